What follows belongs to an exercise in optimizing a design on an open flow for small area; a production flow would make more cautious choices.
RTL that was checked went through simulation tests only; none was proved equivalent to the original.
The runs stand in the order in which they began. Some may have run side by side, so a run need not build on the results above it, and the first need not be the original design.
Some runs may be left out. An edit can pass the tests and still lose a function that they never use.
No functional check of the RTL was part of runs 1 to 7, 10, 11, 14, 15, 17 and 18.
Power figures rest on the tool's default switching activity, not on a simulated workload.

==> design.v <==
module tap(reset, clk, data_in, data_out, coef, sum_in, sum_out);
    input reset, clk;
    input signed [7:0] data_in;
    input signed [15:0] coef;
    input signed [23:0] sum_in;
    output reg signed [7:0] data_out;
    output reg signed [23:0] sum_out;
    always@(posedge clk) begin
        if(reset) begin
			  sum_out <= 0;
			  data_out <= 0;
        end else begin
			  data_out <= data_in;
			  sum_out <= sum_in + coef * data_in;
        end
    end
endmodule
module SRRC_filter (clk, reset, symb_in, symb_out);
	input clk, reset;
	input signed[7:0] symb_in;
	output reg signed[7:0] symb_out;
	wire signed [15:0] coeff [0:20];
	wire signed [23:0] sum [0:20];
	wire signed [7:0] buffer [0:20];
	wire signed [23:0] acc;
    integer i;
    tap tap0 (reset, clk, symb_in, buffer[0], coeff[0], 0, sum[0]);
    tap tap1 (reset, clk, symb_in, buffer[1], coeff[1], sum[0], sum[1]);
    tap tap2 (reset, clk, symb_in, buffer[2], coeff[2], sum[1], sum[2]);
    tap tap3 (reset, clk, symb_in, buffer[3], coeff[3], sum[2], sum[3]);
    tap tap4 (reset, clk, symb_in, buffer[4], coeff[4], sum[3], sum[4]);
    tap tap5 (reset, clk, symb_in, buffer[5], coeff[5], sum[4], sum[5]);
    tap tap6 (reset, clk, symb_in, buffer[6], coeff[6], sum[5], sum[6]);
    tap tap7 (reset, clk, symb_in, buffer[7], coeff[7], sum[6], sum[7]);
    tap tap8 (reset, clk, symb_in, buffer[8], coeff[8], sum[7], sum[8]);
    tap tap9 (reset, clk, symb_in, buffer[9], coeff[9], sum[8], sum[9]);
    tap tap10 (reset, clk, symb_in, buffer[10], coeff[10], sum[9], sum[10]);
    tap tap11 (reset, clk, symb_in, buffer[11], coeff[11], sum[10], sum[11]);
    tap tap12 (reset, clk, symb_in, buffer[12], coeff[12], sum[11], sum[12]);
    tap tap13 (reset, clk, symb_in, buffer[13], coeff[13], sum[12], sum[13]);
    tap tap14 (reset, clk, symb_in, buffer[14], coeff[14], sum[13], sum[14]);
    tap tap15 (reset, clk, symb_in, buffer[15], coeff[15], sum[14], sum[15]);
    tap tap16 (reset, clk, symb_in, buffer[16], coeff[16], sum[15], sum[16]);
    tap tap17 (reset, clk, symb_in, buffer[17], coeff[17], sum[16], sum[17]);
    tap tap18 (reset, clk, symb_in, buffer[18], coeff[18], sum[17], sum[18]);
    tap tap19 (reset, clk, symb_in, buffer[19], coeff[19], sum[18], sum[19]);
    tap tap20 (reset, clk, symb_in, buffer[20], coeff[20], sum[19], acc);
    always @(posedge clk) begin
        if (reset) begin
            symb_out <= 8'b0;
        end else begin
				symb_out <= acc[23:16];
        end
    end
	assign coeff[0] = -16'sd 171;
	assign coeff[1] = 16'sd 265;
	assign coeff[2] = 16'sd 453;
	assign coeff[3] = -16'sd 85;
	assign coeff[4] = -16'sd 1145;
	assign coeff[5] = -16'sd 1604;
	assign coeff[6] = -16'sd 2;
	assign coeff[7] = 16'sd 4318;
	assign coeff[8] = 16'sd 10364;
	assign coeff[9] = 16'sd 15720;
	assign coeff[10] = 16'sd 17862;
	assign coeff[11] = 16'sd 15720;
	assign coeff[12] = 16'sd 10364;
	assign coeff[13] = 16'sd 4318;
	assign coeff[14] = -16'sd 2;
	assign coeff[15] = -16'sd 1604;
	assign coeff[16] = -16'sd 1145;
	assign coeff[17] = -16'sd 85;
	assign coeff[18] = 16'sd 453;
	assign coeff[19] = 16'sd 265;
	assign coeff[20] = -16'sd 171;
endmodule
==> run.sh <==
#!/bin/bash
# synth_recipe.tcl (not shown) runs the flow's synth.tcl, then flattens the netlist and writes it again
# the make line also repeats each setting of config.mk as NAME=value (left out here)
make -C /OpenROAD-flow-scripts/flow DESIGN_CONFIG=/design/flow/config.mk WORK_HOME=/design/flow/orfs CLKGATE_MAP_FILE= SYNTH_SCRIPT=/design/flow/synth_recipe.tcl finish
==> config.mk <==
export PLATFORM = sky130hd
export DESIGN_NAME = SRRC_filter
export DESIGN_NICKNAME = SRRC_filter
export VERILOG_FILES = /design/flow/design.v
export SDC_FILE = /design/flow/constraint.sdc
export NUM_CORES = 4
export LEC_CHECK = 0
export CAP_MARGIN = 20
export CORE_MARGIN = 2
export CORE_UTILIZATION = 40
export SLEW_MARGIN = 20
==> constraint.sdc <==
create_clock -name core_clock -period 10.0 [get_ports {clk}]
set_input_delay 2.0000 -clock core_clock [delete_from_list [all_inputs] [get_ports {clk}]]
set_output_delay 2.0000 -clock core_clock [all_outputs]
set_load 0.01 [all_outputs]
==> results of run 1 <==
==> how the worst min path moves through the flow <==
stage / endpoint / cells after the start / from / slack, ns
floorplan: symb_out[0] / 1 / tap20.sum_out[16] / 0.41
global placement: tap11.sum_out[0] / 1 / tap10.sum_out[0] / 0.42
detailed placement: tap11.sum_out[0] / 1 / tap10.sum_out[0] / 0.42
CTS: tap11.sum_out[0] / 1 / tap10.sum_out[0] / 0.44
global route: tap12.sum_out[1] / 1 / tap11.sum_out[1] / 0.45
finish: tap11.sum_out[0] / 1 / tap10.sum_out[0] / 0.43
==> area by class of cell <==
cell class              count  area (um^2)  area share, %
clock buffers              71         1530           3.21
flip-flops and latches    489         9790           20.5
well taps                1414         1770           3.71
multi-input cells        3968        31800           66.7
clock inverters            30          483           1.01
repair buffers             68          561           1.18
inverters                 468         1760           3.69
==> logic make-up after synthesis <==
kind of cell / after synthesis
simple gates: 1390
compound gates: 1152
fa+ha+maj: 946
buf+inv: 538
flops: 489
xor+xnor: 459
mux: 21
==> worst max-delay path, stage by stage <==
cell             delay [ns]
clkdlybuf4s50_1        0.84
inv_1                  0.22
ha_1                   0.67
ha_1                   0.33
inv_1                  0.08
fa_1                   0.45
fa_1                   0.50
inv_1                  0.04
ha_1                   0.32
o21ai_0                0.20
o21bai_1               0.12
a21oi_1                0.34
o21bai_1               0.15
a21oi_1                0.36
xnor2_1                0.20
ha_1                   0.43
and3_1                 0.23
a2111oi_2              0.07
nor4b_1                0.27
nor3b_1                0.30
nor2_2                 0.12
o31ai_2                0.31
o31a_1                 0.20
mux2_1                 0.31
or3_1                  0.37
==> synth_stat cells (14+ instances only) <==
| cell type | n |
|---|---|
| ha_1 | 764 |
| nor2_1 | 598 |
| dfxtp_1 | 489 |
| inv_1 | 468 |
| a21oi_1 | 332 |
| xnor2_1 | 264 |
| o21ai_0 | 202 |
| xor2_1 | 190 |
| fa_1 | 182 |
| a21o_1 | 159 |
| nand2_1 | 159 |
| nor2b_1 | 147 |
| nor3_1 | 125 |
| nand2b_1 | 68 |
| o21a_1 | 66 |
| nand3_1 | 65 |
| clkbuf_1 | 60 |
| a211oi_1 | 56 |
| o21bai_1 | 54 |
| a31oi_1 | 49 |
| o211ai_1 | 40 |
| and3_1 | 38 |
| or3_1 | 35 |
| and2_1 | 24 |
| nand4_1 | 24 |
| nor3b_1 | 24 |
| o31ai_1 | 23 |
| or2_2 | 23 |
| a211o_1 | 17 |
| a21boi_0 | 17 |
| nor4_1 | 14 |
==> per-layer routing <==
layer	vias to the layer above	global-route usage, %
li1	17600	-
met1	16400	29.6
met2	744	36.7
met3	181	2.91
met4	0	7.88
met5	-	0
==> metrics by stage <==
stage	setup slack, ns	hold slack [ns]
after global placement	0.683	0.416
after global routing	0.717	0.447
final	1.05	0.435
after floorplan	0.925	0.414
after detailed placement	0.444	0.424
after CTS	1.14	0.438
==> flow_metrics.tcl, run 1 <==
set metrics [dict create \
    status "finished clean" \
    startpoint_type "input port" \
    htreeDepth 2 \
    dieWidth_um 334 \
    yosysTopAreaCell "dfxtp_1" \
    fin_crit_ns 8.95 \
    clk_latency_ns 0.65 \
    ys_seq_area_share_pct 22.5 \
    antenna_found_initial 3 \
    final_area_um2 47600 \
    start_util_pct 40.2 \
    yosysWarnings 2 \
    highest_layer "met4" \
    grt_max_degree 173 \
    numCtsBuffers 56 \
    synth_cell_types 83 \
    cts-root-buf "clkbuf_16" \
    slew_headroom_pct 28.9 \
    hold_buffers 0 \
    syn_to_final_growth_pct 9.37 \
    dieArea_um2 112000 \
    cts_resized 0 \
    wl_met2_um 57400 \
    detail_route.iter0.violations 2355 \
    wl_met3_um 5800 \
    rrSetupSlack_ns 6.53 \
    ant_nets 0 \
    layout_common_cells "ha_1 (763), nor2_1 (598), dfxtp_1 (489)" \
    viasPerCell 5.36 \
    grt_first_pass_wirelength_um 192000 \
    critPathKind "input port to flip-flop" \
    maxCapViolations 0 \
    synth-simple-area-share_pct 15.4 \
    grt.total_usage_pct 22.2 \
    synth_seq_cells 489 \
    synthXorXnorAreaFrac_pct 9.39 \
    hold_viol 0 \
    cts.sinks 489 \
    arrival_ns 9.48 \
    critPathLaunch "symb_in[3]" \
    drt-total-wl_um 126000 \
    drc_errors 0 \
    port_buffers 17 \
    netlist_instances 4995 \
    synthMuxAreaShare_pct 0.514 \
    num_rows 121 \
    r2r_cells 11 \
    post_drt_wl_per_cell_um 19.4 \
    timing.rr.end "tap6.sum_out[23]" \
    skew_ns 0.0223 \
    required_ns 10.53 \
    setup_viol 0 \
    numPlacedInstances 6407 \
    drv_slew 0 \
    layoutNonFillerInstCount 6508 \
    netlist.area_leader.share_pct 22.5 \
    synth_top_family_by_area "adder cells" \
    async_flop_share_pct 0 \
    fill_cells 10800 \
    antenna_cells 0 \
    dpl_cell_area_um2 45600 \
    max_clock_freq_mhz 112 \
    core_region_area_um2 108000 \
    ys_top_cells_by_area "dfxtp_1 (22%), ha_1 (22%), fa_1 (8.4%)" \
    synthAdderAreaFrac_pct 30.3 \
    tightestPinTransition_ns 1.06 \
    routabilityCongestion 0.947 \
    max-clock-path-buffers 3 \
    crit_path_max_fanout 9 \
    drive_gt1_share_pct 4.08 \
    cts_tree "built" \
    final_common_cell "ha_1" \
    nNetsFinal 6007 \
    grt_pass1_vias 33500 \
    finalCritPeriodShare_pct 89.5 \
    avgSynthCellArea_um2 8.72 \
    hold_class "flip-flop to flip-flop" \
    post_cts_buffers 0 \
    r2r-start "tap5.sum_out[1]" \
    cp-endpoint "tap13.sum_out[22]" \
    die_h_um 334 \
    finalSetupTns_ns 0 \
    place_hpwl_um 103000 \
    gr-total-overflow 0 \
    synth_ff_type "dfxtp_1" \
    fin_util_pct 43.9 \
    wl_met1_um 58100 \
    clk_pin_slew_ns 0.06 \
    synth_compound_area_share_pct 17.3 \
    endpoint_kind "flip-flop" \
    synth_edf_count 0 \
    rsz0062_at_grt "no" \
    ios 18 \
    vias 34900 \
    syn_area_um2 43600 \
    firstDrtPassIters 6 \
]
Power of run 1 is left out: the tool's default activity adds up to more than one toggle a clock period on the data nets, which glitch-free logic cannot reach.
==> run 2, diff against run 1 <==
==> design.v (replaced) <==
module srrc_fa (a, b, c, s, co);
	input a, b, c;
	output s, co;
	assign s = a ^ b ^ c;
	assign co = (a & b) | (c & (a ^ b));
endmodule
module SRRC_filter (clk, reset, symb_in, symb_out);
	input clk, reset;
	input signed [7:0] symb_in;
	output reg signed [7:0] symb_out;
	reg [7:0] r1;
	reg [7:0] r2;
	reg [7:0] r3;
	reg [7:0] r4;
	reg [7:0] r5;
	reg [7:0] r6;
	reg [7:0] r7;
	reg [7:0] r8;
	reg [7:0] r9;
	reg [7:0] r10;
	reg [7:0] r11;
	reg [7:0] r12;
	reg [7:0] r13;
	reg [7:0] r14;
	reg [7:0] r15;
	reg [7:0] r16;
	reg [7:0] r17;
	reg [7:0] r18;
	reg [7:0] r19;
	reg [7:0] r20;
	reg [7:0] r21;
	wire [23:0] rowa, rowb, acc;
	wire s1;
	wire c2;
	wire s3;
	wire c4;
	wire s5;
	wire c6;
	wire s7;
	wire c8;
	wire s9;
	wire c10;
	wire s11;
	wire c12;
	wire s13;
	wire c14;
	wire s15;
	wire c16;
	wire s17;
	wire c18;
	wire s19;
	wire c20;
	wire s21;
	wire c22;
	wire s23;
	wire c24;
	wire s25;
	wire c26;
	wire s27;
	wire c28;
	wire s29;
	wire c30;
	wire s31;
	wire c32;
	wire s33;
	wire c34;
	wire s35;
	wire c36;
	wire s37;
	wire c38;
	wire s39;
	wire c40;
	wire s41;
	wire c42;
	wire s43;
	wire c44;
	wire s45;
	wire c46;
	wire s47;
	wire c48;
	wire s49;
	wire c50;
	wire s51;
	wire c52;
	wire s53;
	wire c54;
	wire s55;
	wire c56;
	wire s57;
	wire c58;
	wire s59;
	wire c60;
	wire s61;
	wire c62;
	wire s63;
	wire c64;
	wire s65;
	wire c66;
	wire s67;
	wire c68;
	wire s69;
	wire c70;
	wire s71;
	wire c72;
	wire s73;
	wire c74;
	wire s75;
	wire c76;
	wire s77;
	wire c78;
	wire s79;
	wire c80;
	wire s81;
	wire c82;
	wire s83;
	wire c84;
	wire s85;
	wire c86;
	wire s87;
	wire c88;
	wire s89;
	wire c90;
	wire s91;
	wire c92;
	wire s93;
	wire c94;
	wire s95;
	wire c96;
	wire s97;
	wire c98;
	wire s99;
	wire c100;
	wire s101;
	wire c102;
	wire s103;
	wire c104;
	wire s105;
	wire c106;
	wire s107;
	wire c108;
	wire s109;
	wire c110;
	wire s111;
	wire c112;
	wire s113;
	wire c114;
	wire s115;
	wire c116;
	wire s117;
	wire c118;
	wire s119;
	wire c120;
	wire s121;
	wire c122;
	wire s123;
	wire c124;
	wire s125;
	wire c126;
	wire s127;
	wire c128;
	wire s129;
	wire c130;
	wire s131;
	wire c132;
	wire s133;
	wire c134;
	wire s135;
	wire c136;
	wire s137;
	wire c138;
	wire s139;
	wire c140;
	wire s141;
	wire c142;
	wire s143;
	wire c144;
	wire s145;
	wire c146;
	wire n147;
	wire s148;
	wire c149;
	wire s150;
	wire c151;
	wire s152;
	wire c153;
	wire s154;
	wire c155;
	wire s156;
	wire c157;
	wire n158;
	wire s159;
	wire c160;
	wire s161;
	wire c162;
	wire s163;
	wire c164;
	wire s165;
	wire c166;
	wire s167;
	wire c168;
	wire s169;
	wire c170;
	wire s171;
	wire c172;
	wire s173;
	wire c174;
	wire s175;
	wire c176;
	wire n177;
	wire s178;
	wire c179;
	wire n180;
	wire s181;
	wire c182;
	wire s183;
	wire c184;
	wire s185;
	wire c186;
	wire s187;
	wire c188;
	wire s189;
	wire c190;
	wire s191;
	wire c192;
	wire s193;
	wire c194;
	wire s195;
	wire c196;
	wire s197;
	wire c198;
	wire s199;
	wire c200;
	wire s201;
	wire c202;
	wire s203;
	wire c204;
	wire n205;
	wire s206;
	wire c207;
	wire s208;
	wire c209;
	wire s210;
	wire c211;
	wire s212;
	wire c213;
	wire s214;
	wire c215;
	wire s216;
	wire c217;
	wire s218;
	wire c219;
	wire s220;
	wire c221;
	wire s222;
	wire c223;
	wire s224;
	wire c225;
	wire s226;
	wire c227;
	wire s228;
	wire c229;
	wire s230;
	wire c231;
	wire s232;
	wire c233;
	wire s234;
	wire c235;
	wire s236;
	wire c237;
	wire n238;
	wire s239;
	wire c240;
	wire s241;
	wire c242;
	wire s243;
	wire c244;
	wire s245;
	wire c246;
	wire s247;
	wire c248;
	wire s249;
	wire c250;
	wire s251;
	wire c252;
	wire s253;
	wire c254;
	wire s255;
	wire c256;
	wire s257;
	wire c258;
	wire s259;
	wire c260;
	wire s261;
	wire c262;
	wire s263;
	wire c264;
	wire s265;
	wire c266;
	wire s267;
	wire c268;
	wire s269;
	wire c270;
	wire s271;
	wire c272;
	wire s273;
	wire c274;
	wire s275;
	wire c276;
	wire n277;
	wire s278;
	wire c279;
	wire s280;
	wire c281;
	wire s282;
	wire c283;
	wire s284;
	wire c285;
	wire s286;
	wire c287;
	wire s288;
	wire c289;
	wire s290;
	wire c291;
	wire s292;
	wire c293;
	wire s294;
	wire c295;
	wire s296;
	wire c297;
	wire s298;
	wire c299;
	wire s300;
	wire c301;
	wire s302;
	wire c303;
	wire s304;
	wire c305;
	wire s306;
	wire c307;
	wire s308;
	wire c309;
	wire s310;
	wire c311;
	wire s312;
	wire c313;
	wire s314;
	wire c315;
	wire s316;
	wire c317;
	wire s318;
	wire c319;
	wire n320;
	wire s321;
	wire c322;
	wire n323;
	wire s324;
	wire c325;
	wire s326;
	wire c327;
	wire s328;
	wire c329;
	wire s330;
	wire c331;
	wire s332;
	wire c333;
	wire s334;
	wire c335;
	wire s336;
	wire c337;
	wire s338;
	wire c339;
	wire s340;
	wire c341;
	wire s342;
	wire c343;
	wire s344;
	wire c345;
	wire s346;
	wire c347;
	wire s348;
	wire c349;
	wire s350;
	wire c351;
	wire s352;
	wire c353;
	wire s354;
	wire c355;
	wire s356;
	wire c357;
	wire s358;
	wire c359;
	wire s360;
	wire c361;
	wire s362;
	wire c363;
	wire s364;
	wire c365;
	wire s366;
	wire c367;
	wire s368;
	wire c369;
	wire s370;
	wire c371;
	wire s372;
	wire c373;
	wire n374;
	wire s375;
	wire c376;
	wire s377;
	wire c378;
	wire s379;
	wire c380;
	wire s381;
	wire c382;
	wire s383;
	wire c384;
	wire s385;
	wire c386;
	wire s387;
	wire c388;
	wire s389;
	wire c390;
	wire s391;
	wire c392;
	wire s393;
	wire c394;
	wire s395;
	wire c396;
	wire s397;
	wire c398;
	wire s399;
	wire c400;
	wire s401;
	wire c402;
	wire s403;
	wire c404;
	wire s405;
	wire c406;
	wire s407;
	wire c408;
	wire s409;
	wire c410;
	wire s411;
	wire c412;
	wire s413;
	wire c414;
	wire s415;
	wire c416;
	wire s417;
	wire c418;
	wire s419;
	wire c420;
	wire s421;
	wire c422;
	wire s423;
	wire c424;
	wire s425;
	wire c426;
	wire s427;
	wire c428;
	wire s429;
	wire c430;
	wire n431;
	wire s432;
	wire c433;
	wire s434;
	wire c435;
	wire s436;
	wire c437;
	wire s438;
	wire c439;
	wire s440;
	wire c441;
	wire s442;
	wire c443;
	wire s444;
	wire c445;
	wire s446;
	wire c447;
	wire s448;
	wire c449;
	wire s450;
	wire c451;
	wire s452;
	wire c453;
	wire s454;
	wire c455;
	wire s456;
	wire c457;
	wire s458;
	wire c459;
	wire s460;
	wire c461;
	wire s462;
	wire c463;
	wire s464;
	wire c465;
	wire s466;
	wire c467;
	wire s468;
	wire c469;
	wire s470;
	wire c471;
	wire s472;
	wire c473;
	wire s474;
	wire c475;
	wire s476;
	wire c477;
	wire s478;
	wire c479;
	wire s480;
	wire c481;
	wire s482;
	wire c483;
	wire s484;
	wire c485;
	wire n486;
	wire s487;
	wire c488;
	wire s489;
	wire c490;
	wire s491;
	wire c492;
	wire s493;
	wire c494;
	wire s495;
	wire c496;
	wire s497;
	wire c498;
	wire s499;
	wire c500;
	wire s501;
	wire c502;
	wire s503;
	wire c504;
	wire s505;
	wire c506;
	wire s507;
	wire c508;
	wire s509;
	wire c510;
	wire s511;
	wire c512;
	wire s513;
	wire c514;
	wire s515;
	wire c516;
	wire s517;
	wire c518;
	wire s519;
	wire c520;
	wire s521;
	wire c522;
	wire s523;
	wire c524;
	wire s525;
	wire c526;
	wire s527;
	wire c528;
	wire s529;
	wire c530;
	wire s531;
	wire c532;
	wire s533;
	wire c534;
	wire s535;
	wire c536;
	wire s537;
	wire c538;
	wire s539;
	wire c540;
	wire s541;
	wire c542;
	wire n543;
	wire s544;
	wire c545;
	wire n546;
	wire s547;
	wire c548;
	wire s549;
	wire c550;
	wire s551;
	wire c552;
	wire s553;
	wire c554;
	wire s555;
	wire c556;
	wire s557;
	wire c558;
	wire s559;
	wire c560;
	wire s561;
	wire c562;
	wire s563;
	wire c564;
	wire s565;
	wire c566;
	wire s567;
	wire c568;
	wire s569;
	wire c570;
	wire s571;
	wire c572;
	wire s573;
	wire c574;
	wire s575;
	wire c576;
	wire s577;
	wire c578;
	wire s579;
	wire c580;
	wire s581;
	wire c582;
	wire s583;
	wire c584;
	wire s585;
	wire c586;
	wire s587;
	wire c588;
	wire s589;
	wire c590;
	wire s591;
	wire c592;
	wire s593;
	wire c594;
	wire s595;
	wire c596;
	wire n597;
	wire s598;
	wire c599;
	wire n600;
	wire s601;
	wire c602;
	wire s603;
	wire c604;
	wire s605;
	wire c606;
	wire s607;
	wire c608;
	wire s609;
	wire c610;
	wire s611;
	wire c612;
	wire s613;
	wire c614;
	wire s615;
	wire c616;
	wire s617;
	wire c618;
	wire s619;
	wire c620;
	wire s621;
	wire c622;
	wire s623;
	wire c624;
	wire s625;
	wire c626;
	wire s627;
	wire c628;
	wire s629;
	wire c630;
	wire s631;
	wire c632;
	wire s633;
	wire c634;
	wire s635;
	wire c636;
	wire s637;
	wire c638;
	wire s639;
	wire c640;
	wire s641;
	wire c642;
	wire s643;
	wire c644;
	wire s645;
	wire c646;
	wire s647;
	wire c648;
	wire n649;
	wire s650;
	wire c651;
	wire s652;
	wire c653;
	wire s654;
	wire c655;
	wire s656;
	wire c657;
	wire s658;
	wire c659;
	wire s660;
	wire c661;
	wire s662;
	wire c663;
	wire s664;
	wire c665;
	wire s666;
	wire c667;
	wire s668;
	wire c669;
	wire s670;
	wire c671;
	wire s672;
	wire c673;
	wire s674;
	wire c675;
	wire s676;
	wire c677;
	wire s678;
	wire c679;
	wire s680;
	wire c681;
	wire s682;
	wire c683;
	wire s684;
	wire c685;
	wire s686;
	wire c687;
	wire s688;
	wire c689;
	wire s690;
	wire c691;
	wire s692;
	wire c693;
	wire n694;
	wire s695;
	wire c696;
	wire s697;
	wire c698;
	wire s699;
	wire c700;
	wire s701;
	wire c702;
	wire s703;
	wire c704;
	wire s705;
	wire c706;
	wire s707;
	wire c708;
	wire s709;
	wire c710;
	wire s711;
	wire c712;
	wire s713;
	wire c714;
	wire s715;
	wire c716;
	wire s717;
	wire c718;
	wire s719;
	wire c720;
	wire s721;
	wire c722;
	wire s723;
	wire c724;
	wire s725;
	wire c726;
	wire s727;
	wire c728;
	wire s729;
	wire c730;
	wire s731;
	wire c732;
	wire s733;
	wire c734;
	wire s735;
	wire c736;
	wire s737;
	wire c738;
	wire n739;
	wire s740;
	wire c741;
	wire s742;
	wire c743;
	wire s744;
	wire c745;
	wire s746;
	wire c747;
	wire s748;
	wire c749;
	wire s750;
	wire c751;
	wire s752;
	wire c753;
	wire s754;
	wire c755;
	wire s756;
	wire c757;
	wire s758;
	wire c759;
	wire s760;
	wire c761;
	wire s762;
	wire c763;
	wire s764;
	wire c765;
	wire s766;
	wire c767;
	wire s768;
	wire c769;
	wire s770;
	wire c771;
	wire s772;
	wire c773;
	wire s774;
	wire c775;
	wire s776;
	wire c777;
	wire s778;
	wire c779;
	wire n780;
	wire s781;
	wire c782;
	wire s783;
	wire c784;
	wire s785;
	wire c786;
	wire s787;
	wire c788;
	wire s789;
	wire c790;
	wire s791;
	wire c792;
	wire s793;
	wire c794;
	wire s795;
	wire c796;
	wire s797;
	wire c798;
	wire s799;
	wire c800;
	wire s801;
	wire c802;
	wire s803;
	wire c804;
	wire s805;
	wire c806;
	wire s807;
	wire c808;
	wire s809;
	wire c810;
	wire s811;
	wire c812;
	wire n813;
	wire s814;
	wire c815;
	wire s816;
	wire c817;
	wire s818;
	wire c819;
	wire s820;
	wire c821;
	wire s822;
	wire c823;
	wire s824;
	wire c825;
	wire s826;
	wire c827;
	wire s828;
	wire c829;
	wire s830;
	wire c831;
	wire s832;
	wire c833;
	wire s834;
	wire c835;
	wire s836;
	wire c837;
	wire n838;
	wire s839;
	wire c840;
	wire s841;
	wire c842;
	wire s843;
	wire c844;
	wire s845;
	wire c846;
	wire s847;
	wire c848;
	wire s849;
	wire c850;
	wire s851;
	wire c852;
	wire s853;
	wire c854;
	wire s855;
	wire c856;
	wire s857;
	wire c858;
	wire n859;
	wire s860;
	wire c861;
	wire n862;
	wire s863;
	wire c864;
	wire s865;
	wire c866;
	wire s867;
	wire c868;
	wire s869;
	wire c870;
	wire s871;
	wire c872;
	wire s873;
	wire c874;
	wire n875;
	wire s876;
	wire c877;
	wire n878;
	wire s879;
	wire c880;
	wire s881;
	wire c882;
	wire s883;
	wire c884;
	wire s885;
	wire c886;
	wire n887;
	wire s888;
	wire c889;
	wire n890;
	wire s891;
	wire c892;
	wire s893;
	wire c894;
	wire s895;
	wire c896;
	wire n897;
	wire n898;
	wire s899;
	wire c900;
	wire n901;
	always @(posedge clk) begin
		if (reset) begin
			r1 <= 8'h7f;
			r2 <= 8'h80;
			r3 <= 8'h7f;
			r4 <= 8'h80;
			r5 <= 8'h7f;
			r6 <= 8'h80;
			r7 <= 8'h7f;
			r8 <= 8'h80;
			r9 <= 8'h7f;
			r10 <= 8'h80;
			r11 <= 8'h7f;
			r12 <= 8'h80;
			r13 <= 8'h7f;
			r14 <= 8'h80;
			r15 <= 8'h7f;
			r16 <= 8'h80;
			r17 <= 8'h7f;
			r18 <= 8'h80;
			r19 <= 8'h7f;
			r20 <= 8'h80;
			r21 <= 8'h7f;
			symb_out <= 8'd0;
		end else begin
			r1 <= {symb_in[7], ~symb_in[6:0]};
			r2 <= ~r1;
			r3 <= ~r2;
			r4 <= ~r3;
			r5 <= ~r4;
			r6 <= ~r5;
			r7 <= ~r6;
			r8 <= ~r7;
			r9 <= ~r8;
			r10 <= ~r9;
			r11 <= ~r10;
			r12 <= ~r11;
			r13 <= ~r12;
			r14 <= ~r13;
			r15 <= ~r14;
			r16 <= ~r15;
			r17 <= ~r16;
			r18 <= ~r17;
			r19 <= ~r18;
			r20 <= ~r19;
			r21 <= ~r20;
			symb_out <= acc[23:16];
		end
	end
	assign s1 = r1[0] ^ r21[0];
	assign c2 = r1[0] & r21[0];
	srrc_fa us3 (r1[1], r21[1], c2, s3, c4);
	srrc_fa us5 (r1[2], r21[2], c4, s5, c6);
	srrc_fa us7 (r1[3], r21[3], c6, s7, c8);
	srrc_fa us9 (r1[4], r21[4], c8, s9, c10);
	srrc_fa us11 (r1[5], r21[5], c10, s11, c12);
	srrc_fa us13 (r1[6], r21[6], c12, s13, c14);
	srrc_fa us15 (r1[7], r21[7], c14, s15, c16);
	assign s17 = r2[0] ^ r20[0];
	assign c18 = r2[0] & r20[0];
	srrc_fa us19 (r2[1], r20[1], c18, s19, c20);
	srrc_fa us21 (r2[2], r20[2], c20, s21, c22);
	srrc_fa us23 (r2[3], r20[3], c22, s23, c24);
	srrc_fa us25 (r2[4], r20[4], c24, s25, c26);
	srrc_fa us27 (r2[5], r20[5], c26, s27, c28);
	srrc_fa us29 (r2[6], r20[6], c28, s29, c30);
	srrc_fa us31 (r2[7], r20[7], c30, s31, c32);
	assign s33 = r3[0] ^ r19[0];
	assign c34 = r3[0] & r19[0];
	srrc_fa us35 (r3[1], r19[1], c34, s35, c36);
	srrc_fa us37 (r3[2], r19[2], c36, s37, c38);
	srrc_fa us39 (r3[3], r19[3], c38, s39, c40);
	srrc_fa us41 (r3[4], r19[4], c40, s41, c42);
	srrc_fa us43 (r3[5], r19[5], c42, s43, c44);
	srrc_fa us45 (r3[6], r19[6], c44, s45, c46);
	srrc_fa us47 (r3[7], r19[7], c46, s47, c48);
	assign s49 = r4[0] ^ r18[0];
	assign c50 = r4[0] & r18[0];
	srrc_fa us51 (r4[1], r18[1], c50, s51, c52);
	srrc_fa us53 (r4[2], r18[2], c52, s53, c54);
	srrc_fa us55 (r4[3], r18[3], c54, s55, c56);
	srrc_fa us57 (r4[4], r18[4], c56, s57, c58);
	srrc_fa us59 (r4[5], r18[5], c58, s59, c60);
	srrc_fa us61 (r4[6], r18[6], c60, s61, c62);
	srrc_fa us63 (r4[7], r18[7], c62, s63, c64);
	assign s65 = r5[0] ^ r17[0];
	assign c66 = r5[0] & r17[0];
	srrc_fa us67 (r5[1], r17[1], c66, s67, c68);
	srrc_fa us69 (r5[2], r17[2], c68, s69, c70);
	srrc_fa us71 (r5[3], r17[3], c70, s71, c72);
	srrc_fa us73 (r5[4], r17[4], c72, s73, c74);
	srrc_fa us75 (r5[5], r17[5], c74, s75, c76);
	srrc_fa us77 (r5[6], r17[6], c76, s77, c78);
	srrc_fa us79 (r5[7], r17[7], c78, s79, c80);
	assign s81 = r6[0] ^ r16[0];
	assign c82 = r6[0] & r16[0];
	srrc_fa us83 (r6[1], r16[1], c82, s83, c84);
	srrc_fa us85 (r6[2], r16[2], c84, s85, c86);
	srrc_fa us87 (r6[3], r16[3], c86, s87, c88);
	srrc_fa us89 (r6[4], r16[4], c88, s89, c90);
	srrc_fa us91 (r6[5], r16[5], c90, s91, c92);
	srrc_fa us93 (r6[6], r16[6], c92, s93, c94);
	srrc_fa us95 (r6[7], r16[7], c94, s95, c96);
	assign s97 = r8[0] ^ r14[0];
	assign c98 = r8[0] & r14[0];
	srrc_fa us99 (r8[1], r14[1], c98, s99, c100);
	srrc_fa us101 (r8[2], r14[2], c100, s101, c102);
	srrc_fa us103 (r8[3], r14[3], c102, s103, c104);
	srrc_fa us105 (r8[4], r14[4], c104, s105, c106);
	srrc_fa us107 (r8[5], r14[5], c106, s107, c108);
	srrc_fa us109 (r8[6], r14[6], c108, s109, c110);
	srrc_fa us111 (r8[7], r14[7], c110, s111, c112);
	assign s113 = r9[0] ^ r13[0];
	assign c114 = r9[0] & r13[0];
	srrc_fa us115 (r9[1], r13[1], c114, s115, c116);
	srrc_fa us117 (r9[2], r13[2], c116, s117, c118);
	srrc_fa us119 (r9[3], r13[3], c118, s119, c120);
	srrc_fa us121 (r9[4], r13[4], c120, s121, c122);
	srrc_fa us123 (r9[5], r13[5], c122, s123, c124);
	srrc_fa us125 (r9[6], r13[6], c124, s125, c126);
	srrc_fa us127 (r9[7], r13[7], c126, s127, c128);
	assign s129 = r10[0] ^ r12[0];
	assign c130 = r10[0] & r12[0];
	srrc_fa us131 (r10[1], r12[1], c130, s131, c132);
	srrc_fa us133 (r10[2], r12[2], c132, s133, c134);
	srrc_fa us135 (r10[3], r12[3], c134, s135, c136);
	srrc_fa us137 (r10[4], r12[4], c136, s137, c138);
	srrc_fa us139 (r10[5], r12[5], c138, s139, c140);
	srrc_fa us141 (r10[6], r12[6], c140, s141, c142);
	srrc_fa us143 (r10[7], r12[7], c142, s143, c144);
	srrc_fa us145 (s1, s33, s49, s145, c146);
	assign n147 = ~s145;
	srrc_fa us148 (s17, s65, n147, s148, c149);
	srrc_fa us150 (r7[0], r15[0], r11[0], s150, c151);
	srrc_fa us152 (s150, s19, s67, s152, c153);
	srrc_fa us154 (s97, c146, s3, s154, c155);
	srrc_fa us156 (s35, s51, s154, s156, c157);
	assign n158 = ~s156;
	srrc_fa us159 (s152, c149, n158, s159, c160);
	srrc_fa us161 (r7[1], r15[1], r11[1], s161, c162);
	srrc_fa us163 (s1, s33, s49, s163, c164);
	srrc_fa us165 (s113, c151, s161, s165, c166);
	srrc_fa us167 (s81, s99, s163, s167, c168);
	srrc_fa us169 (s165, c153, s21, s169, c170);
	srrc_fa us171 (c155, s5, s37, s171, c172);
	srrc_fa us173 (s53, s167, c157, s173, c174);
	srrc_fa us175 (s69, s169, c160, s175, c176);
	assign n177 = ~s175;
	srrc_fa us178 (s171, s173, n177, s178, c179);
	assign n180 = ~s178;
	srrc_fa us181 (r7[2], r15[2], r11[2], s181, c182);
	srrc_fa us183 (s17, s129, c162, s183, c184);
	srrc_fa us185 (r11[0], s65, c164, s185, c186);
	srrc_fa us187 (s3, s35, s51, s187, c188);
	srrc_fa us189 (s181, s115, c166, s189, c190);
	srrc_fa us191 (s83, c168, s185, s191, c192);
	srrc_fa us193 (s183, s189, c170, s193, c194);
	srrc_fa us195 (s101, s187, c172, s195, c196);
	srrc_fa us197 (s191, s7, s39, s197, c198);
	srrc_fa us199 (s23, s71, s193, s199, c200);
	srrc_fa us201 (s55, c174, s195, s201, c202);
	srrc_fa us203 (s197, s201, c179, s203, c204);
	assign n205 = ~s203;
	srrc_fa us206 (s199, c176, n205, s206, c207);
	srrc_fa us208 (r7[3], r15[3], r11[3], s208, c209);
	srrc_fa us210 (r11[1], s1, s49, s210, c211);
	srrc_fa us212 (c182, s208, s19, s212, c213);
	srrc_fa us214 (s67, s210, c186, s214, c215);
	srrc_fa us216 (s131, c184, s117, s216, c217);
	srrc_fa us218 (c188, s5, s37, s218, c219);
	srrc_fa us220 (s53, s85, c192, s220, c221);
	srrc_fa us222 (s212, c190, s216, s222, c223);
	srrc_fa us224 (s214, s103, s218, s224, c225);
	srrc_fa us226 (c196, s220, c198, s226, c227);
	srrc_fa us228 (c194, s25, s73, s228, c229);
	srrc_fa us230 (s9, s41, s57, s230, c231);
	srrc_fa us232 (s224, c202, s226, s232, c233);
	srrc_fa us234 (s222, c200, s228, s234, c235);
	srrc_fa us236 (s230, s232, c204, s236, c237);
	assign n238 = ~s236;
	srrc_fa us239 (s234, c207, n238, s239, c240);
	srrc_fa us241 (r7[4], r15[4], r11[4], s241, c242);
	srrc_fa us243 (r11[2], s97, s129, s243, c244);
	srrc_fa us245 (c211, s3, s51, s245, c246);
	srrc_fa us247 (c209, s241, c213, s247, c248);
	srrc_fa us249 (s243, s69, s245, s249, c250);
	srrc_fa us251 (s21, s133, c217, s251, c252);
	srrc_fa us253 (c215, c219, s7, s253, c254);
	srrc_fa us255 (s39, s55, s87, s255, c256);
	srrc_fa us257 (s247, s119, s251, s257, c258);
	srrc_fa us259 (s249, c221, c225, s259, c260);
	srrc_fa us261 (s105, s253, s255, s261, c262);
	srrc_fa us263 (c223, s257, c229, s263, c264);
	srrc_fa us265 (c227, c231, s259, s265, c266);
	srrc_fa us267 (s11, s43, s59, s267, c268);
	srrc_fa us269 (s27, s75, c235, s269, c270);
	srrc_fa us271 (s261, c233, s265, s271, c272);
	srrc_fa us273 (s267, s271, c237, s273, c274);
	srrc_fa us275 (s263, s269, c240, s275, c276);
	assign n277 = ~s273;
	srrc_fa us278 (r7[5], r15[5], r11[5], s278, c279);
	srrc_fa us280 (r11[3], s1, s49, s280, c281);
	srrc_fa us282 (r11[0], s33, c242, s282, c283);
	srrc_fa us284 (s81, c244, s99, s284, c285);
	srrc_fa us286 (s131, s280, c246, s286, c287);
	srrc_fa us288 (s5, s53, s284, s288, c289);
	srrc_fa us290 (s278, s282, c248, s290, c291);
	srrc_fa us292 (c250, s286, s71, s292, c293);
	srrc_fa us294 (s23, s135, c252, s294, c295);
	srrc_fa us296 (s288, c254, c256, s296, c297);
	srrc_fa us298 (s9, s41, s57, s298, c299);
	srrc_fa us300 (s290, s121, s294, s300, c301);
	srrc_fa us302 (s89, s292, c260, s302, c303);
	srrc_fa us304 (c262, s296, s107, s304, c305);
	srrc_fa us306 (c258, s300, c264, s306, c307);
	srrc_fa us308 (s298, c266, s302, s308, c309);
	srrc_fa us310 (c268, s13, s45, s310, c311);
	srrc_fa us312 (s29, s77, c270, s312, c313);
	srrc_fa us314 (s61, s304, c272, s314, c315);
	srrc_fa us316 (s308, s310, s314, s316, c317);
	srrc_fa us318 (s306, s312, c276, s318, c319);
	assign n320 = ~s318;
	srrc_fa us321 (s316, c274, n320, s321, c322);
	assign n323 = ~s321;
	srrc_fa us324 (r7[6], r15[6], r11[6], s324, c325);
	srrc_fa us326 (r11[4], s113, s129, s326, c327);
	srrc_fa us328 (r11[1], s65, c279, s328, c329);
	srrc_fa us330 (c281, s3, s51, s330, c331);
	srrc_fa us332 (s324, s35, c283, s332, c333);
	srrc_fa us334 (s83, s326, c285, s334, c335);
	srrc_fa us336 (s101, s133, s330, s336, c337);
	srrc_fa us338 (c287, c289, s334, s338, c339);
	srrc_fa us340 (s7, s55, s336, s340, c341);
	srrc_fa us342 (s328, s332, c291, s342, c343);
	srrc_fa us344 (s338, c293, s73, s344, c345);
	srrc_fa us346 (s25, s137, c295, s346, c347);
	srrc_fa us348 (s340, c297, c299, s348, c349);
	srrc_fa us350 (s11, s43, s59, s350, c351);
	srrc_fa us352 (s342, s123, c301, s352, c353);
	srrc_fa us354 (s91, s344, c303, s354, c355);
	srrc_fa us356 (c305, s348, s109, s356, c357);
	srrc_fa us358 (s346, s352, c307, s358, c359);
	srrc_fa us360 (s350, c309, s354, s360, c361);
	srrc_fa us362 (c311, s15, s47, s362, c363);
	srrc_fa us364 (s31, s79, c313, s364, c365);
	srrc_fa us366 (s63, s356, c315, s366, c367);
	srrc_fa us368 (s360, s362, c317, s368, c369);
	srrc_fa us370 (s358, s364, c319, s370, c371);
	srrc_fa us372 (s366, s368, c322, s372, c373);
	assign n374 = ~s372;
	srrc_fa us375 (r7[7], r15[7], r11[7], s375, c376);
	srrc_fa us377 (r11[2], s1, s17, s377, c378);
	srrc_fa us379 (s97, c325, s375, s379, c380);
	srrc_fa us381 (r11[5], c327, s115, s381, c382);
	srrc_fa us383 (s67, s377, c329, s383, c384);
	srrc_fa us385 (s379, s37, c333, s385, c386);
	srrc_fa us387 (s131, c331, s5, s387, c388);
	srrc_fa us389 (s53, s85, s381, s389, c390);
	srrc_fa us391 (c335, c337, s103, s391, c392);
	srrc_fa us393 (s135, s387, s389, s393, c394);
	srrc_fa us395 (c339, c341, s9, s395, c396);
	srrc_fa us397 (s57, s391, s393, s397, c398);
	srrc_fa us399 (s383, s385, c343, s399, c400);
	srrc_fa us401 (c345, s75, s395, s401, c402);
	srrc_fa us403 (s27, s139, c347, s403, c404);
	srrc_fa us405 (s397, c349, c351, s405, c406);
	srrc_fa us407 (s13, s45, s61, s407, c408);
	srrc_fa us409 (s399, s125, c353, s409, c410);
	srrc_fa us411 (s93, s401, c355, s411, c412);
	srrc_fa us413 (s403, c32, c80, s413, c414);
	srrc_fa us415 (c357, s405, c16, s415, c416);
	srrc_fa us417 (c48, c64, s111, s417, c418);
	srrc_fa us419 (s407, c361, s411, s419, c420);
	srrc_fa us421 (s409, c359, s413, s421, c422);
	srrc_fa us423 (c363, s415, s417, s423, c424);
	srrc_fa us425 (c367, s419, s423, s425, c426);
	srrc_fa us427 (c365, s421, c371, s427, c428);
	srrc_fa us429 (c369, s425, c373, s429, c430);
	assign n431 = ~s429;
	srrc_fa us432 (r11[3], r11[0], s81, s432, c433);
	srrc_fa us434 (r11[6], s33, s129, s434, c435);
	srrc_fa us436 (c376, c378, s3, s436, c437);
	srrc_fa us438 (s19, s99, s432, s438, c439);
	srrc_fa us440 (c380, s69, c384, s440, c441);
	srrc_fa us442 (s434, c382, s117, s442, c443);
	srrc_fa us444 (s436, s438, c386, s444, c445);
	srrc_fa us446 (s133, c388, c390, s446, c447);
	srrc_fa us448 (s7, s55, s87, s448, c449);
	srrc_fa us450 (s39, s440, s444, s450, c451);
	srrc_fa us452 (s442, s446, c392, s452, c453);
	srrc_fa us454 (c394, s105, s137, s454, c455);
	srrc_fa us456 (s448, c396, c398, s456, c457);
	srrc_fa us458 (s452, s11, s59, s458, c459);
	srrc_fa us460 (s454, c402, s456, s460, c461);
	srrc_fa us462 (s450, c400, s29, s462, c463);
	srrc_fa us464 (s77, s458, c406, s464, c465);
	srrc_fa us466 (s141, c404, s127, s466, c467);
	srrc_fa us468 (c408, s460, s15, s468, c469);
	srrc_fa us470 (s47, s63, s95, s470, c471);
	srrc_fa us472 (c112, c412, s464, s472, c473);
	srrc_fa us474 (s462, c410, c414, s474, c475);
	srrc_fa us476 (c416, c418, s468, s476, c477);
	srrc_fa us478 (s470, c420, s472, s478, c479);
	srrc_fa us480 (s466, c422, s474, s480, c481);
	srrc_fa us482 (c424, s476, s478, s482, c483);
	srrc_fa us484 (c426, s482, c430, s484, c485);
	assign n486 = ~s484;
	srrc_fa us487 (s480, c428, n486, s487, c488);
	srrc_fa us489 (r11[4], r11[1], s65, s489, c490);
	srrc_fa us491 (c433, s83, s489, s491, c492);
	srrc_fa us493 (r11[7], c435, s35, s493, c494);
	srrc_fa us495 (c437, c439, s5, s495, c496);
	srrc_fa us497 (s21, s101, s491, s497, c498);
	srrc_fa us499 (s131, s493, c443, s499, c500);
	srrc_fa us501 (c441, s71, s495, s501, c502);
	srrc_fa us503 (s119, s135, c447, s503, c504);
	srrc_fa us505 (s497, c445, s41, s505, c506);
	srrc_fa us507 (s499, c449, s9, s507, c508);
	srrc_fa us509 (s57, s89, s503, s509, c510);
	srrc_fa us511 (s501, c451, s505, s511, c512);
	srrc_fa us513 (c453, c455, s107, s513, c514);
	srrc_fa us515 (s139, s507, s509, s515, c516);
	srrc_fa us517 (c457, c459, s13, s517, c518);
	srrc_fa us519 (s61, s513, s515, s519, c520);
	srrc_fa us521 (s511, c463, s31, s521, c522);
	srrc_fa us523 (c461, c16, c48, s523, c524);
	srrc_fa us525 (c64, s79, c96, s525, c526);
	srrc_fa us527 (s517, c465, s519, s527, c528);
	srrc_fa us529 (c128, s143, c467, s529, c530);
	srrc_fa us531 (c469, c471, s523, s531, c532);
	srrc_fa us533 (s525, c473, s527, s533, c534);
	srrc_fa us535 (s521, c475, s529, s535, c536);
	srrc_fa us537 (c477, s531, c479, s537, c538);
	srrc_fa us539 (s533, c483, s537, s539, c540);
	srrc_fa us541 (c481, s535, c488, s541, c542);
	assign n543 = ~s541;
	srrc_fa us544 (s539, c485, n543, s544, c545);
	assign n546 = ~s544;
	srrc_fa us547 (r11[0], s81, s113, s547, c548);
	srrc_fa us549 (r11[5], r11[2], c490, s549, c550);
	srrc_fa us551 (s67, c492, s549, s551, c552);
	srrc_fa us553 (s547, c494, s37, s553, c554);
	srrc_fa us555 (s85, c496, c498, s555, c556);
	srrc_fa us557 (s551, s7, s23, s557, c558);
	srrc_fa us559 (s133, s553, c500, s559, c560);
	srrc_fa us561 (s103, s555, c502, s561, c562);
	srrc_fa us563 (s121, s137, c504, s563, c564);
	srrc_fa us565 (s73, s557, c506, s565, c566);
	srrc_fa us567 (s559, c508, s11, s567, c568);
	srrc_fa us569 (s59, s91, c510, s569, c570);
	srrc_fa us571 (s561, s43, c512, s571, c572);
	srrc_fa us573 (s563, c514, s109, s573, c574);
	srrc_fa us575 (s141, s567, c516, s575, c576);
	srrc_fa us577 (s565, s571, c32, s577, c578);
	srrc_fa us579 (s569, c518, s15, s579, c580);
	srrc_fa us581 (s63, c80, s573, s581, c582);
	srrc_fa us583 (c520, s575, c524, s583, c584);
	srrc_fa us585 (c144, c522, s577, s585, c586);
	srrc_fa us587 (c526, s579, s581, s587, c588);
	srrc_fa us589 (c528, c532, s583, s589, c590);
	srrc_fa us591 (c530, s585, c536, s591, c592);
	srrc_fa us593 (s587, c534, s589, s593, c594);
	srrc_fa us595 (c538, s593, c540, s595, c596);
	assign n597 = ~s595;
	srrc_fa us598 (s591, n597, c542, s598, c599);
	assign n600 = ~c545;
	srrc_fa us601 (r11[6], r11[3], s97, s601, c602);
	srrc_fa us603 (r11[1], c548, s83, s603, c604);
	srrc_fa us605 (s601, c550, s69, s605, c606);
	srrc_fa us607 (s115, s603, c554, s607, c608);
	srrc_fa us609 (c552, s87, s605, s609, c610);
	srrc_fa us611 (s39, s135, s607, s611, c612);
	srrc_fa us613 (c556, c558, s9, s613, c614);
	srrc_fa us615 (s25, s105, s609, s615, c616);
	srrc_fa us617 (c562, s75, s613, s617, c618);
	srrc_fa us619 (c560, s611, s123, s619, c620);
	srrc_fa us621 (s139, c564, c568, s621, c622);
	srrc_fa us623 (s615, c566, s45, s623, c624);
	srrc_fa us625 (s13, s61, s93, s625, c626);
	srrc_fa us627 (s619, c570, c574, s627, c628);
	srrc_fa us629 (s617, c572, s623, s629, c630);
	srrc_fa us631 (s621, c16, c64, s631, c632);
	srrc_fa us633 (s111, s143, s625, s633, c634);
	srrc_fa us635 (c576, c580, c582, s635, c636);
	srrc_fa us637 (s627, s631, s633, s637, c638);
	srrc_fa us639 (c578, s629, c586, s639, c640);
	srrc_fa us641 (c584, c588, s635, s641, c642);
	srrc_fa us643 (s637, c590, s641, s643, c644);
	srrc_fa us645 (c594, s643, c596, s645, c646);
	srrc_fa us647 (s639, c592, c599, s647, c648);
	assign n649 = ~s645;
	srrc_fa us650 (r11[7], r11[4], c602, s650, c651);
	srrc_fa us652 (r11[2], s113, c604, s652, c653);
	srrc_fa us654 (s99, s650, c606, s654, c655);
	srrc_fa us656 (s85, s117, s652, s656, c657);
	srrc_fa us658 (s71, s654, c610, s658, c659);
	srrc_fa us660 (c608, s656, s41, s660, c661);
	srrc_fa us662 (s89, c614, c616, s662, c663);
	srrc_fa us664 (s658, s11, s27, s664, c665);
	srrc_fa us666 (s137, c612, s660, s666, c667);
	srrc_fa us668 (s107, c618, s662, s668, c669);
	srrc_fa us670 (c620, s125, s141, s670, c671);
	srrc_fa us672 (s77, s664, c624, s672, c673);
	srrc_fa us674 (s666, c622, c626, s674, c675);
	srrc_fa us676 (s15, s63, s95, s676, c677);
	srrc_fa us678 (c112, c144, s670, s678, c679);
	srrc_fa us680 (s668, s47, c630, s680, c681);
	srrc_fa us682 (c628, c632, c634, s682, c683);
	srrc_fa us684 (s674, s676, s678, s684, c685);
	srrc_fa us686 (c636, c638, s682, s686, c687);
	srrc_fa us688 (s672, s680, c640, s688, c689);
	srrc_fa us690 (s684, c642, s686, s690, c691);
	srrc_fa us692 (c644, s690, c646, s692, c693);
	assign n694 = ~s692;
	srrc_fa us695 (s688, n694, c648, s695, c696);
	srrc_fa us697 (r11[3], r11[0], s115, s697, c698);
	srrc_fa us699 (r11[5], s129, c651, s699, c700);
	srrc_fa us701 (s697, c653, s87, s701, c702);
	srrc_fa us703 (s101, s699, c655, s703, c704);
	srrc_fa us705 (s119, c657, s701, s705, c706);
	srrc_fa us707 (s73, s703, c659, s707, c708);
	srrc_fa us709 (c661, s43, s139, s709, c710);
	srrc_fa us711 (s91, c663, s707, s711, c712);
	srrc_fa us713 (c665, s13, s29, s713, c714);
	srrc_fa us715 (s705, c667, s709, s715, c716);
	srrc_fa us717 (s109, c669, s711, s717, c718);
	srrc_fa us719 (c48, s79, s713, s719, c720);
	srrc_fa us721 (c671, c16, c64, s721, c722);
	srrc_fa us723 (c96, s127, s143, s723, c724);
	srrc_fa us725 (s715, c675, c677, s725, c726);
	srrc_fa us727 (c673, s717, s719, s727, c728);
	srrc_fa us729 (c679, s721, s723, s729, c730);
	srrc_fa us731 (c683, c685, s725, s731, c732);
	srrc_fa us733 (s729, c687, s731, s733, c734);
	srrc_fa us735 (c681, s727, c689, s735, c736);
	srrc_fa us737 (c691, s733, c693, s737, c738);
	assign n739 = ~s737;
	srrc_fa us740 (s735, n739, c696, s740, c741);
	srrc_fa us742 (r11[4], r11[1], c698, s742, c743);
	srrc_fa us744 (r11[6], s131, c700, s744, c745);
	srrc_fa us746 (s117, s742, c702, s746, c747);
	srrc_fa us748 (s103, s744, c704, s748, c749);
	srrc_fa us750 (s89, s121, c706, s750, c751);
	srrc_fa us752 (s75, s748, c708, s752, c753);
	srrc_fa us754 (s746, c710, s750, s754, c755);
	srrc_fa us756 (s93, c712, s752, s756, c757);
	srrc_fa us758 (s45, s141, c716, s758, c759);
	srrc_fa us760 (c714, s15, s31, s760, c761);
	srrc_fa us762 (s754, c128, c144, s762, c763);
	srrc_fa us764 (c80, s111, c718, s764, c765);
	srrc_fa us766 (c722, c724, s758, s766, c767);
	srrc_fa us768 (s756, c720, s760, s768, c769);
	srrc_fa us770 (s762, c726, c730, s770, c771);
	srrc_fa us772 (s764, c728, s768, s772, c773);
	srrc_fa us774 (s766, c732, s770, s774, c775);
	srrc_fa us776 (c734, s774, c738, s776, c777);
	srrc_fa us778 (s772, c736, c741, s778, c779);
	assign n780 = ~s776;
	srrc_fa us781 (r11[5], r11[2], c743, s781, c782);
	srrc_fa us783 (r11[7], s133, c745, s783, c784);
	srrc_fa us785 (s119, s781, c747, s785, c786);
	srrc_fa us787 (s105, s783, c749, s787, c788);
	srrc_fa us789 (s91, s123, c751, s789, c790);
	srrc_fa us791 (s77, s787, c753, s791, c792);
	srrc_fa us793 (s785, c755, s789, s793, c794);
	srrc_fa us795 (c16, c32, s95, s795, c796);
	srrc_fa us797 (c112, c757, s791, s797, c798);
	srrc_fa us799 (s47, s143, c759, s799, c800);
	srrc_fa us801 (c761, s795, c765, s801, c802);
	srrc_fa us803 (s793, c763, c767, s803, c804);
	srrc_fa us805 (s797, c769, s801, s805, c806);
	srrc_fa us807 (s799, c771, s803, s807, c808);
	srrc_fa us809 (c775, s807, c777, s809, c810);
	srrc_fa us811 (c773, s805, c779, s811, c812);
	assign n813 = ~s809;
	srrc_fa us814 (r11[6], r11[3], c782, s814, c815);
	srrc_fa us816 (s135, c784, s107, s816, c817);
	srrc_fa us818 (s121, s814, c786, s818, c819);
	srrc_fa us820 (s93, s125, c790, s820, c821);
	srrc_fa us822 (s816, c788, s79, s822, c823);
	srrc_fa us824 (s818, c48, c144, s824, c825);
	srrc_fa us826 (c96, c792, c796, s826, c827);
	srrc_fa us828 (c794, s820, s824, s828, c829);
	srrc_fa us830 (s822, c798, s826, s830, c831);
	srrc_fa us832 (c800, s828, c804, s832, c833);
	srrc_fa us834 (c802, s830, c806, s834, c835);
	srrc_fa us836 (c808, s832, c810, s836, c837);
	assign n838 = ~s836;
	srrc_fa us839 (s834, n838, c812, s839, c840);
	srrc_fa us841 (r11[7], r11[4], c815, s841, c842);
	srrc_fa us843 (s137, c817, s109, s843, c844);
	srrc_fa us845 (s123, s841, c819, s845, c846);
	srrc_fa us847 (s95, s127, c821, s847, c848);
	srrc_fa us849 (c80, s843, c823, s849, c850);
	srrc_fa us851 (s845, c825, s847, s851, c852);
	srrc_fa us853 (c827, s849, c831, s853, c854);
	srrc_fa us855 (c829, s851, c833, s855, c856);
	srrc_fa us857 (s853, c835, c840, s857, c858);
	assign n859 = ~s857;
	srrc_fa us860 (s855, c837, n859, s860, c861);
	assign n862 = ~s860;
	srrc_fa us863 (r11[5], c842, s125, s863, c864);
	srrc_fa us865 (s139, c844, s111, s865, c866);
	srrc_fa us867 (c96, c128, s863, s867, c868);
	srrc_fa us869 (c846, s867, c848, s869, c870);
	srrc_fa us871 (s865, c850, c854, s871, c872);
	srrc_fa us873 (c852, s869, c856, s873, c874);
	assign n875 = ~s873;
	srrc_fa us876 (s871, n875, c858, s876, c877);
	assign n878 = ~c861;
	srrc_fa us879 (r11[6], c864, s127, s879, c880);
	srrc_fa us881 (s141, c112, c866, s881, c882);
	srrc_fa us883 (c868, s879, c870, s883, c884);
	srrc_fa us885 (s881, c872, c877, s885, c886);
	assign n887 = ~s885;
	srrc_fa us888 (s883, c874, n887, s888, c889);
	assign n890 = ~s888;
	srrc_fa us891 (r11[7], c128, c880, s891, c892);
	srrc_fa us893 (s143, c882, c886, s893, c894);
	srrc_fa us895 (s891, c884, c889, s895, c896);
	assign n897 = ~s895;
	assign n898 = ~c892;
	srrc_fa us899 (c144, n898, c894, s899, c900);
	assign n901 = ~c896;
	assign rowa = {c900, s899, s893, n890, s876, n862, s839, s811, s778, s740, s695, s647, s598, n546, s487, s427, s370, n323, s275, s239, s206, n180, s159, s148};
	assign rowb = {1'b0, n901, n897, 1'b0, n878, 1'b0, 1'b0, n813, n780, 1'b0, 1'b0, n649, n600, 1'b0, 1'b0, n431, n374, 1'b0, n277, 1'b0, 1'b0, 1'b0, 1'b0, 1'b0};
	assign acc = rowa + rowb + 24'h4ab449;
endmodule
--- a/config.mk
+++ b/config.mk
@@ -9,3 +9,5 @@
 export CORE_MARGIN = 2
 export CORE_UTILIZATION = 40
 export SLEW_MARGIN = 20
+export SYNTH_HIERARCHICAL = 1
+export SYNTH_MINIMUM_KEEP_SIZE = 0
==> flow_metrics.tcl, run 2 <==
set metrics [dict create \
    crit_path_top_delay_cell "fa_2" \
    synth_cell_types 47 \
    fin_crit_ns 13.28 \
    max_stage_delay_ns 0.55 \
    syn_to_final_growth_pct 20.5 \
    grt_max_degree 112 \
    antenna_found_initial 0 \
    cp_common_cell "fa_2" \
    synthAdderAreaFrac_pct 63.4 \
    synth_ff_type "dfxtp_1" \
    final_critical_path_setup_slack_ns -3.28 \
    viasPerCell 4.75 \
    netlist_instances 945 \
    yosysTopAreaCell "fa_1" \
    ant_nets 0 \
    grt.total_usage_pct 21.3 \
    arrival_ns 13.59 \
    synth_top_family_by_area "adder cells" \
    synth_edf_count 0 \
    rsz0062_at_grt "yes" \
    critPathLaunch "r1[0]" \
    r2r-start "r1[0]" \
    ys_top_cells_by_area "fa_1 (60%), dfxtp_1 (25%), nand2b_1 (3.9%)" \
    cp-endpoint "symb_out[7]" \
    synth-simple-area-share_pct 7.59 \
    async_flop_share_pct 0 \
    max_clock_freq_mhz 75.3 \
    antenna_cells 0 \
    drc_errors 0 \
    detail_route.iter0.violations 522 \
    setup_viol 8 \
    die_h_um 192 \
    clk_pin_slew_ns 0.07 \
    status "failed layout checks" \
    nNetsFinal 1609 \
    cts.sinks 176 \
    yosysWarnings 7 \
    maxCapViolations 0 \
    fill_cells 2981 \
    violations "negative setup slack" \
    dieWidth_um 192 \
    grt_pass1_vias 8912 \
    timing.rr.end "symb_out[7]" \
    hold_buffers 0 \
    startpoint_type "flip-flop" \
    clk_latency_ns 0.44 \
    drive_gt1_share_pct 24.8 \
    final_common_cell "fa_1" \
    synthXorXnorAreaFrac_pct 0.310 \
    syn_area_um2 14100 \
    layoutNonFillerInstCount 1605 \
    max-clock-path-buffers 2 \
    hold_class "flip-flop to flip-flop" \
    numCtsBuffers 17 \
    routabilityCongestion 0.951 \
    crit_path_max_fanout 3 \
    dieArea_um2 36900 \
    yosysMostFrequentCell "fa_1" \
    tightestPinTransition_ns 0.927 \
    synthMuxAreaShare_pct 0.186 \
    finalCritPeriodShare_pct 133 \
    place_hpwl_um 32100 \
    firstDrtPassIters 5 \
    drv_slew 0 \
    critPathKind "flip-flop to flip-flop" \
    synth_seq_cells 176 \
    fin_util_pct 49.1 \
    port_buffers 17 \
    synth_common_cells "fa_1 (426), dfxtp_1 (176), nor2_1 (89)" \
    numPlacedInstances 1573 \
    drt-total-wl_um 35600 \
    r2r_cells 44 \
    cts_tree "built" \
    synth_compound_area_share_pct 1.96 \
    vias 7631 \
    layout_common_cells "fa_1 (399), dfxtp_1 (174), buf_4 (172)" \
    htreeDepth 4 \
    rrSetupSlack_ns -3.28 \
    skew_ns 0.0180 \
    netlist.area_leader.share_pct 60.3 \
    num_rows 68 \
    cts-root-buf "clkbuf_16" \
    start_util_pct 40.7 \
    ys_seq_area_share_pct 24.9 \
    required_ns 10.31 \
    endpoint_kind "flip-flop" \
    core_region_area_um2 34700 \
    slew_headroom_pct 38.2 \
    gr-total-overflow 0 \
    post_drt_wl_per_cell_um 22.2 \
    avgSynthCellArea_um2 15.0 \
    grt_first_pass_wirelength_um 54600 \
    whs_ns 0.399 \
    ios 18 \
    hold_viol 0 \
]
==> run 2: cell count changes after synthesis, moves of 152 or more <==
cell	delta
fa_1	+244
nand2_1	-152
xor2_1	-188
nor2_1	-509
a21oi_1	-327
xnor2_1	-261
ha_1	-729
a21o_1	-155
o21ai_0	-200
dfxtp_1	-313
inv_1	-429
==> run 2: modules after synthesis, one instance, submodules excluded <==
module / cells / times used / flops+latches / cell area [um^2]
SRRC_filter: 519 / 1 / 176 / 5610
srrc_fa: 1 / 426 / 0 / 20.0
==> run 2: timing repair <==
action                                 4_1_cts  5_1_grt
resized for setup                           28        7
pin swaps                                    9        6
endpoints found under the hold margin        0        0
setup buffers                                1        1
setup endpoints to repair                    8        8
==> run 2: layout make-up <==
type | instances | area [um^2] | area share, %
multi-input cells | 709 | 10700 | 62.6
inverters | 39 | 146 | 0.859
repair buffers | 195 | 1530 | 8.98
well taps | 455 | 569 | 3.34
clock buffers | 18 | 439 | 2.58
flip-flops and latches | 176 | 3530 | 20.7
clock inverters | 13 | 154 | 0.903
==> run 2: critical path: cells and delay by family, from the launching register on <==
kind	cells	cell delay, ns
AOI/OAI and AO/OA	2	0.27
DFF	1	0.34
and+or+nand+nor	2	0.17
buffers and inverters	7	0.32
xor gates and xnor gates	1	0.13
adders and majority gates	32	11.89
==> run 2: metrics by stage <==
| step | setup WS, ns | setup TNS [ns] | area [um^2] |
|---|---|---|---|
| 5_1_grt | -3.67 | -21.11 | 17000 |
| 3_5_place_dp | -3.46 | -19.68 | 16300 |
| 3_3_place_gp | -3.30 | -18.75 | 16300 |
| 2_1_floorplan | -3.12 | -16.72 | 14300 |
| 4_1_cts | -3.39 | -18.91 | 17000 |
| 6_report | -3.28 | -18.34 | 17000 |
==> run 2: worst min path at each step <==
stage | start | to | slack (ns) | depth (start not counted)
after floorplan | r12[0] | r13[0] | 0.37 | 1
after CTS | r12[0] | r13[0] | 0.40 | 1
after global routing | r16[0] | r17[0] | 0.42 | 1
final | r12[0] | r13[0] | 0.40 | 1
after global placement | r18[0] | r19[0] | 0.38 | 1
after detailed placement | r12[0] | r13[0] | 0.39 | 1
==> run 2: layer usage <==
| metal | up-vias | track usage [%] | share of wire, % |
|---|---|---|---|
| li1 | 3303 | - | - |
| met1 | 4132 | 29.5 | 43 |
| met2 | 176 | 33.7 | 49 |
| met3 | 20 | 5.72 | 7.0 |
| met4 | 0 | 4.87 | 1.4 |
| met5 | - | 0 | 0 |
==> run 2: cell families after synthesis <==
| logic type | after synthesis |
|---|---|
| adders and majority gates | 461 |
| and+or+nand+nor | 206 |
| DFF | 176 |
| buffers and inverters | 60 |
| AOI/OAI and AO/OA | 35 |
| xor gates and xnor gates | 5 |
| muxes | 2 |
Power of run 2 is left out for the same reason.
--- run 3: outline of the changes from run 2 ---
design.v: 1461 -> 1861 lines; modules unchanged: 0
  SRRC_filter: edited, 1455 -> 1833 lines, shown in part
  srrc_fa: edited, 6 -> 6 lines
  srrc_cpa: new, 6 lines
  srrc_ha: new, 6 lines
  srrc_nand2: new, 5 lines
  srrc_nor2: new, 5 lines
==> module SRRC_filter, changes in run 3, first 126 of 2578 lines <==
@@ -23,7 +23,29 @@
 	reg [7:0] r19;
 	reg [7:0] r20;
 	reg [7:0] r21;
-	wire [23:0] rowa, rowb, acc;
+	wire [7:0] acc;
+	wire nrst;
+	wire [7:0] d1;
+	wire [7:0] d2;
+	wire [7:0] d3;
+	wire [7:0] d4;
+	wire [7:0] d5;
+	wire [7:0] d6;
+	wire [7:0] d7;
+	wire [7:0] d8;
+	wire [7:0] d9;
+	wire [7:0] d10;
+	wire [7:0] d11;
+	wire [7:0] d12;
+	wire [7:0] d13;
+	wire [7:0] d14;
+	wire [7:0] d15;
+	wire [7:0] d16;
+	wire [7:0] d17;
+	wire [7:0] d18;
+	wire [7:0] d19;
+	wire [7:0] d20;
+	wire [7:0] d21;
 	wire s1;
 	wire c2;
 	wire s3;
@@ -179,13 +201,13 @@
 	wire c153;
 	wire s154;
 	wire c155;
-	wire s156;
-	wire c157;
-	wire n158;
-	wire s159;
-	wire c160;
-	wire s161;
-	wire c162;
+	wire n156;
+	wire s157;
+	wire c158;
+	wire n159;
+	wire s160;
+	wire c161;
+	wire n162;
 	wire s163;
 	wire c164;
 	wire s165;
@@ -200,76 +222,76 @@
 	wire c174;
 	wire s175;
 	wire c176;
-	wire n177;
-	wire s178;
-	wire c179;
-	wire n180;
-	wire s181;
-	wire c182;
-	wire s183;
-	wire c184;
-	wire s185;
-	wire c186;
-	wire s187;
-	wire c188;
-	wire s189;
-	wire c190;
-	wire s191;
-	wire c192;
-	wire s193;
-	wire c194;
-	wire s195;
-	wire c196;
-	wire s197;
-	wire c198;
-	wire s199;
-	wire c200;
-	wire s201;
-	wire c202;
-	wire s203;
-	wire c204;
-	wire n205;
-	wire s206;
-	wire c207;
+	wire s177;
+	wire c178;
+	wire s179;
+	wire c180;
+	wire n181;
+	wire s182;
+	wire c183;
+	wire s184;
+	wire c185;
+	wire s186;
+	wire c187;
+	wire s188;
+	wire c189;
+	wire s190;
+	wire c191;
+	wire s192;
+	wire c193;
+	wire s194;
+	wire c195;
+	wire s196;
+	wire c197;
+	wire s198;
+	wire c199;
+	wire s200;
+	wire c201;
+	wire s202;
+	wire c203;
+	wire n204;
+	wire s205;
+	wire c206;
+	wire n207;
 	wire s208;
 	wire c209;
-	wire s210;
-	wire c211;
-	wire s212;
-	wire c213;
-	wire s214;
-	wire c215;
==> module srrc_fa as of run 3 <==
module srrc_fa (a, b, ci, s, co);
	input a, b, ci;
	output s, co;
	assign s = a ^ b ^ ci;
	assign co = (a & b) | (ci & (a ^ b));
endmodule
==> module srrc_cpa as of run 3 <==
module srrc_cpa (a, b, ci, s);
	input [15:0] a, b;
	input ci;
	output [15:0] s;
	assign s = a + b + ci;
endmodule
==> module srrc_ha as of run 3 <==
module srrc_ha (a, b, s, co);
	input a, b;
	output s, co;
	assign s = a ^ b;
	assign co = a & b;
endmodule
==> module srrc_nand2 as of run 3 <==
module srrc_nand2 (a, b, y);
	input a, b;
	output y;
	assign y = ~(a & b);
endmodule
==> module srrc_nor2 as of run 3 <==
module srrc_nor2 (a, b, y);
	input a, b;
	output y;
	assign y = ~(a | b);
endmodule
==> flow_metrics.tcl, run 3 <==
set metrics [dict create \
    status "finished clean" \
    tightestPinTransition_ns 1.05 \
    antenna_cells 0 \
    endpoint_kind "flip-flop" \
    dieWidth_um 192 \
    viasPerCell 4.96 \
    port_buffers 17 \
    drv_slew 0 \
    startpoint_type "flip-flop" \
    final_common_cell "fa_1" \
    gr-total-overflow 0 \
    drc_errors 0 \
    maxCapViolations 0 \
    rsz0062_at_grt "no" \
    num_rows 68 \
    drt-total-wl_um 33500 \
    nNetsFinal 1517 \
    numCtsBuffers 17 \
    critPathKind "flip-flop to flip-flop" \
    cts_tree "built" \
    syn_area_um2 14100 \
    routabilityCongestion 0.923 \
    firstDrtPassIters 5 \
    grt_pass1_vias 8609 \
    skew_ns 0.00829 \
    cts_resized 0 \
    post_drt_wl_per_cell_um 22.4 \
    grt_max_degree 91 \
    clk_latency_ns 0.44 \
    arrival_ns 9.60 \
    detail_route.iter0.violations 514 \
    setup_viol 0 \
    grt.total_usage_pct 20.1 \
    yosysWarnings 7 \
    crit_path_max_fanout 5 \
    cts.sinks 176 \
    max_clock_freq_mhz 107 \
    die_h_um 192 \
    htreeDepth 4 \
    dieArea_um2 36800 \
    place_hpwl_um 29000 \
    vias 7418 \
    syn_to_final_growth_pct 10.2 \
    cts-root-buf "clkbuf_16" \
    antenna_found_initial 0 \
    post_cts_buffers 0 \
    hold_viol 0 \
    finalSetupTns_ns 0 \
    seq_area_um2 3520 \
    hold_buffers 0 \
    slew_headroom_pct 30.3 \
    start_util_pct 40.7 \
    hold_class "flip-flop to flip-flop" \
    ant_nets 0 \
    fill_cells 3072 \
    max-clock-path-buffers 2 \
    avgSynthCellArea_um2 14.4 \
    drive_gt1_share_pct 4.99 \
    core_region_area_um2 34600 \
    netlist_instances 980 \
    grt_first_pass_wirelength_um 52000 \
    ios 18 \
    required_ns 10.29 \
    fin_crit_ns 9.30 \
    clk_pin_slew_ns 0.08 \
    multi_input_area_um2 10300 \
    layout_common_cells "fa_1 (421), dfxtp_1 (176), nand2_1 (95)" \
    finalCritPeriodShare_pct 93.0 \
]
## run 3: path summary, 6_finish.rpt
| kind | startpoint | endpoint | slack (ns) | cells past startpoint |
|---|---|---|---|---|
| worst max-delay path | r3[0] | symb_out[6] | 0.70 | 25 |
| worst min-delay path | r16[0] | r17[0] | 0.39 | 1 |
| worst max register to register | r3[0] | symb_out[6] | 0.70 | 25 |
| worst min register to register | r16[0] | r17[0] | 0.39 | 1 |
## run 3: metal layers
layer / up-vias / track usage [%] / routed length (um)
li1: 3097 / - / -
met1: 4097 / 28.2 / 14400
met4: 0 / 4.14 / 409
met5: - / 0 / 0
met3: 28 / 3.25 / 1820
met2: 196 / 33.1 / 16900
## run 3: layout make-up
type	count	share of cell area, %
clock inverters	15	1.18
clock buffers	17	2.74
flip-flops and latches	176	22.7
inverters	88	2.13
repair buffers	28	1.59
well taps	455	3.66
multi-input cells	718	66.0
## run 3: metrics by stage
stage	area [um^2]	utilization [%]	worst slack (ns)	cells	hold WS (ns)
after floorplan	14100	-	1.37	982	0.362
after global placement	14900	43.1	0.773	1465	0.366
after detailed placement	14900	43.1	0.657	1465	0.376
after CTS	15500	44.9	0.638	1497	0.397
after global routing	15500	44.9	0.369	1497	0.412
final	15500	44.9	0.697	1497	0.391
## run 3: worst max-delay path, stage by stage, from the launching register on
cell	delay, ns
dfxtp_1	0.33
ha_1	0.21
fa_1	0.38
fa_1	0.40
fa_1	0.78
fa_1	0.51
fa_1	0.41
fa_1	0.44
fa_1	0.46
fa_1	0.44
fa_1	0.52
inv_1	0.05
fa_1	0.51
fa_1	0.44
fa_1	0.40
fa_1	0.42
fa_1	0.40
fa_1	0.44
ha_1	0.28
inv_1	0.04
ha_1	0.35
and3_1	0.22
a31oi_2	0.26
o221ai_1	0.18
xor2_1	0.16
nor2b_1	0.13
Power of run 3 is not shown: the default activity estimate is doubtful for this run.
## Run 4: large edit since run 3, in outline
design.v: 1861 -> 1761 lines; modules unchanged: 4
  SRRC_filter: edited, 1833 -> 1733 lines, shown in part
  srrc_cpa: edited, 6 -> 6 lines
==> module SRRC_filter, changes in run 4, first 136 of 2289 lines <==
@@ -190,43 +190,43 @@
 	wire c142;
 	wire s143;
 	wire c144;
-	wire s145;
-	wire c146;
+	wire n145;
+	wire n146;
 	wire n147;
-	wire s148;
-	wire c149;
-	wire s150;
-	wire c151;
-	wire s152;
-	wire c153;
+	wire n148;
+	wire n149;
+	wire n150;
+	wire n151;
+	wire n152;
+	wire n153;
 	wire s154;
 	wire c155;
-	wire n156;
-	wire s157;
-	wire c158;
-	wire n159;
+	wire s156;
+	wire c157;
+	wire s158;
+	wire c159;
 	wire s160;
 	wire c161;
-	wire n162;
-	wire s163;
-	wire c164;
-	wire s165;
-	wire c166;
-	wire s167;
-	wire c168;
-	wire s169;
-	wire c170;
-	wire s171;
-	wire c172;
-	wire s173;
-	wire c174;
-	wire s175;
-	wire c176;
-	wire s177;
-	wire c178;
-	wire s179;
-	wire c180;
-	wire n181;
+	wire s162;
+	wire c163;
+	wire s164;
+	wire c165;
+	wire s166;
+	wire c167;
+	wire s168;
+	wire c169;
+	wire s170;
+	wire c171;
+	wire s172;
+	wire c173;
+	wire s174;
+	wire c175;
+	wire s176;
+	wire c177;
+	wire s178;
+	wire c179;
+	wire s180;
+	wire c181;
 	wire s182;
 	wire c183;
 	wire s184;
@@ -235,27 +235,27 @@
 	wire c187;
 	wire s188;
 	wire c189;
-	wire s190;
-	wire c191;
-	wire s192;
-	wire c193;
-	wire s194;
-	wire c195;
-	wire s196;
-	wire c197;
-	wire s198;
-	wire c199;
-	wire s200;
-	wire c201;
-	wire s202;
-	wire c203;
-	wire n204;
+	wire n190;
+	wire n191;
+	wire n192;
+	wire n193;
+	wire n194;
+	wire n195;
+	wire n196;
+	wire n197;
+	wire n198;
+	wire s199;
+	wire c200;
+	wire s201;
+	wire c202;
+	wire s203;
+	wire c204;
 	wire s205;
 	wire c206;
-	wire n207;
-	wire s208;
-	wire c209;
-	wire n210;
+	wire s207;
+	wire c208;
+	wire s209;
+	wire c210;
 	wire s211;
 	wire c212;
 	wire s213;
@@ -278,20 +278,20 @@
 	wire c230;
 	wire s231;
 	wire c232;
-	wire n233;
-	wire s234;
-	wire c235;
-	wire s236;
-	wire c237;
-	wire s238;
-	wire c239;
-	wire s240;
-	wire c241;
==> module srrc_cpa as of run 4 <==
module srrc_cpa (a, b, ci, s);
	input [11:0] a, b;
	input ci;
	output [11:0] s;
	assign s = a + b + ci;
endmodule
==> flow_metrics.tcl, run 4 <==
set metrics [dict create \
    ant_nets 0 \
    peakVddDrop_mv 0.265 \
    dieArea_um2 34200 \
    nNetsFinal 1429 \
    tightestPinTransition_ns 0.710 \
    status "finished clean" \
    grt.total_usage_pct 19.2 \
    hold_viol 0 \
    maxCapViolations 0 \
    cellInternalPower_mw 2.26 \
    layout_common_cells "fa_1 (358), dfxtp_1 (176), inv_1 (125)" \
    dieWidth_um 185 \
    port_buffers 17 \
    viasPerCell 4.74 \
    skew_ns 0.0104 \
    max_clock_freq_mhz 106 \
    swShare_pct 39.1 \
    endpoint_kind "flip-flop" \
    core_region_area_um2 32400 \
    numCtsBuffers 17 \
    finalSetupTns_ns 0 \
    max-clock-path-buffers 2 \
    yosysWarnings 7 \
    grt_max_degree 67 \
    switchingPower_mw 1.45 \
    avgSynthCellArea_um2 13.7 \
    finalCritPeriodShare_pct 94.5 \
    arrival_ns 9.76 \
    setup_viol 0 \
    ios 18 \
    routabilityCongestion 0.938 \
    drive_gt1_share_pct 4.65 \
    power_frac_comb_pct 60.8 \
    clk_latency_ns 0.44 \
    netlist_instances 956 \
    powerDensity_nw_per_um2 257 \
    hold_buffers 0 \
    cts.sinks 176 \
    leakagePower_nw 5.76 \
    r2r_cells 26 \
    place_hpwl_um 26100 \
    start_util_pct 40.4 \
    rsz0062_at_grt "no" \
    slew_headroom_pct 52.7 \
    post_cts_buffers 0 \
    cts_resized 0 \
    pwr-share-seq_pct 19.8 \
    antenna_found_initial 0 \
    clk_pin_slew_ns 0.07 \
    power_frac_clock_pct 19.4 \
    syn_area_um2 13100 \
    drt-total-wl_um 29700 \
    startpoint_type "flip-flop" \
    grt_pass1_vias 8060 \
    vias 6885 \
    num_rows 66 \
    hp-start "r10[0]" \
    cts_tree "built" \
    hold_depth 1 \
    drv_slew 0 \
    antenna_cells 0 \
    crit_path_max_fanout 4 \
    grt_first_pass_wirelength_um 46800 \
    final_common_cell "fa_1" \
    htreeDepth 4 \
    r2r-start "r4[0]" \
    rrSetupSlack_ns 0.55 \
    die_h_um 185 \
    syn_to_final_growth_pct 10.7 \
    required_ns 10.31 \
    firstDrtPassIters 5 \
    cts-root-buf "clkbuf_16" \
    critPathKind "flip-flop to flip-flop" \
    fin_util_pct 44.7 \
    final_area_um2 14500 \
    detail_route.iter0.violations 375 \
    post_drt_wl_per_cell_um 20.5 \
    dpl_cell_area_um2 13800 \
    hold_class "flip-flop to flip-flop" \
    gr-total-overflow 0 \
    min_to "r11[0]" \
    drc_errors 0 \
    fin_crit_ns 9.45 \
    timing.rr.end "symb_out[4]" \
]
run 4: power groups by stage:
stage	clock network (mW)	registers, mW	logic (mW)
CTS	0.736	0.735	2.34
detailed placement	0	0.751	2.33
finish	0.721	0.735	2.26
global route	0.765	0.736	2.65
floorplan	0	0.757	1.82
global placement	0	0.751	2.27
run 4: how the worst max path moves through the flow:
stage | start | endpoint | slack [ns] | cells past startpoint
after floorplan | r1[0] | symb_out[4] | 1.08 | 25
after global placement | r4[0] | symb_out[4] | 0.53 | 27
after detailed placement | r4[0] | symb_out[4] | 0.51 | 26
after CTS | r4[0] | symb_out[4] | 0.48 | 26
after global routing | r4[0] | symb_out[6] | 0.19 | 26
final | r4[0] | symb_out[4] | 0.55 | 26
run 4: cell type report:
type	count	area, um^2
fillers	2949	17900
multi-input cells	655	9080
flip-flops and latches	176	3520
well taps	442	553
inverters	126	473
clock buffers	20	457
repair buffers	23	210
clock inverters	11	179
run 4: metrics by stage:
| step | worst slack, ns | hold slack [ns] | power (mW) | cells |
|---|---|---|---|---|
| floorplan | 1.08 | 0.358 | 2.58 | 957 |
| global placement | 0.528 | 0.371 | 3.02 | 1422 |
| detailed placement | 0.507 | 0.370 | 3.08 | 1422 |
| CTS | 0.479 | 0.384 | 3.81 | 1453 |
| global route | 0.187 | 0.395 | 4.16 | 1453 |
| finish | 0.550 | 0.387 | 3.71 | 1453 |
run 4: per-layer routing:
metal	GRT usage (%)	routed length, um	vias to the layer above
met5	0	0	-
met3	4.09	1440	39
li1	-	-	2965
met4	6.16	677	0
met2	30.6	14700	171
met1	26.6	12900	3710
run 4: worst max-delay path: stages, from the launching register on:
cell and delay, ns:
dfxtp_1 0.32, ha_1 0.21, fa_1 0.39, fa_1 0.41
fa_1 0.41, fa_1 0.39, fa_1 0.43, fa_1 0.41
fa_1 0.49, fa_1 0.79, fa_1 0.53, fa_1 0.45
fa_1 0.49, fa_1 0.49, inv_1 0.05, fa_1 0.39
fa_1 0.42, fa_1 0.46, fa_1 0.42, inv_1 0.08
fa_1 0.16, nor2b_1 0.05, o31a_1 0.29, o21a_1 0.20
o41a_1 0.32, xor2_1 0.14, nor2b_1 0.12
==> run 5, diff against run 4 <==
--- a/config.mk
+++ b/config.mk
@@ -8,6 +8,8 @@
 export CAP_MARGIN = 20
 export CORE_MARGIN = 2
 export CORE_UTILIZATION = 40
+export CTS_BUF_LIST = sky130_fd_sc_hd__clkbuf_8
+export CTS_CLUSTER_SIZE = 20
 export SLEW_MARGIN = 20
 export SYNTH_HIERARCHICAL = 1
 export SYNTH_MINIMUM_KEEP_SIZE = 0
==> flow_metrics.tcl, run 5 <==
set metrics [dict create \
    routabilityCongestion 0.938 \
    htreeDepth 4 \
    detail_route.iter0.violations 403 \
    dieWidth_um 185 \
    whs_ns 0.391 \
    post_cts_buffers 0 \
    hold_viol 0 \
    core_region_area_um2 32400 \
    grt_first_pass_wirelength_um 46500 \
    grt.total_usage_pct 19.1 \
    vias 6807 \
    netlist_instances 956 \
    max_stage_delay_ns 0.79 \
    ant_nets 0 \
    syn_to_final_growth_pct 9.26 \
    finalCritPeriodShare_pct 94.3 \
    arrival_ns 9.78 \
    finalSetupTns_ns 0 \
    peakVddDrop_mv 0.265 \
    rsz0062_at_grt "no" \
    swShare_pct 40.4 \
    die_h_um 185 \
    cts-root-buf "clkbuf_8" \
    power_frac_clock_pct 15.6 \
    hold_class "flip-flop to flip-flop" \
    layoutNonFillerInstCount 1453 \
    tightestPinTransition_ns 0.690 \
    grt_pass1_vias 8073 \
    powerDensity_nw_per_um2 248 \
    viasPerCell 4.68 \
    antenna_found_initial 0 \
    cp_top_family "adder cells" \
    num_rows 66 \
    ios 18 \
    final_common_cell "fa_1" \
    startpoint_type "flip-flop" \
    antenna_cells 0 \
    yosysWarnings 7 \
    leakagePower_nw 5.68 \
    power_frac_comb_pct 63.7 \
    avgSynthCellArea_um2 13.7 \
    place_hpwl_um 26100 \
    timing.rr.end "symb_out[4]" \
    drt-total-wl_um 29500 \
    path_buf_inv 2 \
    clk_latency_ns 0.47 \
    max_clock_freq_mhz 106 \
    skew_ns 0.0179 \
    fin_crit_ns 9.43 \
    hp-start "r10[0]" \
    nNetsFinal 1429 \
    dieArea_um2 34200 \
    cp_common_cell "fa_1" \
    gr-total-overflow 0 \
    maxCapViolations 0 \
    cts.sinks 176 \
    status "finished clean" \
    switchingPower_mw 1.43 \
    cts_resized 0 \
    drv_slew 0 \
    rrSetupSlack_ns 0.57 \
    max-clock-path-buffers 2 \
    endpoint_kind "flip-flop" \
    firstDrtPassIters 4 \
    hold_depth 1 \
    r2r_cells 26 \
    clk_pin_slew_ns 0.10 \
    drc_errors 0 \
    layout_common_cells "fa_1 (358), dfxtp_1 (176), inv_1 (126)" \
    grt_max_degree 67 \
    drive_gt1_share_pct 4.65 \
    r2r-start "r4[0]" \
    numCtsBuffers 17 \
    numPlacedInstances 1422 \
    hold_buffers 0 \
    min_to "r11[0]" \
    post_drt_wl_per_cell_um 20.3 \
    cts_tree "built" \
    required_ns 10.35 \
    slew_headroom_pct 54.0 \
    crit_path_top_delay_cell "fa_1" \
    fin_util_pct 44.1 \
    port_buffers 17 \
    setup_viol 0 \
    syn_area_um2 13100 \
    start_util_pct 40.4 \
    pwr-share-seq_pct 20.7 \
    cellInternalPower_mw 2.11 \
    critPathKind "flip-flop to flip-flop" \
    crit_path_max_fanout 4 \
]
## run 5: cell type report
type / count / area (um^2)
fill: 2978 / 18100
multi-input combinational: 655 / 9080
sequential: 176 / 3520
tap: 442 / 553
inverter: 126 / 473
clock buffer: 19 / 262
timing repair buffer: 23 / 210
clock inverter: 12 / 183
## run 5: how the worst max path moves through the flow
stage / startpoint / to / cells past startpoint
global placement: r4[0] / symb_out[4] / 27
floorplan: r1[0] / symb_out[4] / 25
finish: r4[0] / symb_out[4] / 26
global route: r4[0] / symb_out[6] / 26
CTS: r4[0] / symb_out[4] / 26
detailed placement: r4[0] / symb_out[4] / 26
## run 5: per-stage QoR
| stage | total power, mW | setup slack [ns] | instance area, um^2 |
|---|---|---|---|
| after CTS | 3.64 | 0.501 | 14300 |
| after global routing | 3.99 | 0.194 | 14300 |
| after floorplan | 2.58 | 1.08 | 13100 |
| final | 3.55 | 0.567 | 14300 |
| after detailed placement | 3.08 | 0.507 | 13800 |
| after global placement | 3.02 | 0.528 | 13800 |
## run 5: power by group through the flow
stage	Clock, mW	Combinational, mW	Sequential, mW
2_1_floorplan	0	1.82	0.757
3_3_place_gp	0	2.27	0.751
3_5_place_dp	0	2.33	0.751
4_1_cts	0.567	2.34	0.734
5_1_grt	0.595	2.65	0.736
6_report	0.552	2.26	0.734
## run 5: metal layers
metal	wire [um]	share of wire, %	track usage [%]	up-vias
met4	638	2.2	5.90	0
met2	14600	50	30.4	152
li1	-	-	-	2960
met1	12700	43	26.5	3662
met5	0	0	0	-
met3	1570	5.3	4.01	33
==> run 6, diff against run 5 <==
==> flow/run.sh (new file) <==
#!/bin/bash
# The standard layout (standard.sh) with two changes:
#  * clock tree synthesis adds no dummy balancing loads on the leaves;
#  * the port buffers that buffer_ports inserts are buf_1 cells.
set -e
export CTS_ARGS="-sink_clustering_enable -repair_clock_nets -dont_use_dummy_load"
export BUFFER_PORTS_ARGS="-buffer_cell sky130_fd_sc_hd__buf_1"
bash standard.sh > standard.log 2>&1
==> standard.sh (new file) <==
#!/bin/bash
# synth_recipe.tcl (not shown) runs the flow's synth.tcl, then flattens the netlist and writes it again
# the make line also repeats each setting of config.mk as NAME=value (left out here)
make -C /OpenROAD-flow-scripts/flow DESIGN_CONFIG=/design/flow/config.mk WORK_HOME=/design/flow/orfs CLKGATE_MAP_FILE= SYNTH_SCRIPT=/design/flow/synth_recipe.tcl "${@:-finish}"
--- a/config.mk
+++ b/config.mk
@@ -9,7 +9,6 @@
 export CORE_MARGIN = 2
 export CORE_UTILIZATION = 40
 export CTS_BUF_LIST = sky130_fd_sc_hd__clkbuf_8
-export CTS_CLUSTER_SIZE = 20
 export SLEW_MARGIN = 20
 export SYNTH_HIERARCHICAL = 1
 export SYNTH_MINIMUM_KEEP_SIZE = 0
removed: run.sh
==> flow_metrics.tcl, run 6 <==
set metrics [dict create \
    status "finished clean" \
    dieArea_um2 34200 \
    peakVddDrop_mv 0.230 \
    detail_route.iter0.violations 441 \
    clk_latency_ns 0.45 \
    drt-total-wl_um 29200 \
    antenna_cells 0 \
    max_stage_delay_ns 0.51 \
    critPathKind "flip-flop to flip-flop" \
    finalSetupTns_ns 0 \
    endpoint_kind "flip-flop" \
    hold_viol 0 \
    crit_path_top_delay_cell "fa_1" \
    drc_errors 0 \
    ios 18 \
    vias 6770 \
    start_util_pct 40.4 \
    rsz0062_at_grt "no" \
    cts.sinks 176 \
    startpoint_type "flip-flop" \
    syn_to_final_growth_pct 8.35 \
    ant_nets 0 \
    post_drt_wl_per_cell_um 20.3 \
    cts_resized 0 \
    r2r_cells 27 \
    slew_headroom_pct 45.4 \
    path_depth 27 \
    fill_cells 2964 \
    fin_crit_ns 9.47 \
    nNetsFinal 1429 \
    port_buffers 17 \
    place_hpwl_um 25900 \
    dieWidth_um 185 \
    hold_buffers 0 \
    drive_gt1_share_pct 3.41 \
    post_cts_buffers 0 \
    tightestPinTransition_ns 0.819 \
    routabilityCongestion 0.946 \
    finalPower_mw 3.49 \
    layout_common_cells "fa_1 (358), dfxtp_1 (176), inv_1 (125)" \
    grt.total_usage_pct 18.8 \
    skew_ns 0.0351 \
    viasPerCell 4.70 \
    gr-total-overflow 0 \
    hold_depth 1 \
    max-clock-path-buffers 2 \
    drv_slew 0 \
    finalCritPeriodShare_pct 94.7 \
    cp_top_family "adder cells" \
    required_ns 10.27 \
    arrival_ns 9.74 \
    hold_class "flip-flop to flip-flop" \
    die_h_um 185 \
    clk_pin_slew_ns 0.07 \
    max_clock_freq_mhz 106 \
    cp_common_cell "fa_1" \
    avgSynthCellArea_um2 13.7 \
    num_rows 66 \
    grt_pass1_vias 7940 \
    grt_max_degree 76 \
    core_region_area_um2 32400 \
    final_common_cell "fa_1" \
    powerDensity_nw_per_um2 246 \
    rrSetupSlack_ns 0.53 \
    firstDrtPassIters 4 \
    netlist_instances 956 \
    whs_ns 0.388 \
    htreeDepth 4 \
    cts_tree "built" \
    cts-root-buf "clkbuf_16" \
    yosysWarnings 7 \
    syn_area_um2 13100 \
    path_buf_inv 2 \
    crit_path_max_fanout 4 \
    numCtsBuffers 17 \
    maxCapViolations 0 \
    antenna_found_initial 0 \
    grt_first_pass_wirelength_um 45800 \
    leakagePower_nw 5.63 \
    setup_viol 0 \
]
run 6: per-layer routing:
| layer | up-vias | global-route usage [%] | wire [um] |
|---|---|---|---|
| met2 | 158 | 31.0 | 14800 |
| met4 | 0 | 4.73 | 458 |
| met3 | 27 | 4.07 | 1480 |
| met5 | - | 0 | 0 |
| li1 | 2949 | - | - |
| met1 | 3636 | 25.3 | 12500 |
run 6: final cells by class:
| cell class | count | area [um^2] | share of cell area (%) |
|---|---|---|---|
| timing repair buffer | 23 | 110 | 0.777 |
| multi-input combinational | 655 | 9080 | 64.1 |
| sequential | 176 | 3520 | 24.9 |
| tap | 442 | 553 | 3.90 |
| clock buffer | 17 | 425 | 3.00 |
| inverter | 126 | 473 | 3.34 |
run 6: worst register-to-register path, cell delays in order, from the launching register on:
cell	delay (ns)
dfxtp_1	0.32
ha_1	0.21
fa_1	0.38
fa_1	0.40
fa_1	0.42
fa_1	0.41
fa_1	0.44
fa_1	0.50
fa_1	0.47
fa_1	0.39
fa_1	0.39
ha_1	0.47
fa_1	0.49
fa_1	0.40
fa_1	0.51
inv_1	0.05
fa_1	0.39
fa_1	0.41
fa_1	0.46
fa_1	0.42
inv_1	0.08
fa_1	0.15
nor2b_1	0.05
o31a_1	0.29
o21a_1	0.21
o41a_1	0.32
xor2_1	0.14
nor2b_1	0.12
run 6: worst paths after layout:
kind / from / end
worst max-delay path: r4[0] / symb_out[4]
worst max register to register: r4[0] / symb_out[4]
worst min-delay path: r8[0] / r9[0]
worst min register to register: r8[0] / r9[0]
run 6: power breakdown:
part	internal (mW)	switching [mW]
sequential	0.727	0.00774
combinational	1.07	1.15
clock	0.295	0.239
run 6: per-stage QoR:
stage | utilization (%) | instance area, um^2 | setup slack, ns | instances
floorplan | - | 13100 | 1.08 | 957
global placement | 42.5 | 13700 | 0.534 | 1422
detailed placement | 42.5 | 13700 | 0.500 | 1422
CTS | 43.8 | 14200 | 0.468 | 1439
global route | 43.8 | 14200 | 0.227 | 1439
finish | 43.8 | 14200 | 0.534 | 1439
==> run 7, diff against run 6 <==
--- a/config.mk
+++ b/config.mk
@@ -8,7 +8,9 @@
 export CAP_MARGIN = 20
 export CORE_MARGIN = 2
 export CORE_UTILIZATION = 40
-export CTS_BUF_LIST = sky130_fd_sc_hd__clkbuf_8
+export CTS_BUF_LIST = sky130_fd_sc_hd__clkbuf_4 sky130_fd_sc_hd__clkbuf_8
+export CTS_CLUSTER_DIAMETER = 100
+export CTS_CLUSTER_SIZE = 30
 export SLEW_MARGIN = 20
 export SYNTH_HIERARCHICAL = 1
 export SYNTH_MINIMUM_KEEP_SIZE = 0
==> flow_metrics.tcl, run 7 <==
set metrics [dict create \
    status "finished clean" \
    nNetsFinal 1429 \
    cts-root-buf "clkbuf_16" \
    routabilityCongestion 0.946 \
    rsz0062_at_grt "no" \
    use_met3_pct 4.07 \
    yosysWarnings 7 \
    layout_common_cells "fa_1 (358), dfxtp_1 (176), inv_1 (125)" \
    tightestPinTransition_ns 0.819 \
    avgSynthCellArea_um2 13.7 \
    ios 18 \
    netlist_instances 956 \
    dieWidth_um 185 \
    start_util_pct 40.4 \
    required_ns 10.27 \
    place_hpwl_um 25900 \
    final_area_um2 14200 \
    post_drt_wl_per_cell_um 20.3 \
    cts.sinks 176 \
    grt_use_met1_pct 25.3 \
    port_buffers 17 \
    grt_util_met2_pct 31.0 \
    drv_slew 0 \
    hold_class "flip-flop to flip-flop" \
    max_clock_freq_mhz 106 \
    finalCritPeriodShare_pct 94.7 \
    fin_crit_ns 9.47 \
    viasPerCell 4.70 \
    num_rows 66 \
    cts_resized 0 \
    numCtsBuffers 17 \
    drt-total-wl_um 29200 \
    syn_to_final_growth_pct 8.35 \
    numPlacedInstances 1422 \
    cts_tree "built" \
    slew_headroom_pct 45.4 \
    drive_gt1_share_pct 3.41 \
    gr-total-overflow 0 \
    final_common_cell "fa_1" \
    dieArea_um2 34200 \
    peakVddDrop_mv 0.230 \
    rrSetupSlack_ns 0.53 \
    htreeDepth 4 \
    dpl_cell_area_um2 13700 \
    grt.total_usage_pct 18.8 \
    firstDrtPassIters 4 \
    antenna_cells 0 \
    max-clock-path-buffers 2 \
    detail_route.iter0.violations 441 \
    drc_errors 0 \
    hold_buffers 0 \
    clk_latency_ns 0.45 \
    post_cts_buffers 0 \
    vias 6770 \
    grt_first_pass_wirelength_um 45800 \
    maxCapViolations 0 \
    critPathKind "flip-flop to flip-flop" \
    setup_viol 0 \
    skew_ns 0.0351 \
    leakagePower_nw 5.63 \
    endpoint_kind "flip-flop" \
    grt_pass1_vias 7940 \
    layoutNonFillerInstCount 1439 \
    finalSetupTns_ns 0 \
    arrival_ns 9.74 \
    antenna_found_initial 0 \
    crit_path_max_fanout 4 \
    r2r_cells 27 \
    clk_pin_slew_ns 0.07 \
    hold_viol 0 \
    hold_depth 1 \
    powerDensity_nw_per_um2 246 \
    ant_nets 0 \
    syn_area_um2 13100 \
    grt_max_degree 76 \
    startpoint_type "flip-flop" \
    core_region_area_um2 32400 \
    die_h_um 185 \
    gr-max-usage-layer "met2" \
]
==> run 7: per-stage QoR <==
stage / power [mW] / worst slack [ns] / hold slack [ns] / utilization (%)
3_3_place_gp: 3.00 / 0.534 / 0.375 / 42.5
2_1_floorplan: 2.58 / 1.08 / 0.358 / -
3_5_place_dp: 3.02 / 0.500 / 0.376 / 42.5
4_1_cts: 3.56 / 0.468 / 0.389 / 43.8
5_1_grt: 3.90 / 0.227 / 0.399 / 43.8
6_report: 3.49 / 0.534 / 0.388 / 43.8
==> run 7: layout make-up <==
type	count	area, um^2
repair buffers	23	110
well taps	442	553
multi-input cells	655	9080
clock buffers	17	425
inverters	126	473
fillers	2964	18200
flip-flops and latches	176	3520
==> run 7: path summary, 6_finish.rpt <==
| path | from | endpoint |
|---|---|---|
| setup reg to reg | r4[0] | symb_out[4] |
| hold reg to reg | r8[0] | r9[0] |
| setup / recovery | r4[0] | symb_out[4] |
| hold / removal | r8[0] | r9[0] |
==> run 7: routing by layer <==
| layer | wire length [um] | up-vias |
|---|---|---|
| met2 | 14800 | 158 |
| met5 | 0 | - |
| met4 | 458 | 0 |
| li1 | - | 2949 |
| met1 | 12500 | 3636 |
| met3 | 1480 | 27 |
==> run 7: report_power, final <==
group / switching (mW) / internal, mW
Clock: 0.239 / 0.295
Sequential: 0.00774 / 0.727
Combinational: 1.15 / 1.07
Total: 1.39 / 2.09
==> run 7: critical path, stage by stage, from the launching register on <==
cell and delay (ns):
dfxtp_1 0.32, ha_1 0.21, fa_1 0.38, fa_1 0.39
fa_1 0.42, fa_1 0.41, fa_1 0.44, fa_1 0.50
fa_1 0.47, fa_1 0.39, fa_1 0.39, ha_1 0.47
fa_1 0.48, fa_1 0.40, fa_1 0.51, inv_1 0.05
fa_1 0.39, fa_1 0.41, fa_1 0.46, fa_1 0.42
inv_1 0.08, fa_1 0.15, nor2b_1 0.05, o31a_1 0.29
o21a_1 0.21, o41a_1 0.32, xor2_1 0.14, nor2b_1 0.12
## Run 8: large edit since run 7, in outline
design.v: 1761 -> 1719 lines; modules unchanged: 4
  SRRC_filter: edited, 1733 -> 1697 lines, shown in part
  removed: srrc_cpa
==> module SRRC_filter, changes in run 8, first 128 of 2091 lines <==
@@ -1,7 +1,7 @@
 module SRRC_filter (clk, reset, symb_in, symb_out);
 	input clk, reset;
 	input signed [7:0] symb_in;
-	output reg signed [7:0] symb_out;
+	output signed [7:0] symb_out;
 	reg [7:0] r1;
 	reg [7:0] r2;
 	reg [7:0] r3;
@@ -24,6 +24,37 @@
 	reg [7:0] r20;
 	reg [7:0] r21;
 	wire [7:0] acc;
+	reg rc;
+	reg ra16;
+	reg rb16;
+	reg ra17;
+	reg rb17;
+	reg ra18;
+	reg rb18;
+	reg ra19;
+	reg rb19;
+	reg ra20;
+	reg rb20;
+	reg ra21;
+	reg rb21;
+	reg ra22;
+	reg rb22;
+	reg ra23;
+	reg rb23;
+	wire q16;
+	wire qc16;
+	wire q17;
+	wire qc17;
+	wire q18;
+	wire qc18;
+	wire q19;
+	wire qc19;
+	wire q20;
+	wire qc20;
+	wire q21;
+	wire qc21;
+	wire q22;
+	wire qc22;
 	wire nrst;
 	wire [7:0] d1;
 	wire [7:0] d2;
@@ -235,87 +266,87 @@
 	wire c187;
 	wire s188;
 	wire c189;
-	wire n190;
-	wire n191;
-	wire n192;
-	wire n193;
-	wire n194;
-	wire n195;
-	wire n196;
-	wire n197;
-	wire n198;
-	wire s199;
-	wire c200;
-	wire s201;
-	wire c202;
-	wire s203;
-	wire c204;
-	wire s205;
-	wire c206;
-	wire s207;
-	wire c208;
-	wire s209;
-	wire c210;
-	wire s211;
-	wire c212;
-	wire s213;
-	wire c214;
-	wire s215;
-	wire c216;
-	wire s217;
-	wire c218;
-	wire s219;
-	wire c220;
-	wire s221;
-	wire c222;
-	wire s223;
-	wire c224;
-	wire s225;
-	wire c226;
-	wire s227;
-	wire c228;
-	wire s229;
-	wire c230;
-	wire s231;
-	wire c232;
-	wire s233;
-	wire c234;
-	wire s235;
-	wire c236;
-	wire s237;
-	wire c238;
-	wire s239;
-	wire c240;
-	wire s241;
-	wire c242;
-	wire s243;
-	wire c244;
-	wire s245;
-	wire c246;
-	wire s247;
-	wire c248;
-	wire s249;
-	wire c250;
-	wire s251;
-	wire c252;
+	wire s190;
+	wire c191;
+	wire s192;
+	wire c193;
+	wire s194;
+	wire c195;
+	wire s196;
+	wire c197;
+	wire s198;
+	wire c199;
+	wire s200;
+	wire c201;
+	wire s202;
+	wire c203;
==> flow/run.sh (replaced) <==
#!/bin/bash
# The standard layout (standard.sh) with two changes:
#  * clock tree synthesis uses clkbuf_4/8, clusters of up to 24 sinks and adds no dummy balancing loads;
#  * the port buffers that buffer_ports inserts are buf_1 cells.
set -e
export CTS_ARGS="-sink_clustering_enable -repair_clock_nets -dont_use_dummy_load -buf_list {sky130_fd_sc_hd__clkbuf_4 sky130_fd_sc_hd__clkbuf_8} -sink_clustering_size 24 -sink_clustering_max_diameter 80"
export BUFFER_PORTS_ARGS="-buffer_cell sky130_fd_sc_hd__buf_1"
bash standard.sh > standard.log 2>&1
--- a/config.mk
+++ b/config.mk
@@ -8,9 +8,6 @@
 export CAP_MARGIN = 20
 export CORE_MARGIN = 2
 export CORE_UTILIZATION = 40
-export CTS_BUF_LIST = sky130_fd_sc_hd__clkbuf_4 sky130_fd_sc_hd__clkbuf_8
-export CTS_CLUSTER_DIAMETER = 100
-export CTS_CLUSTER_SIZE = 30
 export SLEW_MARGIN = 20
 export SYNTH_HIERARCHICAL = 1
 export SYNTH_MINIMUM_KEEP_SIZE = 0
==> flow_metrics.tcl, run 8 <==
set metrics [dict create \
    status "finished clean" \
    grt.total_usage_pct 18.5 \
    syn_area_um2 12600 \
    grt_max_degree 90 \
    drt-total-wl_um 27900 \
    drive_gt1_share_pct 2.39 \
    finalCritPeriodShare_pct 91.7 \
    path_buf_inv 0 \
    timing.rr.end "rb16" \
    numCtsBuffers 17 \
    hold_class "flip-flop to flip-flop" \
    grt_util_met2_pct 29.9 \
    critPathLaunch "r8[0]" \
    synth_seq_cells 185 \
    dieWidth_um 182 \
    synth_cell_types 25 \
    post_cts_buffers 0 \
    grt_use_met1_pct 25.3 \
    layoutNonFillerInstCount 1323 \
    cellInternalPower_mw 1.63 \
    tightestPinTransition_ns 0.738 \
    hp-start "r18[4]" \
    synth_edf_count 0 \
    netlist.area_leader.share_pct 55.7 \
    antenna_found_initial 0 \
    max_stage_delay_ns 0.54 \
    dieArea_um2 33000 \
    viasPerCell 4.71 \
    place_hpwl_um 25100 \
    num_rows 65 \
    leakagePower_nw 5.28 \
    synth_common_cells "fa_1 (352), dfxtp_1 (185), inv_1 (96)" \
    fill_cells 2842 \
    cp_top_family "adder cells" \
    use_met3_pct 3.63 \
    detail_route.iter0.violations 398 \
    r2r-start "r8[0]" \
    r2r_cells 21 \
    ios 18 \
    yosysTopAreaCell "fa_1" \
    antenna_cells 0 \
    arrival_ns 9.47 \
    nNetsFinal 1333 \
    ant_nets 0 \
    netlist_instances 894 \
    avgSynthCellArea_um2 14.1 \
    core_region_area_um2 31300 \
    yosysWarnings 7 \
    firstDrtPassIters 4 \
    syn_to_final_growth_pct 5.97 \
    grt_pass1_vias 7349 \
    maxCapViolations 0 \
    rrSetupSlack_ns 0.83 \
    die_h_um 182 \
    skew_ns 0.0367 \
    hold_viol 0 \
    ys_top_cells_by_area "fa_1 (56%), dfxtp_1 (29%), ha_1 (4.8%)" \
    power_frac_clock_pct 14.3 \
    pwr-share-seq_pct 29.4 \
    finalSetupTns_ns 0 \
    hold_buffers 0 \
    switchingPower_mw 1.02 \
    drc_errors 0 \
    grt_first_pass_wirelength_um 43100 \
    required_ns 10.30 \
    crit_path_max_fanout 2 \
    vias 6234 \
    crit_path_top_delay_cell "fa_1" \
    gr-total-overflow 0 \
    final_common_cell "fa_1" \
    cts-root-buf "clkbuf_8" \
    critPathKind "flip-flop to flip-flop" \
    ys_seq_area_share_pct 29.3 \
    startpoint_type "flip-flop" \
    htreeDepth 4 \
    powerDensity_nw_per_um2 198 \
    swShare_pct 38.5 \
    yosysMostFrequentCell "fa_1" \
    synth_ff_type "dfxtp_1" \
    cts_resized 0 \
    port_buffers 17 \
    setup_viol 0 \
    power_frac_comb_pct 56.3 \
    min_to "r19[4]" \
    max-clock-path-buffers 2 \
    async_flop_share_pct 0 \
    path_cells "ha_1 > fa_1 > fa_1 > fa_1 > fa_1 > fa_1 > fa_1 > fa_1 > fa_1 > fa_1 > fa_1 > fa_1 > fa_1 > fa_1 > fa_1 > fa_1 > fa_1 > fa_1 > fa_1 > fa_1 > nor2_1" \
    max_clock_freq_mhz 109 \
    clk_pin_slew_ns 0.10 \
    endpoint_kind "flip-flop" \
    hold_depth 1 \
    fin_crit_ns 9.17 \
    routabilityCongestion 0.920 \
    peakVddDrop_mv 0.180 \
    cp_common_cell "fa_1" \
    start_util_pct 40.4 \
    post_drt_wl_per_cell_um 21.1 \
    slew_headroom_pct 50.8 \
    numPlacedInstances 1306 \
    cts_tree "built" \
    clk_latency_ns 0.47 \
    layout_common_cells "fa_1 (352), dfxtp_1 (185), inv_1 (96)" \
    cts.sinks 185 \
    rsz0062_at_grt "no" \
    seq_area_um2 3700 \
    drv_slew 0 \
    gr-max-usage-layer "met2" \
    multi_input_area_um2 8500 \
]
==> run 8: power by group through the flow <==
| stage | Clock (mW) | Combinational [mW] | Sequential [mW] |
|---|---|---|---|
| 2_1_floorplan | 0 | 1.22 | 0.796 |
| 3_3_place_gp | 0 | 1.50 | 0.799 |
| 3_5_place_dp | 0 | 1.54 | 0.799 |
| 4_1_cts | 0.401 | 1.54 | 0.782 |
| 5_1_grt | 0.423 | 1.74 | 0.785 |
| 6_report | 0.380 | 1.50 | 0.781 |
==> run 8: metal layers <==
layer  vias to the layer above  share of wire, %
li1                       2715                 -
met5                         -                 0
met1                      3369                42
met3                        29               6.0
met2                       121                49
met4                         0               2.1
==> run 8: cells by family after synthesis <==
family                     count (synthesis)  synth area share (%)
AOI/OAI and AO/OA                          9                 0.574
adders and majority gates                401                  60.6
and+or+nand+nor                          191                  5.90
buffers and inverters                    105                  3.44
DFF                                      185                  29.3
xor gates and xnor gates                   3                 0.208
==> run 8: final cells by class <==
cell class	instances	share of cell area [%]
clock buffers	17	1.75
well taps	402	3.75
flip-flops and latches	185	27.6
repair buffers	18	0.560
multi-input cells	604	63.5
inverters	97	2.82
==> run 8: Yosys stat by module (local to each module, per instance) <==
module       copies in the design  flops+latches  area (um^2)  cells inside
srrc_fa                       352              0         20.0             1
srrc_nand2                     87              0         3.75             1
srrc_nor2                      80              0         3.75             1
SRRC_filter                     1            185         4620           347
srrc_ha                        28              0         12.5             1
==> run 8: how the worst max path moves through the flow <==
stage,endpoint,slack [ns],cells past startpoint
floorplan,rb16,1.32,21
global placement,rb16,0.88,21
detailed placement,rb16,0.79,21
global route,rb16,0.55,21
CTS,rb16,0.75,21
finish,rb16,0.83,21
==> run 8: worst register-to-register path: stages (launching register included) <==
cell and delay (ns):
dfxtp_1 0.33, ha_1 0.21, fa_1 0.44, fa_1 0.40
fa_1 0.41, fa_1 0.40, fa_1 0.39, fa_1 0.54
fa_1 0.48, fa_1 0.39, fa_1 0.52, fa_1 0.48
fa_1 0.42, fa_1 0.54, fa_1 0.44, fa_1 0.39
fa_1 0.40, fa_1 0.48, fa_1 0.43, fa_1 0.41
fa_1 0.50, nor2_1 0.04
==> run 8: metrics by stage <==
stage | setup WS (ns) | cell area [um^2] | utilization (%) | hold WS, ns | total power, mW
floorplan | 1.32 | 12600 | - | 0.358 | 2.02
global placement | 0.877 | 13200 | 42.0 | 0.368 | 2.30
detailed placement | 0.790 | 13200 | 42.0 | 0.375 | 2.34
CTS | 0.746 | 13400 | 42.8 | 0.378 | 2.73
global route | 0.554 | 13400 | 42.8 | 0.387 | 2.94
finish | 0.826 | 13400 | 42.8 | 0.380 | 2.66
==> run 9, diff against run 8 <==
==> flow/run.sh (replaced) <==
#!/bin/bash
# The standard layout (standard.sh) with two changes:
#  * clock tree synthesis uses clkbuf_8 and adds no dummy balancing loads;
#  * the port buffers that buffer_ports inserts are buf_1 cells.
set -e
export CTS_ARGS="-sink_clustering_enable -repair_clock_nets -dont_use_dummy_load -buf_list sky130_fd_sc_hd__clkbuf_8"
export BUFFER_PORTS_ARGS="-buffer_cell sky130_fd_sc_hd__buf_1"
bash standard.sh > standard.log 2>&1
==> flow_metrics.tcl, run 9 <==
set metrics [dict create \
    num_rows 65 \
    place_hpwl_um 25100 \
    htreeDepth 4 \
    cts_tree "built" \
    power_frac_clock_pct 14.3 \
    grt_util_met2_pct 29.9 \
    hold_buffers 0 \
    pre_cts_ws_ns 0.790 \
    min_to "r19[4]" \
    power_frac_comb_pct 56.3 \
    cp_common_cell "fa_1" \
    peakVddDrop_mv 0.180 \
    switchingPower_mw 1.02 \
    tightestPinTransition_ns 0.738 \
    crit_path_max_fanout 2 \
    timing.rr.end "rb16" \
    routabilityCongestion 0.920 \
    async_flop_share_pct 0 \
    hold_class "flip-flop to flip-flop" \
    grt.total_usage_pct 18.5 \
    drc_errors 0 \
    use_met3_pct 3.63 \
    viasPerCell 4.71 \
    startpoint_type "flip-flop" \
    ant_nets 0 \
    arrival_ns 9.47 \
    post_drt_wl_per_cell_um 21.1 \
    max_stage_delay_ns 0.54 \
    dieWidth_um 182 \
    drv_slew 0 \
    dpl_cell_area_um2 13200 \
    finalCritPeriodShare_pct 91.7 \
    cts.sinks 185 \
    maxCapViolations 0 \
    finalSetupTns_ns 0 \
    clk_latency_ns 0.47 \
    endpoint_kind "flip-flop" \
    vias 6234 \
    swShare_pct 38.5 \
    fin_crit_ns 9.17 \
    synth_ff_type "dfxtp_1" \
    hold_depth 1 \
    required_ns 10.30 \
    netlist_instances 894 \
    setup_viol 0 \
    drive_gt1_share_pct 2.39 \
    numCtsBuffers 17 \
    antenna_found_initial 0 \
    critPathLaunch "r8[0]" \
    fill_cells 2842 \
    ys_seq_area_share_pct 29.3 \
    final_area_um2 13400 \
    max_clock_freq_mhz 109 \
    syn_to_final_growth_pct 5.97 \
    port_buffers 17 \
    skew_ns 0.0367 \
    pwr-share-seq_pct 29.4 \
    yosysTopAreaCell "fa_1" \
    crit_path_top_delay_cell "fa_1" \
    hold_viol 0 \
    critPathKind "flip-flop to flip-flop" \
    leakagePower_nw 5.28 \
    post_cts_buffers 0 \
    detail_route.iter0.violations 398 \
    grt_use_met1_pct 25.3 \
    antenna_cells 0 \
    gr-total-overflow 0 \
    rsz0062_at_grt "no" \
    grt_max_degree 90 \
    cellInternalPower_mw 1.63 \
    ys_top_cells_by_area "fa_1 (56%), dfxtp_1 (29%), ha_1 (4.8%)" \
    grt_first_pass_wirelength_um 43100 \
    synth_cell_types 25 \
    yosysWarnings 7 \
    powerDensity_nw_per_um2 198 \
    r2r-start "r8[0]" \
    status "finished clean" \
    nNetsFinal 1333 \
    yosysMostFrequentCell "fa_1" \
    grt_pass1_vias 7349 \
    whs_ns 0.380 \
    die_h_um 182 \
    final_common_cell "fa_1" \
    cts_resized 0 \
    syn_area_um2 12600 \
    synth_seq_cells 185 \
    netlist.area_leader.share_pct 55.7 \
    synth_edf_count 0 \
    path_cells "ha_1 > fa_1 > fa_1 > fa_1 > fa_1 > fa_1 > fa_1 > fa_1 > fa_1 > fa_1 > fa_1 > fa_1 > fa_1 > fa_1 > fa_1 > fa_1 > fa_1 > fa_1 > fa_1 > fa_1 > nor2_1" \
    avgSynthCellArea_um2 14.1 \
    clk_pin_slew_ns 0.10 \
    synth_common_cells "fa_1 (352), dfxtp_1 (185), inv_1 (96)" \
    cts-root-buf "clkbuf_8" \
    rrSetupSlack_ns 0.83 \
    final_critical_path_setup_slack_ns 0.826 \
    layout_common_cells "fa_1 (352), dfxtp_1 (185), inv_1 (96)" \
    core_region_area_um2 31300 \
    firstDrtPassIters 4 \
    hp-start "r18[4]" \
    dieArea_um2 33000 \
    ios 18 \
    max-clock-path-buffers 2 \
    finalPower_mw 2.66 \
    drt-total-wl_um 27900 \
    gr-max-usage-layer "met2" \
    start_util_pct 40.4 \
    r2r_cells 21 \
    slew_headroom_pct 50.8 \
]
-- run 9: cell counts in the layout (fill, tap and decap cells not counted) --
No cell type changed its count.
-- run 9: metal layers --
layer	part of all wire (%)	up-vias
met4	2.1	0
met2	49	121
met1	42	3369
met5	0	-
met3	6.0	29
li1	-	2715
-- run 9: cell type report --
| type | count | area [um^2] | share of cell area [%] |
|---|---|---|---|
| sequential | 185 | 3700 | 27.6 |
| multi-input combinational | 604 | 8500 | 63.5 |
| timing repair buffer | 18 | 75.1 | 0.560 |
| clock buffer | 17 | 234 | 1.75 |
| tap | 402 | 503 | 3.75 |
| inverter | 97 | 378 | 2.82 |
-- run 9: worst max-delay path by stage --
stage	slack [ns]	cells after the start	end
finish	0.83	21	rb16
global placement	0.88	21	rb16
detailed placement	0.79	21	rb16
floorplan	1.32	21	rb16
CTS	0.75	21	rb16
global route	0.55	21	rb16
-- run 9: worst max-delay path: cells and delay by family (launching register included) --
kind	cells	cell delay, ns
adders and majority gates	20	8.65
and+or+nand+nor	1	0.04
DFF	1	0.33
-- run 9: per-stage QoR --
stage,util [%],cells
after floorplan,-,894
after global placement,42.0,1306
after detailed placement,42.0,1306
after CTS,42.8,1323
after global routing,42.8,1323
final,42.8,1323
-- run 9: kinds of logic (layout without fill, tap and decap cells) --
group	count (synthesis)	after routing	share of synthesized area [%]
compound gates	9	9	0.574
xor+xnor	3	3	0.208
fa+ha+maj	401	401	60.6
buf+inv	105	132	3.44
flops	185	185	29.3
simple gates	191	191	5.90
-- run 9: per-module statistics from Yosys, one instance, submodules excluded --
module | flops+latches | area (um^2) | copies in the design
srrc_nand2 | 0 | 3.75 | 87
srrc_ha | 0 | 12.5 | 28
srrc_nor2 | 0 | 3.75 | 80
SRRC_filter | 185 | 4620 | 1
srrc_fa | 0 | 20.0 | 352
-- run 9: power by group through the flow --
stage | clock network [mW] | registers (mW) | logic, mW
CTS | 0.401 | 0.782 | 1.54
global placement | 0 | 0.799 | 1.50
detailed placement | 0 | 0.799 | 1.54
finish | 0.380 | 0.781 | 1.50
floorplan | 0 | 0.796 | 1.22
global route | 0.423 | 0.785 | 1.74
==> run 10: too many edits to list; what changed since run 9 <==
design.v: 1719 -> 1647 lines; modules unchanged: 4
  SRRC_filter: edited, 1697 -> 1625 lines, shown in part
==> module SRRC_filter, changes in run 10, first 135 of 1559 lines <==
@@ -26,13 +26,11 @@
 	wire [7:0] acc;
 	reg rc;
 	reg ra16;
-	reg rb16;
 	reg ra17;
 	reg rb17;
 	reg ra18;
 	reg rb18;
 	reg ra19;
-	reg rb19;
 	reg ra20;
 	reg rb20;
 	reg ra21;
@@ -318,8 +316,8 @@
 	wire c239;
 	wire s240;
 	wire c241;
-	wire s242;
-	wire c243;
+	wire n242;
+	wire n243;
 	wire n244;
 	wire n245;
 	wire n246;
@@ -327,8 +325,8 @@
 	wire n248;
 	wire n249;
 	wire n250;
-	wire n251;
-	wire n252;
+	wire s251;
+	wire c252;
 	wire s253;
 	wire c254;
 	wire s255;
@@ -361,8 +359,8 @@
 	wire c282;
 	wire s283;
 	wire c284;
-	wire s285;
-	wire c286;
+	wire n285;
+	wire n286;
 	wire n287;
 	wire n288;
 	wire n289;
@@ -370,8 +368,8 @@
 	wire n291;
 	wire n292;
 	wire n293;
-	wire n294;
-	wire n295;
+	wire s294;
+	wire c295;
 	wire s296;
 	wire c297;
 	wire s298;
@@ -390,35 +388,35 @@
 	wire c311;
 	wire s312;
 	wire c313;
-	wire s314;
-	wire c315;
-	wire n316;
-	wire s317;
-	wire c318;
-	wire s319;
-	wire c320;
-	wire s321;
-	wire c322;
-	wire s323;
-	wire c324;
-	wire s325;
-	wire c326;
-	wire n327;
-	wire s328;
-	wire c329;
-	wire n330;
-	wire s331;
-	wire c332;
-	wire s333;
-	wire c334;
-	wire s335;
-	wire c336;
-	wire s337;
-	wire c338;
-	wire s339;
-	wire c340;
-	wire s341;
-	wire c342;
+	wire n314;
+	wire s315;
+	wire c316;
+	wire n317;
+	wire s318;
+	wire c319;
+	wire s320;
+	wire c321;
+	wire s322;
+	wire c323;
+	wire s324;
+	wire c325;
+	wire n326;
+	wire s327;
+	wire c328;
+	wire n329;
+	wire s330;
+	wire c331;
+	wire s332;
+	wire c333;
+	wire s334;
+	wire c335;
+	wire s336;
+	wire c337;
+	wire s338;
+	wire c339;
+	wire s340;
+	wire c341;
+	wire n342;
 	wire s343;
 	wire c344;
 	wire n345;
@@ -438,9 +436,9 @@
 	wire c359;
 	wire s360;
 	wire c361;
-	wire n362;
-	wire s363;
-	wire c364;
+	wire s362;
+	wire c363;
+	wire n364;
 	wire s365;
 	wire c366;
==> flow_metrics.tcl, run 10 <==
set metrics [dict create \
    num_rows 64 \
    rsz0062_at_grt "no" \
    hold_buffers 0 \
    pre_cts_ws_ns 0.937 \
    peakVddDrop_mv 0.210 \
    finalCritPeriodShare_pct 90.2 \
    seq_area_um2 3660 \
    leakagePower_nw 5.20 \
    core_region_area_um2 30500 \
    hold_class "flip-flop to flip-flop" \
    skew_ns 0.0340 \
    die_h_um 180 \
    setup_viol 0 \
    clk_pin_slew_ns 0.08 \
    status "finished clean" \
    dieWidth_um 180 \
    finalPower_mw 2.52 \
    yosysMostFrequentCell "fa_1" \
    cp_common_cell "fa_1" \
    max_stage_delay_ns 0.59 \
    post_drt_wl_per_cell_um 21.9 \
    grt_pass1_vias 7330 \
    syn_area_um2 12400 \
    avgSynthCellArea_um2 14.2 \
    cts_tree "built" \
    antenna_found_initial 0 \
    startpoint_type "flip-flop" \
    rrSetupSlack_ns 0.98 \
    firstDrtPassIters 4 \
    drt-total-wl_um 28400 \
    ios 18 \
    yosysWarnings 7 \
    r2r_cells 21 \
    nNetsFinal 1295 \
    synth_edf_count 0 \
    port_buffers 17 \
    crit_path_max_fanout 2 \
    viasPerCell 4.75 \
    netlist_instances 871 \
    vias 6157 \
    crit_path_top_delay_cell "fa_1" \
    ys_top_cells_by_area "fa_1 (56%), dfxtp_1 (30%), ha_1 (3.6%)" \
    powerDensity_nw_per_um2 192 \
    required_ns 10.32 \
    synth_common_cells "fa_1 (348), dfxtp_1 (183), inv_1 (94)" \
    max_clock_freq_mhz 111 \
    synth_seq_cells 183 \
    final_critical_path_setup_slack_ns 0.980 \
    htreeDepth 4 \
    synth_cell_types 23 \
    fill_cells 2795 \
    drc_errors 0 \
    cts-root-buf "clkbuf_8" \
    synth_ff_type "dfxtp_1" \
    critPathKind "flip-flop to flip-flop" \
    clk_latency_ns 0.47 \
    ys_seq_area_share_pct 29.7 \
    multi_input_area_um2 8280 \
    dieArea_um2 32300 \
    yosysTopAreaCell "fa_1" \
    start_util_pct 40.5 \
    grt_first_pass_wirelength_um 43800 \
    tightestPinTransition_ns 0.901 \
    max-clock-path-buffers 2 \
    routabilityCongestion 0.933 \
    layout_common_cells "fa_1 (348), dfxtp_1 (183), inv_1 (93)" \
    grt.total_usage_pct 18.8 \
    fin_crit_ns 9.02 \
    finalSetupTns_ns 0 \
    final_common_cell "fa_1" \
    grt_max_degree 87 \
    gr-total-overflow 0 \
    place_hpwl_um 25500 \
    hold_viol 0 \
    numCtsBuffers 17 \
    syn_to_final_growth_pct 6.12 \
    async_flop_share_pct 0 \
    drv_slew 0 \
    arrival_ns 9.34 \
    antenna_cells 0 \
    drive_gt1_share_pct 2.67 \
    endpoint_kind "flip-flop" \
    detail_route.iter0.violations 325 \
    ant_nets 0 \
    path_cells "ha_1 > fa_1 > fa_1 > fa_1 > fa_1 > fa_1 > fa_1 > fa_1 > fa_1 > fa_1 > fa_1 > fa_1 > fa_1 > fa_1 > fa_1 > fa_1 > fa_1 > fa_1 > fa_1 > fa_1 > nor2_1" \
    cts_resized 0 \
    cts.sinks 183 \
    slew_headroom_pct 39.9 \
    netlist.area_leader.share_pct 56.4 \
    post_cts_buffers 0 \
    maxCapViolations 0 \
    hold_depth 1 \
]
[run 10: area by class of cell]
class	count	share of cell area (%)
clock buffers	17	1.78
inverters	94	2.69
multi-input cells	586	63.2
flip-flops and latches	183	27.9
well taps	396	3.78
repair buffers	19	0.630
[run 10: through the flow]
step | utilization [%] | area (um^2) | std cells | hold WS (ns)
after floorplan | - | 12400 | 871 | 0.362
after global placement | 42.2 | 12900 | 1278 | 0.373
after detailed placement | 42.2 | 12900 | 1278 | 0.371
after CTS | 43.0 | 13100 | 1295 | 0.395
after global routing | 43.0 | 13100 | 1295 | 0.404
final | 43.0 | 13100 | 1295 | 0.388
[run 10: final timing paths]
kind                            startpoint      to
worst min-delay path                r20[0]  r21[0]
worst min register to register      r20[0]  r21[0]
worst max-delay path                 r8[0]    ra16
worst max register to register       r8[0]    ra16
[run 10: Yosys stat by module (local to each module, per instance)]
| module | cells | flip-flops and latches | copies in the design | area, um^2 |
|---|---|---|---|---|
| SRRC_filter | 330 | 183 | 1 | 4440 |
| srrc_fa | 1 | 0 | 348 | 20.0 |
| srrc_ha | 1 | 0 | 26 | 12.5 |
| srrc_nand2 | 1 | 0 | 87 | 3.75 |
| srrc_nor2 | 1 | 0 | 80 | 3.75 |
[run 10: worst max-delay path, delay by kind of cell, from the launching register on]
| kind | cells | cell delay [ns] |
|---|---|---|
| fa+ha+maj | 20 | 8.54 |
| flops | 1 | 0.31 |
| simple gates | 1 | 0.04 |
[run 10: cell families after synthesis]
group / share of synthesized area, %
AOI/OAI and AO/OA: 0.719
DFF: 29.7
and+or+nand+nor: 5.95
xor gates and xnor gates: 0.142
buffers and inverters: 3.31
adders and majority gates: 60.2
[run 10: power breakdown]
part           switching [mW]  total (mW)  internal (mW)  leakage (nW)
registers              0.0117       0.764          0.752          1.49
logic                   0.731        1.38          0.650          3.59
clock network           0.222       0.372          0.150         0.122
total                   0.964        2.52           1.55          5.20
[run 10: layer usage]
| layer | GRT usage (%) | routed length (um) | vias up |
|---|---|---|---|
| met4 | 5.89 | 694 | 0 |
| li1 | - | - | 2639 |
| met2 | 30.1 | 13800 | 127 |
| met1 | 25.1 | 12200 | 3357 |
| met3 | 5.27 | 1680 | 34 |
| met5 | 0 | 0 | - |
## Run 11: large edit since run 10, in outline
design.v: 1647 -> 1606 lines; modules unchanged: 4
  SRRC_filter: edited, 1625 -> 1584 lines, shown in part
==> module SRRC_filter, changes in run 11, first 137 of 1682 lines <==
@@ -26,8 +26,8 @@
 	wire [7:0] acc;
 	reg rc;
 	reg ra16;
+	reg rb16;
 	reg ra17;
-	reg rb17;
 	reg ra18;
 	reg rb18;
 	reg ra19;
@@ -316,100 +316,100 @@
 	wire c239;
 	wire s240;
 	wire c241;
-	wire n242;
-	wire n243;
-	wire n244;
-	wire n245;
-	wire n246;
-	wire n247;
-	wire n248;
-	wire n249;
-	wire n250;
-	wire s251;
-	wire c252;
-	wire s253;
-	wire c254;
-	wire s255;
-	wire c256;
-	wire s257;
-	wire c258;
-	wire s259;
-	wire c260;
-	wire s261;
-	wire c262;
-	wire s263;
-	wire c264;
-	wire s265;
-	wire c266;
-	wire s267;
-	wire c268;
-	wire s269;
-	wire c270;
-	wire s271;
-	wire c272;
-	wire s273;
-	wire c274;
-	wire s275;
-	wire c276;
-	wire s277;
-	wire c278;
-	wire s279;
-	wire c280;
-	wire s281;
-	wire c282;
-	wire s283;
-	wire c284;
-	wire n285;
-	wire n286;
-	wire n287;
+	wire s242;
+	wire c243;
+	wire s244;
+	wire c245;
+	wire s246;
+	wire c247;
+	wire s248;
+	wire c249;
+	wire s250;
+	wire c251;
+	wire s252;
+	wire c253;
+	wire s254;
+	wire c255;
+	wire s256;
+	wire c257;
+	wire s258;
+	wire c259;
+	wire s260;
+	wire c261;
+	wire s262;
+	wire c263;
+	wire s264;
+	wire c265;
+	wire s266;
+	wire c267;
+	wire s268;
+	wire c269;
+	wire s270;
+	wire c271;
+	wire s272;
+	wire c273;
+	wire s274;
+	wire c275;
+	wire s276;
+	wire c277;
+	wire s278;
+	wire c279;
+	wire s280;
+	wire c281;
+	wire s282;
+	wire c283;
+	wire s284;
+	wire c285;
+	wire s286;
+	wire c287;
 	wire n288;
 	wire n289;
 	wire n290;
 	wire n291;
 	wire n292;
 	wire n293;
-	wire s294;
-	wire c295;
-	wire s296;
-	wire c297;
-	wire s298;
-	wire c299;
-	wire s300;
-	wire c301;
-	wire s302;
-	wire c303;
-	wire s304;
-	wire c305;
-	wire s306;
-	wire c307;
-	wire s308;
-	wire c309;
-	wire s310;
-	wire c311;
-	wire s312;
-	wire c313;
-	wire n314;
+	wire n294;
+	wire n295;
+	wire n296;
+	wire s297;
==> flow_metrics.tcl, run 11 <==
set metrics [dict create \
    drc_errors 0 \
    max-clock-path-buffers 2 \
    maxCapViolations 0 \
    power_frac_comb_pct 57.5 \
    synth_edf_count 0 \
    core_region_area_um2 29600 \
    synth_common_cells "fa_1 (333), dfxtp_1 (183), nor2_1 (92)" \
    grt.total_usage_pct 18.8 \
    tightestPinTransition_ns 0.970 \
    cts-root-buf "clkbuf_8" \
    synth_seq_cells 183 \
    leakagePower_nw 4.92 \
    drt-total-wl_um 27000 \
    setup_viol 0 \
    place_hpwl_um 24200 \
    cts_tree "built" \
    fin_util_pct 43.2 \
    skew_ns 0.0242 \
    hold_class "flip-flop to flip-flop" \
    yosysTopAreaCell "fa_1" \
    critPathKind "flip-flop to flip-flop" \
    synth_cell_types 23 \
    fill_cells 2784 \
    finalCritPeriodShare_pct 96.2 \
    crit_path_top_delay_cell "fa_1" \
    grt_pass1_vias 6884 \
    async_flop_share_pct 0 \
    rsz0062_at_grt "no" \
    layout_common_cells "fa_1 (325), dfxtp_1 (183), nor2_1 (92)" \
    max_clock_freq_mhz 104 \
    cts.sinks 183 \
    start_util_pct 40.6 \
    grt_max_degree 89 \
    antenna_cells 0 \
    power_frac_clock_pct 14.0 \
    detail_route.iter0.violations 341 \
    num_rows 63 \
    yosysMostFrequentCell "fa_1" \
    nNetsFinal 1258 \
    max_stage_delay_ns 0.59 \
    antenna_found_initial 0 \
    ios 18 \
    peakVddDrop_mv 0.227 \
    avgSynthCellArea_um2 14.3 \
    switchingPower_mw 1.06 \
    path_cells "ha_1 > fa_1 > fa_2 > fa_1 > fa_1 > fa_1 > fa_1 > fa_1 > fa_1 > fa_1 > fa_2 > fa_1 > fa_1 > fa_2 > fa_1 > fa_1 > fa_1 > inv_1 > fa_1 > fa_1 > fa_1 > nand3b_4 > or4_1 > o21bai_1" \
    yosysWarnings 7 \
    fin_crit_ns 9.62 \
    synth_ff_type "dfxtp_1" \
    routabilityCongestion 0.934 \
    ys_seq_area_share_pct 30.4 \
    drv_slew 0 \
    hold_viol 0 \
    gr-total-overflow 0 \
    netlist.area_leader.share_pct 55.4 \
    required_ns 10.40 \
    grt_first_pass_wirelength_um 41300 \
    numPlacedInstances 1245 \
    numCtsBuffers 17 \
    layoutNonFillerInstCount 1262 \
    viasPerCell 4.76 \
    arrival_ns 10.02 \
    syn_to_final_growth_pct 6.51 \
    firstDrtPassIters 4 \
    post_drt_wl_per_cell_um 21.4 \
    ant_nets 0 \
    powerDensity_nw_per_um2 210 \
    cp_common_cell "fa_1" \
    endpoint_kind "flip-flop" \
    post_cts_buffers 0 \
    hold_buffers 0 \
    drive_gt1_share_pct 3.78 \
    netlist_instances 842 \
    die_h_um 177 \
    final_common_cell "fa_1" \
    crit_path_max_fanout 3 \
    status "finished clean" \
    clk_latency_ns 0.47 \
    swShare_pct 39.4 \
    syn_area_um2 12000 \
    dieArea_um2 31500 \
    startpoint_type "flip-flop" \
    clk_pin_slew_ns 0.08 \
    finalSetupTns_ns 0 \
    ys_top_cells_by_area "fa_1 (55%), dfxtp_1 (30%), ha_1 (4.3%)" \
    htreeDepth 4 \
    dieWidth_um 177 \
    path_buf_inv 1 \
    slew_headroom_pct 35.3 \
    port_buffers 17 \
    cellInternalPower_mw 1.63 \
    rrSetupSlack_ns 0.38 \
    cp_top_family "adder cells" \
    pwr-share-seq_pct 28.5 \
    vias 6001 \
]
-- run 11: layer usage --
layer  vias to the layer above  GRT usage [%]  share of wire [%]
li1                       2588              -                  -
met1                      3280           25.7                 43
met2                       119           30.1                 49
met3                        14           4.97                6.7
met4                         0           4.30               0.99
met5                         -              0                  0
-- run 11: layout make-up --
| cell class | instances | area, um^2 | share of cell area (%) |
|---|---|---|---|
| Sequential cell | 183 | 3660 | 28.6 |
| Tap cell | 390 | 488 | 3.81 |
| Inverter | 72 | 270 | 2.11 |
| Multi-Input combinational cell | 579 | 8070 | 62.9 |
| Clock buffer | 17 | 234 | 1.83 |
| Timing Repair Buffer | 21 | 97.6 | 0.761 |
-- run 11: path summary, 6_finish.rpt --
| path | from | end | cells past startpoint |
|---|---|---|---|
| worst min register to register | r8[0] | r9[0] | 1 |
| worst min-delay path | r8[0] | r9[0] | 1 |
| worst max-delay path | r8[0] | rc | 24 |
| worst max register to register | r8[0] | rc | 24 |
-- run 11: repair_timing --
item / CTS / global route
endpoints found under the setup margin: 0 / 1
hold endpoints to repair: 0 / 0
gates resized for setup: 0 / 8
-- run 11: per-module statistics from Yosys (local to each module, per instance) --
module,cells inside,flops+latches
srrc_ha,1,0
srrc_nor2,1,0
SRRC_filter,308,183
srrc_nand2,1,0
srrc_fa,1,0
-- run 11: power by group through the flow --
stage | clock network, mW | logic [mW] | registers (mW)
final | 0.376 | 1.55 | 0.767
after global routing | 0.417 | 1.82 | 0.770
after CTS | 0.388 | 1.60 | 0.767
after detailed placement | 0 | 1.60 | 0.784
after global placement | 0 | 1.56 | 0.783
after floorplan | 0 | 1.23 | 0.782
-- run 11: logic make-up after synthesis --
kind of cell | after synthesis | share of synthesized area, %
adders and majority gates | 374 | 59.7
and+or+nand+nor | 193 | 6.44
DFF | 183 | 30.4
buffers and inverters | 80 | 2.71
AOI/OAI and AO/OA | 9 | 0.541
xor gates and xnor gates | 3 | 0.218
-- run 11: per-stage QoR --
stage                     hold WS, ns  setup slack, ns  cell area [um^2]  power, mW
after floorplan                 0.362            0.509             12000       2.01
after global placement          0.370            0.258             12600       2.34
after detailed placement        0.373            0.155             12600       2.38
after CTS                       0.390            0.168             12800       2.75
after global routing            0.400           0.0482             12800       3.00
final                           0.391            0.385             12800       2.69
-- run 11: worst register-to-register path, delay by kind of cell, from the launching register on --
kind | cells | cell delay (ns)
and+or+nand+nor | 2 | 0.58
AOI/OAI and AO/OA | 1 | 0.12
buffers and inverters | 1 | 0.05
adders and majority gates | 20 | 8.49
DFF | 1 | 0.31
==> run 12, diff against run 11 <==
--- a/design.v
+++ b/design.v
@@ -26,7 +26,6 @@
 	wire [7:0] acc;
 	reg rc;
 	reg ra16;
-	reg rb16;
 	reg ra17;
 	reg ra18;
 	reg rb18;
@@ -34,11 +33,9 @@
 	reg ra20;
 	reg rb20;
 	reg ra21;
-	reg rb21;
 	reg ra22;
 	reg rb22;
 	reg ra23;
-	reg rb23;
 	wire q16;
 	wire qc16;
 	wire q17;
@@ -656,13 +653,13 @@
 	wire c579;
 	wire s580;
 	wire c581;
-	wire s582;
-	wire c583;
-	wire n584;
-	wire s585;
-	wire c586;
-	wire s587;
-	wire c588;
+	wire n582;
+	wire s583;
+	wire c584;
+	wire n585;
+	wire s586;
+	wire c587;
+	wire n588;
 	wire s589;
 	wire c590;
 	wire s591;
@@ -683,61 +680,61 @@
 	wire c606;
 	wire s607;
 	wire c608;
-	wire n609;
-	wire s610;
-	wire c611;
-	wire n612;
-	wire s613;
-	wire c614;
-	wire s615;
-	wire c616;
-	wire s617;
-	wire c618;
-	wire s619;
-	wire c620;
-	wire s621;
-	wire c622;
-	wire s623;
-	wire c624;
-	wire s625;
-	wire c626;
-	wire s627;
-	wire c628;
-	wire s629;
-	wire c630;
-	wire s631;
-	wire c632;
-	wire n633;
+	wire s609;
+	wire c610;
+	wire n611;
+	wire s612;
+	wire c613;
+	wire n614;
+	wire n615;
+	wire s616;
+	wire c617;
+	wire s618;
+	wire c619;
+	wire s620;
+	wire c621;
+	wire s622;
+	wire c623;
+	wire s624;
+	wire c625;
+	wire s626;
+	wire c627;
+	wire s628;
+	wire c629;
+	wire s630;
+	wire c631;
+	wire s632;
+	wire c633;
 	wire s634;
 	wire c635;
 	wire n636;
 	wire s637;
 	wire c638;
-	wire s639;
-	wire c640;
-	wire s641;
-	wire c642;
-	wire s643;
-	wire c644;
-	wire s645;
-	wire c646;
-	wire s647;
-	wire c648;
-	wire s649;
-	wire c650;
-	wire s651;
-	wire c652;
-	wire s653;
-	wire c654;
-	wire s655;
-	wire c656;
-	wire s657;
-	wire c658;
-	wire n659;
-	wire s660;
-	wire c661;
-	wire s662;
-	wire c663;
+	wire n639;
+	wire s640;
+	wire c641;
+	wire s642;
+	wire c643;
+	wire s644;
+	wire c645;
+	wire s646;
+	wire c647;
+	wire s648;
+	wire c649;
+	wire s650;
+	wire c651;
+	wire s652;
+	wire c653;
+	wire s654;
+	wire c655;
+	wire s656;
+	wire c657;
+	wire s658;
+	wire c659;
+	wire n660;
+	wire s661;
+	wire c662;
+	wire n663;
 	wire s664;
 	wire c665;
 	wire s666;
@@ -758,9 +755,9 @@
 	wire c681;
 	wire s682;
 	wire c683;
-	wire n684;
-	wire s685;
-	wire c686;
+	wire s684;
+	wire c685;
+	wire n686;
 	wire s687;
 	wire c688;
 	wire s689;
@@ -799,9 +796,9 @@
 	wire n722;
 	wire s723;
 	wire c724;
-	wire s725;
-	wire c726;
-	wire n727;
+	wire n725;
+	wire s726;
+	wire c727;
 	wire s728;
 	wire c729;
 	wire n730;
@@ -820,21 +817,21 @@
 	wire n743;
 	wire s744;
 	wire c745;
-	wire s746;
-	wire c747;
-	wire n748;
+	wire n746;
+	wire s747;
+	wire c748;
 	wire n749;
-	wire s750;
-	wire c751;
-	wire s752;
-	wire c753;
-	wire s754;
-	wire c755;
-	wire s756;
-	wire c757;
-	wire s758;
-	wire c759;
-	wire n760;
+	wire n750;
+	wire s751;
+	wire c752;
+	wire s753;
+	wire c754;
+	wire s755;
+	wire c756;
+	wire s757;
+	wire c758;
+	wire s759;
+	wire c760;
 	wire s761;
 	wire c762;
 	wire n763;
@@ -859,22 +856,22 @@
 	wire c782;
 	wire s783;
 	wire c784;
-	wire s785;
-	wire c786;
-	wire n787;
-	wire n788;
-	wire s789;
-	wire c790;
+	wire n785;
+	wire s786;
+	wire c787;
+	wire s788;
+	wire c789;
+	wire n790;
 	wire s791;
 	wire c792;
 	wire n793;
-	wire n794;
-	wire s795;
-	wire c796;
-	wire n797;
-	wire n798;
-	wire s799;
-	wire c800;
+	wire s794;
+	wire c795;
+	wire s796;
+	wire c797;
+	wire s798;
+	wire c799;
+	wire k800;
 	wire k801;
 	wire k802;
 	wire k803;
@@ -890,7 +887,6 @@
 	wire k813;
 	wire k814;
 	wire k815;
-	wire k816;
 	assign nrst = ~reset;
 	srrc_nand2 g1_0 (.a(nrst), .b(symb_in[0]), .y(d1[0]));
 	srrc_nand2 g1_1 (.a(nrst), .b(symb_in[1]), .y(d1[1]));
@@ -1085,7 +1081,6 @@
 		if (reset) begin
 			rc <= 1'b0;
 			ra16 <= 1'b0;
-			rb16 <= 1'b0;
 			ra17 <= 1'b0;
 			ra18 <= 1'b0;
 			rb18 <= 1'b0;
@@ -1093,27 +1088,22 @@
 			ra20 <= 1'b0;
 			rb20 <= 1'b0;
 			ra21 <= 1'b0;
-			rb21 <= 1'b0;
 			ra22 <= 1'b0;
 			rb22 <= 1'b0;
 			ra23 <= 1'b0;
-			rb23 <= 1'b0;
 		end else begin
-			rc <= k816;
-			ra16 <= c686;
-			rb16 <= n709;
+			rc <= k815;
+			ra16 <= n709;
 			ra17 <= n730;
-			ra18 <= n748;
-			rb18 <= n749;
+			ra18 <= n749;
+			rb18 <= n750;
 			ra19 <= n766;
-			ra20 <= 1'b1;
+			ra20 <= s778;
 			rb20 <= n780;
-			ra21 <= n787;
-			rb21 <= n788;
-			ra22 <= n793;
-			rb22 <= n794;
-			ra23 <= s795;
-			rb23 <= n798;
+			ra21 <= s794;
+			ra22 <= s796;
+			rb22 <= c795;
+			ra23 <= s798;
 		end
 	end
 	srrc_ha us1 (.a(r1[0]), .b(r21[0]), .s(s1), .co(c2));
@@ -1413,7 +1403,7 @@
 	srrc_fa us552 (.a(c526), .b(s550), .ci(s242), .s(s552), .co(c553));
 	srrc_fa us554 (.a(s546), .b(c522), .ci(c530), .s(s554), .co(c555));
 	assign n556 = ~s554;
-	srrc_ha us557 (.a(c528), .b(s552), .s(s557), .co(c558));
+	srrc_fa us557 (.a(c528), .b(s552), .ci(n556), .s(s557), .co(c558));
 	assign n559 = ~s557;
 	assign s560 = ~(s81 ^ s315);
 	assign c561 = s81 | s315;
@@ -1427,159 +1417,160 @@
 	srrc_fa us576 (.a(c332), .b(s570), .ci(c547), .s(s576), .co(c577));
 	srrc_fa us578 (.a(c549), .b(s572), .ci(s574), .s(s578), .co(c579));
 	srrc_fa us580 (.a(c551), .b(s578), .ci(s244), .s(s580), .co(c581));
-	srrc_fa us582 (.a(c553), .b(c558), .ci(s580), .s(s582), .co(c583));
-	assign n584 = ~s582;
-	srrc_fa us585 (.a(s576), .b(c555), .ci(n584), .s(s585), .co(c586));
-	srrc_fa us587 (.a(s83), .b(c561), .ci(s317), .s(s587), .co(c588));
-	srrc_fa us589 (.a(s587), .b(s276), .ci(s123), .s(s589), .co(c590));
-	assign s591 = ~(s97 ^ s260);
-	assign c592 = s97 | s260;
-	srrc_fa us593 (.a(s591), .b(s194), .ci(c565), .s(s593), .co(c594));
-	srrc_fa us595 (.a(s282), .b(c567), .ci(s593), .s(s595), .co(c596));
-	srrc_fa us597 (.a(c563), .b(s589), .ci(c314), .s(s597), .co(c598));
-	srrc_fa us599 (.a(c569), .b(s597), .ci(c573), .s(s599), .co(c600));
-	srrc_fa us601 (.a(s218), .b(c575), .ci(s238), .s(s601), .co(c602));
-	srrc_fa us603 (.a(c571), .b(s595), .ci(c577), .s(s603), .co(c604));
-	srrc_fa us605 (.a(s599), .b(c579), .ci(s601), .s(s605), .co(c606));
-	srrc_fa us607 (.a(s605), .b(c581), .ci(s246), .s(s607), .co(c608));
-	assign n609 = ~s603;
-	srrc_fa us610 (.a(n609), .b(c583), .ci(s607), .s(s610), .co(c611));
-	assign n612 = ~s610;
-	srrc_fa us613 (.a(s113), .b(s85), .ci(s319), .s(s613), .co(c614));
-	srrc_fa us615 (.a(c588), .b(s613), .ci(s278), .s(s615), .co(c616));
-	srrc_fa us617 (.a(s99), .b(c592), .ci(s262), .s(s617), .co(c618));
-	srrc_fa us619 (.a(s125), .b(c590), .ci(s615), .s(s619), .co(c620));
-	srrc_fa us621 (.a(s196), .b(c594), .ci(s617), .s(s621), .co(c622));
-	srrc_fa us623 (.a(s284), .b(c596), .ci(s621), .s(s623), .co(c624));
-	srrc_fa us625 (.a(s619), .b(c598), .ci(c600), .s(s625), .co(c626));
-	srrc_fa us627 (.a(s220), .b(s240), .ci(c602), .s(s627), .co(c628));
-	srrc_fa us629 (.a(s625), .b(s627), .ci(c606), .s(s629), .co(c630));
-	srrc_fa us631 (.a(s629), .b(s248), .ci(c608), .s(s631), .co(c632));
-	assign n633 = ~s631;
-	srrc_fa us634 (.a(s623), .b(c604), .ci(n633), .s(s634), .co(c635));
-	assign n636 = ~c611;
-	assign s637 = ~(s297 ^ s115);
-	assign c638 = s297 | s115;
-	srrc_fa us639 (.a(s637), .b(s87), .ci(s321), .s(s639), .co(c640));
-	srrc_fa us641 (.a(c614), .b(s639), .ci(s280), .s(s641), .co(c642));
-	srrc_fa us643 (.a(s101), .b(s264), .ci(c618), .s(s643), .co(c644));
-	srrc_fa us645 (.a(c616), .b(s127), .ci(c620), .s(s645), .co(c646));
-	srrc_fa us647 (.a(s198), .b(c622), .ci(s643), .s(s647), .co(c648));
-	srrc_fa us649 (.a(s286), .b(c624), .ci(s647), .s(s649), .co(c650));
-	srrc_fa us651 (.a(s641), .b(s645), .ci(c626), .s(s651), .co(c652));
-	srrc_fa us653 (.a(s222), .b(s242), .ci(c628), .s(s653), .co(c654));
-	srrc_fa us655 (.a(s651), .b(c630), .ci(s653), .s(s655), .co(c656));
-	srrc_fa us657 (.a(s655), .b(s250), .ci(c632), .s(s657), .co(c658));
-	assign n659 = ~s657;
-	srrc_fa us660 (.a(s649), .b(c635), .ci(n659), .s(s660), .co(c661));
-	srrc_fa us662 (.a(c638), .b(s117), .ci(s299), .s(s662), .co(c663));
-	srrc_fa us664 (.a(s662), .b(s89), .ci(s323), .s(s664), .co(c665));
-	srrc_fa us666 (.a(c640), .b(s664), .ci(c128), .s(s666), .co(c667));
-	srrc_fa us668 (.a(s282), .b(c642), .ci(s666), .s(s668), .co(c669));
-	srrc_fa us670 (.a(s103), .b(s266), .ci(c644), .s(s670), .co(c671));
-	srrc_fa us672 (.a(c287), .b(s200), .ci(c648), .s(s672), .co(c673));
-	srrc_fa us674 (.a(s670), .b(c650), .ci(s672), .s(s674), .co(c675));
-	srrc_fa us676 (.a(c646), .b(s668), .ci(s224), .s(s676), .co(c677));
-	srrc_fa us678 (.a(c652), .b(s244), .ci(c654), .s(s678), .co(c679));
-	srrc_fa us680 (.a(s676), .b(s678), .ci(c656), .s(s680), .co(c681));
-	srrc_fa us682 (.a(c251), .b(s680), .ci(c658), .s(s682), .co(c683));
-	assign n684 = ~s682;
-	srrc_fa us685 (.a(s674), .b(c661), .ci(n684), .s(s685), .co(c686));
-	srrc_fa us687 (.a(s119), .b(s301), .ci(c663), .s(s687), .co(c688));
-	srrc_fa us689 (.a(s687), .b(s91), .ci(s325), .s(s689), .co(c690));
-	srrc_fa us691 (.a(c665), .b(s689), .ci(c667), .s(s691), .co(c692));
-	srrc_fa us693 (.a(s284), .b(s691), .ci(c669), .s(s693), .co(c694));
-	srrc_fa us695 (.a(s105), .b(s268), .ci(c671), .s(s695), .co(c696));
-	srrc_fa us697 (.a(s202), .b(s695), .ci(c673), .s(s697), .co(c698));
+	assign n582 = ~s576;
+	srrc_fa us583 (.a(n582), .b(c553), .ci(s580), .s(s583), .co(c584));
+	assign n585 = ~c555;
+	srrc_fa us586 (.a(n585), .b(s583), .ci(c558), .s(s586), .co(c587));
+	assign n588 = ~s586;
+	srrc_fa us589 (.a(s83), .b(c561), .ci(s317), .s(s589), .co(c590));
+	srrc_fa us591 (.a(s589), .b(s276), .ci(s123), .s(s591), .co(c592));
+	assign s593 = ~(s97 ^ s260);
+	assign c594 = s97 | s260;
+	srrc_fa us595 (.a(s593), .b(s194), .ci(c565), .s(s595), .co(c596));
+	srrc_fa us597 (.a(s282), .b(c567), .ci(s595), .s(s597), .co(c598));
+	srrc_fa us599 (.a(c563), .b(s591), .ci(c314), .s(s599), .co(c600));
+	srrc_fa us601 (.a(c569), .b(s599), .ci(c573), .s(s601), .co(c602));
+	srrc_fa us603 (.a(s218), .b(c575), .ci(s238), .s(s603), .co(c604));
+	srrc_fa us605 (.a(c571), .b(s597), .ci(c577), .s(s605), .co(c606));
+	srrc_fa us607 (.a(s601), .b(c579), .ci(s603), .s(s607), .co(c608));
+	srrc_fa us609 (.a(s607), .b(c581), .ci(s246), .s(s609), .co(c610));
+	assign n611 = ~s605;
+	srrc_fa us612 (.a(n611), .b(c584), .ci(s609), .s(s612), .co(c613));
+	assign n614 = ~s612;
+	assign n615 = ~c587;
+	srrc_fa us616 (.a(s113), .b(s85), .ci(s319), .s(s616), .co(c617));
+	srrc_fa us618 (.a(c590), .b(s616), .ci(s278), .s(s618), .co(c619));
+	srrc_fa us620 (.a(s99), .b(c594), .ci(s262), .s(s620), .co(c621));
+	srrc_fa us622 (.a(s125), .b(c592), .ci(s618), .s(s622), .co(c623));
+	srrc_fa us624 (.a(s196), .b(c596), .ci(s620), .s(s624), .co(c625));
+	srrc_fa us626 (.a(s284), .b(c598), .ci(s624), .s(s626), .co(c627));
+	srrc_fa us628 (.a(s622), .b(c600), .ci(c602), .s(s628), .co(c629));
+	srrc_fa us630 (.a(s220), .b(s240), .ci(c604), .s(s630), .co(c631));
+	srrc_fa us632 (.a(s628), .b(s630), .ci(c608), .s(s632), .co(c633));
+	srrc_fa us634 (.a(s632), .b(s248), .ci(c610), .s(s634), .co(c635));
+	assign n636 = ~s634;
+	srrc_fa us637 (.a(s626), .b(c606), .ci(n636), .s(s637), .co(c638));
+	assign n639 = ~c613;
+	srrc_fa us640 (.a(s297), .b(s115), .ci(s87), .s(s640), .co(c641));
+	srrc_fa us642 (.a(s321), .b(c617), .ci(s640), .s(s642), .co(c643));
+	srrc_fa us644 (.a(s642), .b(s280), .ci(c619), .s(s644), .co(c645));
+	srrc_fa us646 (.a(s101), .b(s264), .ci(c621), .s(s646), .co(c647));
+	srrc_fa us648 (.a(s127), .b(c623), .ci(s644), .s(s648), .co(c649));
+	srrc_fa us650 (.a(s198), .b(c625), .ci(s646), .s(s650), .co(c651));
+	srrc_fa us652 (.a(s286), .b(c627), .ci(s650), .s(s652), .co(c653));
+	srrc_fa us654 (.a(s648), .b(c629), .ci(s222), .s(s654), .co(c655));
+	srrc_fa us656 (.a(s242), .b(c631), .ci(s654), .s(s656), .co(c657));
+	srrc_fa us658 (.a(c633), .b(s656), .ci(s250), .s(s658), .co(c659));
+	assign n660 = ~s652;
+	srrc_fa us661 (.a(n660), .b(c635), .ci(s658), .s(s661), .co(c662));
+	assign n663 = ~s661;
+	srrc_fa us664 (.a(s117), .b(s299), .ci(s89), .s(s664), .co(c665));
+	srrc_fa us666 (.a(c641), .b(s323), .ci(c643), .s(s666), .co(c667));
+	srrc_fa us668 (.a(s664), .b(s666), .ci(c128), .s(s668), .co(c669));
+	srrc_fa us670 (.a(s282), .b(c645), .ci(s668), .s(s670), .co(c671));
+	srrc_fa us672 (.a(s103), .b(s266), .ci(c647), .s(s672), .co(c673));
+	srrc_fa us674 (.a(c287), .b(s200), .ci(c651), .s(s674), .co(c675));
+	srrc_fa us676 (.a(s672), .b(c653), .ci(s674), .s(s676), .co(c677));
+	srrc_fa us678 (.a(c649), .b(s670), .ci(s224), .s(s678), .co(c679));
+	srrc_fa us680 (.a(c655), .b(s244), .ci(s678), .s(s680), .co(c681));
+	srrc_fa us682 (.a(c657), .b(s680), .ci(c251), .s(s682), .co(c683));
+	srrc_fa us684 (.a(c659), .b(s682), .ci(c662), .s(s684), .co(c685));
+	assign n686 = ~s684;
+	srrc_fa us687 (.a(s119), .b(s301), .ci(s91), .s(s687), .co(c688));
+	srrc_fa us689 (.a(c665), .b(s325), .ci(c667), .s(s689), .co(c690));
+	srrc_fa us691 (.a(s687), .b(s689), .ci(c669), .s(s691), .co(c692));
+	srrc_fa us693 (.a(s284), .b(s691), .ci(c671), .s(s693), .co(c694));
+	srrc_fa us695 (.a(s105), .b(s268), .ci(c673), .s(s695), .co(c696));
+	srrc_fa us697 (.a(s202), .b(s695), .ci(c675), .s(s697), .co(c698));
 	assign n699 = ~s693;
-	srrc_fa us700 (.a(n699), .b(s697), .ci(c675), .s(s700), .co(c701));
-	srrc_fa us702 (.a(c225), .b(c677), .ci(s246), .s(s702), .co(c703));
-	srrc_fa us704 (.a(c679), .b(c681), .ci(s702), .s(s704), .co(c705));
+	srrc_fa us700 (.a(n699), .b(s697), .ci(c677), .s(s700), .co(c701));
+	srrc_fa us702 (.a(c225), .b(c679), .ci(s246), .s(s702), .co(c703));
+	srrc_fa us704 (.a(c681), .b(s702), .ci(c683), .s(s704), .co(c705));
 	assign n706 = ~s700;
-	srrc_fa us707 (.a(n706), .b(s704), .ci(c683), .s(s707), .co(c708));
+	srrc_fa us707 (.a(n706), .b(s704), .ci(c685), .s(s707), .co(c708));
 	assign n709 = ~s707;
-	srrc_fa us710 (.a(s121), .b(s303), .ci(c688), .s(s710), .co(c711));
-	srrc_fa us712 (.a(s710), .b(s93), .ci(s327), .s(s712), .co(c713));
-	srrc_fa us714 (.a(c690), .b(s712), .ci(c692), .s(s714), .co(c715));
+	srrc_fa us710 (.a(s121), .b(s303), .ci(s93), .s(s710), .co(c711));
+	srrc_fa us712 (.a(c688), .b(s327), .ci(c690), .s(s712), .co(c713));
+	srrc_fa us714 (.a(s710), .b(s712), .ci(c692), .s(s714), .co(c715));
 	srrc_fa us716 (.a(s286), .b(c694), .ci(s714), .s(s716), .co(c717));
 	srrc_fa us718 (.a(s107), .b(c269), .ci(c696), .s(s718), .co(c719));
 	srrc_fa us720 (.a(s204), .b(c698), .ci(s718), .s(s720), .co(c721));
 	assign n722 = ~s716;
 	srrc_fa us723 (.a(n722), .b(c701), .ci(s720), .s(s723), .co(c724));
-	srrc_fa us725 (.a(s248), .b(c703), .ci(c705), .s(s725), .co(c726));
-	assign n727 = ~s723;
-	srrc_fa us728 (.a(n727), .b(s725), .ci(c708), .s(s728), .co(c729));
+	assign n725 = ~s723;
+	srrc_fa us726 (.a(n725), .b(s248), .ci(c703), .s(s726), .co(c727));
+	srrc_fa us728 (.a(s726), .b(c705), .ci(c708), .s(s728), .co(c729));
 	assign n730 = ~s728;
-	srrc_fa us731 (.a(s123), .b(s305), .ci(c711), .s(s731), .co(c732));
-	srrc_fa us733 (.a(s731), .b(s95), .ci(s329), .s(s733), .co(c734));
-	srrc_fa us735 (.a(c713), .b(c287), .ci(s733), .s(s735), .co(c736));
+	srrc_fa us731 (.a(s123), .b(s305), .ci(s95), .s(s731), .co(c732));
+	srrc_fa us733 (.a(c711), .b(s329), .ci(c713), .s(s733), .co(c734));
+	srrc_fa us735 (.a(s731), .b(c287), .ci(s733), .s(s735), .co(c736));
 	srrc_fa us737 (.a(c715), .b(s735), .ci(c717), .s(s737), .co(c738));
-	srrc_fa us739 (.a(s109), .b(c719), .ci(s206), .s(s739), .co(c740));
-	srrc_fa us741 (.a(c721), .b(s739), .ci(c724), .s(s741), .co(c742));
-	assign n743 = ~s741;
-	srrc_fa us744 (.a(s737), .b(n743), .ci(s250), .s(s744), .co(c745));
-	srrc_ha us746 (.a(s744), .b(c726), .s(s746), .co(c747));
-	assign n748 = ~s746;
-	assign n749 = ~c729;
-	srrc_fa us750 (.a(s125), .b(s307), .ci(c732), .s(s750), .co(c751));
-	srrc_fa us752 (.a(c96), .b(s750), .ci(s331), .s(s752), .co(c753));
-	srrc_fa us754 (.a(c734), .b(s752), .ci(c736), .s(s754), .co(c755));
-	srrc_fa us756 (.a(s111), .b(c207), .ci(c740), .s(s756), .co(c757));
-	srrc_fa us758 (.a(s754), .b(c738), .ci(c251), .s(s758), .co(c759));
-	assign n760 = ~c745;
-	srrc_fa us761 (.a(s756), .b(c742), .ci(n760), .s(s761), .co(c762));
-	assign n763 = ~s761;
-	srrc_fa us764 (.a(s758), .b(n763), .ci(c747), .s(s764), .co(c765));
+	assign s739 = ~(s109 ^ c719);
+	assign c740 = s109 | c719;
+	srrc_fa us741 (.a(s739), .b(s206), .ci(c721), .s(s741), .co(c742));
+	assign n743 = ~s737;
+	srrc_fa us744 (.a(n743), .b(s741), .ci(c724), .s(s744), .co(c745));
+	assign n746 = ~s744;
+	srrc_fa us747 (.a(n746), .b(s250), .ci(c727), .s(s747), .co(c748));
+	assign n749 = ~s747;
+	assign n750 = ~c729;
+	srrc_fa us751 (.a(s125), .b(s307), .ci(c96), .s(s751), .co(c752));
+	srrc_fa us753 (.a(c732), .b(s751), .ci(s331), .s(s753), .co(c754));
+	srrc_fa us755 (.a(c734), .b(s753), .ci(c736), .s(s755), .co(c756));
+	srrc_fa us757 (.a(s111), .b(c740), .ci(c207), .s(s757), .co(c758));
+	srrc_fa us759 (.a(c742), .b(s757), .ci(c745), .s(s759), .co(c760));
+	srrc_fa us761 (.a(s755), .b(c738), .ci(c251), .s(s761), .co(c762));
+	assign n763 = ~s759;
+	srrc_fa us764 (.a(n763), .b(s761), .ci(c748), .s(s764), .co(c765));
 	assign n766 = ~s764;
-	srrc_fa us767 (.a(s127), .b(s309), .ci(c751), .s(s767), .co(c768));
-	srrc_fa us769 (.a(c332), .b(s767), .ci(c753), .s(s769), .co(c770));
-	assign n771 = ~c112;
-	srrc_fa us772 (.a(n771), .b(s769), .ci(c755), .s(s772), .co(c773));
-	assign n774 = ~c757;
-	srrc_fa us775 (.a(s772), .b(n774), .ci(c759), .s(s775), .co(c776));
+	srrc_fa us767 (.a(s127), .b(s309), .ci(c752), .s(s767), .co(c768));
+	srrc_fa us769 (.a(c332), .b(s767), .ci(c754), .s(s769), .co(c770));
+	assign n771 = ~s769;
+	assign s772 = ~(c112 ^ n771);
+	assign c773 = c112 | n771;
+	assign n774 = ~c756;
+	srrc_fa us775 (.a(s772), .b(n774), .ci(c758), .s(s775), .co(c776));
 	assign n777 = ~c762;
-	srrc_fa us778 (.a(s775), .b(n777), .ci(c765), .s(s778), .co(c779));
-	assign n780 = ~s778;
+	srrc_fa us778 (.a(s775), .b(c760), .ci(n777), .s(s778), .co(c779));
+	assign n780 = ~c765;
 	srrc_fa us781 (.a(c128), .b(s311), .ci(c768), .s(s781), .co(c782));
-	srrc_fa us783 (.a(s781), .b(c770), .ci(c773), .s(s783), .co(c784));
-	srrc_ha us785 (.a(s783), .b(c776), .s(s785), .co(c786));
-	assign n787 = ~s785;
-	assign n788 = ~c779;
-	assign s789 = ~(s313 ^ c782);
-	assign c790 = s313 | c782;
-	srrc_ha us791 (.a(s789), .b(c784), .s(s791), .co(c792));
+	assign s783 = ~(s781 ^ c770);
+	assign c784 = s781 | c770;
+	assign n785 = ~s783;
+	srrc_fa us786 (.a(n785), .b(c773), .ci(c776), .s(s786), .co(c787));
+	srrc_fa us788 (.a(s313), .b(c782), .ci(c784), .s(s788), .co(c789));
+	assign n790 = ~s788;
+	srrc_fa us791 (.a(c314), .b(c789), .ci(s788), .s(s791), .co(c792));
 	assign n793 = ~s791;
-	assign n794 = ~c786;
-	assign s795 = ~(c314 ^ c790);
-	assign c796 = c314 | c790;
-	assign n797 = ~s795;
-	assign n798 = ~c792;
-	assign s799 = ~(n559 ^ s554);
-	assign c800 = n559 | s554;
-	assign k801 = s252 & n335;
-	assign k802 = (n345 & s343) | (n345 & k801) | (s343 & k801);
-	assign k803 = s357 & k802;
-	assign k804 = s374 & k803;
-	assign k805 = s395 & k804;
-	assign k806 = s418 & k805;
-	assign k807 = n445 & k806;
-	assign k808 = (s472 & n471) | (s472 & k807) | (n471 & k807);
-	assign k809 = (s501 & n503) | (s501 & k808) | (n503 & k808);
-	assign k810 = (n531 & s529) | (n531 & k809) | (s529 & k809);
-	assign k811 = s799 & k810;
-	assign k812 = (c800 & s585) | (c800 & k811) | (s585 & k811);
-	assign k813 = (c586 & n612) | (c586 & k812) | (n612 & k812);
-	assign k814 = (n636 & s634) | (n636 & k813) | (s634 & k813);
-	assign k815 = s660 & k814;
-	assign k816 = s685 & k815;
-	srrc_fa uq16 (.a(ra16), .b(rb16), .ci(rc), .s(q16), .co(qc16));
+	assign s794 = ~(s786 ^ c779);
+	assign c795 = s786 | c779;
+	srrc_ha us796 (.a(s788), .b(c787), .s(s796), .co(c797));
+	assign s798 = ~(n793 ^ c797);
+	assign c799 = n793 | c797;
+	assign k800 = s252 & n335;
+	assign k801 = (n345 & s343) | (n345 & k800) | (s343 & k800);
+	assign k802 = s357 & k801;
+	assign k803 = s374 & k802;
+	assign k804 = s395 & k803;
+	assign k805 = s418 & k804;
+	assign k806 = n445 & k805;
+	assign k807 = (s472 & n471) | (s472 & k806) | (n471 & k806);
+	assign k808 = (s501 & n503) | (s501 & k807) | (n503 & k807);
+	assign k809 = (n531 & s529) | (n531 & k808) | (s529 & k808);
+	assign k810 = n559 & k809;
+	assign k811 = n588 | k810;
+	assign k812 = (n614 & n615) | (n614 & k811) | (n615 & k811);
+	assign k813 = (n639 & s637) | (n639 & k812) | (s637 & k812);
+	assign k814 = (c638 & n663) | (c638 & k813) | (n663 & k813);
+	assign k815 = (s676 & n686) | (s676 & k814) | (n686 & k814);
+	srrc_ha uq16 (.a(ra16), .b(rc), .s(q16), .co(qc16));
 	srrc_ha uq17 (.a(ra17), .b(qc16), .s(q17), .co(qc17));
 	srrc_fa uq18 (.a(ra18), .b(rb18), .ci(qc17), .s(q18), .co(qc18));
 	srrc_ha uq19 (.a(ra19), .b(qc18), .s(q19), .co(qc19));
 	srrc_fa uq20 (.a(ra20), .b(rb20), .ci(qc19), .s(q20), .co(qc20));
-	srrc_fa uq21 (.a(ra21), .b(rb21), .ci(qc20), .s(q21), .co(qc21));
+	srrc_ha uq21 (.a(ra21), .b(qc20), .s(q21), .co(qc21));
 	srrc_fa uq22 (.a(ra22), .b(rb22), .ci(qc21), .s(q22), .co(qc22));
-	assign acc = {ra23 ^ rb23 ^ qc22, q22, q21, q20, q19, q18, q17, q16};
+	assign acc = {ra23 ^ qc22, q22, q21, q20, q19, q18, q17, q16};
 	assign symb_out = acc;
 endmodule
 module srrc_fa (a, b, ci, s, co);
==> flow_metrics.tcl, run 12 <==
set metrics [dict create \
    status "finished clean" \
    synth_edf_count 0 \
    cp_common_cell "fa_1" \
    ant_nets 0 \
    cts_resized 0 \
    ys_top_cells_by_area "fa_1 (56%), dfxtp_1 (30%), ha_1 (4.3%)" \
    syn_area_um2 11900 \
    ios 18 \
    hold_viol 0 \
    synth_compound_area_share_pct 0.586 \
    peakVddDrop_mv 0.184 \
    finalSetupTns_ns 0 \
    final_area_um2 12700 \
    htreeDepth 4 \
    max-clock-path-buffers 2 \
    num_rows 63 \
    cts_tree "built" \
    synth_seq_cells 180 \
    grt_first_pass_wirelength_um 41000 \
    synth-simple-area-share_pct 5.96 \
    yosysWarnings 7 \
    tightestPinTransition_ns 0.943 \
    post_drt_wl_per_cell_um 21.1 \
    nNetsFinal 1252 \
    crit_path_max_fanout 2 \
    clk_pin_slew_ns 0.08 \
    synthAdderAreaFrac_pct 60.2 \
    synthXorXnorAreaFrac_pct 0.147 \
    core_region_area_um2 29600 \
    synth_ff_type "dfxtp_1" \
    setup_viol 0 \
    firstDrtPassIters 4 \
    min_to "r9[0]" \
    layout_common_cells "fa_1 (332), dfxtp_1 (180), nor2_1 (90)" \
    dieArea_um2 31300 \
    pre_cts_ws_ns 0.568 \
    synth_top_family_by_area "adder cells" \
    async_flop_share_pct 0 \
    arrival_ns 9.74 \
    drt-total-wl_um 26600 \
    post_cts_buffers 0 \
    numPlacedInstances 1240 \
    grt.total_usage_pct 18.7 \
    finalCritPeriodShare_pct 94.1 \
    critPathKind "flip-flop to flip-flop" \
    dieWidth_um 177 \
    startpoint_type "flip-flop" \
    cts-root-buf "clkbuf_8" \
    maxCapViolations 0 \
    synthMuxAreaShare_pct 0 \
    skew_ns 0.0292 \
    required_ns 10.33 \
    numCtsBuffers 17 \
    netlist_instances 839 \
    synth_cell_types 23 \
    crit_path_top_delay_cell "fa_1" \
    port_buffers 17 \
    max_stage_delay_ns 0.52 \
    yosysMostFrequentCell "fa_1" \
    drive_gt1_share_pct 3.00 \
    dpl_cell_area_um2 12500 \
    fin_crit_ns 9.41 \
    hold_class "flip-flop to flip-flop" \
    timing.rr.end "ra17" \
    powerDensity_nw_per_um2 202 \
    drc_errors 0 \
    syn_to_final_growth_pct 6.26 \
    hold_buffers 0 \
    antenna_cells 0 \
    viasPerCell 4.74 \
    layoutNonFillerInstCount 1257 \
    r2r_cells 23 \
    leakagePower_nw 4.97 \
    fin_util_pct 43.0 \
    drv_slew 0 \
    whs_ns 0.382 \
    ys_seq_area_share_pct 30.2 \
    synth_common_cells "fa_1 (332), dfxtp_1 (180), nor2_1 (90)" \
    rsz0062_at_grt "no" \
    yosysTopAreaCell "fa_1" \
    grt_pass1_vias 6876 \
    finalPower_mw 2.56 \
    hold_depth 1 \
    avgSynthCellArea_um2 14.2 \
    detail_route.iter0.violations 343 \
    routabilityCongestion 0.952 \
    gr-total-overflow 0 \
    antenna_found_initial 0 \
    final_critical_path_setup_slack_ns 0.588 \
    hp-start "r8[0]" \
    place_hpwl_um 23800 \
    max_clock_freq_mhz 106 \
    cts.sinks 180 \
    r2r-start "r8[0]" \
    grt_max_degree 88 \
    netlist.area_leader.share_pct 55.6 \
    final_common_cell "fa_1" \
    vias 5961 \
    start_util_pct 40.4 \
    endpoint_kind "flip-flop" \
    path_cells "ha_1 > fa_1 > fa_1 > fa_1 > fa_1 > fa_1 > fa_1 > fa_1 > fa_1 > fa_1 > fa_1 > fa_1 > fa_1 > fa_1 > fa_1 > ha_1 > ha_1 > fa_1 > fa_1 > fa_1 > fa_1 > fa_1 > nor2_1" \
    rrSetupSlack_ns 0.59 \
    slew_headroom_pct 37.1 \
    die_h_um 177 \
    clk_latency_ns 0.47 \
]
==> run 12: cell count changes after synthesis, sizes merged, moves of 2 or more <==
cell,delta
nor2,-2
a221oi,+2
dfxtp,-3
nand3b,-2
inv,+7
xnor2,-2
maj3,+3
nand2b,-3
==> run 12: cell families (layout without fill, tap and decap cells) <==
kind of cell	after synthesis	after routing
simple gates	185	185
flops	180	180
compound gates	9	9
xor+xnor	2	2
fa+ha+maj	376	376
buf+inv	87	115
==> run 12: critical path, delay by kind of cell, from the launching register on <==
| kind | cells | cell delay (ns) |
|---|---|---|
| and+or+nand+nor | 1 | 0.04 |
| adders and majority gates | 22 | 8.93 |
| DFF | 1 | 0.32 |
==> run 12: per-layer routing <==
metal / GRT usage, % / vias to the layer above / share of wire [%]
met5: 0 / - / 0
met4: 5.41 / 0 / 2.2
met3: 5.09 / 33 / 8.2
met2: 29.6 / 173 / 48
met1: 25.4 / 3192 / 42
li1: - / 2563 / -
==> run 12: final cells by class <==
class | count | area (um^2)
clock buffers | 17 | 234
fillers | 2712 | 16900
inverters | 79 | 297
multi-input cells | 572 | 7990
flip-flops and latches | 180 | 3600
well taps | 390 | 488
repair buffers | 19 | 82.6
==> run 12: how the worst max path moves through the flow <==
stage | start | slack [ns] | endpoint
global route | r14[0] | 0.20 | rc
CTS | r14[0] | 0.55 | ra17
global placement | r8[0] | 0.64 | ra17
detailed placement | r8[0] | 0.57 | ra17
finish | r8[0] | 0.59 | ra17
floorplan | r8[0] | 0.93 | ra17
==> run 12: where the power goes <==
part | internal, mW | total (mW) | switching [mW]
logic | 0.694 | 1.44 | 0.744
clock network | 0.150 | 0.371 | 0.221
registers | 0.741 | 0.751 | 0.0101
total | 1.59 | 2.56 | 0.975
==> run 12: Yosys stat by module, one instance, submodules excluded <==
module | flops+latches | copies in the design | cells inside | cell area [um^2]
SRRC_filter | 180 | 1 | 307 | 4260
srrc_nor2 | 0 | 80 | 1 | 3.75
srrc_nand2 | 0 | 87 | 1 | 3.75
srrc_fa | 0 | 332 | 1 | 20.0
srrc_ha | 0 | 33 | 1 | 12.5
==> run 13, diff against run 12 <==
==> flow/run.sh (replaced) <==
#!/bin/bash
# The standard layout (standard.sh) with two changes:
#  * clock tree synthesis uses clkbuf_8 and adds no dummy balancing loads;
#  * the port buffers that buffer_ports inserts are buf_1 cells.
set -e
export CTS_ARGS="-sink_clustering_enable -repair_clock_nets -dont_use_dummy_load -buf_list sky130_fd_sc_hd__clkbuf_8 -sink_clustering_size 60 -sink_clustering_max_diameter 500"
export BUFFER_PORTS_ARGS="-buffer_cell sky130_fd_sc_hd__buf_1"
bash standard.sh > standard.log 2>&1
==> flow_metrics.tcl, run 13 <==
set metrics [dict create \
    grt_first_pass_wirelength_um 41000 \
    tightestPinTransition_ns 0.943 \
    antenna_found_initial 0 \
    maxCapViolations 0 \
    synth_common_cells "fa_1 (332), dfxtp_1 (180), nor2_1 (90)" \
    post_drt_wl_per_cell_um 21.1 \
    arrival_ns 9.74 \
    startpoint_type "flip-flop" \
    crit_path_top_delay_cell "fa_1" \
    setup_viol 0 \
    status "finished clean" \
    final_common_cell "fa_1" \
    ios 18 \
    viasPerCell 4.74 \
    powerDensity_nw_per_um2 202 \
    fin_crit_ns 9.41 \
    ys_top_cells_by_area "fa_1 (56%), dfxtp_1 (30%), ha_1 (4.3%)" \
    hp-start "r8[0]" \
    hold_buffers 0 \
    timing.rr.end "ra17" \
    netlist.area_leader.share_pct 55.6 \
    max-clock-path-buffers 2 \
    fill_cells 2712 \
    required_ns 10.33 \
    cts-root-buf "clkbuf_8" \
    syn_area_um2 11900 \
    leakagePower_nw 4.97 \
    cts.sinks 180 \
    synth_edf_count 0 \
    drt-total-wl_um 26600 \
    skew_ns 0.0292 \
    synth_cell_types 23 \
    gr-total-overflow 0 \
    dieWidth_um 177 \
    r2r-start "r8[0]" \
    seq_area_um2 3600 \
    async_flop_share_pct 0 \
    critPathKind "flip-flop to flip-flop" \
    rrSetupSlack_ns 0.59 \
    place_hpwl_um 23800 \
    yosysTopAreaCell "fa_1" \
    cp_common_cell "fa_1" \
    ant_nets 0 \
    avgSynthCellArea_um2 14.2 \
    nNetsFinal 1252 \
    clk_pin_slew_ns 0.08 \
    path_buf_inv 0 \
    finalPower_mw 2.56 \
    multi_input_area_um2 7990 \
    hold_class "flip-flop to flip-flop" \
    slew_headroom_pct 37.1 \
    netlist_instances 839 \
    post_cts_buffers 0 \
    synth_seq_cells 180 \
    ys_seq_area_share_pct 30.2 \
    max_clock_freq_mhz 106 \
    path_cells "ha_1 > fa_1 > fa_1 > fa_1 > fa_1 > fa_1 > fa_1 > fa_1 > fa_1 > fa_1 > fa_1 > fa_1 > fa_1 > fa_1 > fa_1 > ha_1 > ha_1 > fa_1 > fa_1 > fa_1 > fa_1 > fa_1 > nor2_1" \
    layout_common_cells "fa_1 (332), dfxtp_1 (180), nor2_1 (90)" \
    core_region_area_um2 29600 \
    yosysMostFrequentCell "fa_1" \
    rsz0062_at_grt "no" \
    routabilityCongestion 0.952 \
    peakVddDrop_mv 0.184 \
    numCtsBuffers 17 \
    num_rows 63 \
    cts_tree "built" \
    drv_slew 0 \
    synth_ff_type "dfxtp_1" \
    min_to "r9[0]" \
    yosysWarnings 7 \
    cp_top_family "adder cells" \
    vias 5961 \
    syn_to_final_growth_pct 6.26 \
    hold_depth 1 \
    clk_latency_ns 0.47 \
    r2r_cells 23 \
    grt_pass1_vias 6876 \
    port_buffers 17 \
    antenna_cells 0 \
    die_h_um 177 \
    crit_path_max_fanout 2 \
    finalCritPeriodShare_pct 94.1 \
    start_util_pct 40.4 \
    detail_route.iter0.violations 343 \
    drive_gt1_share_pct 3.00 \
    finalSetupTns_ns 0 \
    htreeDepth 4 \
    dieArea_um2 31300 \
    endpoint_kind "flip-flop" \
    max_stage_delay_ns 0.52 \
    hold_viol 0 \
    grt_max_degree 88 \
    firstDrtPassIters 4 \
    cts_resized 0 \
    grt.total_usage_pct 18.7 \
    drc_errors 0 \
]
run 13: kinds of logic after synthesis:
group | count (synthesis) | share of synthesized area (%)
fa+ha+maj | 376 | 60.2
simple gates | 185 | 5.96
flops | 180 | 30.2
buf+inv | 87 | 2.95
compound gates | 9 | 0.586
xor+xnor | 2 | 0.147
run 13: cell type report:
type,count,area share [%]
Clock buffer,17,1.84
Inverter,79,2.34
Multi-Input combinational cell,572,62.9
Sequential cell,180,28.4
Tap cell,390,3.84
Timing Repair Buffer,19,0.650
run 13: report_power, final:
part	total, mW	switching, mW	internal [mW]
Sequential	0.751	0.0101	0.741
Clock	0.371	0.221	0.150
Combinational	1.44	0.744	0.694
run 13: metrics by stage:
stage | utilization (%) | setup slack, ns | hold WS, ns | cell area (um^2) | cells
4_1_cts | 43.0 | 0.554 | 0.375 | 12700 | 1257
5_1_grt | 43.0 | 0.198 | 0.386 | 12700 | 1257
6_report | 43.0 | 0.588 | 0.382 | 12700 | 1257
3_3_place_gp | 42.2 | 0.643 | 0.368 | 12500 | 1240
2_1_floorplan | - | 0.930 | 0.362 | 11900 | 839
3_5_place_dp | 42.2 | 0.568 | 0.373 | 12500 | 1240
run 13: worst register-to-register path: cells and delay by family (launching register included):
kind          cells  cell delay [ns]
fa+ha+maj        22             8.93
flops             1             0.32
simple gates      1             0.04
run 13: worst max-delay path by stage:
stage / from / to / slack (ns) / cells past startpoint
6_report: r8[0] / ra17 / 0.59 / 23
5_1_grt: r14[0] / rc / 0.20 / 22
4_1_cts: r14[0] / ra17 / 0.55 / 22
3_5_place_dp: r8[0] / ra17 / 0.57 / 22
3_3_place_gp: r8[0] / ra17 / 0.64 / 22
2_1_floorplan: r8[0] / ra17 / 0.93 / 22
run 13: layer usage:
layer  global-route usage, %  wire length [um]  vias up
met2                    29.6             12800      173
met4                    5.41               577        0
met5                       0                 0        -
li1                        -                 -     2563
met3                    5.09              2170       33
met1                    25.4             11000     3192
run 13: Yosys stat by module, one instance, submodules excluded:
module	flops+latches	area, um^2	cells	copies in the design
SRRC_filter	180	4260	307	1
srrc_fa	0	20.0	1	332
srrc_ha	0	12.5	1	33
srrc_nand2	0	3.75	1	87
srrc_nor2	0	3.75	1	80
==> run 14, diff against run 13 <==
==> design.v (replaced) <==
module SRRC_filter (clk, reset, symb_in, symb_out);
	input clk, reset;
	input signed [7:0] symb_in;
	output signed [7:0] symb_out;
	reg [7:0] r1;
	reg [7:0] r2;
	reg [7:0] r3;
	reg [7:0] r4;
	reg [7:0] r5;
	reg [7:0] r6;
	reg [7:0] r7;
	reg [7:0] r8;
	reg [7:0] r9;
	reg [7:0] r10;
	reg [7:0] r11;
	reg [7:0] r12;
	reg [7:0] r13;
	reg [7:0] r14;
	reg [7:0] r15;
	reg [7:0] r16;
	reg [7:0] r17;
	reg [7:0] r18;
	reg [7:0] r19;
	reg [7:0] r20;
	reg [7:0] r21;
	wire [7:0] acc;
	reg rc;
	reg ra16;
	reg ra17;
	reg rb17;
	reg ra18;
	reg ra19;
	reg rb19;
	reg ra20;
	reg rb20;
	reg ra21;
	reg rb21;
	reg ra22;
	reg rb22;
	reg ra23;
	reg rb23;
	wire q16;
	wire qc16;
	wire q17;
	wire qc17;
	wire q18;
	wire qc18;
	wire q19;
	wire qc19;
	wire q20;
	wire qc20;
	wire q21;
	wire qc21;
	wire q22;
	wire qc22;
	wire nrst;
	wire [7:0] d1;
	wire [7:0] d2;
	wire [7:0] d3;
	wire [7:0] d4;
	wire [7:0] d5;
	wire [7:0] d6;
	wire [7:0] d7;
	wire [7:0] d8;
	wire [7:0] d9;
	wire [7:0] d10;
	wire [7:0] d11;
	wire [7:0] d12;
	wire [7:0] d13;
	wire [7:0] d14;
	wire [7:0] d15;
	wire [7:0] d16;
	wire [7:0] d17;
	wire [7:0] d18;
	wire [7:0] d19;
	wire [7:0] d20;
	wire [7:0] d21;
	wire s1;
	wire c2;
	wire s3;
	wire c4;
	wire s5;
	wire c6;
	wire s7;
	wire c8;
	wire s9;
	wire c10;
	wire s11;
	wire c12;
	wire s13;
	wire c14;
	wire s15;
	wire c16;
	wire s17;
	wire c18;
	wire s19;
	wire c20;
	wire s21;
	wire c22;
	wire s23;
	wire c24;
	wire s25;
	wire c26;
	wire s27;
	wire c28;
	wire s29;
	wire c30;
	wire s31;
	wire c32;
	wire s33;
	wire c34;
	wire s35;
	wire c36;
	wire s37;
	wire c38;
	wire s39;
	wire c40;
	wire s41;
	wire c42;
	wire s43;
	wire c44;
	wire s45;
	wire c46;
	wire s47;
	wire c48;
	wire s49;
	wire c50;
	wire s51;
	wire c52;
	wire s53;
	wire c54;
	wire s55;
	wire c56;
	wire s57;
	wire c58;
	wire s59;
	wire c60;
	wire s61;
	wire c62;
	wire s63;
	wire c64;
	wire s65;
	wire c66;
	wire s67;
	wire c68;
	wire s69;
	wire c70;
	wire s71;
	wire c72;
	wire s73;
	wire c74;
	wire s75;
	wire c76;
	wire s77;
	wire c78;
	wire s79;
	wire c80;
	wire s81;
	wire c82;
	wire s83;
	wire c84;
	wire s85;
	wire c86;
	wire s87;
	wire c88;
	wire s89;
	wire c90;
	wire s91;
	wire c92;
	wire s93;
	wire c94;
	wire s95;
	wire c96;
	wire s97;
	wire c98;
	wire s99;
	wire c100;
	wire s101;
	wire c102;
	wire s103;
	wire c104;
	wire s105;
	wire c106;
	wire s107;
	wire c108;
	wire s109;
	wire c110;
	wire s111;
	wire c112;
	wire s113;
	wire c114;
	wire s115;
	wire c116;
	wire s117;
	wire c118;
	wire s119;
	wire c120;
	wire s121;
	wire c122;
	wire s123;
	wire c124;
	wire s125;
	wire c126;
	wire s127;
	wire c128;
	wire s129;
	wire c130;
	wire s131;
	wire c132;
	wire s133;
	wire c134;
	wire s135;
	wire c136;
	wire s137;
	wire c138;
	wire s139;
	wire c140;
	wire s141;
	wire c142;
	wire s143;
	wire c144;
	wire n145;
	wire n146;
	wire n147;
	wire n148;
	wire n149;
	wire n150;
	wire n151;
	wire n152;
	wire n153;
	wire s154;
	wire c155;
	wire s156;
	wire c157;
	wire s158;
	wire c159;
	wire s160;
	wire c161;
	wire s162;
	wire c163;
	wire s164;
	wire c165;
	wire s166;
	wire c167;
	wire s168;
	wire c169;
	wire s170;
	wire c171;
	wire s172;
	wire c173;
	wire s174;
	wire c175;
	wire s176;
	wire c177;
	wire s178;
	wire c179;
	wire s180;
	wire c181;
	wire s182;
	wire c183;
	wire s184;
	wire c185;
	wire s186;
	wire c187;
	wire s188;
	wire c189;
	wire s190;
	wire c191;
	wire s192;
	wire c193;
	wire s194;
	wire c195;
	wire s196;
	wire c197;
	wire s198;
	wire c199;
	wire s200;
	wire c201;
	wire s202;
	wire c203;
	wire s204;
	wire c205;
	wire s206;
	wire c207;
	wire s208;
	wire c209;
	wire s210;
	wire c211;
	wire s212;
	wire c213;
	wire s214;
	wire c215;
	wire s216;
	wire c217;
	wire s218;
	wire c219;
	wire s220;
	wire c221;
	wire s222;
	wire c223;
	wire s224;
	wire c225;
	wire s226;
	wire c227;
	wire s228;
	wire c229;
	wire s230;
	wire c231;
	wire s232;
	wire c233;
	wire s234;
	wire c235;
	wire s236;
	wire c237;
	wire s238;
	wire c239;
	wire s240;
	wire c241;
	wire s242;
	wire c243;
	wire s244;
	wire c245;
	wire s246;
	wire c247;
	wire s248;
	wire c249;
	wire s250;
	wire c251;
	wire s252;
	wire c253;
	wire s254;
	wire c255;
	wire s256;
	wire c257;
	wire s258;
	wire c259;
	wire s260;
	wire c261;
	wire s262;
	wire c263;
	wire s264;
	wire c265;
	wire s266;
	wire c267;
	wire s268;
	wire c269;
	wire s270;
	wire c271;
	wire s272;
	wire c273;
	wire s274;
	wire c275;
	wire s276;
	wire c277;
	wire s278;
	wire c279;
	wire s280;
	wire c281;
	wire s282;
	wire c283;
	wire s284;
	wire c285;
	wire s286;
	wire c287;
	wire s288;
	wire c289;
	wire s290;
	wire c291;
	wire s292;
	wire c293;
	wire s294;
	wire c295;
	wire s296;
	wire c297;
	wire s298;
	wire c299;
	wire s300;
	wire c301;
	wire s302;
	wire c303;
	wire s304;
	wire c305;
	wire s306;
	wire c307;
	wire s308;
	wire c309;
	wire s310;
	wire c311;
	wire s312;
	wire c313;
	wire s314;
	wire c315;
	wire s316;
	wire c317;
	wire s318;
	wire c319;
	wire s320;
	wire c321;
	wire s322;
	wire c323;
	wire s324;
	wire c325;
	wire s326;
	wire c327;
	wire s328;
	wire c329;
	wire n330;
	wire n331;
	wire n332;
	wire n333;
	wire n334;
	wire n335;
	wire n336;
	wire n337;
	wire s338;
	wire c339;
	wire s340;
	wire c341;
	wire s342;
	wire c343;
	wire s344;
	wire c345;
	wire s346;
	wire c347;
	wire s348;
	wire c349;
	wire s350;
	wire c351;
	wire s352;
	wire c353;
	wire s354;
	wire c355;
	wire n356;
	wire s357;
	wire c358;
	wire s359;
	wire c360;
	wire n361;
	wire s362;
	wire c363;
	wire s364;
	wire c365;
	wire s366;
	wire c367;
	wire s368;
	wire c369;
	wire s370;
	wire c371;
	wire n372;
	wire s373;
	wire c374;
	wire n375;
	wire s376;
	wire c377;
	wire s378;
	wire c379;
	wire s380;
	wire c381;
	wire s382;
	wire c383;
	wire s384;
	wire c385;
	wire s386;
	wire c387;
	wire n388;
	wire s389;
	wire c390;
	wire s391;
	wire c392;
	wire s393;
	wire c394;
	wire s395;
	wire c396;
	wire n397;
	wire s398;
	wire c399;
	wire s400;
	wire c401;
	wire s402;
	wire c403;
	wire s404;
	wire c405;
	wire s406;
	wire c407;
	wire n408;
	wire s409;
	wire c410;
	wire s411;
	wire c412;
	wire s413;
	wire c414;
	wire s415;
	wire c416;
	wire s417;
	wire c418;
	wire s419;
	wire c420;
	wire s421;
	wire c422;
	wire s423;
	wire c424;
	wire s425;
	wire c426;
	wire s427;
	wire c428;
	wire n429;
	wire s430;
	wire c431;
	wire s432;
	wire c433;
	wire s434;
	wire c435;
	wire s436;
	wire c437;
	wire s438;
	wire c439;
	wire s440;
	wire c441;
	wire s442;
	wire c443;
	wire s444;
	wire c445;
	wire s446;
	wire c447;
	wire s448;
	wire c449;
	wire s450;
	wire c451;
	wire s452;
	wire c453;
	wire n454;
	wire s455;
	wire c456;
	wire s457;
	wire c458;
	wire s459;
	wire c460;
	wire s461;
	wire c462;
	wire s463;
	wire c464;
	wire s465;
	wire c466;
	wire s467;
	wire c468;
	wire s469;
	wire c470;
	wire s471;
	wire c472;
	wire s473;
	wire c474;
	wire s475;
	wire c476;
	wire n477;
	wire s478;
	wire c479;
	wire s480;
	wire c481;
	wire s482;
	wire c483;
	wire s484;
	wire c485;
	wire s486;
	wire c487;
	wire s488;
	wire c489;
	wire s490;
	wire c491;
	wire s492;
	wire c493;
	wire s494;
	wire c495;
	wire s496;
	wire c497;
	wire s498;
	wire c499;
	wire s500;
	wire c501;
	wire n502;
	wire s503;
	wire c504;
	wire s505;
	wire c506;
	wire s507;
	wire c508;
	wire s509;
	wire c510;
	wire s511;
	wire c512;
	wire s513;
	wire c514;
	wire s515;
	wire c516;
	wire s517;
	wire c518;
	wire s519;
	wire c520;
	wire s521;
	wire c522;
	wire s523;
	wire c524;
	wire s525;
	wire c526;
	wire s527;
	wire c528;
	wire n529;
	wire n530;
	wire s531;
	wire c532;
	wire s533;
	wire c534;
	wire s535;
	wire c536;
	wire s537;
	wire c538;
	wire s539;
	wire c540;
	wire s541;
	wire c542;
	wire s543;
	wire c544;
	wire s545;
	wire c546;
	wire s547;
	wire c548;
	wire s549;
	wire c550;
	wire n551;
	wire s552;
	wire c553;
	wire n554;
	wire n555;
	wire s556;
	wire c557;
	wire n558;
	wire s559;
	wire c560;
	wire s561;
	wire c562;
	wire s563;
	wire c564;
	wire s565;
	wire c566;
	wire s567;
	wire c568;
	wire s569;
	wire c570;
	wire s571;
	wire c572;
	wire n573;
	wire s574;
	wire c575;
	wire s576;
	wire c577;
	wire n578;
	wire s579;
	wire c580;
	wire n581;
	wire s582;
	wire c583;
	wire n584;
	wire s585;
	wire c586;
	wire s587;
	wire c588;
	wire s589;
	wire c590;
	wire s591;
	wire c592;
	wire s593;
	wire c594;
	wire n595;
	wire s596;
	wire c597;
	wire n598;
	wire s599;
	wire c600;
	wire s601;
	wire c602;
	wire n603;
	wire s604;
	wire c605;
	wire n606;
	wire s607;
	wire c608;
	wire n609;
	wire s610;
	wire c611;
	wire s612;
	wire c613;
	wire s614;
	wire c615;
	wire s616;
	wire c617;
	wire s618;
	wire c619;
	wire s620;
	wire c621;
	wire n622;
	wire s623;
	wire c624;
	wire s625;
	wire c626;
	wire n627;
	wire s628;
	wire c629;
	wire n630;
	wire s631;
	wire c632;
	wire s633;
	wire c634;
	wire n635;
	wire s636;
	wire c637;
	wire s638;
	wire c639;
	wire s640;
	wire c641;
	wire s642;
	wire c643;
	wire s644;
	wire c645;
	wire n646;
	wire s647;
	wire c648;
	wire n649;
	wire s650;
	wire c651;
	wire s652;
	wire c653;
	wire n654;
	wire n655;
	wire s656;
	wire c657;
	wire s658;
	wire c659;
	wire s660;
	wire c661;
	wire s662;
	wire c663;
	wire s664;
	wire c665;
	wire s666;
	wire c667;
	wire s668;
	wire c669;
	wire s670;
	wire c671;
	wire s672;
	wire c673;
	wire n674;
	wire s675;
	wire c676;
	wire s677;
	wire c678;
	wire s679;
	wire c680;
	wire s681;
	wire c682;
	wire s683;
	wire c684;
	wire s685;
	wire c686;
	wire n687;
	wire s688;
	wire c689;
	wire n690;
	wire s691;
	wire c692;
	wire s693;
	wire c694;
	wire n695;
	wire s696;
	wire c697;
	wire s698;
	wire c699;
	wire s700;
	wire c701;
	wire s702;
	wire c703;
	wire s704;
	wire c705;
	wire s706;
	wire c707;
	wire n708;
	wire s709;
	wire c710;
	wire n711;
	wire s712;
	wire c713;
	wire n714;
	wire n715;
	wire s716;
	wire c717;
	wire s718;
	wire c719;
	wire s720;
	wire c721;
	wire n722;
	wire s723;
	wire c724;
	wire s725;
	wire c726;
	wire s727;
	wire c728;
	wire s729;
	wire c730;
	wire n731;
	wire s732;
	wire c733;
	wire s734;
	wire c735;
	wire s736;
	wire c737;
	wire n738;
	wire s739;
	wire c740;
	wire s741;
	wire c742;
	wire n743;
	wire s744;
	wire c745;
	wire n746;
	wire s747;
	wire c748;
	wire n749;
	wire s750;
	wire c751;
	wire s752;
	wire c753;
	wire n754;
	wire s755;
	wire c756;
	wire n757;
	wire s758;
	wire c759;
	wire n760;
	wire s761;
	wire c762;
	wire n763;
	wire n764;
	wire s765;
	wire c766;
	wire n767;
	wire s768;
	wire c769;
	wire n770;
	wire s771;
	wire c772;
	wire n773;
	wire s774;
	wire c775;
	wire n776;
	wire s777;
	wire c778;
	wire s779;
	wire c780;
	wire k781;
	wire k782;
	wire k783;
	wire k784;
	wire k785;
	wire k786;
	wire k787;
	wire k788;
	wire k789;
	wire k790;
	wire k791;
	wire k792;
	wire k793;
	wire k794;
	wire k795;
	wire k796;
	assign nrst = ~reset;
	srrc_nand2 g1_0 (.a(nrst), .b(symb_in[0]), .y(d1[0]));
	srrc_nand2 g1_1 (.a(nrst), .b(symb_in[1]), .y(d1[1]));
	srrc_nand2 g1_2 (.a(nrst), .b(symb_in[2]), .y(d1[2]));
	srrc_nand2 g1_3 (.a(nrst), .b(symb_in[3]), .y(d1[3]));
	srrc_nand2 g1_4 (.a(nrst), .b(symb_in[4]), .y(d1[4]));
	srrc_nand2 g1_5 (.a(nrst), .b(symb_in[5]), .y(d1[5]));
	srrc_nand2 g1_6 (.a(nrst), .b(symb_in[6]), .y(d1[6]));
	assign d1[7] = nrst & symb_in[7];
	srrc_nor2 g2_0 (.a(reset), .b(r1[0]), .y(d2[0]));
	srrc_nor2 g2_1 (.a(reset), .b(r1[1]), .y(d2[1]));
	srrc_nor2 g2_2 (.a(reset), .b(r1[2]), .y(d2[2]));
	srrc_nor2 g2_3 (.a(reset), .b(r1[3]), .y(d2[3]));
	srrc_nor2 g2_4 (.a(reset), .b(r1[4]), .y(d2[4]));
	srrc_nor2 g2_5 (.a(reset), .b(r1[5]), .y(d2[5]));
	srrc_nor2 g2_6 (.a(reset), .b(r1[6]), .y(d2[6]));
	srrc_nand2 g2_7 (.a(nrst), .b(r1[7]), .y(d2[7]));
	srrc_nand2 g3_0 (.a(nrst), .b(r2[0]), .y(d3[0]));
	srrc_nand2 g3_1 (.a(nrst), .b(r2[1]), .y(d3[1]));
	srrc_nand2 g3_2 (.a(nrst), .b(r2[2]), .y(d3[2]));
	srrc_nand2 g3_3 (.a(nrst), .b(r2[3]), .y(d3[3]));
	srrc_nand2 g3_4 (.a(nrst), .b(r2[4]), .y(d3[4]));
	srrc_nand2 g3_5 (.a(nrst), .b(r2[5]), .y(d3[5]));
	srrc_nand2 g3_6 (.a(nrst), .b(r2[6]), .y(d3[6]));
	srrc_nor2 g3_7 (.a(reset), .b(r2[7]), .y(d3[7]));
	srrc_nor2 g4_0 (.a(reset), .b(r3[0]), .y(d4[0]));
	srrc_nor2 g4_1 (.a(reset), .b(r3[1]), .y(d4[1]));
	srrc_nor2 g4_2 (.a(reset), .b(r3[2]), .y(d4[2]));
	srrc_nor2 g4_3 (.a(reset), .b(r3[3]), .y(d4[3]));
	srrc_nor2 g4_4 (.a(reset), .b(r3[4]), .y(d4[4]));
	srrc_nor2 g4_5 (.a(reset), .b(r3[5]), .y(d4[5]));
	srrc_nor2 g4_6 (.a(reset), .b(r3[6]), .y(d4[6]));
	srrc_nand2 g4_7 (.a(nrst), .b(r3[7]), .y(d4[7]));
	srrc_nand2 g5_0 (.a(nrst), .b(r4[0]), .y(d5[0]));
	srrc_nand2 g5_1 (.a(nrst), .b(r4[1]), .y(d5[1]));
	srrc_nand2 g5_2 (.a(nrst), .b(r4[2]), .y(d5[2]));
	srrc_nand2 g5_3 (.a(nrst), .b(r4[3]), .y(d5[3]));
	srrc_nand2 g5_4 (.a(nrst), .b(r4[4]), .y(d5[4]));
	srrc_nand2 g5_5 (.a(nrst), .b(r4[5]), .y(d5[5]));
	srrc_nand2 g5_6 (.a(nrst), .b(r4[6]), .y(d5[6]));
	srrc_nor2 g5_7 (.a(reset), .b(r4[7]), .y(d5[7]));
	srrc_nor2 g6_0 (.a(reset), .b(r5[0]), .y(d6[0]));
	srrc_nor2 g6_1 (.a(reset), .b(r5[1]), .y(d6[1]));
	srrc_nor2 g6_2 (.a(reset), .b(r5[2]), .y(d6[2]));
	srrc_nor2 g6_3 (.a(reset), .b(r5[3]), .y(d6[3]));
	srrc_nor2 g6_4 (.a(reset), .b(r5[4]), .y(d6[4]));
	srrc_nor2 g6_5 (.a(reset), .b(r5[5]), .y(d6[5]));
	srrc_nor2 g6_6 (.a(reset), .b(r5[6]), .y(d6[6]));
	srrc_nand2 g6_7 (.a(nrst), .b(r5[7]), .y(d6[7]));
	srrc_nand2 g7_0 (.a(nrst), .b(r6[0]), .y(d7[0]));
	srrc_nand2 g7_1 (.a(nrst), .b(r6[1]), .y(d7[1]));
	srrc_nand2 g7_2 (.a(nrst), .b(r6[2]), .y(d7[2]));
	srrc_nand2 g7_3 (.a(nrst), .b(r6[3]), .y(d7[3]));
	srrc_nand2 g7_4 (.a(nrst), .b(r6[4]), .y(d7[4]));
	srrc_nand2 g7_5 (.a(nrst), .b(r6[5]), .y(d7[5]));
	srrc_nand2 g7_6 (.a(nrst), .b(r6[6]), .y(d7[6]));
	srrc_nor2 g7_7 (.a(reset), .b(r6[7]), .y(d7[7]));
	srrc_nor2 g8_0 (.a(reset), .b(r7[0]), .y(d8[0]));
	srrc_nor2 g8_1 (.a(reset), .b(r7[1]), .y(d8[1]));
	srrc_nor2 g8_2 (.a(reset), .b(r7[2]), .y(d8[2]));
	srrc_nor2 g8_3 (.a(reset), .b(r7[3]), .y(d8[3]));
	srrc_nor2 g8_4 (.a(reset), .b(r7[4]), .y(d8[4]));
	srrc_nor2 g8_5 (.a(reset), .b(r7[5]), .y(d8[5]));
	srrc_nor2 g8_6 (.a(reset), .b(r7[6]), .y(d8[6]));
	srrc_nand2 g8_7 (.a(nrst), .b(r7[7]), .y(d8[7]));
	srrc_nand2 g9_0 (.a(nrst), .b(r8[0]), .y(d9[0]));
	srrc_nand2 g9_1 (.a(nrst), .b(r8[1]), .y(d9[1]));
	srrc_nand2 g9_2 (.a(nrst), .b(r8[2]), .y(d9[2]));
	srrc_nand2 g9_3 (.a(nrst), .b(r8[3]), .y(d9[3]));
	srrc_nand2 g9_4 (.a(nrst), .b(r8[4]), .y(d9[4]));
	srrc_nand2 g9_5 (.a(nrst), .b(r8[5]), .y(d9[5]));
	srrc_nand2 g9_6 (.a(nrst), .b(r8[6]), .y(d9[6]));
	srrc_nor2 g9_7 (.a(reset), .b(r8[7]), .y(d9[7]));
	srrc_nor2 g10_0 (.a(reset), .b(r9[0]), .y(d10[0]));
	srrc_nor2 g10_1 (.a(reset), .b(r9[1]), .y(d10[1]));
	srrc_nor2 g10_2 (.a(reset), .b(r9[2]), .y(d10[2]));
	srrc_nor2 g10_3 (.a(reset), .b(r9[3]), .y(d10[3]));
	srrc_nor2 g10_4 (.a(reset), .b(r9[4]), .y(d10[4]));
	srrc_nor2 g10_5 (.a(reset), .b(r9[5]), .y(d10[5]));
	srrc_nor2 g10_6 (.a(reset), .b(r9[6]), .y(d10[6]));
	srrc_nand2 g10_7 (.a(nrst), .b(r9[7]), .y(d10[7]));
	srrc_nand2 g11_0 (.a(nrst), .b(r10[0]), .y(d11[0]));
	srrc_nand2 g11_1 (.a(nrst), .b(r10[1]), .y(d11[1]));
	srrc_nand2 g11_2 (.a(nrst), .b(r10[2]), .y(d11[2]));
	srrc_nand2 g11_3 (.a(nrst), .b(r10[3]), .y(d11[3]));
	srrc_nand2 g11_4 (.a(nrst), .b(r10[4]), .y(d11[4]));
	srrc_nand2 g11_5 (.a(nrst), .b(r10[5]), .y(d11[5]));
	srrc_nand2 g11_6 (.a(nrst), .b(r10[6]), .y(d11[6]));
	srrc_nor2 g11_7 (.a(reset), .b(r10[7]), .y(d11[7]));
	srrc_nor2 g12_0 (.a(reset), .b(r11[0]), .y(d12[0]));
	srrc_nor2 g12_1 (.a(reset), .b(r11[1]), .y(d12[1]));
	srrc_nor2 g12_2 (.a(reset), .b(r11[2]), .y(d12[2]));
	srrc_nor2 g12_3 (.a(reset), .b(r11[3]), .y(d12[3]));
	srrc_nor2 g12_4 (.a(reset), .b(r11[4]), .y(d12[4]));
	srrc_nor2 g12_5 (.a(reset), .b(r11[5]), .y(d12[5]));
	srrc_nor2 g12_6 (.a(reset), .b(r11[6]), .y(d12[6]));
	srrc_nand2 g12_7 (.a(nrst), .b(r11[7]), .y(d12[7]));
	srrc_nand2 g13_0 (.a(nrst), .b(r12[0]), .y(d13[0]));
	srrc_nand2 g13_1 (.a(nrst), .b(r12[1]), .y(d13[1]));
	srrc_nand2 g13_2 (.a(nrst), .b(r12[2]), .y(d13[2]));
	srrc_nand2 g13_3 (.a(nrst), .b(r12[3]), .y(d13[3]));
	srrc_nand2 g13_4 (.a(nrst), .b(r12[4]), .y(d13[4]));
	srrc_nand2 g13_5 (.a(nrst), .b(r12[5]), .y(d13[5]));
	srrc_nand2 g13_6 (.a(nrst), .b(r12[6]), .y(d13[6]));
	srrc_nor2 g13_7 (.a(reset), .b(r12[7]), .y(d13[7]));
	srrc_nor2 g14_0 (.a(reset), .b(r13[0]), .y(d14[0]));
	srrc_nor2 g14_1 (.a(reset), .b(r13[1]), .y(d14[1]));
	srrc_nor2 g14_2 (.a(reset), .b(r13[2]), .y(d14[2]));
	srrc_nor2 g14_3 (.a(reset), .b(r13[3]), .y(d14[3]));
	srrc_nor2 g14_4 (.a(reset), .b(r13[4]), .y(d14[4]));
	srrc_nor2 g14_5 (.a(reset), .b(r13[5]), .y(d14[5]));
	srrc_nor2 g14_6 (.a(reset), .b(r13[6]), .y(d14[6]));
	srrc_nand2 g14_7 (.a(nrst), .b(r13[7]), .y(d14[7]));
	srrc_nand2 g15_0 (.a(nrst), .b(r14[0]), .y(d15[0]));
	srrc_nand2 g15_1 (.a(nrst), .b(r14[1]), .y(d15[1]));
	srrc_nand2 g15_2 (.a(nrst), .b(r14[2]), .y(d15[2]));
	srrc_nand2 g15_3 (.a(nrst), .b(r14[3]), .y(d15[3]));
	srrc_nand2 g15_4 (.a(nrst), .b(r14[4]), .y(d15[4]));
	srrc_nand2 g15_5 (.a(nrst), .b(r14[5]), .y(d15[5]));
	srrc_nand2 g15_6 (.a(nrst), .b(r14[6]), .y(d15[6]));
	srrc_nor2 g15_7 (.a(reset), .b(r14[7]), .y(d15[7]));
	srrc_nor2 g16_0 (.a(reset), .b(r15[0]), .y(d16[0]));
	srrc_nor2 g16_1 (.a(reset), .b(r15[1]), .y(d16[1]));
	srrc_nor2 g16_2 (.a(reset), .b(r15[2]), .y(d16[2]));
	srrc_nor2 g16_3 (.a(reset), .b(r15[3]), .y(d16[3]));
	srrc_nor2 g16_4 (.a(reset), .b(r15[4]), .y(d16[4]));
	srrc_nor2 g16_5 (.a(reset), .b(r15[5]), .y(d16[5]));
	srrc_nor2 g16_6 (.a(reset), .b(r15[6]), .y(d16[6]));
	srrc_nand2 g16_7 (.a(nrst), .b(r15[7]), .y(d16[7]));
	srrc_nand2 g17_0 (.a(nrst), .b(r16[0]), .y(d17[0]));
	srrc_nand2 g17_1 (.a(nrst), .b(r16[1]), .y(d17[1]));
	srrc_nand2 g17_2 (.a(nrst), .b(r16[2]), .y(d17[2]));
	srrc_nand2 g17_3 (.a(nrst), .b(r16[3]), .y(d17[3]));
	srrc_nand2 g17_4 (.a(nrst), .b(r16[4]), .y(d17[4]));
	srrc_nand2 g17_5 (.a(nrst), .b(r16[5]), .y(d17[5]));
	srrc_nand2 g17_6 (.a(nrst), .b(r16[6]), .y(d17[6]));
	srrc_nor2 g17_7 (.a(reset), .b(r16[7]), .y(d17[7]));
	srrc_nor2 g18_0 (.a(reset), .b(r17[0]), .y(d18[0]));
	srrc_nor2 g18_1 (.a(reset), .b(r17[1]), .y(d18[1]));
	srrc_nor2 g18_2 (.a(reset), .b(r17[2]), .y(d18[2]));
	srrc_nor2 g18_3 (.a(reset), .b(r17[3]), .y(d18[3]));
	srrc_nor2 g18_4 (.a(reset), .b(r17[4]), .y(d18[4]));
	srrc_nor2 g18_5 (.a(reset), .b(r17[5]), .y(d18[5]));
	srrc_nor2 g18_6 (.a(reset), .b(r17[6]), .y(d18[6]));
	srrc_nand2 g18_7 (.a(nrst), .b(r17[7]), .y(d18[7]));
	srrc_nand2 g19_0 (.a(nrst), .b(r18[0]), .y(d19[0]));
	srrc_nand2 g19_1 (.a(nrst), .b(r18[1]), .y(d19[1]));
	srrc_nand2 g19_2 (.a(nrst), .b(r18[2]), .y(d19[2]));
	srrc_nand2 g19_3 (.a(nrst), .b(r18[3]), .y(d19[3]));
	srrc_nand2 g19_4 (.a(nrst), .b(r18[4]), .y(d19[4]));
	srrc_nand2 g19_5 (.a(nrst), .b(r18[5]), .y(d19[5]));
	srrc_nand2 g19_6 (.a(nrst), .b(r18[6]), .y(d19[6]));
	srrc_nor2 g19_7 (.a(reset), .b(r18[7]), .y(d19[7]));
	srrc_nor2 g20_0 (.a(reset), .b(r19[0]), .y(d20[0]));
	srrc_nor2 g20_1 (.a(reset), .b(r19[1]), .y(d20[1]));
	srrc_nor2 g20_2 (.a(reset), .b(r19[2]), .y(d20[2]));
	srrc_nor2 g20_3 (.a(reset), .b(r19[3]), .y(d20[3]));
	srrc_nor2 g20_4 (.a(reset), .b(r19[4]), .y(d20[4]));
	srrc_nor2 g20_5 (.a(reset), .b(r19[5]), .y(d20[5]));
	srrc_nor2 g20_6 (.a(reset), .b(r19[6]), .y(d20[6]));
	srrc_nand2 g20_7 (.a(nrst), .b(r19[7]), .y(d20[7]));
	srrc_nand2 g21_0 (.a(nrst), .b(r20[0]), .y(d21[0]));
	srrc_nand2 g21_1 (.a(nrst), .b(r20[1]), .y(d21[1]));
	srrc_nand2 g21_2 (.a(nrst), .b(r20[2]), .y(d21[2]));
	srrc_nand2 g21_3 (.a(nrst), .b(r20[3]), .y(d21[3]));
	srrc_nand2 g21_4 (.a(nrst), .b(r20[4]), .y(d21[4]));
	srrc_nand2 g21_5 (.a(nrst), .b(r20[5]), .y(d21[5]));
	srrc_nand2 g21_6 (.a(nrst), .b(r20[6]), .y(d21[6]));
	srrc_nor2 g21_7 (.a(reset), .b(r20[7]), .y(d21[7]));
	always @(posedge clk) begin
		r1 <= d1;
		r2 <= d2;
		r3 <= d3;
		r4 <= d4;
		r5 <= d5;
		r6 <= d6;
		r7 <= d7;
		r8 <= d8;
		r9 <= d9;
		r10 <= d10;
		r11 <= d11;
		r12 <= d12;
		r13 <= d13;
		r14 <= d14;
		r15 <= d15;
		r16 <= d16;
		r17 <= d17;
		r18 <= d18;
		r19 <= d19;
		r20 <= d20;
		r21 <= d21;
		if (reset) begin
			rc <= 1'b0;
			ra16 <= 1'b0;
			ra17 <= 1'b0;
			rb17 <= 1'b0;
			ra18 <= 1'b0;
			ra19 <= 1'b0;
			rb19 <= 1'b0;
			ra20 <= 1'b0;
			rb20 <= 1'b0;
			ra21 <= 1'b0;
			rb21 <= 1'b0;
			ra22 <= 1'b0;
			rb22 <= 1'b0;
			ra23 <= 1'b0;
			rb23 <= 1'b0;
		end else begin
			rc <= k796;
			ra16 <= n695;
			ra17 <= s712;
			rb17 <= n715;
			ra18 <= s779;
			ra19 <= n749;
			rb19 <= c780;
			ra20 <= s761;
			rb20 <= n763;
			ra21 <= s771;
			rb21 <= c762;
			ra22 <= s777;
			rb22 <= c772;
			ra23 <= c775;
			rb23 <= c778;
		end
	end
	srrc_ha us1 (.a(r1[0]), .b(r21[0]), .s(s1), .co(c2));
	srrc_fa us3 (.a(r1[1]), .b(r21[1]), .ci(c2), .s(s3), .co(c4));
	srrc_fa us5 (.a(r1[2]), .b(r21[2]), .ci(c4), .s(s5), .co(c6));
	srrc_fa us7 (.a(r1[3]), .b(r21[3]), .ci(c6), .s(s7), .co(c8));
	srrc_fa us9 (.a(r1[4]), .b(r21[4]), .ci(c8), .s(s9), .co(c10));
	srrc_fa us11 (.a(r1[5]), .b(r21[5]), .ci(c10), .s(s11), .co(c12));
	srrc_fa us13 (.a(r1[6]), .b(r21[6]), .ci(c12), .s(s13), .co(c14));
	srrc_fa us15 (.a(r1[7]), .b(r21[7]), .ci(c14), .s(s15), .co(c16));
	srrc_ha us17 (.a(r2[0]), .b(r20[0]), .s(s17), .co(c18));
	srrc_fa us19 (.a(r2[1]), .b(r20[1]), .ci(c18), .s(s19), .co(c20));
	srrc_fa us21 (.a(r2[2]), .b(r20[2]), .ci(c20), .s(s21), .co(c22));
	srrc_fa us23 (.a(r2[3]), .b(r20[3]), .ci(c22), .s(s23), .co(c24));
	srrc_fa us25 (.a(r2[4]), .b(r20[4]), .ci(c24), .s(s25), .co(c26));
	srrc_fa us27 (.a(r2[5]), .b(r20[5]), .ci(c26), .s(s27), .co(c28));
	srrc_fa us29 (.a(r2[6]), .b(r20[6]), .ci(c28), .s(s29), .co(c30));
	srrc_fa us31 (.a(r2[7]), .b(r20[7]), .ci(c30), .s(s31), .co(c32));
	srrc_ha us33 (.a(r3[0]), .b(r19[0]), .s(s33), .co(c34));
	srrc_fa us35 (.a(r3[1]), .b(r19[1]), .ci(c34), .s(s35), .co(c36));
	srrc_fa us37 (.a(r3[2]), .b(r19[2]), .ci(c36), .s(s37), .co(c38));
	srrc_fa us39 (.a(r3[3]), .b(r19[3]), .ci(c38), .s(s39), .co(c40));
	srrc_fa us41 (.a(r3[4]), .b(r19[4]), .ci(c40), .s(s41), .co(c42));
	srrc_fa us43 (.a(r3[5]), .b(r19[5]), .ci(c42), .s(s43), .co(c44));
	srrc_fa us45 (.a(r3[6]), .b(r19[6]), .ci(c44), .s(s45), .co(c46));
	srrc_fa us47 (.a(r3[7]), .b(r19[7]), .ci(c46), .s(s47), .co(c48));
	srrc_ha us49 (.a(r4[0]), .b(r18[0]), .s(s49), .co(c50));
	srrc_fa us51 (.a(r4[1]), .b(r18[1]), .ci(c50), .s(s51), .co(c52));
	srrc_fa us53 (.a(r4[2]), .b(r18[2]), .ci(c52), .s(s53), .co(c54));
	srrc_fa us55 (.a(r4[3]), .b(r18[3]), .ci(c54), .s(s55), .co(c56));
	srrc_fa us57 (.a(r4[4]), .b(r18[4]), .ci(c56), .s(s57), .co(c58));
	srrc_fa us59 (.a(r4[5]), .b(r18[5]), .ci(c58), .s(s59), .co(c60));
	srrc_fa us61 (.a(r4[6]), .b(r18[6]), .ci(c60), .s(s61), .co(c62));
	srrc_fa us63 (.a(r4[7]), .b(r18[7]), .ci(c62), .s(s63), .co(c64));
	srrc_ha us65 (.a(r5[0]), .b(r17[0]), .s(s65), .co(c66));
	srrc_fa us67 (.a(r5[1]), .b(r17[1]), .ci(c66), .s(s67), .co(c68));
	srrc_fa us69 (.a(r5[2]), .b(r17[2]), .ci(c68), .s(s69), .co(c70));
	srrc_fa us71 (.a(r5[3]), .b(r17[3]), .ci(c70), .s(s71), .co(c72));
	srrc_fa us73 (.a(r5[4]), .b(r17[4]), .ci(c72), .s(s73), .co(c74));
	srrc_fa us75 (.a(r5[5]), .b(r17[5]), .ci(c74), .s(s75), .co(c76));
	srrc_fa us77 (.a(r5[6]), .b(r17[6]), .ci(c76), .s(s77), .co(c78));
	srrc_fa us79 (.a(r5[7]), .b(r17[7]), .ci(c78), .s(s79), .co(c80));
	srrc_ha us81 (.a(r6[0]), .b(r16[0]), .s(s81), .co(c82));
	srrc_fa us83 (.a(r6[1]), .b(r16[1]), .ci(c82), .s(s83), .co(c84));
	srrc_fa us85 (.a(r6[2]), .b(r16[2]), .ci(c84), .s(s85), .co(c86));
	srrc_fa us87 (.a(r6[3]), .b(r16[3]), .ci(c86), .s(s87), .co(c88));
	srrc_fa us89 (.a(r6[4]), .b(r16[4]), .ci(c88), .s(s89), .co(c90));
	srrc_fa us91 (.a(r6[5]), .b(r16[5]), .ci(c90), .s(s91), .co(c92));
	srrc_fa us93 (.a(r6[6]), .b(r16[6]), .ci(c92), .s(s93), .co(c94));
	srrc_fa us95 (.a(r6[7]), .b(r16[7]), .ci(c94), .s(s95), .co(c96));
	srrc_ha us97 (.a(r8[0]), .b(r14[0]), .s(s97), .co(c98));
	srrc_fa us99 (.a(r8[1]), .b(r14[1]), .ci(c98), .s(s99), .co(c100));
	srrc_fa us101 (.a(r8[2]), .b(r14[2]), .ci(c100), .s(s101), .co(c102));
	srrc_fa us103 (.a(r8[3]), .b(r14[3]), .ci(c102), .s(s103), .co(c104));
	srrc_fa us105 (.a(r8[4]), .b(r14[4]), .ci(c104), .s(s105), .co(c106));
	srrc_fa us107 (.a(r8[5]), .b(r14[5]), .ci(c106), .s(s107), .co(c108));
	srrc_fa us109 (.a(r8[6]), .b(r14[6]), .ci(c108), .s(s109), .co(c110));
	srrc_fa us111 (.a(r8[7]), .b(r14[7]), .ci(c110), .s(s111), .co(c112));
	srrc_ha us113 (.a(r9[0]), .b(r13[0]), .s(s113), .co(c114));
	srrc_fa us115 (.a(r9[1]), .b(r13[1]), .ci(c114), .s(s115), .co(c116));
	srrc_fa us117 (.a(r9[2]), .b(r13[2]), .ci(c116), .s(s117), .co(c118));
	srrc_fa us119 (.a(r9[3]), .b(r13[3]), .ci(c118), .s(s119), .co(c120));
	srrc_fa us121 (.a(r9[4]), .b(r13[4]), .ci(c120), .s(s121), .co(c122));
	srrc_fa us123 (.a(r9[5]), .b(r13[5]), .ci(c122), .s(s123), .co(c124));
	srrc_fa us125 (.a(r9[6]), .b(r13[6]), .ci(c124), .s(s125), .co(c126));
	srrc_fa us127 (.a(r9[7]), .b(r13[7]), .ci(c126), .s(s127), .co(c128));
	srrc_ha us129 (.a(r10[0]), .b(r12[0]), .s(s129), .co(c130));
	srrc_fa us131 (.a(r10[1]), .b(r12[1]), .ci(c130), .s(s131), .co(c132));
	srrc_fa us133 (.a(r10[2]), .b(r12[2]), .ci(c132), .s(s133), .co(c134));
	srrc_fa us135 (.a(r10[3]), .b(r12[3]), .ci(c134), .s(s135), .co(c136));
	srrc_fa us137 (.a(r10[4]), .b(r12[4]), .ci(c136), .s(s137), .co(c138));
	srrc_fa us139 (.a(r10[5]), .b(r12[5]), .ci(c138), .s(s139), .co(c140));
	srrc_fa us141 (.a(r10[6]), .b(r12[6]), .ci(c140), .s(s141), .co(c142));
	srrc_fa us143 (.a(r10[7]), .b(r12[7]), .ci(c142), .s(s143), .co(c144));
	assign n145 = ~s1;
	assign n146 = ~s3;
	assign n147 = ~s5;
	assign n148 = ~s7;
	assign n149 = ~s9;
	assign n150 = ~s11;
	assign n151 = ~s13;
	assign n152 = ~s15;
	assign n153 = ~c16;
	srrc_ha us154 (.a(s51), .b(n145), .s(s154), .co(c155));
	srrc_fa us156 (.a(s53), .b(n146), .ci(c155), .s(s156), .co(c157));
	srrc_fa us158 (.a(s55), .b(n147), .ci(c157), .s(s158), .co(c159));
	srrc_fa us160 (.a(s57), .b(n148), .ci(c159), .s(s160), .co(c161));
	srrc_fa us162 (.a(s59), .b(n149), .ci(c161), .s(s162), .co(c163));
	srrc_fa us164 (.a(s61), .b(n150), .ci(c163), .s(s164), .co(c165));
	srrc_fa us166 (.a(s63), .b(n151), .ci(c165), .s(s166), .co(c167));
	srrc_fa us168 (.a(c64), .b(n152), .ci(c167), .s(s168), .co(c169));
	srrc_ha us170 (.a(n153), .b(c169), .s(s170), .co(c171));
	srrc_ha us172 (.a(s158), .b(s129), .s(s172), .co(c173));
	srrc_fa us174 (.a(s160), .b(s131), .ci(c173), .s(s174), .co(c175));
	srrc_fa us176 (.a(s162), .b(s133), .ci(c175), .s(s176), .co(c177));
	srrc_fa us178 (.a(s164), .b(s135), .ci(c177), .s(s178), .co(c179));
	srrc_fa us180 (.a(s166), .b(s137), .ci(c179), .s(s180), .co(c181));
	srrc_fa us182 (.a(s168), .b(s139), .ci(c181), .s(s182), .co(c183));
	srrc_fa us184 (.a(s170), .b(s141), .ci(c183), .s(s184), .co(c185));
	srrc_fa us186 (.a(c171), .b(s143), .ci(c185), .s(s186), .co(c187));
	srrc_ha us188 (.a(c144), .b(c187), .s(s188), .co(c189));
	srrc_ha us190 (.a(s99), .b(s81), .s(s190), .co(c191));
	srrc_fa us192 (.a(s101), .b(s83), .ci(c191), .s(s192), .co(c193));
	srrc_fa us194 (.a(s103), .b(s85), .ci(c193), .s(s194), .co(c195));
	srrc_fa us196 (.a(s105), .b(s87), .ci(c195), .s(s196), .co(c197));
	srrc_fa us198 (.a(s107), .b(s89), .ci(c197), .s(s198), .co(c199));
	srrc_fa us200 (.a(s109), .b(s91), .ci(c199), .s(s200), .co(c201));
	srrc_fa us202 (.a(s111), .b(s93), .ci(c201), .s(s202), .co(c203));
	srrc_fa us204 (.a(c112), .b(s95), .ci(c203), .s(s204), .co(c205));
	srrc_ha us206 (.a(c96), .b(c205), .s(s206), .co(c207));
	srrc_ha us208 (.a(s192), .b(s65), .s(s208), .co(c209));
	srrc_fa us210 (.a(s194), .b(s67), .ci(c209), .s(s210), .co(c211));
	srrc_fa us212 (.a(s196), .b(s69), .ci(c211), .s(s212), .co(c213));
	srrc_fa us214 (.a(s198), .b(s71), .ci(c213), .s(s214), .co(c215));
	srrc_fa us216 (.a(s200), .b(s73), .ci(c215), .s(s216), .co(c217));
	srrc_fa us218 (.a(s202), .b(s75), .ci(c217), .s(s218), .co(c219));
	srrc_fa us220 (.a(s204), .b(s77), .ci(c219), .s(s220), .co(c221));
	srrc_fa us222 (.a(s206), .b(s79), .ci(c221), .s(s222), .co(c223));
	srrc_fa us224 (.a(c207), .b(c80), .ci(c223), .s(s224), .co(c225));
	srrc_ha us226 (.a(s154), .b(s97), .s(s226), .co(c227));
	srrc_fa us228 (.a(s156), .b(s190), .ci(c227), .s(s228), .co(c229));
	srrc_fa us230 (.a(s172), .b(s208), .ci(c229), .s(s230), .co(c231));
	srrc_fa us232 (.a(s174), .b(s210), .ci(c231), .s(s232), .co(c233));
	srrc_fa us234 (.a(s176), .b(s212), .ci(c233), .s(s234), .co(c235));
	srrc_fa us236 (.a(s178), .b(s214), .ci(c235), .s(s236), .co(c237));
	srrc_fa us238 (.a(s180), .b(s216), .ci(c237), .s(s238), .co(c239));
	srrc_fa us240 (.a(s182), .b(s218), .ci(c239), .s(s240), .co(c241));
	srrc_fa us242 (.a(s184), .b(s220), .ci(c241), .s(s242), .co(c243));
	srrc_fa us244 (.a(s186), .b(s222), .ci(c243), .s(s244), .co(c245));
	srrc_fa us246 (.a(s188), .b(s224), .ci(c245), .s(s246), .co(c247));
	srrc_fa us248 (.a(c189), .b(c225), .ci(c247), .s(s248), .co(c249));
	srrc_ha us250 (.a(s228), .b(s49), .s(s250), .co(c251));
	srrc_fa us252 (.a(s230), .b(s154), .ci(c251), .s(s252), .co(c253));
	srrc_fa us254 (.a(s232), .b(s156), .ci(c253), .s(s254), .co(c255));
	srrc_fa us256 (.a(s234), .b(s172), .ci(c255), .s(s256), .co(c257));
	srrc_fa us258 (.a(s236), .b(s174), .ci(c257), .s(s258), .co(c259));
	srrc_fa us260 (.a(s238), .b(s176), .ci(c259), .s(s260), .co(c261));
	srrc_fa us262 (.a(s240), .b(s178), .ci(c261), .s(s262), .co(c263));
	srrc_fa us264 (.a(s242), .b(s180), .ci(c263), .s(s264), .co(c265));
	srrc_fa us266 (.a(s244), .b(s182), .ci(c265), .s(s266), .co(c267));
	srrc_fa us268 (.a(s246), .b(s184), .ci(c267), .s(s268), .co(c269));
	srrc_fa us270 (.a(s248), .b(s186), .ci(c269), .s(s270), .co(c271));
	srrc_fa us272 (.a(c249), .b(s188), .ci(c271), .s(s272), .co(c273));
	srrc_ha us274 (.a(c189), .b(c273), .s(s274), .co(c275));
	srrc_ha us276 (.a(s260), .b(s113), .s(s276), .co(c277));
	srrc_fa us278 (.a(s262), .b(s115), .ci(c277), .s(s278), .co(c279));
	srrc_fa us280 (.a(s264), .b(s117), .ci(c279), .s(s280), .co(c281));
	srrc_fa us282 (.a(s266), .b(s119), .ci(c281), .s(s282), .co(c283));
	srrc_fa us284 (.a(s268), .b(s121), .ci(c283), .s(s284), .co(c285));
	srrc_fa us286 (.a(s270), .b(s123), .ci(c285), .s(s286), .co(c287));
	srrc_fa us288 (.a(s272), .b(s125), .ci(c287), .s(s288), .co(c289));
	srrc_fa us290 (.a(s274), .b(s127), .ci(c289), .s(s290), .co(c291));
	srrc_fa us292 (.a(c275), .b(c128), .ci(c291), .s(s292), .co(c293));
	srrc_ha us294 (.a(s17), .b(s65), .s(s294), .co(c295));
	srrc_fa us296 (.a(s19), .b(s67), .ci(c295), .s(s296), .co(c297));
	srrc_fa us298 (.a(s21), .b(s69), .ci(c297), .s(s298), .co(c299));
	srrc_fa us300 (.a(s23), .b(s71), .ci(c299), .s(s300), .co(c301));
	srrc_fa us302 (.a(s25), .b(s73), .ci(c301), .s(s302), .co(c303));
	srrc_fa us304 (.a(s27), .b(s75), .ci(c303), .s(s304), .co(c305));
	srrc_fa us306 (.a(s29), .b(s77), .ci(c305), .s(s306), .co(c307));
	srrc_fa us308 (.a(s31), .b(s79), .ci(c307), .s(s308), .co(c309));
	srrc_fa us310 (.a(c32), .b(c80), .ci(c309), .s(s310), .co(c311));
	srrc_ha us312 (.a(s296), .b(r11[0]), .s(s312), .co(c313));
	srrc_fa us314 (.a(s298), .b(r11[1]), .ci(c313), .s(s314), .co(c315));
	srrc_fa us316 (.a(s300), .b(r11[2]), .ci(c315), .s(s316), .co(c317));
	srrc_fa us318 (.a(s302), .b(r11[3]), .ci(c317), .s(s318), .co(c319));
	srrc_fa us320 (.a(s304), .b(r11[4]), .ci(c319), .s(s320), .co(c321));
	srrc_fa us322 (.a(s306), .b(r11[5]), .ci(c321), .s(s322), .co(c323));
	srrc_fa us324 (.a(s308), .b(r11[6]), .ci(c323), .s(s324), .co(c325));
	srrc_fa us326 (.a(s310), .b(r11[7]), .ci(c325), .s(s326), .co(c327));
	srrc_ha us328 (.a(c311), .b(c327), .s(s328), .co(c329));
	assign n330 = ~r11[0];
	assign n331 = ~r11[1];
	assign n332 = ~r11[2];
	assign n333 = ~r11[3];
	assign n334 = ~r11[4];
	assign n335 = ~r11[5];
	assign n336 = ~r11[6];
	assign n337 = ~r11[7];
	srrc_ha us338 (.a(s316), .b(n330), .s(s338), .co(c339));
	srrc_fa us340 (.a(s318), .b(n331), .ci(c339), .s(s340), .co(c341));
	srrc_fa us342 (.a(s320), .b(n332), .ci(c341), .s(s342), .co(c343));
	srrc_fa us344 (.a(s322), .b(n333), .ci(c343), .s(s344), .co(c345));
	srrc_fa us346 (.a(s324), .b(n334), .ci(c345), .s(s346), .co(c347));
	srrc_fa us348 (.a(s326), .b(n335), .ci(c347), .s(s348), .co(c349));
	srrc_fa us350 (.a(s328), .b(n336), .ci(c349), .s(s350), .co(c351));
	srrc_fa us352 (.a(c329), .b(n337), .ci(c351), .s(s352), .co(c353));
	srrc_fa us354 (.a(s33), .b(s49), .ci(n145), .s(s354), .co(c355));
	assign n356 = ~s354;
	srrc_fa us357 (.a(r7[0]), .b(r15[0]), .ci(s3), .s(s357), .co(c358));
	srrc_fa us359 (.a(s35), .b(c355), .ci(s226), .s(s359), .co(c360));
	assign n361 = ~s359;
	srrc_fa us362 (.a(s357), .b(s312), .ci(n361), .s(s362), .co(c363));
	srrc_fa us364 (.a(r7[1]), .b(r15[1]), .ci(s113), .s(s364), .co(c365));
	srrc_fa us366 (.a(s364), .b(s5), .ci(c358), .s(s366), .co(c367));
	srrc_fa us368 (.a(s33), .b(s37), .ci(c360), .s(s368), .co(c369));
	srrc_fa us370 (.a(s366), .b(s314), .ci(c363), .s(s370), .co(c371));
	assign n372 = ~s370;
	srrc_fa us373 (.a(s368), .b(s250), .ci(n372), .s(s373), .co(c374));
	assign n375 = ~s373;
	assign s376 = ~(r7[2] ^ r15[2]);
	assign c377 = r7[2] | r15[2];
	srrc_fa us378 (.a(s376), .b(s17), .ci(c365), .s(s378), .co(c379));
	srrc_fa us380 (.a(s115), .b(s378), .ci(s7), .s(s380), .co(c381));
	srrc_fa us382 (.a(s35), .b(s39), .ci(c369), .s(s382), .co(c383));
	srrc_fa us384 (.a(c367), .b(s380), .ci(c371), .s(s384), .co(c385));
	srrc_fa us386 (.a(s382), .b(c374), .ci(s252), .s(s386), .co(c387));
	assign n388 = ~s386;
	srrc_ha us389 (.a(s338), .b(s384), .s(s389), .co(c390));
	assign s391 = ~(r7[3] ^ r15[3]);
	assign c392 = r7[3] | r15[3];
	srrc_fa us393 (.a(c377), .b(s391), .ci(s129), .s(s393), .co(c394));
	srrc_fa us395 (.a(s19), .b(s393), .ci(c379), .s(s395), .co(c396));
	assign n397 = ~s117;
	srrc_fa us398 (.a(s49), .b(s37), .ci(n397), .s(s398), .co(c399));
	srrc_fa us400 (.a(s395), .b(s9), .ci(c381), .s(s400), .co(c401));
	srrc_fa us402 (.a(s398), .b(s41), .ci(c383), .s(s402), .co(c403));
	srrc_fa us404 (.a(s400), .b(c385), .ci(s340), .s(s404), .co(c405));
	srrc_fa us406 (.a(s402), .b(c387), .ci(s254), .s(s406), .co(c407));
	assign n408 = ~s406;
	srrc_fa us409 (.a(c390), .b(s404), .ci(n408), .s(s409), .co(c410));
	assign s411 = ~(r7[4] ^ r15[4]);
	assign c412 = r7[4] | r15[4];
	srrc_fa us413 (.a(c392), .b(s411), .ci(c394), .s(s413), .co(c414));
	srrc_fa us415 (.a(s131), .b(s21), .ci(s413), .s(s415), .co(c416));
	srrc_fa us417 (.a(s226), .b(s39), .ci(c399), .s(s417), .co(c418));
	srrc_fa us419 (.a(c396), .b(s119), .ci(s415), .s(s419), .co(c420));
	srrc_fa us421 (.a(s419), .b(s11), .ci(c401), .s(s421), .co(c422));
	srrc_fa us423 (.a(s417), .b(s43), .ci(c403), .s(s423), .co(c424));
	srrc_fa us425 (.a(s421), .b(s342), .ci(c405), .s(s425), .co(c426));
	srrc_fa us427 (.a(s423), .b(s256), .ci(c407), .s(s427), .co(c428));
	assign n429 = ~s427;
	srrc_fa us430 (.a(s425), .b(n429), .ci(c410), .s(s430), .co(c431));
	assign s432 = ~(r11[0] ^ r7[5]);
	assign c433 = r11[0] | r7[5];
	srrc_fa us434 (.a(r15[5]), .b(c412), .ci(s432), .s(s434), .co(c435));
	srrc_fa us436 (.a(s33), .b(s434), .ci(c414), .s(s436), .co(c437));
	srrc_fa us438 (.a(s133), .b(s23), .ci(c416), .s(s438), .co(c439));
	srrc_fa us440 (.a(s436), .b(s121), .ci(c420), .s(s440), .co(c441));
	srrc_fa us442 (.a(s41), .b(c418), .ci(s250), .s(s442), .co(c443));
	srrc_fa us444 (.a(s438), .b(s440), .ci(s13), .s(s444), .co(c445));
	srrc_fa us446 (.a(s45), .b(s442), .ci(c424), .s(s446), .co(c447));
	srrc_fa us448 (.a(c422), .b(s444), .ci(s344), .s(s448), .co(c449));
	srrc_fa us450 (.a(s446), .b(s258), .ci(c428), .s(s450), .co(c451));
	srrc_fa us452 (.a(c426), .b(s448), .ci(c431), .s(s452), .co(c453));
	assign n454 = ~s450;
	srrc_fa us455 (.a(r11[1]), .b(r7[6]), .ci(r15[6]), .s(s455), .co(c456));
	srrc_fa us457 (.a(c433), .b(s455), .ci(c435), .s(s457), .co(c458));
	srrc_fa us459 (.a(s35), .b(s457), .ci(c437), .s(s459), .co(c460));
	srrc_fa us461 (.a(s135), .b(s25), .ci(c439), .s(s461), .co(c462));
	srrc_fa us463 (.a(s459), .b(s123), .ci(c441), .s(s463), .co(c464));
	srrc_fa us465 (.a(s461), .b(s463), .ci(s15), .s(s465), .co(c466));
	srrc_fa us467 (.a(s43), .b(c443), .ci(s47), .s(s467), .co(c468));
	srrc_fa us469 (.a(s252), .b(s467), .ci(c447), .s(s469), .co(c470));
	srrc_fa us471 (.a(c445), .b(s465), .ci(c449), .s(s471), .co(c472));
	srrc_fa us473 (.a(s469), .b(c451), .ci(s276), .s(s473), .co(c474));
	srrc_fa us475 (.a(s346), .b(s471), .ci(c453), .s(s475), .co(c476));
	assign n477 = ~s473;
	assign s478 = ~(r11[2] ^ r7[7]);
	assign c479 = r11[2] | r7[7];
	srrc_fa us480 (.a(r15[7]), .b(s478), .ci(s97), .s(s480), .co(c481));
	srrc_fa us482 (.a(c456), .b(s294), .ci(s480), .s(s482), .co(c483));
	srrc_fa us484 (.a(c458), .b(s37), .ci(s482), .s(s484), .co(c485));
	srrc_fa us486 (.a(s484), .b(c460), .ci(s137), .s(s486), .co(c487));
	srrc_fa us488 (.a(s27), .b(c462), .ci(s486), .s(s488), .co(c489));
	srrc_fa us490 (.a(s125), .b(c464), .ci(s488), .s(s490), .co(c491));
	srrc_fa us492 (.a(c16), .b(s490), .ci(c466), .s(s492), .co(c493));
	srrc_fa us494 (.a(s45), .b(c48), .ci(c468), .s(s494), .co(c495));
	srrc_fa us496 (.a(s254), .b(s494), .ci(c470), .s(s496), .co(c497));
	srrc_fa us498 (.a(s492), .b(s348), .ci(c472), .s(s498), .co(c499));
	srrc_fa us500 (.a(s496), .b(c474), .ci(s278), .s(s500), .co(c501));
	assign n502 = ~s500;
	srrc_fa us503 (.a(s498), .b(c476), .ci(n502), .s(s503), .co(c504));
	assign s505 = ~(r11[3] ^ c479);
	assign c506 = r11[3] | c479;
	srrc_fa us507 (.a(s505), .b(c481), .ci(s190), .s(s507), .co(c508));
	srrc_fa us509 (.a(c483), .b(s39), .ci(s312), .s(s509), .co(c510));
	srrc_fa us511 (.a(s507), .b(c485), .ci(s509), .s(s511), .co(c512));
	srrc_fa us513 (.a(s139), .b(c487), .ci(s511), .s(s513), .co(c514));
	srrc_fa us515 (.a(s29), .b(c489), .ci(s513), .s(s515), .co(c516));
	srrc_fa us517 (.a(s127), .b(c491), .ci(s515), .s(s517), .co(c518));
	srrc_fa us519 (.a(s33), .b(s47), .ci(c495), .s(s519), .co(c520));
	srrc_fa us521 (.a(s256), .b(s519), .ci(c497), .s(s521), .co(c522));
	srrc_fa us523 (.a(c493), .b(s517), .ci(c499), .s(s523), .co(c524));
	srrc_fa us525 (.a(s521), .b(c501), .ci(s280), .s(s525), .co(c526));
	srrc_fa us527 (.a(s350), .b(s523), .ci(c504), .s(s527), .co(c528));
	assign n529 = ~s525;
	assign n530 = ~s35;
	srrc_fa us531 (.a(r11[4]), .b(c506), .ci(n530), .s(s531), .co(c532));
	srrc_fa us533 (.a(s531), .b(c508), .ci(s41), .s(s533), .co(c534));
	srrc_fa us535 (.a(s208), .b(c510), .ci(s314), .s(s535), .co(c536));
	srrc_fa us537 (.a(s533), .b(c512), .ci(s535), .s(s537), .co(c538));
	srrc_fa us539 (.a(s141), .b(c514), .ci(c128), .s(s539), .co(c540));
	srrc_fa us541 (.a(s31), .b(s537), .ci(c516), .s(s541), .co(c542));
	srrc_fa us543 (.a(s539), .b(s541), .ci(c518), .s(s543), .co(c544));
	srrc_fa us545 (.a(c48), .b(c520), .ci(s258), .s(s545), .co(c546));
	srrc_fa us547 (.a(s543), .b(s352), .ci(c524), .s(s547), .co(c548));
	srrc_fa us549 (.a(c522), .b(s545), .ci(s282), .s(s549), .co(c550));
	assign n551 = ~s547;
	srrc_fa us552 (.a(n551), .b(c526), .ci(s549), .s(s552), .co(c553));
	assign n554 = ~s552;
	assign n555 = ~s81;
	assign s556 = ~(r11[5] ^ n555);
	assign c557 = r11[5] | n555;
	assign n558 = ~s37;
	srrc_fa us559 (.a(s556), .b(c532), .ci(n558), .s(s559), .co(c560));
	srrc_fa us561 (.a(s559), .b(s43), .ci(c534), .s(s561), .co(c562));
	srrc_fa us563 (.a(s210), .b(c536), .ci(s561), .s(s563), .co(c564));
	srrc_fa us565 (.a(s338), .b(c32), .ci(c538), .s(s565), .co(c566));
	srrc_fa us567 (.a(s143), .b(s563), .ci(c540), .s(s567), .co(c568));
	srrc_fa us569 (.a(s565), .b(c542), .ci(s567), .s(s569), .co(c570));
	srrc_fa us571 (.a(c544), .b(s569), .ci(c353), .s(s571), .co(c572));
	assign n573 = ~c548;
	srrc_fa us574 (.a(c546), .b(s276), .ci(n573), .s(s574), .co(c575));
	srrc_fa us576 (.a(s574), .b(c550), .ci(s284), .s(s576), .co(c577));
	assign n578 = ~s571;
	srrc_fa us579 (.a(n578), .b(c553), .ci(s576), .s(s579), .co(c580));
	assign n581 = ~s579;
	srrc_fa us582 (.a(r11[6]), .b(s97), .ci(c557), .s(s582), .co(c583));
	assign n584 = ~s582;
	srrc_fa us585 (.a(s83), .b(n584), .ci(s39), .s(s585), .co(c586));
	srrc_fa us587 (.a(c560), .b(s45), .ci(c562), .s(s587), .co(c588));
	srrc_fa us589 (.a(s212), .b(c144), .ci(c564), .s(s589), .co(c590));
	srrc_fa us591 (.a(s587), .b(s340), .ci(c566), .s(s591), .co(c592));
	srrc_fa us593 (.a(s589), .b(c568), .ci(s591), .s(s593), .co(c594));
	assign n595 = ~s585;
	srrc_fa us596 (.a(n595), .b(c570), .ci(s593), .s(s596), .co(c597));
	assign n598 = ~s278;
	srrc_fa us599 (.a(s596), .b(n598), .ci(c572), .s(s599), .co(c600));
	srrc_fa us601 (.a(c575), .b(s286), .ci(c577), .s(s601), .co(c602));
	assign n603 = ~s599;
	srrc_fa us604 (.a(n603), .b(s601), .ci(c580), .s(s604), .co(c605));
	assign n606 = ~s604;
	assign s607 = ~(r11[7] ^ s99);
	assign c608 = r11[7] | s99;
	assign n609 = ~s113;
	srrc_fa us610 (.a(n609), .b(c583), .ci(s607), .s(s610), .co(c611));
	srrc_fa us612 (.a(s85), .b(s41), .ci(c586), .s(s612), .co(c613));
	srrc_fa us614 (.a(s610), .b(s47), .ci(c588), .s(s614), .co(c615));
	srrc_fa us616 (.a(s214), .b(c590), .ci(s614), .s(s616), .co(c617));
	srrc_fa us618 (.a(s342), .b(c592), .ci(s616), .s(s618), .co(c619));
	srrc_fa us620 (.a(c594), .b(s618), .ci(c597), .s(s620), .co(c621));
	assign n622 = ~s620;
	srrc_fa us623 (.a(s612), .b(n622), .ci(s280), .s(s623), .co(c624));
	srrc_fa us625 (.a(s623), .b(s288), .ci(c602), .s(s625), .co(c626));
	assign n627 = ~c600;
	srrc_fa us628 (.a(n627), .b(s625), .ci(c605), .s(s628), .co(c629));
	assign n630 = ~s628;
	assign s631 = ~(n330 ^ s129);
	assign c632 = n330 | s129;
	srrc_fa us633 (.a(s631), .b(c608), .ci(s101), .s(s633), .co(c634));
	assign n635 = ~c611;
	srrc_fa us636 (.a(s115), .b(n635), .ci(s87), .s(s636), .co(c637));
	srrc_fa us638 (.a(s636), .b(s43), .ci(c613), .s(s638), .co(c639));
	srrc_fa us640 (.a(s633), .b(c48), .ci(c615), .s(s640), .co(c641));
	srrc_fa us642 (.a(s216), .b(c617), .ci(s640), .s(s642), .co(c643));
	srrc_fa us644 (.a(s344), .b(s642), .ci(c619), .s(s644), .co(c645));
	assign n646 = ~s638;
	srrc_fa us647 (.a(n646), .b(s644), .ci(c621), .s(s647), .co(c648));
	assign n649 = ~s647;
	srrc_fa us650 (.a(n649), .b(s282), .ci(c624), .s(s650), .co(c651));
	srrc_fa us652 (.a(s650), .b(s290), .ci(c626), .s(s652), .co(c653));
	assign n654 = ~s652;
	assign n655 = ~c629;
	srrc_fa us656 (.a(n331), .b(c632), .ci(s131), .s(s656), .co(c657));
	srrc_fa us658 (.a(s656), .b(s103), .ci(c634), .s(s658), .co(c659));
	srrc_fa us660 (.a(s117), .b(s89), .ci(c637), .s(s660), .co(c661));
	srrc_fa us662 (.a(s660), .b(s45), .ci(c639), .s(s662), .co(c663));
	srrc_fa us664 (.a(s658), .b(c641), .ci(s218), .s(s664), .co(c665));
	srrc_fa us666 (.a(c643), .b(s346), .ci(s664), .s(s666), .co(c667));
	srrc_fa us668 (.a(c645), .b(s666), .ci(c648), .s(s668), .co(c669));
	srrc_fa us670 (.a(s662), .b(s284), .ci(c651), .s(s670), .co(c671));
	srrc_fa us672 (.a(s670), .b(s292), .ci(c653), .s(s672), .co(c673));
	assign n674 = ~s672;
	srrc_fa us675 (.a(n332), .b(s133), .ci(c657), .s(s675), .co(c676));
	srrc_fa us677 (.a(s675), .b(s105), .ci(c659), .s(s677), .co(c678));
	srrc_fa us679 (.a(s119), .b(s91), .ci(c661), .s(s679), .co(c680));
	srrc_fa us681 (.a(s679), .b(s47), .ci(c663), .s(s681), .co(c682));
	srrc_fa us683 (.a(s677), .b(s220), .ci(c665), .s(s683), .co(c684));
	srrc_fa us685 (.a(s348), .b(s683), .ci(c667), .s(s685), .co(c686));
	assign n687 = ~s681;
	srrc_fa us688 (.a(n687), .b(s685), .ci(c669), .s(s688), .co(c689));
	assign n690 = ~s688;
	srrc_fa us691 (.a(n690), .b(s286), .ci(c671), .s(s691), .co(c692));
	srrc_fa us693 (.a(s691), .b(c293), .ci(c673), .s(s693), .co(c694));
	assign n695 = ~s693;
	srrc_fa us696 (.a(n333), .b(s135), .ci(c676), .s(s696), .co(c697));
	srrc_fa us698 (.a(s696), .b(s107), .ci(c678), .s(s698), .co(c699));
	srrc_fa us700 (.a(s121), .b(s93), .ci(c680), .s(s700), .co(c701));
	srrc_fa us702 (.a(c48), .b(s700), .ci(c682), .s(s702), .co(c703));
	srrc_fa us704 (.a(s698), .b(s222), .ci(c684), .s(s704), .co(c705));
	srrc_fa us706 (.a(s350), .b(c686), .ci(s704), .s(s706), .co(c707));
	assign n708 = ~s702;
	srrc_fa us709 (.a(n708), .b(s706), .ci(c689), .s(s709), .co(c710));
	assign n711 = ~s709;
	srrc_fa us712 (.a(n711), .b(s288), .ci(c692), .s(s712), .co(c713));
	assign n714 = ~s712;
	assign n715 = ~c694;
	srrc_fa us716 (.a(n334), .b(s137), .ci(c697), .s(s716), .co(c717));
	srrc_fa us718 (.a(s716), .b(s109), .ci(c699), .s(s718), .co(c719));
	srrc_fa us720 (.a(s123), .b(s95), .ci(c701), .s(s720), .co(c721));
	assign n722 = ~s718;
	srrc_fa us723 (.a(n722), .b(s720), .ci(c703), .s(s723), .co(c724));
	srrc_fa us725 (.a(s224), .b(c705), .ci(s352), .s(s725), .co(c726));
	srrc_fa us727 (.a(c707), .b(s725), .ci(c710), .s(s727), .co(c728));
	srrc_fa us729 (.a(s723), .b(s290), .ci(c713), .s(s729), .co(c730));
	assign n731 = ~s729;
	srrc_fa us732 (.a(n335), .b(s139), .ci(c717), .s(s732), .co(c733));
	srrc_fa us734 (.a(s732), .b(s111), .ci(c719), .s(s734), .co(c735));
	srrc_fa us736 (.a(s125), .b(c96), .ci(c721), .s(s736), .co(c737));
	assign n738 = ~s734;
	srrc_fa us739 (.a(n738), .b(s736), .ci(c724), .s(s739), .co(c740));
	srrc_fa us741 (.a(c225), .b(c353), .ci(c726), .s(s741), .co(c742));
	assign n743 = ~s739;
	srrc_fa us744 (.a(n743), .b(s741), .ci(c728), .s(s744), .co(c745));
	assign n746 = ~s744;
	srrc_fa us747 (.a(n746), .b(s292), .ci(c730), .s(s747), .co(c748));
	assign n749 = ~s747;
	srrc_fa us750 (.a(s141), .b(c733), .ci(c112), .s(s750), .co(c751));
	srrc_fa us752 (.a(r11[6]), .b(s127), .ci(c737), .s(s752), .co(c753));
	assign n754 = ~s752;
	srrc_fa us755 (.a(c735), .b(s750), .ci(n754), .s(s755), .co(c756));
	assign n757 = ~c740;
	srrc_fa us758 (.a(n757), .b(s755), .ci(c742), .s(s758), .co(c759));
	assign n760 = ~c293;
	srrc_fa us761 (.a(s758), .b(c745), .ci(n760), .s(s761), .co(c762));
	assign n763 = ~c748;
	assign n764 = ~s143;
	srrc_fa us765 (.a(r11[7]), .b(c128), .ci(n764), .s(s765), .co(c766));
	assign n767 = ~c751;
	srrc_fa us768 (.a(n767), .b(s765), .ci(c753), .s(s768), .co(c769));
	assign n770 = ~s768;
	srrc_fa us771 (.a(c756), .b(n770), .ci(c759), .s(s771), .co(c772));
	assign n773 = ~c766;
	assign s774 = ~(c144 ^ n773);
	assign c775 = c144 | n773;
	assign n776 = ~c769;
	srrc_ha us777 (.a(s774), .b(n776), .s(s777), .co(c778));
	srrc_fa us779 (.a(s727), .b(n714), .ci(n731), .s(s779), .co(c780));
	assign k781 = s294 & n356;
	assign k782 = s362 & k781;
	assign k783 = n375 & k782;
	assign k784 = (s389 & n388) | (s389 & k783) | (n388 & k783);
	assign k785 = s409 & k784;
	assign k786 = s430 & k785;
	assign k787 = (n454 & s452) | (n454 & k786) | (s452 & k786);
	assign k788 = (n477 & s475) | (n477 & k787) | (s475 & k787);
	assign k789 = s503 & k788;
	assign k790 = (n529 & s527) | (n529 & k789) | (s527 & k789);
	assign k791 = (c528 & n554) | (c528 & k790) | (n554 & k790);
	assign k792 = n581 & k791;
	assign k793 = n606 & k792;
	assign k794 = n630 & k793;
	assign k795 = (n654 & n655) | (n654 & k794) | (n655 & k794);
	assign k796 = (s668 & n674) | (s668 & k795) | (n674 & k795);
	srrc_ha uq16 (.a(ra16), .b(rc), .s(q16), .co(qc16));
	srrc_fa uq17 (.a(ra17), .b(rb17), .ci(qc16), .s(q17), .co(qc17));
	srrc_ha uq18 (.a(ra18), .b(qc17), .s(q18), .co(qc18));
	srrc_fa uq19 (.a(ra19), .b(rb19), .ci(qc18), .s(q19), .co(qc19));
	srrc_fa uq20 (.a(ra20), .b(rb20), .ci(qc19), .s(q20), .co(qc20));
	srrc_fa uq21 (.a(ra21), .b(rb21), .ci(qc20), .s(q21), .co(qc21));
	srrc_fa uq22 (.a(ra22), .b(rb22), .ci(qc21), .s(q22), .co(qc22));
	assign acc = {ra23 ^ rb23 ^ qc22, q22, q21, q20, q19, q18, q17, q16};
	assign symb_out = acc;
endmodule
module srrc_fa (a, b, ci, s, co);
	input a, b, ci;
	output s, co;
	assign s = a ^ b ^ ci;
	assign co = (a & b) | (ci & (a ^ b));
endmodule
module srrc_ha (a, b, s, co);
	input a, b;
	output s, co;
	assign s = a ^ b;
	assign co = a & b;
endmodule
module srrc_nand2 (a, b, y);
	input a, b;
	output y;
	assign y = ~(a & b);
endmodule
module srrc_nor2 (a, b, y);
	input a, b;
	output y;
	assign y = ~(a | b);
endmodule
==> flow/run.sh (replaced) <==
#!/bin/bash
# The standard layout (standard.sh) with two changes:
#  * clock tree synthesis uses clkbuf_8 and adds no dummy balancing loads;
#  * the port buffers that buffer_ports inserts are buf_1 cells.
set -e
export CTS_ARGS="-sink_clustering_enable -repair_clock_nets -dont_use_dummy_load -buf_list sky130_fd_sc_hd__clkbuf_8"
export BUFFER_PORTS_ARGS="-buffer_cell sky130_fd_sc_hd__buf_1"
bash standard.sh > standard.log 2>&1
==> flow_metrics.tcl, run 14 <==
set metrics [dict create \
    gr-total-overflow 0 \
    max_clock_freq_mhz 99.5 \
    cts-root-buf "clkbuf_8" \
    hold_class "flip-flop to flip-flop" \
    post_drt_wl_per_cell_um 19.7 \
    htreeDepth 4 \
    netlist.area_leader.share_pct 54.4 \
    dpl_cell_area_um2 12800 \
    yosysTopAreaCell "fa_1" \
    drt-total-wl_um 26100 \
    grt_pass1_vias 7102 \
    ys_top_cells_by_area "fa_1 (54%), dfxtp_1 (31%), ha_1 (4.0%)" \
    peakVddDrop_mv 0.255 \
    fill_cells 2575 \
    finalCritPeriodShare_pct 101 \
    status "failed layout checks" \
    finalSetupTns_ns -0.0536 \
    powerDensity_nw_per_um2 241 \
    max-clock-path-buffers 2 \
    ios 18 \
    grt_max_degree 73 \
    cp_common_cell "fa_2" \
    cts.sinks 183 \
    cts_tree "built" \
    final_area_um2 13400 \
    ant_nets 0 \
    rsz0062_at_grt "yes" \
    start_util_pct 40.9 \
    grt_first_pass_wirelength_um 40700 \
    avgSynthCellArea_um2 14.0 \
    multi_input_area_um2 8060 \
    seq_area_um2 3670 \
    drive_gt1_share_pct 20.6 \
    arrival_ns 10.40 \
    place_hpwl_um 23300 \
    num_rows 62 \
    numPlacedInstances 1302 \
    endpoint_kind "flip-flop" \
    maxCapViolations 0 \
    setup_viol 1 \
    finalPower_mw 3.22 \
    slew_headroom_pct 47.7 \
    syn_to_final_growth_pct 13.0 \
    firstDrtPassIters 4 \
    async_flop_share_pct 0 \
    max_stage_delay_ns 0.55 \
    port_buffers 17 \
    layout_common_cells "fa_1 (228), dfxtp_1 (181), fa_2 (94)" \
    skew_ns 0.0313 \
    synth_ff_type "dfxtp_1" \
    drv_slew 0 \
    antenna_cells 0 \
    core_region_area_um2 28900 \
    viasPerCell 4.66 \
    synth_edf_count 0 \
    whs_ns 0.386 \
    antenna_found_initial 0 \
    startpoint_type "flip-flop" \
    netlist_instances 843 \
    fin_crit_ns 10.05 \
    final_common_cell "fa_1" \
    yosysMostFrequentCell "fa_1" \
    syn_area_um2 11800 \
    crit_path_top_delay_cell "fa_1" \
    routabilityCongestion 0.867 \
    nNetsFinal 1311 \
    yosysWarnings 7 \
    die_h_um 176 \
    synth_common_cells "fa_1 (322), dfxtp_1 (183), inv_1 (91)" \
    ys_seq_area_share_pct 30.9 \
    clk_latency_ns 0.47 \
    crit_path_max_fanout 2 \
    required_ns 10.35 \
    hold_viol 0 \
    violations "negative setup slack" \
    detail_route.iter0.violations 330 \
    numCtsBuffers 17 \
    dieWidth_um 176 \
    tightestPinTransition_ns 0.785 \
    leakagePower_nw 5.34 \
    layoutNonFillerInstCount 1323 \
    drc_errors 0 \
    final_critical_path_setup_slack_ns -0.0536 \
    vias 6160 \
    grt.total_usage_pct 18.4 \
    critPathKind "flip-flop to flip-flop" \
    dieArea_um2 31000 \
    synth_seq_cells 183 \
    clk_pin_slew_ns 0.10 \
    synth_cell_types 24 \
]
-- run 14: cell types whose count changed after synthesis, sizes merged, moves of 2 or more --
cell   previous run  this run
dfxtp           180       183
fa              332       322
ha               41        38
inv              79        92
maj3              3         1
nor2             90        86
nor2b             4         9
-- run 14: final timing paths --
kind | to | slack (ns) | cells past startpoint | from
max reg2reg | rc | -0.05 | 25 | r4[0]
min | r13[4] | 0.39 | 1 | r12[4]
max | rc | -0.05 | 25 | r4[0]
min reg2reg | r13[4] | 0.39 | 1 | r12[4]
-- run 14: logic make-up after synthesis --
family          Yosys count  share of synthesized area, %
compound gates            8                         0.613
xor+xnor                  2                         0.148
fa+ha+maj               361                          58.5
buf+inv                 100                          3.39
flops                   183                          30.9
simple gates            189                          6.37
-- run 14: timing repair --
| action | 4_1_cts | 5_1_grt |
|---|---|---|
| resized for setup | 48 | 55 |
| setup endpoints to repair | 6 | 8 |
| setup buffers | 0 | 4 |
| pin swaps | 38 | 38 |
| hold buffers | 0 | 0 |
-- run 14: where the power goes --
part           switching (mW)  total (mW)  internal (mW)
clock                   0.219       0.370          0.150
combinational            1.02        2.08           1.06
sequential             0.0121       0.769          0.757
total                    1.25        3.22           1.97
-- run 14: stage by stage --
| stage | utilization [%] | setup WS [ns] |
|---|---|---|
| floorplan | - | -0.219 |
| global placement | 44.3 | -0.475 |
| detailed placement | 44.3 | -0.580 |
| CTS | 45.7 | -0.439 |
| global route | 46.2 | -0.360 |
| finish | 46.2 | -0.0536 |
-- run 14: metal layers --
layer / GRT usage (%) / wire [um] / up-vias
met3: 4.13 / 1010 / 23
met2: 30.5 / 13200 / 102
met1: 24.7 / 11500 / 3333
met4: 4.58 / 388 / 0
li1: - / - / 2702
met5: 0 / 0 / -
-- run 14: Yosys stat by module (local to each module, per instance) --
module,cells,copies in the design,flip-flops and latches
SRRC_filter,326,1,183
srrc_fa,1,322,0
srrc_ha,1,28,0
srrc_nand2,1,87,0
srrc_nor2,1,80,0
-- run 14: final cells by class --
cell class	count	area share, %
inverter	92	2.58
tap	384	3.59
clock buffer	17	1.75
timing repair buffer	87	4.46
sequential	183	27.4
multi-input combinational	560	60.2
-- run 14: critical path: cells and delay by family, from the launching register on --
kind / cells / cell delay (ns)
adder cells (fa/ha/maj): 21 / 8.56
AO/OA/AOI/OAI: 3 / 0.71
flip-flops: 1 / 0.34
AND/OR/NAND/NOR: 1 / 0.32
--- run 15: outline of the changes from run 14 ---
design.v: 1583 -> 1597 lines; modules unchanged: 4
  SRRC_filter: edited, 1561 -> 1575 lines, shown in part
==> module SRRC_filter as of run 15, first 136 of 1575 lines <==
module SRRC_filter (clk, reset, symb_in, symb_out);
	input clk, reset;
	input signed [7:0] symb_in;
	output signed [7:0] symb_out;
	reg [7:0] r1;
	reg [7:0] r2;
	reg [7:0] r3;
	reg [7:0] r4;
	reg [7:0] r5;
	reg [7:0] r6;
	reg [7:0] r7;
	reg [7:0] r8;
	reg [7:0] r9;
	reg [7:0] r10;
	reg [7:0] r11;
	reg [7:0] r12;
	reg [7:0] r13;
	reg [7:0] r14;
	reg [7:0] r15;
	reg [7:0] r16;
	reg [7:0] r17;
	reg [7:0] r18;
	reg [7:0] r19;
	reg [7:0] r20;
	reg [7:0] r21;
	wire [7:0] acc;
	reg rc;
	reg ra16;
	reg ra17;
	reg rb17;
	reg ra18;
	reg ra19;
	reg rb19;
	reg ra20;
	reg rb20;
	reg ra21;
	reg ra22;
	reg ra23;
	wire q16;
	wire qc16;
	wire q17;
	wire qc17;
	wire q18;
	wire qc18;
	wire q19;
	wire qc19;
	wire q20;
	wire qc20;
	wire q21;
	wire qc21;
	wire q22;
	wire qc22;
	wire nrst;
	wire [7:0] d1;
	wire [7:0] d2;
	wire [7:0] d3;
	wire [7:0] d4;
	wire [7:0] d5;
	wire [7:0] d6;
	wire [7:0] d7;
	wire [7:0] d8;
	wire [7:0] d9;
	wire [7:0] d10;
	wire [7:0] d11;
	wire [7:0] d12;
	wire [7:0] d13;
	wire [7:0] d14;
	wire [7:0] d15;
	wire [7:0] d16;
	wire [7:0] d17;
	wire [7:0] d18;
	wire [7:0] d19;
	wire [7:0] d20;
	wire [7:0] d21;
	wire s1;
	wire c2;
	wire s3;
	wire c4;
	wire s5;
	wire c6;
	wire s7;
	wire c8;
	wire s9;
	wire c10;
	wire s11;
	wire c12;
	wire s13;
	wire c14;
	wire s15;
	wire c16;
	wire s17;
	wire c18;
	wire s19;
	wire c20;
	wire s21;
	wire c22;
	wire s23;
	wire c24;
	wire s25;
	wire c26;
	wire s27;
	wire c28;
	wire s29;
	wire c30;
	wire s31;
	wire c32;
	wire s33;
	wire c34;
	wire s35;
	wire c36;
	wire s37;
	wire c38;
	wire s39;
	wire c40;
	wire s41;
	wire c42;
	wire s43;
	wire c44;
	wire s45;
	wire c46;
	wire s47;
	wire c48;
	wire s49;
	wire c50;
	wire s51;
	wire c52;
	wire s53;
	wire c54;
	wire s55;
	wire c56;
	wire s57;
	wire c58;
	wire s59;
	wire c60;
	wire s61;
	wire c62;
==> flow_metrics.tcl, run 15 <==
set metrics [dict create \
    status "finished clean" \
    peakVddDrop_mv 0.179 \
    rrSetupSlack_ns 0.54 \
    drive_gt1_share_pct 2.87 \
    post_cts_buffers 0 \
    start_util_pct 40.5 \
    avgSynthCellArea_um2 14.2 \
    drt-total-wl_um 26600 \
    endpoint_kind "flip-flop" \
    synth_cell_types 27 \
    hold_depth 1 \
    rsz0062_at_grt "no" \
    drc_errors 0 \
    routabilityCongestion 0.951 \
    die_h_um 177 \
    cts_tree "built" \
    netlist_instances 843 \
    numCtsBuffers 17 \
    synth_edf_count 0 \
    crit_path_max_fanout 2 \
    whs_ns 0.384 \
    viasPerCell 4.72 \
    detail_route.iter0.violations 351 \
    ys_top_cells_by_area "fa_1 (55%), dfxtp_1 (30%), ha_1 (4.3%)" \
    antenna_cells 0 \
    nNetsFinal 1256 \
    slew_headroom_pct 34.2 \
    max_clock_freq_mhz 106 \
    yosysMostFrequentCell "fa_1" \
    tightestPinTransition_ns 0.987 \
    cts.sinks 180 \
    async_flop_share_pct 0 \
    dieWidth_um 177 \
    core_region_area_um2 29600 \
    powerDensity_nw_per_um2 199 \
    htreeDepth 4 \
    grt_max_degree 89 \
    grt_first_pass_wirelength_um 41200 \
    hold_buffers 0 \
    cts-root-buf "clkbuf_8" \
    synth_seq_cells 180 \
    fin_crit_ns 9.46 \
    gr-total-overflow 0 \
    vias 5957 \
    hp-start "r10[4]" \
    yosysWarnings 7 \
    finalCritPeriodShare_pct 94.6 \
    min_to "r11[4]" \
    post_drt_wl_per_cell_um 21.1 \
    grt_pass1_vias 6975 \
    cts_resized 0 \
    ant_nets 0 \
    synth_common_cells "fa_1 (331), dfxtp_1 (180), nand2_1 (89)" \
    finalSetupTns_ns 0 \
    syn_area_um2 12000 \
    clk_latency_ns 0.48 \
    firstDrtPassIters 5 \
    pwr-share-seq_pct 29.6 \
    place_hpwl_um 23800 \
    hold_class "flip-flop to flip-flop" \
    r2r-start "r8[0]" \
    arrival_ns 9.79 \
    drv_slew 0 \
    power_frac_comb_pct 55.4 \
    ys_seq_area_share_pct 30.1 \
    maxCapViolations 0 \
    swShare_pct 38.2 \
    synth_ff_type "dfxtp_1" \
    layout_common_cells "fa_1 (331), dfxtp_1 (180), nand2_1 (89)" \
    timing.rr.end "ra18" \
    required_ns 10.33 \
    port_buffers 17 \
    antenna_found_initial 0 \
    max-clock-path-buffers 2 \
    yosysTopAreaCell "fa_1" \
    dieArea_um2 31300 \
    leakagePower_nw 4.91 \
    setup_viol 0 \
    switchingPower_mw 0.968 \
    syn_to_final_growth_pct 6.31 \
    cellInternalPower_mw 1.57 \
    netlist.area_leader.share_pct 55.3 \
    skew_ns 0.0376 \
    grt.total_usage_pct 18.7 \
    finalPower_mw 2.54 \
    power_frac_clock_pct 15.0 \
    ios 18 \
    clk_pin_slew_ns 0.10 \
    critPathKind "flip-flop to flip-flop" \
    num_rows 63 \
    startpoint_type "flip-flop" \
    final_common_cell "fa_1" \
    r2r_cells 23 \
    hold_viol 0 \
]
run 15: cell count changes in the layout (fill, tap and decap cells not counted), moves of 2 or more:
cell	change
nand2b_1	+4
xnor2_1	-2
dfxtp_2	-2
nor2b_1	-2
fa_2	-94
nor2_1	+2
ha_1	+4
buf_4	-66
inv_1	-14
fa_1	+103
run 15: area by class of cell:
class                   instances  area, um^2
fillers                      2725       16800
well taps                     390         488
multi-input cells             577        8030
inverters                      78         293
repair buffers                 20        90.1
clock buffers                  17         234
flip-flops and latches        180        3600
run 15: critical path, cell delays in order, from the launching register on:
cell and delay [ns]:
dfxtp_1 0.33, ha_1 0.21, fa_1 0.41, fa_1 0.47, fa_1 0.42, fa_1 0.40, fa_1 0.56, fa_1 0.47
fa_1 0.48, fa_1 0.45, fa_1 0.51, fa_1 0.46, fa_1 0.39, fa_1 0.39, fa_1 0.38, fa_1 0.44
ha_1 0.21, ha_1 0.24, fa_1 0.39, fa_1 0.39, fa_1 0.40, fa_1 0.39, fa_1 0.48, nor2_1 0.04
run 15: worst max-delay path by stage:
| stage | start | end | slack (ns) | depth (start not counted) |
|---|---|---|---|---|
| final | r8[0] | ra18 | 0.54 | 23 |
| after global routing | r8[0] | ra18 | 0.27 | 23 |
| after detailed placement | r8[0] | ra18 | 0.55 | 23 |
| after global placement | r8[0] | ra18 | 0.63 | 23 |
| after floorplan | r8[0] | ra18 | 1.05 | 23 |
| after CTS | r8[0] | ra18 | 0.53 | 23 |
run 15: cells by family after synthesis:
family          count (synthesis)  share of synthesized area [%]
compound gates                 10                          0.773
xor+xnor                        1                         0.0731
fa+ha+maj                     372                           59.6
buf+inv                        86                           2.91
flops                         180                           30.1
simple gates                  194                           6.55
run 15: modules after synthesis (local to each module, per instance):
| module | flops+latches | copies in the design | area (um^2) |
|---|---|---|---|
| SRRC_filter | 180 | 1 | 4320 |
| srrc_fa | 0 | 331 | 20.0 |
| srrc_ha | 0 | 32 | 12.5 |
| srrc_nand2 | 0 | 87 | 3.75 |
| srrc_nor2 | 0 | 80 | 3.75 |
run 15: through the flow:
stage / instances / util (%) / worst slack [ns] / instance area (um^2)
3_3_place_gp: 1245 / 42.3 / 0.630 / 12500
4_1_cts: 1262 / 43.1 / 0.526 / 12700
2_1_floorplan: 843 / - / 1.05 / 12000
6_report: 1262 / 43.1 / 0.541 / 12700
3_5_place_dp: 1245 / 42.3 / 0.551 / 12500
5_1_grt: 1262 / 43.1 / 0.274 / 12700
run 15: power by group through the flow:
stage	Combinational (mW)	Clock, mW	Sequential, mW
2_1_floorplan	1.14	0	0.766
3_3_place_gp	1.41	0	0.769
3_5_place_dp	1.45	0	0.769
4_1_cts	1.45	0.397	0.753
5_1_grt	1.65	0.418	0.755
6_report	1.41	0.380	0.752
run 15: routing by layer:
metal / track usage [%] / wire length, um / vias up / part of all wire (%)
met2: 31.5 / 13500 / 133 / 51
met5: 0 / 0 / - / 0
met1: 24.1 / 11200 / 3209 / 42
li1: - / - / 2574 / -
met4: 7.09 / 822 / 0 / 3.1
met3: 3.57 / 1110 / 41 / 4.2
==> run 16, diff against run 15 <==
==> design.v: back to that of run 12 <==
--- a/config.mk
+++ b/config.mk
@@ -5,6 +5,7 @@
 export SDC_FILE = /design/flow/constraint.sdc
 export NUM_CORES = 4
 export LEC_CHECK = 0
+export ABC_AREA = 1
 export CAP_MARGIN = 20
 export CORE_MARGIN = 2
 export CORE_UTILIZATION = 40
==> flow_metrics.tcl, run 16 <==
set metrics [dict create \
    cts_resized 0 \
    post_drt_wl_per_cell_um 20.7 \
    peakVddDrop_mv 0.190 \
    synth_ff_type "dfxtp_1" \
    fin_crit_ns 9.54 \
    pre_cts_ws_ns 0.509 \
    r2r_cells 22 \
    finalCritPeriodShare_pct 95.4 \
    synth_cell_types 20 \
    synth_seq_cells 180 \
    ant_nets 0 \
    setup_viol 0 \
    power_frac_clock_pct 14.4 \
    hold_class "flip-flop to flip-flop" \
    synth_edf_count 0 \
    cts.sinks 180 \
    hp-start "r12[0]" \
    hold_buffers 0 \
    grt_first_pass_wirelength_um 40800 \
    status "finished clean" \
    antenna_found_initial 0 \
    required_ns 10.30 \
    finalPower_mw 2.62 \
    num_rows 63 \
    detail_route.iter0.violations 313 \
    cts_tree "built" \
    fin_util_pct 43.1 \
    grt_max_degree 88 \
    yosysWarnings 7 \
    cts-root-buf "clkbuf_8" \
    crit_path_max_fanout 2 \
    clk_latency_ns 0.48 \
    post_cts_buffers 0 \
    max_stage_delay_ns 0.53 \
    pwr-share-seq_pct 28.7 \
    final_critical_path_setup_slack_ns 0.459 \
    syn_area_um2 12000 \
    crit_path_top_delay_cell "fa_1" \
    ys_seq_area_share_pct 30.1 \
    path_cells "ha_1 > fa_1 > fa_1 > fa_1 > fa_1 > fa_1 > fa_1 > fa_1 > fa_1 > fa_1 > fa_1 > fa_1 > fa_1 > fa_1 > fa_1 > fa_1 > fa_1 > fa_1 > fa_1 > fa_1 > fa_1 > nor2_1" \
    skew_ns 0.0361 \
    vias 6045 \
    critPathKind "flip-flop to flip-flop" \
    cp_common_cell "fa_1" \
    min_to "r13[0]" \
    finalSetupTns_ns 0 \
    hold_depth 1 \
    switchingPower_mw 1.01 \
    yosysMostFrequentCell "fa_1" \
    max_clock_freq_mhz 105 \
    highest_layer "met4" \
    syn_to_final_growth_pct 6.24 \
    yosysTopAreaCell "fa_1" \
    synth_common_cells "fa_1 (332), dfxtp_1 (180), nand2_1 (104)" \
    power_frac_comb_pct 56.9 \
    drc_errors 0 \
    cellInternalPower_mw 1.61 \
    numCtsBuffers 17 \
    maxCapViolations 0 \
    gr-total-overflow 0 \
    powerDensity_nw_per_um2 206 \
    hold_viol 0 \
    fill_cells 2747 \
    leakagePower_nw 5.03 \
    swShare_pct 38.4 \
    async_flop_share_pct 0 \
    dieWidth_um 177 \
    wl_met2_um 12900 \
    layout_common_cells "fa_1 (332), dfxtp_1 (180), nand2_1 (104)" \
    avgSynthCellArea_um2 14.0 \
    place_hpwl_um 23500 \
    port_buffers 17 \
    start_util_pct 40.5 \
    drive_gt1_share_pct 3.16 \
    r2r-start "r8[0]" \
    antenna_cells 0 \
    grt_pass1_vias 6951 \
    endpoint_kind "flip-flop" \
    startpoint_type "flip-flop" \
    netlist.area_leader.share_pct 55.5 \
    htreeDepth 4 \
    arrival_ns 9.84 \
    whs_ns 0.382 \
    drt-total-wl_um 26400 \
    ys_top_cells_by_area "fa_1 (55%), dfxtp_1 (30%), ha_1 (4.3%)" \
    timing.rr.end "ra17" \
    firstDrtPassIters 4 \
    drv_slew 0 \
    tightestPinTransition_ns 0.970 \
    wl_met1_um 11200 \
    wl_met3_um 1600 \
    ios 18 \
    clk_pin_slew_ns 0.10 \
    die_h_um 177 \
    grt.total_usage_pct 18.5 \
    max-clock-path-buffers 2 \
    rrSetupSlack_ns 0.46 \
    final_common_cell "fa_1" \
    core_region_area_um2 29600 \
    rsz0062_at_grt "no" \
    dieArea_um2 31400 \
    nNetsFinal 1270 \
    netlist_instances 857 \
    routabilityCongestion 0.928 \
    viasPerCell 4.74 \
    slew_headroom_pct 35.4 \
]
## run 16: cell type report
class | instances | area [um^2] | area share [%]
Multi-Input combinational cell | 582 | 7980 | 62.7
Clock buffer | 17 | 234 | 1.84
Inverter | 87 | 340 | 2.67
Sequential cell | 180 | 3600 | 28.3
Tap cell | 390 | 488 | 3.83
Timing Repair Buffer | 19 | 82.6 | 0.649
## run 16: power groups by stage
stage	Combinational, mW	Clock (mW)	Sequential [mW]
3_3_place_gp	1.51	0	0.767
5_1_grt	1.76	0.418	0.754
4_1_cts	1.54	0.392	0.751
6_report	1.49	0.378	0.751
3_5_place_dp	1.53	0	0.768
2_1_floorplan	1.23	0	0.766
## run 16: modules after synthesis, one instance, submodules excluded
module / cells / area [um^2] / flops+latches / copies in the design
srrc_nor2: 1 / 3.75 / 0 / 80
srrc_nand2: 1 / 3.75 / 0 / 87
SRRC_filter: 325 / 4300 / 180 / 1
srrc_ha: 1 / 12.5 / 0 / 33
srrc_fa: 1 / 20.0 / 0 / 332
## run 16: logic make-up (layout without fill, tap and decap cells)
family / Yosys count / in the layout / synth area share [%]
XOR/XNOR: 2 / 2 / 0.146
AO/OA/AOI/OAI: 9 / 9 / 0.512
adder cells (fa/ha/maj): 373 / 373 / 59.7
AND/OR/NAND/NOR: 198 / 198 / 6.21
flip-flops: 180 / 180 / 30.1
buffers and inverters: 95 / 123 / 3.31
## run 16: per-layer routing
metal	up-vias	GRT usage, %
met5	-	0
met4	0	6.51
met3	39	5.24
met2	152	29.5
met1	3252	24.3
li1	2602	-
## run 16: how the worst max path moves through the flow
| stage | startpoint | endpoint | slack (ns) |
|---|---|---|---|
| floorplan | r8[0] | ra17 | 0.93 |
| global placement | r8[0] | ra17 | 0.64 |
| detailed placement | r8[0] | ra17 | 0.51 |
| CTS | r8[0] | ra17 | 0.45 |
| global route | r8[0] | ra17 | 0.20 |
| finish | r8[0] | ra17 | 0.46 |
## run 16: metrics by stage
step	std cells	cell area, um^2
2_1_floorplan	857	12000
3_3_place_gp	1258	12500
5_1_grt	1275	12700
6_report	1275	12700
3_5_place_dp	1258	12500
4_1_cts	1275	12700
## run 16: critical path: cells and delay by family, from the launching register on
kind                     cells  cell delay (ns)
AND/OR/NAND/NOR              1             0.04
adder cells (fa/ha/maj)     21             8.97
flip-flops                   1             0.33
==> run 17, diff against run 16 <==
--- a/design.v
+++ b/design.v
@@ -657,9 +657,9 @@
 	wire s583;
 	wire c584;
 	wire n585;
-	wire s586;
-	wire c587;
-	wire n588;
+	wire n586;
+	wire s587;
+	wire c588;
 	wire s589;
 	wire c590;
 	wire s591;
@@ -676,88 +676,88 @@
 	wire c602;
 	wire s603;
 	wire c604;
-	wire s605;
-	wire c606;
-	wire s607;
-	wire c608;
-	wire s609;
-	wire c610;
-	wire n611;
-	wire s612;
-	wire c613;
-	wire n614;
-	wire n615;
-	wire s616;
-	wire c617;
-	wire s618;
-	wire c619;
-	wire s620;
-	wire c621;
-	wire s622;
-	wire c623;
-	wire s624;
-	wire c625;
-	wire s626;
-	wire c627;
-	wire s628;
-	wire c629;
-	wire s630;
-	wire c631;
-	wire s632;
-	wire c633;
+	wire n605;
+	wire s606;
+	wire c607;
+	wire s608;
+	wire c609;
+	wire n610;
+	wire s611;
+	wire c612;
+	wire s613;
+	wire c614;
+	wire s615;
+	wire c616;
+	wire s617;
+	wire c618;
+	wire s619;
+	wire c620;
+	wire s621;
+	wire c622;
+	wire s623;
+	wire c624;
+	wire s625;
+	wire c626;
+	wire s627;
+	wire c628;
+	wire s629;
+	wire c630;
+	wire s631;
+	wire c632;
+	wire n633;
 	wire s634;
 	wire c635;
 	wire n636;
 	wire s637;
 	wire c638;
-	wire n639;
-	wire s640;
-	wire c641;
-	wire s642;
-	wire c643;
-	wire s644;
-	wire c645;
-	wire s646;
-	wire c647;
-	wire s648;
-	wire c649;
-	wire s650;
-	wire c651;
-	wire s652;
-	wire c653;
-	wire s654;
-	wire c655;
-	wire s656;
-	wire c657;
+	wire s639;
+	wire c640;
+	wire s641;
+	wire c642;
+	wire s643;
+	wire c644;
+	wire s645;
+	wire c646;
+	wire s647;
+	wire c648;
+	wire s649;
+	wire c650;
+	wire s651;
+	wire c652;
+	wire s653;
+	wire c654;
+	wire s655;
+	wire c656;
+	wire n657;
 	wire s658;
 	wire c659;
 	wire n660;
 	wire s661;
 	wire c662;
-	wire n663;
-	wire s664;
-	wire c665;
-	wire s666;
-	wire c667;
-	wire s668;
-	wire c669;
-	wire s670;
-	wire c671;
-	wire s672;
-	wire c673;
-	wire s674;
-	wire c675;
-	wire s676;
-	wire c677;
-	wire s678;
-	wire c679;
-	wire s680;
-	wire c681;
+	wire s663;
+	wire c664;
+	wire s665;
+	wire c666;
+	wire s667;
+	wire c668;
+	wire s669;
+	wire c670;
+	wire s671;
+	wire c672;
+	wire s673;
+	wire c674;
+	wire s675;
+	wire c676;
+	wire s677;
+	wire c678;
+	wire s679;
+	wire c680;
+	wire n681;
 	wire s682;
 	wire c683;
-	wire s684;
-	wire c685;
-	wire n686;
+	wire n684;
+	wire s685;
+	wire c686;
 	wire s687;
 	wire c688;
 	wire s689;
@@ -768,19 +768,19 @@
 	wire c694;
 	wire s695;
 	wire c696;
-	wire s697;
-	wire c698;
-	wire n699;
+	wire n697;
+	wire s698;
+	wire c699;
 	wire s700;
 	wire c701;
 	wire s702;
 	wire c703;
-	wire s704;
-	wire c705;
-	wire n706;
-	wire s707;
-	wire c708;
-	wire n709;
+	wire n704;
+	wire s705;
+	wire c706;
+	wire n707;
+	wire s708;
+	wire c709;
 	wire s710;
 	wire c711;
 	wire s712;
@@ -791,17 +791,17 @@
 	wire c717;
 	wire s718;
 	wire c719;
-	wire s720;
-	wire c721;
-	wire n722;
-	wire s723;
-	wire c724;
-	wire n725;
+	wire n720;
+	wire s721;
+	wire c722;
+	wire n723;
+	wire s724;
+	wire c725;
 	wire s726;
 	wire c727;
-	wire s728;
-	wire c729;
-	wire n730;
+	wire n728;
+	wire s729;
+	wire c730;
 	wire s731;
 	wire c732;
 	wire s733;
@@ -812,16 +812,16 @@
 	wire c738;
 	wire s739;
 	wire c740;
-	wire s741;
-	wire c742;
-	wire n743;
-	wire s744;
-	wire c745;
-	wire n746;
-	wire s747;
-	wire c748;
-	wire n749;
-	wire n750;
+	wire n741;
+	wire s742;
+	wire c743;
+	wire n744;
+	wire s745;
+	wire c746;
+	wire n747;
+	wire n748;
+	wire s749;
+	wire c750;
 	wire s751;
 	wire c752;
 	wire s753;
@@ -832,46 +832,46 @@
 	wire c758;
 	wire s759;
 	wire c760;
-	wire s761;
-	wire c762;
-	wire n763;
-	wire s764;
-	wire c765;
-	wire n766;
+	wire n761;
+	wire s762;
+	wire c763;
+	wire n764;
+	wire s765;
+	wire c766;
 	wire s767;
 	wire c768;
-	wire s769;
-	wire c770;
-	wire n771;
-	wire s772;
-	wire c773;
-	wire n774;
-	wire s775;
-	wire c776;
-	wire n777;
-	wire s778;
-	wire c779;
-	wire n780;
+	wire n769;
+	wire s770;
+	wire c771;
+	wire n772;
+	wire s773;
+	wire c774;
+	wire n775;
+	wire s776;
+	wire c777;
+	wire n778;
+	wire s779;
+	wire c780;
 	wire s781;
 	wire c782;
-	wire s783;
-	wire c784;
-	wire n785;
+	wire n783;
+	wire s784;
+	wire c785;
 	wire s786;
 	wire c787;
-	wire s788;
-	wire c789;
-	wire n790;
+	wire n788;
+	wire s789;
+	wire c790;
 	wire s791;
 	wire c792;
 	wire n793;
-	wire s794;
-	wire c795;
-	wire s796;
-	wire c797;
-	wire s798;
-	wire c799;
-	wire k800;
+	wire n794;
+	wire s795;
+	wire c796;
+	wire s797;
+	wire c798;
+	wire s799;
+	wire c800;
 	wire k801;
 	wire k802;
 	wire k803;
@@ -887,6 +887,7 @@
 	wire k813;
 	wire k814;
 	wire k815;
+	wire k816;
 	assign nrst = ~reset;
 	srrc_nand2 g1_0 (.a(nrst), .b(symb_in[0]), .y(d1[0]));
 	srrc_nand2 g1_1 (.a(nrst), .b(symb_in[1]), .y(d1[1]));
@@ -1092,18 +1093,18 @@
 			rb22 <= 1'b0;
 			ra23 <= 1'b0;
 		end else begin
-			rc <= k815;
-			ra16 <= n709;
-			ra17 <= n730;
-			ra18 <= n749;
-			rb18 <= n750;
-			ra19 <= n766;
-			ra20 <= s778;
-			rb20 <= n780;
-			ra21 <= s794;
-			ra22 <= s796;
-			rb22 <= c795;
-			ra23 <= s798;
+			rc <= k816;
+			ra16 <= n707;
+			ra17 <= n728;
+			ra18 <= n747;
+			rb18 <= n748;
+			ra19 <= n764;
+			ra20 <= s776;
+			rb20 <= n778;
+			ra21 <= s797;
+			ra22 <= s789;
+			rb22 <= c798;
+			ra23 <= s799;
 		end
 	end
 	srrc_ha us1 (.a(r1[0]), .b(r21[0]), .s(s1), .co(c2));
@@ -1305,7 +1306,7 @@
 	srrc_fa us369 (.a(s258), .b(c353), .ci(s365), .s(s369), .co(c370));
 	srrc_fa us371 (.a(c355), .b(s228), .ci(s367), .s(s371), .co(c372));
 	assign n373 = ~s371;
-	srrc_fa us374 (.a(c358), .b(s369), .ci(n373), .s(s374), .co(c375));
+	srrc_ha us374 (.a(c358), .b(s369), .s(s374), .co(c375));
 	assign s376 = ~(r7[3] ^ r15[3]);
 	assign c377 = r7[3] | r15[3];
 	srrc_fa us378 (.a(s376), .b(c360), .ci(s19), .s(s378), .co(c379));
@@ -1317,7 +1318,7 @@
 	srrc_fa us390 (.a(s260), .b(c370), .ci(s386), .s(s390), .co(c391));
 	srrc_fa us392 (.a(c372), .b(s388), .ci(s230), .s(s392), .co(c393));
 	assign n394 = ~s392;
-	srrc_fa us395 (.a(s390), .b(c375), .ci(n394), .s(s395), .co(c396));
+	srrc_ha us395 (.a(c375), .b(s390), .s(s395), .co(c396));
 	srrc_fa us397 (.a(r7[4]), .b(r15[4]), .ci(c377), .s(s397), .co(c398));
 	srrc_fa us399 (.a(s397), .b(s21), .ci(c379), .s(s399), .co(c400));
 	srrc_fa us401 (.a(s97), .b(s154), .ci(s39), .s(s401), .co(c402));
@@ -1329,7 +1330,7 @@
 	srrc_fa us413 (.a(s162), .b(c389), .ci(s409), .s(s413), .co(c414));
 	srrc_fa us415 (.a(s232), .b(c393), .ci(s413), .s(s415), .co(c416));
 	assign n417 = ~s415;
-	srrc_fa us418 (.a(s411), .b(c396), .ci(n417), .s(s418), .co(c419));
+	srrc_ha us418 (.a(c396), .b(s411), .s(s418), .co(c419));
 	srrc_fa us420 (.a(r7[5]), .b(r15[5]), .ci(c398), .s(s420), .co(c421));
 	srrc_fa us422 (.a(s270), .b(s420), .ci(s23), .s(s422), .co(c423));
 	srrc_fa us424 (.a(s226), .b(s156), .ci(s41), .s(s424), .co(c425));
@@ -1339,10 +1340,10 @@
 	srrc_fa us432 (.a(s424), .b(s45), .ci(c410), .s(s432), .co(c433));
 	srrc_fa us434 (.a(s426), .b(s264), .ci(c412), .s(s434), .co(c435));
 	srrc_fa us436 (.a(s428), .b(s164), .ci(c414), .s(s436), .co(c437));
-	srrc_fa us438 (.a(s432), .b(s234), .ci(c416), .s(s438), .co(c439));
-	srrc_fa us440 (.a(s430), .b(s434), .ci(c419), .s(s440), .co(c441));
-	assign n442 = ~s440;
-	srrc_fa us443 (.a(s436), .b(s438), .ci(n442), .s(s443), .co(c444));
+	srrc_fa us438 (.a(s430), .b(c419), .ci(s434), .s(s438), .co(c439));
+	srrc_fa us440 (.a(s432), .b(s234), .ci(c416), .s(s440), .co(c441));
+	assign n442 = ~s438;
+	srrc_fa us443 (.a(s436), .b(s440), .ci(n442), .s(s443), .co(c444));
 	assign n445 = ~s443;
 	assign n446 = ~s113;
 	srrc_fa us447 (.a(r7[6]), .b(r15[6]), .ci(n446), .s(s447), .co(c448));
@@ -1356,9 +1357,9 @@
 	srrc_fa us463 (.a(s266), .b(c435), .ci(s459), .s(s463), .co(c464));
 	srrc_fa us465 (.a(s457), .b(s166), .ci(c437), .s(s465), .co(c466));
 	srrc_fa us467 (.a(s461), .b(s236), .ci(s465), .s(s467), .co(c468));
-	srrc_fa us469 (.a(c439), .b(s467), .ci(c444), .s(s469), .co(c470));
+	srrc_fa us469 (.a(c441), .b(s467), .ci(c444), .s(s469), .co(c470));
 	assign n471 = ~s469;
-	srrc_ha us472 (.a(s463), .b(c441), .s(s472), .co(c473));
+	srrc_ha us472 (.a(s463), .b(c439), .s(s472), .co(c473));
 	srrc_fa us474 (.a(r7[7]), .b(r15[7]), .ci(s97), .s(s474), .co(c475));
 	srrc_fa us476 (.a(s252), .b(c448), .ci(s474), .s(s476), .co(c477));
 	srrc_fa us478 (.a(s476), .b(s274), .ci(c450), .s(s478), .co(c479));
@@ -1373,7 +1374,7 @@
 	srrc_fa us496 (.a(s168), .b(c466), .ci(s492), .s(s496), .co(c497));
 	srrc_fa us498 (.a(s238), .b(c468), .ci(s496), .s(s498), .co(c499));
 	assign n500 = ~s498;
-	srrc_fa us501 (.a(s494), .b(c473), .ci(n500), .s(s501), .co(c502));
+	srrc_fa us501 (.a(c473), .b(s494), .ci(n500), .s(s501), .co(c502));
 	assign n503 = ~c470;
 	srrc_fa us504 (.a(c475), .b(s172), .ci(c477), .s(s504), .co(c505));
 	assign n506 = ~s254;
@@ -1391,178 +1392,181 @@
 	srrc_fa us529 (.a(c495), .b(s521), .ci(c502), .s(s529), .co(c530));
 	assign n531 = ~s527;
 	srrc_fa us532 (.a(r11[0]), .b(s272), .ci(s119), .s(s532), .co(c533));
-	srrc_fa us534 (.a(c505), .b(s256), .ci(s190), .s(s534), .co(c535));
-	srrc_fa us536 (.a(s278), .b(c510), .ci(s534), .s(s536), .co(c537));
+	assign s534 = ~(c505 ^ s256);
+	assign c535 = c505 | s256;
+	srrc_fa us536 (.a(s534), .b(s190), .ci(s278), .s(s536), .co(c537));
 	srrc_fa us538 (.a(c508), .b(s532), .ci(c48), .s(s538), .co(c539));
-	srrc_fa us540 (.a(s536), .b(s31), .ci(c512), .s(s540), .co(c541));
-	srrc_fa us542 (.a(s538), .b(c514), .ci(s311), .s(s542), .co(c543));
-	srrc_fa us544 (.a(s214), .b(c516), .ci(s234), .s(s544), .co(c545));
-	srrc_fa us546 (.a(s540), .b(s331), .ci(c518), .s(s546), .co(c547));
-	srrc_fa us548 (.a(c520), .b(c171), .ci(s542), .s(s548), .co(c549));
-	srrc_fa us550 (.a(s544), .b(c524), .ci(s548), .s(s550), .co(c551));
-	srrc_fa us552 (.a(c526), .b(s550), .ci(s242), .s(s552), .co(c553));
-	srrc_fa us554 (.a(s546), .b(c522), .ci(c530), .s(s554), .co(c555));
-	assign n556 = ~s554;
-	srrc_fa us557 (.a(c528), .b(s552), .ci(n556), .s(s557), .co(c558));
+	srrc_fa us540 (.a(c510), .b(s536), .ci(s31), .s(s540), .co(c541));
+	srrc_fa us542 (.a(c512), .b(s540), .ci(s331), .s(s542), .co(c543));
+	srrc_fa us544 (.a(s538), .b(c514), .ci(s311), .s(s544), .co(c545));
+	srrc_fa us546 (.a(s214), .b(c516), .ci(s234), .s(s546), .co(c547));
+	srrc_fa us548 (.a(c520), .b(c171), .ci(s544), .s(s548), .co(c549));
+	srrc_fa us550 (.a(c518), .b(s542), .ci(c522), .s(s550), .co(c551));
+	srrc_fa us552 (.a(s546), .b(c524), .ci(s548), .s(s552), .co(c553));
+	srrc_fa us554 (.a(c526), .b(s552), .ci(s242), .s(s554), .co(c555));
+	assign n556 = ~s550;
+	srrc_fa us557 (.a(n556), .b(c528), .ci(s554), .s(s557), .co(c558));
 	assign n559 = ~s557;
-	assign s560 = ~(s81 ^ s315);
-	assign c561 = s81 | s315;
-	srrc_fa us562 (.a(s560), .b(s274), .ci(s121), .s(s562), .co(c563));
-	srrc_fa us564 (.a(s258), .b(c535), .ci(s192), .s(s564), .co(c565));
+	srrc_fa us560 (.a(s81), .b(s315), .ci(s274), .s(s560), .co(c561));
+	srrc_fa us562 (.a(s121), .b(c533), .ci(s560), .s(s562), .co(c563));
+	srrc_fa us564 (.a(c535), .b(s258), .ci(s192), .s(s564), .co(c565));
 	srrc_fa us566 (.a(s280), .b(c537), .ci(c32), .s(s566), .co(c567));
-	srrc_fa us568 (.a(c533), .b(s562), .ci(c539), .s(s568), .co(c569));
-	srrc_fa us570 (.a(s564), .b(c541), .ci(s566), .s(s570), .co(c571));
-	srrc_fa us572 (.a(s313), .b(s568), .ci(c543), .s(s572), .co(c573));
-	srrc_fa us574 (.a(s216), .b(s236), .ci(c545), .s(s574), .co(c575));
-	srrc_fa us576 (.a(c332), .b(s570), .ci(c547), .s(s576), .co(c577));
-	srrc_fa us578 (.a(c549), .b(s572), .ci(s574), .s(s578), .co(c579));
-	srrc_fa us580 (.a(c551), .b(s578), .ci(s244), .s(s580), .co(c581));
-	assign n582 = ~s576;
-	srrc_fa us583 (.a(n582), .b(c553), .ci(s580), .s(s583), .co(c584));
-	assign n585 = ~c555;
-	srrc_fa us586 (.a(n585), .b(s583), .ci(c558), .s(s586), .co(c587));
-	assign n588 = ~s586;
-	srrc_fa us589 (.a(s83), .b(c561), .ci(s317), .s(s589), .co(c590));
-	srrc_fa us591 (.a(s589), .b(s276), .ci(s123), .s(s591), .co(c592));
-	assign s593 = ~(s97 ^ s260);
-	assign c594 = s97 | s260;
-	srrc_fa us595 (.a(s593), .b(s194), .ci(c565), .s(s595), .co(c596));
-	srrc_fa us597 (.a(s282), .b(c567), .ci(s595), .s(s597), .co(c598));
-	srrc_fa us599 (.a(c563), .b(s591), .ci(c314), .s(s599), .co(c600));
-	srrc_fa us601 (.a(c569), .b(s599), .ci(c573), .s(s601), .co(c602));
-	srrc_fa us603 (.a(s218), .b(c575), .ci(s238), .s(s603), .co(c604));
-	srrc_fa us605 (.a(c571), .b(s597), .ci(c577), .s(s605), .co(c606));
-	srrc_fa us607 (.a(s601), .b(c579), .ci(s603), .s(s607), .co(c608));
-	srrc_fa us609 (.a(s607), .b(c581), .ci(s246), .s(s609), .co(c610));
-	assign n611 = ~s605;
-	srrc_fa us612 (.a(n611), .b(c584), .ci(s609), .s(s612), .co(c613));
-	assign n614 = ~s612;
-	assign n615 = ~c587;
-	srrc_fa us616 (.a(s113), .b(s85), .ci(s319), .s(s616), .co(c617));
-	srrc_fa us618 (.a(c590), .b(s616), .ci(s278), .s(s618), .co(c619));
-	srrc_fa us620 (.a(s99), .b(c594), .ci(s262), .s(s620), .co(c621));
-	srrc_fa us622 (.a(s125), .b(c592), .ci(s618), .s(s622), .co(c623));
-	srrc_fa us624 (.a(s196), .b(c596), .ci(s620), .s(s624), .co(c625));
-	srrc_fa us626 (.a(s284), .b(c598), .ci(s624), .s(s626), .co(c627));
-	srrc_fa us628 (.a(s622), .b(c600), .ci(c602), .s(s628), .co(c629));
-	srrc_fa us630 (.a(s220), .b(s240), .ci(c604), .s(s630), .co(c631));
-	srrc_fa us632 (.a(s628), .b(s630), .ci(c608), .s(s632), .co(c633));
-	srrc_fa us634 (.a(s632), .b(s248), .ci(c610), .s(s634), .co(c635));
+	srrc_fa us568 (.a(s564), .b(c541), .ci(s566), .s(s568), .co(c569));
+	srrc_fa us570 (.a(s562), .b(c539), .ci(s313), .s(s570), .co(c571));
+	srrc_fa us572 (.a(c332), .b(s568), .ci(c543), .s(s572), .co(c573));
+	srrc_fa us574 (.a(c545), .b(s216), .ci(s236), .s(s574), .co(c575));
+	srrc_fa us576 (.a(c547), .b(s570), .ci(c549), .s(s576), .co(c577));
+	srrc_fa us578 (.a(s574), .b(c553), .ci(s576), .s(s578), .co(c579));
+	srrc_fa us580 (.a(s578), .b(s244), .ci(c555), .s(s580), .co(c581));
+	assign n582 = ~s580;
+	srrc_fa us583 (.a(s572), .b(c551), .ci(n582), .s(s583), .co(c584));
+	assign n585 = ~c558;
+	assign n586 = ~s83;
+	assign s587 = ~(s97 ^ n586);
+	assign c588 = s97 | n586;
+	srrc_fa us589 (.a(s317), .b(s276), .ci(c561), .s(s589), .co(c590));
+	srrc_fa us591 (.a(s123), .b(c563), .ci(s589), .s(s591), .co(c592));
+	srrc_fa us593 (.a(s587), .b(s260), .ci(s194), .s(s593), .co(c594));
+	srrc_fa us595 (.a(c565), .b(s282), .ci(c567), .s(s595), .co(c596));
+	srrc_fa us597 (.a(s593), .b(s595), .ci(c569), .s(s597), .co(c598));
+	srrc_fa us599 (.a(s591), .b(c314), .ci(c571), .s(s599), .co(c600));
+	srrc_fa us601 (.a(s218), .b(c575), .ci(s238), .s(s601), .co(c602));
+	srrc_fa us603 (.a(s599), .b(c577), .ci(s601), .s(s603), .co(c604));
+	assign n605 = ~c579;
+	srrc_fa us606 (.a(s597), .b(c573), .ci(n605), .s(s606), .co(c607));
+	srrc_fa us608 (.a(s603), .b(s246), .ci(c581), .s(s608), .co(c609));
+	assign n610 = ~s608;
+	srrc_fa us611 (.a(s606), .b(c584), .ci(n610), .s(s611), .co(c612));
+	srrc_fa us613 (.a(s113), .b(s85), .ci(s319), .s(s613), .co(c614));
+	srrc_fa us615 (.a(s613), .b(s278), .ci(c590), .s(s615), .co(c616));
+	srrc_fa us617 (.a(s99), .b(c588), .ci(s262), .s(s617), .co(c618));
+	srrc_fa us619 (.a(s125), .b(c592), .ci(s615), .s(s619), .co(c620));
+	srrc_fa us621 (.a(s196), .b(c594), .ci(s617), .s(s621), .co(c622));
+	srrc_fa us623 (.a(s284), .b(c596), .ci(s621), .s(s623), .co(c624));
+	srrc_fa us625 (.a(s619), .b(c600), .ci(s220), .s(s625), .co(c626));
+	srrc_fa us627 (.a(s240), .b(c602), .ci(s625), .s(s627), .co(c628));
+	srrc_fa us629 (.a(c598), .b(s623), .ci(c607), .s(s629), .co(c630));
+	srrc_fa us631 (.a(c604), .b(s627), .ci(s248), .s(s631), .co(c632));
+	assign n633 = ~s629;
+	srrc_fa us634 (.a(n633), .b(c609), .ci(s631), .s(s634), .co(c635));
 	assign n636 = ~s634;
-	srrc_fa us637 (.a(s626), .b(c606), .ci(n636), .s(s637), .co(c638));
-	assign n639 = ~c613;
-	srrc_fa us640 (.a(s297), .b(s115), .ci(s87), .s(s640), .co(c641));
-	srrc_fa us642 (.a(s321), .b(c617), .ci(s640), .s(s642), .co(c643));
-	srrc_fa us644 (.a(s642), .b(s280), .ci(c619), .s(s644), .co(c645));
-	srrc_fa us646 (.a(s101), .b(s264), .ci(c621), .s(s646), .co(c647));
-	srrc_fa us648 (.a(s127), .b(c623), .ci(s644), .s(s648), .co(c649));
-	srrc_fa us650 (.a(s198), .b(c625), .ci(s646), .s(s650), .co(c651));
-	srrc_fa us652 (.a(s286), .b(c627), .ci(s650), .s(s652), .co(c653));
-	srrc_fa us654 (.a(s648), .b(c629), .ci(s222), .s(s654), .co(c655));
-	srrc_fa us656 (.a(s242), .b(c631), .ci(s654), .s(s656), .co(c657));
-	srrc_fa us658 (.a(c633), .b(s656), .ci(s250), .s(s658), .co(c659));
-	assign n660 = ~s652;
-	srrc_fa us661 (.a(n660), .b(c635), .ci(s658), .s(s661), .co(c662));
-	assign n663 = ~s661;
-	srrc_fa us664 (.a(s117), .b(s299), .ci(s89), .s(s664), .co(c665));
-	srrc_fa us666 (.a(c641), .b(s323), .ci(c643), .s(s666), .co(c667));
-	srrc_fa us668 (.a(s664), .b(s666), .ci(c128), .s(s668), .co(c669));
-	srrc_fa us670 (.a(s282), .b(c645), .ci(s668), .s(s670), .co(c671));
-	srrc_fa us672 (.a(s103), .b(s266), .ci(c647), .s(s672), .co(c673));
-	srrc_fa us674 (.a(c287), .b(s200), .ci(c651), .s(s674), .co(c675));
-	srrc_fa us676 (.a(s672), .b(c653), .ci(s674), .s(s676), .co(c677));
-	srrc_fa us678 (.a(c649), .b(s670), .ci(s224), .s(s678), .co(c679));
-	srrc_fa us680 (.a(c655), .b(s244), .ci(s678), .s(s680), .co(c681));
-	srrc_fa us682 (.a(c657), .b(s680), .ci(c251), .s(s682), .co(c683));
-	srrc_fa us684 (.a(c659), .b(s682), .ci(c662), .s(s684), .co(c685));
-	assign n686 = ~s684;
-	srrc_fa us687 (.a(s119), .b(s301), .ci(s91), .s(s687), .co(c688));
-	srrc_fa us689 (.a(c665), .b(s325), .ci(c667), .s(s689), .co(c690));
-	srrc_fa us691 (.a(s687), .b(s689), .ci(c669), .s(s691), .co(c692));
-	srrc_fa us693 (.a(s284), .b(s691), .ci(c671), .s(s693), .co(c694));
-	srrc_fa us695 (.a(s105), .b(s268), .ci(c673), .s(s695), .co(c696));
-	srrc_fa us697 (.a(s202), .b(s695), .ci(c675), .s(s697), .co(c698));
-	assign n699 = ~s693;
-	srrc_fa us700 (.a(n699), .b(s697), .ci(c677), .s(s700), .co(c701));
-	srrc_fa us702 (.a(c225), .b(c679), .ci(s246), .s(s702), .co(c703));
-	srrc_fa us704 (.a(c681), .b(s702), .ci(c683), .s(s704), .co(c705));
-	assign n706 = ~s700;
-	srrc_fa us707 (.a(n706), .b(s704), .ci(c685), .s(s707), .co(c708));
-	assign n709 = ~s707;
-	srrc_fa us710 (.a(s121), .b(s303), .ci(s93), .s(s710), .co(c711));
-	srrc_fa us712 (.a(c688), .b(s327), .ci(c690), .s(s712), .co(c713));
-	srrc_fa us714 (.a(s710), .b(s712), .ci(c692), .s(s714), .co(c715));
-	srrc_fa us716 (.a(s286), .b(c694), .ci(s714), .s(s716), .co(c717));
-	srrc_fa us718 (.a(s107), .b(c269), .ci(c696), .s(s718), .co(c719));
-	srrc_fa us720 (.a(s204), .b(c698), .ci(s718), .s(s720), .co(c721));
-	assign n722 = ~s716;
-	srrc_fa us723 (.a(n722), .b(c701), .ci(s720), .s(s723), .co(c724));
-	assign n725 = ~s723;
-	srrc_fa us726 (.a(n725), .b(s248), .ci(c703), .s(s726), .co(c727));
-	srrc_fa us728 (.a(s726), .b(c705), .ci(c708), .s(s728), .co(c729));
-	assign n730 = ~s728;
-	srrc_fa us731 (.a(s123), .b(s305), .ci(s95), .s(s731), .co(c732));
-	srrc_fa us733 (.a(c711), .b(s329), .ci(c713), .s(s733), .co(c734));
-	srrc_fa us735 (.a(s731), .b(c287), .ci(s733), .s(s735), .co(c736));
-	srrc_fa us737 (.a(c715), .b(s735), .ci(c717), .s(s737), .co(c738));
-	assign s739 = ~(s109 ^ c719);
-	assign c740 = s109 | c719;
-	srrc_fa us741 (.a(s739), .b(s206), .ci(c721), .s(s741), .co(c742));
-	assign n743 = ~s737;
-	srrc_fa us744 (.a(n743), .b(s741), .ci(c724), .s(s744), .co(c745));
-	assign n746 = ~s744;
-	srrc_fa us747 (.a(n746), .b(s250), .ci(c727), .s(s747), .co(c748));
-	assign n749 = ~s747;
-	assign n750 = ~c729;
-	srrc_fa us751 (.a(s125), .b(s307), .ci(c96), .s(s751), .co(c752));
-	srrc_fa us753 (.a(c732), .b(s751), .ci(s331), .s(s753), .co(c754));
-	srrc_fa us755 (.a(c734), .b(s753), .ci(c736), .s(s755), .co(c756));
-	srrc_fa us757 (.a(s111), .b(c740), .ci(c207), .s(s757), .co(c758));
-	srrc_fa us759 (.a(c742), .b(s757), .ci(c745), .s(s759), .co(c760));
-	srrc_fa us761 (.a(s755), .b(c738), .ci(c251), .s(s761), .co(c762));
-	assign n763 = ~s759;
-	srrc_fa us764 (.a(n763), .b(s761), .ci(c748), .s(s764), .co(c765));
-	assign n766 = ~s764;
-	srrc_fa us767 (.a(s127), .b(s309), .ci(c752), .s(s767), .co(c768));
-	srrc_fa us769 (.a(c332), .b(s767), .ci(c754), .s(s769), .co(c770));
-	assign n771 = ~s769;
-	assign s772 = ~(c112 ^ n771);
-	assign c773 = c112 | n771;
-	assign n774 = ~c756;
-	srrc_fa us775 (.a(s772), .b(n774), .ci(c758), .s(s775), .co(c776));
-	assign n777 = ~c762;
-	srrc_fa us778 (.a(s775), .b(c760), .ci(n777), .s(s778), .co(c779));
-	assign n780 = ~c765;
-	srrc_fa us781 (.a(c128), .b(s311), .ci(c768), .s(s781), .co(c782));
-	assign s783 = ~(s781 ^ c770);
-	assign c784 = s781 | c770;
-	assign n785 = ~s783;
-	srrc_fa us786 (.a(n785), .b(c773), .ci(c776), .s(s786), .co(c787));
-	srrc_fa us788 (.a(s313), .b(c782), .ci(c784), .s(s788), .co(c789));
-	assign n790 = ~s788;
-	srrc_fa us791 (.a(c314), .b(c789), .ci(s788), .s(s791), .co(c792));
+	srrc_fa us637 (.a(s297), .b(s115), .ci(s87), .s(s637), .co(c638));
+	srrc_fa us639 (.a(s321), .b(c614), .ci(s637), .s(s639), .co(c640));
+	srrc_fa us641 (.a(s639), .b(s280), .ci(c616), .s(s641), .co(c642));
+	srrc_fa us643 (.a(s101), .b(s264), .ci(c618), .s(s643), .co(c644));
+	srrc_fa us645 (.a(s127), .b(c620), .ci(s641), .s(s645), .co(c646));
+	srrc_fa us647 (.a(s198), .b(c622), .ci(s643), .s(s647), .co(c648));
+	srrc_fa us649 (.a(s286), .b(c624), .ci(s647), .s(s649), .co(c650));
+	srrc_fa us651 (.a(s645), .b(s222), .ci(c626), .s(s651), .co(c652));
+	srrc_fa us653 (.a(s242), .b(s651), .ci(c628), .s(s653), .co(c654));
+	srrc_fa us655 (.a(s653), .b(s250), .ci(c632), .s(s655), .co(c656));
+	assign n657 = ~s655;
+	srrc_fa us658 (.a(s649), .b(c630), .ci(n657), .s(s658), .co(c659));
+	assign n660 = ~c635;
+	srrc_fa us661 (.a(s117), .b(s299), .ci(s89), .s(s661), .co(c662));
+	srrc_fa us663 (.a(c638), .b(s323), .ci(c640), .s(s663), .co(c664));
+	srrc_fa us665 (.a(s661), .b(s663), .ci(c128), .s(s665), .co(c666));
+	srrc_fa us667 (.a(s282), .b(c642), .ci(s665), .s(s667), .co(c668));
+	srrc_fa us669 (.a(s103), .b(s266), .ci(c644), .s(s669), .co(c670));
+	srrc_fa us671 (.a(c287), .b(s200), .ci(c648), .s(s671), .co(c672));
+	srrc_fa us673 (.a(s669), .b(c650), .ci(s671), .s(s673), .co(c674));
+	srrc_fa us675 (.a(c646), .b(s667), .ci(s224), .s(s675), .co(c676));
+	srrc_fa us677 (.a(c652), .b(s244), .ci(s675), .s(s677), .co(c678));
+	srrc_fa us679 (.a(c654), .b(s677), .ci(c251), .s(s679), .co(c680));
+	assign n681 = ~s673;
+	srrc_fa us682 (.a(n681), .b(s679), .ci(c656), .s(s682), .co(c683));
+	assign n684 = ~s682;
+	srrc_fa us685 (.a(s119), .b(s301), .ci(s91), .s(s685), .co(c686));
+	srrc_fa us687 (.a(c662), .b(s325), .ci(c664), .s(s687), .co(c688));
+	srrc_fa us689 (.a(s685), .b(s687), .ci(c666), .s(s689), .co(c690));
+	srrc_fa us691 (.a(s284), .b(s689), .ci(c668), .s(s691), .co(c692));
+	srrc_fa us693 (.a(s105), .b(s268), .ci(c670), .s(s693), .co(c694));
+	srrc_fa us695 (.a(s202), .b(s693), .ci(c672), .s(s695), .co(c696));
+	assign n697 = ~s691;
+	srrc_fa us698 (.a(n697), .b(s695), .ci(c674), .s(s698), .co(c699));
+	srrc_fa us700 (.a(c225), .b(c676), .ci(s246), .s(s700), .co(c701));
+	srrc_fa us702 (.a(c678), .b(s700), .ci(c680), .s(s702), .co(c703));
+	assign n704 = ~s698;
+	srrc_fa us705 (.a(n704), .b(s702), .ci(c683), .s(s705), .co(c706));
+	assign n707 = ~s705;
+	srrc_fa us708 (.a(s121), .b(s303), .ci(s93), .s(s708), .co(c709));
+	srrc_fa us710 (.a(c686), .b(s327), .ci(c688), .s(s710), .co(c711));
+	srrc_fa us712 (.a(s708), .b(s710), .ci(c690), .s(s712), .co(c713));
+	srrc_fa us714 (.a(s286), .b(c692), .ci(s712), .s(s714), .co(c715));
+	srrc_fa us716 (.a(s107), .b(c269), .ci(c694), .s(s716), .co(c717));
+	srrc_fa us718 (.a(s204), .b(c696), .ci(s716), .s(s718), .co(c719));
+	assign n720 = ~s714;
+	srrc_fa us721 (.a(n720), .b(c699), .ci(s718), .s(s721), .co(c722));
+	assign n723 = ~s721;
+	srrc_fa us724 (.a(n723), .b(s248), .ci(c701), .s(s724), .co(c725));
+	srrc_fa us726 (.a(s724), .b(c703), .ci(c706), .s(s726), .co(c727));
+	assign n728 = ~s726;
+	srrc_fa us729 (.a(s123), .b(s305), .ci(s95), .s(s729), .co(c730));
+	srrc_fa us731 (.a(c709), .b(s329), .ci(c711), .s(s731), .co(c732));
+	srrc_fa us733 (.a(s729), .b(c287), .ci(s731), .s(s733), .co(c734));
+	srrc_fa us735 (.a(c713), .b(s733), .ci(c715), .s(s735), .co(c736));
+	assign s737 = ~(s109 ^ c717);
+	assign c738 = s109 | c717;
+	srrc_fa us739 (.a(s737), .b(s206), .ci(c719), .s(s739), .co(c740));
+	assign n741 = ~s735;
+	srrc_fa us742 (.a(n741), .b(s739), .ci(c722), .s(s742), .co(c743));
+	assign n744 = ~s742;
+	srrc_fa us745 (.a(n744), .b(s250), .ci(c725), .s(s745), .co(c746));
+	assign n747 = ~s745;
+	assign n748 = ~c727;
+	srrc_fa us749 (.a(s125), .b(s307), .ci(c96), .s(s749), .co(c750));
+	srrc_fa us751 (.a(c730), .b(s749), .ci(s331), .s(s751), .co(c752));
+	srrc_fa us753 (.a(c732), .b(s751), .ci(c734), .s(s753), .co(c754));
+	srrc_fa us755 (.a(s111), .b(c738), .ci(c207), .s(s755), .co(c756));
+	srrc_fa us757 (.a(c740), .b(s755), .ci(c743), .s(s757), .co(c758));
+	srrc_fa us759 (.a(s753), .b(c736), .ci(c251), .s(s759), .co(c760));
+	assign n761 = ~s757;
+	srrc_fa us762 (.a(n761), .b(s759), .ci(c746), .s(s762), .co(c763));
+	assign n764 = ~s762;
+	srrc_fa us765 (.a(s127), .b(s309), .ci(c750), .s(s765), .co(c766));
+	srrc_fa us767 (.a(c332), .b(s765), .ci(c752), .s(s767), .co(c768));
+	assign n769 = ~s767;
+	assign s770 = ~(c112 ^ n769);
+	assign c771 = c112 | n769;
+	assign n772 = ~c754;
+	srrc_fa us773 (.a(s770), .b(n772), .ci(c756), .s(s773), .co(c774));
+	assign n775 = ~c760;
+	srrc_fa us776 (.a(s773), .b(c758), .ci(n775), .s(s776), .co(c777));
+	assign n778 = ~c763;
+	srrc_fa us779 (.a(c128), .b(s311), .ci(c766), .s(s779), .co(c780));
+	assign s781 = ~(s779 ^ c768);
+	assign c782 = s779 | c768;
+	assign n783 = ~s781;
+	srrc_fa us784 (.a(n783), .b(c771), .ci(c774), .s(s784), .co(c785));
+	srrc_fa us786 (.a(s313), .b(c780), .ci(c782), .s(s786), .co(c787));
+	assign n788 = ~s786;
+	assign s789 = ~(n788 ^ c785);
+	assign c790 = n788 | c785;
+	assign s791 = ~(c314 ^ c787);
+	assign c792 = c314 | c787;
 	assign n793 = ~s791;
-	assign s794 = ~(s786 ^ c779);
-	assign c795 = s786 | c779;
-	srrc_ha us796 (.a(s788), .b(c787), .s(s796), .co(c797));
-	assign s798 = ~(n793 ^ c797);
-	assign c799 = n793 | c797;
-	assign k800 = s252 & n335;
-	assign k801 = (n345 & s343) | (n345 & k800) | (s343 & k800);
-	assign k802 = s357 & k801;
-	assign k803 = s374 & k802;
-	assign k804 = s395 & k803;
-	assign k805 = s418 & k804;
-	assign k806 = n445 & k805;
-	assign k807 = (s472 & n471) | (s472 & k806) | (n471 & k806);
-	assign k808 = (s501 & n503) | (s501 & k807) | (n503 & k807);
-	assign k809 = (n531 & s529) | (n531 & k808) | (s529 & k808);
-	assign k810 = n559 & k809;
-	assign k811 = n588 | k810;
-	assign k812 = (n614 & n615) | (n614 & k811) | (n615 & k811);
-	assign k813 = (n639 & s637) | (n639 & k812) | (s637 & k812);
-	assign k814 = (c638 & n663) | (c638 & k813) | (n663 & k813);
-	assign k815 = (s676 & n686) | (s676 & k814) | (n686 & k814);
+	assign n794 = ~c530;
+	srrc_ha us795 (.a(c530), .b(n585), .s(s795), .co(c796));
+	assign s797 = ~(s784 ^ c777);
+	assign c798 = s784 | c777;
+	assign s799 = ~(n793 ^ c790);
+	assign c800 = n793 | c790;
+	assign k801 = s252 & n335;
+	assign k802 = (n345 & s343) | (n345 & k801) | (s343 & k801);
+	assign k803 = s357 & k802;
+	assign k804 = (s374 & n373) | (s374 & k803) | (n373 & k803);
+	assign k805 = (s395 & n394) | (s395 & k804) | (n394 & k804);
+	assign k806 = (s418 & n417) | (s418 & k805) | (n417 & k805);
+	assign k807 = n445 & k806;
+	assign k808 = (s472 & n471) | (s472 & k807) | (n471 & k807);
+	assign k809 = (n503 & s501) | (n503 & k808) | (s501 & k808);
+	assign k810 = (n531 & s529) | (n531 & k809) | (s529 & k809);
+	assign k811 = (n794 & n559) | (n794 & k810) | (n559 & k810);
+	assign k812 = (s795 & s583) | (s795 & k811) | (s583 & k811);
+	assign k813 = (c796 & s611) | (c796 & k812) | (s611 & k812);
+	assign k814 = (c612 & n636) | (c612 & k813) | (n636 & k813);
+	assign k815 = (n660 & s658) | (n660 & k814) | (s658 & k814);
+	assign k816 = (c659 & n684) | (c659 & k815) | (n684 & k815);
 	srrc_ha uq16 (.a(ra16), .b(rc), .s(q16), .co(qc16));
 	srrc_ha uq17 (.a(ra17), .b(qc16), .s(q17), .co(qc17));
 	srrc_fa uq18 (.a(ra18), .b(rb18), .ci(qc17), .s(q18), .co(qc18));
--- a/config.mk
+++ b/config.mk
@@ -5,7 +5,6 @@
 export SDC_FILE = /design/flow/constraint.sdc
 export NUM_CORES = 4
 export LEC_CHECK = 0
-export ABC_AREA = 1
 export CAP_MARGIN = 20
 export CORE_MARGIN = 2
 export CORE_UTILIZATION = 40
==> flow_metrics.tcl, run 17 <==
set metrics [dict create \
    synth_compound_area_share_pct 1.04 \
    final_critical_path_setup_slack_ns 0.749 \
    start_util_pct 40.6 \
    required_ns 10.35 \
    hold_class "flip-flop to flip-flop" \
    yosysWarnings 7 \
    vias 6046 \
    final_common_cell "fa_1" \
    drt-total-wl_um 27000 \
    hold_viol 0 \
    timing.rr.end "rc" \
    critPathKind "flip-flop to flip-flop" \
    cts_tree "built" \
    core_region_area_um2 29600 \
    place_hpwl_um 24200 \
    synth_cell_types 24 \
    drc_errors 0 \
    num_rows 63 \
    synth-simple-area-share_pct 6.06 \
    antenna_found_initial 0 \
    syn_area_um2 12000 \
    nNetsFinal 1262 \
    max-clock-path-buffers 2 \
    max_stage_delay_ns 0.52 \
    cts_resized 0 \
    gr-total-overflow 0 \
    whs_ns 0.378 \
    netlist.area_leader.share_pct 54.6 \
    grt_first_pass_wirelength_um 41400 \
    pre_cts_ws_ns 0.703 \
    synthMuxAreaShare_pct 0 \
    dieWidth_um 177 \
    clk_pin_slew_ns 0.09 \
    path_depth 24 \
    ys_seq_area_share_pct 30.1 \
    viasPerCell 4.77 \
    swShare_pct 39.7 \
    powerDensity_nw_per_um2 208 \
    peakVddDrop_mv 0.155 \
    fill_cells 2685 \
    crit_path_max_fanout 2 \
    die_h_um 177 \
    skew_ns 0.0332 \
    antenna_cells 0 \
    netlist_instances 850 \
    cp_common_cell "fa_1" \
    finalCritPeriodShare_pct 92.5 \
    r2r-start "r8[0]" \
    cp_top_family "adder cells" \
    synth_seq_cells 180 \
    synth_ff_type "dfxtp_1" \
    layout_common_cells "fa_1 (327), dfxtp_1 (180), nand2_1 (91)" \
    max_clock_freq_mhz 108 \
    post_cts_buffers 0 \
    post_drt_wl_per_cell_um 21.3 \
    firstDrtPassIters 4 \
    drive_gt1_share_pct 3.08 \
    yosysMostFrequentCell "fa_1" \
    synth_edf_count 0 \
    setup_viol 0 \
    numCtsBuffers 17 \
    htreeDepth 4 \
    rsz0062_at_grt "no" \
    avgSynthCellArea_um2 14.1 \
    power_frac_comb_pct 57.7 \
    startpoint_type "flip-flop" \
    routabilityCongestion 0.947 \
    synthAdderAreaFrac_pct 59.7 \
    path_cells "ha_1 > fa_1 > fa_1 > fa_1 > fa_1 > fa_1 > fa_1 > fa_1 > fa_1 > fa_1 > fa_1 > fa_1 > fa_1 > fa_1 > fa_1 > ha_1 > fa_1 > fa_1 > inv_1 > fa_1 > inv_1 > o221ai_1 > a2111oi_4 > a2111oi_2" \
    seq_area_um2 3600 \
    grt.total_usage_pct 18.8 \
    ant_nets 0 \
    status "finished clean" \
    detail_route.iter0.violations 312 \
    clk_latency_ns 0.47 \
    maxCapViolations 0 \
    power_frac_clock_pct 13.9 \
    slew_headroom_pct 27.1 \
    port_buffers 17 \
    synthXorXnorAreaFrac_pct 0.219 \
    rrSetupSlack_ns 0.75 \
    cp-endpoint "rc" \
    ys_top_cells_by_area "fa_1 (55%), dfxtp_1 (30%), ha_1 (4.7%)" \
    syn_to_final_growth_pct 6.24 \
    crit_path_top_delay_cell "fa_1" \
    yosysTopAreaCell "fa_1" \
    dieArea_um2 31400 \
    r2r_cells 24 \
    switchingPower_mw 1.05 \
    synth_top_family_by_area "adder cells" \
    cts.sinks 180 \
    cellInternalPower_mw 1.60 \
    arrival_ns 9.60 \
    fin_crit_ns 9.25 \
    tightestPinTransition_ns 1.09 \
    cts-root-buf "clkbuf_8" \
    pwr-share-seq_pct 28.4 \
    async_flop_share_pct 0 \
    drv_slew 0 \
    hold_buffers 0 \
    path_buf_inv 2 \
    multi_input_area_um2 8030 \
    finalSetupTns_ns 0 \
    grt_pass1_vias 6981 \
    synth_common_cells "fa_1 (327), dfxtp_1 (180), nand2_1 (91)" \
    endpoint_kind "flip-flop" \
    fin_util_pct 43.1 \
    leakagePower_nw 4.98 \
    critPathLaunch "r8[0]" \
    ios 18 \
    grt_max_degree 94 \
]
## run 17: worst min-delay path by stage
stage / from / endpoint / slack, ns / cells after the start
global route: r16[0] / r17[0] / 0.38 / 1
global placement: r16[0] / r17[0] / 0.37 / 1
floorplan: r12[0] / r13[0] / 0.36 / 1
CTS: r16[0] / r17[0] / 0.38 / 1
detailed placement: r4[0] / r5[0] / 0.37 / 1
finish: r16[0] / r17[0] / 0.38 / 1
## run 17: cell families (layout without fill, tap and decap cells)
family                     after synthesis  count (layout)
buffers and inverters                   88             116
AOI/OAI and AO/OA                       15              15
and+or+nand+nor                        188             188
adders and majority gates              376             376
DFF                                    180             180
xor gates and xnor gates                 3               3
## run 17: final cells by class
cell class                      count  share of cell area [%]
Timing Repair Buffer               19                   0.648
Multi-Input combinational cell    582                    63.0
Inverter                           80                    2.36
Tap cell                          390                    3.83
Sequential cell                   180                    28.3
Clock buffer                       17                    1.84
## run 17: per-layer routing
| layer | wire [um] | global-route usage (%) | up-vias |
|---|---|---|---|
| met5 | 0 | 0 | - |
| met4 | 439 | 5.06 | 0 |
| met3 | 1800 | 5.39 | 28 |
| met2 | 13200 | 30.3 | 146 |
| met1 | 11600 | 25.0 | 3251 |
| li1 | - | - | 2621 |
## run 17: stage by stage
step | power (mW) | area [um^2] | instances
2_1_floorplan | 1.99 | 12000 | 850
3_3_place_gp | 2.30 | 12500 | 1251
3_5_place_dp | 2.32 | 12500 | 1251
4_1_cts | 2.70 | 12700 | 1268
5_1_grt | 2.92 | 12700 | 1268
6_report | 2.65 | 12700 | 1268
## run 17: Yosys stat by module (local to each module, per instance)
module       times used  cells  flip-flops and latches
SRRC_filter           1    320                     180
srrc_nand2           87      1                       0
srrc_ha              36      1                       0
srrc_nor2            80      1                       0
srrc_fa             327      1                       0
## run 17: power groups by stage
stage | Combinational (mW) | Sequential [mW] | Clock, mW
4_1_cts | 1.56 | 0.752 | 0.385
3_3_place_gp | 1.53 | 0.768 | 0
3_5_place_dp | 1.56 | 0.768 | 0
2_1_floorplan | 1.23 | 0.766 | 0
6_report | 1.53 | 0.751 | 0.369
5_1_grt | 1.75 | 0.754 | 0.412
## run 17: worst register-to-register path, stage by stage, from the launching register on
cell and delay [ns]:
dfxtp_1 0.32, ha_1 0.21, fa_1 0.40, fa_1 0.52
fa_1 0.47, fa_1 0.48, fa_1 0.45, fa_1 0.39
fa_1 0.39, fa_1 0.52, fa_1 0.46, fa_1 0.41
fa_1 0.39, fa_1 0.39, fa_1 0.39, fa_1 0.39
ha_1 0.35, fa_1 0.39, fa_1 0.49, inv_1 0.05
fa_1 0.47, inv_1 0.05, o221ai_1 0.32, a2111oi_4 0.10
a2111oi_2 0.36
==> run 18, diff against run 17 <==
==> design.v (replaced) <==
module SRRC_filter (clk, reset, symb_in, symb_out);
	input clk, reset;
	input signed [7:0] symb_in;
	output signed [7:0] symb_out;
	reg [7:0] r1;
	reg [7:0] r2;
	reg [7:0] r3;
	reg [7:0] r4;
	reg [7:0] r5;
	reg [7:0] r6;
	reg [7:0] r7;
	reg [7:0] r8;
	reg [7:0] r9;
	reg [7:0] r10;
	reg [7:0] r11;
	reg [7:0] r12;
	reg [7:0] r13;
	reg [7:0] r14;
	reg [7:0] r15;
	reg [7:0] r16;
	reg [7:0] r17;
	reg [7:0] r18;
	reg [7:0] r19;
	reg [7:0] r20;
	reg [7:0] r21;
	wire [7:0] acc;
	reg rc;
	reg ra16;
	reg ra17;
	reg rb17;
	reg ra18;
	reg ra19;
	reg ra20;
	reg rb20;
	reg ra21;
	reg rb21;
	reg ra22;
	reg ra23;
	reg rb23;
	wire q16;
	wire qc16;
	wire q17;
	wire qc17;
	wire q18;
	wire qc18;
	wire q19;
	wire qc19;
	wire q20;
	wire qc20;
	wire q21;
	wire qc21;
	wire q22;
	wire qc22;
	wire nrst;
	wire [7:0] d1;
	wire [7:0] d2;
	wire [7:0] d3;
	wire [7:0] d4;
	wire [7:0] d5;
	wire [7:0] d6;
	wire [7:0] d7;
	wire [7:0] d8;
	wire [7:0] d9;
	wire [7:0] d10;
	wire [7:0] d11;
	wire [7:0] d12;
	wire [7:0] d13;
	wire [7:0] d14;
	wire [7:0] d15;
	wire [7:0] d16;
	wire [7:0] d17;
	wire [7:0] d18;
	wire [7:0] d19;
	wire [7:0] d20;
	wire [7:0] d21;
	wire s1;
	wire c2;
	wire s3;
	wire c4;
	wire s5;
	wire c6;
	wire s7;
	wire c8;
	wire s9;
	wire c10;
	wire s11;
	wire c12;
	wire s13;
	wire c14;
	wire s15;
	wire c16;
	wire s17;
	wire c18;
	wire s19;
	wire c20;
	wire s21;
	wire c22;
	wire s23;
	wire c24;
	wire s25;
	wire c26;
	wire s27;
	wire c28;
	wire s29;
	wire c30;
	wire s31;
	wire c32;
	wire s33;
	wire c34;
	wire s35;
	wire c36;
	wire s37;
	wire c38;
	wire s39;
	wire c40;
	wire s41;
	wire c42;
	wire s43;
	wire c44;
	wire s45;
	wire c46;
	wire s47;
	wire c48;
	wire s49;
	wire c50;
	wire s51;
	wire c52;
	wire s53;
	wire c54;
	wire s55;
	wire c56;
	wire s57;
	wire c58;
	wire s59;
	wire c60;
	wire s61;
	wire c62;
	wire s63;
	wire c64;
	wire s65;
	wire c66;
	wire s67;
	wire c68;
	wire s69;
	wire c70;
	wire s71;
	wire c72;
	wire s73;
	wire c74;
	wire s75;
	wire c76;
	wire s77;
	wire c78;
	wire s79;
	wire c80;
	wire s81;
	wire c82;
	wire s83;
	wire c84;
	wire s85;
	wire c86;
	wire s87;
	wire c88;
	wire s89;
	wire c90;
	wire s91;
	wire c92;
	wire s93;
	wire c94;
	wire s95;
	wire c96;
	wire s97;
	wire c98;
	wire s99;
	wire c100;
	wire s101;
	wire c102;
	wire s103;
	wire c104;
	wire s105;
	wire c106;
	wire s107;
	wire c108;
	wire s109;
	wire c110;
	wire s111;
	wire c112;
	wire s113;
	wire c114;
	wire s115;
	wire c116;
	wire s117;
	wire c118;
	wire s119;
	wire c120;
	wire s121;
	wire c122;
	wire s123;
	wire c124;
	wire s125;
	wire c126;
	wire s127;
	wire c128;
	wire s129;
	wire c130;
	wire s131;
	wire c132;
	wire s133;
	wire c134;
	wire s135;
	wire c136;
	wire s137;
	wire c138;
	wire s139;
	wire c140;
	wire s141;
	wire c142;
	wire s143;
	wire c144;
	wire n145;
	wire n146;
	wire n147;
	wire n148;
	wire n149;
	wire n150;
	wire n151;
	wire n152;
	wire n153;
	wire s154;
	wire c155;
	wire s156;
	wire c157;
	wire s158;
	wire c159;
	wire s160;
	wire c161;
	wire s162;
	wire c163;
	wire s164;
	wire c165;
	wire s166;
	wire c167;
	wire s168;
	wire c169;
	wire s170;
	wire c171;
	wire n172;
	wire n173;
	wire n174;
	wire n175;
	wire n176;
	wire n177;
	wire n178;
	wire n179;
	wire s180;
	wire c181;
	wire s182;
	wire c183;
	wire s184;
	wire c185;
	wire s186;
	wire c187;
	wire s188;
	wire c189;
	wire s190;
	wire c191;
	wire s192;
	wire c193;
	wire s194;
	wire c195;
	wire s196;
	wire c197;
	wire s198;
	wire c199;
	wire s200;
	wire c201;
	wire s202;
	wire c203;
	wire s204;
	wire c205;
	wire s206;
	wire c207;
	wire s208;
	wire c209;
	wire s210;
	wire c211;
	wire s212;
	wire c213;
	wire s214;
	wire c215;
	wire s216;
	wire c217;
	wire s218;
	wire c219;
	wire s220;
	wire c221;
	wire s222;
	wire c223;
	wire s224;
	wire c225;
	wire s226;
	wire c227;
	wire s228;
	wire c229;
	wire s230;
	wire c231;
	wire s232;
	wire c233;
	wire s234;
	wire c235;
	wire s236;
	wire c237;
	wire s238;
	wire c239;
	wire s240;
	wire c241;
	wire s242;
	wire c243;
	wire s244;
	wire c245;
	wire s246;
	wire c247;
	wire s248;
	wire c249;
	wire s250;
	wire c251;
	wire s252;
	wire c253;
	wire s254;
	wire c255;
	wire s256;
	wire c257;
	wire s258;
	wire c259;
	wire s260;
	wire c261;
	wire s262;
	wire c263;
	wire s264;
	wire c265;
	wire s266;
	wire c267;
	wire s268;
	wire c269;
	wire s270;
	wire c271;
	wire s272;
	wire c273;
	wire s274;
	wire c275;
	wire s276;
	wire c277;
	wire s278;
	wire c279;
	wire s280;
	wire c281;
	wire s282;
	wire c283;
	wire s284;
	wire c285;
	wire s286;
	wire c287;
	wire s288;
	wire c289;
	wire s290;
	wire c291;
	wire s292;
	wire c293;
	wire s294;
	wire c295;
	wire s296;
	wire c297;
	wire s298;
	wire c299;
	wire s300;
	wire c301;
	wire s302;
	wire c303;
	wire s304;
	wire c305;
	wire s306;
	wire c307;
	wire s308;
	wire c309;
	wire s310;
	wire c311;
	wire n312;
	wire s313;
	wire c314;
	wire s315;
	wire c316;
	wire s317;
	wire c318;
	wire n319;
	wire s320;
	wire c321;
	wire n322;
	wire s323;
	wire c324;
	wire s325;
	wire c326;
	wire s327;
	wire c328;
	wire s329;
	wire c330;
	wire s331;
	wire c332;
	wire n333;
	wire s334;
	wire c335;
	wire n336;
	wire s337;
	wire c338;
	wire s339;
	wire c340;
	wire s341;
	wire c342;
	wire s343;
	wire c344;
	wire s345;
	wire c346;
	wire s347;
	wire c348;
	wire s349;
	wire c350;
	wire n351;
	wire s352;
	wire c353;
	wire n354;
	wire s355;
	wire c356;
	wire s357;
	wire c358;
	wire s359;
	wire c360;
	wire s361;
	wire c362;
	wire s363;
	wire c364;
	wire s365;
	wire c366;
	wire s367;
	wire c368;
	wire s369;
	wire c370;
	wire s371;
	wire c372;
	wire n373;
	wire s374;
	wire c375;
	wire s376;
	wire c377;
	wire s378;
	wire c379;
	wire s380;
	wire c381;
	wire s382;
	wire c383;
	wire s384;
	wire c385;
	wire s386;
	wire c387;
	wire s388;
	wire c389;
	wire s390;
	wire c391;
	wire s392;
	wire c393;
	wire n394;
	wire s395;
	wire c396;
	wire s397;
	wire c398;
	wire s399;
	wire c400;
	wire s401;
	wire c402;
	wire s403;
	wire c404;
	wire s405;
	wire c406;
	wire s407;
	wire c408;
	wire s409;
	wire c410;
	wire s411;
	wire c412;
	wire s413;
	wire c414;
	wire n415;
	wire s416;
	wire c417;
	wire n418;
	wire s419;
	wire c420;
	wire s421;
	wire c422;
	wire s423;
	wire c424;
	wire s425;
	wire c426;
	wire s427;
	wire c428;
	wire s429;
	wire c430;
	wire s431;
	wire c432;
	wire s433;
	wire c434;
	wire s435;
	wire c436;
	wire s437;
	wire c438;
	wire s439;
	wire c440;
	wire s441;
	wire c442;
	wire n443;
	wire s444;
	wire c445;
	wire s446;
	wire c447;
	wire s448;
	wire c449;
	wire s450;
	wire c451;
	wire s452;
	wire c453;
	wire s454;
	wire c455;
	wire s456;
	wire c457;
	wire s458;
	wire c459;
	wire s460;
	wire c461;
	wire s462;
	wire c463;
	wire s464;
	wire c465;
	wire s466;
	wire c467;
	wire s468;
	wire c469;
	wire s470;
	wire c471;
	wire s472;
	wire c473;
	wire n474;
	wire s475;
	wire c476;
	wire n477;
	wire s478;
	wire c479;
	wire s480;
	wire c481;
	wire s482;
	wire c483;
	wire s484;
	wire c485;
	wire s486;
	wire c487;
	wire s488;
	wire c489;
	wire s490;
	wire c491;
	wire s492;
	wire c493;
	wire s494;
	wire c495;
	wire s496;
	wire c497;
	wire s498;
	wire c499;
	wire s500;
	wire c501;
	wire s502;
	wire c503;
	wire s504;
	wire c505;
	wire n506;
	wire s507;
	wire c508;
	wire n509;
	wire s510;
	wire c511;
	wire s512;
	wire c513;
	wire s514;
	wire c515;
	wire s516;
	wire c517;
	wire s518;
	wire c519;
	wire s520;
	wire c521;
	wire s522;
	wire c523;
	wire s524;
	wire c525;
	wire s526;
	wire c527;
	wire s528;
	wire c529;
	wire s530;
	wire c531;
	wire s532;
	wire c533;
	wire s534;
	wire c535;
	wire n536;
	wire s537;
	wire c538;
	wire n539;
	wire s540;
	wire c541;
	wire s542;
	wire c543;
	wire s544;
	wire c545;
	wire s546;
	wire c547;
	wire s548;
	wire c549;
	wire s550;
	wire c551;
	wire s552;
	wire c553;
	wire s554;
	wire c555;
	wire s556;
	wire c557;
	wire s558;
	wire c559;
	wire s560;
	wire c561;
	wire s562;
	wire c563;
	wire n564;
	wire s565;
	wire c566;
	wire n567;
	wire s568;
	wire c569;
	wire s570;
	wire c571;
	wire s572;
	wire c573;
	wire s574;
	wire c575;
	wire s576;
	wire c577;
	wire s578;
	wire c579;
	wire s580;
	wire c581;
	wire s582;
	wire c583;
	wire s584;
	wire c585;
	wire s586;
	wire c587;
	wire s588;
	wire c589;
	wire n590;
	wire s591;
	wire c592;
	wire n593;
	wire s594;
	wire c595;
	wire s596;
	wire c597;
	wire s598;
	wire c599;
	wire s600;
	wire c601;
	wire s602;
	wire c603;
	wire s604;
	wire c605;
	wire s606;
	wire c607;
	wire s608;
	wire c609;
	wire s610;
	wire c611;
	wire n612;
	wire s613;
	wire c614;
	wire n615;
	wire s616;
	wire c617;
	wire s618;
	wire c619;
	wire s620;
	wire c621;
	wire s622;
	wire c623;
	wire s624;
	wire c625;
	wire s626;
	wire c627;
	wire s628;
	wire c629;
	wire s630;
	wire c631;
	wire s632;
	wire c633;
	wire s634;
	wire c635;
	wire s636;
	wire c637;
	wire n638;
	wire s639;
	wire c640;
	wire s641;
	wire c642;
	wire s643;
	wire c644;
	wire s645;
	wire c646;
	wire s647;
	wire c648;
	wire s649;
	wire c650;
	wire s651;
	wire c652;
	wire s653;
	wire c654;
	wire s655;
	wire c656;
	wire s657;
	wire c658;
	wire s659;
	wire c660;
	wire s661;
	wire c662;
	wire n663;
	wire s664;
	wire c665;
	wire n666;
	wire s667;
	wire c668;
	wire s669;
	wire c670;
	wire s671;
	wire c672;
	wire s673;
	wire c674;
	wire s675;
	wire c676;
	wire s677;
	wire c678;
	wire s679;
	wire c680;
	wire s681;
	wire c682;
	wire s683;
	wire c684;
	wire n685;
	wire s686;
	wire c687;
	wire n688;
	wire s689;
	wire c690;
	wire n691;
	wire s692;
	wire c693;
	wire s694;
	wire c695;
	wire s696;
	wire c697;
	wire s698;
	wire c699;
	wire s700;
	wire c701;
	wire s702;
	wire c703;
	wire s704;
	wire c705;
	wire n706;
	wire s707;
	wire c708;
	wire s709;
	wire c710;
	wire n711;
	wire s712;
	wire c713;
	wire n714;
	wire s715;
	wire c716;
	wire s717;
	wire c718;
	wire s719;
	wire c720;
	wire s721;
	wire c722;
	wire s723;
	wire c724;
	wire s725;
	wire c726;
	wire s727;
	wire c728;
	wire s729;
	wire c730;
	wire n731;
	wire s732;
	wire c733;
	wire s734;
	wire c735;
	wire s736;
	wire c737;
	wire s738;
	wire c739;
	wire s740;
	wire c741;
	wire n742;
	wire s743;
	wire c744;
	wire s745;
	wire c746;
	wire s747;
	wire c748;
	wire n749;
	wire s750;
	wire c751;
	wire s752;
	wire c753;
	wire s754;
	wire c755;
	wire n756;
	wire s757;
	wire c758;
	wire s759;
	wire c760;
	wire n761;
	wire s762;
	wire c763;
	wire n764;
	wire s765;
	wire c766;
	wire n767;
	wire s768;
	wire c769;
	wire n770;
	wire s771;
	wire c772;
	wire n773;
	wire n774;
	wire s775;
	wire c776;
	wire n777;
	wire s778;
	wire c779;
	wire n780;
	wire n781;
	wire s782;
	wire c783;
	wire s784;
	wire c785;
	wire k786;
	wire k787;
	wire k788;
	wire k789;
	wire k790;
	wire k791;
	wire k792;
	wire k793;
	wire k794;
	wire k795;
	wire k796;
	wire k797;
	wire k798;
	wire k799;
	wire k800;
	wire k801;
	assign nrst = ~reset;
	srrc_nand2 g1_0 (.a(nrst), .b(symb_in[0]), .y(d1[0]));
	srrc_nand2 g1_1 (.a(nrst), .b(symb_in[1]), .y(d1[1]));
	srrc_nand2 g1_2 (.a(nrst), .b(symb_in[2]), .y(d1[2]));
	srrc_nand2 g1_3 (.a(nrst), .b(symb_in[3]), .y(d1[3]));
	srrc_nand2 g1_4 (.a(nrst), .b(symb_in[4]), .y(d1[4]));
	srrc_nand2 g1_5 (.a(nrst), .b(symb_in[5]), .y(d1[5]));
	srrc_nand2 g1_6 (.a(nrst), .b(symb_in[6]), .y(d1[6]));
	assign d1[7] = nrst & symb_in[7];
	srrc_nor2 g2_0 (.a(reset), .b(r1[0]), .y(d2[0]));
	srrc_nor2 g2_1 (.a(reset), .b(r1[1]), .y(d2[1]));
	srrc_nor2 g2_2 (.a(reset), .b(r1[2]), .y(d2[2]));
	srrc_nor2 g2_3 (.a(reset), .b(r1[3]), .y(d2[3]));
	srrc_nor2 g2_4 (.a(reset), .b(r1[4]), .y(d2[4]));
	srrc_nor2 g2_5 (.a(reset), .b(r1[5]), .y(d2[5]));
	srrc_nor2 g2_6 (.a(reset), .b(r1[6]), .y(d2[6]));
	srrc_nand2 g2_7 (.a(nrst), .b(r1[7]), .y(d2[7]));
	srrc_nand2 g3_0 (.a(nrst), .b(r2[0]), .y(d3[0]));
	srrc_nand2 g3_1 (.a(nrst), .b(r2[1]), .y(d3[1]));
	srrc_nand2 g3_2 (.a(nrst), .b(r2[2]), .y(d3[2]));
	srrc_nand2 g3_3 (.a(nrst), .b(r2[3]), .y(d3[3]));
	srrc_nand2 g3_4 (.a(nrst), .b(r2[4]), .y(d3[4]));
	srrc_nand2 g3_5 (.a(nrst), .b(r2[5]), .y(d3[5]));
	srrc_nand2 g3_6 (.a(nrst), .b(r2[6]), .y(d3[6]));
	srrc_nor2 g3_7 (.a(reset), .b(r2[7]), .y(d3[7]));
	srrc_nor2 g4_0 (.a(reset), .b(r3[0]), .y(d4[0]));
	srrc_nor2 g4_1 (.a(reset), .b(r3[1]), .y(d4[1]));
	srrc_nor2 g4_2 (.a(reset), .b(r3[2]), .y(d4[2]));
	srrc_nor2 g4_3 (.a(reset), .b(r3[3]), .y(d4[3]));
	srrc_nor2 g4_4 (.a(reset), .b(r3[4]), .y(d4[4]));
	srrc_nor2 g4_5 (.a(reset), .b(r3[5]), .y(d4[5]));
	srrc_nor2 g4_6 (.a(reset), .b(r3[6]), .y(d4[6]));
	srrc_nand2 g4_7 (.a(nrst), .b(r3[7]), .y(d4[7]));
	srrc_nand2 g5_0 (.a(nrst), .b(r4[0]), .y(d5[0]));
	srrc_nand2 g5_1 (.a(nrst), .b(r4[1]), .y(d5[1]));
	srrc_nand2 g5_2 (.a(nrst), .b(r4[2]), .y(d5[2]));
	srrc_nand2 g5_3 (.a(nrst), .b(r4[3]), .y(d5[3]));
	srrc_nand2 g5_4 (.a(nrst), .b(r4[4]), .y(d5[4]));
	srrc_nand2 g5_5 (.a(nrst), .b(r4[5]), .y(d5[5]));
	srrc_nand2 g5_6 (.a(nrst), .b(r4[6]), .y(d5[6]));
	srrc_nor2 g5_7 (.a(reset), .b(r4[7]), .y(d5[7]));
	srrc_nor2 g6_0 (.a(reset), .b(r5[0]), .y(d6[0]));
	srrc_nor2 g6_1 (.a(reset), .b(r5[1]), .y(d6[1]));
	srrc_nor2 g6_2 (.a(reset), .b(r5[2]), .y(d6[2]));
	srrc_nor2 g6_3 (.a(reset), .b(r5[3]), .y(d6[3]));
	srrc_nor2 g6_4 (.a(reset), .b(r5[4]), .y(d6[4]));
	srrc_nor2 g6_5 (.a(reset), .b(r5[5]), .y(d6[5]));
	srrc_nor2 g6_6 (.a(reset), .b(r5[6]), .y(d6[6]));
	srrc_nand2 g6_7 (.a(nrst), .b(r5[7]), .y(d6[7]));
	srrc_nand2 g7_0 (.a(nrst), .b(r6[0]), .y(d7[0]));
	srrc_nand2 g7_1 (.a(nrst), .b(r6[1]), .y(d7[1]));
	srrc_nand2 g7_2 (.a(nrst), .b(r6[2]), .y(d7[2]));
	srrc_nand2 g7_3 (.a(nrst), .b(r6[3]), .y(d7[3]));
	srrc_nand2 g7_4 (.a(nrst), .b(r6[4]), .y(d7[4]));
	srrc_nand2 g7_5 (.a(nrst), .b(r6[5]), .y(d7[5]));
	srrc_nand2 g7_6 (.a(nrst), .b(r6[6]), .y(d7[6]));
	srrc_nor2 g7_7 (.a(reset), .b(r6[7]), .y(d7[7]));
	srrc_nor2 g8_0 (.a(reset), .b(r7[0]), .y(d8[0]));
	srrc_nor2 g8_1 (.a(reset), .b(r7[1]), .y(d8[1]));
	srrc_nor2 g8_2 (.a(reset), .b(r7[2]), .y(d8[2]));
	srrc_nor2 g8_3 (.a(reset), .b(r7[3]), .y(d8[3]));
	srrc_nor2 g8_4 (.a(reset), .b(r7[4]), .y(d8[4]));
	srrc_nor2 g8_5 (.a(reset), .b(r7[5]), .y(d8[5]));
	srrc_nor2 g8_6 (.a(reset), .b(r7[6]), .y(d8[6]));
	srrc_nand2 g8_7 (.a(nrst), .b(r7[7]), .y(d8[7]));
	srrc_nand2 g9_0 (.a(nrst), .b(r8[0]), .y(d9[0]));
	srrc_nand2 g9_1 (.a(nrst), .b(r8[1]), .y(d9[1]));
	srrc_nand2 g9_2 (.a(nrst), .b(r8[2]), .y(d9[2]));
	srrc_nand2 g9_3 (.a(nrst), .b(r8[3]), .y(d9[3]));
	srrc_nand2 g9_4 (.a(nrst), .b(r8[4]), .y(d9[4]));
	srrc_nand2 g9_5 (.a(nrst), .b(r8[5]), .y(d9[5]));
	srrc_nand2 g9_6 (.a(nrst), .b(r8[6]), .y(d9[6]));
	srrc_nor2 g9_7 (.a(reset), .b(r8[7]), .y(d9[7]));
	srrc_nor2 g10_0 (.a(reset), .b(r9[0]), .y(d10[0]));
	srrc_nor2 g10_1 (.a(reset), .b(r9[1]), .y(d10[1]));
	srrc_nor2 g10_2 (.a(reset), .b(r9[2]), .y(d10[2]));
	srrc_nor2 g10_3 (.a(reset), .b(r9[3]), .y(d10[3]));
	srrc_nor2 g10_4 (.a(reset), .b(r9[4]), .y(d10[4]));
	srrc_nor2 g10_5 (.a(reset), .b(r9[5]), .y(d10[5]));
	srrc_nor2 g10_6 (.a(reset), .b(r9[6]), .y(d10[6]));
	srrc_nand2 g10_7 (.a(nrst), .b(r9[7]), .y(d10[7]));
	srrc_nand2 g11_0 (.a(nrst), .b(r10[0]), .y(d11[0]));
	srrc_nand2 g11_1 (.a(nrst), .b(r10[1]), .y(d11[1]));
	srrc_nand2 g11_2 (.a(nrst), .b(r10[2]), .y(d11[2]));
	srrc_nand2 g11_3 (.a(nrst), .b(r10[3]), .y(d11[3]));
	srrc_nand2 g11_4 (.a(nrst), .b(r10[4]), .y(d11[4]));
	srrc_nand2 g11_5 (.a(nrst), .b(r10[5]), .y(d11[5]));
	srrc_nand2 g11_6 (.a(nrst), .b(r10[6]), .y(d11[6]));
	srrc_nor2 g11_7 (.a(reset), .b(r10[7]), .y(d11[7]));
	srrc_nor2 g12_0 (.a(reset), .b(r11[0]), .y(d12[0]));
	srrc_nor2 g12_1 (.a(reset), .b(r11[1]), .y(d12[1]));
	srrc_nor2 g12_2 (.a(reset), .b(r11[2]), .y(d12[2]));
	srrc_nor2 g12_3 (.a(reset), .b(r11[3]), .y(d12[3]));
	srrc_nor2 g12_4 (.a(reset), .b(r11[4]), .y(d12[4]));
	srrc_nor2 g12_5 (.a(reset), .b(r11[5]), .y(d12[5]));
	srrc_nor2 g12_6 (.a(reset), .b(r11[6]), .y(d12[6]));
	srrc_nand2 g12_7 (.a(nrst), .b(r11[7]), .y(d12[7]));
	srrc_nand2 g13_0 (.a(nrst), .b(r12[0]), .y(d13[0]));
	srrc_nand2 g13_1 (.a(nrst), .b(r12[1]), .y(d13[1]));
	srrc_nand2 g13_2 (.a(nrst), .b(r12[2]), .y(d13[2]));
	srrc_nand2 g13_3 (.a(nrst), .b(r12[3]), .y(d13[3]));
	srrc_nand2 g13_4 (.a(nrst), .b(r12[4]), .y(d13[4]));
	srrc_nand2 g13_5 (.a(nrst), .b(r12[5]), .y(d13[5]));
	srrc_nand2 g13_6 (.a(nrst), .b(r12[6]), .y(d13[6]));
	srrc_nor2 g13_7 (.a(reset), .b(r12[7]), .y(d13[7]));
	srrc_nor2 g14_0 (.a(reset), .b(r13[0]), .y(d14[0]));
	srrc_nor2 g14_1 (.a(reset), .b(r13[1]), .y(d14[1]));
	srrc_nor2 g14_2 (.a(reset), .b(r13[2]), .y(d14[2]));
	srrc_nor2 g14_3 (.a(reset), .b(r13[3]), .y(d14[3]));
	srrc_nor2 g14_4 (.a(reset), .b(r13[4]), .y(d14[4]));
	srrc_nor2 g14_5 (.a(reset), .b(r13[5]), .y(d14[5]));
	srrc_nor2 g14_6 (.a(reset), .b(r13[6]), .y(d14[6]));
	srrc_nand2 g14_7 (.a(nrst), .b(r13[7]), .y(d14[7]));
	srrc_nand2 g15_0 (.a(nrst), .b(r14[0]), .y(d15[0]));
	srrc_nand2 g15_1 (.a(nrst), .b(r14[1]), .y(d15[1]));
	srrc_nand2 g15_2 (.a(nrst), .b(r14[2]), .y(d15[2]));
	srrc_nand2 g15_3 (.a(nrst), .b(r14[3]), .y(d15[3]));
	srrc_nand2 g15_4 (.a(nrst), .b(r14[4]), .y(d15[4]));
	srrc_nand2 g15_5 (.a(nrst), .b(r14[5]), .y(d15[5]));
	srrc_nand2 g15_6 (.a(nrst), .b(r14[6]), .y(d15[6]));
	srrc_nor2 g15_7 (.a(reset), .b(r14[7]), .y(d15[7]));
	srrc_nor2 g16_0 (.a(reset), .b(r15[0]), .y(d16[0]));
	srrc_nor2 g16_1 (.a(reset), .b(r15[1]), .y(d16[1]));
	srrc_nor2 g16_2 (.a(reset), .b(r15[2]), .y(d16[2]));
	srrc_nor2 g16_3 (.a(reset), .b(r15[3]), .y(d16[3]));
	srrc_nor2 g16_4 (.a(reset), .b(r15[4]), .y(d16[4]));
	srrc_nor2 g16_5 (.a(reset), .b(r15[5]), .y(d16[5]));
	srrc_nor2 g16_6 (.a(reset), .b(r15[6]), .y(d16[6]));
	srrc_nand2 g16_7 (.a(nrst), .b(r15[7]), .y(d16[7]));
	srrc_nand2 g17_0 (.a(nrst), .b(r16[0]), .y(d17[0]));
	srrc_nand2 g17_1 (.a(nrst), .b(r16[1]), .y(d17[1]));
	srrc_nand2 g17_2 (.a(nrst), .b(r16[2]), .y(d17[2]));
	srrc_nand2 g17_3 (.a(nrst), .b(r16[3]), .y(d17[3]));
	srrc_nand2 g17_4 (.a(nrst), .b(r16[4]), .y(d17[4]));
	srrc_nand2 g17_5 (.a(nrst), .b(r16[5]), .y(d17[5]));
	srrc_nand2 g17_6 (.a(nrst), .b(r16[6]), .y(d17[6]));
	srrc_nor2 g17_7 (.a(reset), .b(r16[7]), .y(d17[7]));
	srrc_nor2 g18_0 (.a(reset), .b(r17[0]), .y(d18[0]));
	srrc_nor2 g18_1 (.a(reset), .b(r17[1]), .y(d18[1]));
	srrc_nor2 g18_2 (.a(reset), .b(r17[2]), .y(d18[2]));
	srrc_nor2 g18_3 (.a(reset), .b(r17[3]), .y(d18[3]));
	srrc_nor2 g18_4 (.a(reset), .b(r17[4]), .y(d18[4]));
	srrc_nor2 g18_5 (.a(reset), .b(r17[5]), .y(d18[5]));
	srrc_nor2 g18_6 (.a(reset), .b(r17[6]), .y(d18[6]));
	srrc_nand2 g18_7 (.a(nrst), .b(r17[7]), .y(d18[7]));
	srrc_nand2 g19_0 (.a(nrst), .b(r18[0]), .y(d19[0]));
	srrc_nand2 g19_1 (.a(nrst), .b(r18[1]), .y(d19[1]));
	srrc_nand2 g19_2 (.a(nrst), .b(r18[2]), .y(d19[2]));
	srrc_nand2 g19_3 (.a(nrst), .b(r18[3]), .y(d19[3]));
	srrc_nand2 g19_4 (.a(nrst), .b(r18[4]), .y(d19[4]));
	srrc_nand2 g19_5 (.a(nrst), .b(r18[5]), .y(d19[5]));
	srrc_nand2 g19_6 (.a(nrst), .b(r18[6]), .y(d19[6]));
	srrc_nor2 g19_7 (.a(reset), .b(r18[7]), .y(d19[7]));
	srrc_nor2 g20_0 (.a(reset), .b(r19[0]), .y(d20[0]));
	srrc_nor2 g20_1 (.a(reset), .b(r19[1]), .y(d20[1]));
	srrc_nor2 g20_2 (.a(reset), .b(r19[2]), .y(d20[2]));
	srrc_nor2 g20_3 (.a(reset), .b(r19[3]), .y(d20[3]));
	srrc_nor2 g20_4 (.a(reset), .b(r19[4]), .y(d20[4]));
	srrc_nor2 g20_5 (.a(reset), .b(r19[5]), .y(d20[5]));
	srrc_nor2 g20_6 (.a(reset), .b(r19[6]), .y(d20[6]));
	srrc_nand2 g20_7 (.a(nrst), .b(r19[7]), .y(d20[7]));
	srrc_nand2 g21_0 (.a(nrst), .b(r20[0]), .y(d21[0]));
	srrc_nand2 g21_1 (.a(nrst), .b(r20[1]), .y(d21[1]));
	srrc_nand2 g21_2 (.a(nrst), .b(r20[2]), .y(d21[2]));
	srrc_nand2 g21_3 (.a(nrst), .b(r20[3]), .y(d21[3]));
	srrc_nand2 g21_4 (.a(nrst), .b(r20[4]), .y(d21[4]));
	srrc_nand2 g21_5 (.a(nrst), .b(r20[5]), .y(d21[5]));
	srrc_nand2 g21_6 (.a(nrst), .b(r20[6]), .y(d21[6]));
	srrc_nor2 g21_7 (.a(reset), .b(r20[7]), .y(d21[7]));
	always @(posedge clk) begin
		r1 <= d1;
		r2 <= d2;
		r3 <= d3;
		r4 <= d4;
		r5 <= d5;
		r6 <= d6;
		r7 <= d7;
		r8 <= d8;
		r9 <= d9;
		r10 <= d10;
		r11 <= d11;
		r12 <= d12;
		r13 <= d13;
		r14 <= d14;
		r15 <= d15;
		r16 <= d16;
		r17 <= d17;
		r18 <= d18;
		r19 <= d19;
		r20 <= d20;
		r21 <= d21;
		if (reset) begin
			rc <= 1'b0;
			ra16 <= 1'b0;
			ra17 <= 1'b0;
			rb17 <= 1'b0;
			ra18 <= 1'b0;
			ra19 <= 1'b0;
			ra20 <= 1'b0;
			rb20 <= 1'b0;
			ra21 <= 1'b0;
			rb21 <= 1'b0;
			ra22 <= 1'b0;
			ra23 <= 1'b0;
			rb23 <= 1'b0;
		end else begin
			rc <= k801;
			ra16 <= n691;
			ra17 <= s712;
			rb17 <= n714;
			ra18 <= s732;
			ra19 <= s750;
			ra20 <= n764;
			rb20 <= c751;
			ra21 <= n773;
			rb21 <= n774;
			ra22 <= n780;
			ra23 <= c776;
			rb23 <= n781;
		end
	end
	srrc_ha us1 (.a(r1[0]), .b(r21[0]), .s(s1), .co(c2));
	srrc_fa us3 (.a(r1[1]), .b(r21[1]), .ci(c2), .s(s3), .co(c4));
	srrc_fa us5 (.a(r1[2]), .b(r21[2]), .ci(c4), .s(s5), .co(c6));
	srrc_fa us7 (.a(r1[3]), .b(r21[3]), .ci(c6), .s(s7), .co(c8));
	srrc_fa us9 (.a(r1[4]), .b(r21[4]), .ci(c8), .s(s9), .co(c10));
	srrc_fa us11 (.a(r1[5]), .b(r21[5]), .ci(c10), .s(s11), .co(c12));
	srrc_fa us13 (.a(r1[6]), .b(r21[6]), .ci(c12), .s(s13), .co(c14));
	srrc_fa us15 (.a(r1[7]), .b(r21[7]), .ci(c14), .s(s15), .co(c16));
	srrc_ha us17 (.a(r2[0]), .b(r20[0]), .s(s17), .co(c18));
	srrc_fa us19 (.a(r2[1]), .b(r20[1]), .ci(c18), .s(s19), .co(c20));
	srrc_fa us21 (.a(r2[2]), .b(r20[2]), .ci(c20), .s(s21), .co(c22));
	srrc_fa us23 (.a(r2[3]), .b(r20[3]), .ci(c22), .s(s23), .co(c24));
	srrc_fa us25 (.a(r2[4]), .b(r20[4]), .ci(c24), .s(s25), .co(c26));
	srrc_fa us27 (.a(r2[5]), .b(r20[5]), .ci(c26), .s(s27), .co(c28));
	srrc_fa us29 (.a(r2[6]), .b(r20[6]), .ci(c28), .s(s29), .co(c30));
	srrc_fa us31 (.a(r2[7]), .b(r20[7]), .ci(c30), .s(s31), .co(c32));
	srrc_ha us33 (.a(r3[0]), .b(r19[0]), .s(s33), .co(c34));
	srrc_fa us35 (.a(r3[1]), .b(r19[1]), .ci(c34), .s(s35), .co(c36));
	srrc_fa us37 (.a(r3[2]), .b(r19[2]), .ci(c36), .s(s37), .co(c38));
	srrc_fa us39 (.a(r3[3]), .b(r19[3]), .ci(c38), .s(s39), .co(c40));
	srrc_fa us41 (.a(r3[4]), .b(r19[4]), .ci(c40), .s(s41), .co(c42));
	srrc_fa us43 (.a(r3[5]), .b(r19[5]), .ci(c42), .s(s43), .co(c44));
	srrc_fa us45 (.a(r3[6]), .b(r19[6]), .ci(c44), .s(s45), .co(c46));
	srrc_fa us47 (.a(r3[7]), .b(r19[7]), .ci(c46), .s(s47), .co(c48));
	srrc_ha us49 (.a(r4[0]), .b(r18[0]), .s(s49), .co(c50));
	srrc_fa us51 (.a(r4[1]), .b(r18[1]), .ci(c50), .s(s51), .co(c52));
	srrc_fa us53 (.a(r4[2]), .b(r18[2]), .ci(c52), .s(s53), .co(c54));
	srrc_fa us55 (.a(r4[3]), .b(r18[3]), .ci(c54), .s(s55), .co(c56));
	srrc_fa us57 (.a(r4[4]), .b(r18[4]), .ci(c56), .s(s57), .co(c58));
	srrc_fa us59 (.a(r4[5]), .b(r18[5]), .ci(c58), .s(s59), .co(c60));
	srrc_fa us61 (.a(r4[6]), .b(r18[6]), .ci(c60), .s(s61), .co(c62));
	srrc_fa us63 (.a(r4[7]), .b(r18[7]), .ci(c62), .s(s63), .co(c64));
	srrc_ha us65 (.a(r5[0]), .b(r17[0]), .s(s65), .co(c66));
	srrc_fa us67 (.a(r5[1]), .b(r17[1]), .ci(c66), .s(s67), .co(c68));
	srrc_fa us69 (.a(r5[2]), .b(r17[2]), .ci(c68), .s(s69), .co(c70));
	srrc_fa us71 (.a(r5[3]), .b(r17[3]), .ci(c70), .s(s71), .co(c72));
	srrc_fa us73 (.a(r5[4]), .b(r17[4]), .ci(c72), .s(s73), .co(c74));
	srrc_fa us75 (.a(r5[5]), .b(r17[5]), .ci(c74), .s(s75), .co(c76));
	srrc_fa us77 (.a(r5[6]), .b(r17[6]), .ci(c76), .s(s77), .co(c78));
	srrc_fa us79 (.a(r5[7]), .b(r17[7]), .ci(c78), .s(s79), .co(c80));
	srrc_ha us81 (.a(r6[0]), .b(r16[0]), .s(s81), .co(c82));
	srrc_fa us83 (.a(r6[1]), .b(r16[1]), .ci(c82), .s(s83), .co(c84));
	srrc_fa us85 (.a(r6[2]), .b(r16[2]), .ci(c84), .s(s85), .co(c86));
	srrc_fa us87 (.a(r6[3]), .b(r16[3]), .ci(c86), .s(s87), .co(c88));
	srrc_fa us89 (.a(r6[4]), .b(r16[4]), .ci(c88), .s(s89), .co(c90));
	srrc_fa us91 (.a(r6[5]), .b(r16[5]), .ci(c90), .s(s91), .co(c92));
	srrc_fa us93 (.a(r6[6]), .b(r16[6]), .ci(c92), .s(s93), .co(c94));
	srrc_fa us95 (.a(r6[7]), .b(r16[7]), .ci(c94), .s(s95), .co(c96));
	srrc_ha us97 (.a(r8[0]), .b(r14[0]), .s(s97), .co(c98));
	srrc_fa us99 (.a(r8[1]), .b(r14[1]), .ci(c98), .s(s99), .co(c100));
	srrc_fa us101 (.a(r8[2]), .b(r14[2]), .ci(c100), .s(s101), .co(c102));
	srrc_fa us103 (.a(r8[3]), .b(r14[3]), .ci(c102), .s(s103), .co(c104));
	srrc_fa us105 (.a(r8[4]), .b(r14[4]), .ci(c104), .s(s105), .co(c106));
	srrc_fa us107 (.a(r8[5]), .b(r14[5]), .ci(c106), .s(s107), .co(c108));
	srrc_fa us109 (.a(r8[6]), .b(r14[6]), .ci(c108), .s(s109), .co(c110));
	srrc_fa us111 (.a(r8[7]), .b(r14[7]), .ci(c110), .s(s111), .co(c112));
	srrc_ha us113 (.a(r9[0]), .b(r13[0]), .s(s113), .co(c114));
	srrc_fa us115 (.a(r9[1]), .b(r13[1]), .ci(c114), .s(s115), .co(c116));
	srrc_fa us117 (.a(r9[2]), .b(r13[2]), .ci(c116), .s(s117), .co(c118));
	srrc_fa us119 (.a(r9[3]), .b(r13[3]), .ci(c118), .s(s119), .co(c120));
	srrc_fa us121 (.a(r9[4]), .b(r13[4]), .ci(c120), .s(s121), .co(c122));
	srrc_fa us123 (.a(r9[5]), .b(r13[5]), .ci(c122), .s(s123), .co(c124));
	srrc_fa us125 (.a(r9[6]), .b(r13[6]), .ci(c124), .s(s125), .co(c126));
	srrc_fa us127 (.a(r9[7]), .b(r13[7]), .ci(c126), .s(s127), .co(c128));
	srrc_ha us129 (.a(r10[0]), .b(r12[0]), .s(s129), .co(c130));
	srrc_fa us131 (.a(r10[1]), .b(r12[1]), .ci(c130), .s(s131), .co(c132));
	srrc_fa us133 (.a(r10[2]), .b(r12[2]), .ci(c132), .s(s133), .co(c134));
	srrc_fa us135 (.a(r10[3]), .b(r12[3]), .ci(c134), .s(s135), .co(c136));
	srrc_fa us137 (.a(r10[4]), .b(r12[4]), .ci(c136), .s(s137), .co(c138));
	srrc_fa us139 (.a(r10[5]), .b(r12[5]), .ci(c138), .s(s139), .co(c140));
	srrc_fa us141 (.a(r10[6]), .b(r12[6]), .ci(c140), .s(s141), .co(c142));
	srrc_fa us143 (.a(r10[7]), .b(r12[7]), .ci(c142), .s(s143), .co(c144));
	assign n145 = ~s1;
	assign n146 = ~s3;
	assign n147 = ~s5;
	assign n148 = ~s7;
	assign n149 = ~s9;
	assign n150 = ~s11;
	assign n151 = ~s13;
	assign n152 = ~s15;
	assign n153 = ~c16;
	srrc_ha us154 (.a(s51), .b(n145), .s(s154), .co(c155));
	srrc_fa us156 (.a(s53), .b(n146), .ci(c155), .s(s156), .co(c157));
	srrc_fa us158 (.a(s55), .b(n147), .ci(c157), .s(s158), .co(c159));
	srrc_fa us160 (.a(s57), .b(n148), .ci(c159), .s(s160), .co(c161));
	srrc_fa us162 (.a(s59), .b(n149), .ci(c161), .s(s162), .co(c163));
	srrc_fa us164 (.a(s61), .b(n150), .ci(c163), .s(s164), .co(c165));
	srrc_fa us166 (.a(s63), .b(n151), .ci(c165), .s(s166), .co(c167));
	srrc_fa us168 (.a(c64), .b(n152), .ci(c167), .s(s168), .co(c169));
	srrc_ha us170 (.a(n153), .b(c169), .s(s170), .co(c171));
	assign n172 = ~r11[0];
	assign n173 = ~r11[1];
	assign n174 = ~r11[2];
	assign n175 = ~r11[3];
	assign n176 = ~r11[4];
	assign n177 = ~r11[5];
	assign n178 = ~r11[6];
	assign n179 = ~r11[7];
	srrc_ha us180 (.a(s99), .b(n172), .s(s180), .co(c181));
	srrc_fa us182 (.a(s101), .b(n173), .ci(c181), .s(s182), .co(c183));
	srrc_fa us184 (.a(s103), .b(n174), .ci(c183), .s(s184), .co(c185));
	srrc_fa us186 (.a(s105), .b(n175), .ci(c185), .s(s186), .co(c187));
	srrc_fa us188 (.a(s107), .b(n176), .ci(c187), .s(s188), .co(c189));
	srrc_fa us190 (.a(s109), .b(n177), .ci(c189), .s(s190), .co(c191));
	srrc_fa us192 (.a(s111), .b(n178), .ci(c191), .s(s192), .co(c193));
	srrc_fa us194 (.a(c112), .b(n179), .ci(c193), .s(s194), .co(c195));
	srrc_ha us196 (.a(s35), .b(r11[0]), .s(s196), .co(c197));
	srrc_fa us198 (.a(s37), .b(r11[1]), .ci(c197), .s(s198), .co(c199));
	srrc_fa us200 (.a(s39), .b(r11[2]), .ci(c199), .s(s200), .co(c201));
	srrc_fa us202 (.a(s41), .b(r11[3]), .ci(c201), .s(s202), .co(c203));
	srrc_fa us204 (.a(s43), .b(r11[4]), .ci(c203), .s(s204), .co(c205));
	srrc_fa us206 (.a(s45), .b(r11[5]), .ci(c205), .s(s206), .co(c207));
	srrc_fa us208 (.a(s47), .b(r11[6]), .ci(c207), .s(s208), .co(c209));
	srrc_fa us210 (.a(c48), .b(r11[7]), .ci(c209), .s(s210), .co(c211));
	srrc_ha us212 (.a(s180), .b(s81), .s(s212), .co(c213));
	srrc_fa us214 (.a(s182), .b(s83), .ci(c213), .s(s214), .co(c215));
	srrc_fa us216 (.a(s184), .b(s85), .ci(c215), .s(s216), .co(c217));
	srrc_fa us218 (.a(s186), .b(s87), .ci(c217), .s(s218), .co(c219));
	srrc_fa us220 (.a(s188), .b(s89), .ci(c219), .s(s220), .co(c221));
	srrc_fa us222 (.a(s190), .b(s91), .ci(c221), .s(s222), .co(c223));
	srrc_fa us224 (.a(s192), .b(s93), .ci(c223), .s(s224), .co(c225));
	srrc_fa us226 (.a(s194), .b(s95), .ci(c225), .s(s226), .co(c227));
	srrc_fa us228 (.a(c195), .b(c96), .ci(c227), .s(s228), .co(c229));
	srrc_ha us230 (.a(s214), .b(s65), .s(s230), .co(c231));
	srrc_fa us232 (.a(s216), .b(s67), .ci(c231), .s(s232), .co(c233));
	srrc_fa us234 (.a(s218), .b(s69), .ci(c233), .s(s234), .co(c235));
	srrc_fa us236 (.a(s220), .b(s71), .ci(c235), .s(s236), .co(c237));
	srrc_fa us238 (.a(s222), .b(s73), .ci(c237), .s(s238), .co(c239));
	srrc_fa us240 (.a(s224), .b(s75), .ci(c239), .s(s240), .co(c241));
	srrc_fa us242 (.a(s226), .b(s77), .ci(c241), .s(s242), .co(c243));
	srrc_fa us244 (.a(s228), .b(s79), .ci(c243), .s(s244), .co(c245));
	srrc_fa us246 (.a(c229), .b(c80), .ci(c245), .s(s246), .co(c247));
	srrc_ha us248 (.a(s158), .b(s129), .s(s248), .co(c249));
	srrc_fa us250 (.a(s160), .b(s131), .ci(c249), .s(s250), .co(c251));
	srrc_fa us252 (.a(s162), .b(s133), .ci(c251), .s(s252), .co(c253));
	srrc_fa us254 (.a(s164), .b(s135), .ci(c253), .s(s254), .co(c255));
	srrc_fa us256 (.a(s166), .b(s137), .ci(c255), .s(s256), .co(c257));
	srrc_fa us258 (.a(s168), .b(s139), .ci(c257), .s(s258), .co(c259));
	srrc_fa us260 (.a(s170), .b(s141), .ci(c259), .s(s260), .co(c261));
	srrc_fa us262 (.a(c171), .b(s143), .ci(c261), .s(s262), .co(c263));
	srrc_ha us264 (.a(c144), .b(c263), .s(s264), .co(c265));
	srrc_ha us266 (.a(s17), .b(s65), .s(s266), .co(c267));
	srrc_fa us268 (.a(s19), .b(s67), .ci(c267), .s(s268), .co(c269));
	srrc_fa us270 (.a(s21), .b(s69), .ci(c269), .s(s270), .co(c271));
	srrc_fa us272 (.a(s23), .b(s71), .ci(c271), .s(s272), .co(c273));
	srrc_fa us274 (.a(s25), .b(s73), .ci(c273), .s(s274), .co(c275));
	srrc_fa us276 (.a(s27), .b(s75), .ci(c275), .s(s276), .co(c277));
	srrc_fa us278 (.a(s29), .b(s77), .ci(c277), .s(s278), .co(c279));
	srrc_fa us280 (.a(s31), .b(s79), .ci(c279), .s(s280), .co(c281));
	srrc_fa us282 (.a(c32), .b(c80), .ci(c281), .s(s282), .co(c283));
	srrc_ha us284 (.a(s212), .b(s49), .s(s284), .co(c285));
	srrc_fa us286 (.a(s230), .b(s154), .ci(c285), .s(s286), .co(c287));
	srrc_fa us288 (.a(s232), .b(s156), .ci(c287), .s(s288), .co(c289));
	srrc_fa us290 (.a(s234), .b(s248), .ci(c289), .s(s290), .co(c291));
	srrc_fa us292 (.a(s236), .b(s250), .ci(c291), .s(s292), .co(c293));
	srrc_fa us294 (.a(s238), .b(s252), .ci(c293), .s(s294), .co(c295));
	srrc_fa us296 (.a(s240), .b(s254), .ci(c295), .s(s296), .co(c297));
	srrc_fa us298 (.a(s242), .b(s256), .ci(c297), .s(s298), .co(c299));
	srrc_fa us300 (.a(s244), .b(s258), .ci(c299), .s(s300), .co(c301));
	srrc_fa us302 (.a(s246), .b(s260), .ci(c301), .s(s302), .co(c303));
	srrc_fa us304 (.a(c247), .b(s262), .ci(c303), .s(s304), .co(c305));
	srrc_ha us306 (.a(s264), .b(c305), .s(s306), .co(c307));
	srrc_ha us308 (.a(c265), .b(c307), .s(s308), .co(c309));
	srrc_fa us310 (.a(s49), .b(s33), .ci(n145), .s(s310), .co(c311));
	assign n312 = ~s310;
	assign s313 = ~(r7[0] ^ r15[0]);
	assign c314 = r7[0] | r15[0];
	srrc_fa us315 (.a(s97), .b(c311), .ci(s154), .s(s315), .co(c316));
	srrc_fa us317 (.a(s313), .b(s3), .ci(s268), .s(s317), .co(c318));
	assign n319 = ~s317;
	srrc_fa us320 (.a(s196), .b(s315), .ci(n319), .s(s320), .co(c321));
	assign n322 = ~s320;
	assign s323 = ~(r7[1] ^ r15[1]);
	assign c324 = r7[1] | r15[1];
	srrc_fa us325 (.a(c314), .b(s323), .ci(s113), .s(s325), .co(c326));
	srrc_fa us327 (.a(s325), .b(s5), .ci(s270), .s(s327), .co(c328));
	srrc_fa us329 (.a(s33), .b(c316), .ci(s156), .s(s329), .co(c330));
	srrc_fa us331 (.a(s198), .b(s284), .ci(s329), .s(s331), .co(c332));
	assign n333 = ~c321;
	srrc_fa us334 (.a(c318), .b(s327), .ci(n333), .s(s334), .co(c335));
	assign n336 = ~s331;
	assign s337 = ~(r7[2] ^ r15[2]);
	assign c338 = r7[2] | r15[2];
	srrc_fa us339 (.a(c324), .b(s337), .ci(s17), .s(s339), .co(c340));
	srrc_fa us341 (.a(s129), .b(c326), .ci(s115), .s(s341), .co(c342));
	srrc_fa us343 (.a(s339), .b(s341), .ci(s7), .s(s343), .co(c344));
	srrc_fa us345 (.a(s272), .b(c328), .ci(s343), .s(s345), .co(c346));
	srrc_fa us347 (.a(s196), .b(s158), .ci(s200), .s(s347), .co(c348));
	srrc_fa us349 (.a(c330), .b(c332), .ci(s347), .s(s349), .co(c350));
	assign n351 = ~s286;
	srrc_fa us352 (.a(s345), .b(c335), .ci(n351), .s(s352), .co(c353));
	assign n354 = ~s349;
	srrc_fa us355 (.a(r7[3]), .b(r15[3]), .ci(c338), .s(s355), .co(c356));
	srrc_fa us357 (.a(c340), .b(s355), .ci(s19), .s(s357), .co(c358));
	srrc_fa us359 (.a(s131), .b(s117), .ci(c342), .s(s359), .co(c360));
	srrc_fa us361 (.a(s357), .b(s359), .ci(s9), .s(s361), .co(c362));
	srrc_fa us363 (.a(c344), .b(s274), .ci(c346), .s(s363), .co(c364));
	srrc_fa us365 (.a(s49), .b(s198), .ci(s160), .s(s365), .co(c366));
	srrc_fa us367 (.a(s202), .b(c348), .ci(c350), .s(s367), .co(c368));
	srrc_fa us369 (.a(s361), .b(s363), .ci(c353), .s(s369), .co(c370));
	srrc_fa us371 (.a(s365), .b(s367), .ci(s288), .s(s371), .co(c372));
	assign n373 = ~s371;
	srrc_fa us374 (.a(r7[4]), .b(r15[4]), .ci(c356), .s(s374), .co(c375));
	srrc_fa us376 (.a(s374), .b(s21), .ci(s133), .s(s376), .co(c377));
	srrc_fa us378 (.a(c358), .b(s119), .ci(c360), .s(s378), .co(c379));
	srrc_fa us380 (.a(s97), .b(s154), .ci(s200), .s(s380), .co(c381));
	srrc_fa us382 (.a(s376), .b(s378), .ci(s11), .s(s382), .co(c383));
	srrc_fa us384 (.a(c362), .b(s276), .ci(c364), .s(s384), .co(c385));
	srrc_fa us386 (.a(s380), .b(s162), .ci(s204), .s(s386), .co(c387));
	srrc_fa us388 (.a(c366), .b(c368), .ci(s386), .s(s388), .co(c389));
	srrc_fa us390 (.a(s382), .b(s384), .ci(c370), .s(s390), .co(c391));
	srrc_fa us392 (.a(s388), .b(s290), .ci(c372), .s(s392), .co(c393));
	assign n394 = ~s392;
	srrc_fa us395 (.a(r7[5]), .b(r15[5]), .ci(s33), .s(s395), .co(c396));
	srrc_fa us397 (.a(s395), .b(c375), .ci(s23), .s(s397), .co(c398));
	srrc_fa us399 (.a(s135), .b(c377), .ci(s121), .s(s399), .co(c400));
	srrc_fa us401 (.a(c379), .b(s397), .ci(s399), .s(s401), .co(c402));
	srrc_fa us403 (.a(s156), .b(s284), .ci(s202), .s(s403), .co(c404));
	srrc_fa us405 (.a(s13), .b(c383), .ci(s401), .s(s405), .co(c406));
	srrc_fa us407 (.a(c381), .b(s403), .ci(s164), .s(s407), .co(c408));
	srrc_fa us409 (.a(s278), .b(c385), .ci(s405), .s(s409), .co(c410));
	srrc_fa us411 (.a(s206), .b(c387), .ci(c389), .s(s411), .co(c412));
	srrc_fa us413 (.a(s407), .b(s411), .ci(s292), .s(s413), .co(c414));
	assign n415 = ~c393;
	srrc_fa us416 (.a(s409), .b(c391), .ci(n415), .s(s416), .co(c417));
	assign n418 = ~s413;
	assign s419 = ~(r7[6] ^ r15[6]);
	assign c420 = r7[6] | r15[6];
	srrc_fa us421 (.a(s419), .b(c396), .ci(s35), .s(s421), .co(c422));
	srrc_fa us423 (.a(s421), .b(s25), .ci(s137), .s(s423), .co(c424));
	srrc_fa us425 (.a(c398), .b(s123), .ci(c400), .s(s425), .co(c426));
	srrc_fa us427 (.a(s423), .b(c402), .ci(s425), .s(s427), .co(c428));
	srrc_fa us429 (.a(s113), .b(s248), .ci(s204), .s(s429), .co(c430));
	srrc_fa us431 (.a(s15), .b(c406), .ci(s427), .s(s431), .co(c432));
	srrc_fa us433 (.a(c404), .b(s286), .ci(s429), .s(s433), .co(c434));
	srrc_fa us435 (.a(s166), .b(s208), .ci(c408), .s(s435), .co(c436));
	srrc_fa us437 (.a(s280), .b(c410), .ci(s431), .s(s437), .co(c438));
	srrc_fa us439 (.a(s433), .b(c412), .ci(s435), .s(s439), .co(c440));
	srrc_fa us441 (.a(s439), .b(c414), .ci(s294), .s(s441), .co(c442));
	assign n443 = ~s441;
	srrc_ha us444 (.a(s437), .b(c417), .s(s444), .co(c445));
	assign s446 = ~(r7[7] ^ r15[7]);
	assign c447 = r7[7] | r15[7];
	srrc_fa us448 (.a(c420), .b(s446), .ci(s97), .s(s448), .co(c449));
	srrc_fa us450 (.a(s266), .b(s448), .ci(s37), .s(s450), .co(c451));
	srrc_fa us452 (.a(c422), .b(s450), .ci(s27), .s(s452), .co(c453));
	srrc_fa us454 (.a(s139), .b(c424), .ci(s125), .s(s454), .co(c455));
	srrc_fa us456 (.a(c426), .b(s452), .ci(c16), .s(s456), .co(c457));
	srrc_fa us458 (.a(s115), .b(s250), .ci(s206), .s(s458), .co(c459));
	srrc_fa us460 (.a(c428), .b(s454), .ci(s456), .s(s460), .co(c461));
	srrc_fa us462 (.a(c430), .b(s288), .ci(c434), .s(s462), .co(c463));
	srrc_fa us464 (.a(c432), .b(s282), .ci(s460), .s(s464), .co(c465));
	srrc_fa us466 (.a(s458), .b(s168), .ci(s210), .s(s466), .co(c467));
	srrc_fa us468 (.a(c436), .b(s462), .ci(s466), .s(s468), .co(c469));
	srrc_fa us470 (.a(c438), .b(s464), .ci(c445), .s(s470), .co(c471));
	srrc_fa us472 (.a(c440), .b(s468), .ci(c442), .s(s472), .co(c473));
	assign n474 = ~s470;
	srrc_fa us475 (.a(s296), .b(n474), .ci(s472), .s(s475), .co(c476));
	assign n477 = ~s475;
	assign s478 = ~(c447 ^ c449);
	assign c479 = c447 | c449;
	srrc_fa us480 (.a(s478), .b(s268), .ci(s212), .s(s480), .co(c481));
	srrc_fa us482 (.a(s39), .b(c451), .ci(s480), .s(s482), .co(c483));
	srrc_fa us484 (.a(s482), .b(s29), .ci(s141), .s(s484), .co(c485));
	srrc_fa us486 (.a(c453), .b(s127), .ci(c455), .s(s486), .co(c487));
	srrc_fa us488 (.a(s33), .b(s117), .ci(s252), .s(s488), .co(c489));
	srrc_fa us490 (.a(s484), .b(c457), .ci(s486), .s(s490), .co(c491));
	srrc_fa us492 (.a(s208), .b(c459), .ci(s488), .s(s492), .co(c493));
	srrc_fa us494 (.a(c283), .b(c461), .ci(s490), .s(s494), .co(c495));
	srrc_fa us496 (.a(c211), .b(s290), .ci(c463), .s(s496), .co(c497));
	srrc_fa us498 (.a(s170), .b(s492), .ci(c467), .s(s498), .co(c499));
	srrc_fa us500 (.a(s496), .b(c469), .ci(s498), .s(s500), .co(c501));
	srrc_fa us502 (.a(c465), .b(s494), .ci(c471), .s(s502), .co(c503));
	srrc_fa us504 (.a(s500), .b(s298), .ci(c473), .s(s504), .co(c505));
	assign n506 = ~s502;
	srrc_fa us507 (.a(n506), .b(c476), .ci(s504), .s(s507), .co(c508));
	assign n509 = ~s507;
	assign s510 = ~(c479 ^ s270);
	assign c511 = c479 | s270;
	srrc_fa us512 (.a(c481), .b(s510), .ci(s41), .s(s512), .co(c513));
	srrc_fa us514 (.a(c483), .b(s512), .ci(s230), .s(s514), .co(c515));
	srrc_fa us516 (.a(s514), .b(c128), .ci(s31), .s(s516), .co(c517));
	srrc_fa us518 (.a(s143), .b(c485), .ci(c487), .s(s518), .co(c519));
	srrc_fa us520 (.a(s196), .b(s119), .ci(s254), .s(s520), .co(c521));
	srrc_fa us522 (.a(s516), .b(c491), .ci(s518), .s(s522), .co(c523));
	srrc_fa us524 (.a(c489), .b(s210), .ci(c171), .s(s524), .co(c525));
	srrc_fa us526 (.a(c493), .b(s520), .ci(s292), .s(s526), .co(c527));
	srrc_fa us528 (.a(c497), .b(s524), .ci(c499), .s(s528), .co(c529));
	srrc_fa us530 (.a(s526), .b(s528), .ci(c501), .s(s530), .co(c531));
	srrc_fa us532 (.a(s522), .b(c495), .ci(c503), .s(s532), .co(c533));
	srrc_fa us534 (.a(s530), .b(c505), .ci(s300), .s(s534), .co(c535));
	assign n536 = ~s532;
	srrc_fa us537 (.a(n536), .b(c508), .ci(s534), .s(s537), .co(c538));
	assign n539 = ~s537;
	srrc_fa us540 (.a(s81), .b(s113), .ci(s198), .s(s540), .co(c541));
	srrc_fa us542 (.a(c511), .b(s272), .ci(s43), .s(s542), .co(c543));
	srrc_fa us544 (.a(c513), .b(s542), .ci(c515), .s(s544), .co(c545));
	srrc_fa us546 (.a(c32), .b(c144), .ci(s232), .s(s546), .co(c547));
	srrc_fa us548 (.a(s544), .b(c517), .ci(s546), .s(s548), .co(c549));
	srrc_fa us550 (.a(s121), .b(s540), .ci(c211), .s(s550), .co(c551));
	srrc_fa us552 (.a(c519), .b(s548), .ci(c523), .s(s552), .co(c553));
	srrc_fa us554 (.a(s256), .b(c521), .ci(s550), .s(s554), .co(c555));
	srrc_fa us556 (.a(c525), .b(c527), .ci(s294), .s(s556), .co(c557));
	srrc_fa us558 (.a(s554), .b(c529), .ci(s556), .s(s558), .co(c559));
	srrc_fa us560 (.a(c531), .b(s558), .ci(s302), .s(s560), .co(c561));
	srrc_fa us562 (.a(c535), .b(s560), .ci(c538), .s(s562), .co(c563));
	assign n564 = ~s562;
	srrc_ha us565 (.a(s552), .b(c533), .s(s565), .co(c566));
	assign n567 = ~s97;
	srrc_fa us568 (.a(n567), .b(s83), .ci(s115), .s(s568), .co(c569));
	srrc_fa us570 (.a(s568), .b(s200), .ci(c541), .s(s570), .co(c571));
	srrc_fa us572 (.a(s274), .b(s45), .ci(c543), .s(s572), .co(c573));
	srrc_fa us574 (.a(s572), .b(c545), .ci(s234), .s(s574), .co(c575));
	srrc_fa us576 (.a(c547), .b(c549), .ci(s574), .s(s576), .co(c577));
	srrc_fa us578 (.a(s123), .b(s570), .ci(c551), .s(s578), .co(c579));
	srrc_fa us580 (.a(s258), .b(c555), .ci(s578), .s(s580), .co(c581));
	srrc_fa us582 (.a(c557), .b(s296), .ci(s580), .s(s582), .co(c583));
	srrc_fa us584 (.a(s576), .b(c553), .ci(c566), .s(s584), .co(c585));
	srrc_fa us586 (.a(c559), .b(s582), .ci(c561), .s(s586), .co(c587));
	srrc_fa us588 (.a(s304), .b(s586), .ci(c563), .s(s588), .co(c589));
	assign n590 = ~s588;
	srrc_fa us591 (.a(s113), .b(s85), .ci(s117), .s(s591), .co(c592));
	assign n593 = ~c569;
	assign s594 = ~(s99 ^ n593);
	assign c595 = s99 | n593;
	srrc_fa us596 (.a(s591), .b(s202), .ci(c571), .s(s596), .co(c597));
	srrc_fa us598 (.a(s594), .b(s276), .ci(s47), .s(s598), .co(c599));
	srrc_fa us600 (.a(c573), .b(s598), .ci(s236), .s(s600), .co(c601));
	srrc_fa us602 (.a(c575), .b(s600), .ci(c577), .s(s602), .co(c603));
	srrc_fa us604 (.a(s125), .b(s596), .ci(c579), .s(s604), .co(c605));
	srrc_fa us606 (.a(s260), .b(s604), .ci(c581), .s(s606), .co(c607));
	srrc_fa us608 (.a(s298), .b(s606), .ci(c583), .s(s608), .co(c609));
	srrc_fa us610 (.a(s608), .b(s306), .ci(c587), .s(s610), .co(c611));
	assign n612 = ~s610;
	srrc_fa us613 (.a(s602), .b(c585), .ci(n612), .s(s613), .co(c614));
	assign n615 = ~c589;
	srrc_fa us616 (.a(s129), .b(s101), .ci(c595), .s(s616), .co(c617));
	srrc_fa us618 (.a(r11[0]), .b(s115), .ci(s87), .s(s618), .co(c619));
	srrc_fa us620 (.a(s119), .b(c592), .ci(s618), .s(s620), .co(c621));
	srrc_fa us622 (.a(s620), .b(s204), .ci(c597), .s(s622), .co(c623));
	srrc_fa us624 (.a(s616), .b(c48), .ci(s278), .s(s624), .co(c625));
	srrc_fa us626 (.a(c599), .b(s624), .ci(s238), .s(s626), .co(c627));
	srrc_fa us628 (.a(c601), .b(c603), .ci(s626), .s(s628), .co(c629));
	srrc_fa us630 (.a(s127), .b(s622), .ci(c605), .s(s630), .co(c631));
	srrc_fa us632 (.a(s262), .b(c607), .ci(s630), .s(s632), .co(c633));
	srrc_fa us634 (.a(s300), .b(c609), .ci(s632), .s(s634), .co(c635));
	srrc_fa us636 (.a(s634), .b(s308), .ci(c611), .s(s636), .co(c637));
	assign n638 = ~s636;
	srrc_fa us639 (.a(s628), .b(c614), .ci(n638), .s(s639), .co(c640));
	assign s641 = ~(s131 ^ s103);
	assign c642 = s131 | s103;
	srrc_fa us643 (.a(r11[1]), .b(s117), .ci(s89), .s(s643), .co(c644));
	srrc_fa us645 (.a(s121), .b(c619), .ci(c621), .s(s645), .co(c646));
	srrc_fa us647 (.a(s643), .b(s645), .ci(c128), .s(s647), .co(c648));
	srrc_fa us649 (.a(s206), .b(c623), .ci(s647), .s(s649), .co(c650));
	srrc_fa us651 (.a(s641), .b(c617), .ci(s280), .s(s651), .co(c652));
	srrc_fa us653 (.a(c625), .b(s651), .ci(c627), .s(s653), .co(c654));
	srrc_fa us655 (.a(s240), .b(s653), .ci(c629), .s(s655), .co(c656));
	srrc_fa us657 (.a(s649), .b(c631), .ci(s264), .s(s657), .co(c658));
	srrc_fa us659 (.a(c633), .b(s657), .ci(s302), .s(s659), .co(c660));
	srrc_fa us661 (.a(c635), .b(s659), .ci(c309), .s(s661), .co(c662));
	assign n663 = ~s655;
	srrc_fa us664 (.a(n663), .b(s661), .ci(c637), .s(s664), .co(c665));
	assign n666 = ~s664;
	srrc_fa us667 (.a(s133), .b(c642), .ci(s105), .s(s667), .co(c668));
	srrc_fa us669 (.a(r11[2]), .b(s119), .ci(s91), .s(s669), .co(c670));
	srrc_fa us671 (.a(s123), .b(c644), .ci(c646), .s(s671), .co(c672));
	srrc_fa us673 (.a(s669), .b(s671), .ci(c648), .s(s673), .co(c674));
	srrc_fa us675 (.a(s208), .b(s673), .ci(c650), .s(s675), .co(c676));
	srrc_fa us677 (.a(s667), .b(s282), .ci(c652), .s(s677), .co(c678));
	srrc_fa us679 (.a(s677), .b(s242), .ci(c654), .s(s679), .co(c680));
	srrc_fa us681 (.a(s675), .b(c265), .ci(c658), .s(s681), .co(c682));
	srrc_fa us683 (.a(s681), .b(c660), .ci(s304), .s(s683), .co(c684));
	assign n685 = ~s683;
	srrc_fa us686 (.a(c656), .b(s679), .ci(n685), .s(s686), .co(c687));
	assign n688 = ~s686;
	srrc_fa us689 (.a(c662), .b(n688), .ci(c665), .s(s689), .co(c690));
	assign n691 = ~s689;
	assign s692 = ~(s135 ^ s107);
	assign c693 = s135 | s107;
	srrc_fa us694 (.a(r11[3]), .b(s121), .ci(s93), .s(s694), .co(c695));
	srrc_fa us696 (.a(s125), .b(c670), .ci(c672), .s(s696), .co(c697));
	srrc_fa us698 (.a(s694), .b(s696), .ci(c674), .s(s698), .co(c699));
	srrc_fa us700 (.a(c668), .b(s692), .ci(c283), .s(s700), .co(c701));
	srrc_fa us702 (.a(s210), .b(c676), .ci(s698), .s(s702), .co(c703));
	srrc_fa us704 (.a(c678), .b(s700), .ci(c680), .s(s704), .co(c705));
	assign n706 = ~s702;
	srrc_fa us707 (.a(n706), .b(s244), .ci(s704), .s(s707), .co(c708));
	srrc_fa us709 (.a(c682), .b(s306), .ci(c684), .s(s709), .co(c710));
	assign n711 = ~s709;
	srrc_fa us712 (.a(s707), .b(n711), .ci(c687), .s(s712), .co(c713));
	assign n714 = ~c690;
	srrc_fa us715 (.a(s137), .b(c693), .ci(s109), .s(s715), .co(c716));
	srrc_fa us717 (.a(r11[4]), .b(s123), .ci(s95), .s(s717), .co(c718));
	srrc_fa us719 (.a(s127), .b(c695), .ci(c697), .s(s719), .co(c720));
	srrc_fa us721 (.a(s717), .b(c211), .ci(s719), .s(s721), .co(c722));
	srrc_fa us723 (.a(c699), .b(s721), .ci(c703), .s(s723), .co(c724));
	srrc_fa us725 (.a(s715), .b(c701), .ci(s246), .s(s725), .co(c726));
	srrc_fa us727 (.a(c705), .b(c708), .ci(s725), .s(s727), .co(c728));
	srrc_fa us729 (.a(s723), .b(s308), .ci(c710), .s(s729), .co(c730));
	assign n731 = ~s729;
	srrc_fa us732 (.a(s727), .b(c713), .ci(n731), .s(s732), .co(c733));
	srrc_fa us734 (.a(r11[5]), .b(s125), .ci(c96), .s(s734), .co(c735));
	srrc_fa us736 (.a(s139), .b(s111), .ci(c716), .s(s736), .co(c737));
	srrc_fa us738 (.a(c128), .b(c718), .ci(s734), .s(s738), .co(c739));
	srrc_fa us740 (.a(c720), .b(s738), .ci(c722), .s(s740), .co(c741));
	assign n742 = ~s736;
	srrc_fa us743 (.a(n742), .b(s740), .ci(c724), .s(s743), .co(c744));
	srrc_fa us745 (.a(c247), .b(c726), .ci(c728), .s(s745), .co(c746));
	srrc_fa us747 (.a(s743), .b(c309), .ci(c730), .s(s747), .co(c748));
	assign n749 = ~s747;
	srrc_fa us750 (.a(s745), .b(n749), .ci(c733), .s(s750), .co(c751));
	srrc_fa us752 (.a(r11[6]), .b(s127), .ci(c735), .s(s752), .co(c753));
	srrc_fa us754 (.a(s141), .b(c112), .ci(c737), .s(s754), .co(c755));
	assign n756 = ~s754;
	srrc_fa us757 (.a(s752), .b(c739), .ci(n756), .s(s757), .co(c758));
	srrc_fa us759 (.a(s757), .b(c741), .ci(c744), .s(s759), .co(c760));
	assign n761 = ~c746;
	srrc_fa us762 (.a(s759), .b(n761), .ci(c748), .s(s762), .co(c763));
	assign n764 = ~s762;
	srrc_fa us765 (.a(r11[7]), .b(c128), .ci(c753), .s(s765), .co(c766));
	assign n767 = ~s765;
	srrc_fa us768 (.a(s143), .b(c755), .ci(n767), .s(s768), .co(c769));
	assign n770 = ~s768;
	srrc_fa us771 (.a(c758), .b(n770), .ci(c760), .s(s771), .co(c772));
	assign n773 = ~s771;
	assign n774 = ~c763;
	assign s775 = ~(c144 ^ c769);
	assign c776 = c144 | c769;
	assign n777 = ~s775;
	srrc_fa us778 (.a(c766), .b(n777), .ci(c772), .s(s778), .co(c779));
	assign n780 = ~s778;
	assign n781 = ~c779;
	assign s782 = ~(n418 ^ s416);
	assign c783 = n418 | s416;
	srrc_fa us784 (.a(s444), .b(c783), .ci(n443), .s(s784), .co(c785));
	assign k786 = s266 & n312;
	assign k787 = n322 & k786;
	assign k788 = (n336 & s334) | (n336 & k787) | (s334 & k787);
	assign k789 = (n354 & s352) | (n354 & k788) | (s352 & k788);
	assign k790 = (s369 & n373) | (s369 & k789) | (n373 & k789);
	assign k791 = (s390 & n394) | (s390 & k790) | (n394 & k790);
	assign k792 = s782 & k791;
	assign k793 = s784 & k792;
	assign k794 = (c785 & n477) | (c785 & k793) | (n477 & k793);
	assign k795 = n509 & k794;
	assign k796 = n539 & k795;
	assign k797 = (s565 & n564) | (s565 & k796) | (n564 & k796);
	assign k798 = (s584 & n590) | (s584 & k797) | (n590 & k797);
	assign k799 = (n615 & s613) | (n615 & k798) | (s613 & k798);
	assign k800 = s639 & k799;
	assign k801 = (c640 & n666) | (c640 & k800) | (n666 & k800);
	srrc_ha uq16 (.a(ra16), .b(rc), .s(q16), .co(qc16));
	srrc_fa uq17 (.a(ra17), .b(rb17), .ci(qc16), .s(q17), .co(qc17));
	srrc_ha uq18 (.a(ra18), .b(qc17), .s(q18), .co(qc18));
	srrc_ha uq19 (.a(ra19), .b(qc18), .s(q19), .co(qc19));
	srrc_fa uq20 (.a(ra20), .b(rb20), .ci(qc19), .s(q20), .co(qc20));
	srrc_fa uq21 (.a(ra21), .b(rb21), .ci(qc20), .s(q21), .co(qc21));
	srrc_ha uq22 (.a(ra22), .b(qc21), .s(q22), .co(qc22));
	assign acc = {ra23 ^ rb23 ^ qc22, q22, q21, q20, q19, q18, q17, q16};
	assign symb_out = acc;
endmodule
module srrc_fa (a, b, ci, s, co);
	input a, b, ci;
	output s, co;
	assign s = a ^ b ^ ci;
	assign co = (a & b) | (ci & (a ^ b));
endmodule
module srrc_ha (a, b, s, co);
	input a, b;
	output s, co;
	assign s = a ^ b;
	assign co = a & b;
endmodule
module srrc_nand2 (a, b, y);
	input a, b;
	output y;
	assign y = ~(a & b);
endmodule
module srrc_nor2 (a, b, y);
	input a, b;
	output y;
	assign y = ~(a | b);
endmodule
==> flow_metrics.tcl, run 18 <==
set metrics [dict create \
    leakagePower_nw 5.11 \
    fin_crit_ns 9.73 \
    multi_input_area_um2 8020 \
    r2r-start "r8[0]" \
    numCtsBuffers 17 \
    fill_cells 2796 \
    rrSetupSlack_ns 0.27 \
    hp-start "r7[7]" \
    start_util_pct 40.5 \
    swShare_pct 41.3 \
    pwr-share-seq_pct 27.3 \
    ys_seq_area_share_pct 30.2 \
    yosysTopAreaCell "fa_1" \
    max-clock-path-buffers 2 \
    synth_common_cells "fa_1 (329), dfxtp_1 (181), nor2_1 (90)" \
    crit_path_top_delay_cell "fa_1" \
    antenna_cells 0 \
    post_cts_buffers 0 \
    rsz0062_at_grt "no" \
    vias 6052 \
    hold_buffers 0 \
    viasPerCell 4.76 \
    drive_gt1_share_pct 4.88 \
    grt_max_degree 88 \
    num_rows 63 \
    dieWidth_um 177 \
    syn_area_um2 12000 \
    routabilityCongestion 0.930 \
    netlist_instances 851 \
    clk_latency_ns 0.47 \
    finalSetupTns_ns 0 \
    post_drt_wl_per_cell_um 20.6 \
    power_frac_comb_pct 59.4 \
    drv_slew 0 \
    timing.rr.end "rc" \
    tightestPinTransition_ns 0.964 \
    drc_errors 0 \
    required_ns 10.40 \
    final_area_um2 12800 \
    detail_route.iter0.violations 345 \
    syn_to_final_growth_pct 6.51 \
    yosysWarnings 7 \
    hold_viol 0 \
    power_frac_clock_pct 13.4 \
    place_hpwl_um 23300 \
    synth_seq_cells 181 \
    setup_viol 0 \
    whs_ns 0.383 \
    max_stage_delay_ns 0.56 \
    cts_tree "built" \
    core_region_area_um2 29600 \
    endpoint_kind "flip-flop" \
    skew_ns 0.0278 \
    cts.sinks 181 \
    nNetsFinal 1261 \
    async_flop_share_pct 0 \
    startpoint_type "flip-flop" \
    ant_nets 0 \
    seq_area_um2 3620 \
    cellInternalPower_mw 1.62 \
    drt-total-wl_um 26200 \
    grt_first_pass_wirelength_um 40700 \
    final_common_cell "fa_1" \
    finalCritPeriodShare_pct 97.3 \
    yosysMostFrequentCell "fa_1" \
    status "finished clean" \
    arrival_ns 10.13 \
    hold_depth 1 \
    clk_pin_slew_ns 0.09 \
    synth_ff_type "dfxtp_1" \
    min_to "r8[7]" \
    finalPower_mw 2.76 \
    firstDrtPassIters 4 \
    netlist.area_leader.share_pct 54.8 \
    hold_class "flip-flop to flip-flop" \
    gr-total-overflow 0 \
    grt.total_usage_pct 18.2 \
    synth_edf_count 0 \
    dpl_cell_area_um2 12500 \
    r2r_cells 25 \
    powerDensity_nw_per_um2 216 \
    crit_path_max_fanout 2 \
    cp_common_cell "fa_1" \
    synth_cell_types 28 \
    slew_headroom_pct 35.7 \
    ios 18 \
    antenna_found_initial 0 \
    die_h_um 177 \
    dieArea_um2 31400 \
    ys_top_cells_by_area "fa_1 (55%), dfxtp_1 (30%), ha_1 (4.1%)" \
    layout_common_cells "fa_1 (321), dfxtp_1 (181), nor2_1 (90)" \
    max_clock_freq_mhz 103 \
    htreeDepth 4 \
    peakVddDrop_mv 0.207 \
    port_buffers 17 \
    grt_pass1_vias 6901 \
    switchingPower_mw 1.14 \
    maxCapViolations 0 \
    critPathKind "flip-flop to flip-flop" \
    cts-root-buf "clkbuf_8" \
    avgSynthCellArea_um2 14.1 \
]
[run 18: area by class of cell]
type	instances	share of cell area, %
repair buffers	21	0.763
flip-flops and latches	181	28.3
clock buffers	17	1.83
well taps	390	3.81
multi-input cells	574	62.7
inverters	88	2.58
[run 18: kinds of logic after synthesis]
| kind of cell | synth area share (%) |
|---|---|
| AOI/OAI and AO/OA | 1.16 |
| and+or+nand+nor | 6.21 |
| DFF | 30.2 |
| adders and majority gates | 59.1 |
| buffers and inverters | 3.23 |
| xor gates and xnor gates | 0.146 |
[run 18: stage by stage]
stage / setup slack (ns) / utilization, % / std cells
6_report: 0.267 / 43.2 / 1271
5_1_grt: 0.0124 / 43.2 / 1271
4_1_cts: 0.115 / 43.1 / 1271
3_5_place_dp: 0.153 / 42.3 / 1254
3_3_place_gp: 0.279 / 42.3 / 1254
2_1_floorplan: 0.560 / - / 851
[run 18: how the worst max path moves through the flow]
| stage | from | endpoint | cells past startpoint |
|---|---|---|---|
| after CTS | r8[0] | rc | 25 |
| final | r8[0] | rc | 25 |
| after global placement | r8[0] | rc | 25 |
| after global routing | r8[0] | rc | 25 |
| after floorplan | r8[0] | rc | 25 |
| after detailed placement | r8[0] | rc | 25 |
[run 18: critical path, delay by kind of cell, from the launching register on]
family          cells  cell delay [ns]
fa+ha+maj          20             8.64
compound gates      4             0.64
flops               1             0.33
buf+inv             1             0.05
[run 18: timing repair]
action	in CTS	in global routing
endpoints found under the hold margin	0	0
setup endpoints to repair	0	3
resized for setup	0	8
[run 18: power by group through the flow]
stage	Sequential (mW)	Clock [mW]	Combinational (mW)
detailed placement	0.771	0	1.68
global placement	0.771	0	1.67
finish	0.754	0.369	1.64
floorplan	0.769	0	1.33
global route	0.756	0.407	1.88
CTS	0.754	0.387	1.69
[run 18: layer usage]
layer | part of all wire, % | GRT usage [%] | routed length (um) | up-vias
met1 | 45 | 25.5 | 11900 | 3325
met2 | 50 | 29.7 | 13000 | 105
met4 | 1.6 | 4.92 | 418 | 0
met5 | 0 | 0 | 0 | -
li1 | - | - | - | 2596
met3 | 3.5 | 3.05 | 912 | 26
[run 18: Yosys stat by module (local to each module, per instance)]
module | cells inside | times used
SRRC_filter | 328 | 1
srrc_fa | 1 | 329
srrc_ha | 1 | 27
srrc_nand2 | 1 | 87
srrc_nor2 | 1 | 80

[re-timing with driven ports]
In the flow no input, the clock included, has a driving cell. The finished layouts below were timed again as built, in two steps.
Step 1: set_driving_cell puts a clkbuf_16 on clk and a buf_2 on each other input, an assumption about the parent block.
Step 2 moves the port delays by t, midway between the first and last clock arrival at a register: inputs arrive t later, outputs are due t later. That takes back most of the time a late clock gives input paths.
Three values: ideal ports, drivers, drivers and shift; two values: the first two.
run	t (ns)	slack for setup (ns)	cell pins on the clock port's net
run 1	0.716	1.051 / 1.099 / 0.384	1
run 2	0.487	-3.276 / -3.277 / -3.277	1
run 3	0.488	0.697 / 0.697 / 0.697	1
run 4	0.480	0.550 / 0.550 / 0.550	1
run 5	0.507	0.567 / 0.567 / 0.567	1
run 6	0.476	0.534 / 0.534 / 0.534	1
run 7	0.476	0.534 / 0.534 / 0.534	1
run 8	0.499	0.826 / 0.826 / 0.826	1
run 9	0.499	0.826 / 0.826 / 0.826	1
run 10	0.500	0.980 / 0.980 / 0.980	1
run 11	0.495	0.385 / 0.385 / 0.385	1
run 12	0.496	0.588 / 0.587 / 0.587	1
run 13	0.496	0.588 / 0.587 / 0.587	1
run 14	0.494	-0.054 / -0.054 / -0.054	1
run 15	0.513	0.541 / 0.541 / 0.541	1
run 16	0.505	0.459 / 0.459 / 0.459	1
run 17	0.502	0.749 / 0.749 / 0.749	1
run 18	0.497	0.267 / 0.267 / 0.267	1
For run 1, which loses most, drivers alone change the setup slack by +0.048 ns; drivers and shift together by -0.667 ns.
